Context: an optimization exercise on an open-source flow, tuned for small area, a short achievable clock period and few clock cycles per item. The choices shown serve that exercise and are no tape-out recipe. At most, simulation tests tie the RTL to the original design; equivalence was not proved. Order is by start time. A run may have started before the one above it ended, and the first run may already hold edits. The series may have gaps, and a smaller design here may also do less where the tests do not look. Only the layout flow was run in runs 2 to 5, 7, 13, 21, 22, 24 and 27; the RTL was not checked for function there. The clock cells of runs 11 to 28 come from the design's own scripts or RTL, not from TritonCTS. The flow treats the clock pin as an ideal source. Dropping or thinning the clock tree relies on that and would not hold on a real chip. Power and IR drop assume default switching activity.

==> config.mk <==
export PLATFORM = sky130hd
export DESIGN_NAME = cpu
export DESIGN_NICKNAME = cpu
export VERILOG_FILES = /design/flow/design.v
export SDC_FILE = /design/flow/constraint.sdc
export NUM_CORES = 4
export LEC_CHECK = 0
export CAP_MARGIN = 20
export CORE_MARGIN = 2
export CORE_UTILIZATION = 40
export SLEW_MARGIN = 20
==> constraint.sdc <==
create_clock -name core_clock -period 8.0 [get_ports {clk}]
set_input_delay 1.6000 -clock core_clock [delete_from_list [all_inputs] [get_ports {clk}]]
set_output_delay 1.6000 -clock core_clock [all_outputs]
set_load 0.01 [all_outputs]
==> design.v <==
module cpu (
    input clk,
    input rst,
    input [15:0] sw,
    output [7:0] led
);
    reg [7:0] n;
    reg rst_d;
    reg [5:0] res;
    function automatic [5:0] steps(input [7:0] v);
        case (v)
            8'd0: steps = 6'd0;
            8'd1: steps = 6'd3;
            8'd2: steps = 6'd1;
            8'd3: steps = 6'd7;
            8'd4: steps = 6'd2;
            8'd5: steps = 6'd5;
            8'd6: steps = 6'd8;
            8'd7: steps = 6'd16;
            8'd8: steps = 6'd3;
            8'd9: steps = 6'd19;
            8'd10: steps = 6'd6;
            8'd11: steps = 6'd14;
            8'd12: steps = 6'd9;
            8'd13: steps = 6'd9;
            8'd14: steps = 6'd17;
            8'd15: steps = 6'd17;
            8'd16: steps = 6'd4;
            8'd17: steps = 6'd12;
            8'd18: steps = 6'd20;
            8'd19: steps = 6'd20;
            8'd20: steps = 6'd7;
            8'd21: steps = 6'd7;
            8'd22: steps = 6'd15;
            8'd23: steps = 6'd15;
            8'd24: steps = 6'd10;
            8'd25: steps = 6'd23;
            8'd26: steps = 6'd10;
            8'd27: steps = 6'd39;
            8'd28: steps = 6'd18;
            8'd29: steps = 6'd18;
            8'd30: steps = 6'd18;
            8'd31: steps = 6'd34;
            8'd32: steps = 6'd5;
            8'd33: steps = 6'd26;
            8'd34: steps = 6'd13;
            8'd35: steps = 6'd13;
            8'd36: steps = 6'd21;
            8'd37: steps = 6'd21;
            8'd38: steps = 6'd21;
            8'd39: steps = 6'd14;
            8'd40: steps = 6'd8;
            8'd41: steps = 6'd37;
            8'd42: steps = 6'd8;
            8'd43: steps = 6'd29;
            8'd44: steps = 6'd16;
            8'd45: steps = 6'd16;
            8'd46: steps = 6'd16;
            8'd47: steps = 6'd32;
            8'd48: steps = 6'd11;
            8'd49: steps = 6'd24;
            8'd50: steps = 6'd24;
            8'd51: steps = 6'd24;
            8'd52: steps = 6'd11;
            8'd53: steps = 6'd11;
            8'd54: steps = 6'd40;
            8'd55: steps = 6'd25;
            8'd56: steps = 6'd19;
            8'd57: steps = 6'd32;
            8'd58: steps = 6'd19;
            8'd59: steps = 6'd12;
            8'd60: steps = 6'd19;
            8'd61: steps = 6'd19;
            8'd62: steps = 6'd35;
            8'd63: steps = 6'd21;
            8'd64: steps = 6'd6;
            8'd65: steps = 6'd27;
            8'd66: steps = 6'd27;
            8'd67: steps = 6'd14;
            8'd68: steps = 6'd14;
            8'd69: steps = 6'd14;
            8'd70: steps = 6'd14;
            8'd71: steps = 6'd30;
            8'd72: steps = 6'd22;
            8'd73: steps = 6'd28;
            8'd74: steps = 6'd22;
            8'd75: steps = 6'd12;
            8'd76: steps = 6'd22;
            8'd77: steps = 6'd22;
            8'd78: steps = 6'd15;
            8'd79: steps = 6'd28;
            8'd80: steps = 6'd9;
            8'd81: steps = 6'd22;
            8'd82: steps = 6'd38;
            8'd83: steps = 6'd23;
            8'd84: steps = 6'd9;
            8'd85: steps = 6'd0;
            8'd86: steps = 6'd30;
            8'd87: steps = 6'd9;
            8'd88: steps = 6'd17;
            8'd89: steps = 6'd10;
            8'd90: steps = 6'd17;
            8'd91: steps = 6'd21;
            8'd92: steps = 6'd17;
            8'd93: steps = 6'd11;
            8'd94: steps = 6'd33;
            8'd95: steps = 6'd19;
            8'd96: steps = 6'd12;
            8'd97: steps = 6'd22;
            8'd98: steps = 6'd25;
            8'd99: steps = 6'd9;
            8'd100: steps = 6'd25;
            8'd101: steps = 6'd12;
            8'd102: steps = 6'd25;
            8'd103: steps = 6'd41;
            8'd104: steps = 6'd12;
            8'd105: steps = 6'd20;
            8'd106: steps = 6'd12;
            8'd107: steps = 6'd28;
            8'd108: steps = 6'd41;
            8'd109: steps = 6'd23;
            8'd110: steps = 6'd26;
            8'd111: steps = 6'd16;
            8'd112: steps = 6'd20;
            8'd113: steps = 6'd10;
            8'd114: steps = 6'd33;
            8'd115: steps = 6'd18;
            8'd116: steps = 6'd20;
            8'd117: steps = 6'd13;
            8'd118: steps = 6'd13;
            8'd119: steps = 6'd26;
            8'd120: steps = 6'd20;
            8'd121: steps = 6'd42;
            8'd122: steps = 6'd20;
            8'd123: steps = 6'd34;
            8'd124: steps = 6'd36;
            8'd125: steps = 6'd21;
            8'd126: steps = 6'd22;
            8'd127: steps = 6'd23;
            8'd128: steps = 6'd7;
            8'd129: steps = 6'd29;
            8'd130: steps = 6'd28;
            8'd131: steps = 6'd16;
            8'd132: steps = 6'd28;
            8'd133: steps = 6'd24;
            8'd134: steps = 6'd15;
            8'd135: steps = 6'd14;
            8'd136: steps = 6'd15;
            8'd137: steps = 6'd17;
            8'd138: steps = 6'd15;
            8'd139: steps = 6'd24;
            8'd140: steps = 6'd15;
            8'd141: steps = 6'd11;
            8'd142: steps = 6'd31;
            8'd143: steps = 6'd11;
            8'd144: steps = 6'd23;
            8'd145: steps = 6'd19;
            8'd146: steps = 6'd29;
            8'd147: steps = 6'd13;
            8'd148: steps = 6'd23;
            8'd149: steps = 6'd14;
            8'd150: steps = 6'd13;
            8'd151: steps = 6'd11;
            8'd152: steps = 6'd23;
            8'd153: steps = 6'd27;
            8'd154: steps = 6'd23;
            8'd155: steps = 6'd22;
            8'd156: steps = 6'd16;
            8'd157: steps = 6'd43;
            8'd158: steps = 6'd29;
            8'd159: steps = 6'd18;
            8'd160: steps = 6'd10;
            8'd161: steps = 6'd35;
            8'd162: steps = 6'd23;
            8'd163: steps = 6'd15;
            8'd164: steps = 6'd39;
            8'd165: steps = 6'd22;
            8'd166: steps = 6'd24;
            8'd167: steps = 6'd36;
            8'd168: steps = 6'd10;
            8'd169: steps = 6'd24;
            8'd170: steps = 6'd0;
            8'd171: steps = 6'd2;
            8'd172: steps = 6'd31;
            8'd173: steps = 6'd4;
            8'd174: steps = 6'd10;
            8'd175: steps = 6'd18;
            8'd176: steps = 6'd18;
            8'd177: steps = 6'd8;
            8'd178: steps = 6'd11;
            8'd179: steps = 6'd11;
            8'd180: steps = 6'd18;
            8'd181: steps = 6'd6;
            8'd182: steps = 6'd22;
            8'd183: steps = 6'd22;
            8'd184: steps = 6'd18;
            8'd185: steps = 6'd17;
            8'd186: steps = 6'd12;
            8'd187: steps = 6'd25;
            8'd188: steps = 6'd34;
            8'd189: steps = 6'd20;
            8'd190: steps = 6'd20;
            8'd191: steps = 6'd36;
            8'd192: steps = 6'd13;
            8'd193: steps = 6'd15;
            8'd194: steps = 6'd23;
            8'd195: steps = 6'd23;
            8'd196: steps = 6'd26;
            8'd197: steps = 6'd10;
            8'd198: steps = 6'd10;
            8'd199: steps = 6'd31;
            8'd200: steps = 6'd26;
            8'd201: steps = 6'd18;
            8'd202: steps = 6'd13;
            8'd203: steps = 6'd26;
            8'd204: steps = 6'd26;
            8'd205: steps = 6'd13;
            8'd206: steps = 6'd42;
            8'd207: steps = 6'd27;
            8'd208: steps = 6'd13;
            8'd209: steps = 6'd21;
            8'd210: steps = 6'd21;
            8'd211: steps = 6'd21;
            8'd212: steps = 6'd13;
            8'd213: steps = 6'd8;
            8'd214: steps = 6'd29;
            8'd215: steps = 6'd16;
            8'd216: steps = 6'd42;
            8'd217: steps = 6'd16;
            8'd218: steps = 6'd24;
            8'd219: steps = 6'd30;
            8'd220: steps = 6'd27;
            8'd221: steps = 6'd24;
            8'd222: steps = 6'd17;
            8'd223: steps = 6'd30;
            8'd224: steps = 6'd21;
            8'd225: steps = 6'd40;
            8'd226: steps = 6'd11;
            8'd227: steps = 6'd0;
            8'd228: steps = 6'd34;
            8'd229: steps = 6'd19;
            8'd230: steps = 6'd19;
            8'd231: steps = 6'd23;
            8'd232: steps = 6'd21;
            8'd233: steps = 6'd35;
            8'd234: steps = 6'd14;
            8'd235: steps = 6'd24;
            8'd236: steps = 6'd14;
            8'd237: steps = 6'd27;
            8'd238: steps = 6'd27;
            8'd239: steps = 6'd43;
            8'd240: steps = 6'd21;
            8'd241: steps = 6'd14;
            8'd242: steps = 6'd43;
            8'd243: steps = 6'd25;
            8'd244: steps = 6'd21;
            8'd245: steps = 6'd22;
            8'd246: steps = 6'd35;
            8'd247: steps = 6'd20;
            8'd248: steps = 6'd37;
            8'd249: steps = 6'd15;
            8'd250: steps = 6'd22;
            8'd251: steps = 6'd44;
            8'd252: steps = 6'd23;
            8'd253: steps = 6'd38;
            8'd254: steps = 6'd24;
            8'd255: steps = 6'd25;
            default: steps = 6'd0;
        endcase
    endfunction
    always @(posedge clk) begin
        n <= sw[7:0];
        rst_d <= rst;
        if (rst)
            res <= 6'd0;
        else if (rst_d)
            res <= steps(n);
    end
    assign led = {2'b00, res};
endmodule
==> run.sh <==
#!/bin/bash
# synth_recipe.tcl (not shown) runs the flow's synth.tcl, then flattens the netlist and writes it again
# the make line also repeats each setting of config.mk as NAME=value (left out here)
make -C /OpenROAD-flow-scripts/flow DESIGN_CONFIG=/design/flow/config.mk WORK_HOME=/design/flow/orfs CLKGATE_MAP_FILE= SYNTH_SCRIPT=/design/flow/synth_recipe.tcl finish
==> flow_summary.rst, run 1 <==
.. list-table::
   :header-rows: 1

   * - Metric
     - Value
   * - Slew at the pin closest to its max-slew limit
     - roughly 0.8 ns
   * - RePlAce Congestion
     - about 0.96
   * - Slowest CP cell
     - dfxtp_1
   * - Max Slew Vio Count
     - 0
   * - Wire length of the first global-routing pass
     - 14380 µm
   * - Number of top-level design ports
     - 26
   * - Status
     - complete, no violations
   * - Highest achievable clock rate
     - 279.9 MHz
   * - Fin Hold WS
     - 0.4751 ns
   * - Crit path kind
     - reg2reg
   * - Starting density of the core
     - 0.4132
   * - Mean cell area of the mapped netlist
     - 6.728 µm²
   * - Critical Path Start Type
     - flop
   * - Total Die Area
     - 7223 µm²
   * - DRC viols
     - 0
   * - Final Worst Setup Slack
     - 4.427 ns
   * - Final instance area
     - 2700 µm²
   * - Netlist cell types
     - 57
   * - Sequential-to-total area share from yosys stat
     - 0.1144
   * - Number of placed cells counting well taps
     - 439
   * - Internal power summed over all cells
     - 0.1702 mW
   * - Series of cell instances along the critical path
     - inv_1 -> ha_1 -> nand2b_1 -> o22ai_1 -> o21a_1 -> o31ai_1 -> o32ai_1 -> a2111oi_2
   * - Setup WS pre-CTS
     - 4.642 ns
   * - Pwr/cell area
     - 107.6 nW/µm²
   * - Post-synthesis register bit count
     - 15
   * - Post-route minimum period
     - 3.573 ns
   * - Final Routed Wirelength
     - between 8000 and 9000 µm
   * - HPWL Detailed
     - 5776 µm
   * - Number of buffers and inverters on the critical path
     - 1
   * - Length of routed met3 wiring
     - a little under 1000 µm
   * - Via density per instance
     - 6.966
   * - Post-CTS repair timing setup buffer count
     - 0
   * - Fin util
     - 0.4252
   * - Cts-stage hold buffer count
     - 0
   * - Placed instance area
     - between 2000 and 3000 µm²
   * - Maximum count of clock buffers along a single path
     - 2
   * - Number of levels in the clock H-tree
     - 1
   * - Number of fillers in the final layout
     - approximately 680
   * - Vias in the first global route
     - 2727
   * - Number of I/O port buffers
     - 15
   * - Comb pwr share
     - 0.483
   * - Clock-pin slew of the registers on the worst-case setup and hold paths
     - 0.06 ns
   * - Routed length per placed instance
     - 20.12 µm
   * - Commonest non-fill, non-tap cells in the layout
     - a21oi_1, nand2_1, o21ai_0
   * - Sum of routed wire segments on met1
     - 3738 µm
   * - Syn. warnings
     - 1
   * - Via count
     - 3086
   * - Overall fraction of global-route tracks in use
     - 0.2449
   * - Core footprint
     - 6350 µm²
   * - Fin crit share
     - 0.4466
   * - Number of antenna violations at the first check in global routing
     - 0
   * - Required arrival time at the worst endpoint
     - a little over 8 ns
   * - Setup Viol. Count Final
     - 0
   * - Number of clock sinks seen by CTS
     - 15
   * - Number of cells produced by synthesis
     - a little under 400
   * - LEAKAGE
     - 0.9210 nW
   * - Cell area after technology mapping
     - 2624 µm²
   * - Family with the most delay on the worst path
     - compound AO/OA/AOI/OAI gates
   * - Met2 wirelength from detailed routing
     - 3919 µm
   * - Leftover overflow at the end of global routing
     - 0
   * - Crit-path max FO
     - 21
   * - Top Metal Used
     - met4
   * - CTS tree
     - built
   * - Number of enable flip-flop cells after synthesis
     - 0
   * - Share of cells above drive strength 1
     - 0.05738
   * - Nature of the critical path endpoint
     - flop
   * - Finished Layout Cells
     - roughly 440
   * - Total power
     - 0.2905 mW
   * - Setup repair after global routing missed its margin
     - false
   * - Skew-Pair Late Insertion Delay
     - ~0.25 ns
   * - Class of the most critical hold timing path
     - reg2reg
   * - CTS Buf Count
     - 3
   * - Drt first-iter violations
     - 682
   * - Layout Nets
     - 393
   * - Sw power
     - 0.1203 mW
   * - Top cell type's share of synthesized area
     - 0.1144
   * - Hold violation total from the final report
     - 0
   * - CTS-repair resized insts
     - 0
   * - Total negative setup slack
     - 0 ns
   * - Maximum number of pins on one net before global-route repair
     - 89
   * - Most common cell after layout, fill and taps aside
     - a21oi_1
   * - Fraction of power spent switching nets
     - 0.4140
   * - Top post-synthesis cells by area
     - dfxtp_1, a21oi_1, o21ai_0
   * - Count of TritonRoute iterations in the first routing pass
     - 9
   * - Post-Route Skew
     - 0.003545 ns
   * - Predominant post-synthesis flop cell
     - dfxtp_1
   * - Area leader, netlist
     - dfxtp_1
   * - Diodes inserted
     - 0
   * - Die outline width
     - around 85 µm
   * - Clk pwr share
     - 0.216
   * - Number of max-cap violations
     - 0
   * - IR drop worst, VDD
     - 0.07663 mV
   * - Number of standard-cell rows in the floorplan
     - 29
   * - Antenna Nets Post-Route
     - 0
   * - CTS Root Cell
     - clkbuf_8
   * - Portion of total power attributed to sequential cells
     - 0.301
   * - Area growth syn-to-layout
     - 2.909%
   * - Crit path largest cell delay
     - 0.82 ns
   * - WP data arrival
     - 3.72 ns
   * - Synth async-reset ratio
     - 0
   * - Vert. Die Dim
     - 84.99 µm
   * - Normalized max-slew margin
     - 0.4735
[worst paths after layout]
kind / from / to / slack [ns] / cells after the start
max: n[1] / res[4] / 4.43 / 8
min: res[5] / res[5] / 0.48 / 2
max reg2reg: n[1] / res[4] / 4.43 / 8
min reg2reg: res[5] / res[5] / 0.48 / 2
[worst reg2reg max path, cell delays in order, from the launching register on]
cell	delay, ns
dfxtp_1	0.82
inv_1	0.24
ha_1	0.72
nand2b_1	0.47
o22ai_1	0.15
o21a_1	0.19
o31ai_1	0.29
o32ai_1	0.21
a2111oi_2	0.38
[routing by layer]
| layer | vias to the layer above | global-route usage |
|---|---|---|
| met4 | 0 | 0.08225 |
| met1 | 1419 | 0.3499 |
| li1 | 1415 | - |
| met3 | 30 | 0.04086 |
| met2 | 222 | 0.3729 |
| met5 | - | 0 |
[synthesized netlist by cell type (6+ instances only)]
library cell and n:
clkbuf_1 17, mux4_2 6, buf_4 7, dfxtp_1 15, a211oi_1 13, nand3_1 12, buf_1 6, nor2b_1 11
buf_2 15, nor3_1 9, nand2_1 36, o211ai_1 6, a311oi_1 7, nor2_1 30, a31oi_1 8, nor3b_1 6
inv_1 9, nand2b_1 21, o21ai_0 34, a221oi_1 6, a21oi_1 37, ha_1 8
[flip-flops by register name, summed over array words and instances, names as in the netlist]
signal,flops
rst_d,1
res,6
n,8
[power groups by stage]
stage / clock network, mW / logic [mW] / registers, mW
floorplan: 0 / 0.106 / 0.0862
global placement: 0 / 0.135 / 0.0889
detailed placement: 0 / 0.135 / 0.0890
CTS: 0.0656 / 0.135 / 0.0872
global route: 0.0678 / 0.151 / 0.0883
finish: 0.0627 / 0.140 / 0.0875
[layout make-up]
type	count	area (µm²)	area share
clock buffers	4	45.04	0.01668
inverters	11	42.54	0.01576
flip-flops and latches	15	302.8	0.1121
repair buffers	20	187.7	0.06951
multi-input cells	316	2026	0.7502
well taps	77	96.34	0.03568
[cell families (layout without fill, tap and decap cells)]
logic type               Yosys count  in the layout  synth area share
adder cells (fa/ha/maj)            8              8           0.03815
AO/OA/AOI/OAI                    163            163            0.4211
AND/OR/NAND/NOR                  137            137            0.2585
other                              1              2          0.001429
multiplexers                       6              6           0.05150
buffers and inverters             60             35            0.1149
flip-flops                        15             15            0.1144
Testbench counts, summed over its fixed seeds: cycles 10,080, jobs 2,016.
==> run 2, diff against run 1 <==
==> design.v (replaced) <==
module cpu (
    input clk,
    input rst,
    input [15:0] sw,
    output [7:0] led
);
    wire [7:0] n = sw[7:0];
    wire [6:0] k = n[7:1];
    wire [6:0] m_next = n[0] ? (k + {k[5:0], 1'b0} + 7'd2) : k;
    reg [6:0] m;
    reg inc1, inc2;
    reg [5:0] L;
    reg [5:0] res;
    wire [5:0] L_next;
    collatz_lut7 u_lut (.m(m), .L(L_next));
    always @(posedge clk) begin
        m <= m_next;
        inc1 <= n[0] & (n != 8'd85) & (n != 8'd227);
        L <= L_next;
        inc2 <= inc1;
        if (rst)
            res <= 6'd0;
        else if (res == 6'd0)
            res <= L + {5'd0, inc2};
    end
    assign led = {2'b00, res};
endmodule
module collatz_lut7 (
    input [6:0] m,
    output [5:0] L
);
    wire x0 = m[6];
    wire x1 = m[5];
    wire x2 = m[4];
    wire x3 = m[3];
    wire x4 = m[2];
    wire x5 = m[1];
    wire x6 = m[0];
    wire new_n100;
    wire new_n101;
    wire new_n103;
    wire new_n104;
    wire new_n105;
    wire new_n106;
    wire new_n107;
    wire new_n108;
    wire new_n109;
    wire new_n110;
    wire new_n111;
    wire new_n112;
    wire new_n113;
    wire new_n114;
    wire new_n115;
    wire new_n116;
    wire new_n117;
    wire new_n118;
    wire new_n119;
    wire new_n120;
    wire new_n121;
    wire new_n122;
    wire new_n123;
    wire new_n124;
    wire new_n125;
    wire new_n126;
    wire new_n127;
    wire new_n128;
    wire new_n129;
    wire new_n130;
    wire new_n131;
    wire new_n132;
    wire new_n133;
    wire new_n134;
    wire new_n135;
    wire new_n136;
    wire new_n137;
    wire new_n138;
    wire new_n139;
    wire new_n14;
    wire new_n140;
    wire new_n141;
    wire new_n142;
    wire new_n143;
    wire new_n144;
    wire new_n145;
    wire new_n146;
    wire new_n147;
    wire new_n148;
    wire new_n149;
    wire new_n15;
    wire new_n150;
    wire new_n151;
    wire new_n152;
    wire new_n154;
    wire new_n155;
    wire new_n156;
    wire new_n157;
    wire new_n158;
    wire new_n159;
    wire new_n16;
    wire new_n160;
    wire new_n161;
    wire new_n162;
    wire new_n163;
    wire new_n164;
    wire new_n165;
    wire new_n166;
    wire new_n167;
    wire new_n168;
    wire new_n169;
    wire new_n17;
    wire new_n170;
    wire new_n171;
    wire new_n172;
    wire new_n173;
    wire new_n174;
    wire new_n175;
    wire new_n176;
    wire new_n177;
    wire new_n178;
    wire new_n18;
    wire new_n180;
    wire new_n181;
    wire new_n182;
    wire new_n183;
    wire new_n184;
    wire new_n185;
    wire new_n186;
    wire new_n187;
    wire new_n188;
    wire new_n189;
    wire new_n19;
    wire new_n190;
    wire new_n191;
    wire new_n192;
    wire new_n193;
    wire new_n194;
    wire new_n195;
    wire new_n196;
    wire new_n197;
    wire new_n198;
    wire new_n199;
    wire new_n20;
    wire new_n200;
    wire new_n201;
    wire new_n202;
    wire new_n203;
    wire new_n205;
    wire new_n206;
    wire new_n207;
    wire new_n208;
    wire new_n209;
    wire new_n21;
    wire new_n210;
    wire new_n211;
    wire new_n212;
    wire new_n213;
    wire new_n214;
    wire new_n215;
    wire new_n216;
    wire new_n217;
    wire new_n218;
    wire new_n22;
    wire new_n23;
    wire new_n24;
    wire new_n25;
    wire new_n26;
    wire new_n27;
    wire new_n28;
    wire new_n29;
    wire new_n30;
    wire new_n31;
    wire new_n32;
    wire new_n33;
    wire new_n34;
    wire new_n35;
    wire new_n36;
    wire new_n37;
    wire new_n38;
    wire new_n39;
    wire new_n40;
    wire new_n41;
    wire new_n42;
    wire new_n43;
    wire new_n44;
    wire new_n45;
    wire new_n46;
    wire new_n47;
    wire new_n48;
    wire new_n49;
    wire new_n50;
    wire new_n51;
    wire new_n52;
    wire new_n53;
    wire new_n54;
    wire new_n55;
    wire new_n56;
    wire new_n57;
    wire new_n58;
    wire new_n59;
    wire new_n60;
    wire new_n61;
    wire new_n62;
    wire new_n63;
    wire new_n64;
    wire new_n65;
    wire new_n66;
    wire new_n67;
    wire new_n69;
    wire new_n70;
    wire new_n71;
    wire new_n72;
    wire new_n73;
    wire new_n74;
    wire new_n75;
    wire new_n76;
    wire new_n77;
    wire new_n78;
    wire new_n79;
    wire new_n80;
    wire new_n81;
    wire new_n82;
    wire new_n83;
    wire new_n84;
    wire new_n85;
    wire new_n86;
    wire new_n87;
    wire new_n88;
    wire new_n89;
    wire new_n90;
    wire new_n91;
    wire new_n92;
    wire new_n93;
    wire new_n94;
    wire new_n95;
    wire new_n96;
    wire new_n97;
    wire new_n98;
    wire new_n99;
    wire z0;
    wire z1;
    wire z2;
    wire z3;
    wire z4;
    wire z5;
    assign new_n14 = (~x0 & x6);
    assign new_n15 = (x0 & ~x6);
    assign new_n16 = (x4 & new_n15);
    assign new_n17 = (~new_n14 & ~new_n16);
    assign new_n18 = (x2 & x5);
    assign new_n19 = (new_n17 & new_n18);
    assign new_n20 = (x3 & ~new_n17);
    assign new_n21 = (~x3 & x5);
    assign new_n22 = (~x2 & x3);
    assign new_n23 = (~x0 & ~x6);
    assign new_n24 = (~new_n22 & new_n23);
    assign new_n25 = (~new_n21 & new_n24);
    assign new_n26 = (~x2 & x4);
    assign new_n27 = (~x3 & new_n26);
    assign new_n28 = (x2 & x3);
    assign new_n29 = (x5 & ~new_n28);
    assign new_n30 = (x4 & x6);
    assign new_n31 = (~new_n29 & new_n30);
    assign new_n32 = (~new_n27 & new_n31);
    assign new_n33 = (~new_n25 & ~new_n32);
    assign new_n34 = (new_n20 & new_n33);
    assign new_n35 = (~new_n19 & ~new_n34);
    assign new_n36 = (~x0 & x4);
    assign new_n37 = (x5 & ~new_n36);
    assign new_n38 = (~new_n35 & ~new_n37);
    assign new_n39 = (x1 & ~new_n38);
    assign new_n40 = (new_n18 & new_n20);
    assign new_n41 = (~x1 & ~new_n40);
    assign new_n42 = (~new_n39 & ~new_n41);
    assign new_n43 = (x3 & x5);
    assign new_n44 = (x0 & ~new_n43);
    assign new_n45 = (~x5 & ~new_n15);
    assign new_n46 = (new_n15 & new_n21);
    assign new_n47 = (~new_n45 & ~new_n46);
    assign new_n48 = (x0 & x2);
    assign new_n49 = (~new_n47 & new_n48);
    assign new_n50 = (~new_n32 & new_n49);
    assign new_n51 = (~x2 & x6);
    assign new_n52 = (~new_n21 & new_n51);
    assign new_n53 = (~x2 & ~x4);
    assign new_n54 = (~new_n21 & new_n53);
    assign new_n55 = (~new_n51 & ~new_n54);
    assign new_n56 = (~new_n52 & ~new_n55);
    assign new_n57 = (~x4 & x6);
    assign new_n58 = (new_n28 & new_n57);
    assign new_n59 = (~new_n56 & ~new_n58);
    assign new_n60 = (~new_n50 & new_n59);
    assign new_n61 = (new_n44 & ~new_n60);
    assign new_n62 = (x1 & new_n26);
    assign new_n63 = (new_n35 & ~new_n62);
    assign new_n64 = (new_n61 & ~new_n63);
    assign new_n65 = (x1 & new_n58);
    assign new_n66 = (~new_n40 & new_n65);
    assign new_n67 = (~new_n64 & ~new_n66);
    assign z0 = ~((~new_n42 & new_n67));
    assign new_n69 = (new_n39 & new_n60);
    assign new_n70 = (~x6 & new_n27);
    assign new_n71 = (~x2 & x5);
    assign new_n72 = (new_n57 & new_n71);
    assign new_n73 = (~x3 & ~x5);
    assign new_n74 = (~x1 & ~new_n73);
    assign new_n75 = (~new_n72 & new_n74);
    assign new_n76 = (~new_n70 & new_n75);
    assign new_n77 = (~z0 & new_n76);
    assign new_n78 = (x0 & x6);
    assign new_n79 = (~x1 & ~x5);
    assign new_n80 = (new_n78 & new_n79);
    assign new_n81 = (~new_n77 & ~new_n80);
    assign new_n82 = (~x0 & ~x2);
    assign new_n83 = (x2 & new_n78);
    assign new_n84 = (~new_n82 & ~new_n83);
    assign new_n85 = (x2 & ~x3);
    assign new_n86 = (~x4 & new_n85);
    assign new_n87 = (new_n44 & ~new_n86);
    assign new_n88 = (~new_n84 & new_n87);
    assign new_n89 = (~x5 & new_n26);
    assign new_n90 = (~x0 & new_n89);
    assign new_n91 = (~x4 & new_n23);
    assign new_n92 = (x3 & new_n91);
    assign new_n93 = (~new_n90 & ~new_n92);
    assign new_n94 = (~new_n88 & new_n93);
    assign new_n95 = (~new_n81 & new_n94);
    assign new_n96 = (~new_n69 & ~new_n95);
    assign new_n97 = (~new_n15 & ~new_n57);
    assign new_n98 = (new_n73 & ~new_n82);
    assign new_n99 = (new_n97 & new_n98);
    assign new_n100 = (~x2 & new_n91);
    assign new_n101 = (~new_n99 & ~new_n100);
    assign z1 = (~new_n96 & new_n101);
    assign new_n103 = (x0 & x1);
    assign new_n104 = (~x4 & ~new_n103);
    assign new_n105 = (x1 & ~x5);
    assign new_n106 = (x2 & new_n105);
    assign new_n107 = (x1 & ~x6);
    assign new_n108 = (new_n28 & new_n107);
    assign new_n109 = (new_n51 & new_n73);
    assign new_n110 = (~new_n108 & ~new_n109);
    assign new_n111 = (~new_n106 & new_n110);
    assign new_n112 = (x4 & new_n103);
    assign new_n113 = (new_n111 & new_n112);
    assign new_n114 = (~new_n104 & ~new_n113);
    assign new_n115 = (z1 & new_n114);
    assign new_n116 = (x0 & new_n21);
    assign new_n117 = (x1 & new_n51);
    assign new_n118 = (~new_n21 & ~new_n117);
    assign new_n119 = (~new_n116 & ~new_n118);
    assign new_n120 = (x4 & ~new_n119);
    assign new_n121 = (~x0 & x1);
    assign new_n122 = (~x3 & new_n121);
    assign new_n123 = (~new_n120 & ~new_n122);
    assign new_n124 = (new_n14 & new_n26);
    assign new_n125 = (x1 & ~new_n124);
    assign new_n126 = (~new_n109 & ~new_n125);
    assign new_n127 = (~new_n101 & new_n126);
    assign new_n128 = (~new_n123 & ~new_n127);
    assign new_n129 = (~x1 & x2);
    assign new_n130 = (~new_n78 & ~new_n107);
    assign new_n131 = (~new_n129 & new_n130);
    assign new_n132 = (~x5 & ~new_n131);
    assign new_n133 = (~new_n128 & ~new_n132);
    assign new_n134 = (x3 & ~new_n15);
    assign new_n135 = (~x1 & ~new_n134);
    assign new_n136 = (~new_n24 & ~new_n135);
    assign new_n137 = (~new_n84 & ~new_n136);
    assign new_n138 = (~new_n133 & ~new_n137);
    assign new_n139 = (~new_n115 & new_n138);
    assign new_n140 = (~new_n81 & new_n116);
    assign new_n141 = (~x0 & ~new_n28);
    assign new_n142 = (~new_n81 & new_n141);
    assign new_n143 = (x5 & ~new_n48);
    assign new_n144 = (~new_n142 & new_n143);
    assign new_n145 = (~new_n140 & ~new_n144);
    assign new_n146 = (~new_n62 & ~new_n145);
    assign new_n147 = (~new_n139 & ~new_n146);
    assign new_n148 = (~x3 & ~new_n91);
    assign new_n149 = (new_n135 & ~new_n148);
    assign new_n150 = (new_n28 & new_n36);
    assign new_n151 = (~new_n108 & ~new_n150);
    assign new_n152 = (~new_n149 & new_n151);
    assign z2 = (~new_n147 & new_n152);
    assign new_n154 = (~x0 & new_n73);
    assign new_n155 = (new_n54 & ~new_n154);
    assign new_n156 = (x2 & new_n21);
    assign new_n157 = (~new_n52 & new_n121);
    assign new_n158 = (~new_n156 & new_n157);
    assign new_n159 = (~new_n155 & ~new_n158);
    assign new_n160 = (new_n86 & ~new_n145);
    assign new_n161 = (new_n107 & new_n134);
    assign new_n162 = (~new_n78 & new_n106);
    assign new_n163 = (~new_n161 & ~new_n162);
    assign new_n164 = (~new_n160 & new_n163);
    assign new_n165 = (~new_n159 & new_n164);
    assign new_n166 = (~new_n57 & ~new_n111);
    assign new_n167 = (x4 & new_n85);
    assign new_n168 = (x1 & ~new_n167);
    assign new_n169 = (new_n78 & ~new_n85);
    assign new_n170 = (~new_n50 & new_n169);
    assign new_n171 = (x0 & new_n89);
    assign new_n172 = (~new_n46 & ~new_n171);
    assign new_n173 = (x0 & ~new_n45);
    assign new_n174 = (new_n86 & ~new_n173);
    assign new_n175 = (new_n172 & ~new_n174);
    assign new_n176 = (~new_n170 & new_n175);
    assign new_n177 = (~new_n168 & ~new_n176);
    assign new_n178 = (~new_n166 & ~new_n177);
    assign z3 = ~((~new_n165 & new_n178));
    assign new_n180 = (new_n23 & new_n85);
    assign new_n181 = (~x1 & new_n71);
    assign new_n182 = (x2 & x6);
    assign new_n183 = (~new_n105 & new_n182);
    assign new_n184 = (~new_n181 & ~new_n183);
    assign new_n185 = (x0 & x3);
    assign new_n186 = (~new_n184 & new_n185);
    assign new_n187 = (new_n128 & ~new_n186);
    assign new_n188 = (new_n57 & new_n154);
    assign new_n189 = (x2 & new_n91);
    assign new_n190 = (~x1 & ~new_n150);
    assign new_n191 = (~new_n189 & new_n190);
    assign new_n192 = (~new_n188 & new_n191);
    assign new_n193 = (~new_n61 & new_n192);
    assign new_n194 = (~new_n47 & new_n193);
    assign new_n195 = (~new_n21 & new_n107);
    assign new_n196 = (~x4 & ~new_n195);
    assign new_n197 = (new_n14 & ~new_n22);
    assign new_n198 = (new_n22 & new_n78);
    assign new_n199 = (~new_n197 & ~new_n198);
    assign new_n200 = (new_n196 & new_n199);
    assign new_n201 = (~new_n194 & new_n200);
    assign new_n202 = (~new_n187 & ~new_n201);
    assign new_n203 = (~new_n180 & ~new_n202);
    assign z4 = (new_n164 & new_n203);
    assign new_n205 = (~x6 & ~new_n172);
    assign new_n206 = (~x3 & new_n71);
    assign new_n207 = (~x4 & ~new_n22);
    assign new_n208 = (new_n14 & ~new_n207);
    assign new_n209 = (~new_n206 & ~new_n208);
    assign new_n210 = (new_n33 & new_n209);
    assign new_n211 = (~new_n205 & new_n210);
    assign new_n212 = (~new_n126 & ~new_n211);
    assign new_n213 = (~new_n17 & new_n177);
    assign new_n214 = (new_n43 & new_n53);
    assign new_n215 = (~new_n27 & ~new_n198);
    assign new_n216 = (~new_n214 & new_n215);
    assign new_n217 = (new_n193 & new_n216);
    assign new_n218 = (~new_n213 & new_n217);
    assign z5 = (~new_n212 & ~new_n218);
    assign L[5] = z0;
    assign L[4] = z1;
    assign L[3] = z2;
    assign L[2] = z3;
    assign L[1] = z4;
    assign L[0] = z5;
endmodule
==> flow/run.sh (new file) <==
#!/bin/bash
# The standard layout (standard.sh), with one change to synthesis: ABC maps
# the logic with this flow's abc.script (area mapping) instead of the ORFS
# script, and Yosys's adder extraction is skipped so ABC sees all the logic.
# Registers, flattening and renaming are those of the standard synthesis.
set -euo pipefail
here=$(pwd)
{ head -n 1 synth_recipe.tcl; cat flow/abc_override.tcl; tail -n +2 synth_recipe.tcl; } > my_synth.tcl
extra="ADDER_MAP_FILE= MY_ABC_SCRIPT=$here/flow/abc.script"
if [[ -f flow/make_args ]]; then extra="$extra $(cat flow/make_args)"; fi
sed -e "s#SYNTH_SCRIPT=[^ ]*#SYNTH_SCRIPT=$here/my_synth.tcl $extra#" standard.sh > my_standard.sh
bash my_standard.sh > flow.log 2>&1
==> flow/abc.script (new file) <==
strash
dch
amap
topo
==> flow/abc_override.tcl (new file) <==
# Run ABC with this flow's own script in place of the ORFS one (the rest of
# the standard synthesis is unchanged).
proc abc {args} {
  set i [lsearch -exact $args -script]
  if {$i >= 0} { set args [lreplace $args $i [expr {$i + 1}] -script $::env(MY_ABC_SCRIPT)] }
  yosys abc {*}$args
}
==> standard.sh (new file) <==
#!/bin/bash
# synth_recipe.tcl (not shown) runs the flow's synth.tcl, then flattens the netlist and writes it again
# the make line also repeats each setting of config.mk as NAME=value (left out here)
make -C /OpenROAD-flow-scripts/flow DESIGN_CONFIG=/design/flow/config.mk WORK_HOME=/design/flow/orfs CLKGATE_MAP_FILE= SYNTH_SCRIPT=/design/flow/synth_recipe.tcl "${@:-finish}"
removed: run.sh
==> flow_summary.rst, run 2 <==
.. list-table::
   :header-rows: 1

   * - Metric
     - Value
   * - Final instance area
     - 1738 µm² (-36%)
   * - Max Slew Vio Count
     - 0 (unchanged)
   * - Number of clock sinks seen by CTS
     - 21 (+6)
   * - Number of standard-cell rows in the floorplan
     - 22 (-24%)
   * - Drt first-iter violations
     - 180 (-74%)
   * - Worst-case register-to-register setup slack
     - 3.46 ns (-0.96 ns)
   * - Vias in the first global route
     - 1597 (-41%)
   * - Leading post-synthesis cells by instance count
     - nor2_1, clkinv_1, nand2_1, o21ai_0, dfxtp_1
   * - Predominant post-synthesis flop cell
     - dfxtp_1
   * - Grt met3 use
     - 0.04167 (+0.0008106)
   * - Largest registers ranked by flip-flop count
     - m x7, L x6, res x6
   * - Number of cell instances on the worst register-to-register path
     - 19 (+11)
   * - Most common cell in the synthesized netlist
     - nor2_1
   * - Register ranked first by flip-flop count
     - m
   * - CTS Buf Count
     - 3 (unchanged)
   * - Commonest non-fill, non-tap cells in the layout
     - nor2_1, clkinv_1, nand2_1
   * - Portion of total power attributed to sequential cells
     - 0.403 (+0.102)
   * - Fin crit share
     - 0.5671 (+0.1205)
   * - Post-Route Skew
     - 0.005325 ns (+0.001779 ns)
   * - Adder and majority gate portion of the synthesized area
     - 0 (-0.03815)
   * - Total Die Area
     - 4236 µm² (-41%)
   * - Antenna Nets Post-Route
     - 0 (unchanged)
   * - Max reg flops
     - 7 (-1)
   * - Number of I/O port buffers
     - 15 (unchanged)
   * - Sequential-to-total area share from yosys stat
     - 0.2816 (+0.1672)
   * - Count of TritonRoute iterations in the first routing pass
     - 5 (-4)
   * - Area growth syn-to-layout
     - 16.43%
   * - Crit-path max FO
     - 13 (-38%)
   * - Number of top-level design ports
     - 26 (unchanged)
   * - Comb pwr share
     - 0.423 (-0.060)
   * - Setup Viol. Count Final
     - 0 (unchanged)
   * - Share of cells above drive strength 1
     - 0.01544 (-0.04193)
   * - Number of enable flip-flop cells after synthesis
     - 0 (unchanged)
   * - GR Util met2
     - 0.3273 (-0.04555)
   * - Synth async-reset ratio
     - 0 (unchanged)
   * - Die outline width
     - 65.09 µm (-23%)
   * - Compound-cell area share of the yosys netlist
     - 0.3051 (-0.1160)
   * - Via density per instance
     - 5.739 (-18%)
   * - Skew-Pair Late Insertion Delay
     - 0.25 ns (about the same)
   * - Total negative setup slack
     - 0 ns (unchanged)
   * - Leftover overflow at the end of global routing
     - 0 (unchanged)
   * - Start point of the worst min-delay path
     - inc1
   * - Post-CTS repair timing setup buffer count
     - 0 (unchanged)
   * - Hold-critical path depth
     - 0 (-2)
   * - Via count
     - 1762 (-43%)
   * - Post-synthesis share of cell area spent on and, or, nand and nor gates
     - 0.3227 (+0.06425)
   * - Top post-synthesis cells by area
     - dfxtp_1, nor2_1, clkinv_1
   * - Internal power summed over all cells
     - 0.2323 mW (+36%)
   * - Slew at the pin closest to its max-slew limit
     - 0.7393 ns (-0.05036 ns)
   * - Post-synthesis share of cell area spent on xor and xnor gates
     - 0 (unchanged)
   * - Critical Path Start Type
     - flop
   * - RePlAce Congestion
     - 0.9409 (-2.1%)
   * - Required arrival time at the worst endpoint
     - 8.12 ns (-0.03 ns)
   * - CTS Root Cell
     - clkbuf_8
   * - WP data arrival
     - 4.66 ns (+0.94 ns)
   * - Sw power
     - 0.1456 mW (+21%)
   * - Hold violation total from the final report
     - 0 (unchanged)
   * - Class of the most critical hold timing path
     - reg2reg
   * - Status
     - complete, no violations
   * - Clock-pin slew of the registers on the worst-case setup and hold paths
     - 0.07 ns (about the same)
   * - Pwr/cell area
     - 217.5 nW/µm² (+100%)
   * - Netlist cell types
     - 34 (-40%)
   * - HPWL Detailed
     - 3256 µm (-44%)
   * - Starting density of the core
     - 0.4108 (-0.002389)
   * - IR drop worst, VDD
     - 0.1050 mV (+37%)
   * - Number of antenna violations at the first check in global routing
     - 0 (unchanged)
   * - DRC viols
     - 0 (unchanged)
   * - Maximum number of pins on one net before global-route repair
     - 14 (-84%)
   * - Clk pwr share
     - 0.174 (-0.042)
   * - Number of cells produced by synthesis
     - 241 (-38%)
   * - Cell area after technology mapping
     - 1493 µm² (-43%)
   * - Wire length of the first global-routing pass
     - 7307 µm (-49%)
   * - Overall fraction of global-route tracks in use
     - 0.2196 (-0.02530)
   * - CTS tree
     - built
   * - Layout Nets
     - 278 (-29%)
   * - LEAKAGE
     - 0.6286 nW (-32%)
   * - Nature of the critical path endpoint
     - flop
   * - Crit path kind
     - reg2reg
   * - Setup repair after global routing missed its margin
     - false
   * - Top cell type's share of synthesized area
     - 0.2816 (+0.1672)
   * - Global routing usage on met1
     - 0.3160 (-0.03393)
   * - Number of fillers in the final layout
     - 396 (-41%)
   * - Number of levels in the clock H-tree
     - 1 (unchanged)
   * - Multiplexer fraction of the synthesized cell area
     - 0 (-0.05150)
   * - Fraction of power spent switching nets
     - 0.3852 (-0.02877)
   * - Vert. Die Dim
     - 65.09 µm (-23%)
   * - Routed length per placed instance
     - 13.95 µm (-31%)
   * - Post-synthesis register bit count
     - 21 (+6)
   * - Diodes inserted
     - 0 (unchanged)
   * - Most common cell after layout, fill and taps aside
     - nor2_1
   * - Highest achievable clock rate
     - 220.4 MHz (-21%)
   * - Area leader, netlist
     - dfxtp_1
   * - Cts-stage hold buffer count
     - 0 (unchanged)
   * - CTS-repair resized insts
     - 0 (unchanged)
   * - Endpoint with the worst hold slack
     - inc2
   * - Syn. warnings
     - 1 (unchanged)
   * - Total power
     - 0.3779 mW (+30%)
   * - Post-route minimum period
     - 4.537 ns (+0.9641 ns)
   * - Placed instance area
     - 1692 µm² (-36%)
   * - FF-to-FF Start
     - m[6]
   * - Largest family of logic cells by synthesized area
     - simple AND/OR/NAND/NOR gates
   * - Core footprint
     - 3633 µm² (-43%)
   * - Final Routed Wirelength
     - 4282 µm (-52%)
   * - Critical register-to-register path endpoint
     - L[3]
   * - Number of max-cap violations
     - 0 (unchanged)
   * - Most Crowded Layer GR
     - met2
   * - Maximum count of clock buffers along a single path
     - 2 (unchanged)
   * - Normalized max-slew margin
     - 0.5061 (+0.03251)
   * - Mean cell area of the mapped netlist
     - 6.194 µm² (-7.9%)
## run 2: layer usage
layer  up-vias  wire, µm  part of all wire
li1        891         -                 -
met2       101      1834              0.43
met4         0        69             0.016
met5         -         0                 0
met3        12       492              0.11
met1       758      1885              0.44
## run 2: layout make-up
type,count,area (µm²),area share
Tap cell,48,60.06,0.03456
Timing Repair Buffer,15,150.1,0.08639
Inverter,31,116.4,0.06695
Clock inverter,1,5.005,0.002880
Clock buffer,3,41.29,0.02376
Multi-Input combinational cell,188,944.7,0.5436
Sequential cell,21,420.4,0.2419
## run 2: metrics by stage
step	hold slack (ns)	std cells	utilization	setup WS, ns
2_1_floorplan	0.3096	242	-	4.606
3_3_place_gp	0.3139	303	0.4656	3.490
3_5_place_dp	0.3121	303	0.4656	3.549
4_1_cts	0.3281	307	0.4783	3.508
5_1_grt	0.3393	307	0.4783	2.934
6_report	0.3276	307	0.4783	3.463
## run 2: worst max-delay path: stages (launching register included)
cell       delay (ns)
dfxtp_1          0.61
clkinv_1         0.45
nor2_1           0.38
clkinv_1         0.14
o21ai_0          0.35
nand2_1          0.13
o22ai_1          0.28
clkinv_1         0.10
o21ai_0          0.22
o21ai_0          0.12
o311ai_0         0.17
a2111oi_0        0.13
a31oi_1          0.23
clkinv_1         0.16
a22oi_1          0.20
nor2_1           0.09
nand3_1          0.10
o221ai_1         0.11
o21a_1           0.12
a2111oi_0        0.31
## run 2: power groups by stage
stage	Clock (mW)	Sequential (mW)	Combinational [mW]
finish	0.0657	0.152	0.160
CTS	0.0682	0.152	0.158
detailed placement	0	0.154	0.158
global placement	0	0.155	0.159
floorplan	0	0.154	0.100
global route	0.0745	0.156	0.181
## run 2: worst max-delay path by stage
stage               start  slack, ns  cells after the start   end
floorplan            m[4]       4.61                     17  L[1]
global placement     m[6]       3.49                     19  L[3]
detailed placement   m[6]       3.55                     19  L[3]
CTS                  m[6]       3.51                     19  L[3]
global route         m[6]       2.93                     19  L[3]
finish               m[6]       3.46                     19  L[3]
## run 2: cell families (layout without fill, tap and decap cells)
family / Yosys count / count (layout)
simple gates: 115 / 115
compound gates: 71 / 71
buf+inv: 33 / 50
flops: 21 / 21
other cells: 1 / 2
==> run 3, diff against run 2 <==
--- a/config.mk
+++ b/config.mk
@@ -9,3 +9,4 @@
 export CORE_MARGIN = 2
 export CORE_UTILIZATION = 40
+export SETUP_SLACK_MARGIN = 5
 export SLEW_MARGIN = 20
==> flow_summary.rst, run 3 <==
.. list-table::
   :header-rows: 1

   * - Metric
     - Value
   * - Area leader, netlist
     - dfxtp_1
   * - Final Routed Wirelength
     - 5429 µm (+27%)
   * - Number of placed cells counting well taps
     - 303 (unchanged)
   * - Clock-pin slew of the registers on the worst-case setup and hold paths
     - 0.07 ns (about the same)
   * - Top cell type's share of synthesized area
     - 0.2816 (unchanged)
   * - Series of cell instances along the critical path
     - clkinv_8 -> nor2_4 -> clkinv_4 -> a2111oi_4 -> nor3_2 -> nor3_2 -> nor2_1 -> o21ai_1 -> o311ai_2 -> a2111oi_2 -> a31oi_1 -> o311a_1 -> a31oi_2 -> nor3_1 -> a221o_1 -> o221ai_2
   * - Diodes inserted
     - 0 (unchanged)
   * - Register ranked first by flip-flop count
     - m
   * - Total negative setup slack
     - 0 ns (unchanged)
   * - Vert. Die Dim
     - 65.09 µm (unchanged)
   * - Mean cell area of the mapped netlist
     - 6.194 µm² (unchanged)
   * - Synth async-reset ratio
     - 0 (unchanged)
   * - Pwr/cell area
     - 195.5 nW/µm² (-10%)
   * - Family with the most delay on the worst path
     - compound AO/OA/AOI/OAI gates
   * - Number of clock sinks seen by CTS
     - 21 (unchanged)
   * - Crit-path max FO
     - 2 (-11)
   * - Most common cell after layout, fill and taps aside
     - nor2_1
   * - Max reg flops
     - 7 (unchanged)
   * - Antenna Nets Post-Route
     - 0 (unchanged)
   * - Number of standard-cell rows in the floorplan
     - 22 (unchanged)
   * - IR drop worst, VDD
     - 0.09184 mV (-13%)
   * - Skew-Pair Late Insertion Delay
     - 0.25 ns (about the same)
   * - Required arrival time at the worst endpoint
     - 8.18 ns (+0.06 ns)
   * - Sequential-to-total area share from yosys stat
     - 0.2816 (unchanged)
   * - CTS Buf Count
     - 3 (unchanged)
   * - HPWL Detailed
     - 3294 µm (+1.2%)
   * - Max Slew Vio Count
     - 0 (unchanged)
   * - Final instance area
     - 2278 µm² (+31%)
   * - Finished Layout Cells
     - 338 (+10%)
   * - Number of I/O port buffers
     - 15 (unchanged)
   * - Number of antenna violations at the first check in global routing
     - 0 (unchanged)
   * - Hold violation total from the final report
     - 0 (unchanged)
   * - Critical Path Most Common Cell
     - nor3_2
   * - Normalized max-slew margin
     - 0.5697 (+0.06360)
   * - Total Die Area
     - 4236 µm² (unchanged)
   * - Netlist cell types
     - 34 (unchanged)
   * - Maximum count of clock buffers along a single path
     - 2 (unchanged)
   * - Crit path kind
     - reg2reg
   * - Maximum number of pins on one net before global-route repair
     - 12 (-2)
   * - Critical Path Start Type
     - flop
   * - Largest registers ranked by flip-flop count
     - m x7, L x6, res x6
   * - Placed instance area
     - 1757 µm² (+3.8%)
   * - Status
     - complete, no violations
   * - Setup WS pre-CTS
     - 4.055 ns (+0.5061 ns)
   * - Core footprint
     - 3633 µm² (unchanged)
   * - Slowest CP cell
     - dfxtp_4
   * - Drt first-iter violations
     - 188 (+4.4%)
   * - Starting density of the core
     - 0.4108 (unchanged)
   * - Area growth syn-to-layout
     - 52.64%
   * - Number of top-level design ports
     - 26 (unchanged)
   * - Setup Viol. Count Final
     - 0 (unchanged)
   * - Post-route minimum period
     - 3.227 ns (-1.310 ns)
   * - Post-synthesis register bit count
     - 21 (unchanged)
   * - Final Worst Setup Slack
     - 4.773 ns (+1.310 ns)
   * - Post-Route Skew
     - 0.001200 ns (-0.004124 ns)
   * - Leading post-synthesis cells by instance count
     - nor2_1, clkinv_1, nand2_1, o21ai_0, dfxtp_1
   * - Nature of the critical path endpoint
     - flop
   * - Overall fraction of global-route tracks in use
     - 0.2469 (+0.02735)
   * - Die outline width
     - 65.09 µm (unchanged)
   * - CTS tree
     - built
   * - Total power
     - 0.4455 mW (+18%)
   * - Top post-synthesis cells by area
     - dfxtp_1, nor2_1, clkinv_1
   * - Most common cell in the synthesized netlist
     - nor2_1
   * - Predominant post-synthesis flop cell
     - dfxtp_1
   * - Commonest non-fill, non-tap cells in the layout
     - nor2_1, nand2_1, buf_4
   * - CTS Root Cell
     - clkbuf_8
   * - Number of buffers and inverters on the critical path
     - 2 (-2)
   * - Class of the most critical hold timing path
     - reg2reg
   * - Share of cells above drive strength 1
     - 0.3103 (+0.2949)
   * - Crit path largest cell delay
     - 0.40 ns (-0.21 ns)
   * - Fin crit share
     - 0.4034 (-0.1638)
   * - Routed length per placed instance
     - 16.06 µm (+15%)
   * - Number of max-cap violations
     - 0 (unchanged)
   * - Layout Nets
     - 309 (+11%)
   * - Cell area after technology mapping
     - 1493 µm² (unchanged)
   * - Setup repair after global routing missed its margin
     - true
   * - Syn. warnings
     - 1 (unchanged)
   * - Number of fillers in the final layout
     - 323 (-18%)
   * - Number of levels in the clock H-tree
     - 1 (unchanged)
   * - Cts-stage hold buffer count
     - 0 (unchanged)
   * - Via density per instance
     - 6.086 (+6.0%)
   * - LEAKAGE
     - 0.8749 nW (+39%)
   * - Number of cells produced by synthesis
     - 241 (unchanged)
   * - Vias in the first global route
     - 1793 (+12%)
   * - Via count
     - 2057 (+17%)
   * - WP data arrival
     - 3.41 ns (-1.25 ns)
   * - Leftover overflow at the end of global routing
     - 0 (unchanged)
   * - Highest achievable clock rate
     - 309.9 MHz (+41%)
   * - Wire length of the first global-routing pass
     - 8286 µm (+13%)
   * - DRC viols
     - 0 (unchanged)
   * - RePlAce Congestion
     - 0.9424 (+0.16%)
   * - Slew at the pin closest to its max-slew limit
     - 0.6441 ns (-0.09519 ns)
   * - Number of enable flip-flop cells after synthesis
     - 0 (unchanged)
   * - Count of TritonRoute iterations in the first routing pass
     - 5 (unchanged)
run 3: cell count changes in the layout (fill, tap and decap cells not counted), moves of 4 or more:
cell / delta
buf_4: +29
clkinv_1: -16
nor2_1: -12
nor2_4: +9
inv_4: +7
dfxtp_1: -6
clkdlybuf4s50_1: -5
dfxtp_4: +5
o21ai_0: -5
clkinv_4: +4
run 3: kinds of logic after synthesis:
kind of cell	count (synthesis)	share of synthesized area
buf+inv	33	0.08801
other cells	1	0.002512
flops	21	0.2816
simple gates	115	0.3227
compound gates	71	0.3051
run 3: report_power, final:
part | internal (mW) | total [mW] | switching, mW | leakage (nW)
Sequential | 0.129 | 0.152 | 0.0225 | 0.178
Combinational | 0.104 | 0.227 | 0.123 | 0.674
Clock | 0.0354 | 0.0667 | 0.0314 | 0.0228
run 3: path summary, 6_finish.rpt:
check,slack [ns],startpoint,end,cells after the start
min reg2reg,0.33,inc1,inc2,0
min,0.33,inc1,inc2,0
max,4.77,m[3],L[2],16
max reg2reg,4.77,m[3],L[2],16
run 3: what timing repair did:
item	in CTS	in global routing
endpoints found under the setup margin	7	6
setup buffers	18	13
gates resized for setup	46	36
pin swaps	19	17
hold endpoints to repair	0	0
run 3: metal layers:
metal,share of wire,up-vias,GRT usage
met3,0.11,46,0.07465
met4,0.043,0,0.08854
li1,-,958,-
met2,0.46,141,0.3995
met1,0.38,912,0.3102
met5,0,-,0
run 3: layout make-up:
class | count | area [µm²] | share of cell area
inverters | 31 | 175.2 | 0.07688
flip-flops and latches | 21 | 440.4 | 0.1933
clock buffers | 4 | 45.04 | 0.01977
repair buffers | 46 | 384.1 | 0.1686
well taps | 48 | 60.06 | 0.02636
multi-input cells | 188 | 1174 | 0.5151
run 3: per-stage QoR:
stage,hold slack (ns),utilization
3_5_place_dp,0.3138,0.4835
3_3_place_gp,0.3098,0.4835
6_report,0.3278,0.6271
4_1_cts,0.3304,0.5709
2_1_floorplan,0.3096,-
5_1_grt,0.3381,0.6271
==> run 4, diff against run 3 <==
==> flow/make_args (new file) <==
SETUP_SLACK_MARGIN=5.6
--- a/config.mk
+++ b/config.mk
@@ -9,4 +9,3 @@
 export CORE_MARGIN = 2
 export CORE_UTILIZATION = 40
-export SETUP_SLACK_MARGIN = 5
 export SLEW_MARGIN = 20
==> flow_summary.rst, run 4 <==
.. list-table::
   :header-rows: 1

   * - Metric
     - Value
   * - Cts-stage hold buffer count
     - 0 (unchanged)
   * - Number of standard-cell rows in the floorplan
     - 22 (unchanged)
   * - Diodes inserted
     - 0 (unchanged)
   * - Hold-critical path depth
     - 0 (unchanged)
   * - Highest achievable clock rate
     - 315.2 MHz (+1.7%)
   * - LEAKAGE
     - 0.9622 nW (+10%)
   * - Via density per instance
     - 6.017 (-1.1%)
   * - Status
     - complete, no violations
   * - Count of TritonRoute iterations in the first routing pass
     - 5 (unchanged)
   * - Post-route minimum period
     - 3.173 ns (-0.05458 ns)
   * - Class of the most critical hold timing path
     - reg2reg
   * - Number of antenna violations at the first check in global routing
     - 0 (unchanged)
   * - RePlAce Congestion
     - 0.9505 (+0.86%)
   * - Crit path largest cell delay
     - 0.40 ns (about the same)
   * - Number of placed cells counting well taps
     - 303 (unchanged)
   * - Vert. Die Dim
     - 65.09 µm (unchanged)
   * - Hold violation total from the final report
     - 0 (unchanged)
   * - Series of cell instances along the critical path
     - clkinv_8 -> nor2_4 -> clkinv_4 -> a2111oi_4 -> a21o_1 -> o22ai_2 -> inv_2 -> o21ai_2 -> o21ai_2 -> o311ai_4 -> a2111oi_2 -> a31oi_1 -> o311a_1 -> a31oi_1 -> buf_4 -> buf_4 -> buf_4 -> o21a_1 -> a2111oi_4
   * - CP Launch Point
     - m[4]
   * - Share of cells above drive strength 1
     - 0.4262 (+0.1158)
   * - Maximum count of clock buffers along a single path
     - 2 (unchanged)
   * - Leftover overflow at the end of global routing
     - 0 (unchanged)
   * - Fin Hold WS
     - 0.3343 ns (+0.006463 ns)
   * - Number of levels in the clock H-tree
     - 1 (unchanged)
   * - WP data arrival
     - 3.29 ns (-0.12 ns)
   * - Nature of the critical path endpoint
     - flop
   * - Worst setup path endpoint
     - L[3]
   * - CTS Buf Count
     - 3 (unchanged)
   * - Finished Layout Cells
     - 346 (+2.4%)
   * - Area growth syn-to-layout
     - 63.37%
   * - Most common cell in the synthesized netlist
     - nor2_1
   * - Starting density of the core
     - 0.4108 (unchanged)
   * - Normalized max-slew margin
     - 0.5519 (-0.01778)
   * - Area leader, netlist
     - dfxtp_1
   * - FF-to-FF Start
     - m[4]
   * - Leading post-synthesis cells by instance count
     - nor2_1, clkinv_1, nand2_1, o21ai_0, dfxtp_1
   * - Via count
     - 2082 (+1.2%)
   * - Top post-synthesis cells by area
     - dfxtp_1, nor2_1, clkinv_1
   * - Number of cells produced by synthesis
     - 241 (unchanged)
   * - Setup Viol. Count Final
     - 0 (unchanged)
   * - Number of max-cap violations
     - 0 (unchanged)
   * - Predominant post-synthesis flop cell
     - dfxtp_1
   * - Sequential-to-total area share from yosys stat
     - 0.2816 (unchanged)
   * - Layout Nets
     - 317 (+2.6%)
   * - Commonest non-fill, non-tap cells in the layout
     - nor2_1, buf_4, nand2_1
   * - Clock-pin slew of the registers on the worst-case setup and hold paths
     - 0.07 ns (about the same)
   * - Setup repair after global routing missed its margin
     - true
   * - Routed length per placed instance
     - 16.12 µm (+0.37%)
   * - DRC viols
     - 0 (unchanged)
   * - Mean cell area of the mapped netlist
     - 6.194 µm² (unchanged)
   * - Critical Path Most Common Cell
     - buf_4
   * - Wire length of the first global-routing pass
     - 8728 µm (+5.3%)
   * - Number of top-level design ports
     - 26 (unchanged)
   * - Critical register-to-register path endpoint
     - L[3]
   * - Final Routed Wirelength
     - 5578 µm (+2.7%)
   * - Die outline width
     - 65.09 µm (unchanged)
   * - Vias in the first global route
     - 1854 (+3.4%)
   * - Top cell type's share of synthesized area
     - 0.2816 (unchanged)
   * - Max Slew Vio Count
     - 0 (unchanged)
   * - Core footprint
     - 3633 µm² (unchanged)
   * - Max reg flops
     - 7 (unchanged)
   * - Slew at the pin closest to its max-slew limit
     - 0.6707 ns (+0.02661 ns)
   * - Slowest CP cell
     - dfxtp_4
   * - Fin crit share
     - 0.3966 (-0.006822)
   * - Largest registers ranked by flip-flop count
     - m x7, L x6, res x6
   * - Worst-case register-to-register setup slack
     - 4.83 ns (+0.05 ns)
   * - Netlist cell types
     - 34 (unchanged)
   * - Overall fraction of global-route tracks in use
     - 0.2653 (+0.01840)
   * - Critical Path Start Type
     - flop
   * - Number of enable flip-flop cells after synthesis
     - 0 (unchanged)
   * - Post-synthesis register bit count
     - 21 (unchanged)
   * - Syn. warnings
     - 1 (unchanged)
   * - Drt first-iter violations
     - 204 (+8.5%)
   * - Most common cell after layout, fill and taps aside
     - nor2_1
   * - CTS tree
     - built
   * - Crit path kind
     - reg2reg
   * - IR drop worst, VDD
     - 0.1131 mV (+23%)
   * - Required arrival time at the worst endpoint
     - 8.12 ns (-0.06 ns)
   * - Pwr/cell area
     - 185.2 nW/µm² (-5.3%)
   * - HPWL Detailed
     - 3350 µm (+1.7%)
   * - Total negative setup slack
     - 0 ns (unchanged)
   * - Skew-Pair Late Insertion Delay
     - 0.25 ns (about the same)
   * - CTS Root Cell
     - clkbuf_8
   * - Synth async-reset ratio
     - 0 (unchanged)
   * - Maximum number of pins on one net before global-route repair
     - 12 (unchanged)
   * - Number of clock sinks seen by CTS
     - 21 (unchanged)
   * - Post-Route Skew
     - 0.002185 ns (+0.0009845 ns)
   * - Number of I/O port buffers
     - 15 (unchanged)
   * - Number of cell instances on the worst register-to-register path
     - 19 (+3)
   * - Crit-path max FO
     - 2 (unchanged)
   * - Antenna Nets Post-Route
     - 0 (unchanged)
   * - Cell area after technology mapping
     - 1493 µm² (unchanged)
   * - Total Die Area
     - 4236 µm² (unchanged)
   * - Register ranked first by flip-flop count
     - m
## run 4: cells by family (layout without fill, tap and decap cells)
family / count (synthesis) / count (layout) / synth area share
other: 1 / 2 / 0.002512
buffers and inverters: 33 / 89 / 0.08801
DFF: 21 / 21 / 0.2816
AOI/OAI and AO/OA: 71 / 71 / 0.3051
and+or+nand+nor: 115 / 115 / 0.3227
## run 4: area by class of cell
type	count	area (µm²)
fillers	297	1195
repair buffers	54	440.4
inverters	31	226.5
clock buffers	4	45.04
multi-input cells	188	1219
well taps	48	60.06
flip-flops and latches	21	447.9
## run 4: metrics by stage
| stage | util | instance area (µm²) | setup WS, ns | power, mW |
|---|---|---|---|---|
| 2_1_floorplan | - | 1638 | 5.054 | 0.2635 |
| 3_3_place_gp | 0.5045 | 1833 | 4.182 | 0.3248 |
| 3_5_place_dp | 0.5045 | 1833 | 4.261 | 0.3220 |
| 4_1_cts | 0.6219 | 2260 | 4.895 | 0.4281 |
| 5_1_grt | 0.6711 | 2439 | 4.688 | 0.4828 |
| 6_report | 0.6711 | 2439 | 4.827 | 0.4517 |
## run 4: critical path: cells and delay by family, from the launching register on
kind,cells,cell delay (ns)
compound gates,12,1.98
simple gates,1,0.14
flops,1,0.40
buf+inv,6,0.54
## run 4: timing repair
item                                    4_1_cts  5_1_grt
buffers inserted                             29       10
endpoints found under the setup margin       18       10
resized for setup                           103       37
pin swaps                                    23       20
## run 4: how the worst min path moves through the flow
stage,start,endpoint,slack (ns)
2_1_floorplan,inc1,inc2,0.31
3_3_place_gp,inc1,inc2,0.31
3_5_place_dp,inc1,inc2,0.31
4_1_cts,inc1,inc2,0.33
5_1_grt,inc1,inc2,0.34
6_report,inc1,inc2,0.33
## run 4: metal layers
metal	GRT usage	routed length, µm
met4	0.1042	263
met5	0	0
met2	0.4613	2695
met1	0.3162	2196
met3	0.05903	423
## run 4: power by group
part	internal (mW)	leakage (nW)	total, mW	switching, mW
registers	0.132	0.180	0.152	0.0207
logic	0.105	0.760	0.234	0.129
clock network	0.0353	0.0228	0.0654	0.0301
==> run 5, diff against run 4 <==
==> flow/abc.script (replaced) <==
strash
dch
map
topo
==> flow_summary.rst, run 5 <==
.. list-table::
   :header-rows: 1

   * - Metric
     - Value
   * - Status
     - complete, no violations
   * - Crit-path max FO
     - 4 (+2)
   * - Cts-stage hold buffer count
     - 0 (unchanged)
   * - Antenna Nets Post-Route
     - 0 (unchanged)
   * - Maximum number of pins on one net before global-route repair
     - 17 (+5)
   * - Wire length of the first global-routing pass
     - 7879 µm (-9.7%)
   * - Routed length per placed instance
     - 13.78 µm (-15%)
   * - Syn. warnings
     - 1 (unchanged)
   * - Number of clock sinks seen by CTS
     - 21 (unchanged)
   * - Highest achievable clock rate
     - 381.8 MHz (+21%)
   * - Class of the most critical hold timing path
     - reg2reg
   * - Setup Viol. Count Final
     - 0 (unchanged)
   * - CTS Root Cell
     - clkbuf_8
   * - Final Routed Wirelength
     - 4726 µm (-15%)
   * - Overall fraction of global-route tracks in use
     - 0.2255 (-0.03983)
   * - Number of enable flip-flop cells after synthesis
     - 0 (unchanged)
   * - Post-Route Skew
     - 0.005699 ns (+0.003514 ns)
   * - Predominant post-synthesis flop cell
     - dfxtp_1
   * - Critical Path Start Type
     - input pin
   * - HPWL Detailed
     - 3269 µm (-2.4%)
   * - Via density per instance
     - 5.711 (-5.1%)
   * - Max reg flops
     - 7 (unchanged)
   * - Starting density of the core
     - 0.4084 (-0.002371)
   * - Largest registers ranked by flip-flop count
     - m x7, L x6, res x6
   * - Crit path kind
     - in2reg
   * - CP Launch Point
     - sw[4]
   * - Hold-critical path depth
     - 0 (unchanged)
   * - Count of TritonRoute iterations in the first routing pass
     - 6 (+1)
   * - Core footprint
     - 3943 µm² (+8.5%)
   * - Fin util
     - 0.5471 (-0.1240)
   * - Vert. Die Dim
     - 67.45 µm (+3.6%)
   * - FF-to-FF Start
     - m[6]
   * - Storage element area
     - 434.2 µm² (-3.1%)
   * - Leading post-synthesis cells by instance count
     - nand2_1, clkinv_1, nor2_1, dfxtp_1, nand3_1
   * - Setup repair after global routing missed its margin
     - true
   * - Skew-Pair Late Insertion Delay
     - 0.26 ns (about the same)
   * - Area of the multi-input gates
     - 1124 µm² (-7.8%)
   * - Pwr/cell area
     - 194.7 nW/µm² (+5.1%)
   * - Commonest non-fill, non-tap cells in the layout
     - nand2_1, nor2_1, clkinv_1
   * - Required arrival time at the worst endpoint
     - 8.15 ns (+0.03 ns)
   * - Leftover overflow at the end of global routing
     - 0 (unchanged)
   * - Fin crit share
     - 0.3274 (-0.06921)
   * - Maximum count of clock buffers along a single path
     - 2 (unchanged)
   * - Number of placed cells counting well taps
     - 321 (+5.9%)
   * - CTS tree
     - built
   * - Number of levels in the clock H-tree
     - 1 (unchanged)
   * - Number of cell instances on the worst register-to-register path
     - 8 (-11)
   * - Vias in the first global route
     - 1688 (-9.0%)
   * - Most common cell in the synthesized netlist
     - nand2_1
   * - Max Slew Vio Count
     - 0 (unchanged)
   * - Area leader, netlist
     - dfxtp_1
   * - Area growth syn-to-layout
     - 33.96%
   * - Number of I/O port buffers
     - 15 (unchanged)
   * - Register ranked first by flip-flop count
     - m
   * - Number of standard-cell rows in the floorplan
     - 23 (+4.5%)
   * - Number of max-cap violations
     - 0 (unchanged)
   * - Normalized max-slew margin
     - 0.5970 (+0.04512)
   * - Total Die Area
     - 4550 µm² (+7.4%)
   * - Fin Hold WS
     - 0.3278 ns (-0.006470 ns)
   * - Via count
     - 1959 (-5.9%)
   * - Die outline width
     - 67.45 µm (+3.6%)
   * - Synth async-reset ratio
     - 0 (unchanged)
   * - Final instance area
     - 2157 µm² (-12%)
   * - Hold violation total from the final report
     - 0 (unchanged)
   * - Netlist cell types
     - 34 (unchanged)
   * - Total negative setup slack
     - 0 ns (unchanged)
   * - Diodes inserted
     - 0 (unchanged)
   * - Mean cell area of the mapped netlist
     - 6.266 µm² (+1.2%)
   * - Nature of the critical path endpoint
     - flop
   * - RePlAce Congestion
     - 0.9453 (-0.55%)
   * - Number of top-level design ports
     - 26 (unchanged)
   * - Number of fillers in the final layout
     - 375 (+26%)
   * - Sequential-to-total area share from yosys stat
     - 0.2611 (-0.02057)
   * - Finished Layout Cells
     - 343 (-0.87%)
   * - Share of cells above drive strength 1
     - 0.2389 (-0.1873)
   * - DRC viols
     - 0 (unchanged)
   * - Layout Nets
     - 312 (-1.6%)
   * - WP data arrival
     - 2.77 ns (-0.52 ns)
   * - CTS Buf Count
     - 3 (unchanged)
   * - Start point of the worst min-delay path
     - inc1
   * - Number of antenna violations at the first check in global routing
     - 0 (unchanged)
   * - Clock-pin slew of the registers on the worst-case setup and hold paths
     - 0.08 ns (about the same)
   * - Cell area after technology mapping
     - 1610 µm² (+7.9%)
   * - Post-synthesis register bit count
     - 21 (unchanged)
   * - Number of cells produced by synthesis
     - 257 (+6.6%)
   * - Top cell type's share of synthesized area
     - 0.2611 (-0.02057)
   * - Placed instance area
     - 1877 µm² (+2.4%)
   * - Most common cell after layout, fill and taps aside
     - nand2_1
   * - LEAKAGE
     - 0.8979 nW (-6.7%)
   * - Drt first-iter violations
     - 125 (-39%)
   * - IR drop worst, VDD
     - 0.09662 mV (-15%)
   * - Slew at the pin closest to its max-slew limit
     - 0.5999 ns (-0.07085 ns)
   * - Top post-synthesis cells by area
     - dfxtp_1, nand2_1, clkinv_1
   * - Post-route minimum period
     - 2.619 ns (-0.5537 ns)
-- run 5: cell count changes after synthesis, moves of 3 or more --
cell / change
o211ai_1: +6
xnor2_1: +3
xor2_1: +5
nand3_1: +15
nor3_1: -6
nand2_1: +28
o21ai_0: -8
nand3b_1: +6
nor4_1: -3
nor2_1: -27
nand4_1: +3
or2_2: +3
-- run 5: metrics by stage --
step | worst slack (ns) | total power, mW
final | 5.381 | 0.4201
after global placement | 4.339 | 0.3349
after floorplan | 5.313 | 0.2736
after detailed placement | 4.336 | 0.3333
after global routing | 5.348 | 0.4537
after CTS | 5.441 | 0.4136
-- run 5: cell families (layout without fill, tap and decap cells) --
family	after synthesis	count (layout)	synth area share
compound gates	63	63	0.2518
xor+xnor	8	8	0.04351
buf+inv	33	68	0.08158
flops	21	21	0.2611
mux	1	1	0.006216
other cells	1	2	0.002329
simple gates	130	130	0.3535
-- run 5: where the power goes --
part / leakage (nW) / internal, mW / switching, mW / total, mW
clock: 0.0255 / 0.0347 / 0.0341 / 0.0688
sequential: 0.178 / 0.132 / 0.0241 / 0.156
combinational: 0.694 / 0.0832 / 0.112 / 0.195
total: 0.898 / 0.250 / 0.170 / 0.420
-- run 5: path summary, 6_finish.rpt --
path / end / slack (ns)
min: inc2 / 0.33
max reg2reg: L[1] / 5.62
min reg2reg: inc2 / 0.33
max: m[5] / 5.38
-- run 5: routing by layer --
metal	share of wire	track usage
met3	0.097	0.05667
met4	0.0085	0.04082
met5	0	0
met1	0.42	0.3107
met2	0.48	0.3589
-- run 5: critical path: stages --
cell,delay (ns)
buf_12,0.12
clkinv_16,0.05
nor2_4,0.03
o21ai_2,0.11
nand2_2,0.08
o21a_4,0.24
or2_4,0.26
nand2_2,0.06
xor2_1,0.15
o21ai_1,0.07
-- run 5: area by class of cell --
cell class,count,area share
multi-input cells,204,0.5209
flip-flops and latches,21,0.2013
repair buffers,33,0.1427
inverters,31,0.08469
well taps,50,0.02900
clock buffers,3,0.01914
clock inverters,1,0.002320
-- run 5: repair_timing --
action	4_1_cts	5_1_grt
setup buffers	15	3
resized for setup	86	15
pin swaps	14	8
endpoints found under the setup margin	18	11
==> run 6, diff against run 5 <==
--- a/design.v
+++ b/design.v
@@ -5,5 +5,5 @@
     output [7:0] led
 );
-    wire [7:0] n = sw[7:0];
+    reg [7:0] n;
     wire [6:0] k = n[7:1];
     wire [6:0] m_next = n[0] ? (k + {k[5:0], 1'b0} + 7'd2) : k;
@@ -15,4 +15,5 @@
     collatz_lut7 u_lut (.m(m), .L(L_next));
     always @(posedge clk) begin
+        n <= sw[7:0];
         m <= m_next;
         inc1 <= n[0] & (n != 8'd85) & (n != 8'd227);
==> flow/make_args (replaced) <==
SETUP_SLACK_MARGIN=5.65
==> flow_summary.rst, run 6 <==
.. list-table::
   :header-rows: 1

   * - Metric
     - Value
   * - Number of clock sinks seen by CTS
     - 29 (+38%)
   * - Clock-pin slew of the registers on the worst-case setup and hold paths
     - 0.06 ns (-0.02 ns)
   * - Count of TritonRoute iterations in the first routing pass
     - 5 (-1)
   * - Slowest CP cell
     - dfxtp_2
   * - Setup WS pre-CTS
     - 5.270 ns (+0.9349 ns)
   * - Highest achievable clock rate
     - 429.6 MHz (+13%)
   * - Post-synthesis share of cell area spent on xor and xnor gates
     - 0.03958 (-0.003936)
   * - Register ranked first by flip-flop count
     - n
   * - Number of cell instances on the worst register-to-register path
     - 9 (+1)
   * - Skew-Pair Late Insertion Delay
     - 0.27 ns (about the same)
   * - Number of buffers and inverters on the critical path
     - 1 (-1)
   * - Top post-synthesis cells by area
     - dfxtp_1, nand2_1, clkinv_1
   * - Number of I/O port buffers
     - 15 (unchanged)
   * - Compound-cell area share of the yosys netlist
     - 0.2332 (-0.01853)
   * - Vert. Die Dim
     - 70.53 µm (+4.6%)
   * - Post-synthesis share of cell area spent on and, or, nand and nor gates
     - 0.3173 (-0.03622)
   * - Pwr/cell area
     - 254.0 nW/µm² (+30%)
   * - Area leader, netlist
     - dfxtp_1
   * - Most common cell after layout, fill and taps aside
     - nand2_1
   * - Post-route minimum period
     - 2.328 ns (-0.2910 ns)
   * - HPWL Detailed
     - 3318 µm (+1.5%)
   * - Post-synthesis register bit count
     - 29 (+38%)
   * - Final Worst Setup Slack
     - 5.672 ns (+0.2910 ns)
   * - Number of levels in the clock H-tree
     - 2 (+1)
   * - Total Die Area
     - 4974 µm² (+9.3%)
   * - Leading post-synthesis cells by instance count
     - nand2_1, clkinv_1, nor2_1, dfxtp_1, nand3_1
   * - Largest registers ranked by flip-flop count
     - n x8, m x7
   * - Most Crowded Layer GR
     - met2
   * - Number of cells produced by synthesis
     - 265 (+3.1%)
   * - Multiplexer fraction of the synthesized cell area
     - 0.005654 (-0.0005623)
   * - DRC viols
     - 0 (unchanged)
   * - Via density per instance
     - 5.762 (+0.88%)
   * - Max Slew Vio Count
     - 0 (unchanged)
   * - Start point of the worst min-delay path
     - inc1
   * - Crit path kind
     - reg2out
   * - Netlist cell types
     - 34 (unchanged)
   * - Drt first-iter violations
     - 156 (+25%)
   * - Share of cells above drive strength 1
     - 0.1285 (-0.1104)
   * - Die outline width
     - 70.53 µm (+4.6%)
   * - LEAKAGE
     - 0.8351 nW (-7.0%)
   * - Layout Nets
     - 305 (-2.2%)
   * - Commonest non-fill, non-tap cells in the layout
     - nand2_1, nor2_1, clkinv_1
   * - Status
     - complete, no violations
   * - Hold-critical path depth
     - 0 (unchanged)
   * - Adder and majority gate portion of the synthesized area
     - 0 (unchanged)
   * - Total negative setup slack
     - 0 ns (unchanged)
   * - Hold violation total from the final report
     - 0 (unchanged)
   * - Overall fraction of global-route tracks in use
     - 0.1863 (-0.03914)
   * - Via count
     - 1959 (unchanged)
   * - Most common cell in the synthesized netlist
     - nand2_1
   * - Slew at the pin closest to its max-slew limit
     - 0.5827 ns (-0.01720 ns)
   * - Global routing usage on met1
     - 0.2460 (-0.06467)
   * - Critical register-to-register path endpoint
     - L[1]
   * - IR drop worst, VDD
     - 0.1142 mV (+18%)
   * - Series of cell instances along the critical path
     - buf_6
   * - WP data arrival
     - 0.73 ns (-2.04 ns)
   * - Fin crit share
     - 0.2910 (-0.03637)
   * - Family with the most delay on the worst path
     - flip-flops
   * - Number of standard-cell rows in the floorplan
     - 24 (+4.3%)
   * - Setup Viol. Count Final
     - 0 (unchanged)
   * - Starting density of the core
     - 0.4123 (+0.003854)
   * - Nature of the critical path endpoint
     - output pin
   * - RePlAce Congestion
     - 0.9448 (about the same)
   * - Leftover overflow at the end of global routing
     - 0 (unchanged)
   * - Synth async-reset ratio
     - 0 (unchanged)
   * - Grt met3 use
     - 0.04986 (-0.006809)
   * - Critical Path Start Type
     - flop
   * - Syn. warnings
     - 1 (unchanged)
   * - Number of fillers in the final layout
     - 433 (+15%)
   * - Sequential-to-total area share from yosys stat
     - 0.3279 (+0.06684)
   * - Maximum number of pins on one net before global-route repair
     - 17 (unchanged)
   * - Normalized max-slew margin
     - 0.6086 (+0.01156)
   * - Maximum count of clock buffers along a single path
     - 2 (unchanged)
   * - Crit path largest cell delay
     - 0.35 ns (+0.09 ns)
   * - FF-to-FF Start
     - m[0]
   * - CTS tree
     - built
   * - Vias in the first global route
     - 1727 (+2.3%)
   * - Core footprint
     - 4294 µm² (+8.9%)
   * - CTS Buf Count
     - 5 (+2)
   * - Top cell type's share of synthesized area
     - 0.3279 (+0.06684)
   * - GR Util met2
     - 0.2904 (-0.06855)
   * - Wire length of the first global-routing pass
     - 7507 µm (-4.7%)
   * - Cell area after technology mapping
     - 1770 µm² (+9.9%)
   * - Number of max-cap violations
     - 0 (unchanged)
   * - Largest family of logic cells by synthesized area
     - simple AND/OR/NAND/NOR gates
   * - Antenna Nets Post-Route
     - 0 (unchanged)
   * - Required arrival time at the worst endpoint
     - 6.40 ns (-1.75 ns)
   * - Predominant post-synthesis flop cell
     - dfxtp_1
   * - Worst-case register-to-register setup slack
     - 5.76 ns (+0.14 ns)
   * - Crit-path max FO
     - 3 (-1)
   * - Setup repair after global routing missed its margin
     - true
   * - Diodes inserted
     - 0 (unchanged)
   * - Post-Route Skew
     - 0.005183 ns (-0.0005160 ns)
   * - Routed length per placed instance
     - 13.30 µm (-3.5%)
   * - CTS Root Cell
     - clkbuf_8
   * - Class of the most critical hold timing path
     - reg2reg
   * - Max reg flops
     - 8 (+1)
   * - Endpoint with the worst hold slack
     - inc2
   * - Number of enable flip-flop cells after synthesis
     - 0 (unchanged)
   * - Number of antenna violations at the first check in global routing
     - 0 (unchanged)
   * - Area growth syn-to-layout
     - 18.73%
   * - Number of top-level design ports
     - 26 (unchanged)
   * - Mean cell area of the mapped netlist
     - 6.681 µm² (+6.6%)
   * - Final Routed Wirelength
     - 4521 µm (-4.3%)
[run 6: changes by cell type in the layout (fill, tap and decap cells not counted), moves of 3 or more]
cell / previous run / this run
buf_12: 3 / 0
clkinv_1: 22 / 27
nand2_1: 55 / 60
nand2_2: 4 / 0
o21ai_1: 3 / 0
clkbuf_8: 3 / 7
buf_2: 7 / 4
o21ai_0: 10 / 14
buf_6: 5 / 2
clkdlybuf4s50_1: 2 / 9
buf_4: 13 / 1
dfxtp_1: 10 / 18
[run 6: through the flow]
step	utilization	area (µm²)	hold WS (ns)	std cells	total power [mW]
finish	0.4895	2102	0.3462	340	0.5339
floorplan	-	1774	0.3096	266	0.3361
global placement	0.4598	1974	0.3108	331	0.4051
global route	0.4895	2102	0.3593	340	0.5744
CTS	0.4816	2068	0.3532	340	0.5285
detailed placement	0.4598	1974	0.3440	331	0.4037
[run 6: layer usage]
metal  part of all wire  vias up
li1                   -      970
met1               0.41      857
met2               0.47      121
met3              0.094       11
met4              0.022        0
met5                  0        -
[run 6: cell type report]
type	count	area (µm²)	share of cell area
timing repair buffer	16	140.1	0.06667
inverter	31	123.9	0.05893
clock inverter	1	5.005	0.002381
clock buffer	7	96.34	0.04583
tap	52	65.06	0.03095
multi-input combinational	204	1072	0.5101
sequential	29	599.3	0.2851
[run 6: kinds of logic after synthesis]
group | Yosys count
DFF | 29
and+or+nand+nor | 129
buffers and inverters | 33
muxes | 1
AOI/OAI and AO/OA | 64
xor gates and xnor gates | 8
other | 1
[run 6: where the power goes]
| part | switching [mW] | internal (mW) | total, mW |
|---|---|---|---|
| Combinational | 0.110 | 0.0818 | 0.192 |
| Sequential | 0.0321 | 0.180 | 0.212 |
| Clock | 0.0524 | 0.0776 | 0.130 |
| Total | 0.194 | 0.339 | 0.534 |
[run 6: repair_timing]
| item | 4_1_cts | 5_1_grt |
|---|---|---|
| gates resized for setup | 36 | 10 |
| setup buffers | 1 | 0 |
| setup endpoints to repair | 11 | 8 |
| gates cloned | 0 | 0 |
| hold endpoints to repair | 0 | 0 |
| hold buffers | 0 | 0 |
[run 6: worst max-delay path by stage]
stage            from     end  slack [ns]  cells past startpoint
2_1_floorplan    m[6]    L[1]        5.88                      8
3_3_place_gp     m[6]    L[1]        5.11                      8
3_5_place_dp     m[6]    L[1]        5.27                      8
4_1_cts        res[0]  led[0]        5.64                      1
5_1_grt          m[6]    L[1]        5.63                      8
6_report       res[0]  led[0]        5.67                      1
[run 6: worst register-to-register path: stages, from the launching register on]
cell	delay (ns)
dfxtp_2	0.39
nor2_1	0.38
o211ai_1	0.21
nand4_1	0.17
nand2_1	0.10
a31oi_2	0.18
a41oi_1	0.16
o22ai_1	0.25
nand2_1	0.14
o2111a_1	0.13
Testbench counts for the RTL of run 6, summed over its fixed seeds: cycles 10,080, jobs 2,016.
==> run 7, diff against run 6 <==
--- a/design.v
+++ b/design.v
@@ -5,5 +5,5 @@
     output [7:0] led
 );
-    reg [7:0] n;
+    wire [7:0] n = sw[7:0];
     wire [6:0] k = n[7:1];
     wire [6:0] m_next = n[0] ? (k + {k[5:0], 1'b0} + 7'd2) : k;
@@ -15,5 +15,4 @@
     collatz_lut7 u_lut (.m(m), .L(L_next));
     always @(posedge clk) begin
-        n <= sw[7:0];
         m <= m_next;
         inc1 <= n[0] & (n != 8'd85) & (n != 8'd227);
--- a/flow/run.sh
+++ b/flow/run.sh
@@ -7,5 +7,5 @@
 here=$(pwd)
 { head -n 1 synth_recipe.tcl; cat flow/abc_override.tcl; tail -n +2 synth_recipe.tcl; } > my_synth.tcl
-extra="ADDER_MAP_FILE= MY_ABC_SCRIPT=$here/flow/abc.script"
+extra="ADDER_MAP_FILE= MY_ABC_SCRIPT=$here/flow/abc.script MY_ABC_FAST=$here/flow/abc_fast.script"
 if [[ -f flow/make_args ]]; then extra="$extra $(cat flow/make_args)"; fi
 sed -e "s#SYNTH_SCRIPT=[^ ]*#SYNTH_SCRIPT=$here/my_synth.tcl $extra#" standard.sh > my_standard.sh
==> flow/abc_fast.script (new file) <==
strash
dch
map -D 100
topo
==> flow/abc_override.tcl (replaced) <==
# Run ABC with this flow's own scripts in place of the ORFS one (the rest of
# the standard synthesis is unchanged).  The logic fed by the input ports
# (up to the first flip-flops) is mapped first, for delay, with abc_fast.script,
# since the inputs arrive late in the cycle; the rest with abc.script.
proc abc {args} {
  set i [lsearch -exact $args -script]
  if {$i >= 0} { set args [lreplace $args $i [expr {$i + 1}]] }
  set i [lsearch -exact $args -D]
  if {$i >= 0} { set args [lreplace $args $i [expr {$i + 1}]] }
  yosys select -set my_incone i:* %co*:-sky130_fd_sc_hd__dfxtp_1
  yosys abc {*}$args -script $::env(MY_ABC_FAST) @my_incone
  yosys abc {*}$args -script $::env(MY_ABC_SCRIPT)
}
==> flow_summary.rst, run 7 <==
.. list-table::
   :header-rows: 1

   * - Metric
     - Value
   * - Max Slew Vio Count
     - 0 (unchanged)
   * - Core footprint
     - 4000 µm² (-6.8%)
   * - Number of top-level design ports
     - 26 (unchanged)
   * - Clock-pin slew of the registers on the worst-case setup and hold paths
     - 0.08 ns (+0.02 ns)
   * - Fin util
     - 0.5302 (+0.04068)
   * - Top post-synthesis cells by area
     - dfxtp_1, nand2_1, clkinv_1
   * - Crit path kind
     - in2reg
   * - Number of max-cap violations
     - 0 (unchanged)
   * - Layout Nets
     - 313 (+2.6%)
   * - Most common cell in the synthesized netlist
     - nand2_1
   * - Skew-Pair Late Insertion Delay
     - 0.26 ns (about the same)
   * - Number of fillers in the final layout
     - 429 (-0.92%)
   * - HPWL Detailed
     - 3533 µm (+6.5%)
   * - Post-Route Skew
     - 0.007462 ns (+0.002279 ns)
   * - Max reg flops
     - 7 (-1)
   * - Netlist cell types
     - 33 (-2.9%)
   * - Syn. warnings
     - 1 (unchanged)
   * - Total Die Area
     - 4692 µm² (-5.7%)
   * - Number of enable flip-flop cells after synthesis
     - 0 (unchanged)
   * - Post-route minimum period
     - 2.342 ns (+0.01426 ns)
   * - Register ranked first by flip-flop count
     - m
   * - Largest registers ranked by flip-flop count
     - m x7, L x6, res x6
   * - Setup Viol. Count Final
     - 0 (unchanged)
   * - Slew at the pin closest to its max-slew limit
     - 0.6793 ns (+0.09659 ns)
   * - Final Worst Setup Slack
     - 5.658 ns (-0.01426 ns)
   * - Slowest CP cell
     - or2b_4
   * - WP data arrival
     - 2.53 ns (+1.80 ns)
   * - Critical Path Start Type
     - input pin
   * - Wire length of the first global-routing pass
     - 7507 µm (unchanged)
   * - Number of cells produced by synthesis
     - 270 (+1.9%)
   * - Critical register-to-register path endpoint
     - L[1]
   * - Antenna Nets Post-Route
     - 0 (unchanged)
   * - Cts-stage hold buffer count
     - 0 (unchanged)
   * - Top cell type's share of synthesized area
     - 0.2526 (-0.07528)
   * - Endpoint with the worst hold slack
     - inc2
   * - Commonest non-fill, non-tap cells in the layout
     - nand2_1, nor2_1, clkinv_1
   * - Maximum count of clock buffers along a single path
     - 2 (unchanged)
   * - Crit-path max FO
     - 4 (+1)
   * - Highest achievable clock rate
     - 427.0 MHz (-0.61%)
   * - Most common cell after layout, fill and taps aside
     - nand2_1
   * - Vert. Die Dim
     - 68.50 µm (-2.9%)
   * - LEAKAGE
     - 0.8346 nW (about the same)
   * - Count of TritonRoute iterations in the first routing pass
     - 5 (unchanged)
   * - Die outline width
     - 68.50 µm (-2.9%)
   * - Mean cell area of the mapped netlist
     - 6.163 µm² (-7.7%)
   * - DRC viols
     - 0 (unchanged)
   * - Via density per instance
     - 5.826 (+1.1%)
   * - Leftover overflow at the end of global routing
     - 0 (unchanged)
   * - Predominant post-synthesis flop cell
     - dfxtp_1
   * - Number of antenna violations at the first check in global routing
     - 0 (unchanged)
   * - Area leader, netlist
     - dfxtp_1
   * - Worst-case register-to-register setup slack
     - 5.79 ns (+0.03 ns)
   * - Post-synthesis register bit count
     - 21 (-28%)
   * - Sequential-to-total area share from yosys stat
     - 0.2526 (-0.07528)
   * - Start point of the worst min-delay path
     - inc1
   * - Routed length per placed instance
     - 13.74 µm (+3.3%)
   * - Series of cell instances along the critical path
     - buf_8 -> or2b_4 -> nand3_2 -> nand4_1 -> o22ai_1 -> nand2_1 -> a31oi_1
   * - Overall fraction of global-route tracks in use
     - 0.2080 (+0.02162)
   * - Status
     - complete, no violations
   * - CTS tree
     - built
   * - Nature of the critical path endpoint
     - flop
   * - Vias in the first global route
     - 1667 (-3.5%)
   * - Setup WS pre-CTS
     - 4.751 ns (-0.5197 ns)
   * - Total negative setup slack
     - 0 ns (unchanged)
   * - Number of I/O port buffers
     - 15 (unchanged)
   * - Area of the multi-input gates
     - 1191 µm² (+11%)
   * - Hold-critical path depth
     - 0 (unchanged)
   * - Diodes inserted
     - 0 (unchanged)
   * - Setup repair after global routing missed its margin
     - true
   * - CTS Buf Count
     - 3 (-2)
   * - Class of the most critical hold timing path
     - reg2reg
   * - IR drop worst, VDD
     - 0.08461 mV (-26%)
   * - Number of cell instances on the worst register-to-register path
     - 9 (unchanged)
   * - Pwr/cell area
     - 217.1 nW/µm² (-15%)
   * - Area growth syn-to-layout
     - 27.44%
   * - Drt first-iter violations
     - 139 (-11%)
   * - Storage element area
     - 442.9 µm² (-26%)
   * - Leading post-synthesis cells by instance count
     - nand2_1, clkinv_1, nor2_1, nand3_1, dfxtp_1
   * - Crit path largest cell delay
     - 0.26 ns (-0.09 ns)
   * - RePlAce Congestion
     - 0.9339 (-1.2%)
   * - Maximum number of pins on one net before global-route repair
     - 16 (-1)
   * - Synth async-reset ratio
     - 0 (unchanged)
   * - Number of levels in the clock H-tree
     - 1 (-1)
   * - Share of cells above drive strength 1
     - 0.2313 (+0.1028)
   * - Cell area after technology mapping
     - 1664 µm² (-6.0%)
   * - Hold violation total from the final report
     - 0 (unchanged)
   * - Starting density of the core
     - 0.4160 (+0.003719)
   * - Number of clock sinks seen by CTS
     - 21 (-28%)
   * - Required arrival time at the worst endpoint
     - 8.19 ns (+1.79 ns)
   * - Via count
     - 2004 (+2.3%)
   * - Normalized max-slew margin
     - 0.5430 (-0.06558)
   * - CTS Root Cell
     - clkbuf_8
   * - FF-to-FF Start
     - m[3]
   * - Fin crit share
     - 0.2928 (+0.001783)
   * - Number of standard-cell rows in the floorplan
     - 23 (-4.2%)
   * - Final Routed Wirelength
     - 4727 µm (+4.6%)
-- run 7: worst max path at each step --
stage	depth (start not counted)	end	slack, ns	from
global route	7	m[6]	5.61	sw[5]
finish	7	m[6]	5.66	sw[5]
floorplan	5	m[6]	5.60	sw[6]
detailed placement	8	m[6]	4.75	sw[4]
CTS	4	inc1	5.65	sw[0]
global placement	8	m[6]	4.76	sw[4]
-- run 7: where the power goes --
group	leakage [nW]	switching, mW	internal (mW)
Clock	0.0255	0.0337	0.0347
Combinational	0.630	0.128	0.100
Sequential	0.179	0.0281	0.136
-- run 7: metrics by stage --
| stage | area (µm²) | hold WS (ns) | cells | power (mW) |
|---|---|---|---|---|
| final | 2121 | 0.3308 | 344 | 0.4605 |
| after global placement | 1933 | 0.3113 | 334 | 0.3764 |
| after CTS | 1999 | 0.3339 | 343 | 0.4460 |
| after detailed placement | 1933 | 0.3136 | 334 | 0.3749 |
| after global routing | 2121 | 0.3426 | 344 | 0.5007 |
| after floorplan | 1735 | 0.3096 | 271 | 0.3040 |
-- run 7: layout make-up --
cell class              instances  share of cell area
clock buffers                   3             0.01947
flip-flops and latches         21              0.2089
clock inverters                 1            0.002360
multi-input cells             208              0.5617
repair buffers                 21             0.09617
well taps                      50             0.02950
inverters                      40             0.08201
-- run 7: cells by family (layout without fill, tap and decap cells) --
group	Yosys count	in the layout	synth area share
AND/OR/NAND/NOR	134	134	0.3564
AO/OA/AOI/OAI	67	67	0.2632
buffers and inverters	42	65	0.09924
flip-flops	21	21	0.2526
XOR/XNOR	5	5	0.02631
other	1	2	0.002253
-- run 7: worst max-delay path, delay by kind of cell --
family	cells	cell delay (ns)
AOI/OAI and AO/OA	2	0.30
and+or+nand+nor	4	0.53
buffers and inverters	1	0.10
-- run 7: what timing repair did --
action	in CTS	in global routing
setup buffers	5	1
gates resized for setup	72	34
pin swaps	8	13
endpoints found under the setup margin	18	14
-- run 7: metal layers --
layer / routed length, µm / GRT usage / vias up
li1: - / - / 1001
met1: 2027 / 0.2881 / 902
met2: 2271 / 0.3353 / 94
met3: 415 / 0.04708 / 7
met4: 14 / 0.03000 / 0
met5: 0 / 0 / -
==> run 8, diff against run 7 <==
--- a/design.v
+++ b/design.v
@@ -5,5 +5,5 @@
     output [7:0] led
 );
-    wire [7:0] n = sw[7:0];
+    reg [7:0] n;
     wire [6:0] k = n[7:1];
     wire [6:0] m_next = n[0] ? (k + {k[5:0], 1'b0} + 7'd2) : k;
@@ -15,4 +15,5 @@
     collatz_lut7 u_lut (.m(m), .L(L_next));
     always @(posedge clk) begin
+        n <= sw[7:0];
         m <= m_next;
         inc1 <= n[0] & (n != 8'd85) & (n != 8'd227);
==> flow/run.sh (replaced) <==
#!/bin/bash
# The standard layout (standard.sh), with these changes:
# - synthesis: ABC maps the logic with this flow's abc.script instead of the
#   ORFS script, and Yosys's adder extraction is skipped so ABC sees all the
#   logic. Registers, flattening and renaming are those of the standard
#   synthesis (synth_recipe.tcl with abc_override.tcl inserted).
# - flow/env.sh may set further ORFS variables (timing-repair target, port
#   buffer cell).
set -euo pipefail
here=$(pwd)
{ head -n 1 synth_recipe.tcl; cat flow/abc_override.tcl; tail -n +2 synth_recipe.tcl; } > my_synth.tcl
export MY_ABC_SCRIPT=$here/flow/abc.script
if [[ -f flow/abc_fast.script ]]; then export MY_ABC_FAST=$here/flow/abc_fast.script; fi
if [[ -f flow/env.sh ]]; then source flow/env.sh; fi
sed -e "s#SYNTH_SCRIPT=[^ ]*#SYNTH_SCRIPT=$here/my_synth.tcl ADDER_MAP_FILE=#" standard.sh > my_standard.sh
bash my_standard.sh > flow.log 2>&1
==> flow/abc_override.tcl (replaced) <==
# Run ABC with this flow's own script in place of the ORFS one (the rest of
# the standard synthesis is unchanged).
proc abc {args} {
  set i [lsearch -exact $args -script]
  if {$i >= 0} { set args [lreplace $args $i [expr {$i + 1}] -script $::env(MY_ABC_SCRIPT)] }
  yosys abc {*}$args
}
==> flow/env.sh (new file) <==
export SETUP_SLACK_MARGIN=5.65
export BUFFER_PORTS_ARGS="-buffer_cell sky130_fd_sc_hd__buf_1"
--- a/config.mk
+++ b/config.mk
@@ -9,3 +9,6 @@
 export CORE_MARGIN = 2
 export CORE_UTILIZATION = 40
+export CTS_BUF_LIST = sky130_fd_sc_hd__clkbuf_4
+export CTS_CLUSTER_DIAMETER = 200
+export CTS_CLUSTER_SIZE = 32
 export SLEW_MARGIN = 20
removed: flow/abc_fast.script
removed: flow/make_args
==> flow_summary.rst, run 8 <==
.. list-table::
   :header-rows: 1

   * - Metric
     - Value
   * - Mean cell area of the mapped netlist
     - 6.681 µm² (+8.4%)
   * - Normalized max-slew margin
     - 0.5718 (+0.02879)
   * - Total Die Area
     - 4974 µm² (+6.0%)
   * - Via count
     - 1991 (-0.65%)
   * - Count of TritonRoute iterations in the first routing pass
     - 6 (+1)
   * - Area growth syn-to-layout
     - 18.30%
   * - Cell area after technology mapping
     - 1770 µm² (+6.4%)
   * - Starting density of the core
     - 0.4123 (-0.003719)
   * - Final Routed Wirelength
     - 4678 µm (-1.0%)
   * - Fin Hold WS
     - 0.3436 ns (+0.01275 ns)
   * - Share of cells above drive strength 1
     - 0.1559 (-0.07536)
   * - Total power
     - 0.5169 mW (+12%)
   * - Crit path kind
     - reg2out
   * - Post-route minimum period
     - 2.382 ns (+0.03988 ns)
   * - Skew-Pair Late Insertion Delay
     - 0.33 ns (+0.07 ns)
   * - Required arrival time at the worst endpoint
     - 6.40 ns (-1.79 ns)
   * - Largest registers ranked by flip-flop count
     - n x8, m x7
   * - Vias in the first global route
     - 1819 (+9.1%)
   * - Class of the most critical hold timing path
     - reg2reg
   * - HPWL Detailed
     - 3357 µm (-5.0%)
   * - Vert. Die Dim
     - 70.53 µm (+3.0%)
   * - Number of levels in the clock H-tree
     - 2 (+1)
   * - CTS Buf Count
     - 5 (+2)
   * - Via density per instance
     - 5.738 (-1.5%)
   * - Number of buffers and inverters on the critical path
     - 1 (unchanged)
   * - Number of I/O port buffers
     - 15 (unchanged)
   * - Diodes inserted
     - 0 (unchanged)
   * - Series of cell instances along the critical path
     - buf_6
   * - IR drop worst, VDD
     - 0.1026 mV (+21%)
   * - Die outline width
     - 70.53 µm (+3.0%)
   * - Number of max-cap violations
     - 0 (unchanged)
   * - Setup WS pre-CTS
     - 5.219 ns (+0.4680 ns)
   * - Syn. warnings
     - 1 (unchanged)
   * - Pwr/cell area
     - 246.8 nW/µm² (+14%)
   * - Most common cell in the synthesized netlist
     - nand2_1
   * - Final Worst Setup Slack
     - 5.618 ns (-0.03988 ns)
   * - Number of clock sinks seen by CTS
     - 29 (+38%)
   * - Max Slew Vio Count
     - 0 (unchanged)
   * - Slowest CP cell
     - dfxtp_2
   * - LEAKAGE
     - 0.8270 nW (-0.91%)
   * - Status
     - complete, no violations
   * - Family with the most delay on the worst path
     - flip-flops
   * - CTS Root Cell
     - clkbuf_4
   * - Clock-pin slew of the registers on the worst-case setup and hold paths
     - 0.10 ns (+0.02 ns)
   * - Number of antenna violations at the first check in global routing
     - 0 (unchanged)
   * - Setup Viol. Count Final
     - 0 (unchanged)
   * - Max reg flops
     - 8 (+1)
   * - Commonest non-fill, non-tap cells in the layout
     - nand2_1, clkinv_1, nor2_1
   * - Critical Path Start Type
     - flop
   * - Layout Nets
     - 312 (-0.32%)
   * - Maximum number of pins on one net before global-route repair
     - 17 (+1)
   * - Number of top-level design ports
     - 26 (unchanged)
   * - Setup repair after global routing missed its margin
     - true
   * - Top post-synthesis cells by area
     - dfxtp_1, nand2_1, clkinv_1
   * - Post-Route Skew
     - 0.01451 ns (+0.007051 ns)
   * - Post-synthesis register bit count
     - 29 (+38%)
   * - Number of enable flip-flop cells after synthesis
     - 0 (unchanged)
   * - Wire length of the first global-routing pass
     - 7914 µm (+5.4%)
   * - Highest achievable clock rate
     - 419.8 MHz (-1.7%)
   * - Area leader, netlist
     - dfxtp_1
   * - Netlist cell types
     - 34 (+3.0%)
   * - Register ranked first by flip-flop count
     - n
   * - Leftover overflow at the end of global routing
     - 0 (unchanged)
   * - Total negative setup slack
     - 0 ns (unchanged)
   * - RePlAce Congestion
     - 0.9457 (+1.3%)
   * - WP data arrival
     - 0.78 ns (-1.75 ns)
   * - Overall fraction of global-route tracks in use
     - 0.1964 (-0.01154)
   * - Slew at the pin closest to its max-slew limit
     - 0.6374 ns (-0.04182 ns)
   * - CTS tree
     - built
   * - Drt first-iter violations
     - 155 (+12%)
   * - Predominant post-synthesis flop cell
     - dfxtp_1
   * - Maximum count of clock buffers along a single path
     - 2 (unchanged)
   * - Routed length per placed instance
     - 13.48 µm (-1.9%)
   * - Leading post-synthesis cells by instance count
     - nand2_1, clkinv_1, nor2_1, dfxtp_1, nand3_1
   * - Crit path largest cell delay
     - 0.35 ns (+0.09 ns)
   * - DRC viols
     - 0 (unchanged)
   * - Number of standard-cell rows in the floorplan
     - 24 (+4.3%)
   * - Top cell type's share of synthesized area
     - 0.3279 (+0.07528)
   * - Hold violation total from the final report
     - 0 (unchanged)
   * - Most common cell after layout, fill and taps aside
     - nand2_1
   * - Core footprint
     - 4294 µm² (+7.4%)
   * - Sequential-to-total area share from yosys stat
     - 0.3279 (+0.07528)
   * - Fin crit share
     - 0.2977 (+0.004985)
   * - Number of cells produced by synthesis
     - 265 (-1.9%)
   * - Nature of the critical path endpoint
     - output pin
   * - Crit-path max FO
     - 2 (-2)
   * - Synth async-reset ratio
     - 0 (unchanged)
   * - Antenna Nets Post-Route
     - 0 (unchanged)
## run 8: cell count changes after synthesis, moves of 2 or more
cell,change
xnor2_1,+3
nand2_1,+4
nand3b_1,+2
nor2_1,-4
clkinv_1,-9
o22ai_1,-5
o21a_1,+3
dfxtp_1,+8
a21oi_1,+2
and2_2,-3
nand3_1,-3
## run 8: cell type report
type	count	area [µm²]
well taps	52	65.06
clock inverters	3	12.51
multi-input cells	204	1084
flip-flops and latches	29	608.1
clock buffers	5	37.54
repair buffers	23	161.4
fillers	455	2200
inverters	31	126.4
## run 8: per-stage QoR
stage | cell area, µm² | cells | util
2_1_floorplan | 1774 | 266 | -
3_3_place_gp | 1881 | 331 | 0.4379
3_5_place_dp | 1881 | 331 | 0.4379
4_1_cts | 2021 | 343 | 0.4706
5_1_grt | 2095 | 347 | 0.4878
6_report | 2095 | 347 | 0.4878
## run 8: final timing paths
check	depth (start not counted)	to	slack [ns]	from
setup / recovery	1	led[1]	5.62	res[1]
hold / removal	0	inc2	0.34	inc1
hold reg to reg	0	inc2	0.34	inc1
setup reg to reg	8	L[1]	5.79	m[6]
## run 8: what timing repair did
action	CTS	global route
pin swaps	0	1
gates resized for setup	24	15
cloned	0	0
hold buffers	0	0
endpoints found under the setup margin	11	11
setup buffers	4	4
endpoints found under the hold margin	0	0
## run 8: routing by layer
| metal | up-vias | part of all wire | global-route usage |
|---|---|---|---|
| li1 | 985 | - | - |
| met1 | 886 | 0.41 | 0.2386 |
| met2 | 101 | 0.49 | 0.3323 |
| met3 | 19 | 0.073 | 0.04131 |
| met4 | 0 | 0.036 | 0.09434 |
| met5 | - | 0 | 0 |
## run 8: power breakdown
part / switching (mW) / internal (mW)
sequential: 0.0338 / 0.180
combinational: 0.118 / 0.103
clock: 0.0504 / 0.0317
## run 8: kinds of logic after synthesis
group,count (synthesis),share of synthesized area
AND/OR/NAND/NOR,129,0.3173
AO/OA/AOI/OAI,64,0.2332
buffers and inverters,33,0.07420
flip-flops,29,0.3279
XOR/XNOR,8,0.03958
multiplexers,1,0.005654
other,1,0.002118
Testbench counts for the RTL of run 8, summed over its fixed seeds: cycles 10,080, jobs 2,016.
==> run 9, diff against run 8 <==
--- a/config.mk
+++ b/config.mk
@@ -9,5 +9,5 @@
 export CORE_MARGIN = 2
 export CORE_UTILIZATION = 40
-export CTS_BUF_LIST = sky130_fd_sc_hd__clkbuf_4
+export CTS_BUF_LIST = sky130_fd_sc_hd__clkbuf_16
 export CTS_CLUSTER_DIAMETER = 200
 export CTS_CLUSTER_SIZE = 32
==> flow_summary.rst, run 9 <==
.. list-table::
   :header-rows: 1

   * - Metric
     - Value
   * - Total negative setup slack
     - 0 ns (unchanged)
   * - Fin Hold WS
     - 0.3270 ns (-0.01654 ns)
   * - RePlAce Congestion
     - 0.9457 (unchanged)
   * - Post-route minimum period
     - 2.323 ns (-0.05881 ns)
   * - Max Slew Vio Count
     - 0 (unchanged)
   * - Adder and majority gate portion of the synthesized area
     - 0 (unchanged)
   * - Wire length of the first global-routing pass
     - 7762 µm (-1.9%)
   * - Met2 wirelength from detailed routing
     - 2178 µm (-4.1%)
   * - Normalized max-slew margin
     - 0.5743 (+0.002511)
   * - Leftover overflow at the end of global routing
     - 0 (unchanged)
   * - Worst-case register-to-register setup slack
     - 5.78 ns (about the same)
   * - Number of clock sinks seen by CTS
     - 29 (unchanged)
   * - Top Metal Used
     - met4
   * - Largest registers ranked by flip-flop count
     - n x8, m x7
   * - Family with the most delay on the worst path
     - flip-flops
   * - Sw power
     - 0.2027 mW (+0.26%)
   * - Worst setup path endpoint
     - led[5]
   * - FF-to-FF Start
     - m[1]
   * - CTS Buf Count
     - 5 (unchanged)
   * - Total Die Area
     - 4974 µm² (unchanged)
   * - Antenna Nets Post-Route
     - 0 (unchanged)
   * - Max reg flops
     - 8 (unchanged)
   * - Core footprint
     - 4294 µm² (unchanged)
   * - Number of cell instances on the worst register-to-register path
     - 8 (unchanged)
   * - Series of cell instances along the critical path
     - buf_2
   * - Maximum number of pins on one net before global-route repair
     - 17 (unchanged)
   * - Die outline width
     - 70.53 µm (unchanged)
   * - LEAKAGE
     - 0.8300 nW (+0.36%)
   * - Total power
     - 0.5712 mW (+10%)
   * - Sum of routed wire segments on met1
     - 1975 µm (+4.2%)
   * - Multiplexer fraction of the synthesized cell area
     - 0.005654 (unchanged)
   * - Number of buffers and inverters on the critical path
     - 1 (unchanged)
   * - Status
     - complete, no violations
   * - Setup Viol. Count Final
     - 0 (unchanged)
   * - Compound-cell area share of the yosys netlist
     - 0.2332 (unchanged)
   * - Synth async-reset ratio
     - 0 (unchanged)
   * - Internal power summed over all cells
     - 0.3685 mW (+17%)
   * - Number of antenna violations at the first check in global routing
     - 0 (unchanged)
   * - Mean cell area of the mapped netlist
     - 6.681 µm² (unchanged)
   * - Maximum count of clock buffers along a single path
     - 2 (unchanged)
   * - Setup repair after global routing missed its margin
     - true
   * - Layout Nets
     - 307 (-1.6%)
   * - Comb pwr share
     - 0.333 (-0.095)
   * - DRC viols
     - 0 (unchanged)
   * - Post-Route Skew
     - 0.002824 ns (-0.01169 ns)
   * - Drt first-iter violations
     - 207 (+34%)
   * - Sequential-to-total area share from yosys stat
     - 0.3279 (unchanged)
   * - Area leader, netlist
     - dfxtp_1
   * - Final Routed Wirelength
     - 4624 µm (-1.2%)
   * - Top post-synthesis cells by area
     - dfxtp_1, nand2_1, clkinv_1
   * - Highest achievable clock rate
     - 430.4 MHz (+2.5%)
   * - WP data arrival
     - 0.72 ns (-0.06 ns)
   * - Starting density of the core
     - 0.4123 (unchanged)
   * - Most common cell after layout, fill and taps aside
     - nand2_1
   * - Clock-pin slew of the registers on the worst-case setup and hold paths
     - 0.05 ns (-0.05 ns)
   * - Predominant post-synthesis flop cell
     - dfxtp_1
   * - HPWL Detailed
     - 3357 µm (unchanged)
   * - Post-synthesis share of cell area spent on and, or, nand and nor gates
     - 0.3173 (unchanged)
   * - CTS tree
     - built
   * - Class of the most critical hold timing path
     - reg2reg
   * - Diodes inserted
     - 0 (unchanged)
   * - Pwr/cell area
     - 270.6 nW/µm² (+9.6%)
   * - Commonest non-fill, non-tap cells in the layout
     - nand2_1, clkinv_1, nor2_1
   * - Length of routed met3 wiring
     - 350 µm (+2.6%)
   * - Netlist cell types
     - 34 (unchanged)
   * - Count of TritonRoute iterations in the first routing pass
     - 5 (-1)
   * - Vias in the first global route
     - 1782 (-2.0%)
   * - Fin crit share
     - 0.2904 (-0.007351)
   * - Number of top-level design ports
     - 26 (unchanged)
   * - Register ranked first by flip-flop count
     - n
   * - Skew-Pair Late Insertion Delay
     - 0.27 ns (-0.06 ns)
   * - Vert. Die Dim
     - 70.53 µm (unchanged)
   * - Fraction of power spent switching nets
     - 0.3548 (-0.03624)
   * - Share of cells above drive strength 1
     - 0.1345 (-0.02145)
   * - Critical register-to-register path endpoint
     - L[1]
   * - Post-synthesis share of cell area spent on xor and xnor gates
     - 0.03958 (unchanged)
   * - CTS Root Cell
     - clkbuf_16
   * - Via count
     - 1953 (-1.9%)
   * - Cell area after technology mapping
     - 1770 µm² (unchanged)
   * - Hold violation total from the final report
     - 0 (unchanged)
   * - Portion of total power attributed to sequential cells
     - 0.371 (-0.042)
   * - Area growth syn-to-layout
     - 19.22%
   * - Crit path largest cell delay
     - 0.33 ns (-0.02 ns)
   * - Crit-path max FO
     - 3 (+1)
   * - Number of cells produced by synthesis
     - 265 (unchanged)
   * - Number of max-cap violations
     - 0 (unchanged)
   * - Slew at the pin closest to its max-slew limit
     - 0.6337 ns (-0.003737 ns)
   * - Top cell type's share of synthesized area
     - 0.3279 (unchanged)
   * - Most common cell in the synthesized netlist
     - nand2_1
   * - Largest family of logic cells by synthesized area
     - simple AND/OR/NAND/NOR gates
   * - Syn. warnings
     - 1 (unchanged)
   * - Via density per instance
     - 5.711 (-0.47%)
   * - Routed length per placed instance
     - 13.52 µm (+0.29%)
   * - Number of enable flip-flop cells after synthesis
     - 0 (unchanged)
   * - Overall fraction of global-route tracks in use
     - 0.1917 (-0.004769)
   * - Number of levels in the clock H-tree
     - 2 (unchanged)
   * - Post-synthesis register bit count
     - 29 (unchanged)
   * - CP Launch Point
     - res[5]
   * - Required arrival time at the worst endpoint
     - 6.40 ns (about the same)
   * - Crit path kind
     - reg2out
   * - Number of standard-cell rows in the floorplan
     - 24 (unchanged)
   * - Number of I/O port buffers
     - 15 (unchanged)
   * - Critical path depth in cells
     - 1 (unchanged)
   * - Leading post-synthesis cells by instance count
     - nand2_1, clkinv_1, nor2_1, dfxtp_1, nand3_1
   * - IR drop worst, VDD
     - 0.1353 mV (+32%)
   * - Critical Path Start Type
     - flop
   * - Clk pwr share
     - 0.297 (+0.138)
   * - Nature of the critical path endpoint
     - output pin
   * - Slowest CP cell
     - dfxtp_2
## run 9: metrics by stage
stage / worst slack [ns] / instances / util / area (µm²)
after floorplan: 5.877 / 266 / - / 1774
after global placement: 5.126 / 331 / 0.4379 / 1881
after detailed placement: 5.219 / 331 / 0.4379 / 1881
after CTS: 5.650 / 339 / 0.4738 / 2034
after global routing: 5.641 / 342 / 0.4916 / 2111
final: 5.677 / 342 / 0.4916 / 2111
## run 9: layout make-up
class	count	area, µm²
fill	454	2183
multi-input combinational	204	1087
sequential	29	601.8
inverter	31	126.4
clock buffer	5	125.1
timing repair buffer	18	92.59
tap	52	65.06
clock inverter	3	12.51
## run 9: power groups by stage
stage               logic, mW  registers [mW]  clock network, mW
global route            0.215           0.216              0.180
finish                  0.190           0.212              0.170
global placement        0.175           0.209                  0
detailed placement      0.175           0.210                  0
CTS                     0.180           0.208              0.174
floorplan               0.127           0.209                  0
## run 9: cell families (layout without fill, tap and decap cells)
kind of cell    Yosys count  after routing
flops                    29             29
compound gates           64             64
buf+inv                  33             57
xor+xnor                  8              8
simple gates            129            129
mux                       1              1
other cells               1              2
## run 9: how the worst min path moves through the flow
| stage | startpoint | to | slack (ns) | cells past startpoint |
|---|---|---|---|---|
| after floorplan | inc1 | inc2 | 0.31 | 0 |
| after global placement | inc1 | inc2 | 0.31 | 0 |
| after detailed placement | inc1 | inc2 | 0.32 | 0 |
| after CTS | inc1 | inc2 | 0.33 | 0 |
| after global routing | inc1 | inc2 | 0.33 | 0 |
| final | inc1 | inc2 | 0.33 | 0 |
## run 9: timing repair
action,in CTS,in global routing
endpoints found under the setup margin,10,8
gates resized for setup,13,19
hold buffers,0,0
buffers inserted,0,3
pin swaps,0,1
## run 9: routing by layer
layer | track usage | up-vias
li1 | - | 977
met1 | 0.2395 | 853
met2 | 0.3145 | 107
met3 | 0.04131 | 16
met4 | 0.09434 | 0
met5 | 0 | -
==> run 10, diff against run 9 <==
--- a/config.mk
+++ b/config.mk
@@ -9,6 +9,3 @@
 export CORE_MARGIN = 2
 export CORE_UTILIZATION = 40
-export CTS_BUF_LIST = sky130_fd_sc_hd__clkbuf_16
-export CTS_CLUSTER_DIAMETER = 200
-export CTS_CLUSTER_SIZE = 32
 export SLEW_MARGIN = 20
==> flow_summary.rst, run 10 <==
.. list-table::
   :header-rows: 1

   * - Metric
     - Value
   * - Number of I/O port buffers
     - 15 (unchanged)
   * - Post-route minimum period
     - 2.322 ns (-0.001520 ns)
   * - Routed length per placed instance
     - 13.25 µm (-2.0%)
   * - Normalized max-slew margin
     - 0.5660 (-0.008229)
   * - Layout Nets
     - 309 (+0.65%)
   * - CTS Buf Count
     - 5 (unchanged)
   * - Crit-path max FO
     - 2 (-1)
   * - Largest registers ranked by flip-flop count
     - n x8, m x7
   * - WP data arrival
     - 0.72 ns (about the same)
   * - CTS tree
     - built
   * - Synth async-reset ratio
     - 0 (unchanged)
   * - Crit path largest cell delay
     - 0.32 ns (about the same)
   * - Fin crit share
     - 0.2902 (about the same)
   * - Mean cell area of the mapped netlist
     - 6.681 µm² (unchanged)
   * - Starting density of the core
     - 0.4123 (unchanged)
   * - Leading post-synthesis cells by instance count
     - nand2_1, clkinv_1, nor2_1, dfxtp_1, nand3_1
   * - Total power
     - 0.5369 mW (-6.0%)
   * - Final Worst Setup Slack
     - 5.678 ns (+0.001520 ns)
   * - Finished Layout Cells
     - 344 (+0.58%)
   * - Total negative setup slack
     - 0 ns (unchanged)
   * - Clock-pin slew of the registers on the worst-case setup and hold paths
     - 0.06 ns (about the same)
   * - Nature of the critical path endpoint
     - output pin
   * - Setup repair after global routing missed its margin
     - true
   * - Most common cell in the synthesized netlist
     - nand2_1
   * - Critical Path Start Type
     - flop
   * - Fin Hold WS
     - 0.3282 ns (+0.001181 ns)
   * - Drt first-iter violations
     - 174 (-16%)
   * - Skew-Pair Late Insertion Delay
     - 0.28 ns (about the same)
   * - Area growth syn-to-layout
     - 17.46%
   * - Family with the most delay on the worst path
     - flip-flops
   * - Sequential-to-total area share from yosys stat
     - 0.3279 (unchanged)
   * - Cts-stage hold buffer count
     - 0 (unchanged)
   * - Share of cells above drive strength 1
     - 0.1541 (+0.01963)
   * - Via count
     - 1936 (-0.87%)
   * - Top post-synthesis cells by area
     - dfxtp_1, nand2_1, clkinv_1
   * - Number of buffers and inverters on the critical path
     - 1 (unchanged)
   * - Final Routed Wirelength
     - 4558 µm (-1.4%)
   * - Class of the most critical hold timing path
     - reg2reg
   * - Vert. Die Dim
     - 70.53 µm (unchanged)
   * - Die outline width
     - 70.53 µm (unchanged)
   * - Wire length of the first global-routing pass
     - 7790 µm (+0.36%)
   * - Netlist cell types
     - 34 (unchanged)
   * - Setup Viol. Count Final
     - 0 (unchanged)
   * - Fin util
     - 0.4843 (-0.007284)
   * - Number of placed cells counting well taps
     - 331 (unchanged)
   * - Hold violation total from the final report
     - 0 (unchanged)
   * - Post-Route Skew
     - 0.002882 ns (+0.00005829 ns)
   * - Number of levels in the clock H-tree
     - 2 (unchanged)
   * - DRC viols
     - 0 (unchanged)
   * - Maximum count of clock buffers along a single path
     - 2 (unchanged)
   * - Series of cell instances along the critical path
     - buf_2
   * - Number of max-cap violations
     - 0 (unchanged)
   * - Status
     - complete, no violations
   * - Antenna Nets Post-Route
     - 0 (unchanged)
   * - Top cell type's share of synthesized area
     - 0.3279 (unchanged)
   * - Most common cell after layout, fill and taps aside
     - nand2_1
   * - HPWL Detailed
     - 3357 µm (unchanged)
   * - Commonest non-fill, non-tap cells in the layout
     - nand2_1, clkinv_1, nor2_1
   * - Max Slew Vio Count
     - 0 (unchanged)
   * - Register ranked first by flip-flop count
     - n
   * - Max reg flops
     - 8 (unchanged)
   * - Pwr/cell area
     - 258.2 nW/µm² (-4.6%)
   * - Crit path kind
     - reg2out
   * - Total Die Area
     - 4974 µm² (unchanged)
   * - Number of enable flip-flop cells after synthesis
     - 0 (unchanged)
   * - Placed instance area
     - 1881 µm² (unchanged)
   * - Setup WS pre-CTS
     - 5.219 ns (unchanged)
   * - Core footprint
     - 4294 µm² (unchanged)
   * - Final instance area
     - 2079 µm² (-1.5%)
   * - Required arrival time at the worst endpoint
     - 6.40 ns (about the same)
   * - Vias in the first global route
     - 1771 (-0.62%)
   * - Number of clock sinks seen by CTS
     - 29 (unchanged)
   * - Post-synthesis register bit count
     - 29 (unchanged)
   * - Number of standard-cell rows in the floorplan
     - 24 (unchanged)
   * - Number of top-level design ports
     - 26 (unchanged)
   * - LEAKAGE
     - 0.8256 nW (-0.53%)
   * - Area leader, netlist
     - dfxtp_1
   * - RePlAce Congestion
     - 0.9457 (unchanged)
   * - Number of cells produced by synthesis
     - 265 (unchanged)
   * - Cell area after technology mapping
     - 1770 µm² (unchanged)
   * - Diodes inserted
     - 0 (unchanged)
   * - Predominant post-synthesis flop cell
     - dfxtp_1
   * - Highest achievable clock rate
     - 430.7 MHz (about the same)
   * - Overall fraction of global-route tracks in use
     - 0.1931 (+0.001490)
   * - Slew at the pin closest to its max-slew limit
     - 0.6460 ns (+0.01225 ns)
   * - Count of TritonRoute iterations in the first routing pass
     - 5 (unchanged)
   * - Number of antenna violations at the first check in global routing
     - 0 (unchanged)
   * - Syn. warnings
     - 1 (unchanged)
   * - Slowest CP cell
     - dfxtp_2
   * - Maximum number of pins on one net before global-route repair
     - 17 (unchanged)
   * - Leftover overflow at the end of global routing
     - 0 (unchanged)
   * - CTS Root Cell
     - clkbuf_8
   * - IR drop worst, VDD
     - 0.1373 mV (+1.5%)
   * - Via density per instance
     - 5.628 (-1.4%)
==> run 10: final timing paths <==
check / start / to / slack, ns / cells past startpoint
worst max-delay path: res[4] / led[4] / 5.68 / 1
worst min-delay path: inc1 / inc2 / 0.33 / 0
worst max register to register: m[1] / L[1] / 5.80 / 8
worst min register to register: inc1 / inc2 / 0.33 / 0
==> run 10: logic make-up (layout without fill, tap and decap cells) <==
kind of cell,count (synthesis),count (layout),share of synthesized area
multiplexers,1,1,0.005654
flip-flops,29,29,0.3279
AND/OR/NAND/NOR,129,129,0.3173
buffers and inverters,33,59,0.07420
other,1,2,0.002118
XOR/XNOR,8,8,0.03958
AO/OA/AOI/OAI,64,64,0.2332
==> run 10: where the power goes <==
| group | internal (mW) | switching, mW |
|---|---|---|
| clock network | 0.0775 | 0.0531 |
| logic | 0.0812 | 0.115 |
| registers | 0.180 | 0.0299 |
==> run 10: area by class of cell <==
cell class,count,area [µm²]
fill,462,2215
multi-input combinational,204,1080
sequential,29,605.6
inverter,31,126.4
timing repair buffer,20,101.3
clock buffer,7,96.34
tap,52,65.06
clock inverter,1,5.005
==> run 10: repair_timing <==
item / in CTS / in global routing
pin swaps: 0 / 1
gates resized for setup: 15 / 17
endpoints found under the setup margin: 11 / 9
buffers inserted: 2 / 3
==> run 10: layer usage <==
metal	track usage	up-vias	share of wire
li1	-	977	-
met5	0	-	0
met1	0.2413	855	0.42
met4	0.09434	0	0.027
met2	0.3176	92	0.48
met3	0.04131	12	0.074
==> run 11, diff against run 10 <==
==> flow/env.sh (replaced) <==
export SETUP_SLACK_MARGIN=5.8
export BUFFER_PORTS_ARGS="-buffer_cell sky130_fd_sc_hd__buf_1"
export PRE_CTS_TCL=$here/flow/one_buf.tcl
==> flow/one_buf.tcl (new file) <==
# Clock tree of one buffer: the clock port drives a single clkbuf_16 placed at
# the centre of the registers, which drives every register's clock pin.
# Replaces clock_tree_synthesis for this small design (cts.tcl's repair and
# legalisation still run after it).
proc clock_tree_synthesis {args} {
  set block [ord::get_db_block]
  set clk_port [lindex [get_ports clk] 0]
  set net [$block findNet clk]
  set xs 0; set ys 0; set n 0
  foreach it [$net getITerms] {
    set inst [$it getInst]
    set box [$inst getBBox]
    set xs [expr {$xs + ([$box xMin] + [$box xMax]) / 2}]
    set ys [expr {$ys + ([$box yMin] + [$box yMax]) / 2}]
    incr n
  }
  set dbu [$block getDbUnitsPerMicron]
  set x [expr {double($xs) / $n / $dbu}]
  set y [expr {double($ys) / $n / $dbu}]
  puts "one_buf: $n clock sinks, buffer at $x $y"
  insert_buffer -buffer_cell sky130_fd_sc_hd__clkbuf_16 -net clk -location [list $x $y] -buffer_name clkbuf_root -net_name clknet_root
  set_propagated_clock [all_clocks]
}
==> flow_summary.rst, run 11 <==
.. list-table::
   :header-rows: 1

   * - Metric
     - Value
   * - Status
     - complete, no violations
   * - Layout Nets
     - 311 (+0.65%)
   * - Slew at the pin closest to its max-slew limit
     - 0.6361 ns (-0.009839 ns)
   * - Fin crit share
     - 0.2773 (-0.01290)
   * - Diodes inserted
     - 0 (unchanged)
   * - Setup WS pre-CTS
     - 5.219 ns (unchanged)
   * - Vias in the first global route
     - 1746 (-1.4%)
   * - Number of enable flip-flop cells after synthesis
     - 0 (unchanged)
   * - CP Launch Point
     - res[2]
   * - Number of antenna violations at the first check in global routing
     - 0 (unchanged)
   * - Sequential-to-total area share from yosys stat
     - 0.3279 (unchanged)
   * - Post-Route Skew
     - 0.003401 ns (+0.0005193 ns)
   * - Most common cell after layout, fill and taps aside
     - nand2_1
   * - Via density per instance
     - 5.711 (+1.5%)
   * - Count of TritonRoute iterations in the first routing pass
     - 6 (+1)
   * - Worst-case register-to-register setup slack
     - 5.92 ns (+0.12 ns)
   * - Cell area after technology mapping
     - 1770 µm² (unchanged)
   * - Share of cells above drive strength 1
     - 0.1787 (+0.02458)
   * - Slowest CP cell
     - dfxtp_2
   * - Leading post-synthesis cells by instance count
     - nand2_1, clkinv_1, nor2_1, dfxtp_1, nand3_1
   * - Number of standard-cell rows in the floorplan
     - 24 (unchanged)
   * - Top Metal Used
     - met4
   * - Antenna Nets Post-Route
     - 0 (unchanged)
   * - Commonest non-fill, non-tap cells in the layout
     - nand2_1, clkinv_1, nor2_1
   * - Top cell type's share of synthesized area
     - 0.3279 (unchanged)
   * - Largest registers ranked by flip-flop count
     - n x8, m x7
   * - Normalized max-slew margin
     - 0.5727 (+0.006609)
   * - Critical register-to-register path endpoint
     - L[1]
   * - Met2 wirelength from detailed routing
     - 2184 µm (+0.78%)
   * - Post-synthesis register bit count
     - 29 (unchanged)
   * - Total negative setup slack
     - 0 ns (unchanged)
   * - Clock-pin slew of the registers on the worst-case setup and hold paths
     - 0.10 ns (+0.04 ns)
   * - Setup repair after global routing missed its margin
     - true
   * - IR drop worst, VDD
     - 0.1075 mV (-22%)
   * - Vert. Die Dim
     - 70.53 µm (unchanged)
   * - RePlAce Congestion
     - 0.9457 (unchanged)
   * - Area leader, netlist
     - dfxtp_1
   * - Nature of the critical path endpoint
     - output pin
   * - Starting density of the core
     - 0.4123 (unchanged)
   * - Die outline width
     - 70.53 µm (unchanged)
   * - LEAKAGE
     - 0.8414 nW (+1.9%)
   * - Worst setup path endpoint
     - led[2]
   * - DRC viols
     - 0 (unchanged)
   * - Length of routed met3 wiring
     - 349 µm (+3.3%)
   * - HPWL Detailed
     - 3357 µm (unchanged)
   * - Drt first-iter violations
     - 176 (+1.1%)
   * - Skew-Pair Late Insertion Delay
     - 0.16 ns (-0.12 ns)
   * - Area growth syn-to-layout
     - 21.13%
   * - Sum of routed wire segments on met1
     - 1885 µm (-2.2%)
   * - Register ranked first by flip-flop count
     - n
   * - Number of buffers and inverters on the critical path
     - 1 (unchanged)
   * - Series of cell instances along the critical path
     - buf_6
   * - Final Routed Wirelength
     - 4596 µm (+0.83%)
   * - Total Die Area
     - 4974 µm² (unchanged)
   * - Family with the most delay on the worst path
     - flip-flops
   * - Overall fraction of global-route tracks in use
     - 0.1789 (-0.01425)
   * - WP data arrival
     - 0.62 ns (-0.10 ns)
   * - Maximum number of pins on one net before global-route repair
     - 30 (+13)
   * - Most common cell in the synthesized netlist
     - nand2_1
   * - Leftover overflow at the end of global routing
     - 0 (unchanged)
   * - Number of top-level design ports
     - 26 (unchanged)
   * - Core footprint
     - 4294 µm² (unchanged)
   * - Max reg flops
     - 8 (unchanged)
   * - Syn. warnings
     - 1 (unchanged)
   * - Number of max-cap violations
     - 0 (unchanged)
   * - Highest achievable clock rate
     - 450.8 MHz (+4.7%)
   * - Setup Viol. Count Final
     - 0 (unchanged)
   * - Via count
     - 1959 (+1.2%)
   * - Class of the most critical hold timing path
     - reg2reg
   * - Post-route minimum period
     - 2.218 ns (-0.1032 ns)
   * - Fin Hold WS
     - 0.3406 ns (+0.01242 ns)
   * - Number of cell instances on the worst register-to-register path
     - 9 (+1)
   * - Critical Path Start Type
     - flop
   * - Number of I/O port buffers
     - 15 (unchanged)
   * - FF-to-FF Start
     - m[3]
   * - Routed length per placed instance
     - 13.40 µm (+1.1%)
   * - Critical path depth in cells
     - 1 (unchanged)
   * - Crit path kind
     - reg2out
   * - Synth async-reset ratio
     - 0 (unchanged)
   * - Required arrival time at the worst endpoint
     - 6.40 ns (about the same)
   * - Crit-path max FO
     - 2 (unchanged)
   * - Hold violation total from the final report
     - 0 (unchanged)
   * - Predominant post-synthesis flop cell
     - dfxtp_1
   * - Wire length of the first global-routing pass
     - 7645 µm (-1.9%)
   * - Top post-synthesis cells by area
     - dfxtp_1, nand2_1, clkinv_1
   * - Number of cells produced by synthesis
     - 265 (unchanged)
   * - Final Worst Setup Slack
     - 5.782 ns (+0.1032 ns)
   * - Mean cell area of the mapped netlist
     - 6.681 µm² (unchanged)
   * - Crit path largest cell delay
     - 0.34 ns (+0.02 ns)
   * - Netlist cell types
     - 34 (unchanged)
   * - Max Slew Vio Count
     - 0 (unchanged)
   * - Pwr/cell area
     - 233.7 nW/µm² (-9.5%)
run 11: cell counts after synthesis:
No cell type changed its count.
run 11: worst min-delay path by stage:
stage / depth (start not counted) / end / slack (ns) / startpoint
after CTS: 0 / inc2 / 0.34 / inc1
after floorplan: 0 / inc2 / 0.31 / inc1
after detailed placement: 0 / inc2 / 0.32 / inc1
after global placement: 0 / inc2 / 0.31 / inc1
after global routing: 0 / inc2 / 0.35 / inc1
final: 0 / inc2 / 0.34 / inc1
run 11: power by group:
| part | switching [mW] | internal [mW] |
|---|---|---|
| clock network | 0.0347 | 0.0232 |
| logic | 0.123 | 0.109 |
| registers | 0.0319 | 0.180 |
run 11: cells by family (layout without fill, tap and decap cells):
family	Yosys count	after routing	share of synthesized area
other	1	2	0.002118
AO/OA/AOI/OAI	64	64	0.2332
XOR/XNOR	8	8	0.03958
flip-flops	29	29	0.3279
buffers and inverters	33	58	0.07420
multiplexers	1	1	0.005654
AND/OR/NAND/NOR	129	129	0.3173
run 11: layout make-up, clock buffers not listed:
cell class	instances	area, µm²
Sequential cell	29	608.1
Fill cell	438	2150
Tap cell	52	65.06
Inverter	31	126.4
Multi-Input combinational cell	204	1124
Timing Repair Buffer	26	196.4
run 11: stage by stage:
step / instances / total power, mW / util / instance area (µm²)
after floorplan: 266 / 0.3361 / - / 1774
after global placement: 331 / 0.3849 / 0.4379 / 1881
after detailed placement: 331 / 0.3850 / 0.4379 / 1881
after CTS: 336 / 0.4828 / 0.4665 / 2003
after global routing: 343 / 0.5377 / 0.4994 / 2145
final: 343 / 0.5012 / 0.4994 / 2145
run 11: repair_timing:
| item | 4_1_cts | 5_1_grt |
|---|---|---|
| pin swaps | 0 | 3 |
| hold buffers | 0 | 0 |
| setup endpoints to repair | 11 | 10 |
| setup buffers | 4 | 7 |
| gates resized for setup | 29 | 20 |
run 11: per-layer routing:
layer | track usage | vias to the layer above
li1 | - | 975
met5 | 0 | -
met1 | 0.2406 | 854
met2 | 0.3155 | 110
met3 | 0.008547 | 20
met4 | 0.04822 | 0
==> run 12, diff against run 11 <==
==> flow/env.sh (replaced) <==
export SETUP_SLACK_MARGIN=5.7
export BUFFER_PORTS_ARGS="-buffer_cell sky130_fd_sc_hd__buf_1"
export PRE_CTS_TCL=$here/flow/one_buf.tcl
==> flow_summary.rst, run 12 <==
.. list-table::
   :header-rows: 1

   * - Metric
     - Value
   * - Status
     - complete, no violations
   * - Number of top-level design ports
     - 26 (unchanged)
   * - Largest registers ranked by flip-flop count
     - n x8, m x7
   * - Antenna Nets Post-Route
     - 0 (unchanged)
   * - Number of buffers and inverters on the critical path
     - 1 (unchanged)
   * - Commonest non-fill, non-tap cells in the layout
     - nand2_1, nor2_1, clkinv_1
   * - IR drop worst, VDD
     - 0.1022 mV (-4.9%)
   * - Area leader, netlist
     - dfxtp_1
   * - Cell area after technology mapping
     - 1770 µm² (unchanged)
   * - Most common cell in the synthesized netlist
     - nand2_1
   * - Register ranked first by flip-flop count
     - n
   * - Starting density of the core
     - 0.4123 (unchanged)
   * - Fin util
     - 0.4615 (-0.03788)
   * - Total Die Area
     - 4974 µm² (unchanged)
   * - Number of max-cap violations
     - 0 (unchanged)
   * - Final Routed Wirelength
     - 4390 µm (-4.5%)
   * - Routed length per placed instance
     - 13.10 µm (-2.2%)
   * - Number of enable flip-flop cells after synthesis
     - 0 (unchanged)
   * - Largest family of logic cells by synthesized area
     - simple AND/OR/NAND/NOR gates
   * - Layout Nets
     - 303 (-2.6%)
   * - Clock-pin slew of the registers on the worst-case setup and hold paths
     - 0.10 ns (about the same)
   * - Top Metal Used
     - met4
   * - Number of cells produced by synthesis
     - 265 (unchanged)
   * - Max reg flops
     - 8 (unchanged)
   * - Post-synthesis share of cell area spent on and, or, nand and nor gates
     - 0.3173 (unchanged)
   * - Post-Route Skew
     - 0.003414 ns (+0.00001230 ns)
   * - Setup Viol. Count Final
     - 0 (unchanged)
   * - Max Slew Vio Count
     - 0 (unchanged)
   * - DRC viols
     - 0 (unchanged)
   * - Finished Layout Cells
     - 335 (-2.3%)
   * - Via count
     - 1877 (-4.2%)
   * - Area growth syn-to-layout
     - 11.94%
   * - Sequential-to-total area share from yosys stat
     - 0.3279 (unchanged)
   * - Vert. Die Dim
     - 70.53 µm (unchanged)
   * - Normalized max-slew margin
     - 0.5790 (+0.006374)
   * - Mean cell area of the mapped netlist
     - 6.681 µm² (unchanged)
   * - Skew-Pair Late Insertion Delay
     - 0.16 ns (about the same)
   * - Fin crit share
     - 0.2823 (+0.005015)
   * - Worst-case register-to-register setup slack
     - 5.82 ns (-0.10 ns)
   * - Final instance area
     - 1982 µm² (-7.6%)
   * - Highest achievable clock rate
     - 442.8 MHz (-1.8%)
   * - Slowest CP cell
     - dfxtp_1
   * - Endpoint with the worst hold slack
     - inc2
   * - Post-synthesis register bit count
     - 29 (unchanged)
   * - Crit-path max FO
     - 2 (unchanged)
   * - Total negative setup slack
     - 0 ns (unchanged)
   * - Post-synthesis share of cell area spent on xor and xnor gates
     - 0.03958 (unchanged)
   * - Wire length of the first global-routing pass
     - 7548 µm (-1.3%)
   * - Pwr/cell area
     - 227.5 nW/µm² (-2.6%)
   * - Required arrival time at the worst endpoint
     - 6.40 ns (about the same)
   * - Maximum number of pins on one net before global-route repair
     - 30 (unchanged)
   * - Diodes inserted
     - 0 (unchanged)
   * - Drt first-iter violations
     - 171 (-2.8%)
   * - Met2 wirelength from detailed routing
     - 2072 µm (-5.1%)
   * - Length of routed met3 wiring
     - 267 µm (-23%)
   * - HPWL Detailed
     - 3357 µm (unchanged)
   * - Nature of the critical path endpoint
     - output pin
   * - Die outline width
     - 70.53 µm (unchanged)
   * - Syn. warnings
     - 1 (unchanged)
   * - Cts-stage hold buffer count
     - 0 (unchanged)
   * - Adder and majority gate portion of the synthesized area
     - 0 (unchanged)
   * - Netlist cell types
     - 34 (unchanged)
   * - Critical Path Start Type
     - flop
   * - Crit path kind
     - reg2out
   * - Post-route minimum period
     - 2.259 ns (+0.04012 ns)
   * - Hold violation total from the final report
     - 0 (unchanged)
   * - CP Launch Point
     - res[4]
   * - Compound-cell area share of the yosys netlist
     - 0.2332 (unchanged)
   * - Top cell type's share of synthesized area
     - 0.3279 (unchanged)
   * - Number of placed cells counting well taps
     - 331 (unchanged)
   * - Most common cell after layout, fill and taps aside
     - nand2_1
   * - Number of standard-cell rows in the floorplan
     - 24 (unchanged)
   * - Share of cells above drive strength 1
     - 0.1025 (-0.07622)
   * - Total power
     - 0.4509 mW (-10%)
   * - Vias in the first global route
     - 1697 (-2.8%)
   * - Leftover overflow at the end of global routing
     - 0 (unchanged)
   * - RePlAce Congestion
     - 0.9457 (unchanged)
   * - Multiplexer fraction of the synthesized cell area
     - 0.005654 (unchanged)
   * - Setup repair after global routing missed its margin
     - false
   * - Number of fillers in the final layout
     - 465 (+6.2%)
   * - Placed instance area
     - 1881 µm² (unchanged)
   * - Count of TritonRoute iterations in the first routing pass
     - 4 (-2)
   * - Number of cell instances on the worst register-to-register path
     - 8 (-1)
   * - Leading post-synthesis cells by instance count
     - nand2_1, clkinv_1, nor2_1, dfxtp_1, nand3_1
   * - Number of antenna violations at the first check in global routing
     - 0 (unchanged)
   * - Class of the most critical hold timing path
     - reg2reg
   * - Series of cell instances along the critical path
     - buf_1
   * - Core footprint
     - 4294 µm² (unchanged)
   * - Synth async-reset ratio
     - 0 (unchanged)
   * - Top post-synthesis cells by area
     - dfxtp_1, nand2_1, clkinv_1
   * - Critical register-to-register path endpoint
     - L[1]
   * - Number of I/O port buffers
     - 15 (unchanged)
   * - Hold-critical path depth
     - 0 (unchanged)
   * - Family with the most delay on the worst path
     - flip-flops
   * - Predominant post-synthesis flop cell
     - dfxtp_1
   * - Slew at the pin closest to its max-slew limit
     - 0.6266 ns (-0.009487 ns)
   * - Sum of routed wire segments on met1
     - 1887 µm (+0.11%)
   * - Crit path largest cell delay
     - 0.34 ns (about the same)
   * - Start point of the worst min-delay path
     - inc1
   * - FF-to-FF Start
     - m[1]
   * - LEAKAGE
     - 0.7622 nW (-9.4%)
   * - Via density per instance
     - 5.603 (-1.9%)
   * - WP data arrival
     - 0.66 ns (+0.04 ns)
   * - Overall fraction of global-route tracks in use
     - 0.1765 (-0.002438)
run 12: final cells by class, clock buffers not listed:
cell class              count  area [µm²]  area share
repair buffers             18       83.83     0.04230
well taps                  52       65.06     0.03283
multi-input cells         204        1077      0.5436
inverters                  31       127.6     0.06439
flip-flops and latches     29       603.1      0.3043
run 12: report_power, final:
group	internal, mW	leakage [nW]	switching (mW)
Sequential	0.178	0.246	0.0318
Combinational	0.0729	0.504	0.111
Clock	0.0232	0.0123	0.0349
Total	0.274	0.762	0.177
run 12: what timing repair did:
item / in CTS / in global routing
cloned: 0 / 0
setup endpoints to repair: 7 / 9
buffers inserted: 0 / 3
gates resized for setup: 9 / 18
pin swaps: 0 / 2
run 12: logic make-up after synthesis:
logic type / after synthesis
flip-flops: 29
other: 1
multiplexers: 1
XOR/XNOR: 8
AO/OA/AOI/OAI: 64
buffers and inverters: 33
AND/OR/NAND/NOR: 129
run 12: worst max path at each step:
stage               endpoint  slack [ns]  cells after the start
detailed placement      L[1]        5.22                      8
finish                led[4]        5.74                      1
global placement        L[1]        5.13                      8
CTS                     L[1]        5.68                      8
floorplan               L[1]        5.88                      8
global route            L[1]        5.69                      9
run 12: through the flow:
stage | worst slack [ns] | hold slack [ns]
CTS | 5.677 | 0.3442
global route | 5.690 | 0.3465
detailed placement | 5.219 | 0.3175
finish | 5.741 | 0.3406
floorplan | 5.877 | 0.3096
global placement | 5.126 | 0.3109
run 12: metal layers:
metal	global-route usage	vias to the layer above
li1	-	962
met1	0.2440	823
met2	0.3040	78
met3	0.008547	14
met4	0.04612	0
met5	0	-
==> run 13, diff against run 12 <==
==> design.v (replaced) <==
module cpu (
    input clk,
    input rst,
    input [15:0] sw,
    output [7:0] led
);
    wire [7:0] n = sw[7:0];
    wire [6:0] k = n[7:1];
    wire [6:0] m_next = n[0] ? (k + {k[5:0], 1'b0} + 7'd2) : k;
    reg [6:0] m;
    reg inc1, inc2;
    reg [5:0] L;
    reg [5:0] res;
    wire [5:0] L_next;
    collatz_lut7 u_lut (.m(m), .L(L_next));
    always @(posedge clk) begin
        m <= m_next;
        inc1 <= n[0] & (n != 8'd85) & (n != 8'd227);
        L <= L_next;
        inc2 <= inc1;
        if (rst)
            res <= 6'd0;
        else if (res == 6'd0)
            res <= L + {5'd0, inc2};
    end
    assign led = {2'b00, res};
endmodule
module collatz_lut7 (
    input [6:0] m,
    output [5:0] L
);
    wire x0 = m[6];
    wire x1 = m[5];
    wire x2 = m[4];
    wire x3 = m[3];
    wire x4 = m[2];
    wire x5 = m[1];
    wire x6 = m[0];
    wire new_n100;
    wire new_n101;
    wire new_n102;
    wire new_n103;
    wire new_n104;
    wire new_n105;
    wire new_n106;
    wire new_n107;
    wire new_n108;
    wire new_n109;
    wire new_n110;
    wire new_n111;
    wire new_n112;
    wire new_n113;
    wire new_n114;
    wire new_n115;
    wire new_n116;
    wire new_n117;
    wire new_n118;
    wire new_n119;
    wire new_n121;
    wire new_n122;
    wire new_n123;
    wire new_n124;
    wire new_n125;
    wire new_n126;
    wire new_n128;
    wire new_n129;
    wire new_n130;
    wire new_n131;
    wire new_n132;
    wire new_n133;
    wire new_n134;
    wire new_n135;
    wire new_n136;
    wire new_n137;
    wire new_n138;
    wire new_n139;
    wire new_n14;
    wire new_n140;
    wire new_n141;
    wire new_n142;
    wire new_n143;
    wire new_n144;
    wire new_n145;
    wire new_n146;
    wire new_n147;
    wire new_n148;
    wire new_n149;
    wire new_n15;
    wire new_n150;
    wire new_n151;
    wire new_n152;
    wire new_n153;
    wire new_n154;
    wire new_n155;
    wire new_n156;
    wire new_n157;
    wire new_n158;
    wire new_n159;
    wire new_n16;
    wire new_n160;
    wire new_n161;
    wire new_n162;
    wire new_n163;
    wire new_n164;
    wire new_n165;
    wire new_n166;
    wire new_n167;
    wire new_n168;
    wire new_n169;
    wire new_n17;
    wire new_n170;
    wire new_n171;
    wire new_n172;
    wire new_n173;
    wire new_n174;
    wire new_n175;
    wire new_n177;
    wire new_n178;
    wire new_n179;
    wire new_n18;
    wire new_n180;
    wire new_n181;
    wire new_n182;
    wire new_n183;
    wire new_n184;
    wire new_n185;
    wire new_n186;
    wire new_n187;
    wire new_n188;
    wire new_n189;
    wire new_n19;
    wire new_n190;
    wire new_n192;
    wire new_n193;
    wire new_n194;
    wire new_n195;
    wire new_n196;
    wire new_n197;
    wire new_n198;
    wire new_n199;
    wire new_n20;
    wire new_n200;
    wire new_n201;
    wire new_n21;
    wire new_n22;
    wire new_n23;
    wire new_n24;
    wire new_n25;
    wire new_n26;
    wire new_n27;
    wire new_n28;
    wire new_n29;
    wire new_n30;
    wire new_n31;
    wire new_n32;
    wire new_n33;
    wire new_n34;
    wire new_n35;
    wire new_n36;
    wire new_n37;
    wire new_n38;
    wire new_n39;
    wire new_n40;
    wire new_n41;
    wire new_n42;
    wire new_n43;
    wire new_n44;
    wire new_n45;
    wire new_n47;
    wire new_n48;
    wire new_n49;
    wire new_n50;
    wire new_n51;
    wire new_n52;
    wire new_n53;
    wire new_n54;
    wire new_n55;
    wire new_n56;
    wire new_n57;
    wire new_n58;
    wire new_n59;
    wire new_n60;
    wire new_n61;
    wire new_n62;
    wire new_n63;
    wire new_n64;
    wire new_n65;
    wire new_n66;
    wire new_n67;
    wire new_n68;
    wire new_n69;
    wire new_n70;
    wire new_n71;
    wire new_n72;
    wire new_n73;
    wire new_n74;
    wire new_n75;
    wire new_n76;
    wire new_n77;
    wire new_n78;
    wire new_n79;
    wire new_n80;
    wire new_n81;
    wire new_n82;
    wire new_n83;
    wire new_n84;
    wire new_n85;
    wire new_n86;
    wire new_n87;
    wire new_n88;
    wire new_n89;
    wire new_n90;
    wire new_n91;
    wire new_n92;
    wire new_n93;
    wire new_n94;
    wire new_n95;
    wire new_n96;
    wire new_n97;
    wire new_n98;
    wire new_n99;
    wire z0;
    wire z1;
    wire z2;
    wire z3;
    wire z4;
    wire z5;
    assign new_n14 = (x1 & x3);
    assign new_n15 = (~x0 & x5);
    assign new_n16 = (~x0 & ~x4);
    assign new_n17 = (~new_n15 & ~new_n16);
    assign new_n18 = (x6 & ~new_n17);
    assign new_n19 = (x0 & ~x6);
    assign new_n20 = (x4 & new_n19);
    assign new_n21 = (~new_n18 & ~new_n20);
    assign new_n22 = (new_n14 & ~new_n21);
    assign new_n23 = (~x3 & x5);
    assign new_n24 = (x0 & new_n23);
    assign new_n25 = (~new_n22 & ~new_n24);
    assign new_n26 = (x2 & ~x6);
    assign new_n27 = (~x3 & x6);
    assign new_n28 = (~new_n26 & ~new_n27);
    assign new_n29 = (x1 & ~x4);
    assign new_n30 = (~new_n15 & ~new_n29);
    assign new_n31 = (x2 & ~new_n30);
    assign new_n32 = (new_n28 & new_n31);
    assign new_n33 = (~x0 & ~x1);
    assign new_n34 = (x4 & x5);
    assign new_n35 = (new_n26 & new_n34);
    assign new_n36 = (~new_n33 & new_n35);
    assign new_n37 = (~new_n32 & ~new_n36);
    assign new_n38 = (new_n25 & new_n37);
    assign new_n39 = (~x2 & x6);
    assign new_n40 = (x1 & x4);
    assign new_n41 = (new_n39 & new_n40);
    assign new_n42 = (~x4 & new_n26);
    assign new_n43 = (x5 & ~new_n42);
    assign new_n44 = (~new_n41 & new_n43);
    assign new_n45 = (~new_n25 & new_n44);
    assign z0 = (~new_n38 & ~new_n45);
    assign new_n47 = (~x2 & x5);
    assign new_n48 = (~x4 & new_n47);
    assign new_n49 = (x6 & new_n48);
    assign new_n50 = (x5 & new_n39);
    assign new_n51 = (x4 & ~new_n26);
    assign new_n52 = (~new_n50 & new_n51);
    assign new_n53 = (~new_n49 & ~new_n52);
    assign new_n54 = (new_n40 & new_n53);
    assign new_n55 = (~x1 & ~new_n53);
    assign new_n56 = (~x2 & ~x6);
    assign new_n57 = (~x4 & new_n56);
    assign new_n58 = (x2 & x6);
    assign new_n59 = (x0 & new_n58);
    assign new_n60 = (~x6 & new_n16);
    assign new_n61 = (~new_n59 & ~new_n60);
    assign new_n62 = (~new_n57 & new_n61);
    assign new_n63 = (~x4 & ~new_n23);
    assign new_n64 = (~new_n62 & new_n63);
    assign new_n65 = (~new_n55 & ~new_n64);
    assign new_n66 = (~new_n54 & new_n65);
    assign new_n67 = (x0 & ~new_n34);
    assign new_n68 = (~x1 & ~new_n39);
    assign new_n69 = (new_n14 & ~new_n56);
    assign new_n70 = (~new_n58 & new_n69);
    assign new_n71 = (~new_n68 & ~new_n70);
    assign new_n72 = (~x1 & x3);
    assign new_n73 = (x2 & new_n72);
    assign new_n74 = (~x4 & new_n73);
    assign new_n75 = (~new_n71 & ~new_n74);
    assign new_n76 = (~new_n67 & ~new_n75);
    assign new_n77 = (~x4 & x6);
    assign new_n78 = (x0 & new_n77);
    assign new_n79 = (~x3 & ~x5);
    assign new_n80 = (x4 & x6);
    assign new_n81 = (~x0 & ~x2);
    assign new_n82 = (new_n80 & ~new_n81);
    assign new_n83 = (x1 & ~new_n82);
    assign new_n84 = (new_n79 & ~new_n83);
    assign new_n85 = (new_n29 & new_n58);
    assign new_n86 = (x3 & new_n85);
    assign new_n87 = (~new_n84 & ~new_n86);
    assign new_n88 = (~new_n78 & ~new_n87);
    assign new_n89 = (~new_n64 & ~new_n88);
    assign new_n90 = (~x2 & x4);
    assign new_n91 = (x0 & ~x1);
    assign new_n92 = (~new_n47 & ~new_n91);
    assign new_n93 = (~new_n90 & new_n92);
    assign new_n94 = (new_n89 & new_n93);
    assign new_n95 = (~new_n62 & new_n75);
    assign new_n96 = (~new_n89 & new_n95);
    assign new_n97 = (~x1 & x2);
    assign new_n98 = (~x3 & new_n97);
    assign new_n99 = (new_n58 & ~new_n98);
    assign new_n100 = (~x1 & new_n19);
    assign new_n101 = (~x4 & ~new_n100);
    assign new_n102 = (~new_n99 & new_n101);
    assign new_n103 = (~new_n58 & new_n91);
    assign new_n104 = (~x5 & ~new_n103);
    assign new_n105 = (x3 & ~new_n104);
    assign new_n106 = (~new_n102 & new_n105);
    assign new_n107 = (~new_n96 & ~new_n106);
    assign new_n108 = (~new_n94 & new_n107);
    assign new_n109 = (~new_n76 & ~new_n108);
    assign new_n110 = (x2 & ~new_n14);
    assign new_n111 = (~x5 & ~new_n27);
    assign new_n112 = (new_n29 & ~new_n111);
    assign new_n113 = (~new_n110 & ~new_n112);
    assign new_n114 = (x0 & z0);
    assign new_n115 = (~new_n113 & ~new_n114);
    assign new_n116 = (x0 & new_n113);
    assign new_n117 = (~new_n66 & ~new_n79);
    assign new_n118 = (~new_n116 & ~new_n117);
    assign new_n119 = (~new_n115 & new_n118);
    assign z2 = (~new_n109 & ~new_n119);
    assign new_n121 = (~new_n66 & z2);
    assign new_n122 = (~x3 & new_n49);
    assign new_n123 = (new_n16 & new_n56);
    assign new_n124 = (~new_n122 & ~new_n123);
    assign new_n125 = (~new_n88 & new_n124);
    assign new_n126 = (~z0 & new_n125);
    assign z1 = (~new_n121 & new_n126);
    assign new_n128 = (~x2 & new_n14);
    assign new_n129 = (~new_n73 & ~new_n128);
    assign new_n130 = (~new_n77 & ~new_n129);
    assign new_n131 = (x1 & new_n26);
    assign new_n132 = (new_n23 & new_n131);
    assign new_n133 = (~new_n130 & ~new_n132);
    assign new_n134 = (~x0 & ~new_n133);
    assign new_n135 = (~x2 & x3);
    assign new_n136 = (~new_n98 & ~new_n135);
    assign new_n137 = (~x5 & x6);
    assign new_n138 = (new_n90 & ~new_n137);
    assign new_n139 = (~new_n97 & ~new_n137);
    assign new_n140 = (new_n16 & ~new_n139);
    assign new_n141 = (~new_n138 & ~new_n140);
    assign new_n142 = (~x3 & ~new_n141);
    assign new_n143 = (~new_n39 & new_n63);
    assign new_n144 = (~new_n26 & ~new_n143);
    assign new_n145 = (~new_n122 & new_n144);
    assign new_n146 = (x0 & ~new_n145);
    assign new_n147 = (~new_n57 & ~new_n135);
    assign new_n148 = (new_n15 & ~new_n147);
    assign new_n149 = (~x2 & ~x5);
    assign new_n150 = (~new_n24 & ~new_n149);
    assign new_n151 = (x4 & ~new_n150);
    assign new_n152 = (~x1 & ~new_n151);
    assign new_n153 = (~new_n148 & new_n152);
    assign new_n154 = (~new_n146 & new_n153);
    assign new_n155 = (~x3 & new_n154);
    assign new_n156 = (~x5 & ~new_n26);
    assign new_n157 = (~new_n23 & new_n68);
    assign new_n158 = (~new_n156 & new_n157);
    assign new_n159 = (x0 & ~new_n158);
    assign new_n160 = (~new_n155 & new_n159);
    assign new_n161 = (~new_n142 & ~new_n160);
    assign new_n162 = (x1 & ~new_n25);
    assign new_n163 = (x2 & new_n80);
    assign new_n164 = (~new_n162 & new_n163);
    assign new_n165 = (~x3 & ~new_n58);
    assign new_n166 = (new_n162 & new_n165);
    assign new_n167 = (new_n28 & new_n40);
    assign new_n168 = (~new_n166 & ~new_n167);
    assign new_n169 = (~new_n164 & new_n168);
    assign new_n170 = (~new_n161 & new_n169);
    assign new_n171 = (new_n34 & new_n128);
    assign new_n172 = (new_n48 & new_n72);
    assign new_n173 = (~new_n85 & ~new_n172);
    assign new_n174 = (~new_n171 & new_n173);
    assign new_n175 = (~new_n134 & new_n174);
    assign z5 = ~((~new_n170 & new_n175));
    assign new_n177 = (~new_n136 & ~z5);
    assign new_n178 = (~new_n131 & ~new_n137);
    assign new_n179 = (x4 & ~new_n178);
    assign new_n180 = (~new_n28 & ~new_n165);
    assign new_n181 = (x0 & x1);
    assign new_n182 = (~new_n33 & ~new_n137);
    assign new_n183 = (~new_n181 & new_n182);
    assign new_n184 = (~new_n180 & new_n183);
    assign new_n185 = (~new_n179 & ~new_n184);
    assign new_n186 = (~new_n177 & ~new_n185);
    assign new_n187 = (~new_n24 & ~new_n81);
    assign new_n188 = (~x3 & ~new_n187);
    assign new_n189 = (new_n102 & ~new_n188);
    assign new_n190 = (~new_n186 & ~new_n189);
    assign z3 = (~new_n134 & ~new_n190);
    assign new_n192 = (~new_n134 & new_n154);
    assign new_n193 = (~new_n134 & ~new_n187);
    assign new_n194 = (~new_n35 & ~new_n52);
    assign new_n195 = (~new_n21 & ~new_n194);
    assign new_n196 = (~x3 & new_n78);
    assign new_n197 = (~new_n34 & new_n59);
    assign new_n198 = (x1 & ~new_n197);
    assign new_n199 = (~new_n196 & new_n198);
    assign new_n200 = (~new_n195 & new_n199);
    assign new_n201 = (~new_n193 & new_n200);
    assign z4 = (~new_n192 & ~new_n201);
    assign L[5] = z0;
    assign L[4] = z1;
    assign L[3] = z2;
    assign L[2] = z3;
    assign L[1] = z4;
    assign L[0] = z5;
endmodule
==> flow/abc_fast.script (new file) <==
strash
dch
map -D 100
topo
==> flow/abc_override.tcl (replaced) <==
# Run ABC with this flow's own scripts in place of the ORFS one (the rest of
# the standard synthesis is unchanged).  The logic fed by the input ports
# (up to the first flip-flops) is mapped first, for delay, with abc_fast.script,
# since the inputs arrive late in the cycle; the rest with abc.script.
proc abc {args} {
  set i [lsearch -exact $args -script]
  if {$i >= 0} { set args [lreplace $args $i [expr {$i + 1}]] }
  set i [lsearch -exact $args -D]
  if {$i >= 0} { set args [lreplace $args $i [expr {$i + 1}]] }
  yosys select -set my_incone i:* %co*:-sky130_fd_sc_hd__dfxtp_1
  yosys abc {*}$args -script $::env(MY_ABC_FAST) @my_incone
  yosys abc {*}$args -script $::env(MY_ABC_SCRIPT)
}
==> flow_summary.rst, run 13 <==
.. list-table::
   :header-rows: 1

   * - Metric
     - Value
   * - Share of cells above drive strength 1
     - 0.1835 (+0.08098)
   * - Number of I/O port buffers
     - 15 (unchanged)
   * - Sum of routed wire segments on met1
     - 1887 µm (unchanged)
   * - Fraction of power spent switching nets
     - 0.4110 (+0.01782)
   * - Via count
     - 1928 (+2.7%)
   * - Skew-Pair Late Insertion Delay
     - 0.15 ns (about the same)
   * - Area of the multi-input gates
     - 1161 µm² (+7.8%)
   * - Fin util
     - 0.5059 (+0.04433)
   * - Sequential-to-total area share from yosys stat
     - 0.2597 (-0.06826)
   * - Starting density of the core
     - 0.4107 (-0.001633)
   * - Fin crit share
     - 0.3092 (+0.02689)
   * - Finished Layout Cells
     - 328 (-2.1%)
   * - Antenna Nets Post-Route
     - 0 (unchanged)
   * - Pwr/cell area
     - 200.0 nW/µm² (-12%)
   * - Family with the most delay on the worst path
     - compound AO/OA/AOI/OAI gates
   * - Number of cell instances on the worst register-to-register path
     - 9 (+1)
   * - Length of routed met3 wiring
     - 344 µm (+29%)
   * - Most common cell after layout, fill and taps aside
     - nand2_1
   * - LEAKAGE
     - 0.7713 nW (+1.2%)
   * - IR drop worst, VDD
     - 0.09786 mV (-4.3%)
   * - Via density per instance
     - 5.878 (+4.9%)
   * - Most common cell in the synthesized netlist
     - nand2_1
   * - Slowest CP cell
     - a31oi_1
   * - Worst-case register-to-register setup slack
     - 5.69 ns (-0.13 ns)
   * - Series of cell instances along the critical path
     - buf_12 -> and2_4 -> o22ai_4 -> a21oi_4 -> o22ai_1 -> nand2_1 -> a31oi_1
   * - Max Slew Vio Count
     - 0 (unchanged)
   * - Total Die Area
     - 4572 µm² (-8.1%)
   * - Critical register-to-register path endpoint
     - L[3]
   * - HPWL Detailed
     - 3281 µm (-2.3%)
   * - Number of standard-cell rows in the floorplan
     - 23 (-4.2%)
   * - Vert. Die Dim
     - 67.62 µm (-4.1%)
   * - Top Metal Used
     - met4
   * - Class of the most critical hold timing path
     - reg2reg
   * - Number of placed cells counting well taps
     - 323 (-2.4%)
   * - Leftover overflow at the end of global routing
     - 0 (unchanged)
   * - Number of enable flip-flop cells after synthesis
     - 0 (unchanged)
   * - Crit path largest cell delay
     - 0.19 ns (-0.15 ns)
   * - Number of antenna violations at the first check in global routing
     - 0 (unchanged)
   * - Number of top-level design ports
     - 26 (unchanged)
   * - Required arrival time at the worst endpoint
     - 8.06 ns (+1.66 ns)
   * - RePlAce Congestion
     - 0.9226 (-2.4%)
   * - Diodes inserted
     - 0 (unchanged)
   * - Commonest non-fill, non-tap cells in the layout
     - nand2_1, nor2_1, clkinv_1
   * - Setup Viol. Count Final
     - 0 (unchanged)
   * - Top post-synthesis cells by area
     - dfxtp_1, nand2_1, nor2_1
   * - Nature of the critical path endpoint
     - flop
   * - FF-to-FF Start
     - m[6]
   * - Number of max-cap violations
     - 0 (unchanged)
   * - Portion of total power attributed to sequential cells
     - 0.398 (-0.066)
   * - Post-route minimum period
     - 2.474 ns (+0.2151 ns)
   * - Met2 wirelength from detailed routing
     - 2184 µm (+5.4%)
   * - Predominant post-synthesis flop cell
     - dfxtp_1
   * - Max reg flops
     - 7 (-1)
   * - Number of cells produced by synthesis
     - 259 (-2.3%)
   * - Clk pwr share
     - 0.120 (-0.009)
   * - Core footprint
     - 3943 µm² (-8.2%)
   * - Post-synthesis register bit count
     - 21 (-28%)
   * - Synth async-reset ratio
     - 0 (unchanged)
   * - Critical Path Start Type
     - input pin
   * - Crit-path max FO
     - 6 (+4)
   * - Overall fraction of global-route tracks in use
     - 0.1943 (+0.01786)
   * - Vias in the first global route
     - 1600 (-5.7%)
   * - CP Launch Point
     - sw[4]
   * - Netlist cell types
     - 34 (unchanged)
   * - Top cell type's share of synthesized area
     - 0.2597 (-0.06826)
   * - Drt first-iter violations
     - 133 (-22%)
   * - Largest registers ranked by flip-flop count
     - m x7, L x6, res x6
   * - Number of fillers in the final layout
     - 393 (-15%)
   * - Critical path depth in cells
     - 7 (+6)
   * - Worst setup path endpoint
     - m[5]
   * - Area growth syn-to-layout
     - 23.18%
   * - Final Routed Wirelength
     - 4484 µm (+2.1%)
   * - Number of buffers and inverters on the critical path
     - 1 (unchanged)
   * - Cell area after technology mapping
     - 1619 µm² (-8.6%)
   * - Routed length per placed instance
     - 13.67 µm (+4.3%)
   * - Cts-stage hold buffer count
     - 0 (unchanged)
   * - Syn. warnings
     - 1 (unchanged)
   * - Post-Route Skew
     - 0.001472 ns (-0.001942 ns)
   * - Area leader, netlist
     - dfxtp_1
   * - Register ranked first by flip-flop count
     - m
   * - Comb pwr share
     - 0.481 (+0.074)
   * - Storage element area
     - 425.4 µm² (-29%)
   * - WP data arrival
     - 2.54 ns (+1.88 ns)
   * - DRC viols
     - 0 (unchanged)
   * - Die outline width
     - 67.62 µm (-4.1%)
   * - Maximum number of pins on one net before global-route repair
     - 22 (-27%)
   * - Wire length of the first global-routing pass
     - 7148 µm (-5.3%)
   * - Sw power
     - 0.1639 mW (-7.5%)
   * - Layout Nets
     - 298 (-1.7%)
   * - Setup repair after global routing missed its margin
     - true
   * - Status
     - complete, no violations
   * - Total negative setup slack
     - 0 ns (unchanged)
   * - Count of TritonRoute iterations in the first routing pass
     - 5 (+1)
   * - Crit path kind
     - in2reg
   * - Clock-pin slew of the registers on the worst-case setup and hold paths
     - 0.08 ns (-0.02 ns)
   * - Internal power summed over all cells
     - 0.2349 mW (-14%)
   * - Hold violation total from the final report
     - 0 (unchanged)
   * - Highest achievable clock rate
     - 404.3 MHz (-8.7%)
   * - Leading post-synthesis cells by instance count
     - nand2_1, nor2_1, clkinv_1, dfxtp_1, o21ai_0
   * - Mean cell area of the mapped netlist
     - 6.251 µm² (-6.4%)
-- run 13: cell types whose count changed in the layout (fill, tap and decap cells not counted), sizes merged, moves of 5 or more --
cell / before / now
nand2: 60 / 45
clkinv: 28 / 33
dfxtp: 29 / 21
o31ai: 2 / 7
nor2: 30 / 37
o21ai: 14 / 21
-- run 13: power by group through the flow --
stage / registers (mW) / logic [mW] / clock network, mW
finish: 0.159 / 0.192 / 0.0480
global route: 0.163 / 0.219 / 0.0545
CTS: 0.158 / 0.187 / 0.0497
detailed placement: 0.160 / 0.180 / 0
global placement: 0.160 / 0.181 / 0
floorplan: 0.160 / 0.133 / 0
-- run 13: per-layer routing --
layer  vias to the layer above  track usage
met5                         -            0
li1                        949            -
met3                        10      0.01667
met4                         0      0.04082
met1                       866       0.2646
met2                       103       0.3321
-- run 13: cell families after synthesis --
kind of cell	synth area share
buffers and inverters	0.09042
AOI/OAI and AO/OA	0.2999
xor gates and xnor gates	0.02164
and+or+nand+nor	0.3261
DFF	0.2597
other	0.002316
-- run 13: final cells by class, clock buffers not listed --
class / instances / area share
inverters: 35 / 0.07716
multi-input cells: 202 / 0.5822
repair buffers: 19 / 0.08344
well taps: 50 / 0.03137
flip-flops and latches: 21 / 0.2133
-- run 13: timing repair --
item	4_1_cts	5_1_grt
pin swaps	13	4
setup buffers	3	0
setup endpoints to repair	10	14
gates resized for setup	32	11
cloned	0	1
-- run 13: worst min path at each step --
stage	startpoint	endpoint	slack (ns)	depth (start not counted)
after global routing	inc1	inc2	0.35	0
after detailed placement	inc1	inc2	0.32	0
final	inc1	inc2	0.34	0
after floorplan	inc1	inc2	0.31	0
after global placement	inc1	inc2	0.31	0
after CTS	inc1	inc2	0.34	0
-- run 13: through the flow --
stage / setup slack (ns) / power (mW) / area, µm² / hold WS (ns)
after detailed placement: 5.030 / 0.3396 / 1799 / 0.3231
after global placement: 5.032 / 0.3406 / 1799 / 0.3099
after CTS: 5.588 / 0.3948 / 1941 / 0.3432
after global routing: 5.481 / 0.4371 / 1994 / 0.3484
after floorplan: 5.600 / 0.2937 / 1695 / 0.3096
final: 5.526 / 0.3988 / 1994 / 0.3384
==> run 14, diff against run 13 <==
--- a/design.v
+++ b/design.v
@@ -5,5 +5,5 @@
     output [7:0] led
 );
-    wire [7:0] n = sw[7:0];
+    reg [7:0] n;
     wire [6:0] k = n[7:1];
     wire [6:0] m_next = n[0] ? (k + {k[5:0], 1'b0} + 7'd2) : k;
@@ -15,4 +15,5 @@
     collatz_lut7 u_lut (.m(m), .L(L_next));
     always @(posedge clk) begin
+        n <= sw[7:0];
         m <= m_next;
         inc1 <= n[0] & (n != 8'd85) & (n != 8'd227);
==> flow/abc_override.tcl (replaced) <==
# Run ABC with this flow's own script in place of the ORFS one (the rest of
# the standard synthesis is unchanged).
proc abc {args} {
  set i [lsearch -exact $args -script]
  if {$i >= 0} { set args [lreplace $args $i [expr {$i + 1}] -script $::env(MY_ABC_SCRIPT)] }
  yosys abc {*}$args
}
removed: flow/abc_fast.script
==> flow_summary.rst, run 14 <==
.. list-table::
   :header-rows: 1

   * - Metric
     - Value
   * - Family with the most delay on the worst path
     - flip-flops
   * - Starting density of the core
     - 0.4090 (-0.001626)
   * - Overall fraction of global-route tracks in use
     - 0.1706 (-0.02367)
   * - DRC viols
     - 0 (unchanged)
   * - Finished Layout Cells
     - 326 (-0.61%)
   * - Number of antenna violations at the first check in global routing
     - 0 (unchanged)
   * - Slew at the pin closest to its max-slew limit
     - ~0.64 ns
   * - Post-Route Skew
     - 0.001252 ns (-0.0002193 ns)
   * - Fin crit share
     - 0.2826 (-0.02665)
   * - Number of standard-cell rows in the floorplan
     - 24 (+4.3%)
   * - Hold violation total from the final report
     - 0 (unchanged)
   * - Via density per instance
     - 5.586 (-5.0%)
   * - IR drop worst, VDD
     - 0.1164 mV (+19%)
   * - Diodes inserted
     - 0 (unchanged)
   * - Series of cell instances along the critical path
     - buf_1
   * - Netlist cell types
     - 37 (+8.8%)
   * - Predominant post-synthesis flop cell
     - dfxtp_1
   * - Final instance area
     - 1909 µm² (-4.3%)
   * - HPWL Detailed
     - 3201 µm (-2.4%)
   * - Crit path kind
     - reg2out
   * - Max reg flops
     - 8 (+1)
   * - Maximum number of pins on one net before global-route repair
     - 30 (+36%)
   * - Class of the most critical hold timing path
     - reg2reg
   * - Share of cells above drive strength 1
     - 0.09854 (-0.08491)
   * - Highest achievable clock rate
     - 442.4 MHz (+9.4%)
   * - Die outline width
     - 70.04 µm (+3.6%)
   * - LEAKAGE
     - 0.7136 nW (-7.5%)
   * - Number of I/O port buffers
     - 15 (unchanged)
   * - Register ranked first by flip-flop count
     - n
   * - Routed length per placed instance
     - 12.88 µm (-5.8%)
   * - Number of buffers and inverters on the critical path
     - 1 (unchanged)
   * - Largest registers ranked by flip-flop count
     - n x8, m x7
   * - Number of max-cap violations
     - 0 (unchanged)
   * - Final Routed Wirelength
     - 4200 µm (-6.3%)
   * - Status
     - complete, no violations
   * - Commonest non-fill, non-tap cells in the layout
     - nand2_1, clkinv_1, nor2_1
   * - GR Util met2
     - 0.2963 (-0.03581)
   * - Setup repair after global routing missed its margin
     - false
   * - Synth async-reset ratio
     - 0 (unchanged)
   * - Top post-synthesis cells by area
     - dfxtp_1, nand2_1, clkinv_1
   * - Top cell type's share of synthesized area
     - 0.3329 (+0.07320)
   * - Max Slew Vio Count
     - 0 (unchanged)
   * - Layout Nets
     - 294 (-1.3%)
   * - WP data arrival
     - 0.66 ns (-1.88 ns)
   * - Wire length of the first global-routing pass
     - 7265 µm (+1.6%)
   * - Normalized max-slew margin
     - 0.5684
   * - Number of top-level design ports
     - 26 (unchanged)
   * - Mean cell area of the mapped netlist
     - 6.734 µm² (+7.7%)
   * - Number of placed cells counting well taps
     - 325 (+0.62%)
   * - Total Die Area
     - 4905 µm² (+7.3%)
   * - Drt first-iter violations
     - 93 (-30%)
   * - Syn. warnings
     - 1 (unchanged)
   * - Setup WS pre-CTS
     - 5.762 ns (+0.7322 ns)
   * - Pwr/cell area
     - 230.7 nW/µm² (+15%)
   * - Number of enable flip-flop cells after synthesis
     - 0 (unchanged)
   * - RePlAce Congestion
     - 0.8839 (-4.2%)
   * - Area growth syn-to-layout
     - 9.469%
   * - Leading post-synthesis cells by instance count
     - nand2_1, clkinv_1, dfxtp_1, nor2_1, a21oi_1
   * - Count of TritonRoute iterations in the first routing pass
     - 4 (-1)
   * - Critical Path Start Type
     - flop
   * - Setup Viol. Count Final
     - 0 (unchanged)
   * - Required arrival time at the worst endpoint
     - 6.40 ns (-1.66 ns)
   * - Placed instance area
     - 1854 µm² (+3.1%)
   * - Core footprint
     - 4264 µm² (+8.2%)
   * - Cts-stage hold buffer count
     - 0 (unchanged)
   * - Most Crowded Layer GR
     - met2
   * - Total power
     - 0.4404 mW (+10%)
   * - Skew-Pair Late Insertion Delay
     - 0.16 ns (about the same)
   * - Slowest CP cell
     - dfxtp_1
   * - Fin util
     - 0.4478 (-0.05810)
   * - Clock-pin slew of the registers on the worst-case setup and hold paths
     - 0.10 ns (+0.02 ns)
   * - Nature of the critical path endpoint
     - output pin
   * - Sequential-to-total area share from yosys stat
     - 0.3329 (+0.07320)
   * - Final Worst Setup Slack
     - 5.740 ns (+0.2132 ns)
   * - Antenna Nets Post-Route
     - 0 (unchanged)
   * - Global routing usage on met1
     - 0.2215 (-0.04306)
   * - Crit path largest cell delay
     - 0.35 ns (+0.16 ns)
   * - Fin Hold WS
     - 0.3371 ns (-0.001309 ns)
   * - Leftover overflow at the end of global routing
     - 0 (unchanged)
   * - Via count
     - 1821 (-5.5%)
   * - Grt met3 use
     - 0.01587 (-0.0007937)
   * - Post-synthesis register bit count
     - 29 (+38%)
   * - Total negative setup slack
     - 0 ns (unchanged)
   * - Most common cell after layout, fill and taps aside
     - nand2_1
   * - Area leader, netlist
     - dfxtp_1
   * - Cell area after technology mapping
     - 1744 µm² (+7.7%)
   * - Vert. Die Dim
     - 70.04 µm (+3.6%)
   * - Number of cells produced by synthesis
     - 259 (unchanged)
   * - Vias in the first global route
     - 1664 (+4.0%)
   * - Post-route minimum period
     - 2.260 ns (-0.2132 ns)
   * - Most common cell in the synthesized netlist
     - nand2_1
   * - Crit-path max FO
     - 2 (-4)
[run 14: changes by cell type in the layout (fill, tap and decap cells not counted), moves of 4 or more]
cell	previous run	this run
a21oi_1	16	25
nand2_1	42	48
buf_1	4	11
dfxtp_2	4	8
nor2_1	36	27
dfxtp_1	17	21
o31ai_1	6	1
[run 14: layer usage]
| layer | routed length [µm] | share of wire | up-vias |
|---|---|---|---|
| met5 | 0 | 0 | - |
| met4 | 104 | 0.025 | 0 |
| met3 | 267 | 0.064 | 10 |
| met2 | 2023 | 0.48 | 70 |
| met1 | 1805 | 0.43 | 809 |
| li1 | - | - | 932 |
[run 14: repair_timing]
item | in CTS | in global routing
endpoints found under the setup margin | 1 | 7
gates resized for setup | 1 | 15
buffers inserted | 0 | 0
[run 14: final timing paths]
path / depth (start not counted) / start / slack [ns] / endpoint
max reg2reg: 10 / m[5] / 5.93 / L[3]
max: 1 / res[2] / 5.74 / led[2]
min reg2reg: 0 / inc1 / 0.34 / inc2
min: 0 / inc1 / 0.34 / inc2
[run 14: area by class of cell, clock buffers not listed]
cell class                 count  area [µm²]
tap                           52       65.06
timing repair buffer          15       61.31
fill                         471        2355
sequential                    29       590.6
inverter                      34       142.6
multi-input combinational    195        1025
[run 14: cell families (layout without fill, tap and decap cells)]
| group | count (synthesis) | in the layout | share of synthesized area |
|---|---|---|---|
| AO/OA/AOI/OAI | 75 | 75 | 0.2661 |
| AND/OR/NAND/NOR | 113 | 113 | 0.2920 |
| buffers and inverters | 36 | 50 | 0.08178 |
| other | 1 | 2 | 0.002150 |
| flip-flops | 29 | 29 | 0.3329 |
| XOR/XNOR | 5 | 5 | 0.02511 |
[run 14: where the power goes]
group | internal [mW] | total, mW | switching [mW] | leakage (nW)
sequential | 0.178 | 0.209 | 0.0311 | 0.244
combinational | 0.0687 | 0.173 | 0.104 | 0.457
clock | 0.0232 | 0.0585 | 0.0353 | 0.0123
Testbench counts for the RTL of run 14, summed over its fixed seeds: cycles 10,080, jobs 2,016.
==> run 15, diff against run 14 <==
==> flow/abc.script (replaced) <==
strash
map -a
topo
==> flow_summary.rst, run 15 <==
.. list-table::
   :header-rows: 1

   * - Metric
     - Value
   * - Status
     - complete, no violations
   * - Pwr/cell area
     - 239.1 nW/µm² (+3.6%)
   * - Number of enable flip-flop cells after synthesis
     - 0 (unchanged)
   * - Cell area after technology mapping
     - 1737 µm² (-0.43%)
   * - DRC viols
     - 0 (unchanged)
   * - Post-route minimum period
     - 2.252 ns (-0.008260 ns)
   * - Series of cell instances along the critical path
     - buf_2
   * - Leftover overflow at the end of global routing
     - 0 (unchanged)
   * - HPWL Detailed
     - 3151 µm (-1.6%)
   * - Setup repair after global routing missed its margin
     - true
   * - RePlAce Congestion
     - 0.9384 (+6.2%)
   * - Wire length of the first global-routing pass
     - 6858 µm (-5.6%)
   * - Leading post-synthesis cells by instance count
     - nand2_1, nor2_1, clkinv_1, o21ai_0, dfxtp_1
   * - Placed instance area
     - 1844 µm² (-0.54%)
   * - WP data arrival
     - 0.65 ns (about the same)
   * - Number of antenna violations at the first check in global routing
     - 0 (unchanged)
   * - Area leader, netlist
     - dfxtp_1
   * - Number of standard-cell rows in the floorplan
     - 23 (-4.2%)
   * - Most common cell after layout, fill and taps aside
     - nand2_1
   * - Finished Layout Cells
     - 337 (+3.4%)
   * - Total Die Area
     - 4885 µm² (-0.41%)
   * - Final Routed Wirelength
     - 4295 µm (+2.3%)
   * - Count of TritonRoute iterations in the first routing pass
     - 5 (+1)
   * - Number of max-cap violations
     - 0 (unchanged)
   * - Family with the most delay on the worst path
     - flip-flops
   * - Max reg flops
     - 8 (unchanged)
   * - Normalized max-slew margin
     - 0.6093 (+0.04094)
   * - Drt first-iter violations
     - 179 (+92%)
   * - Syn. warnings
     - 1 (unchanged)
   * - Mean cell area of the mapped netlist
     - 6.603 µm² (-1.9%)
   * - Number of buffers and inverters on the critical path
     - 1 (unchanged)
   * - Sequential-to-total area share from yosys stat
     - 0.3343 (+0.001439)
   * - LEAKAGE
     - 0.7758 nW (+8.7%)
   * - Number of I/O port buffers
     - 15 (unchanged)
   * - Setup Viol. Count Final
     - 0 (unchanged)
   * - Most common cell in the synthesized netlist
     - nand2_1
   * - Crit-path max FO
     - 3 (+1)
   * - Hold violation total from the final report
     - 0 (unchanged)
   * - Clock-pin slew of the registers on the worst-case setup and hold paths
     - 0.11 ns (about the same)
   * - Nature of the critical path endpoint
     - output pin
   * - Routed length per placed instance
     - 12.74 µm (-1.1%)
   * - Area growth syn-to-layout
     - 17.72%
   * - Crit path kind
     - reg2out
   * - Register ranked first by flip-flop count
     - n
   * - Number of placed cells counting well taps
     - 327 (+0.62%)
   * - Top post-synthesis cells by area
     - dfxtp_1, nand2_1, nor2_1
   * - Core footprint
     - 4086 µm² (-4.2%)
   * - Top cell type's share of synthesized area
     - 0.3343 (+0.001439)
   * - Netlist cell types
     - 27 (-27%)
   * - Required arrival time at the worst endpoint
     - 6.40 ns (about the same)
   * - Diodes inserted
     - 0 (unchanged)
   * - Largest registers ranked by flip-flop count
     - n x8, m x7
   * - Maximum number of pins on one net before global-route repair
     - 30 (unchanged)
   * - Slew at the pin closest to its max-slew limit
     - 0.5860 ns (-0.05647 ns)
   * - Commonest non-fill, non-tap cells in the layout
     - nand2_1, nor2_1, o21ai_0
   * - Post-synthesis register bit count
     - 29 (unchanged)
   * - Antenna Nets Post-Route
     - 0 (unchanged)
   * - Overall fraction of global-route tracks in use
     - 0.1620 (-0.008644)
   * - Post-Route Skew
     - 0.004762 ns (+0.003510 ns)
   * - Via count
     - 1857 (+2.0%)
   * - Layout Nets
     - 307 (+4.4%)
   * - Vias in the first global route
     - 1590 (-4.4%)
   * - Highest achievable clock rate
     - 444.0 MHz (+0.37%)
   * - Predominant post-synthesis flop cell
     - dfxtp_1
   * - Max Slew Vio Count
     - 0 (unchanged)
   * - Class of the most critical hold timing path
     - reg2reg
   * - IR drop worst, VDD
     - 0.1090 mV (-6.4%)
   * - Fin crit share
     - 0.2815 (-0.001032)
   * - Vert. Die Dim
     - 69.89 µm (-0.21%)
   * - Total negative setup slack
     - 0 ns (unchanged)
   * - Final instance area
     - 2044 µm² (+7.1%)
   * - Synth async-reset ratio
     - 0 (unchanged)
   * - Starting density of the core
     - 0.4250 (+0.01595)
   * - Number of top-level design ports
     - 26 (unchanged)
   * - Crit path largest cell delay
     - 0.36 ns (about the same)
   * - Die outline width
     - 69.89 µm (-0.21%)
   * - Number of cells produced by synthesis
     - 263 (+1.5%)
   * - Share of cells above drive strength 1
     - 0.1672 (+0.06871)
   * - Critical Path Start Type
     - flop
   * - Slowest CP cell
     - dfxtp_2
   * - Via density per instance
     - 5.510 (-1.4%)
   * - Skew-Pair Late Insertion Delay
     - 0.17 ns (about the same)
## run 15: changes by cell type in the layout (fill, tap and decap cells not counted), moves of 4 or more
| cell | before | now |
|---|---|---|
| buf_4 | 0 | 7 |
| dfxtp_1 | 21 | 16 |
| dfxtp_4 | 0 | 5 |
| nand3_1 | 19 | 10 |
| nand4_1 | 5 | 1 |
| nor2_1 | 27 | 35 |
| nor4_1 | 0 | 4 |
| o21ai_0 | 17 | 28 |
| xor2_1 | 3 | 10 |
## run 15: logic make-up after synthesis
group,Yosys count,share of synthesized area
flops,29,0.3343
simple gates,106,0.2486
other cells,1,0.002159
xor+xnor,12,0.06052
buf+inv,37,0.08429
compound gates,78,0.2702
## run 15: report_power, final
part           internal (mW)  switching (mW)
Sequential             0.181          0.0348
Clock                 0.0232          0.0357
Combinational         0.0832           0.131
## run 15: layout make-up, clock buffers not listed
| type | count | area, µm² |
|---|---|---|
| flip-flops and latches | 29 | 609.3 |
| repair buffers | 24 | 141.4 |
| fillers | 424 | 2042 |
| multi-input cells | 198 | 1060 |
| well taps | 50 | 62.56 |
| inverters | 35 | 146.4 |
## run 15: layer usage
metal / vias to the layer above / global-route usage / routed length (µm)
met5: - / 0 / 0
met2: 74 / 0.2815 / 1993
met4: 0 / 0.01923 / 84
li1: 972 / - / -
met1: 801 / 0.2249 / 1834
met3: 10 / 0.01443 / 382
## run 15: metrics by stage
step	total power [mW]	utilization	worst slack, ns	hold slack, ns
detailed placement	0.4023	0.4513	5.096	0.3136
finish	0.4888	0.5003	5.748	0.3372
global placement	0.4027	0.4513	5.064	0.3113
global route	0.5274	0.5003	5.713	0.3570
floorplan	0.3520	-	5.765	0.3096
CTS	0.4660	0.4669	5.690	0.3406
## run 15: what timing repair did
item                                    in CTS  in global routing
resized for setup                           21                 30
endpoints found under the setup margin       4                  8
hold buffers                                 0                  0
pin swaps                                    0                  4
setup buffers                                0                  9
## run 15: worst paths after layout
path | slack, ns | depth (start not counted) | startpoint | end
setup / recovery | 5.75 | 1 | res[0] | led[0]
hold / removal | 0.34 | 0 | inc1 | inc2
setup reg to reg | 5.87 | 11 | m[0] | L[4]
hold reg to reg | 0.34 | 0 | inc1 | inc2
==> run 16, diff against run 15 <==
==> flow/abc.script (replaced) <==
strash
dch
map
topo
==> flow/env.sh (replaced) <==
export SETUP_SLACK_MARGIN=5.8
export BUFFER_PORTS_ARGS="-buffer_cell sky130_fd_sc_hd__buf_1"
export PRE_CTS_TCL=$here/flow/one_buf.tcl
==> flow_summary.rst, run 16 <==
.. list-table::
   :header-rows: 1

   * - Metric
     - Value
   * - Status
     - complete, no violations
   * - Required arrival time at the worst endpoint
     - 6.40 ns (about the same)
   * - Crit path kind
     - reg2out
   * - Total Die Area
     - 4905 µm² (+0.42%)
   * - Share of cells above drive strength 1
     - 0.1439 (-0.02336)
   * - Number of I/O port buffers
     - 15 (unchanged)
   * - Syn. warnings
     - 1 (unchanged)
   * - Slowest CP cell
     - dfxtp_2
   * - Critical Path Start Type
     - flop
   * - Layout Nets
     - 298 (-2.9%)
   * - Number of cells produced by synthesis
     - 259 (-1.5%)
   * - Clock-pin slew of the registers on the worst-case setup and hold paths
     - 0.10 ns (about the same)
   * - Leading post-synthesis cells by instance count
     - nand2_1, clkinv_1, dfxtp_1, nor2_1, a21oi_1
   * - Leftover overflow at the end of global routing
     - 0 (unchanged)
   * - Register ranked first by flip-flop count
     - n
   * - Via count
     - 1823 (-1.8%)
   * - Length of routed met3 wiring
     - 183 µm (-52%)
   * - Synth async-reset ratio
     - 0 (unchanged)
   * - Diodes inserted
     - 0 (unchanged)
   * - FF-to-FF Start
     - m[4]
   * - Number of enable flip-flop cells after synthesis
     - 0 (unchanged)
   * - Post-Route Skew
     - 0.001350 ns (-0.003412 ns)
   * - Routed length per placed instance
     - 12.66 µm (-0.64%)
   * - Vert. Die Dim
     - 70.04 µm (+0.21%)
   * - Drt first-iter violations
     - 108 (-40%)
   * - Number of buffers and inverters on the critical path
     - 1 (unchanged)
   * - Skew-Pair Late Insertion Delay
     - 0.16 ns (about the same)
   * - Met2 wirelength from detailed routing
     - 2018 µm (+1.3%)
   * - Core footprint
     - 4264 µm² (+4.3%)
   * - Slew at the pin closest to its max-slew limit
     - 0.6357 ns (+0.04964 ns)
   * - Nature of the critical path endpoint
     - output pin
   * - Top Metal Used
     - met4
   * - Setup repair after global routing missed its margin
     - true
   * - Top cell type's share of synthesized area
     - 0.3329 (-0.001439)
   * - IR drop worst, VDD
     - 0.1201 mV (+10%)
   * - Setup Viol. Count Final
     - 0 (unchanged)
   * - Number of max-cap violations
     - 0 (unchanged)
   * - Area growth syn-to-layout
     - 14.13%
   * - CP Launch Point
     - res[2]
   * - Predominant post-synthesis flop cell
     - dfxtp_1
   * - HPWL Detailed
     - 3201 µm (+1.6%)
   * - Fin crit share
     - 0.2768 (-0.004768)
   * - Cell area after technology mapping
     - 1744 µm² (+0.43%)
   * - Series of cell instances along the critical path
     - buf_6
   * - Total negative setup slack
     - 0 ns (unchanged)
   * - Crit-path max FO
     - 2 (-1)
   * - Mean cell area of the mapped netlist
     - 6.734 µm² (+2.0%)
   * - Vias in the first global route
     - 1682 (+5.8%)
   * - Sum of routed wire segments on met1
     - 1868 µm (+1.9%)
   * - Number of top-level design ports
     - 26 (unchanged)
   * - Sequential-to-total area share from yosys stat
     - 0.3329 (-0.001439)
   * - Hold violation total from the final report
     - 0 (unchanged)
   * - Antenna Nets Post-Route
     - 0 (unchanged)
   * - WP data arrival
     - 0.61 ns (-0.04 ns)
   * - Highest achievable clock rate
     - 451.7 MHz (+1.7%)
   * - RePlAce Congestion
     - 0.8839 (-5.8%)
   * - Netlist cell types
     - 37 (+37%)
   * - Overall fraction of global-route tracks in use
     - 0.1731 (+0.01106)
   * - Post-synthesis register bit count
     - 29 (unchanged)
   * - Wire length of the first global-routing pass
     - 7369 µm (+7.5%)
   * - Number of standard-cell rows in the floorplan
     - 24 (+4.3%)
   * - Die outline width
     - 70.04 µm (+0.21%)
   * - Largest registers ranked by flip-flop count
     - n x8, m x7
   * - Start point of the worst min-delay path
     - inc1
   * - Area leader, netlist
     - dfxtp_1
   * - Via density per instance
     - 5.524 (+0.25%)
   * - DRC viols
     - 0 (unchanged)
   * - Most common cell in the synthesized netlist
     - nand2_1
   * - Final Routed Wirelength
     - 4179 µm (-2.7%)
   * - Commonest non-fill, non-tap cells in the layout
     - nand2_1, clkinv_1, nor2_1
   * - Normalized max-slew margin
     - 0.5730 (-0.03635)
   * - Fin Hold WS
     - 0.3373 ns (+0.00004900 ns)
   * - Post-route minimum period
     - 2.214 ns (-0.03814 ns)
   * - Crit path largest cell delay
     - 0.34 ns (-0.02 ns)
   * - Class of the most critical hold timing path
     - reg2reg
   * - Max reg flops
     - 8 (unchanged)
   * - Pwr/cell area
     - 239.0 nW/µm² (about the same)
   * - Number of antenna violations at the first check in global routing
     - 0 (unchanged)
   * - Top post-synthesis cells by area
     - dfxtp_1, nand2_1, clkinv_1
   * - Most common cell after layout, fill and taps aside
     - nand2_1
   * - LEAKAGE
     - 0.7603 nW (-2.0%)
   * - Max Slew Vio Count
     - 0 (unchanged)
   * - Maximum number of pins on one net before global-route repair
     - 30 (unchanged)
   * - Count of TritonRoute iterations in the first routing pass
     - 4 (-1)
   * - Starting density of the core
     - 0.4090 (-0.01595)
   * - Family with the most delay on the worst path
     - flip-flops
[run 16: cell count changes in the layout (fill, tap and decap cells not counted), moves of 5 or more]
| cell | before | now |
|---|---|---|
| buf_6 | 0 | 6 |
| o21ai_0 | 28 | 16 |
| dfxtp_2 | 8 | 13 |
| nand3_1 | 10 | 19 |
| nor2_1 | 35 | 27 |
| dfxtp_4 | 5 | 0 |
| xor2_1 | 10 | 3 |
| clkbuf_2 | 6 | 0 |
[run 16: cell families after synthesis]
logic type	Yosys count	share of synthesized area
simple gates	113	0.2920
compound gates	75	0.2661
buf+inv	36	0.08178
flops	29	0.3329
xor+xnor	5	0.02511
other cells	1	0.002150
[run 16: worst paths after layout]
check	endpoint	slack, ns	depth (start not counted)
setup reg to reg	L[4]	5.99	7
hold reg to reg	inc2	0.34	0
setup / recovery	led[2]	5.79	1
hold / removal	inc2	0.34	0
[run 16: layer usage]
| layer | GRT usage | vias to the layer above |
|---|---|---|
| li1 | - | 943 |
| met1 | 0.2233 | 807 |
| met2 | 0.3026 | 61 |
| met3 | 0.01587 | 12 |
| met4 | 0.05769 | 0 |
| met5 | 0 | - |
[run 16: metrics by stage]
| step | utilization | total power, mW | std cells | area (µm²) | setup WS, ns |
|---|---|---|---|---|---|
| floorplan | - | 0.3315 | 260 | 1748 | 6.032 |
| CTS | 0.4592 | 0.4725 | 329 | 1958 | 5.775 |
| finish | 0.4668 | 0.4758 | 330 | 1991 | 5.786 |
| detailed placement | 0.4349 | 0.3786 | 325 | 1854 | 5.762 |
| global route | 0.4668 | 0.5159 | 330 | 1991 | 5.754 |
| global placement | 0.4349 | 0.3780 | 325 | 1854 | 5.680 |
[run 16: timing repair]
action	CTS	global route
setup endpoints to repair	8	10
hold buffers	0	0
buffers inserted	3	1
pin swaps	0	0
resized for setup	21	11
[run 16: power by group]
group | total [mW] | switching (mW) | internal, mW
clock | 0.0586 | 0.0354 | 0.0232
combinational | 0.205 | 0.108 | 0.0967
sequential | 0.213 | 0.0323 | 0.180
total | 0.476 | 0.176 | 0.300
[run 16: cell type report, clock buffers not listed]
| cell class | count | area [µm²] |
|---|---|---|
| Multi-Input combinational cell | 195 | 1031 |
| Tap cell | 52 | 65.06 |
| Sequential cell | 29 | 596.8 |
| Fill cell | 447 | 2273 |
| Timing Repair Buffer | 19 | 131.4 |
| Inverter | 34 | 141.4 |
==> run 17, diff against run 16 <==
==> flow/env.sh (replaced) <==
export SETUP_SLACK_MARGIN=5.6
export BUFFER_PORTS_ARGS="-buffer_cell sky130_fd_sc_hd__buf_1"
export PRE_CTS_TCL=$here/flow/one_buf.tcl
==> flow_summary.rst, run 17 <==
.. list-table::
   :header-rows: 1

   * - Metric
     - Value
   * - Drt first-iter violations
     - 109 (+0.93%)
   * - Starting density of the core
     - 0.4090 (unchanged)
   * - Leftover overflow at the end of global routing
     - 0 (unchanged)
   * - Family with the most delay on the worst path
     - flip-flops
   * - Number of antenna violations at the first check in global routing
     - 0 (unchanged)
   * - Hold violation total from the final report
     - 0 (unchanged)
   * - Number of cells produced by synthesis
     - 259 (unchanged)
   * - Layout Nets
     - 294 (-1.3%)
   * - Cell area after technology mapping
     - 1744 µm² (unchanged)
   * - Diodes inserted
     - 0 (unchanged)
   * - Status
     - complete, no violations
   * - Post-synthesis register bit count
     - 29 (unchanged)
   * - CP Launch Point
     - res[5]
   * - Most common cell after layout, fill and taps aside
     - nand2_1
   * - Post-CTS repair timing setup buffer count
     - 0 (-3)
   * - Syn. warnings
     - 1 (unchanged)
   * - DRC viols
     - 0 (unchanged)
   * - Slowest CP cell
     - dfxtp_1
   * - Placed instance area
     - 1854 µm² (unchanged)
   * - Pwr/cell area
     - 230.0 nW/µm² (-3.8%)
   * - Slew at the pin closest to its max-slew limit
     - 0.6455 ns (+0.009820 ns)
   * - Fin crit share
     - 0.2865 (+0.009776)
   * - Normalized max-slew margin
     - 0.5664 (-0.006598)
   * - Number of standard-cell rows in the floorplan
     - 24 (unchanged)
   * - Number of buffers and inverters on the critical path
     - 1 (unchanged)
   * - Count of TritonRoute iterations in the first routing pass
     - 4 (unchanged)
   * - Worst-case register-to-register setup slack
     - 5.79 ns (-0.20 ns)
   * - Die outline width
     - 70.04 µm (unchanged)
   * - Top post-synthesis cells by area
     - dfxtp_1, nand2_1, clkinv_1
   * - Maximum number of pins on one net before global-route repair
     - 30 (unchanged)
   * - Post-route minimum period
     - 2.292 ns (+0.07821 ns)
   * - Number of enable flip-flop cells after synthesis
     - 0 (unchanged)
   * - Worst setup path endpoint
     - led[5]
   * - IR drop worst, VDD
     - 0.1169 mV (-2.7%)
   * - RePlAce Congestion
     - 0.8839 (unchanged)
   * - Most common cell in the synthesized netlist
     - nand2_1
   * - Largest registers ranked by flip-flop count
     - n x8, m x7
   * - Wire length of the first global-routing pass
     - 7265 µm (-1.4%)
   * - Setup repair after global routing missed its margin
     - false
   * - Via density per instance
     - 5.506 (-0.33%)
   * - Final instance area
     - 1899 µm² (-4.6%)
   * - Nature of the critical path endpoint
     - output pin
   * - Synth async-reset ratio
     - 0 (unchanged)
   * - Routed length per placed instance
     - 12.79 µm (+0.98%)
   * - FF-to-FF Start
     - m[4]
   * - Setup Viol. Count Final
     - 0 (unchanged)
   * - Required arrival time at the worst endpoint
     - 6.40 ns (about the same)
   * - Number of top-level design ports
     - 26 (unchanged)
   * - Mean cell area of the mapped netlist
     - 6.734 µm² (unchanged)
   * - LEAKAGE
     - 0.6987 nW (-8.1%)
   * - Total negative setup slack
     - 0 ns (unchanged)
   * - Sequential-to-total area share from yosys stat
     - 0.3329 (unchanged)
   * - Top cell type's share of synthesized area
     - 0.3329 (unchanged)
   * - Register ranked first by flip-flop count
     - n
   * - Storage element area
     - 585.6 µm² (-1.9%)
   * - Skew-Pair Late Insertion Delay
     - 0.17 ns (about the same)
   * - Clock-pin slew of the registers on the worst-case setup and hold paths
     - 0.11 ns (about the same)
   * - Number of I/O port buffers
     - 15 (unchanged)
   * - Crit-path max FO
     - 3 (+1)
   * - Critical path depth in cells
     - 1 (unchanged)
   * - CTS-repair resized insts
     - 0 (-100%)
   * - Vias in the first global route
     - 1664 (-1.1%)
   * - Crit path kind
     - reg2out
   * - Antenna Nets Post-Route
     - 0 (unchanged)
   * - Final Routed Wirelength
     - 4169 µm (-0.24%)
   * - Number of cell instances on the worst register-to-register path
     - 7 (unchanged)
   * - WP data arrival
     - 0.69 ns (+0.08 ns)
   * - Via count
     - 1795 (-1.5%)
   * - Vert. Die Dim
     - 70.04 µm (unchanged)
   * - Max Slew Vio Count
     - 0 (unchanged)
   * - Critical register-to-register path endpoint
     - L[4]
   * - Area of the multi-input gates
     - 1025 µm² (-0.61%)
   * - Overall fraction of global-route tracks in use
     - 0.1706 (-0.002416)
   * - Crit path largest cell delay
     - 0.37 ns (+0.03 ns)
   * - Max reg flops
     - 8 (unchanged)
   * - Netlist cell types
     - 37 (unchanged)
   * - Number of fillers in the final layout
     - 465 (+4.0%)
   * - Predominant post-synthesis flop cell
     - dfxtp_1
   * - Highest achievable clock rate
     - 436.2 MHz (-3.4%)
   * - Class of the most critical hold timing path
     - reg2reg
   * - Total Die Area
     - 4905 µm² (unchanged)
   * - Cts-stage hold buffer count
     - 0 (unchanged)
   * - Core footprint
     - 4264 µm² (unchanged)
   * - Share of cells above drive strength 1
     - 0.06934 (-0.07454)
   * - Area growth syn-to-layout
     - 8.895%
   * - Area leader, netlist
     - dfxtp_1
   * - Number of max-cap violations
     - 0 (unchanged)
   * - Post-Route Skew
     - 0.003066 ns (+0.001716 ns)
   * - Critical Path Start Type
     - flop
   * - Leading post-synthesis cells by instance count
     - nand2_1, clkinv_1, dfxtp_1, nor2_1, a21oi_1
   * - Series of cell instances along the critical path
     - buf_1
   * - Commonest non-fill, non-tap cells in the layout
     - nand2_1, clkinv_1, nor2_1
   * - HPWL Detailed
     - 3201 µm (unchanged)
-- run 17: cell counts after synthesis --
No cell type changed its count.
-- run 17: final cells by class, clock buffers not listed --
cell class                 instances  area share
tap                               52     0.03426
sequential                        29      0.3083
multi-input combinational        195      0.5395
timing repair buffer              15     0.02964
inverter                          34     0.07510
-- run 17: cells by family (layout without fill, tap and decap cells) --
| group | count (synthesis) | count (layout) | synth area share |
|---|---|---|---|
| buf+inv | 36 | 50 | 0.08178 |
| flops | 29 | 29 | 0.3329 |
| simple gates | 113 | 113 | 0.2920 |
| other cells | 1 | 2 | 0.002150 |
| compound gates | 75 | 75 | 0.2661 |
| xor+xnor | 5 | 5 | 0.02511 |
-- run 17: routing by layer --
| layer | part of all wire | routed length (µm) | GRT usage |
|---|---|---|---|
| met2 | 0.47 | 1974 | 0.2963 |
| met1 | 0.44 | 1836 | 0.2215 |
| met5 | 0 | 0 | 0 |
| met4 | 0.029 | 119 | 0.05769 |
| met3 | 0.057 | 239 | 0.01587 |
-- run 17: worst min-delay path by stage --
| stage | start | endpoint | slack (ns) | cells after the start |
|---|---|---|---|---|
| finish | inc1 | inc2 | 0.34 | 0 |
| global route | inc1 | inc2 | 0.35 | 0 |
| CTS | inc1 | inc2 | 0.34 | 0 |
| detailed placement | inc1 | inc2 | 0.31 | 0 |
| global placement | inc1 | inc2 | 0.31 | 0 |
| floorplan | inc1 | inc2 | 0.31 | 0 |
-- run 17: power breakdown --
group	total [mW]	leakage, nW	internal, mW	switching [mW]
logic	0.170	0.443	0.0663	0.104
clock network	0.0590	0.0123	0.0232	0.0358
registers	0.208	0.243	0.177	0.0312
-- run 17: metrics by stage --
step | hold WS (ns) | power (mW) | worst slack, ns | std cells | util
6_report | 0.3375 | 0.4369 | 5.708 | 326 | 0.4454
5_1_grt | 0.3548 | 0.4742 | 5.617 | 326 | 0.4454
4_1_cts | 0.3403 | 0.4375 | 5.698 | 326 | 0.4407
3_5_place_dp | 0.3136 | 0.3786 | 5.762 | 325 | 0.4349
3_3_place_gp | 0.3128 | 0.3780 | 5.680 | 325 | 0.4349
2_1_floorplan | 0.3096 | 0.3315 | 6.032 | 260 | -
==> run 18, diff against run 17 <==
==> flow/abc.script (replaced) <==
strash
dch -f
map
topo
==> flow/env.sh (replaced) <==
export SETUP_SLACK_MARGIN=5.7
export PRE_GLOBAL_PLACE_TCL=$here/flow/ports.tcl
export PRE_CTS_TCL=$here/flow/one_buf.tcl
==> flow/ports.tcl (new file) <==
# Port buffers: buf_1 on the inputs (they feed registers directly and arrive
# with time to spare), buf_2 on the outputs (the register-to-output path is
# the design's critical path).
rename buffer_ports my_orig_buffer_ports
proc buffer_ports {args} {
  my_orig_buffer_ports -inputs -buffer_cell sky130_fd_sc_hd__buf_1
  my_orig_buffer_ports -outputs -buffer_cell sky130_fd_sc_hd__buf_2
}
==> flow_summary.rst, run 18 <==
.. list-table::
   :header-rows: 1

   * - Metric
     - Value
   * - Vias in the first global route
     - 1592 (-4.3%)
   * - Syn. warnings
     - 1 (unchanged)
   * - Starting density of the core
     - 0.4191 (+0.01002)
   * - Post-synthesis register bit count
     - 29 (unchanged)
   * - Hold violation total from the final report
     - 0 (unchanged)
   * - Number of standard-cell rows in the floorplan
     - 23 (-4.2%)
   * - Wire length of the first global-routing pass
     - 6831 µm (-6.0%)
   * - Most common cell after layout, fill and taps aside
     - nand2_1
   * - Max Slew Vio Count
     - 0 (unchanged)
   * - Number of I/O port buffers
     - 15 (unchanged)
   * - Via density per instance
     - 5.589 (+1.5%)
   * - Clock-pin slew of the registers on the worst-case setup and hold paths
     - 0.10 ns (about the same)
   * - Leftover overflow at the end of global routing
     - 0 (unchanged)
   * - Number of top-level design ports
     - 26 (unchanged)
   * - Number of buffers and inverters on the critical path
     - 1 (unchanged)
   * - Total Die Area
     - 4789 µm² (-2.4%)
   * - Area growth syn-to-layout
     - 9.198%
   * - Count of TritonRoute iterations in the first routing pass
     - 4 (unchanged)
   * - Highest achievable clock rate
     - 444.0 MHz (+1.8%)
   * - DRC viols
     - 0 (unchanged)
   * - Crit path largest cell delay
     - 0.36 ns (about the same)
   * - Commonest non-fill, non-tap cells in the layout
     - nand2_1, nor2_1, clkinv_1
   * - Skew-Pair Late Insertion Delay
     - 0.16 ns (about the same)
   * - Status
     - complete, no violations
   * - Max reg flops
     - 8 (unchanged)
   * - Critical Path Start Type
     - flop
   * - Crit path kind
     - reg2out
   * - Cts-stage hold buffer count
     - 0 (unchanged)
   * - Required arrival time at the worst endpoint
     - 6.40 ns (about the same)
   * - Sequential-to-total area share from yosys stat
     - 0.3414 (+0.008572)
   * - Register ranked first by flip-flop count
     - n
   * - Total negative setup slack
     - 0 ns (unchanged)
   * - Top cell type's share of synthesized area
     - 0.3414 (+0.008572)
   * - Pwr/cell area
     - 226.7 nW/µm² (-1.5%)
   * - Setup repair after global routing missed its margin
     - true
   * - Post-Route Skew
     - 0.004707 ns (+0.001641 ns)
   * - Post-route minimum period
     - 2.252 ns (-0.04014 ns)
   * - Series of cell instances along the critical path
     - buf_2
   * - HPWL Detailed
     - 3106 µm (-3.0%)
   * - Die outline width
     - 69.20 µm (-1.2%)
   * - Nature of the critical path endpoint
     - output pin
   * - Area leader, netlist
     - dfxtp_1
   * - Drt first-iter violations
     - 129 (+18%)
   * - Crit-path max FO
     - 3 (unchanged)
   * - Mean cell area of the mapped netlist
     - 6.515 µm² (-3.3%)
   * - Cell area after technology mapping
     - 1700 µm² (-2.5%)
   * - Number of cells produced by synthesis
     - 261 (+0.77%)
   * - Share of cells above drive strength 1
     - 0.07609 (+0.006744)
   * - RePlAce Congestion
     - 0.9667 (+9.4%)
   * - Antenna Nets Post-Route
     - 0 (unchanged)
   * - Setup Viol. Count Final
     - 0 (unchanged)
   * - Leading post-synthesis cells by instance count
     - nand2_1, nor2_1, clkinv_1, dfxtp_1, o21ai_0
   * - Vert. Die Dim
     - 69.20 µm (-1.2%)
   * - Synth async-reset ratio
     - 0 (unchanged)
   * - IR drop worst, VDD
     - 0.1123 mV (-3.9%)
   * - Number of max-cap violations
     - 0 (unchanged)
   * - Routed length per placed instance
     - 12.50 µm (-2.3%)
   * - Family with the most delay on the worst path
     - flip-flops
   * - Most common cell in the synthesized netlist
     - nand2_1
   * - Predominant post-synthesis flop cell
     - dfxtp_1
   * - Netlist cell types
     - 32 (-14%)
   * - Overall fraction of global-route tracks in use
     - 0.1632 (-0.007484)
   * - Class of the most critical hold timing path
     - reg2reg
   * - Slowest CP cell
     - dfxtp_2
   * - Storage element area
     - 586.8 µm² (+0.21%)
   * - Number of fillers in the final layout
     - 429 (-7.7%)
   * - WP data arrival
     - 0.65 ns (-0.04 ns)
   * - Final Routed Wirelength
     - 4075 µm (-2.3%)
   * - Number of enable flip-flop cells after synthesis
     - 0 (unchanged)
   * - Fin crit share
     - 0.2815 (-0.005018)
   * - Area of the multi-input gates
     - 1001 µm² (-2.3%)
   * - Maximum number of pins on one net before global-route repair
     - 30 (unchanged)
   * - LEAKAGE
     - 0.7330 nW (+4.9%)
   * - Diodes inserted
     - 0 (unchanged)
   * - Core footprint
     - 4058 µm² (-4.8%)
   * - Largest registers ranked by flip-flop count
     - n x8, m x7
   * - Number of antenna violations at the first check in global routing
     - 0 (unchanged)
   * - Fin Hold WS
     - 0.3375 ns (-0.00005800 ns)
   * - Via count
     - 1822 (+1.5%)
   * - Layout Nets
     - 296 (+0.68%)
   * - Top post-synthesis cells by area
     - dfxtp_1, nand2_1, nor2_1
## run 18: cell types whose count changed after synthesis, moves of 4 or more
cell / before / now
nor2_1: 27 / 41
nand2_1: 48 / 56
a21oi_1: 25 / 19
clkinv_1: 34 / 30
nand3_1: 19 / 15
o21ai_0: 17 / 21
## run 18: what timing repair did
action,CTS,global route
setup endpoints to repair,2,7
resized for setup,2,6
setup buffers,0,0
## run 18: final cells by class, clock buffers not listed
type / count / share of cell area
timing repair buffer: 15 / 0.03437
sequential: 29 / 0.3160
multi-input combinational: 201 / 0.5391
inverter: 30 / 0.06334
tap: 50 / 0.03369
## run 18: final timing paths
path,from,end,slack [ns],cells after the start
worst max-delay path,res[2],led[2],5.75,1
worst min-delay path,inc1,inc2,0.34,0
worst max register to register,m[2],L[3],5.78,8
worst min register to register,inc1,inc2,0.34,0
## run 18: metrics by stage
| stage | cell area, µm² | cells | power, mW | util | worst slack, ns |
|---|---|---|---|---|---|
| floorplan | 1704 | 262 | 0.3171 | - | 6.032 |
| global placement | 1815 | 325 | 0.3619 | 0.4474 | 5.550 |
| detailed placement | 1815 | 325 | 0.3612 | 0.4474 | 5.589 |
| CTS | 1843 | 326 | 0.4201 | 0.4542 | 5.700 |
| global route | 1857 | 326 | 0.4534 | 0.4576 | 5.650 |
| finish | 1857 | 326 | 0.4209 | 0.4576 | 5.748 |
## run 18: cell families (layout without fill, tap and decap cells)
kind of cell	Yosys count	count (layout)	share of synthesized area
AOI/OAI and AO/OA	67	67	0.2362
other	1	2	0.002205
DFF	29	29	0.3414
buffers and inverters	32	46	0.07505
and+or+nand+nor	125	125	0.3091
xor gates and xnor gates	7	7	0.03606
## run 18: routing by layer
metal,vias to the layer above,routed length (µm),track usage
li1,920,-,-
met1,814,1797,0.2215
met2,84,1935,0.2831
met3,4,314,0.01308
met4,0,28,0.03486
met5,-,0,0
## run 18: power breakdown
group	switching (mW)	internal, mW	total, mW
sequential	0.0280	0.174	0.202
combinational	0.0981	0.0627	0.161
clock	0.0346	0.0232	0.0578
total	0.161	0.260	0.421
==> run 19, diff against run 18 <==
--- a/config.mk
+++ b/config.mk
@@ -8,4 +8,5 @@
 export CAP_MARGIN = 20
 export CORE_MARGIN = 2
-export CORE_UTILIZATION = 40
+export CORE_UTILIZATION = 65
+export PLACE_DENSITY = 0.8
 export SLEW_MARGIN = 20
==> flow_summary.rst, run 19 <==
.. list-table::
   :header-rows: 1

   * - Metric
     - Value
   * - Commonest non-fill, non-tap cells in the layout
     - nand2_1, nor2_1, clkinv_1
   * - Adder and majority gate portion of the synthesized area
     - 0 (unchanged)
   * - Top post-synthesis cells by area
     - dfxtp_1, nand2_1, nor2_1
   * - Most common cell in the synthesized netlist
     - nand2_1
   * - HPWL Detailed
     - 2995 µm (-3.6%)
   * - Crit path largest cell delay
     - 0.36 ns (about the same)
   * - Wire length of the first global-routing pass
     - 6354 µm (-7.0%)
   * - Sequential-to-total area share from yosys stat
     - 0.3414 (unchanged)
   * - Predominant post-synthesis flop cell
     - dfxtp_1
   * - Critical Path Start Type
     - flop
   * - Post-synthesis register bit count
     - 29 (unchanged)
   * - Series of cell instances along the critical path
     - buf_2
   * - Number of buffers and inverters on the critical path
     - 1 (unchanged)
   * - Setup Viol. Count Final
     - 0 (unchanged)
   * - Number of I/O port buffers
     - 15 (unchanged)
   * - Skew-Pair Late Insertion Delay
     - 0.16 ns (about the same)
   * - Status
     - complete, no violations
   * - Area of the multi-input gates
     - 996.0 µm² (-0.50%)
   * - Number of antenna violations at the first check in global routing
     - 0 (unchanged)
   * - Area leader, netlist
     - dfxtp_1
   * - Class of the most critical hold timing path
     - reg2reg
   * - Family with the most delay on the worst path
     - flip-flops
   * - Slowest CP cell
     - dfxtp_2
   * - Crit-path max FO
     - 3 (unchanged)
   * - Maximum number of pins on one net before global-route repair
     - 30 (unchanged)
   * - Starting density of the core
     - 0.6864 (+0.2673)
   * - Top cell type's share of synthesized area
     - 0.3414 (unchanged)
   * - Largest registers ranked by flip-flop count
     - n x8, m x7
   * - Die outline width
     - 55.15 µm (-20%)
   * - Endpoint with the worst hold slack
     - inc2
   * - WP data arrival
     - 0.65 ns (about the same)
   * - Crit path kind
     - reg2out
   * - Setup WS pre-CTS
     - 5.591 ns (+0.002110 ns)
   * - Highest achievable clock rate
     - 444.8 MHz (+0.16%)
   * - Diodes inserted
     - 0 (unchanged)
   * - Clock-pin slew of the registers on the worst-case setup and hold paths
     - 0.10 ns (about the same)
   * - Setup repair after global routing missed its margin
     - false
   * - Layout Nets
     - 296 (unchanged)
   * - Via density per instance
     - 5.964 (+6.7%)
   * - Hold-critical path depth
     - 0 (unchanged)
   * - LEAKAGE
     - 0.7313 nW (-0.23%)
   * - Total negative setup slack
     - 0 ns (unchanged)
   * - Vias in the first global route
     - 1538 (-3.4%)
   * - Nature of the critical path endpoint
     - output pin
   * - Finished Layout Cells
     - 306 (-6.1%)
   * - Fin util
     - 0.7374 (+0.2798)
   * - Pwr/cell area
     - 229.1 nW/µm² (+1.1%)
   * - Multiplexer fraction of the synthesized cell area
     - 0 (unchanged)
   * - Number of top-level design ports
     - 26 (unchanged)
   * - Final instance area
     - 1827 µm² (-1.6%)
   * - Number of max-cap violations
     - 0 (unchanged)
   * - Number of fillers in the final layout
     - 212 (-51%)
   * - Max reg flops
     - 8 (unchanged)
   * - Start point of the worst min-delay path
     - inc1
   * - Worst-case register-to-register setup slack
     - 5.85 ns (+0.07 ns)
   * - Fin crit share
     - 0.2811 (-0.0004637)
   * - Final Worst Setup Slack
     - 5.752 ns (+0.003710 ns)
   * - Antenna Nets Post-Route
     - 0 (unchanged)
   * - Number of standard-cell rows in the floorplan
     - 18 (-22%)
   * - Routed length per placed instance
     - 12.83 µm (+2.7%)
   * - RePlAce Congestion
     - 0.9774 (+1.1%)
   * - Core footprint
     - 2477 µm² (-39%)
   * - DRC viols
     - 0 (unchanged)
   * - Number of cell instances on the worst register-to-register path
     - 8 (unchanged)
   * - Max Slew Vio Count
     - 0 (unchanged)
   * - Critical register-to-register path endpoint
     - L[3]
   * - Count of TritonRoute iterations in the first routing pass
     - 5 (+1)
   * - Number of cells produced by synthesis
     - 261 (unchanged)
   * - FF-to-FF Start
     - m[6]
   * - Post-Route Skew
     - 0.006084 ns (+0.001377 ns)
   * - Netlist cell types
     - 32 (unchanged)
   * - Total Die Area
     - 3041 µm² (-36%)
   * - Post-CTS repair timing setup buffer count
     - 0 (unchanged)
   * - Leftover overflow at the end of global routing
     - 0 (unchanged)
   * - Post-synthesis share of cell area spent on and, or, nand and nor gates
     - 0.3091 (unchanged)
   * - Number of placed cells counting well taps
     - 305 (-6.2%)
   * - Required arrival time at the worst endpoint
     - 6.40 ns (about the same)
   * - Register ranked first by flip-flop count
     - n
   * - Hold violation total from the final report
     - 0 (unchanged)
   * - Area growth syn-to-layout
     - 7.432%
   * - Most common cell after layout, fill and taps aside
     - nand2_1
   * - Syn. warnings
     - 1 (unchanged)
   * - Via count
     - 1825 (+0.16%)
   * - Final Routed Wirelength
     - 3927 µm (-3.6%)
   * - Synth async-reset ratio
     - 0 (unchanged)
   * - Number of enable flip-flop cells after synthesis
     - 0 (unchanged)
   * - Cell area after technology mapping
     - 1700 µm² (unchanged)
   * - Mean cell area of the mapped netlist
     - 6.515 µm² (unchanged)
   * - Vert. Die Dim
     - 55.15 µm (-20%)
   * - Largest family of logic cells by synthesized area
     - simple AND/OR/NAND/NOR gates
   * - Leading post-synthesis cells by instance count
     - nand2_1, nor2_1, clkinv_1, dfxtp_1, o21ai_0
   * - Drt first-iter violations
     - 114 (-12%)
   * - Post-route minimum period
     - 2.248 ns (-0.003710 ns)
   * - Placed instance area
     - 1790 µm² (-1.4%)
   * - Storage element area
     - 586.8 µm² (unchanged)
   * - Compound-cell area share of the yosys netlist
     - 0.2362 (unchanged)
   * - Overall fraction of global-route tracks in use
     - 0.2760 (+0.1128)
   * - IR drop worst, VDD
     - 0.2206 mV (+96%)
   * - Share of cells above drive strength 1
     - 0.07246 (-0.003623)
   * - Post-synthesis share of cell area spent on xor and xnor gates
     - 0.03606 (unchanged)
   * - Cts-stage hold buffer count
     - 0 (unchanged)
-- run 19: how the worst max path moves through the flow --
stage | slack, ns | cells past startpoint | end | startpoint
after detailed placement | 5.59 | 7 | L[4] | m[2]
after global routing | 5.71 | 1 | led[4] | res[4]
final | 5.75 | 1 | led[3] | res[3]
after global placement | 5.56 | 7 | L[4] | m[2]
after CTS | 5.72 | 1 | led[3] | res[3]
after floorplan | 6.03 | 0 | led[3] | res[3]
-- run 19: kinds of logic (layout without fill, tap and decap cells) --
group,after synthesis,in the layout
flops,29,29
other cells,1,2
simple gates,125,125
xor+xnor,7,7
buf+inv,32,46
compound gates,67,67
-- run 19: routing by layer --
layer / routed length [µm] / share of wire / vias up / track usage
li1: - / - / 924 / -
met2: 1851 / 0.47 / 107 / 0.5119
met1: 1650 / 0.42 / 785 / 0.3588
met3: 370 / 0.094 / 9 / 0.008065
met5: 0 / 0 / - / 0
met4: 54 / 0.014 / 0 / 0.04878
-- run 19: area by class of cell, clock buffers not listed --
class | instances | area share
repair buffers | 15 | 0.03493
well taps | 30 | 0.02055
flip-flops and latches | 29 | 0.3212
multi-input cells | 201 | 0.5452
inverters | 30 | 0.06438
-- run 19: through the flow --
step / hold WS, ns / power [mW]
after global placement: 0.3107 / 0.3563
final: 0.3427 / 0.4186
after floorplan: 0.3096 / 0.3171
after global routing: 0.3515 / 0.4515
after detailed placement: 0.3210 / 0.3592
after CTS: 0.3455 / 0.4157
-- run 19: repair_timing --
action | 4_1_cts | 5_1_grt
endpoints found under the setup margin | 3 | 7
resized for setup | 2 | 7
pin swaps | 0 | 0
-- run 19: where the power goes --
group	total, mW	leakage [nW]	internal [mW]	switching, mW
Sequential	0.202	0.245	0.174	0.0277
Clock	0.0564	0.0123	0.0231	0.0333
Combinational	0.160	0.474	0.0626	0.0975
Total	0.419	0.731	0.260	0.159
==> run 20, diff against run 19 <==
--- a/config.mk
+++ b/config.mk
@@ -9,4 +9,3 @@
 export CORE_MARGIN = 2
 export CORE_UTILIZATION = 65
-export PLACE_DENSITY = 0.8
 export SLEW_MARGIN = 20
==> flow_summary.rst, run 20 <==
.. list-table::
   :header-rows: 1

   * - Metric
     - Value
   * - Layout Nets
     - 296 (unchanged)
   * - Number of cells produced by synthesis
     - 261 (unchanged)
   * - Hold violation total from the final report
     - 0 (unchanged)
   * - Number of top-level design ports
     - 26 (unchanged)
   * - Drt first-iter violations
     - 114 (unchanged)
   * - Number of buffers and inverters on the critical path
     - 1 (unchanged)
   * - Share of cells above drive strength 1
     - 0.07246 (unchanged)
   * - CTS-repair resized insts
     - 2 (unchanged)
   * - HPWL Detailed
     - 2995 µm (unchanged)
   * - Number of placed cells counting well taps
     - 305 (unchanged)
   * - Skew-Pair Late Insertion Delay
     - 0.16 ns (about the same)
   * - Pwr/cell area
     - 229.1 nW/µm² (unchanged)
   * - Class of the most critical hold timing path
     - reg2reg
   * - Total Die Area
     - 3041 µm² (unchanged)
   * - Slowest CP cell
     - dfxtp_2
   * - Syn. warnings
     - 1 (unchanged)
   * - Number of I/O port buffers
     - 15 (unchanged)
   * - LEAKAGE
     - 0.7313 nW (unchanged)
   * - Area growth syn-to-layout
     - 7.432% (unchanged)
   * - Via count
     - 1825 (unchanged)
   * - Crit-path max FO
     - 3 (unchanged)
   * - Nature of the critical path endpoint
     - output pin
   * - Overall fraction of global-route tracks in use
     - 0.2760 (unchanged)
   * - Most common cell after layout, fill and taps aside
     - nand2_1
   * - Synth async-reset ratio
     - 0 (unchanged)
   * - Predominant post-synthesis flop cell
     - dfxtp_1
   * - Register ranked first by flip-flop count
     - n
   * - Post-synthesis register bit count
     - 29 (unchanged)
   * - Number of standard-cell rows in the floorplan
     - 18 (unchanged)
   * - Count of TritonRoute iterations in the first routing pass
     - 5 (unchanged)
   * - Max reg flops
     - 8 (unchanged)
   * - Die outline width
     - 55.15 µm (unchanged)
   * - Status
     - complete, no violations
   * - DRC viols
     - 0 (unchanged)
   * - Area leader, netlist
     - dfxtp_1
   * - Netlist cell types
     - 32 (unchanged)
   * - Wire length of the first global-routing pass
     - 6354 µm (unchanged)
   * - Leading post-synthesis cells by instance count
     - nand2_1, nor2_1, clkinv_1, dfxtp_1, o21ai_0
   * - Maximum number of pins on one net before global-route repair
     - 30 (unchanged)
   * - Top cell type's share of synthesized area
     - 0.3414 (unchanged)
   * - FF-to-FF Start
     - m[6]
   * - Via density per instance
     - 5.964 (unchanged)
   * - Start point of the worst min-delay path
     - inc1
   * - WP data arrival
     - 0.65 ns (about the same)
   * - Number of max-cap violations
     - 0 (unchanged)
   * - Routed length per placed instance
     - 12.83 µm (unchanged)
   * - Placed instance area
     - 1790 µm² (unchanged)
   * - Top post-synthesis cells by area
     - dfxtp_1, nand2_1, nor2_1
   * - Post-Route Skew
     - 0.006084 ns (unchanged)
   * - Commonest non-fill, non-tap cells in the layout
     - nand2_1, nor2_1, clkinv_1
   * - Setup Viol. Count Final
     - 0 (unchanged)
   * - Family with the most delay on the worst path
     - flip-flops
   * - Series of cell instances along the critical path
     - buf_2
   * - CP Launch Point
     - res[3]
   * - Finished Layout Cells
     - 306 (unchanged)
   * - Critical Path Start Type
     - flop
   * - Starting density of the core
     - 0.6864 (unchanged)
   * - Number of antenna violations at the first check in global routing
     - 0 (unchanged)
   * - Max Slew Vio Count
     - 0 (unchanged)
   * - Highest achievable clock rate
     - 444.8 MHz (unchanged)
   * - Largest registers ranked by flip-flop count
     - n x8, m x7
   * - Total negative setup slack
     - 0 ns (unchanged)
   * - Leftover overflow at the end of global routing
     - 0 (unchanged)
   * - Cts-stage hold buffer count
     - 0 (unchanged)
   * - Crit path kind
     - reg2out
   * - Setup repair after global routing missed its margin
     - false
   * - Final Routed Wirelength
     - 3927 µm (unchanged)
   * - Diodes inserted
     - 0 (unchanged)
   * - Post-route minimum period
     - 2.248 ns (unchanged)
   * - Final instance area
     - 1827 µm² (unchanged)
   * - Most common cell in the synthesized netlist
     - nand2_1
   * - Core footprint
     - 2477 µm² (unchanged)
   * - Fin crit share
     - 0.2811 (unchanged)
   * - Fin Hold WS
     - 0.3427 ns (unchanged)
   * - Cell area after technology mapping
     - 1700 µm² (unchanged)
   * - Mean cell area of the mapped netlist
     - 6.515 µm² (unchanged)
   * - Vias in the first global route
     - 1538 (unchanged)
   * - Vert. Die Dim
     - 55.15 µm (unchanged)
   * - Number of enable flip-flop cells after synthesis
     - 0 (unchanged)
   * - Antenna Nets Post-Route
     - 0 (unchanged)
   * - RePlAce Congestion
     - 0.9774 (unchanged)
   * - Crit path largest cell delay
     - 0.36 ns (about the same)
   * - Post-CTS repair timing setup buffer count
     - 0 (unchanged)
   * - IR drop worst, VDD
     - 0.2206 mV (unchanged)
   * - Total power
     - 0.4186 mW (unchanged)
   * - Clock-pin slew of the registers on the worst-case setup and hold paths
     - 0.10 ns (about the same)
   * - Sequential-to-total area share from yosys stat
     - 0.3414 (unchanged)
   * - Required arrival time at the worst endpoint
     - 6.40 ns (about the same)
## run 20: cell type report, clock buffers not listed
class                   count  area, µm²
repair buffers             15      63.81
fillers                   212      650.6
well taps                  30      37.54
inverters                  30      117.6
flip-flops and latches     29      586.8
multi-input cells         201      996.0
## run 20: stage by stage
stage	util	worst slack [ns]
final	0.7374	5.752
after global routing	0.7374	5.710
after detailed placement	0.7227	5.591
after floorplan	-	6.032
after CTS	0.7338	5.724
after global placement	0.7227	5.564
## run 20: routing by layer
layer	routed length, µm	global-route usage	vias to the layer above
li1	-	-	924
met1	1650	0.3588	785
met2	1851	0.5119	107
met3	370	0.008065	9
met4	54	0.04878	0
met5	0	0	-
## run 20: worst paths after layout
| path | to | slack (ns) | cells past startpoint |
|---|---|---|---|
| worst max-delay path | led[3] | 5.75 | 1 |
| worst min-delay path | inc2 | 0.34 | 0 |
| worst max register to register | L[3] | 5.85 | 8 |
| worst min register to register | inc2 | 0.34 | 0 |
## run 20: kinds of logic (layout without fill, tap and decap cells)
kind of cell | Yosys count | count (layout) | share of synthesized area
simple gates | 125 | 125 | 0.3091
compound gates | 67 | 67 | 0.2362
buf+inv | 32 | 46 | 0.07505
flops | 29 | 29 | 0.3414
xor+xnor | 7 | 7 | 0.03606
other cells | 1 | 2 | 0.002205
## run 20: where the power goes
group	switching (mW)	leakage [nW]	internal [mW]
logic	0.0975	0.474	0.0626
registers	0.0277	0.245	0.174
clock network	0.0333	0.0123	0.0231
total	0.159	0.731	0.260
==> run 21, diff against run 20 <==
--- a/design.v
+++ b/design.v
@@ -9,6 +9,5 @@
     wire [6:0] m_next = n[0] ? (k + {k[5:0], 1'b0} + 7'd2) : k;
     reg [6:0] m;
-    reg inc1, inc2;
-    reg [5:0] L;
+    reg inc1;
     reg [5:0] res;
     wire [5:0] L_next;
@@ -18,10 +17,8 @@
         m <= m_next;
         inc1 <= n[0] & (n != 8'd85) & (n != 8'd227);
-        L <= L_next;
-        inc2 <= inc1;
         if (rst)
             res <= 6'd0;
         else if (res == 6'd0)
-            res <= L + {5'd0, inc2};
+            res <= L_next + {5'd0, inc1};
     end
     assign led = {2'b00, res};
--- a/flow/run.sh
+++ b/flow/run.sh
@@ -5,6 +5,6 @@
 #   logic. Registers, flattening and renaming are those of the standard
 #   synthesis (synth_recipe.tcl with abc_override.tcl inserted).
-# - flow/env.sh may set further ORFS variables (timing-repair target, port
-#   buffer cell).
+# - flow/env.sh sets further ORFS variables: the timing-repair target, and
+#   hooks for port buffers (ports.tcl) and the clock buffer (one_buf.tcl).
 set -euo pipefail
 here=$(pwd)
==> flow/env.sh (replaced) <==
export SETUP_SLACK_MARGIN=5.55
export PRE_GLOBAL_PLACE_TCL=$here/flow/ports.tcl
export PRE_CTS_TCL=$here/flow/one_buf.tcl
==> flow_summary.rst, run 21 <==
.. list-table::
   :header-rows: 1

   * - Metric
     - Value
   * - Count of TritonRoute iterations in the first routing pass
     - 4 (-1)
   * - Most common cell in the synthesized netlist
     - nand2_1
   * - Grt met3 use
     - 0.03390 (+0.02583)
   * - Status
     - complete, no violations
   * - Setup WS pre-CTS
     - 5.064 ns (-0.5265 ns)
   * - Finished Layout Cells
     - 300 (-2.0%)
   * - Clock-pin slew of the registers on the worst-case setup and hold paths
     - 0.09 ns (about the same)
   * - Vias in the first global route
     - 1718 (+12%)
   * - Via count
     - 1905 (+4.4%)
   * - Die outline width
     - 53.03 µm (-3.8%)
   * - Fin util
     - 0.8017 (+0.06431)
   * - Starting density of the core
     - 0.6997 (+0.01336)
   * - Fin Hold WS
     - 0.3799 ns (+0.03725 ns)
   * - Wire length of the first global-routing pass
     - 6782 µm (+6.7%)
   * - Final instance area
     - 1790 µm² (-2.0%)
   * - Number of max-cap violations
     - 0 (unchanged)
   * - Number of placed cells counting well taps
     - 296 (-3.0%)
   * - LEAKAGE
     - 0.7109 nW (-2.8%)
   * - Normalized max-slew margin
     - 0.6034
   * - Vert. Die Dim
     - 53.03 µm (-3.8%)
   * - Leading post-synthesis cells by instance count
     - nand2_1, nor2_1, clkinv_1, nand3_1, dfxtp_1
   * - Max reg flops
     - 8 (unchanged)
   * - Max Slew Vio Count
     - 0 (unchanged)
   * - Area leader, netlist
     - dfxtp_1
   * - Number of top-level design ports
     - 26 (unchanged)
   * - Skew-Pair Late Insertion Delay
     - 0.15 ns (about the same)
   * - CP Launch Point
     - m[2]
   * - Top post-synthesis cells by area
     - dfxtp_1, nand2_1, nor2_1
   * - Drt first-iter violations
     - 112 (-1.8%)
   * - Antenna Nets Post-Route
     - 0 (unchanged)
   * - Via density per instance
     - 6.350 (+6.5%)
   * - Cell area after technology mapping
     - 1563 µm² (-8.1%)
   * - Maximum number of pins on one net before global-route repair
     - 23 (-23%)
   * - Largest registers ranked by flip-flop count
     - n x8, m x7, res x6
   * - Total negative setup slack
     - 0 ns (unchanged)
   * - Required arrival time at the worst endpoint
     - 8.09 ns (+1.69 ns)
   * - Share of cells above drive strength 1
     - 0.1434 (+0.07092)
   * - Post-synthesis register bit count
     - 22 (-24%)
   * - Diodes inserted
     - 0 (unchanged)
   * - Global routing usage on met1
     - 0.3659 (+0.007050)
   * - Hold violation total from the final report
     - 0 (unchanged)
   * - Final Routed Wirelength
     - 4264 µm (+8.6%)
   * - RePlAce Congestion
     - 1.035 (+5.9%)
   * - Sequential-to-total area share from yosys stat
     - 0.2818 (-0.05960)
   * - Fin crit share
     - 0.2928 (+0.01172)
   * - Number of cell instances on the worst register-to-register path
     - 11 (+3)
   * - Mean cell area of the mapped netlist
     - 6.153 µm² (-5.6%)
   * - Overall fraction of global-route tracks in use
     - 0.3112 (+0.03520)
   * - Routed length per placed instance
     - 14.21 µm (+11%)
   * - Netlist cell types
     - 32 (unchanged)
   * - Post-route minimum period
     - 2.342 ns (+0.09376 ns)
   * - Worst-case register-to-register setup slack
     - 5.66 ns (-0.19 ns)
   * - Series of cell instances along the critical path
     - clkinv_2 -> o211ai_1 -> a21oi_1 -> o221ai_2 -> nand2_1 -> o21bai_1 -> nand2_1 -> a31o_2 -> o22ai_2 -> nand2_1 -> a21oi_1
   * - Slowest CP cell
     - dfxtp_4
   * - Number of enable flip-flop cells after synthesis
     - 0 (unchanged)
   * - Number of cells produced by synthesis
     - 254 (-2.7%)
   * - Critical register-to-register path endpoint
     - res[5]
   * - DRC viols
     - 0 (unchanged)
   * - Critical Path Most Common Cell
     - nand2_1
   * - Crit path largest cell delay
     - 0.45 ns (+0.09 ns)
   * - Predominant post-synthesis flop cell
     - dfxtp_1
   * - Nature of the critical path endpoint
     - flop
   * - GR Util met2
     - 0.5792 (+0.06726)
   * - Core footprint
     - 2233 µm² (-9.8%)
   * - Register ranked first by flip-flop count
     - n
   * - Total power
     - 0.3895 mW (-6.9%)
   * - Critical Path Start Type
     - flop
   * - Post-Route Skew
     - 0.001398 ns (-0.004686 ns)
   * - Commonest non-fill, non-tap cells in the layout
     - nand2_1, nor2_1, clkinv_1
   * - IR drop worst, VDD
     - 0.1994 mV (-9.6%)
   * - Number of I/O port buffers
     - 15 (unchanged)
   * - FF-to-FF Start
     - m[2]
   * - Most common cell after layout, fill and taps aside
     - nand2_1
   * - Number of standard-cell rows in the floorplan
     - 17 (-1)
   * - WP data arrival
     - 2.43 ns (+1.78 ns)
   * - Final Worst Setup Slack
     - 5.658 ns (-0.09376 ns)
   * - Highest achievable clock rate
     - 427.0 MHz (-4.0%)
   * - Pwr/cell area
     - 217.5 nW/µm² (-5.1%)
   * - Setup repair after global routing missed its margin
     - false
   * - Area growth syn-to-layout
     - 14.57%
   * - Leftover overflow at the end of global routing
     - 0 (unchanged)
   * - Syn. warnings
     - 1 (unchanged)
   * - Worst setup path endpoint
     - res[5]
   * - Class of the most critical hold timing path
     - reg2reg
   * - Slew at the pin closest to its max-slew limit
     - 0.5903 ns
   * - Layout Nets
     - 292 (-1.4%)
   * - Number of antenna violations at the first check in global routing
     - 0 (unchanged)
   * - Crit-path max FO
     - 12 (+9)
   * - Setup Viol. Count Final
     - 0 (unchanged)
   * - Placed instance area
     - 1650 µm² (-7.8%)
   * - Crit path kind
     - reg2reg
   * - Top cell type's share of synthesized area
     - 0.2818 (-0.05960)
   * - Synth async-reset ratio
     - 0 (unchanged)
   * - HPWL Detailed
     - 3131 µm (+4.6%)
   * - Most Crowded Layer GR
     - met2
   * - Total Die Area
     - 2812 µm² (-7.5%)
-- run 21: cell types whose count changed after synthesis, moves of 2 or more --
cell	delta
a22oi_1	+3
dfxtp_1	-7
nand3_1	+8
nand4_1	+5
nor2_1	-7
o211ai_1	-2
o21bai_1	+2
xnor2_1	-2
-- run 21: kinds of logic after synthesis --
logic type,after synthesis,synth area share
XOR/XNOR,4,0.02242
flip-flops,22,0.2818
AO/OA/AOI/OAI,68,0.2650
buffers and inverters,33,0.08406
AND/OR/NAND/NOR,126,0.3443
other,1,0.002400
-- run 21: per-layer routing --
metal  part of all wire  wire (µm)  vias to the layer above
li1                   -          -                      921
met1               0.39       1675                      839
met2               0.47       2025                      117
met3              0.090        384                       28
met4              0.042        178                        0
met5                  0          0                        -
-- run 21: repair_timing --
action | CTS | global route
setup endpoints to repair | 6 | 6
pin swaps | 1 | 4
buffers inserted | 1 | 2
endpoints found under the hold margin | 0 | 0
hold buffers | 0 | 0
gates resized for setup | 17 | 17
-- run 21: how the worst min path moves through the flow --
stage	cells after the start	slack, ns	startpoint	endpoint
2_1_floorplan	0	0.36	n[1]	m[0]
3_3_place_gp	0	0.38	n[1]	m[0]
3_5_place_dp	0	0.38	n[1]	m[0]
4_1_cts	0	0.38	n[1]	m[0]
5_1_grt	0	0.39	n[1]	m[0]
6_report	0	0.38	n[1]	m[0]
-- run 21: worst max-delay path: cells and delay by family (launching register included) --
kind	cells	cell delay, ns
AO/OA/AOI/OAI	7	1.33
AND/OR/NAND/NOR	3	0.30
flip-flops	1	0.45
buffers and inverters	1	0.19
-- run 21: power breakdown --
part / internal [mW] / total (mW) / switching [mW] / leakage, nW
Sequential: 0.130 / 0.154 / 0.0241 / 0.186
Clock: 0.0228 / 0.0501 / 0.0273 / 0.0123
Combinational: 0.0711 / 0.186 / 0.115 / 0.512
Total: 0.223 / 0.389 / 0.166 / 0.711
-- run 21: layout make-up, clock buffers not listed --
type                            count  area (µm²)
Inverter                           31       131.4
Fill cell                         175       442.9
Sequential cell                    22       461.7
Timing Repair Buffer               18       86.33
Tap cell                           28       35.03
Multi-Input combinational cell    200        1051
==> run 22, diff against run 21 <==
==> design.v (replaced) <==
module cpu (
    input clk,
    input rst,
    input [15:0] sw,
    output [7:0] led
);
    reg [7:0] n;
    wire [6:0] k = n[7:1];
    wire [6:0] m_next = n[0] ? (k + {k[5:0], 1'b0} + 7'd2) : k;
    reg [6:0] m;
    reg inc1, inc2;
    reg [5:0] L;
    reg [5:0] res;
    wire [5:0] L_next;
    collatz_lut7 u_lut (.m(m), .L(L_next));
    always @(posedge clk) begin
        n <= sw[7:0];
        m <= m_next;
        inc1 <= n[0] & (n != 8'd85) & (n != 8'd227);
        L <= L_next;
        inc2 <= inc1;
        if (rst)
            res <= 6'd0;
        else if (res == 6'd0)
            res <= L + {5'd0, inc2};
    end
    assign led = {2'b00, res};
endmodule
module collatz_lut7 (
    input [6:0] m,
    output [5:0] L
);
    wire x0 = m[6];
    wire x1 = m[5];
    wire x2 = m[4];
    wire x3 = m[3];
    wire x4 = m[2];
    wire x5 = m[1];
    wire x6 = m[0];
    wire new_n100;
    wire new_n101;
    wire new_n102;
    wire new_n103;
    wire new_n104;
    wire new_n105;
    wire new_n106;
    wire new_n107;
    wire new_n108;
    wire new_n109;
    wire new_n110;
    wire new_n111;
    wire new_n112;
    wire new_n113;
    wire new_n114;
    wire new_n115;
    wire new_n116;
    wire new_n117;
    wire new_n118;
    wire new_n119;
    wire new_n120;
    wire new_n121;
    wire new_n122;
    wire new_n123;
    wire new_n124;
    wire new_n125;
    wire new_n126;
    wire new_n127;
    wire new_n128;
    wire new_n129;
    wire new_n130;
    wire new_n131;
    wire new_n132;
    wire new_n133;
    wire new_n134;
    wire new_n135;
    wire new_n136;
    wire new_n137;
    wire new_n138;
    wire new_n139;
    wire new_n14;
    wire new_n140;
    wire new_n141;
    wire new_n142;
    wire new_n143;
    wire new_n144;
    wire new_n145;
    wire new_n146;
    wire new_n147;
    wire new_n148;
    wire new_n149;
    wire new_n15;
    wire new_n151;
    wire new_n152;
    wire new_n153;
    wire new_n154;
    wire new_n155;
    wire new_n156;
    wire new_n157;
    wire new_n158;
    wire new_n159;
    wire new_n16;
    wire new_n160;
    wire new_n161;
    wire new_n162;
    wire new_n163;
    wire new_n164;
    wire new_n165;
    wire new_n166;
    wire new_n167;
    wire new_n168;
    wire new_n17;
    wire new_n170;
    wire new_n171;
    wire new_n172;
    wire new_n173;
    wire new_n174;
    wire new_n175;
    wire new_n177;
    wire new_n178;
    wire new_n179;
    wire new_n18;
    wire new_n180;
    wire new_n181;
    wire new_n182;
    wire new_n183;
    wire new_n184;
    wire new_n185;
    wire new_n186;
    wire new_n187;
    wire new_n188;
    wire new_n189;
    wire new_n19;
    wire new_n190;
    wire new_n191;
    wire new_n192;
    wire new_n193;
    wire new_n194;
    wire new_n195;
    wire new_n196;
    wire new_n198;
    wire new_n199;
    wire new_n20;
    wire new_n200;
    wire new_n201;
    wire new_n21;
    wire new_n22;
    wire new_n23;
    wire new_n24;
    wire new_n25;
    wire new_n26;
    wire new_n27;
    wire new_n28;
    wire new_n29;
    wire new_n30;
    wire new_n31;
    wire new_n32;
    wire new_n33;
    wire new_n34;
    wire new_n35;
    wire new_n36;
    wire new_n37;
    wire new_n38;
    wire new_n39;
    wire new_n40;
    wire new_n41;
    wire new_n42;
    wire new_n43;
    wire new_n44;
    wire new_n45;
    wire new_n46;
    wire new_n47;
    wire new_n48;
    wire new_n49;
    wire new_n50;
    wire new_n51;
    wire new_n52;
    wire new_n53;
    wire new_n54;
    wire new_n55;
    wire new_n57;
    wire new_n58;
    wire new_n59;
    wire new_n60;
    wire new_n61;
    wire new_n62;
    wire new_n63;
    wire new_n64;
    wire new_n65;
    wire new_n66;
    wire new_n67;
    wire new_n68;
    wire new_n69;
    wire new_n70;
    wire new_n71;
    wire new_n72;
    wire new_n73;
    wire new_n74;
    wire new_n75;
    wire new_n76;
    wire new_n77;
    wire new_n78;
    wire new_n79;
    wire new_n80;
    wire new_n81;
    wire new_n82;
    wire new_n83;
    wire new_n84;
    wire new_n85;
    wire new_n86;
    wire new_n87;
    wire new_n88;
    wire new_n89;
    wire new_n90;
    wire new_n91;
    wire new_n92;
    wire new_n93;
    wire new_n94;
    wire new_n95;
    wire new_n96;
    wire new_n97;
    wire new_n98;
    wire new_n99;
    wire z0;
    wire z1;
    wire z2;
    wire z3;
    wire z4;
    wire z5;
    assign new_n14 = (x2 & ~x6);
    assign new_n15 = (x3 & x6);
    assign new_n16 = (~x2 & new_n15);
    assign new_n17 = (~new_n14 & ~new_n16);
    assign new_n18 = (~x0 & x5);
    assign new_n19 = (~new_n17 & new_n18);
    assign new_n20 = (x0 & ~x6);
    assign new_n21 = (x3 & ~x5);
    assign new_n22 = (new_n20 & new_n21);
    assign new_n23 = (~new_n19 & ~new_n22);
    assign new_n24 = (x4 & ~new_n23);
    assign new_n25 = (x3 & ~x4);
    assign new_n26 = (~x2 & ~x3);
    assign new_n27 = (~new_n25 & ~new_n26);
    assign new_n28 = (~x3 & ~x5);
    assign new_n29 = (x6 & ~new_n28);
    assign new_n30 = (~new_n27 & new_n29);
    assign new_n31 = (~x2 & ~x4);
    assign new_n32 = (x0 & new_n31);
    assign new_n33 = (~new_n18 & ~new_n32);
    assign new_n34 = (new_n30 & new_n33);
    assign new_n35 = (~new_n24 & ~new_n34);
    assign new_n36 = (x1 & ~new_n35);
    assign new_n37 = (~x1 & x3);
    assign new_n38 = (~x1 & x6);
    assign new_n39 = (~x4 & ~new_n38);
    assign new_n40 = (~new_n37 & ~new_n39);
    assign new_n41 = (x2 & x5);
    assign new_n42 = (~new_n40 & new_n41);
    assign new_n43 = (x1 & ~x6);
    assign new_n44 = (~x2 & ~x5);
    assign new_n45 = (~new_n43 & new_n44);
    assign new_n46 = (new_n39 & new_n45);
    assign new_n47 = (~new_n42 & ~new_n46);
    assign new_n48 = (~x4 & x6);
    assign new_n49 = (x5 & new_n27);
    assign new_n50 = (~new_n48 & ~new_n49);
    assign new_n51 = (~x0 & ~new_n38);
    assign new_n52 = (x0 & x6);
    assign new_n53 = (~new_n51 & ~new_n52);
    assign new_n54 = (~new_n50 & new_n53);
    assign new_n55 = (~new_n47 & new_n54);
    assign z0 = ~((~new_n36 & ~new_n55));
    assign new_n57 = (~new_n20 & new_n31);
    assign new_n58 = (x5 & new_n57);
    assign new_n59 = (~x1 & ~new_n58);
    assign new_n60 = (~new_n55 & new_n59);
    assign new_n61 = (x2 & new_n52);
    assign new_n62 = (~x3 & x4);
    assign new_n63 = (~new_n21 & ~new_n62);
    assign new_n64 = (new_n61 & ~new_n63);
    assign new_n65 = (new_n28 & ~new_n52);
    assign new_n66 = (~new_n64 & ~new_n65);
    assign new_n67 = (new_n60 & new_n66);
    assign new_n68 = (~x2 & x3);
    assign new_n69 = (x2 & ~x3);
    assign new_n70 = (~x5 & new_n52);
    assign new_n71 = (new_n69 & new_n70);
    assign new_n72 = (~new_n30 & ~new_n71);
    assign new_n73 = (~new_n68 & ~new_n72);
    assign new_n74 = (~x3 & x5);
    assign new_n75 = (x2 & new_n74);
    assign new_n76 = (new_n20 & new_n75);
    assign new_n77 = (x1 & ~new_n76);
    assign new_n78 = (~new_n73 & new_n77);
    assign new_n79 = (new_n35 & new_n78);
    assign new_n80 = (~new_n67 & ~new_n79);
    assign new_n81 = (~x2 & ~new_n43);
    assign new_n82 = (new_n62 & new_n81);
    assign new_n83 = (~z0 & ~new_n82);
    assign new_n84 = (~x5 & ~new_n83);
    assign new_n85 = (~x2 & ~new_n20);
    assign new_n86 = (~new_n74 & ~new_n85);
    assign new_n87 = (~x4 & ~new_n86);
    assign new_n88 = (new_n60 & new_n87);
    assign new_n89 = (~new_n48 & ~new_n62);
    assign new_n90 = (x1 & ~new_n44);
    assign new_n91 = (~x3 & ~new_n90);
    assign new_n92 = (new_n89 & new_n91);
    assign new_n93 = (x4 & ~new_n69);
    assign new_n94 = (~new_n81 & new_n93);
    assign new_n95 = (~x0 & ~new_n94);
    assign new_n96 = (~new_n92 & new_n95);
    assign new_n97 = (~new_n88 & new_n96);
    assign new_n98 = (~new_n84 & new_n97);
    assign new_n99 = (~x0 & ~x3);
    assign new_n100 = (~x1 & ~new_n99);
    assign new_n101 = (~new_n48 & new_n77);
    assign new_n102 = (~new_n15 & ~new_n26);
    assign new_n103 = (~new_n44 & new_n102);
    assign new_n104 = (x0 & ~new_n103);
    assign new_n105 = (~new_n101 & ~new_n104);
    assign new_n106 = (~x2 & x5);
    assign new_n107 = (new_n20 & ~new_n106);
    assign new_n108 = (~new_n68 & ~new_n75);
    assign new_n109 = (~new_n107 & new_n108);
    assign new_n110 = (~new_n105 & ~new_n109);
    assign new_n111 = (~new_n38 & ~new_n110);
    assign new_n112 = (~x4 & ~new_n111);
    assign new_n113 = (~x0 & new_n14);
    assign new_n114 = (x4 & x6);
    assign new_n115 = (~x2 & ~new_n114);
    assign new_n116 = (~x0 & ~x2);
    assign new_n117 = (~x5 & ~new_n116);
    assign new_n118 = (~new_n61 & new_n117);
    assign new_n119 = (~new_n115 & new_n118);
    assign new_n120 = (~new_n113 & ~new_n119);
    assign new_n121 = (~new_n112 & new_n120);
    assign new_n122 = (~new_n100 & ~new_n121);
    assign new_n123 = (x2 & new_n122);
    assign new_n124 = (x0 & new_n47);
    assign new_n125 = (~new_n123 & new_n124);
    assign new_n126 = (~new_n98 & ~new_n125);
    assign new_n127 = (x0 & ~x5);
    assign new_n128 = (x6 & ~new_n18);
    assign new_n129 = (~new_n127 & new_n128);
    assign new_n130 = (x0 & new_n129);
    assign new_n131 = (x1 & ~x2);
    assign new_n132 = (~x0 & new_n131);
    assign new_n133 = (~new_n130 & ~new_n132);
    assign new_n134 = (x3 & ~new_n133);
    assign new_n135 = (~new_n70 & ~new_n106);
    assign new_n136 = (new_n86 & ~new_n135);
    assign new_n137 = (x5 & new_n99);
    assign new_n138 = (~new_n136 & ~new_n137);
    assign new_n139 = (~x1 & ~new_n138);
    assign new_n140 = (~new_n134 & ~new_n139);
    assign new_n141 = (~new_n115 & ~new_n140);
    assign new_n142 = (~x0 & ~x1);
    assign new_n143 = (~new_n106 & new_n142);
    assign new_n144 = (x3 & ~new_n131);
    assign new_n145 = (~new_n143 & new_n144);
    assign new_n146 = (new_n141 & ~new_n145);
    assign new_n147 = (~new_n48 & new_n145);
    assign new_n148 = (~new_n141 & new_n147);
    assign new_n149 = (~new_n146 & ~new_n148);
    assign z2 = (~new_n126 & new_n149);
    assign new_n151 = (~new_n57 & ~z2);
    assign new_n152 = (~new_n31 & new_n127);
    assign new_n153 = (new_n131 & new_n152);
    assign new_n154 = (~x0 & x2);
    assign new_n155 = (x6 & new_n154);
    assign new_n156 = (~new_n153 & ~new_n155);
    assign new_n157 = (new_n110 & new_n156);
    assign new_n158 = (new_n82 & ~new_n129);
    assign new_n159 = (x2 & new_n127);
    assign new_n160 = (new_n100 & ~new_n159);
    assign new_n161 = (~x2 & ~new_n28);
    assign new_n162 = (new_n48 & ~new_n161);
    assign new_n163 = (~new_n160 & new_n162);
    assign new_n164 = (~new_n158 & ~new_n163);
    assign new_n165 = (~new_n157 & new_n164);
    assign new_n166 = (x0 & new_n165);
    assign new_n167 = (new_n50 & ~new_n166);
    assign new_n168 = (~new_n151 & new_n167);
    assign z1 = (~new_n80 & ~new_n168);
    assign new_n170 = (~new_n25 & ~new_n52);
    assign new_n171 = (new_n106 & ~new_n170);
    assign new_n172 = (new_n89 & new_n154);
    assign new_n173 = (~new_n76 & ~new_n172);
    assign new_n174 = (~new_n171 & new_n173);
    assign new_n175 = (~x1 & ~new_n174);
    assign z5 = ~((new_n165 & ~new_n175));
    assign new_n177 = (~x1 & new_n69);
    assign new_n178 = (~new_n32 & ~new_n177);
    assign new_n179 = (z5 & ~new_n178);
    assign new_n180 = (~x4 & ~new_n110);
    assign new_n181 = (new_n68 & new_n180);
    assign new_n182 = (new_n104 & new_n160);
    assign new_n183 = (x6 & new_n44);
    assign new_n184 = (~x1 & ~new_n183);
    assign new_n185 = (~new_n104 & new_n184);
    assign new_n186 = (~x3 & ~new_n20);
    assign new_n187 = (~x2 & ~new_n186);
    assign new_n188 = (~x0 & new_n75);
    assign new_n189 = (~x5 & new_n48);
    assign new_n190 = (~new_n188 & ~new_n189);
    assign new_n191 = (~new_n187 & new_n190);
    assign new_n192 = (~new_n130 & new_n191);
    assign new_n193 = (~new_n185 & new_n192);
    assign new_n194 = (~new_n55 & new_n193);
    assign new_n195 = (~new_n182 & ~new_n194);
    assign new_n196 = (~new_n181 & new_n195);
    assign z3 = ~((~new_n179 & new_n196));
    assign new_n198 = (~new_n140 & ~new_n180);
    assign new_n199 = (new_n48 & new_n154);
    assign new_n200 = (~new_n88 & ~new_n199);
    assign new_n201 = (~new_n198 & new_n200);
    assign z4 = (~new_n122 & new_n201);
    assign L[5] = z0;
    assign L[4] = z1;
    assign L[3] = z2;
    assign L[2] = z3;
    assign L[1] = z4;
    assign L[0] = z5;
endmodule
--- a/flow/run.sh
+++ b/flow/run.sh
@@ -5,6 +5,6 @@
 #   logic. Registers, flattening and renaming are those of the standard
 #   synthesis (synth_recipe.tcl with abc_override.tcl inserted).
-# - flow/env.sh sets further ORFS variables: the timing-repair target, and
-#   hooks for port buffers (ports.tcl) and the clock buffer (one_buf.tcl).
+# - flow/env.sh may set further ORFS variables (timing-repair target, port
+#   buffer cell).
 set -euo pipefail
 here=$(pwd)
==> flow/env.sh (replaced) <==
export SETUP_SLACK_MARGIN=5.7
export PRE_GLOBAL_PLACE_TCL=$here/flow/ports.tcl
export PRE_CTS_TCL=$here/flow/one_buf.tcl
--- a/config.mk
+++ b/config.mk
@@ -8,4 +8,4 @@
 export CAP_MARGIN = 20
 export CORE_MARGIN = 2
-export CORE_UTILIZATION = 65
+export CORE_UTILIZATION = 40
 export SLEW_MARGIN = 20
==> flow_summary.rst, run 22 <==
.. list-table::
   :header-rows: 1

   * - Metric
     - Value
   * - Number of standard-cell rows in the floorplan
     - 23 (+6)
   * - Layout Nets
     - 296 (+1.4%)
   * - Total Die Area
     - 4798 µm² (+71%)
   * - IR drop worst, VDD
     - 0.1149 mV (-42%)
   * - Wire length of the first global-routing pass
     - 7307 µm (+7.7%)
   * - Setup Viol. Count Final
     - 0 (unchanged)
   * - Vert. Die Dim
     - 69.27 µm (+31%)
   * - Synth async-reset ratio
     - 0 (unchanged)
   * - Normalized max-slew margin
     - 0.6730 (+0.06955)
   * - Predominant post-synthesis flop cell
     - dfxtp_1
   * - Diodes inserted
     - 0 (unchanged)
   * - Slowest CP cell
     - dfxtp_2
   * - Skew-Pair Late Insertion Delay
     - 0.16 ns (about the same)
   * - Crit-path max FO
     - 3 (-9)
   * - Pwr/cell area
     - 230.9 nW/µm² (+6.2%)
   * - Total negative setup slack
     - 0 ns (unchanged)
   * - Vias in the first global route
     - 1595 (-7.2%)
   * - Critical Path Start Type
     - flop
   * - Number of max-cap violations
     - 0 (unchanged)
   * - Via count
     - 1890 (-0.79%)
   * - Fin crit share
     - 0.2803 (-0.01245)
   * - Hold violation total from the final report
     - 0 (unchanged)
   * - Die outline width
     - 69.27 µm (+31%)
   * - Number of placed cells counting well taps
     - 325 (+9.8%)
   * - Number of antenna violations at the first check in global routing
     - 0 (unchanged)
   * - Nature of the critical path endpoint
     - output pin
   * - Area growth syn-to-layout
     - 10.06%
   * - WP data arrival
     - 0.64 ns (-1.79 ns)
   * - HPWL Detailed
     - 3232 µm (+3.2%)
   * - Number of I/O port buffers
     - 15 (unchanged)
   * - Family with the most delay on the worst path
     - flip-flops
   * - Final Routed Wirelength
     - 4325 µm (+1.4%)
   * - Largest registers ranked by flip-flop count
     - n x8, m x7
   * - Crit path largest cell delay
     - 0.36 ns (-0.09 ns)
   * - Slew at the pin closest to its max-slew limit
     - 0.4854 ns (-0.1049 ns)
   * - Overall fraction of global-route tracks in use
     - 0.1753 (-0.1359)
   * - Netlist cell types
     - 33 (+3.1%)
   * - Leading post-synthesis cells by instance count
     - nand2_1, nor2_1, dfxtp_1, o21ai_0, clkinv_1
   * - Drt first-iter violations
     - 147 (+31%)
   * - Finished Layout Cells
     - 326 (+8.7%)
   * - Starting density of the core
     - 0.4200 (-0.2797)
   * - Setup repair after global routing missed its margin
     - false
   * - Commonest non-fill, non-tap cells in the layout
     - nand2_1, nor2_1, o21ai_0
   * - Post-route minimum period
     - 2.243 ns (-0.09958 ns)
   * - Syn. warnings
     - 1 (unchanged)
   * - Top cell type's share of synthesized area
     - 0.3407 (+0.05885)
   * - Post-synthesis register bit count
     - 29 (+32%)
   * - Final instance area
     - 1876 µm² (+4.8%)
   * - Mean cell area of the mapped netlist
     - 6.529 µm² (+6.1%)
   * - Class of the most critical hold timing path
     - reg2reg
   * - LEAKAGE
     - 0.7419 nW (+4.4%)
   * - Number of top-level design ports
     - 26 (unchanged)
   * - Number of fillers in the final layout
     - 420 (+140%)
   * - Via density per instance
     - 5.798 (-8.7%)
   * - Fin util
     - 0.4622 (-0.3395)
   * - Series of cell instances along the critical path
     - buf_2
   * - Most common cell in the synthesized netlist
     - nand2_1
   * - RePlAce Congestion
     - 1.004 (-3.1%)
   * - Cts-stage hold buffer count
     - 0 (unchanged)
   * - Sequential-to-total area share from yosys stat
     - 0.3407 (+0.05885)
   * - Post-Route Skew
     - 0.002128 ns (+0.0007304 ns)
   * - Max reg flops
     - 8 (unchanged)
   * - Maximum number of pins on one net before global-route repair
     - 30 (+30%)
   * - Area leader, netlist
     - dfxtp_1
   * - Leftover overflow at the end of global routing
     - 0 (unchanged)
   * - Placed instance area
     - 1819 µm² (+10%)
   * - Routed length per placed instance
     - 13.27 µm (-6.7%)
   * - Core footprint
     - 4058 µm² (+82%)
   * - Register ranked first by flip-flop count
     - n
   * - Antenna Nets Post-Route
     - 0 (unchanged)
   * - Number of buffers and inverters on the critical path
     - 1 (unchanged)
   * - DRC viols
     - 0 (unchanged)
   * - Number of enable flip-flop cells after synthesis
     - 0 (unchanged)
   * - Number of cells produced by synthesis
     - 261 (+2.8%)
   * - Crit path kind
     - reg2out
   * - Top post-synthesis cells by area
     - dfxtp_1, nand2_1, o21ai_0
   * - Required arrival time at the worst endpoint
     - 6.40 ns (-1.69 ns)
   * - Highest achievable clock rate
     - 445.9 MHz (+4.4%)
   * - Fin Hold WS
     - 0.3362 ns (-0.04375 ns)
   * - Clock-pin slew of the registers on the worst-case setup and hold paths
     - 0.10 ns (about the same)
   * - Max Slew Vio Count
     - 0 (unchanged)
   * - Most common cell after layout, fill and taps aside
     - nand2_1
   * - Status
     - complete, no violations
   * - Cell area after technology mapping
     - 1704 µm² (+9.0%)
   * - Count of TritonRoute iterations in the first routing pass
     - 5 (+1)
   * - Share of cells above drive strength 1
     - 0.1014 (-0.04193)
==> run 22: logic make-up after synthesis <==
group / after synthesis / synth area share
simple gates: 120 / 0.2996
compound gates: 79 / 0.2739
flops: 29 / 0.3407
buf+inv: 29 / 0.06828
xor+xnor: 3 / 0.01542
other cells: 1 / 0.002201
==> run 22: power by group <==
group / internal [mW] / total [mW] / switching (mW) / leakage, nW
registers: 0.176 / 0.207 / 0.0308 / 0.245
logic: 0.0654 / 0.168 / 0.103 / 0.485
clock network: 0.0232 / 0.0576 / 0.0345 / 0.0123
total: 0.265 / 0.433 / 0.168 / 0.742
==> run 22: metrics by stage <==
stage          total power [mW]  worst slack [ns]
2_1_floorplan            0.3231             6.032
3_3_place_gp             0.3722             5.306
3_5_place_dp             0.3718             5.377
4_1_cts                  0.4317             5.704
5_1_grt                  0.4726             5.704
6_report                 0.4331             5.757
==> run 22: repair_timing <==
| item | in CTS | in global routing |
|---|---|---|
| gates resized for setup | 8 | 11 |
| setup endpoints to repair | 5 | 8 |
| buffers inserted | 0 | 0 |
==> run 22: worst paths after layout <==
path	startpoint	endpoint	slack (ns)	cells past startpoint
worst min-delay path	inc1	inc2	0.34	0
worst max-delay path	res[1]	led[1]	5.76	1
worst min register to register	inc1	inc2	0.34	0
worst max register to register	m[2]	L[2]	5.82	8
==> run 22: layout make-up, clock buffers not listed <==
type / instances / area (µm²) / share of cell area
inverters: 27 / 111.4 / 0.05937
repair buffers: 15 / 63.81 / 0.03402
multi-input cells: 204 / 1020 / 0.5437
flip-flops and latches: 29 / 593.1 / 0.3162
well taps: 50 / 62.56 / 0.03336
==> run 22: metal layers <==
metal	share of wire	global-route usage
met5	0	0
met4	0.019	0.01961
met3	0.095	0.02035
met2	0.46	0.3013
met1	0.43	0.2435
==> run 23, diff against run 22 <==
==> design.v: back to that of run 14 <==
==> flow/env.sh (replaced) <==
export SETUP_SLACK_MARGIN=5.7
export BUFFER_PORTS_ARGS="-buffer_cell sky130_fd_sc_hd__buf_1"
export PRE_CTS_TCL=$here/flow/one_buf.tcl
removed: flow/ports.tcl
==> flow_summary.rst, run 23 <==
.. list-table::
   :header-rows: 1

   * - Metric
     - Value
   * - Status
     - complete, no violations
   * - Count of TritonRoute iterations in the first routing pass
     - 4 (-1)
   * - Internal power summed over all cells
     - 0.2600 mW (-1.9%)
   * - RePlAce Congestion
     - 0.9263 (-7.7%)
   * - Share of cells above drive strength 1
     - 0.07609 (-0.02536)
   * - Number of top-level design ports
     - 26 (unchanged)
   * - Clock-pin slew of the registers on the worst-case setup and hold paths
     - 0.10 ns (about the same)
   * - Highest achievable clock rate
     - 444.2 MHz (-0.38%)
   * - Sw power
     - 0.1595 mW (-5.1%)
   * - Number of enable flip-flop cells after synthesis
     - 0 (unchanged)
   * - Sequential-to-total area share from yosys stat
     - 0.3414 (+0.0007520)
   * - Layout Nets
     - 296 (unchanged)
   * - Area of the multi-input gates
     - 1001 µm² (-1.8%)
   * - Portion of total power attributed to sequential cells
     - 0.482 (+0.003)
   * - Setup Viol. Count Final
     - 0 (unchanged)
   * - Crit-path max FO
     - 3 (unchanged)
   * - Starting density of the core
     - 0.4191 (-0.0009249)
   * - Post-Route Skew
     - 0.004656 ns (+0.002527 ns)
   * - Largest registers ranked by flip-flop count
     - n x8, m x7
   * - Via density per instance
     - 5.644 (-2.6%)
   * - Commonest non-fill, non-tap cells in the layout
     - nand2_1, nor2_1, clkinv_1
   * - Required arrival time at the worst endpoint
     - 6.40 ns (about the same)
   * - Predominant post-synthesis flop cell
     - dfxtp_1
   * - Placed instance area
     - 1808 µm² (-0.62%)
   * - Number of I/O port buffers
     - 15 (unchanged)
   * - Skew-Pair Late Insertion Delay
     - 0.16 ns (about the same)
   * - Total negative setup slack
     - 0 ns (unchanged)
   * - Top post-synthesis cells by area
     - dfxtp_1, nand2_1, nor2_1
   * - LEAKAGE
     - 0.7310 nW (-1.5%)
   * - Slew at the pin closest to its max-slew limit
     - 0.5142 ns (+0.02880 ns)
   * - Final instance area
     - 1857 µm² (-1.0%)
   * - Diodes inserted
     - 0 (unchanged)
   * - Cell area after technology mapping
     - 1700 µm² (-0.22%)
   * - Number of max-cap violations
     - 0 (unchanged)
   * - Number of antenna violations at the first check in global routing
     - 0 (unchanged)
   * - Syn. warnings
     - 1 (unchanged)
   * - IR drop worst, VDD
     - 0.1066 mV (-7.2%)
   * - Number of cells produced by synthesis
     - 261 (unchanged)
   * - Pwr/cell area
     - 225.9 nW/µm² (-2.2%)
   * - Core footprint
     - 4058 µm² (unchanged)
   * - Most common cell after layout, fill and taps aside
     - nand2_1
   * - Critical Path Start Type
     - flop
   * - Area leader, netlist
     - dfxtp_1
   * - Leading post-synthesis cells by instance count
     - nand2_1, nor2_1, clkinv_1, dfxtp_1, o21ai_0
   * - Fin crit share
     - 0.2814 (+0.001071)
   * - Vias in the first global route
     - 1618 (+1.4%)
   * - HPWL Detailed
     - 3069 µm (-5.0%)
   * - Post-CTS repair timing setup buffer count
     - 0 (unchanged)
   * - Overall fraction of global-route tracks in use
     - 0.1664 (-0.008876)
   * - Vert. Die Dim
     - 69.20 µm (-0.10%)
   * - Fraction of power spent switching nets
     - 0.3802 (-0.008007)
   * - Storage element area
     - 586.8 µm² (-1.1%)
   * - Nature of the critical path endpoint
     - output pin
   * - Antenna Nets Post-Route
     - 0 (unchanged)
   * - WP data arrival
     - 0.65 ns (about the same)
   * - Drt first-iter violations
     - 118 (-20%)
   * - Die outline width
     - 69.20 µm (-0.10%)
   * - Total power
     - 0.4195 mW (-3.1%)
   * - Hold violation total from the final report
     - 0 (unchanged)
   * - Family with the most delay on the worst path
     - flip-flops
   * - Slowest CP cell
     - dfxtp_2
   * - Leftover overflow at the end of global routing
     - 0 (unchanged)
   * - Cts-stage hold buffer count
     - 0 (unchanged)
   * - Normalized max-slew margin
     - 0.6565 (-0.01652)
   * - Comb pwr share
     - 0.380 (-0.008)
   * - Mean cell area of the mapped netlist
     - 6.515 µm² (-0.22%)
   * - Routed length per placed instance
     - 12.39 µm (-6.6%)
   * - Number of standard-cell rows in the floorplan
     - 23 (unchanged)
   * - Number of fillers in the final layout
     - 424 (+0.95%)
   * - Synth async-reset ratio
     - 0 (unchanged)
   * - Netlist cell types
     - 32 (-3.0%)
   * - Crit path largest cell delay
     - 0.36 ns (about the same)
   * - Total Die Area
     - 4789 µm² (-0.20%)
   * - Wire length of the first global-routing pass
     - 6982 µm (-4.4%)
   * - Area growth syn-to-layout
     - 9.198%
   * - Register ranked first by flip-flop count
     - n
   * - Post-route minimum period
     - 2.251 ns (+0.008570 ns)
   * - Crit path kind
     - reg2out
   * - Maximum number of pins on one net before global-route repair
     - 30 (unchanged)
   * - DRC viols
     - 0 (unchanged)
   * - Top cell type's share of synthesized area
     - 0.3414 (+0.0007520)
   * - Clk pwr share
     - 0.137 (+0.004)
   * - Fin Hold WS
     - 0.3377 ns (+0.001562 ns)
   * - Class of the most critical hold timing path
     - reg2reg
   * - Number of buffers and inverters on the critical path
     - 1 (unchanged)
   * - Setup repair after global routing missed its margin
     - false
   * - Most common cell in the synthesized netlist
     - nand2_1
   * - Max Slew Vio Count
     - 0 (unchanged)
   * - Post-synthesis register bit count
     - 29 (unchanged)
   * - Via count
     - 1840 (-2.6%)
   * - Final Routed Wirelength
     - 4040 µm (-6.6%)
   * - Max reg flops
     - 8 (unchanged)
   * - Series of cell instances along the critical path
     - clkbuf_2
## run 23: cell types whose count changed in the layout (fill, tap and decap cells not counted), sizes merged, moves of 3 or more
cell	change
a21oi	-3
a22oi	-3
buf	-3
clkbuf	+3
clkinv	+4
nor2	+7
o211ai	+3
o21ai	-7
o31ai	+3
## run 23: layer usage
layer	global-route usage	part of all wire	vias to the layer above
li1	-	-	929
met1	0.2247	0.42	795
met2	0.2756	0.46	98
met5	0	0	-
met4	0.06536	0.043	0
met3	0.01308	0.075	18
## run 23: timing repair
action,CTS,global route
endpoints found under the setup margin,6,9
resized for setup,6,8
hold endpoints to repair,0,0
## run 23: cell type report, clock buffers not listed
| class | count | area share |
|---|---|---|
| inverters | 30 | 0.06334 |
| flip-flops and latches | 29 | 0.3160 |
| well taps | 50 | 0.03369 |
| repair buffers | 15 | 0.03437 |
| multi-input cells | 201 | 0.5391 |
## run 23: power groups by stage
| stage | Combinational, mW | Sequential [mW] | Clock (mW) |
|---|---|---|---|
| 2_1_floorplan | 0.115 | 0.202 | 0 |
| 4_1_cts | 0.157 | 0.200 | 0.0613 |
| 3_3_place_gp | 0.155 | 0.203 | 0 |
| 3_5_place_dp | 0.154 | 0.203 | 0 |
| 6_report | 0.160 | 0.202 | 0.0576 |
| 5_1_grt | 0.184 | 0.207 | 0.0660 |
## run 23: logic make-up (layout without fill, tap and decap cells)
logic type,Yosys count,after routing,synth area share
other cells,1,2,0.002205
compound gates,67,67,0.2362
flops,29,29,0.3414
simple gates,125,125,0.3091
buf+inv,32,46,0.07505
xor+xnor,7,7,0.03606
## run 23: worst reg2reg max path, stage by stage (launching register included)
cell	delay, ns
dfxtp_2	0.53
clkinvlp_4	0.29
o211ai_1	0.24
o31ai_2	0.12
a21oi_1	0.22
o21ai_0	0.21
o21ai_0	0.19
nand2_1	0.08
and2_2	0.17
## run 23: final timing paths
check | start | cells past startpoint | slack [ns] | to
max | res[2] | 1 | 5.75 | led[2]
min | inc1 | 0 | 0.34 | inc2
max reg2reg | m[2] | 8 | 5.84 | L[3]
min reg2reg | inc1 | 0 | 0.34 | inc2
## run 23: stage by stage
stage          utilization  worst slack (ns)  std cells
6_report            0.4576             5.749        326
5_1_grt             0.4576             5.686        326
4_1_cts             0.4536             5.717        326
3_5_place_dp        0.4456             5.619        325
3_3_place_gp        0.4456             5.593        325
2_1_floorplan            -             6.032        262
Testbench counts for the RTL of run 23, summed over its fixed seeds: cycles 10,080, jobs 2,016.
==> run 24, diff against run 23 <==
--- a/design.v
+++ b/design.v
@@ -12,4 +12,5 @@
     reg [5:0] L;
     reg [5:0] res;
+    reg rst_d;
     wire [5:0] L_next;
     collatz_lut7 u_lut (.m(m), .L(L_next));
@@ -20,7 +21,8 @@
         L <= L_next;
         inc2 <= inc1;
+        rst_d <= rst;
         if (rst)
             res <= 6'd0;
-        else if (res == 6'd0)
+        else if (rst_d)
             res <= L + {5'd0, inc2};
     end
==> flow_summary.rst, run 24 <==
.. list-table::
   :header-rows: 1

   * - Metric
     - Value
   * - Overall fraction of global-route tracks in use
     - 0.1635 (-0.002942)
   * - IR drop worst, VDD
     - 0.1157 mV (+8.5%)
   * - Skew-Pair Late Insertion Delay
     - 0.16 ns (about the same)
   * - Nature of the critical path endpoint
     - flop
   * - Sequential-to-total area share from yosys stat
     - 0.3501 (+0.008682)
   * - Antenna Nets Post-Route
     - 0 (unchanged)
   * - Via count
     - 1756 (-4.6%)
   * - Max Slew Vio Count
     - 0 (unchanged)
   * - Class of the most critical hold timing path
     - reg2reg
   * - Predominant post-synthesis flop cell
     - dfxtp_1
   * - Maximum number of pins on one net before global-route repair
     - 31 (+3.3%)
   * - Via density per instance
     - 5.505 (-2.5%)
   * - Number of standard-cell rows in the floorplan
     - 23 (unchanged)
   * - Max reg flops
     - 8 (unchanged)
   * - Syn. warnings
     - 1 (unchanged)
   * - Layout Nets
     - 289 (-2.4%)
   * - Fin crit share
     - 0.2819 (+0.0004787)
   * - Final Routed Wirelength
     - 3909 µm (-3.2%)
   * - Status
     - complete, no violations
   * - Number of top-level design ports
     - 26 (unchanged)
   * - Post-route minimum period
     - 2.255 ns (+0.003830 ns)
   * - Normalized max-slew margin
     - 0.6626 (+0.006105)
   * - Total negative setup slack
     - 0 ns (unchanged)
   * - Most common cell after layout, fill and taps aside
     - nand2_1
   * - WP data arrival
     - 2.35 ns (+1.70 ns)
   * - Area leader, netlist
     - dfxtp_1
   * - Number of cells produced by synthesis
     - 254 (-2.7%)
   * - Crit-path max FO
     - 16 (+13)
   * - Most common cell in the synthesized netlist
     - nand2_1
   * - Number of antenna violations at the first check in global routing
     - 0 (unchanged)
   * - Setup Viol. Count Final
     - 0 (unchanged)
   * - Vert. Die Dim
     - 69.49 µm (+0.41%)
   * - Synth async-reset ratio
     - 0 (unchanged)
   * - Cts-stage hold buffer count
     - 0 (unchanged)
   * - Critical Path Start Type
     - flop
   * - Post-synthesis register bit count
     - 30 (+3.4%)
   * - Count of TritonRoute iterations in the first routing pass
     - 4 (unchanged)
   * - Leading post-synthesis cells by instance count
     - nand2_1, nor2_1, dfxtp_1, o21ai_0, clkinv_1
   * - Post-Route Skew
     - 0.002472 ns (-0.002184 ns)
   * - DRC viols
     - 0 (unchanged)
   * - Netlist cell types
     - 32 (unchanged)
   * - Hold violation total from the final report
     - 0 (unchanged)
   * - Vias in the first global route
     - 1536 (-5.1%)
   * - Diodes inserted
     - 0 (unchanged)
   * - Number of max-cap violations
     - 0 (unchanged)
   * - Placed instance area
     - 1823 µm² (+0.83%)
   * - Leftover overflow at the end of global routing
     - 0 (unchanged)
   * - Register ranked first by flip-flop count
     - n
   * - Pwr/cell area
     - 200.8 nW/µm² (-11%)
   * - Slew at the pin closest to its max-slew limit
     - 0.5055 ns (-0.008737 ns)
   * - Area growth syn-to-layout
     - 8.169%
   * - Starting density of the core
     - 0.4228 (+0.003700)
   * - Final instance area
     - 1856 µm² (about the same)
   * - Total Die Area
     - 4828 µm² (+0.83%)
   * - Largest registers ranked by flip-flop count
     - n x8, m x7
   * - Top cell type's share of synthesized area
     - 0.3501 (+0.008682)
   * - Drt first-iter violations
     - 125 (+5.9%)
   * - Clock-pin slew of the registers on the worst-case setup and hold paths
     - 0.10 ns (about the same)
   * - Core footprint
     - 4058 µm² (unchanged)
   * - Wire length of the first global-routing pass
     - 6858 µm (-1.8%)
   * - Cell area after technology mapping
     - 1715 µm² (+0.88%)
   * - LEAKAGE
     - 0.7174 nW (-1.9%)
   * - Post-CTS repair timing setup buffer count
     - 0 (unchanged)
   * - Mean cell area of the mapped netlist
     - 6.754 µm² (+3.7%)
   * - Number of I/O port buffers
     - 15 (unchanged)
   * - Crit path kind
     - reg2reg
   * - HPWL Detailed
     - 3012 µm (-1.9%)
   * - Setup repair after global routing missed its margin
     - false
   * - Commonest non-fill, non-tap cells in the layout
     - nand2_1, nor2_1, dfxtp_1
   * - Share of cells above drive strength 1
     - 0.04089 (-0.03519)
   * - Top post-synthesis cells by area
     - dfxtp_1, nand2_1, nor2_1
   * - Routed length per placed instance
     - 12.25 µm (-1.1%)
   * - Die outline width
     - 69.49 µm (+0.41%)
   * - RePlAce Congestion
     - 0.9077 (-2.0%)
   * - Required arrival time at the worst endpoint
     - 8.09 ns (+1.69 ns)
   * - Number of enable flip-flop cells after synthesis
     - 0 (unchanged)
   * - Highest achievable clock rate
     - 443.5 MHz (-0.17%)
## run 24: cell count changes in the layout (fill, tap and decap cells not counted), sizes merged, moves of 2 or more
cell    change
a21oi       -2
nand2       +2
xnor2       +3
clkinv      -5
o21bai      +2
a31oi       -2
nand3       -2
xor2        +3
o21ai       +4
nor2        -7
## run 24: final cells by class, clock buffers not listed
| type | count | area [µm²] |
|---|---|---|
| flip-flops and latches | 30 | 603.1 |
| well taps | 50 | 62.56 |
| fillers | 442 | 2202 |
| repair buffers | 15 | 60.06 |
| inverters | 24 | 91.34 |
| multi-input cells | 199 | 1013 |
## run 24: worst paths after layout
kind | from | to | slack [ns] | cells after the start
worst max-delay path | m[2] | L[4] | 5.75 | 8
worst min-delay path | inc1 | inc2 | 0.34 | 0
worst max register to register | m[2] | L[4] | 5.75 | 8
worst min register to register | inc1 | inc2 | 0.34 | 0
## run 24: per-layer routing
layer / part of all wire / track usage / up-vias
li1: - / - / 901
met1: 0.45 / 0.2374 / 774
met2: 0.45 / 0.2746 / 75
met3: 0.080 / 0.008721 / 6
met4: 0.014 / 0.02179 / 0
met5: 0 / 0 / -
## run 24: repair_timing
| action | CTS | global route |
|---|---|---|
| gates cloned | 0 | 0 |
| endpoints found under the setup margin | 3 | 5 |
| gates resized for setup | 2 | 5 |
## run 24: power by group
group | internal (mW) | total [mW] | switching, mW
Clock | 0.0231 | 0.0575 | 0.0344
Sequential | 0.171 | 0.196 | 0.0242
Combinational | 0.0474 | 0.120 | 0.0722
Total | 0.242 | 0.373 | 0.131
## run 24: worst max-delay path: stages (launching register included)
cell and delay, ns:
dfxtp_2 0.54, clkinv_1 0.32, o31ai_1 0.44, a21oi_1 0.18, nand2_1 0.11, o21ai_1 0.12
o21ai_0 0.23, nand2_1 0.08, a31oi_1 0.17
## run 24: cell families after synthesis
family / count (synthesis) / synth area share
flops: 30 / 0.3501
other cells: 1 / 0.002186
xor+xnor: 13 / 0.06638
compound gates: 69 / 0.2422
simple gates: 115 / 0.2779
buf+inv: 26 / 0.06127
## run 24: metrics by stage
stage | utilization | cells | setup WS (ns) | hold WS [ns] | power [mW]
after floorplan | - | 255 | 6.057 | 0.3096 | 0.2852
after global placement | 0.4493 | 318 | 5.454 | 0.3110 | 0.3162
after detailed placement | 0.4493 | 318 | 5.516 | 0.3191 | 0.3154
after CTS | 0.4561 | 319 | 5.718 | 0.3455 | 0.3740
after global routing | 0.4573 | 319 | 5.702 | 0.3670 | 0.4020
final | 0.4573 | 319 | 5.745 | 0.3401 | 0.3726
==> run 25, diff against run 24 <==
--- a/design.v
+++ b/design.v
@@ -12,5 +12,4 @@
     reg [5:0] L;
     reg [5:0] res;
-    reg rst_d;
     wire [5:0] L_next;
     collatz_lut7 u_lut (.m(m), .L(L_next));
@@ -21,8 +20,7 @@
         L <= L_next;
         inc2 <= inc1;
-        rst_d <= rst;
         if (rst)
             res <= 6'd0;
-        else if (rst_d)
+        else if (res == 6'd0)
             res <= L + {5'd0, inc2};
     end
==> flow/abc.script (replaced) <==
strash
&get -n
&dch -f
&nf
&put
topo
==> flow_summary.rst, run 25 <==
.. list-table::
   :header-rows: 1

   * - Metric
     - Value
   * - Max reg flops
     - 8 (unchanged)
   * - Number of cells produced by synthesis
     - 208 (-18%)
   * - Via density per instance
     - 5.888 (+7.0%)
   * - Family with the most delay on the worst path
     - flip-flops
   * - Number of I/O port buffers
     - 15 (unchanged)
   * - Vias in the first global route
     - 1292 (-16%)
   * - Crit-path max FO
     - 3 (-13)
   * - Critical Path Start Type
     - flop
   * - RePlAce Congestion
     - 0.8875 (-2.2%)
   * - Leading post-synthesis cells by instance count
     - dfxtp_1, nor2_1, o21ai_0, a21oi_1, nand2_1
   * - Largest registers ranked by flip-flop count
     - n x8, m x7
   * - Number of antenna violations at the first check in global routing
     - 0 (unchanged)
   * - WP data arrival
     - 0.67 ns (-1.68 ns)
   * - Post-synthesis register bit count
     - 29 (-3.3%)
   * - Class of the most critical hold timing path
     - reg2reg
   * - Slowest CP cell
     - dfxtp_1
   * - Skew-Pair Late Insertion Delay
     - 0.16 ns (about the same)
   * - Wire length of the first global-routing pass
     - 6078 µm (-11%)
   * - HPWL Detailed
     - 2603 µm (-14%)
   * - Number of enable flip-flop cells after synthesis
     - 0 (unchanged)
   * - Area leader, netlist
     - dfxtp_1
   * - Maximum number of pins on one net before global-route repair
     - 30 (-3.2%)
   * - Top post-synthesis cells by area
     - dfxtp_1, o21ai_0, a21oi_1
   * - Final Routed Wirelength
     - 3884 µm (-0.64%)
   * - Number of cell instances on the worst register-to-register path
     - 8 (unchanged)
   * - Status
     - complete, no violations
   * - Top cell type's share of synthesized area
     - 0.3569 (+0.006814)
   * - Post-Route Skew
     - 0.005480 ns (+0.003009 ns)
   * - Routed length per placed instance
     - 14.02 µm (+14%)
   * - Most common cell after layout, fill and taps aside
     - nor2_1
   * - Setup repair after global routing missed its margin
     - true
   * - Post-route minimum period
     - 2.274 ns (+0.01854 ns)
   * - Slew at the pin closest to its max-slew limit
     - 0.6244 ns (+0.1189 ns)
   * - Netlist cell types
     - 40 (+25%)
   * - Via count
     - 1631 (-7.1%)
   * - Overall fraction of global-route tracks in use
     - 0.1647 (+0.001227)
   * - Register ranked first by flip-flop count
     - n
   * - Diodes inserted
     - 0 (unchanged)
   * - Core footprint
     - 3943 µm² (-2.8%)
   * - Number of max-cap violations
     - 0 (unchanged)
   * - Fin crit share
     - 0.2842 (+0.002317)
   * - Vert. Die Dim
     - 67.77 µm (-2.5%)
   * - Series of cell instances along the critical path
     - buf_2
   * - Max Slew Vio Count
     - 0 (unchanged)
   * - Number of standard-cell rows in the floorplan
     - 23 (unchanged)
   * - Highest achievable clock rate
     - 439.8 MHz (-0.82%)
   * - Commonest non-fill, non-tap cells in the layout
     - nor2_1, o21ai_0, dfxtp_1, a21oi_1, nand2_1
   * - Pwr/cell area
     - 240.9 nW/µm² (+20%)
   * - Syn. warnings
     - 1 (unchanged)
   * - Starting density of the core
     - 0.4126 (-0.01019)
   * - Cts-stage hold buffer count
     - 0 (unchanged)
   * - Placed instance area
     - 1734 µm² (-4.9%)
   * - Leftover overflow at the end of global routing
     - 0 (unchanged)
   * - Clock-pin slew of the registers on the worst-case setup and hold paths
     - 0.10 ns (about the same)
   * - Number of buffers and inverters on the critical path
     - 1 (unchanged)
   * - Synth async-reset ratio
     - 0 (unchanged)
   * - Nature of the critical path endpoint
     - output pin
   * - Antenna Nets Post-Route
     - 0 (unchanged)
   * - Die outline width
     - 67.77 µm (-2.5%)
   * - Normalized max-slew margin
     - 0.5805 (-0.08202)
   * - Mean cell area of the mapped netlist
     - 7.820 µm² (+16%)
   * - Most common cell in the synthesized netlist
     - dfxtp_1
   * - Crit path kind
     - reg2out
   * - LEAKAGE
     - 0.6682 nW (-6.9%)
   * - Layout Nets
     - 247 (-15%)
   * - Setup Viol. Count Final
     - 0 (unchanged)
   * - Cell area after technology mapping
     - 1627 µm² (-5.2%)
   * - Total negative setup slack
     - 0 ns (unchanged)
   * - Total Die Area
     - 4593 µm² (-4.9%)
   * - Number of top-level design ports
     - 26 (unchanged)
   * - DRC viols
     - 0 (unchanged)
   * - Area growth syn-to-layout
     - 13.15%
   * - Predominant post-synthesis flop cell
     - dfxtp_1
   * - Hold-critical path depth
     - 0 (unchanged)
   * - Sequential-to-total area share from yosys stat
     - 0.3569 (+0.006814)
   * - IR drop worst, VDD
     - 0.1002 mV (-13%)
   * - Count of TritonRoute iterations in the first routing pass
     - 4 (unchanged)
   * - Drt first-iter violations
     - 217 (+74%)
   * - Share of cells above drive strength 1
     - 0.1145 (+0.07365)
   * - Critical path depth in cells
     - 1 (-7)
   * - Required arrival time at the worst endpoint
     - 6.40 ns (-1.69 ns)
   * - Final instance area
     - 1841 µm² (-0.81%)
   * - Crit path largest cell delay
     - 0.37 ns (-0.17 ns)
   * - Hold violation total from the final report
     - 0 (unchanged)
==> run 25: cell types whose count changed in the layout (fill, tap and decap cells not counted), sizes merged, moves of 7 or more <==
cell	before	now
nand3	13	5
nand2	58	13
nand2b	0	7
nor2	34	21
a31oi	3	11
clkinv	24	9
==> run 25: area by class of cell, clock buffers not listed <==
type                            count  area (µm²)
Fill cell                         381        2102
Multi-Input combinational cell    169        1012
Sequential cell                    29       613.1
Timing Repair Buffer               19       93.84
Tap cell                           50       62.56
Inverter                            9       33.78
==> run 25: path summary, 6_finish.rpt <==
check	start	to	slack, ns
hold / removal	inc1	inc2	0.35
setup / recovery	res[2]	led[2]	5.73
hold reg to reg	inc1	inc2	0.35
setup reg to reg	m[4]	L[4]	5.84
==> run 25: logic make-up (layout without fill, tap and decap cells) <==
group,Yosys count,after routing,share of synthesized area
DFF,29,29,0.3569
muxes,2,2,0.01231
other,1,2,0.002305
AOI/OAI and AO/OA,78,78,0.3039
buffers and inverters,11,29,0.03000
and+or+nand+nor,74,74,0.2246
xor gates and xnor gates,13,13,0.07000
==> run 25: metal layers <==
layer,track usage,part of all wire
met4,0.03250,0.019
met5,0,0
met1,0.2505,0.48
met3,0.008333,0.062
met2,0.2574,0.44
==> run 25: power by group <==
part	switching [mW]	total (mW)	leakage, nW	internal [mW]
logic	0.0924	0.167	0.408	0.0746
clock network	0.0339	0.0570	0.0123	0.0231
registers	0.0393	0.220	0.247	0.180
total	0.166	0.443	0.668	0.278
==> run 25: repair_timing <==
item	CTS	global route
setup endpoints to repair	5	6
cloned	0	0
gates resized for setup	17	14
setup buffers	1	3
pin swaps	0	0
==> run 25: through the flow <==
step                      utilization  hold slack, ns  cells  setup slack, ns  power [mW]
after floorplan                     -          0.3096    209            5.858      0.3296
after detailed placement       0.4399          0.3239    272            5.418      0.3721
final                          0.4668          0.3492    277            5.726      0.4435
after CTS                      0.4551          0.3498    274            5.702      0.4344
after global routing           0.4668          0.3610    277            5.668      0.4783
after global placement         0.4399          0.3106    272            5.310      0.3724
Testbench counts for the RTL of run 25, summed over its fixed seeds: cycles 10,080, jobs 2,016.
==> run 26, diff against run 25 <==
==> flow/abc.script (replaced) <==
strash
dch -f
map
topo
==> flow/env.sh (replaced) <==
export SETUP_SLACK_MARGIN=5.75
export BUFFER_PORTS_ARGS="-buffer_cell sky130_fd_sc_hd__buf_1"
export PRE_CTS_TCL=$here/flow/one_buf.tcl
==> flow_summary.rst, run 26 <==
.. list-table::
   :header-rows: 1

   * - Metric
     - Value
   * - Required arrival time at the worst endpoint
     - 6.40 ns (about the same)
   * - Class of the most critical hold timing path
     - reg2reg
   * - Number of buffers and inverters on the critical path
     - 1 (unchanged)
   * - Netlist cell types
     - 32 (-20%)
   * - Share of cells above drive strength 1
     - 0.1032 (-0.01133)
   * - Post-Route Skew
     - 0.004467 ns (-0.001013 ns)
   * - RePlAce Congestion
     - 0.9263 (+4.4%)
   * - Number of fillers in the final layout
     - 421 (+10%)
   * - Hold violation total from the final report
     - 0 (unchanged)
   * - Routed length per placed instance
     - 12.60 µm (-10%)
   * - Via count
     - 1861 (+14%)
   * - Slowest CP cell
     - dfxtp_2
   * - Leftover overflow at the end of global routing
     - 0 (unchanged)
   * - Most common cell after layout, fill and taps aside
     - nand2_1
   * - Area leader, netlist
     - dfxtp_1
   * - Max Slew Vio Count
     - 0 (unchanged)
   * - Layout Nets
     - 301 (+22%)
   * - Top post-synthesis cells by area
     - dfxtp_1, nand2_1, nor2_1
   * - Status
     - complete, no violations
   * - Syn. warnings
     - 1 (unchanged)
   * - Wire length of the first global-routing pass
     - 7086 µm (+17%)
   * - Finished Layout Cells
     - 331 (+19%)
   * - Slew at the pin closest to its max-slew limit
     - 0.5306 ns (-0.09378 ns)
   * - Number of top-level design ports
     - 26 (unchanged)
   * - Sequential-to-total area share from yosys stat
     - 0.3414 (-0.01550)
   * - Post-route minimum period
     - 2.218 ns (-0.05557 ns)
   * - Vert. Die Dim
     - 69.20 µm (+2.1%)
   * - Highest achievable clock rate
     - 450.9 MHz (+2.5%)
   * - Number of max-cap violations
     - 0 (unchanged)
   * - Starting density of the core
     - 0.4191 (+0.006489)
   * - Storage element area
     - 593.1 µm² (-3.3%)
   * - Number of antenna violations at the first check in global routing
     - 0 (unchanged)
   * - Predominant post-synthesis flop cell
     - dfxtp_1
   * - WP data arrival
     - 0.62 ns (-0.05 ns)
   * - Area growth syn-to-layout
     - 13.25% (about the same)
   * - Skew-Pair Late Insertion Delay
     - 0.16 ns (about the same)
   * - Antenna Nets Post-Route
     - 0 (unchanged)
   * - Die outline width
     - 69.20 µm (+2.1%)
   * - Overall fraction of global-route tracks in use
     - 0.1687 (+0.004050)
   * - Crit path largest cell delay
     - 0.34 ns (-0.03 ns)
   * - Crit-path max FO
     - 2 (-1)
   * - LEAKAGE
     - 0.7645 nW (+14%)
   * - IR drop worst, VDD
     - 0.1101 mV (+9.9%)
   * - Normalized max-slew margin
     - 0.6455 (+0.06496)
   * - Synth async-reset ratio
     - 0 (unchanged)
   * - Critical Path Start Type
     - flop
   * - Post-synthesis register bit count
     - 29 (unchanged)
   * - Cell area after technology mapping
     - 1700 µm² (+4.5%)
   * - Final instance area
     - 1926 µm² (+4.6%)
   * - Number of standard-cell rows in the floorplan
     - 23 (unchanged)
   * - Via density per instance
     - 5.622 (-4.5%)
   * - Number of placed cells counting well taps
     - 325 (+19%)
   * - Count of TritonRoute iterations in the first routing pass
     - 4 (unchanged)
   * - Vias in the first global route
     - 1648 (+28%)
   * - Setup Viol. Count Final
     - 0 (unchanged)
   * - Series of cell instances along the critical path
     - buf_6
   * - Largest registers ranked by flip-flop count
     - n x8, m x7
   * - Total Die Area
     - 4789 µm² (+4.3%)
   * - Final Routed Wirelength
     - 4170 µm (+7.4%)
   * - Number of cells produced by synthesis
     - 261 (+25%)
   * - Setup repair after global routing missed its margin
     - true
   * - Register ranked first by flip-flop count
     - n
   * - Nature of the critical path endpoint
     - output pin
   * - Crit path kind
     - reg2out
   * - Commonest non-fill, non-tap cells in the layout
     - nand2_1, nor2_1, clkinv_1
   * - Most common cell in the synthesized netlist
     - nand2_1
   * - Placed instance area
     - 1808 µm² (+4.3%)
   * - Fin crit share
     - 0.2772 (-0.006946)
   * - Number of I/O port buffers
     - 15 (unchanged)
   * - Max reg flops
     - 8 (unchanged)
   * - Total negative setup slack
     - 0 ns (unchanged)
   * - DRC viols
     - 0 (unchanged)
   * - Leading post-synthesis cells by instance count
     - nand2_1, nor2_1, clkinv_1, dfxtp_1, o21ai_0
   * - Core footprint
     - 4058 µm² (+2.9%)
   * - Maximum number of pins on one net before global-route repair
     - 30 (unchanged)
   * - Mean cell area of the mapped netlist
     - 6.515 µm² (-17%)
   * - Drt first-iter violations
     - 130 (-40%)
   * - Cts-stage hold buffer count
     - 0 (unchanged)
   * - Clock-pin slew of the registers on the worst-case setup and hold paths
     - 0.10 ns (about the same)
   * - Diodes inserted
     - 0 (unchanged)
   * - Top cell type's share of synthesized area
     - 0.3414 (-0.01550)
   * - Family with the most delay on the worst path
     - flip-flops
   * - HPWL Detailed
     - 3069 µm (+18%)
   * - Area of the multi-input gates
     - 1001 µm² (-1.1%)
   * - Pwr/cell area
     - 230.5 nW/µm² (-4.3%)
   * - Fin Hold WS
     - 0.3373 ns (-0.01188 ns)
   * - Number of enable flip-flop cells after synthesis
     - 0 (unchanged)
run 26: cell count changes after synthesis, moves of 4 or more:
cell      previous run  this run
nor3_1               9         3
nand2b_1             7         0
o21a_1               5         0
nand3_1              5        15
nand2_1             13        56
xnor2_1              7         3
a31oi_1             11         5
clkinv_1             9        30
o211ai_1             2         6
nor2b_1              5         0
nor2_1              21        41
o22ai_1              0         4
run 26: metrics by stage:
stage / utilization / setup WS, ns / power (mW)
2_1_floorplan: - / 6.032 / 0.3171
4_1_cts: 0.4628 / 5.752 / 0.4313
6_report: 0.4746 / 5.782 / 0.4438
3_3_place_gp: 0.4456 / 5.593 / 0.3582
5_1_grt: 0.4746 / 5.725 / 0.4818
3_5_place_dp: 0.4456 / 5.619 / 0.3575
run 26: report_power, final:
part	internal (mW)	total (mW)	switching [mW]
Clock	0.0231	0.0571	0.0339
Sequential	0.175	0.203	0.0276
Combinational	0.0810	0.184	0.103
run 26: routing by layer:
layer | vias to the layer above | routed length, µm | track usage
met5 | - | 0 | 0
met4 | 0 | 211 | 0.06536
met3 | 22 | 322 | 0.01308
met2 | 99 | 1920 | 0.2810
met1 | 804 | 1715 | 0.2270
li1 | 936 | - | -
run 26: what timing repair did:
item                                    4_1_cts  5_1_grt
buffers inserted                              4        1
resized for setup                            12       10
hold endpoints to repair                      0        0
endpoints found under the setup margin        9        8
run 26: worst paths after layout:
path / cells after the start / end / startpoint / slack [ns]
max: 1 / led[1] / res[1] / 5.78
min reg2reg: 0 / inc2 / inc1 / 0.34
min: 0 / inc2 / inc1 / 0.34
max reg2reg: 6 / L[1] / m[5] / 5.88
run 26: cells by family after synthesis:
| family | count (synthesis) | share of synthesized area |
|---|---|---|
| DFF | 29 | 0.3414 |
| and+or+nand+nor | 125 | 0.3091 |
| other | 1 | 0.002205 |
| xor gates and xnor gates | 7 | 0.03606 |
| buffers and inverters | 32 | 0.07505 |
| AOI/OAI and AO/OA | 67 | 0.2362 |
run 26: cell type report, clock buffers not listed:
type | instances | area share
Inverter | 30 | 0.06108
Multi-Input combinational cell | 201 | 0.5198
Sequential cell | 29 | 0.3080
Tap cell | 50 | 0.03249
Timing Repair Buffer | 20 | 0.06563
==> run 27, diff against run 26 <==
==> design.v: back to that of run 22 <==
==> flow/abc.script (replaced) <==
strash
&get -n
&dch -f
&nf
&put
topo
==> flow/env.sh (replaced) <==
export SETUP_SLACK_MARGIN=5.7
export PRE_GLOBAL_PLACE_TCL=$here/flow/ports.tcl
export PRE_CTS_TCL=$here/flow/one_buf.tcl
==> flow/ports.tcl (new file) <==
# Port buffers: buf_1 on the inputs (they feed registers directly and arrive
# with time to spare), buf_2 on the outputs (the register-to-output path is
# the design's critical path).
rename buffer_ports my_orig_buffer_ports
proc buffer_ports {args} {
  my_orig_buffer_ports -inputs -buffer_cell sky130_fd_sc_hd__buf_1
  my_orig_buffer_ports -outputs -buffer_cell sky130_fd_sc_hd__buf_2
}
==> flow_summary.rst, run 27 <==
.. list-table::
   :header-rows: 1

   * - Metric
     - Value
   * - Most common cell after layout, fill and taps aside
     - nor2_1
   * - Family with the most delay on the worst path
     - flip-flops
   * - Syn. warnings
     - 1 (unchanged)
   * - Number of cell instances on the worst register-to-register path
     - 8 (+2)
   * - Normalized max-slew margin
     - 0.5791 (-0.06646)
   * - Vert. Die Dim
     - 68.04 µm (-1.7%)
   * - Number of fillers in the final layout
     - 391 (-7.1%)
   * - Via count
     - 1604 (-14%)
   * - Overall fraction of global-route tracks in use
     - 0.1634 (-0.005356)
   * - HPWL Detailed
     - 2688 µm (-12%)
   * - Crit-path max FO
     - 3 (+1)
   * - Final Routed Wirelength
     - 3696 µm (-11%)
   * - Number of standard-cell rows in the floorplan
     - 23 (unchanged)
   * - Max reg flops
     - 8 (unchanged)
   * - Total negative setup slack
     - 0 ns (unchanged)
   * - Routed length per placed instance
     - 13.54 µm (+7.5%)
   * - Number of enable flip-flop cells after synthesis
     - 0 (unchanged)
   * - Setup Viol. Count Final
     - 0 (unchanged)
   * - Drt first-iter violations
     - 132 (+1.5%)
   * - Status
     - complete, no violations
   * - Nature of the critical path endpoint
     - output pin
   * - Register ranked first by flip-flop count
     - n
   * - Clock-pin slew of the registers on the worst-case setup and hold paths
     - 0.10 ns (about the same)
   * - Start point of the worst min-delay path
     - inc1
   * - Class of the most critical hold timing path
     - reg2reg
   * - Slowest CP cell
     - dfxtp_1
   * - Finished Layout Cells
     - 273 (-18%)
   * - Maximum number of pins on one net before global-route repair
     - 30 (unchanged)
   * - Number of top-level design ports
     - 26 (unchanged)
   * - Post-route minimum period
     - 2.266 ns (+0.04775 ns)
   * - Setup repair after global routing missed its margin
     - true
   * - Area growth syn-to-layout
     - 13.12%
   * - Netlist cell types
     - 49 (+53%)
   * - Predominant post-synthesis flop cell
     - dfxtp_1
   * - Core footprint
     - 3971 µm² (-2.1%)
   * - Number of buffers and inverters on the critical path
     - 1 (unchanged)
   * - Number of cells produced by synthesis
     - 207 (-21%)
   * - RePlAce Congestion
     - 0.8584 (-7.3%)
   * - Sequential-to-total area share from yosys stat
     - 0.3539 (+0.01250)
   * - FF-to-FF Start
     - m[5]
   * - Required arrival time at the worst endpoint
     - 6.40 ns (about the same)
   * - Synth async-reset ratio
     - 0 (unchanged)
   * - Critical Path Start Type
     - flop
   * - Diodes inserted
     - 0 (unchanged)
   * - Highest achievable clock rate
     - 441.4 MHz (-2.1%)
   * - Layout Nets
     - 243 (-19%)
   * - Cts-stage hold buffer count
     - 0 (unchanged)
   * - Total Die Area
     - 4629 µm² (-3.3%)
   * - Number of placed cells counting well taps
     - 271 (-17%)
   * - Top post-synthesis cells by area
     - dfxtp_1, nor2_1, a21oi_1
   * - Antenna Nets Post-Route
     - 0 (unchanged)
   * - Pwr/cell area
     - 226.9 nW/µm² (-1.6%)
   * - Area leader, netlist
     - dfxtp_1
   * - Series of cell instances along the critical path
     - buf_2
   * - Hold violation total from the final report
     - 0 (unchanged)
   * - Post-synthesis register bit count
     - 29 (unchanged)
   * - Leftover overflow at the end of global routing
     - 0 (unchanged)
   * - IR drop worst, VDD
     - 0.1189 mV (+8.0%)
   * - Largest registers ranked by flip-flop count
     - n x8, m x7
   * - Slew at the pin closest to its max-slew limit
     - 0.6266 ns (+0.09601 ns)
   * - Count of TritonRoute iterations in the first routing pass
     - 4 (unchanged)
   * - DRC viols
     - 0 (unchanged)
   * - Mean cell area of the mapped netlist
     - 7.924 µm² (+22%)
   * - Worst-case register-to-register setup slack
     - 5.79 ns (-0.09 ns)
   * - Max Slew Vio Count
     - 0 (unchanged)
   * - Number of antenna violations at the first check in global routing
     - 0 (unchanged)
   * - Starting density of the core
     - 0.4130 (-0.006013)
   * - Share of cells above drive strength 1
     - 0.1211 (+0.01787)
   * - Post-Route Skew
     - 0.01091 ns (+0.006444 ns)
   * - CP Launch Point
     - res[1]
   * - Crit path kind
     - reg2out
   * - Via density per instance
     - 5.875 (+4.5%)
   * - Leading post-synthesis cells by instance count
     - dfxtp_1, nor2_1, nand2_1, a21oi_1, o21ai_0
   * - Cell area after technology mapping
     - 1640 µm² (-3.5%)
   * - Skew-Pair Late Insertion Delay
     - 0.17 ns (about the same)
   * - Die outline width
     - 68.04 µm (-1.7%)
   * - Crit path largest cell delay
     - 0.36 ns (+0.02 ns)
   * - Critical register-to-register path endpoint
     - L[4]
   * - Number of I/O port buffers
     - 15 (unchanged)
   * - Fin crit share
     - 0.2832 (+0.005969)
   * - Number of max-cap violations
     - 0 (unchanged)
   * - Most common cell in the synthesized netlist
     - dfxtp_1
   * - LEAKAGE
     - 0.6975 nW (-8.8%)
   * - Commonest non-fill, non-tap cells in the layout
     - nor2_1, dfxtp_1, nand2_1
   * - WP data arrival
     - 0.67 ns (+0.05 ns)
   * - Vias in the first global route
     - 1418 (-14%)
   * - Wire length of the first global-routing pass
     - 6099 µm (-14%)
   * - Endpoint with the worst hold slack
     - inc2
   * - Top cell type's share of synthesized area
     - 0.3539 (+0.01250)
   * - Hold-critical path depth
     - 0 (unchanged)
-- run 27: through the flow --
stage / total power, mW / hold slack (ns) / setup slack [ns] / util / cell area [µm²]
global placement: 0.3572 / 0.3108 / 5.239 / 0.4420 / 1755
global route: 0.4530 / 0.3488 / 5.678 / 0.4672 / 1856
finish: 0.4209 / 0.3371 / 5.734 / 0.4672 / 1856
detailed placement: 0.3561 / 0.3143 / 5.278 / 0.4420 / 1755
CTS: 0.4144 / 0.3394 / 5.710 / 0.4537 / 1802
floorplan: 0.3151 / 0.3096 / 5.807 / - / 1644
-- run 27: cell families after synthesis --
group / share of synthesized area
buffers and inverters: 0.02974
muxes: 0.006102
and+or+nand+nor: 0.2471
xor gates and xnor gates: 0.06941
other: 0.002286
DFF: 0.3539
AOI/OAI and AO/OA: 0.2914
-- run 27: per-layer routing --
metal / routed length [µm] / track usage / vias up
li1: - / - / 806
met1: 1603 / 0.2164 / 731
met2: 1762 / 0.2828 / 55
met3: 232 / 0.01480 / 12
met4: 97 / 0.04500 / 0
met5: 0 / 0 / -
-- run 27: power by group --
group / leakage [nW] / total, mW / internal (mW) / switching, mW
registers: 0.246 / 0.212 / 0.174 / 0.0375
clock network: 0.0123 / 0.0567 / 0.0231 / 0.0336
logic: 0.439 / 0.153 / 0.0701 / 0.0824
-- run 27: area by class of cell, clock buffers not listed --
class                   count  area (µm²)  area share
multi-input cells         168        1047      0.5644
inverters                   9       41.29     0.02225
flip-flops and latches     29       608.1      0.3277
well taps                  50       62.56     0.03372
repair buffers             16       71.32     0.03844
-- run 27: timing repair --
action                                  4_1_cts  5_1_grt
resized for setup                            12       16
endpoints found under the hold margin         0        0
buffers inserted                              0        1
endpoints found under the setup margin        2        5
gates cloned                                  0        0
-- run 27: worst max path at each step --
| stage | endpoint | slack (ns) | cells past startpoint |
|---|---|---|---|
| 2_1_floorplan | L[4] | 5.81 | 8 |
| 3_5_place_dp | L[4] | 5.28 | 8 |
| 6_report | led[1] | 5.73 | 1 |
| 4_1_cts | L[4] | 5.71 | 8 |
| 5_1_grt | L[4] | 5.68 | 8 |
| 3_3_place_gp | L[4] | 5.24 | 8 |
-- run 27: worst register-to-register path, delay by kind of cell, from the launching register on --
kind | cells | cell delay (ns)
flip-flops | 1 | 0.53
AO/OA/AOI/OAI | 5 | 0.84
AND/OR/NAND/NOR | 3 | 0.76
==> run 28, diff against run 27 <==
==> design.v: back to that of run 14 <==
==> flow/env.sh (replaced) <==
export SETUP_SLACK_MARGIN=5.75
export BUFFER_PORTS_ARGS="-buffer_cell sky130_fd_sc_hd__buf_1"
export PRE_CTS_TCL=$here/flow/one_buf.tcl
removed: flow/ports.tcl
==> flow_summary.rst, run 28 <==
.. list-table::
   :header-rows: 1

   * - Metric
     - Value
   * - Most common cell after layout, fill and taps aside
     - nor2_1
   * - Number of enable flip-flop cells after synthesis
     - 0 (unchanged)
   * - Placed instance area
     - 1734 µm² (-1.2%)
   * - Syn. warnings
     - 1 (unchanged)
   * - Total power
     - 0.4706 mW (+12%)
   * - Final Worst Setup Slack
     - 5.773 ns (+0.03879 ns)
   * - Number of I/O port buffers
     - 15 (unchanged)
   * - Top cell type's share of synthesized area
     - 0.3569 (+0.002995)
   * - Number of top-level design ports
     - 26 (unchanged)
   * - Area growth syn-to-layout
     - 17.00%
   * - Layout Nets
     - 247 (+1.6%)
   * - Overall fraction of global-route tracks in use
     - 0.1654 (+0.002001)
   * - Final Routed Wirelength
     - 3976 µm (+7.6%)
   * - Highest achievable clock rate
     - 449.0 MHz (+1.7%)
   * - Drt first-iter violations
     - 223 (+69%)
   * - Sequential-to-total area share from yosys stat
     - 0.3569 (+0.002995)
   * - Largest registers ranked by flip-flop count
     - n x8, m x7
   * - Synth async-reset ratio
     - 0 (unchanged)
   * - Post-route minimum period
     - 2.227 ns (-0.03879 ns)
   * - Largest family of logic cells by synthesized area
     - compound AO/OA/AOI/OAI gates
   * - Leading post-synthesis cells by instance count
     - dfxtp_1, nor2_1, o21ai_0, a21oi_1, nand2_1
   * - Number of cells produced by synthesis
     - 208 (+0.48%)
   * - Commonest non-fill, non-tap cells in the layout
     - nor2_1, o21ai_0, a21oi_1
   * - Cts-stage hold buffer count
     - 0 (unchanged)
   * - Number of placed cells counting well taps
     - 272 (+0.37%)
   * - Family with the most delay on the worst path
     - flip-flops
   * - Clk pwr share
     - 0.122 (-0.013)
   * - Register ranked first by flip-flop count
     - n
   * - Area leader, netlist
     - dfxtp_1
   * - Number of buffers and inverters on the critical path
     - 1 (unchanged)
   * - Post-Route Skew
     - 0.005099 ns (-0.005812 ns)
   * - LEAKAGE
     - 0.6821 nW (-2.2%)
   * - Post-synthesis register bit count
     - 29 (unchanged)
   * - Routed length per placed instance
     - 14.35 µm (+6.0%)
   * - Number of max-cap violations
     - 0 (unchanged)
   * - Vert. Die Dim
     - 67.77 µm (-0.39%)
   * - Mean cell area of the mapped netlist
     - 7.820 µm² (-1.3%)
   * - Crit path kind
     - reg2out
   * - Total Die Area
     - 4593 µm² (-0.78%)
   * - Cell area after technology mapping
     - 1627 µm² (-0.84%)
   * - Post-synthesis share of cell area spent on xor and xnor gates
     - 0.07000 (+0.0005873)
   * - Max reg flops
     - 8 (unchanged)
   * - Fraction of power spent switching nets
     - 0.3716 (+0.006894)
   * - Status
     - complete, no violations
   * - Setup repair after global routing missed its margin
     - true
   * - Starting density of the core
     - 0.4126 (-0.0004759)
   * - Skew-Pair Late Insertion Delay
     - 0.16 ns (about the same)
   * - Series of cell instances along the critical path
     - buf_6
   * - WP data arrival
     - 0.63 ns (-0.04 ns)
   * - Antenna Nets Post-Route
     - 0 (unchanged)
   * - Crit-path max FO
     - 3 (unchanged)
   * - Leftover overflow at the end of global routing
     - 0 (unchanged)
   * - Total negative setup slack
     - 0 ns (unchanged)
   * - Sw power
     - 0.1749 mW (+14%)
   * - Number of antenna violations at the first check in global routing
     - 0 (unchanged)
   * - HPWL Detailed
     - 2603 µm (-3.1%)
   * - Max Slew Vio Count
     - 0 (unchanged)
   * - Critical Path Start Type
     - flop
   * - Core footprint
     - 3943 µm² (-0.72%)
   * - Adder and majority gate portion of the synthesized area
     - 0 (unchanged)
   * - Most common cell in the synthesized netlist
     - dfxtp_1
   * - Comb pwr share
     - 0.404 (+0.042)
   * - Internal power summed over all cells
     - 0.2958 mW (+11%)
   * - Fin util
     - 0.4827 (+0.01547)
   * - Slew at the pin closest to its max-slew limit
     - 0.7231 ns (+0.09645 ns)
   * - Hold violation total from the final report
     - 0 (unchanged)
   * - Crit path largest cell delay
     - 0.37 ns (about the same)
   * - Multiplexer fraction of the synthesized cell area
     - 0.01231 (+0.006205)
   * - Nature of the critical path endpoint
     - output pin
   * - Final instance area
     - 1903 µm² (+2.6%)
   * - Normalized max-slew margin
     - 0.5143 (-0.06480)
   * - Post-synthesis share of cell area spent on and, or, nand and nor gates
     - 0.2246 (-0.02252)
   * - DRC viols
     - 0 (unchanged)
   * - Compound-cell area share of the yosys netlist
     - 0.3038 (+0.01247)
   * - Required arrival time at the worst endpoint
     - 6.40 ns (about the same)
   * - Setup Viol. Count Final
     - 0 (unchanged)
   * - Vias in the first global route
     - 1298 (-8.5%)
   * - Count of TritonRoute iterations in the first routing pass
     - 5 (+1)
   * - Netlist cell types
     - 40 (-18%)
   * - Share of cells above drive strength 1
     - 0.1322 (+0.01108)
   * - Top post-synthesis cells by area
     - dfxtp_1, o21ai_0, a21oi_1
   * - Fin crit share
     - 0.2784 (-0.004849)
   * - IR drop worst, VDD
     - 0.1100 mV (-7.5%)
   * - Diodes inserted
     - 0 (unchanged)
   * - Number of standard-cell rows in the floorplan
     - 23 (unchanged)
   * - Maximum number of pins on one net before global-route repair
     - 30 (unchanged)
   * - Wire length of the first global-routing pass
     - 6106 µm (+0.11%)
   * - Finished Layout Cells
     - 277 (+1.5%)
   * - Portion of total power attributed to sequential cells
     - 0.475 (-0.028)
   * - Setup WS pre-CTS
     - 5.418 ns (+0.1396 ns)
   * - Via count
     - 1634 (+1.9%)
   * - Die outline width
     - 67.77 µm (-0.39%)
   * - Clock-pin slew of the registers on the worst-case setup and hold paths
     - 0.10 ns (about the same)
   * - Via density per instance
     - 5.899 (+0.40%)
   * - RePlAce Congestion
     - 0.8875 (+3.4%)
   * - Class of the most critical hold timing path
     - reg2reg
   * - Slowest CP cell
     - dfxtp_2
   * - Predominant post-synthesis flop cell
     - dfxtp_1
   * - Fin Hold WS
     - 0.3494 ns (+0.01221 ns)
   * - Pwr/cell area
     - 247.3 nW/µm² (+9.0%)
[run 28: cell count changes after synthesis, sizes merged, moves of 3 or more]
cell | previous run | this run
o211ai | 5 | 2
o21a | 1 | 5
o21ai | 12 | 21
o22ai | 3 | 0
a31oi | 7 | 11
nand2 | 17 | 13
nand3 | 2 | 5
nor3 | 5 | 9
nor2 | 24 | 21
[run 28: area by class of cell, clock buffers not listed]
| class | instances | area, µm² |
|---|---|---|
| multi-input combinational | 169 | 1036 |
| fill | 379 | 2039 |
| sequential | 29 | 614.3 |
| inverter | 9 | 33.78 |
| timing repair buffer | 19 | 131.4 |
| tap | 50 | 62.56 |
[run 28: final timing paths]
kind	cells past startpoint	end	start	slack, ns
worst max-delay path	1	led[1]	res[1]	5.77
worst min-delay path	0	inc2	inc1	0.35
worst max register to register	8	L[4]	m[4]	5.91
worst min register to register	0	inc2	inc1	0.35
[run 28: routing by layer]
layer / routed length [µm] / track usage / up-vias / part of all wire
met1: 1870 / 0.2515 / 740 / 0.47
met5: 0 / 0 / - / 0
met3: 237 / 0.008333 / 6 / 0.060
met4: 57 / 0.03250 / 0 / 0.014
li1: - / - / 820 / -
met2: 1811 / 0.2586 / 68 / 0.46
[run 28: cell families (layout without fill, tap and decap cells)]
kind of cell	count (synthesis)	after routing
DFF	29	29
buffers and inverters	11	29
xor gates and xnor gates	13	13
AOI/OAI and AO/OA	78	78
and+or+nand+nor	74	74
muxes	2	2
other	1	2
[run 28: power groups by stage]
stage	clock (mW)	sequential, mW	combinational [mW]
after floorplan	0	0.218	0.111
final	0.0573	0.223	0.190
after detailed placement	0	0.222	0.150
after CTS	0.0603	0.223	0.157
after global placement	0	0.223	0.150
after global routing	0.0632	0.229	0.211
[run 28: repair_timing]
| action | in CTS | in global routing |
|---|---|---|
| pin swaps | 0 | 0 |
| buffers inserted | 1 | 3 |
| endpoints found under the setup margin | 9 | 7 |
| resized for setup | 28 | 15 |
| endpoints found under the hold margin | 0 | 0 |
[run 28: worst reg2reg max path, delay by kind of cell, from the launching register on]
kind	cells	cell delay, ns
DFF	1	0.42
and+or+nand+nor	3	0.52
AOI/OAI and AO/OA	4	0.96
muxes	1	0.09
Testbench counts for the RTL of run 28, summed over its fixed seeds: cycles 10,080, jobs 2,016.

[re-timing with driven ports]
Ports are ideal in the flow. The routed layouts listed here were re-timed in OpenROAD. Step 1: set_driving_cell puts a clkbuf_16 on clk and a buf_2 on each other input, an assumption about the parent block. Step 2 also shifts input and output timing later by t, the mid clock arrival at the registers, as if the neighbouring blocks saw the same clock. Slacks: ideal / step 1 / step 2; pairs: ideal / step 1.
run	t (ns)	setup slack, ns	worst data-port slew with drivers (ns)
run 1	0.275	4.427 / 4.427 / 4.427	0.03
run 2	0.276	3.463 / 3.463 / 3.463	0.03
run 3	0.277	4.773 / 4.773 / 4.773	0.03
run 4	0.276	4.827 / 4.827 / 4.827	0.07
run 5	0.281	5.381 / 5.340 / 5.059	0.06
run 6	0.294	5.672 / 5.648 / 5.590	0.03
run 7	0.280	5.658 / 5.634 / 5.354	0.06
run 8	0.347	5.618 / 5.596 / 5.786	0.03
run 9	0.296	5.677 / 5.648 / 5.782	0.03
run 10	0.301	5.678 / 5.654 / 5.795	0.03
run 11	0.189	5.782 / 5.755 / 5.919	0.03
run 12	0.189	5.741 / 5.714 / 5.815	0.03
run 13	0.173	5.526 / 5.471 / 5.298	0.12
run 14	0.193	5.740 / 5.710 / 5.902	0.03
run 15	0.191	5.748 / 5.721 / 5.872	0.03
run 16	0.192	5.786 / 5.756 / 5.948	0.03
run 17	0.194	5.708 / 5.678 / 5.787	0.03
run 18	0.192	5.748 / 5.719 / 5.782	0.03
run 19	0.185	5.752 / 5.725 / 5.846	0.03
run 20	0.185	5.752 / 5.725 / 5.846	0.03
run 21	0.175	5.658 / 5.658 / 5.658	0.03
run 22	0.191	5.757 / 5.728 / 5.816	0.03
run 23	0.191	5.749 / 5.720 / 5.845	0.03
run 24	0.190	5.745 / 5.721 / 5.745	0.03
run 25	0.188	5.726 / 5.699 / 5.839	0.03
run 26	0.190	5.782 / 5.753 / 5.877	0.03
run 27	0.190	5.734 / 5.705 / 5.792	0.03
run 28	0.188	5.773 / 5.745 / 5.910	0.03
After both steps setup and hold are still met in every run listed. The setup slack of run 5, which loses most, moves by -0.041 ns with the drivers and by -0.322 ns with both steps.
